Source: an optimization exercise on an open RTL-to-GDS flow (aim: small area and a short achievable clock period). Production flows keep margins and buffers that such runs may drop.
RTL that was checked went through simulation tests only; none was proved equivalent to the original.
Runs are listed by start time; runs that overlapped did not see each other's results, and the first one shown may already differ from the original design.
Some runs may be left out. An edit can pass the tests and still lose a function that they never use.
No functional check of the RTL was part of runs 2 to 8, 10 to 13, 15, 16, 18 to 21, 23, 27, 29, 30 and 37.
No activity file was given, so power comes from the tool's default toggle rates.

File: design.v
module Registers  (
    input clk,
    input rst,
    input [31:0] in,
    output reg [31:0]  out
);
always @(posedge clk )
begin
    if(rst == 1'b1)
    begin
        out<=0;
    end
    else 
    begin
        out<=in;
    end
end
endmodule
module full_adder
(input i_bit1,input i_bit2, input i_carry,output o_sum,output o_carry);
wire g1,p1;
assign g1=i_bit1 & i_bit2;
assign p1=i_bit1 ^ i_bit2;
assign o_sum=p1 ^ i_carry;
assign o_carry = g1 | (p1&i_carry);
endmodule
module four_bit_adder(input [3:0] A,input [3:0]  B,input Cin,  output [3:0]  Sum,output   Cout);
    wire [3:0] C; 
    genvar i;
    generate
        for (i = 0; i < 4; i = i + 1) begin : loop
            full_adder FA(
                .i_bit1(A[i]),
                .i_bit2(B[i]),
                .i_carry(i == 0 ? Cin : C[i - 1]),
                .o_sum(Sum[i]),
                .o_carry(C[i])
            );
        end
    endgenerate
    assign Cout=C[3];
endmodule
module CSA  #(parameter N = 32)(input [N-1:0] A,input [N-1:0]  B,input Cin,  output [N-1:0]  Sum,output   Cout,output Overflow);
    wire [N-1:0] S0;
    wire [N-1:0] S1;
    wire [(N/4)-1:0] C0;
    wire [(N/4)-1:0] C1;
    wire [(N/4)-1:0] C;
    four_bit_adder A_inst(.A(A[3:0]),.B(B[3:0]),.Cin(Cin),.Sum(Sum[3:0]),.Cout(C[0])); 
    genvar i;
    generate
        for (i = 0; i < N/4-1; i = i + 1) begin : loop1
            four_bit_adder A0(
                .A(A[i*4+7:i*4+4]),
                .B(B[i*4+7:i*4+4]),
                .Cin(1'b0),
                .Sum(S0[i*4+7:i*4+4]),
                .Cout(C0[i+1])
            );
            four_bit_adder A1(
                .A(A[i*4+7:i*4+4]),
                .B(B[i*4+7:i*4+4]),
                .Cin(1'b1),
                .Sum(S1[i*4+7:i*4+4]),
                .Cout(C1[i+1])
            );
        end
    endgenerate
    genvar j;
    generate
    for (j = 0; j < N/4-1; j = j + 1) begin : loop2
        assign Sum[j*4+7:j*4+4] = C[j] ? S1[j*4+7:j*4+4] : S0[j*4+7:j*4+4];
        assign C[j+1] = C[j] ? C1[j+1] : C0[j+1];
    end
endgenerate
    assign Cout=C[(N/4)-1];
    assign Overflow=(A[N-1]==B[N-1]&&(A[N-1])!=Sum[N-1]);
endmodule
module normalizer
(input [23:0] A_mantissa,input [7:0] A_exponent, output  reg [22:0] O_mantissa ,output reg [7:0] O_exponent);
reg [23:0] temp_mantissa;
always @ (*)
begin 
    if(A_mantissa[23:0]==24'b000000000000000000000001)
    begin 
        temp_mantissa=A_mantissa<<23;
        O_exponent=A_exponent-23;
    end
    else if(A_mantissa[23:1]==23'b00000000000000000000001)
    begin 
        temp_mantissa=A_mantissa<<22;
        O_exponent=A_exponent-22;
    end
    else if(A_mantissa[23:2]==22'b0000000000000000000001)
    begin 
        temp_mantissa=A_mantissa<<21;
        O_exponent=A_exponent-21;
    end
    else if(A_mantissa[23:3]==21'b000000000000000000001)
    begin 
        temp_mantissa=A_mantissa<<20;
        O_exponent=A_exponent-20;
    end
    else if(A_mantissa[23:4]==20'b00000000000000000001)
    begin 
        temp_mantissa=A_mantissa<<19;
        O_exponent=A_exponent-19;
    end
    else if(A_mantissa[23:5]==19'b0000000000000000001)
    begin 
        temp_mantissa=A_mantissa<<18;
        O_exponent=A_exponent-18;
    end
    else if(A_mantissa[23:6]==18'b000000000000000001)
    begin 
        temp_mantissa=A_mantissa<<17;
        O_exponent=A_exponent-17;
    end
    else if(A_mantissa[23:7]==17'b00000000000000001)
    begin 
        temp_mantissa=A_mantissa<<16;
        O_exponent=A_exponent-16;
    end
    else if(A_mantissa[23:8]==16'b0000000000000001)
    begin 
        temp_mantissa=A_mantissa<<15;
        O_exponent=A_exponent-15;
    end
    else if(A_mantissa[23:9]==15'b000000000000001)
    begin 
        temp_mantissa=A_mantissa<<14;
        O_exponent=A_exponent-14;
    end
    else if(A_mantissa[23:10]==14'b00000000000001)
    begin 
        temp_mantissa=A_mantissa<<13;
        O_exponent=A_exponent-13;
    end
    else if(A_mantissa[23:11]==13'b0000000000001)
    begin 
        temp_mantissa=A_mantissa<<12;
        O_exponent=A_exponent-12;
    end
    else if(A_mantissa[23:12]==12'b000000000001)
    begin 
        temp_mantissa=A_mantissa<<11;
        O_exponent=A_exponent-11;
    end
    else if(A_mantissa[23:13]==11'b00000000001)
    begin 
        temp_mantissa=A_mantissa<<10;
        O_exponent=A_exponent-10;
    end
    else if(A_mantissa[23:14]==10'b0000000001)
    begin 
        temp_mantissa=A_mantissa<<9;
        O_exponent=A_exponent-9;
    end
    else if(A_mantissa[23:15]==9'b000000001)
    begin 
        temp_mantissa=A_mantissa<<8;
        O_exponent=A_exponent-8;
    end
    else if(A_mantissa[23:16]==8'b00000001)
    begin 
        temp_mantissa=A_mantissa<<7;
        O_exponent=A_exponent-7;
    end
    else if(A_mantissa[23:17]==7'b0000001)
    begin 
        temp_mantissa=A_mantissa<<6;
        O_exponent=A_exponent-6;
    end
    else if(A_mantissa[23:18]==6'b000001)
    begin 
        temp_mantissa=A_mantissa<<5;
        O_exponent=A_exponent-5;
    end
    else if(A_mantissa[23:19]==5'b00001)
    begin 
        temp_mantissa=A_mantissa<<4;
        O_exponent=A_exponent-4;
    end
    else if(A_mantissa[23:20]==4'b0001)
    begin 
        temp_mantissa=A_mantissa<<3;
        O_exponent=A_exponent-3;
    end
    else if(A_mantissa[23:21]==3'b001)
    begin 
        temp_mantissa=A_mantissa<<2;
        O_exponent=A_exponent-2;
    end
    else if(A_mantissa[23:22]==3'b01)
    begin 
        temp_mantissa=A_mantissa<<1;
        O_exponent=A_exponent-1;
    end
    else 
    begin
        temp_mantissa=A_mantissa;
        O_exponent=A_exponent;
    end 
O_mantissa=temp_mantissa[22:0];
end
endmodule
module FPA
(input [31:0] A, input [31:0] B, output [31:0] Sum,output Cout,output reg of);
reg  A_sign;
reg  B_sign;
reg  O_sign;
reg [7:0] A_exponent ;
reg [7:0] B_exponent ;
wire [7:0] O_exponent ;
reg [24:0] O_temp1_exponent ;
reg [24:0] O_temp2_exponent ;
reg [23:0] A_mantissa ;
reg [23:0] B_mantissa ;
reg [23:0] temp1_mantissa ;
reg [23:0] temp2_mantissa ;
reg [23:0] O_mantissa ;
reg [24:0] O_temp1_mantissa ;
reg [24:0] O_temp2_mantissa ;
reg [7:0] temp ;
wire [7:0] final_exponent ;
wire [22:0] final_mantissa ;
wire [7:0] pre_exponent ;
wire [22:0] pre_mantissa ;
reg [23:0] A_Adder ;
reg [23:0] B_Adder ;
wire [23:0] Sum_Adder ;
wire Cin ;
wire c ;
 CSA #(24) c1( A_Adder,B_Adder,Cin,Sum_Adder ,c ,overflow);
assign Cin=1'b0;
always @ (*)
begin
    A_sign=A[31];
    B_sign=B[31];
    A_exponent=A[30:23];
    B_exponent=B[30:23];
    A_mantissa = {1'b1,A[22:0]};
    B_mantissa ={1'b1,B[22:0]};
    if(A_exponent > B_exponent ) begin
        temp=A_exponent-B_exponent;
        O_temp1_exponent=A_exponent;
        B_mantissa=B_mantissa>>temp;
    end
    else if (A_exponent < B_exponent )begin
        temp=B_exponent-A_exponent;
        O_temp1_exponent=B_exponent;
        temp1_mantissa=A_mantissa>>temp;
        A_mantissa=temp1_mantissa;
    end
    else 
    begin
        O_temp1_exponent=A_exponent;
    end
    if(A_sign == B_sign )
    begin
        A_Adder=A_mantissa;
        B_Adder=B_mantissa;
        O_sign=A_sign;
        O_temp1_mantissa={c,Sum_Adder};
    end
     else 
    begin
        if(A_sign==1'b1)
        begin
            temp1_mantissa=~A_mantissa+1'b1;
            temp2_mantissa=B_mantissa;
            A_Adder=temp1_mantissa;
            B_Adder=temp2_mantissa;
            O_temp2_mantissa={c,Sum_Adder};
            if(A_mantissa>= B_mantissa)
            begin 
                O_temp1_mantissa=~O_temp2_mantissa+1;
                O_temp1_mantissa[24]=1'b0;
            end
            else
            begin 
                O_temp1_mantissa=O_temp2_mantissa;
                O_temp1_mantissa[24]=1'b0;
            end
        end
        else 
        begin
            temp1_mantissa=A_mantissa;
            temp2_mantissa=~B_mantissa+1'b1;
            A_Adder=temp1_mantissa;
            B_Adder=temp2_mantissa;
            O_temp2_mantissa={c,Sum_Adder};
            if(A_mantissa <= B_mantissa)
            begin 
                O_temp1_mantissa=~O_temp2_mantissa+1;
                O_temp1_mantissa[24]=1'b0;
            end
            else
            begin 
                O_temp1_mantissa=O_temp2_mantissa;
                O_temp1_mantissa[24]=1'b0;
            end
        end
        if(A_mantissa>B_mantissa)
            O_sign=A_sign;
        else if(A_mantissa<B_mantissa)
            O_sign=B_sign;
        else
        begin
            O_sign=1'b0;
        end
    end
    if(O_temp1_mantissa[24]==1'b1)
    begin
        O_temp2_exponent=O_temp1_exponent+25'd1;
        O_mantissa=O_temp1_mantissa[24:1];
        if(O_mantissa == 23'd0 &  O_temp1_exponent== A_exponent & O_temp1_exponent== B_exponent )
            begin
                O_temp1_exponent=23'd0;
            end
        else
            O_temp1_exponent=O_temp2_exponent;
    end else
    begin
        O_mantissa=O_temp1_mantissa[23:0];
        if(O_mantissa == 23'd0 &  O_temp1_exponent== A_exponent & O_temp1_exponent== B_exponent )
            begin
                O_temp1_exponent=23'd0;
            end
   end 
end
assign O_exponent=O_temp1_exponent;
normalizer N_instance( O_mantissa, O_exponent, pre_mantissa , pre_exponent);
always @ (*)
begin
    if(pre_exponent == 8'd255  || A[30:23] == 8'd255  || B[30:23] == 8'd255)
        of=1'b1;
    else
        of=1'b0;
end
assign final_exponent = of ? 8'd0 : pre_exponent;
assign final_mantissa = of ? 23'd0 : pre_mantissa;
assign Sum={O_sign & ~of,final_exponent,final_mantissa};
assign Cout=O_temp1_mantissa[24];
endmodule
module FPA_final (
input clk,
input rst,
input [31 : 0] in1,
input [31 : 0] in2,
output [31 : 0] OUT
);
wire [31 : 0]A;
wire [31 : 0]B;
wire [31 : 0]C;
Registers operand1_reg (clk,rst, in1, A);
Registers operand2_reg (clk, rst, in2, B);
FPA B1 ( .A(A), .B(B), .Sum(C), .Cout(), .of());
Registers output_reg (clk,rst, C, OUT);
endmodule
File: run.sh
#!/bin/bash
# synth_recipe.tcl (not shown) runs the flow's synth.tcl, then flattens the netlist and writes it again
# the make line also repeats each setting of config.mk as NAME=value (left out here)
make -C /OpenROAD-flow-scripts/flow DESIGN_CONFIG=/design/flow/config.mk WORK_HOME=/design/flow/orfs CLKGATE_MAP_FILE= SYNTH_SCRIPT=/design/flow/synth_recipe.tcl finish
File: config.mk
export PLATFORM = sky130hd
export DESIGN_NAME = FPA_final
export DESIGN_NICKNAME = FPA_final
export VERILOG_FILES = /design/flow/design.v
export SDC_FILE = /design/flow/constraint.sdc
export NUM_CORES = 4
export LEC_CHECK = 0
export CAP_MARGIN = 20
export CORE_MARGIN = 2
export CORE_UTILIZATION = 40
export SLEW_MARGIN = 20
File: constraint.sdc
create_clock -name core_clock -period 22.0 [get_ports {clk}]
set_input_delay 4.4000 -clock core_clock [delete_from_list [all_inputs] [get_ports {clk}]]
set_output_delay 4.4000 -clock core_clock [all_outputs]
set_load 0.01 [all_outputs]
==> run summary, run 1 <==
Synthesis
By area, the combinational part of the netlist is dominated by compound AO/OA/AOI/OAI gates. The synthesized area divided by synthesized cell count is 6.861 µm². The number of synthesized flops with an enable pin is 0. Summing the areas of all fa, ha and maj instances in the mapped netlist gives 7.817% of the synthesized area.

The number of warnings printed during yosys synthesis is 4. The post-synthesis net count is 2627. The synthesized netlist devotes 34.60% of its cell area to compound gates.

The cell area after synthesis is 16930 µm². The simple logic cell fraction of the synthesized area is 27.97%. The number of synthesized register bits is 96. Summing the areas of all xor and xnor instances in the mapped netlist gives 5.874% of the synthesized area. The cell count after synthesis came out at 2468.

The most used flip-flop cell after synthesis is sky130_fd_sc_hd__dfxtp_1. The sequential area share after synthesis is 11.35%. The count of unique library cells instantiated by Yosys is 110. The post-synthesis async set-or-reset flop share is 0%. After synthesis, the share of cell area in mux cells is 6.000%.

Finish
The finished cells cover 18660 µm². The synthesis-to-finish area growth is 10.17%. For this run, the number of standard cells in the final layout without fillers is 3004.

The net count of the finished layout is 2617. The ratio of cells with drive above 1 in the final layout is 7.836%.

Floorplanning
The x dimension of the die is 209.8 µm. During I/O placement, the number of pins put on the boundary was 98. The die covers 44000 µm². Once the floorplan was initialized, standard cells occupied 40.46% of the core. Row generation in the floorplan step produced 75 rows. After floorplanning, the core was sized to cover 41850 µm². Measured along the y axis, the die boundary spans 209.8 µm.

Timing
After layout, the worst path uses 83.48% of the clock period. The number of setup violations in the final report is 0. Subtracting the final worst setup slack from the clock period gives 18.37 ns. For the pin with the worst max-slew slack, the measured transition is 1.170 ns. The final clock skew is 0.03158 ns. The top achievable clock speed is 54.45 MHz. The max-slew violation count came to 0. The headroom to the max-slew limit is 21.17%. Setup repair after global routing left no endpoint under its margin. The final total negative setup slack is 0 ns.

Across all hold checks on the routed design, the worst slack comes to 0.9212 ns. The number of hold violations in the final report is 0.

Global route
The initial antenna violation count is 1. For this run the aggregate overflow at the end of global routing stands at 0. The via count of the first global-routing pass came to 18.92k. Entering global routing, the biggest net connects 66 pins. The total track usage is 34.41%. The wire length of the first global-routing pass is 116.4 mm.

Power
The switching share of power is 59.65%. The total leakage power is 6.912 nW. The internal portion of the total power is 915.4 µW. The sequential group share of total power is 9.6%.

Per report_power, the combinational group accounts for 82.5% of the total. Power spread over the standard cell area amounts to 121.6 nW/µm². Summed over all nets, the switching power comes to 1.353 mW. VDD sags by at most 0.09947 mV.

The power consumption is 2.269 mW. The relative contribution of the clock network to total power is 7.8%.

Clock tree
The clock-pin transition on the worst setup and hold timing paths is 0.08 ns. The clock passes through at most 2 buffers. The total CTS buffers is 9.

The CTS tree is done. After clock tree synthesis, the setup repair step added 0 buffers. The maximum level of the CTS H-tree is 3. The sink count of the clock tree is 96.

The number of buffers inserted for hold repair after clock tree synthesis is 0. In this run, post-CTS repair resized a total of 0 instances. The CTS root buffer is sky130_fd_sc_hd__clkbuf_16. The clock latency reported for the late side of the worst-skew pair is 0.43 ns.

Routing
The detail route stage leaves a number of antenna-violating nets equal to 0. The number of vias in the routed layout is 20.84k. The number of vias per cell after detailed routing is 6.938. Wires add up to 78.02 mm.

Dividing the detail-routed wire length by the instance count gives 25.97 µm. The count of routing violations after the opening detailed-route iteration is 3008. The residual DRC count is 0. The first detailed-routing pass took 8 iterations.

Worst setup path
The slowest stage of the critical path is the sky130_fd_sc_hd__or4_1 cell. The slack of the worst reg-to-reg path is 3.63 ns. The cell occurring most often along the worst timing path is sky130_fd_sc_hd__fa_1.

Among cell families on the critical path, the largest total delay comes from adder cells. Together, buffers and inverters on the worst path number 7. The element type at the critical path end is a register. The arrival time at the worst endpoint is 18.62 ns. Along the worst path, the maximum fanout reaches 23. The data required time of the critical path is 22.25 ns. STA classifies the critical path startpoint as a register. The classification of the worst setup path is register to register.

The largest stage delay on the critical path is 0.69 ns.

Run
The max-capacitance violation count is 0.

Place
At the end of routability-driven placement, the weighted congestion stood at 1.052. In this run the tool buffered the top-level ports with 97 buffer cells. Counting tap cells, the placed design contains a total of 2985 instances. Detailed placement finished with a half-perimeter wire length of 58.78 mm.

In this run the cell area measured after placement is 18340 µm².

Worst hold path
The path class of the tightest hold or removal check is register to register.

Outcome
The run finished with no timing, DRC or antenna violations.
==> registers in the layout, summed over array words and instances (netlist names) <==
register,count
operand2_reg.out,32
operand1_reg.out,32
output_reg.out,32
==> metal layers <==
metal	global-route usage, %	part of all wire, %	up-vias
li1	-	-	9236
met3	10.76	14	239
met1	49.87	43	9832
met2	46.84	39	1530
met4	12.86	3.8	4
met5	1.224	0.11	-
==> final cells by class <==
type	count	area (µm²)
well taps	539	674.4
multi-input cells	2107	13970
diodes	2	5.005
fillers	4379	23200
clock buffers	10	229.0
inverters	77	291.5
clock inverters	6	72.57
flip-flops and latches	96	1922
repair buffers	167	1495
==> through the flow <==
step / util (%) / setup slack (ns)
after floorplan: - / 6.227
after global placement: 43.82 / 4.029
after detailed placement: 43.82 / 3.804
after CTS: 44.54 / 3.653
after global routing: 44.57 / 2.638
final: 44.58 / 3.634
==> worst register-to-register path: cells and delay by family (launching register included) <==
kind / cells / cell delay (ns)
fa+ha+maj: 18 / 7.38
simple gates: 15 / 4.58
mux: 2 / 0.28
flops: 1 / 0.40
compound gates: 18 / 4.19
buf+inv: 7 / 1.23
xor+xnor: 1 / 0.19
==> logic make-up after synthesis <==
group | count (synthesis)
simple gates | 945
compound gates | 882
buf+inv | 265
xor+xnor | 111
flops | 96
fa+ha+maj | 94
mux | 75
==> Yosys cell counts, types with 58 or more instances <==
| cell type | count | area, µm² |
|---|---|---|
| sky130_fd_sc_hd__nor3_1 | 79 | 395.4 |
| sky130_fd_sc_hd__nand3_1 | 69 | 345.3 |
| sky130_fd_sc_hd__nor2b_1 | 83 | 519.3 |
| sky130_fd_sc_hd__o21ai_0 | 187 | 935.9 |
| sky130_fd_sc_hd__xnor2_1 | 81 | 709.4 |
| sky130_fd_sc_hd__dfxtp_1 | 96 | 1922 |
| sky130_fd_sc_hd__inv_1 | 70 | 262.8 |
| sky130_fd_sc_hd__nor2_1 | 217 | 814.5 |
| sky130_fd_sc_hd__a21oi_1 | 200 | 1001 |
| sky130_fd_sc_hd__clkbuf_1 | 137 | 514.2 |
| sky130_fd_sc_hd__a211oi_1 | 58 | 435.4 |
| sky130_fd_sc_hd__ha_1 | 73 | 913.4 |
| sky130_fd_sc_hd__nand2_1 | 257 | 964.7 |
==> layout by cell type, fill, tap and decap left out, types with 70 or more instances in the layout <==
cell type / synthesis / routed
sky130_fd_sc_hd__nand2_1: 257 / 257
sky130_fd_sc_hd__nor2_1: 217 / 217
sky130_fd_sc_hd__a21oi_1: 200 / 200
sky130_fd_sc_hd__o21ai_0: 187 / 187
sky130_fd_sc_hd__clkdlybuf4s50_1: 0 / 96
sky130_fd_sc_hd__dfxtp_1: 96 / 96
sky130_fd_sc_hd__nor2b_1: 83 / 83
sky130_fd_sc_hd__xnor2_1: 81 / 80
sky130_fd_sc_hd__nor3_1: 79 / 78
sky130_fd_sc_hd__ha_1: 73 / 72
sky130_fd_sc_hd__inv_1: 70 / 70
==> power by group through the flow <==
stage                     sequential, mW  clock, mW  combinational (mW)
after floorplan                    0.228          0                1.22
after global routing               0.221      0.187                1.97
final                              0.219      0.178                1.87
after detailed placement           0.223          0                1.77
after global placement             0.223          0                1.78
after CTS                          0.219      0.182                1.78
==> worst paths after layout <==
check	start	endpoint	depth (start not counted)
max	operand1_reg.out[25]	output_reg.out[9]	61
min reg2reg	operand1_reg.out[25]	output_reg.out[27]	4
max reg2reg	operand1_reg.out[25]	output_reg.out[9]	61
min	operand1_reg.out[25]	output_reg.out[27]	4
==> run 2, diff against run 1 <==
==> design.v (replaced) <==
module FPA (input [31:0] A, input [31:0] B, output [31:0] Sum);
  wire        sa = A[31], sb = B[31];
  wire [7:0]  ea = A[30:23], eb = B[30:23];
  wire [23:0] ma = {1'b1, A[22:0]}, mb = {1'b1, B[22:0]};
  wire        agb = A[30:0] >= B[30:0];
  wire        eq  = A[30:0] == B[30:0];
  wire [7:0]  eL  = agb ? ea : eb;
  wire [7:0]  d   = (ea >= eb) ? ea - eb : eb - ea;
  wire [23:0] mL  = agb ? ma : mb;
  wire [23:0] mS  = (agb ? mb : ma) >> d;
  wire        sub = sa ^ sb;
  wire [24:0] r   = sub ? {1'b0, mL} - {1'b0, mS} : {1'b0, mL} + {1'b0, mS};
  reg  [4:0]  lz;
  integer k;
  always @* begin
    lz = 5'd0;
    for (k = 0; k < 25; k = k + 1) if (r[k]) lz = 24 - k;
  end
  wire [24:0] rs = r << lz;
  wire        z  = sub & eq;
  wire [7:0]  pe = z ? 8'd0 : eL + 8'd1 - {3'b0, lz};
  wire        of = (&pe) | (&ea) | (&eb);
  wire        sign = sub ? (~eq & (agb ? sa : sb)) : sa;
  assign Sum = of ? 32'd0 : {sign, pe, rs[23:1]};
endmodule
module FPA_final (
  input         clk,
  input         rst,
  input  [31:0] in1,
  input  [31:0] in2,
  output reg [31:0] OUT
);
  reg  [31:0] A, B;
  wire [31:0] C;
  FPA B1 (.A(A), .B(B), .Sum(C));
  always @(posedge clk) begin
    if (rst) begin
      A <= 32'd0; B <= 32'd0; OUT <= 32'd0;
    end else begin
      A <= in1; B <= in2; OUT <= C;
    end
  end
endmodule
==> run summary, run 2 <==
Timing
Setup repair after global routing missed its margin: false (unchanged). The top achievable clock speed is 75.49 MHz (was 54.45 MHz). The max-slew violation count is 0 (unchanged). The measured slew at the worst slew-check pin is 1.029 ns (was 1.170 ns). The number of hold violations in the final report is 0 (unchanged). The final clock period utilization by the worst path was 60.21% (was 83.48%). The headroom to the max-slew limit is 30.91% (was 21.17%). The final clock skew came to 0.01491 ns (was 0.03158 ns). The number of setup violations in the final report is 0 (unchanged). The final total negative setup slack was 0 ns (unchanged). The final critical path time including I/O delays and setup is 13.25 ns (was 18.37 ns).

Floorplanning
The effective utilization at floorplan is 40.49% (was 40.46%). The x dimension of the die is 163.2 µm (was 209.8 µm). The core region area was 25040 µm² (was 41850 µm²).

The number of top-level pins is 98 (unchanged). The overall die area is 26640 µm² (was 44000 µm²). The number of core rows is 58 (was 75). The die outline height is 163.2 µm (was 209.8 µm).

Worst setup path
The arrival time at the worst endpoint is 13.55 ns (was 18.62 ns). The element type at the critical path end was a register (unchanged). The slack of the worst reg-to-reg path was 8.75 ns (was 3.63 ns). The launching element type of the critical path is a register (unchanged).

The worst reg2reg path startpoint was A[23] (was operand1_reg.out[25]). The slowest cell on the critical path is sky130_fd_sc_hd__or4b_1 (was sky130_fd_sc_hd__or4_1). The critical path startpoint is A[23] (was operand1_reg.out[25]).

The classification of the worst setup path is register to register (unchanged). The reg-to-reg critical path endpoint is OUT[18] (was output_reg.out[9]). The largest stage delay on the critical path is 0.68 ns (was 0.69 ns).

The largest fanout on the critical path is 65 (was 23). The data required time of the critical path came to 22.30 ns (was 22.25 ns). The capturing instance or port of the critical path is OUT[18] (was output_reg.out[9]).

The worst reg-to-reg path cell count is 48 (was 61).

Clock tree
The number of buffers inserted to repair setup after CTS is 0 (unchanged). The CTS root buffer is sky130_fd_sc_hd__clkbuf_16 (unchanged). The clock-pin transition on the worst setup and hold timing paths came to 0.08 ns (about the same). The buffer levels on the longest clock path is 2 (unchanged). The sink count of the clock tree came to 96 (unchanged).

The number of gates resized after CTS was 0 (unchanged). The total CTS buffers was 9 (unchanged). The CTS tree is done (unchanged). The clock latency reported for the late side of the worst-skew pair is 0.37 ns (was 0.43 ns). The number of buffers inserted for hold repair after clock tree synthesis is 0 (unchanged).

The maximum level of the CTS H-tree came to 3 (unchanged).

Finish
The number of nets in the final layout was 1530 (was 2617). The area taken by flip-flops and latches came to 1922 µm² (unchanged). The count of filler cells inserted in the layout is 2556 (was 4379).

Most used cells in the layout excluding fill and tap cells: sky130_fd_sc_hd__nand2_1, sky130_fd_sc_hd__nor2_1, sky130_fd_sc_hd__dfxtp_1, sky130_fd_sc_hd__clkdlybuf4s50_1, sky130_fd_sc_hd__o21ai_0 (was sky130_fd_sc_hd__nand2_1, sky130_fd_sc_hd__nor2_1, sky130_fd_sc_hd__a21oi_1). The diode insertion count for antenna repair is 0 (was 2). The ratio of cells with drive above 1 in the final layout is 7.194% (was 7.836%). The area taken by multi-input logic gates was 7614 µm² (was 13970 µm²). The commonest non-fill, non-tap cell in the layout is sky130_fd_sc_hd__nand2_1 (unchanged). Registers with the most flip-flops: A x32, B x32, OUT x32 (was operand1_reg.out x32, operand2_reg.out x32, output_reg.out x32). The synthesis-to-finish area growth is 14.98% (was 10.17%).

Routing
The per-cell routed wire length was 18.66 µm (was 25.97 µm). The first-pass iteration count of the detailed router is 6 (was 8). The residual DRC count came to 0 (unchanged). The count of routing violations after the opening detailed-route iteration is 823 (was 3008).

The sum of routed wire length over all layers came to 32.09 mm (was 78.02 mm). The number of nets with antenna violations after detailed routing was 0 (unchanged). The number of vias in the routed layout is 10.21k (was 20.84k). The number of vias per cell after detailed routing is 5.934 (was 6.938).

Synthesis
The number of synthesized flops with an enable pin is 0 (unchanged). The count of unique library cells instantiated by Yosys is 101 (was 110). The number of synthesized register bits is 96 (unchanged). Most common library cells after synthesis: sky130_fd_sc_hd__nand2_1, sky130_fd_sc_hd__nor2_1, sky130_fd_sc_hd__dfxtp_1, sky130_fd_sc_hd__o21ai_0, sky130_fd_sc_hd__a21oi_1 (was sky130_fd_sc_hd__nand2_1, sky130_fd_sc_hd__nor2_1, sky130_fd_sc_hd__a21oi_1, sky130_fd_sc_hd__o21ai_0, sky130_fd_sc_hd__clkbuf_1). Most area-consuming cells after synthesis: sky130_fd_sc_hd__dfxtp_1, sky130_fd_sc_hd__ha_1, sky130_fd_sc_hd__mux2i_1 (was sky130_fd_sc_hd__dfxtp_1, sky130_fd_sc_hd__a21oi_1, sky130_fd_sc_hd__nand2_1). The most frequently used flop master after synthesis is sky130_fd_sc_hd__dfxtp_1 (unchanged). The synthesized area divided by synthesized cell count is 7.663 µm² (was 6.861 µm²). The cell count after synthesis is 1323 (was 2468). The share of Yosys cell area claimed by the top area cell type came to 18.96% (was 11.35%).

The post-synthesis net count is 1468 (was 2627). The cell area after synthesis came to 10140 µm² (was 16930 µm²). The library cell occupying the most area in the post-synthesis netlist is sky130_fd_sc_hd__dfxtp_1 (unchanged). The post-synthesis async set-or-reset flop share is 0% (unchanged). The sequential area share after synthesis is 18.96% (was 11.35%).

The number of warnings printed during yosys synthesis is 2 (was 4). The most instantiated library cell after synthesis was sky130_fd_sc_hd__nand2_1 (unchanged).

Place
The final weighted congestion of routability-driven global placement is 0.9866 (was 1.052). The port buffer count is 97 (unchanged). The detailed placement HPWL came to 25.71 mm (was 58.78 mm).

Worst hold path
The type of the most critical hold path is register to register (unchanged).

Run
The max-capacitance violation count was 0 (unchanged).

Global route
The total overflow reported by the global router is 0 (unchanged). The pin count of the biggest net entering global routing is 66 (unchanged). The wire length of the first global-routing pass was 51.23 mm (was 116.4 mm).

The total track usage is 24.19% (was 34.41%). The via count of the first global-routing pass is 9507 (was 18.92k). The initial antenna violation count is 1 (unchanged).

Outcome
Run status: complete, no violations (unchanged).
run 2: changes by cell type in the layout (fill, tap and decap cells not counted), sizes merged, moves of 54 or more:
cell,previous run,this run
nor2,219,106
nor3,90,35
o21ai,204,94
buf,71,17
nand2,257,117
a21oi,206,87
run 2: worst min path at each step:
stage / start / cells after the start / endpoint
after global placement: B[31] / 2 / OUT[31]
after CTS: B[31] / 2 / OUT[31]
final: B[31] / 2 / OUT[31]
after floorplan: B[31] / 2 / OUT[31]
after detailed placement: B[31] / 2 / OUT[31]
after global routing: B[31] / 2 / OUT[31]
run 2: cell families (layout without fill, tap and decap cells):
group,after synthesis,after routing,share of synthesized area [%]
flops,96,96,18.96
mux,101,101,10.53
fa+ha+maj,79,79,10.05
compound gates,396,396,27.13
buf+inv,142,209,5.973
xor+xnor,48,48,4.369
simple gates,461,461,23.00
run 2: stage by stage:
step / utilization (%) / instance area, µm² / worst slack, ns / cells / hold WS (ns)
after floorplan: - / 10140 / 11.51 / 1323 / 0.4822
after global placement: 45.27 / 11330 / 9.103 / 1704 / 0.5759
after detailed placement: 45.27 / 11330 / 9.017 / 1704 / 0.5721
after CTS: 46.56 / 11660 / 8.982 / 1720 / 0.5795
after global routing: 46.56 / 11660 / 7.827 / 1720 / 0.5774
final: 46.56 / 11660 / 8.753 / 1720 / 0.5640
run 2: area by class of cell:
class                      count  share of cell area (%)
tap                          330                   3.542
clock buffer                   9                   1.932
timing repair buffer         113                   9.316
sequential                    96                   16.49
clock inverter                 7                  0.8372
inverter                      80                   2.576
multi-input combinational   1085                   65.31
run 2: per-layer routing:
| metal | vias up | GRT usage, % | part of all wire [%] |
|---|---|---|---|
| met5 | - | 0 | 0.028 |
| met4 | 2 | 6.476 | 2.3 |
| met3 | 55 | 4.139 | 6.3 |
| met2 | 398 | 39.57 | 46 |
| met1 | 4768 | 32.82 | 46 |
| li1 | 4983 | - | - |
run 2: critical path: cells and delay by family (launching register included):
family	cells	cell delay, ns
AO/OA/AOI/OAI	20	5.34
flip-flops	1	0.40
AND/OR/NAND/NOR	10	3.04
multiplexers	2	0.60
buffers and inverters	7	1.60
XOR/XNOR	3	0.39
adder cells (fa/ha/maj)	6	1.73
Power of run 2 is not shown: the default activity estimate is doubtful for this run.
==> run 3, diff against run 2 <==
--- a/config.mk
+++ b/config.mk
@@ -6,4 +6,5 @@
 export NUM_CORES = 4
 export LEC_CHECK = 0
+export ABC_AREA = 1
 export CAP_MARGIN = 20
 export CORE_MARGIN = 2
==> run summary, run 3 <==
Timing
The number of hold violations in the final report is 0 (unchanged). The final clock period utilization by the worst path was 52.50% (was 60.21%). The number of setup violations in the final report came to 0 (unchanged). The measured slew at the worst slew-check pin is 0.8555 ns (was 1.029 ns). The max-slew violation count is 0 (unchanged).

The top achievable clock speed came to 86.57 MHz (was 75.49 MHz). The final clock skew is 0.01980 ns (was 0.01491 ns). The final total negative setup slack is 0 ns (unchanged).

The headroom to the max-slew limit is 42.78% (was 30.91%). Setup repair after global routing missed its margin: false (unchanged). The final critical path time including I/O delays and setup is 11.55 ns (was 13.25 ns).

Finish
The area taken by flip-flops and latches came to 1922 µm² (unchanged). Registers with the most flip-flops: A x32, B x32, OUT x32 (unchanged). Most used cells in the layout excluding fill and tap cells: sky130_fd_sc_hd__nand2_1, sky130_fd_sc_hd__nand3_1, sky130_fd_sc_hd__inv_1 (was sky130_fd_sc_hd__nand2_1, sky130_fd_sc_hd__nor2_1, sky130_fd_sc_hd__dfxtp_1, sky130_fd_sc_hd__clkdlybuf4s50_1, sky130_fd_sc_hd__o21ai_0). The commonest non-fill, non-tap cell in the layout was sky130_fd_sc_hd__nand2_1 (unchanged). The number of standard cells in the final layout excluding fillers was 1971 (was 1720). The area taken by multi-input logic gates is 6399 µm² (was 7614 µm²). The count of filler cells inserted in the layout is 2589 (was 2556). The ratio of cells with drive above 1 in the final layout is 5.448% (was 7.194%). The diode insertion count for antenna repair is 0 (unchanged). The synthesis-to-finish area growth is 14.66% (was 14.98%). The number of nets in the final layout is 1792 (was 1530).

Synthesis
The number of warnings printed during yosys synthesis is 2 (unchanged). The cell count after synthesis is 1587 (was 1323). The synthesized area divided by synthesized cell count is 6.002 µm² (was 7.663 µm²).

The library cell occupying the most area in the post-synthesis netlist is sky130_fd_sc_hd__dfxtp_1 (unchanged). The number of synthesized flops with an enable pin is 0 (unchanged). The most instantiated library cell after synthesis is sky130_fd_sc_hd__nand2_1 (unchanged).

The share of Yosys cell area claimed by the top area cell type is 20.18% (was 18.96%). The number of synthesized register bits is 96 (unchanged). The cell area after synthesis was 9525 µm² (was 10140 µm²). The most frequently used flop master after synthesis is sky130_fd_sc_hd__dfxtp_1 (unchanged). The sequential area share after synthesis came to 20.18% (was 18.96%). Most area-consuming cells after synthesis: sky130_fd_sc_hd__dfxtp_1, sky130_fd_sc_hd__nand2_1, sky130_fd_sc_hd__nand3_1 (was sky130_fd_sc_hd__dfxtp_1, sky130_fd_sc_hd__ha_1, sky130_fd_sc_hd__mux2i_1).

The count of unique library cells instantiated by Yosys was 53 (was 101). The post-synthesis net count was 1732 (was 1468). The post-synthesis async set-or-reset flop share is 0% (unchanged). Most common library cells after synthesis: sky130_fd_sc_hd__nand2_1, sky130_fd_sc_hd__nand3_1, sky130_fd_sc_hd__inv_1, sky130_fd_sc_hd__nor2_1, sky130_fd_sc_hd__dfxtp_1 (was sky130_fd_sc_hd__nand2_1, sky130_fd_sc_hd__nor2_1, sky130_fd_sc_hd__dfxtp_1, sky130_fd_sc_hd__o21ai_0, sky130_fd_sc_hd__a21oi_1).

Routing
The per-cell routed wire length is 14.67 µm (was 18.66 µm). The residual DRC count was 0 (unchanged). The top metal layer carrying routed signals was met4 (was met5).

The sum of routed wire length over all layers is 28.92 mm (was 32.09 mm). The count of routing violations after the opening detailed-route iteration is 904 (was 823). The number of vias per cell after detailed routing is 5.051 (was 5.934). The number of nets with antenna violations after detailed routing is 0 (unchanged). The number of vias in the routed layout is 9955 (was 10.21k). The routed length on met1 is 13.74 mm (was 14.61 mm). The first-pass iteration count of the detailed router is 8 (was 6). The routed length on met2 is 13.28 mm (was 14.71 mm). The detailed route wirelength on metal3 came to 1.444 mm (was 2.026 mm).

Floorplanning
The die outline height was 158.3 µm (was 163.2 µm). The x dimension of the die is 158.3 µm (was 163.2 µm). The number of core rows is 56 (was 58). The number of top-level pins was 98 (unchanged). The core region area came to 23400 µm² (was 25040 µm²). The effective utilization at floorplan was 40.70% (was 40.49%). The overall die area is 25060 µm² (was 26640 µm²).

Run
The max-capacitance violation count came to 0 (unchanged).

Place
The detailed placement HPWL is 23.58 mm (was 25.71 mm). The final weighted congestion of routability-driven global placement is 0.9447 (was 0.9866). The port buffer count is 97 (unchanged).

The cell count after placement was 1955 (was 1704).

Global route
The total overflow reported by the global router is 0 (unchanged). The via count of the first global-routing pass was 8883 (was 9507). The wire length of the first global-routing pass is 45.82 mm (was 51.23 mm). The pin count of the biggest net entering global routing came to 87 (was 66). The total track usage is 23.32% (was 24.19%). The initial antenna violation count is 0 (was 1).

Worst setup path
The data required time of the critical path is 22.30 ns (about the same). The element type at the critical path end is a register (unchanged). The critical path startpoint is A[28] (was A[23]). The slack of the worst reg-to-reg path came to 10.45 ns (was 8.75 ns). The reg-to-reg critical path endpoint is OUT[14] (was OUT[18]). The classification of the worst setup path is register to register (unchanged). The cell occurring most often along the worst timing path is sky130_fd_sc_hd__nand2_1. The largest fanout on the critical path is 86 (was 65).

The worst reg-to-reg path cell count came to 60 (was 48). The count of cell instances traversed by the critical path is 60 (was 48). The launching element type of the critical path is a register (unchanged). The largest stage delay on the critical path is 0.75 ns (was 0.68 ns).

The combined buffer and inverter count along the critical path came to 9 (was 7). The cell family with the largest share of critical-path delay is simple AND/OR/NAND/NOR gates (was compound AO/OA/AOI/OAI gates). The slowest cell on the critical path is sky130_fd_sc_hd__nand3_4 (was sky130_fd_sc_hd__or4b_1). The worst reg2reg path startpoint was A[28] (was A[23]).

The arrival time at the worst endpoint is 11.85 ns (was 13.55 ns).

Worst hold path
The destination of the worst hold path is OUT[31] (unchanged). The source of the worst hold timing path is A[31] (was B[31]). The number of cells on the worst hold path is 2 (unchanged). The type of the most critical hold path is register to register (unchanged).

Clock tree
The CTS root buffer is sky130_fd_sc_hd__clkbuf_16 (unchanged). The clock latency reported for the late side of the worst-skew pair came to 0.37 ns (about the same). The sink count of the clock tree was 96 (unchanged).

The buffer levels on the longest clock path was 2 (unchanged). The total CTS buffers is 9 (unchanged). The maximum level of the CTS H-tree is 3 (unchanged). The CTS tree was done (unchanged).

The number of buffers inserted for hold repair after clock tree synthesis is 0 (unchanged). The number of buffers inserted to repair setup after CTS came to 0 (unchanged). The clock-pin transition on the worst setup and hold timing paths was 0.09 ns (was 0.08 ns). The number of gates resized after CTS is 0 (unchanged).

Outcome
Run status: complete, no violations (unchanged).
-- run 3: worst max path at each step --
| stage | endpoint |
|---|---|
| 2_1_floorplan | OUT[14] |
| 3_5_place_dp | OUT[14] |
| 4_1_cts | OUT[14] |
| 6_report | OUT[14] |
| 5_1_grt | OUT[14] |
| 3_3_place_gp | OUT[14] |
-- run 3: final cells by class --
type	count	share of cell area (%)
Sequential cell	96	17.60
Tap cell	319	3.654
Multi-Input combinational cell	1201	58.59
Clock buffer	9	2.062
Inverter	237	8.168
Clock inverter	7	0.7217
Timing Repair Buffer	102	9.211
-- run 3: worst reg2reg max path: cells and delay by family (launching register included) --
kind | cells | cell delay (ns)
AOI/OAI and AO/OA | 14 | 3.32
xor gates and xnor gates | 4 | 0.82
adders and majority gates | 5 | 1.76
buffers and inverters | 9 | 1.44
DFF | 1 | 0.34
and+or+nand+nor | 28 | 3.82
-- run 3: metal layers --
metal | global-route usage [%] | vias to the layer above
li1 | - | 5182
met1 | 33.42 | 4500
met2 | 37.81 | 240
met3 | 2.531 | 33
met4 | 5.019 | 0
met5 | 0 | -
-- run 3: kinds of logic after synthesis --
logic type,count (synthesis),synth area share (%)
adder cells (fa/ha/maj),79,10.69
flip-flops,96,20.18
AO/OA/AOI/OAI,158,9.247
AND/OR/NAND/NOR,914,42.56
XOR/XNOR,50,4.676
buffers and inverters,290,12.65
-- run 3: metrics by stage --
stage / setup slack [ns] / area [µm²] / hold WS (ns) / util (%)
4_1_cts: 10.58 / 10920 / 0.5602 / 46.66
2_1_floorplan: 13.16 / 9525 / 0.4501 / -
3_3_place_gp: 10.84 / 10620 / 0.5418 / 45.36
3_5_place_dp: 10.63 / 10620 / 0.5430 / 45.36
5_1_grt: 9.125 / 10920 / 0.5774 / 46.67
6_report: 10.45 / 10920 / 0.5719 / 46.67
Power of run 3 is not shown: the default activity estimate is doubtful for this run.
==> run 4, diff against run 3 <==
==> flow/run.sh (new file) <==
#!/bin/bash
# Standard layout, with a tighter internal repair target and small port buffers.
cp standard.sh standard_sh.log
cp config.mk config_orig.log
cat >> config.mk <<'EOC'
export SETUP_SLACK_MARGIN = 13
export BUFFER_PORTS_ARGS = -buffer_cell sky130_fd_sc_hd__buf_1
EOC
bash standard.sh > standard_run.log 2>&1
==> standard.sh (new file) <==
#!/bin/bash
# synth_recipe.tcl (not shown) runs the flow's synth.tcl, then flattens the netlist and writes it again
# the make line also repeats each setting of config.mk as NAME=value (left out here)
make -C /OpenROAD-flow-scripts/flow DESIGN_CONFIG=/design/flow/config.mk WORK_HOME=/design/flow/orfs CLKGATE_MAP_FILE= SYNTH_SCRIPT=/design/flow/synth_recipe.tcl "${@:-finish}"
--- a/config.mk
+++ b/config.mk
@@ -11,2 +11,4 @@
 export CORE_UTILIZATION = 40
 export SLEW_MARGIN = 20
+export SETUP_SLACK_MARGIN = 13
+export BUFFER_PORTS_ARGS = -buffer_cell sky130_fd_sc_hd__buf_1
removed: run.sh
==> run summary, run 4 <==
Outcome
Run status: complete, no violations (unchanged).

Worst setup path
The element type at the critical path end is a register (unchanged). The classification of the worst setup path is register to register (unchanged). The cell occurring most often along the worst timing path is sky130_fd_sc_hd__nand2_2 (was sky130_fd_sc_hd__nand2_1).

The slack of the worst reg-to-reg path is 13.13 ns (was 10.45 ns). The largest fanout on the critical path was 6 (was 86). The slowest cell on the critical path was sky130_fd_sc_hd__fa_2 (was sky130_fd_sc_hd__nand3_4). The arrival time at the worst endpoint is 9.19 ns (was 11.85 ns). The worst reg-to-reg path cell count is 63 (was 60). The data required time of the critical path is 22.32 ns (was 22.30 ns). The launching element type of the critical path is a register (unchanged). The largest stage delay on the critical path is 0.41 ns (was 0.75 ns).

Synthesis
The cell area after synthesis is 9525 µm² (unchanged). Most area-consuming cells after synthesis: sky130_fd_sc_hd__dfxtp_1, sky130_fd_sc_hd__nand2_1, sky130_fd_sc_hd__nand3_1 (unchanged). The number of synthesized flops with an enable pin is 0 (unchanged). The synthesized area divided by synthesized cell count is 6.002 µm² (unchanged). The post-synthesis async set-or-reset flop share came to 0% (unchanged). The largest family of logic cells by synthesized area is simple AND/OR/NAND/NOR gates (unchanged). The post-synthesis net count was 1732 (unchanged). The sequential area share after synthesis is 20.18% (unchanged). Most common library cells after synthesis: sky130_fd_sc_hd__nand2_1, sky130_fd_sc_hd__nand3_1, sky130_fd_sc_hd__inv_1, sky130_fd_sc_hd__nor2_1, sky130_fd_sc_hd__dfxtp_1 (unchanged). The synthesized-area fraction occupied by adder cells came to 10.69% (unchanged). The post-synthesis share of cell area spent on xor and xnor gates is 4.676% (unchanged). The most instantiated library cell after synthesis is sky130_fd_sc_hd__nand2_1 (unchanged). The fraction of the mapped netlist area in compound gates is 9.247% (unchanged).

The simple logic cell fraction of the synthesized area is 42.56% (unchanged). The number of synthesized register bits came to 96 (unchanged). The number of warnings printed during yosys synthesis is 2 (unchanged). The library cell occupying the most area in the post-synthesis netlist is sky130_fd_sc_hd__dfxtp_1 (unchanged).

The cell count after synthesis is 1587 (unchanged). The most frequently used flop master after synthesis is sky130_fd_sc_hd__dfxtp_1 (unchanged). The multiplexer share of the synthesized area came to 0% (unchanged). The count of unique library cells instantiated by Yosys is 53 (unchanged). The share of Yosys cell area claimed by the top area cell type is 20.18% (unchanged).

Routing
The number of vias per cell after detailed routing was 5.292 (was 5.051). The residual DRC count is 0 (unchanged). The number of vias in the routed layout came to 10.99k (was 9955).

The count of routing violations after the opening detailed-route iteration is 1071 (was 904). The number of nets with antenna violations after detailed routing is 0 (unchanged). The per-cell routed wire length is 16.00 µm (was 14.67 µm). The first-pass iteration count of the detailed router is 6 (was 8).

The sum of routed wire length over all layers was 33.21 mm (was 28.92 mm).

Floorplanning
The number of top-level pins is 98 (unchanged). The core region area is 23400 µm² (unchanged). The effective utilization at floorplan is 40.70% (unchanged). The x dimension of the die is 158.3 µm (unchanged). The overall die area is 25060 µm² (unchanged).

The die outline height is 158.3 µm (unchanged). The number of core rows is 56 (unchanged).

Timing
Setup repair after global routing missed its margin: true (was false). The top achievable clock speed was 112.7 MHz (was 86.57 MHz). The measured slew at the worst slew-check pin is 0.9000 ns (was 0.8555 ns). The max-slew violation count is 0 (unchanged). The hold slack came to 0.5385 ns (was 0.5719 ns). The number of setup violations in the final report was 0 (unchanged). The headroom to the max-slew limit is 39.37% (was 42.78%). The number of hold violations in the final report came to 0 (unchanged). The final clock skew was 0.01646 ns (was 0.01980 ns). The final clock period utilization by the worst path is 40.32% (was 52.50%).

The final critical path time including I/O delays and setup came to 8.870 ns (was 11.55 ns). The final total negative setup slack is 0 ns (unchanged).

Worst hold path
The type of the most critical hold path is register to register (unchanged). The number of cells on the worst hold path was 2 (unchanged).

Finish
The number of nets in the final layout came to 1896 (was 1792). Most used cells in the layout excluding fill and tap cells: sky130_fd_sc_hd__nand2_1, sky130_fd_sc_hd__nand3_1, sky130_fd_sc_hd__inv_1 (unchanged). Registers with the most flip-flops: A x32, B x32, OUT x32 (unchanged). The count of filler cells inserted in the layout is 2403 (was 2589).

The area taken by flip-flops and latches is 1931 µm² (was 1922 µm²). The ratio of cells with drive above 1 in the final layout is 19.31% (was 5.448%). The utilization after layout is 52.43% (was 46.67%). The synthesis-to-finish area growth is 28.81% (was 14.66%).

The commonest non-fill, non-tap cell in the layout is sky130_fd_sc_hd__nand2_1 (unchanged). The area taken by multi-input logic gates is 7428 µm² (was 6399 µm²).

Clock tree
The number of buffers inserted for hold repair after clock tree synthesis is 0 (unchanged). The CTS root buffer was sky130_fd_sc_hd__clkbuf_16 (unchanged). The clock latency reported for the late side of the worst-skew pair is 0.37 ns (about the same).

The clock-pin transition on the worst setup and hold timing paths came to 0.09 ns (about the same). The total CTS buffers is 9 (unchanged). The buffer levels on the longest clock path is 2 (unchanged).

The sink count of the clock tree is 96 (unchanged). The CTS tree is done (unchanged). The maximum level of the CTS H-tree is 3 (unchanged).

Global route
The wire length of the first global-routing pass is 48.24 mm (was 45.82 mm). The total track usage is 24.43% (was 23.32%). The total overflow reported by the global router was 0 (unchanged). The via count of the first global-routing pass is 9566 (was 8883). The pin count of the biggest net entering global routing is 66 (was 87). The initial antenna violation count was 2 (was 0).

Place
The port buffer count came to 97 (unchanged). The final weighted congestion of routability-driven global placement is 0.9146 (was 0.9447). The detailed placement HPWL is 22.99 mm (was 23.58 mm).

Run
The max-capacitance violation count is 0 (unchanged).
run 4: layout make-up:
cell class	instances	share of cell area (%)
repair inverters	4	0.2040
clock inverters	7	0.6833
multi-input cells	1216	60.54
flip-flops and latches	96	15.74
inverters	237	7.495
clock buffers	9	1.836
repair buffers	187	10.23
diodes	1	0.02040
well taps	319	3.253
run 4: logic make-up (layout without fill, tap and decap cells):
logic type / after synthesis / in the layout
compound gates: 158 / 159
xor+xnor: 50 / 50
fa+ha+maj: 79 / 79
buf+inv: 290 / 444
flops: 96 / 96
other cells: 0 / 1
simple gates: 914 / 928
run 4: path summary, 6_finish.rpt:
| kind | startpoint | endpoint |
|---|---|---|
| hold reg to reg | A[31] | OUT[31] |
| setup reg to reg | A[23] | OUT[20] |
| setup / recovery | A[23] | OUT[20] |
| hold / removal | A[31] | OUT[31] |
run 4: repair_timing:
action	in CTS	in global routing
resized for setup	85	156
buffers inserted	27	52
endpoints found under the setup margin	32	32
pin swaps	29	81
cloned	13	11
run 4: through the flow:
step                worst slack, ns  cell area [µm²]  std cells
finish                        13.13            12270       2076
global route                  12.61            12270       2075
CTS                           13.01            11040       2012
detailed placement            10.66            10020       1956
global placement              10.87            10020       1956
floorplan                     13.16             9525       1587
run 4: critical path: cells and delay by family (launching register included):
kind / cells / cell delay, ns
XOR/XNOR: 4 / 0.74
AND/OR/NAND/NOR: 29 / 3.05
buffers and inverters: 12 / 1.19
flip-flops: 1 / 0.38
adder cells (fa/ha/maj): 6 / 1.73
AO/OA/AOI/OAI: 12 / 1.77
run 4: layer usage:
layer	share of wire, %	up-vias	global-route usage, %
met5	0.039	-	0
met4	3.1	2	8.966
met3	7.4	95	4.382
met2	46	450	38.26
met1	43	5025	33.59
li1	-	5415	-
Power of run 4 is not shown: the default activity estimate is doubtful for this run.
==> run 5, diff against run 4 <==
==> design.v (replaced) <==
module Registers (
  input  [22:0] fa,
  input  [22:0] fb,
  input         agb,
  input         gt_e,
  input  [4:0]  d,
  input         dbig,
  input  [7:0]  eL,
  input         of_in,
  input         sub,
  input         sgn,
  output [31:0] Sum
);
  wire [23:0] ma = {1'b1, fa}, mb = {1'b1, fb};
  wire [23:0] mL = agb ? ma : mb;
  wire [23:0] mP = agb ? (gt_e ? {1'b0, mb[23:1]} : mb) : ma;
  wire [23:0] mS = dbig ? 24'd0 : mP >> d;
  wire [23:0] s;
  wire        c;
  CSA #(24) add (.a(mL), .b(mS ^ {24{sub}}), .cin(sub), .s(s), .cout(c));
  wire [24:0] r = {c ^ sub, s};
  wire [4:0]  lz;
  wire [24:0] rs;
  normalizer n (.r(r), .lz(lz), .o(rs));
  wire        z  = ~|r;
  wire [7:0]  e1 = eL + 8'd1;
  wire [7:0]  pe = z ? 8'd0 : e1 - {3'd0, lz};
  wire        of = (&pe) | of_in;
  wire        sign = sgn & ~z;
  assign Sum = of ? 32'd0 : {sign, pe, rs[23:1]};
endmodule
module four_bit_adder #(parameter N = 23) (input [N-1:0] a, input [N-1:0] b, output ge);
  wire [N-1:0] s;
  CSA #(N) c (.a(a), .b(~b), .cin(1'b1), .s(s), .cout(ge));
endmodule
module CSA #(parameter N = 24) (input [N-1:0] a, input [N-1:0] b, input cin,
                                output [N-1:0] s, output cout);
  wire [N-1:0] g0 = a & b;
  wire [N-1:0] p0 = a ^ b;
  reg  [N-1:0] g, p;
  integer i, l;
  always @* begin
    g = g0;
    p = p0;
    g[0] = g0[0] | (p0[0] & cin);
    for (l = 0; (1 << l) < N; l = l + 1)
      for (i = 0; i < N; i = i + 1)
        if (i & (1 << l)) begin
          g[i] = g[i] | (p[i] & g[((i >> l) << l) - 1]);
          p[i] = p[i] & p[((i >> l) << l) - 1];
        end
  end
  assign s    = p0 ^ {g[N-2:0], cin};
  assign cout = g[N-1];
endmodule
module normalizer (input [24:0] r, output [4:0] lz, output [24:0] o);
  wire [31:0] x0 = {r, 7'd0};
  wire        z4 = ~|x0[31:16];
  wire [31:0] x1 = z4 ? {x0[15:0], 16'd0} : x0;
  wire        z3 = ~|x1[31:24];
  wire [31:0] x2 = z3 ? {x1[23:0], 8'd0} : x1;
  wire        z2 = ~|x2[31:28];
  wire [31:0] x3 = z2 ? {x2[27:0], 4'd0} : x2;
  wire        z1 = ~|x3[31:30];
  wire [31:0] x4 = z1 ? {x3[29:0], 2'd0} : x3;
  wire        z0 = ~x4[31];
  wire [31:0] x5 = z0 ? {x4[30:0], 1'd0} : x4;
  assign lz = {z4, z3, z2, z1, z0};
  assign o  = x5[31:7];
endmodule
module FPA (
  input  [31:0] A,
  input  [31:0] B,
  output        agb,      
  output        gt_e,     
  output [4:0]  d,        
  output        dbig,     
  output [7:0]  eL,       
  output        of_in,    
  output        sub,      
  output        sgn       
);
  wire [7:0] ea = A[30:23], eb = B[30:23];
  wire [7:0] s0;
  CSA #(8) c (.a(ea), .b(~eb), .cin(1'b0), .s(s0), .cout(gt_e));
  wire eq_e = ea == eb;
  wire fge;
  four_bit_adder #(23) cmp (.a(A[22:0]), .b(B[22:0]), .ge(fge));
  assign agb   = gt_e | (eq_e & fge);
  wire [7:0] dd = s0 ^ {8{~gt_e}};
  assign d     = dd[4:0];
  assign dbig  = |dd[7:5];
  assign eL    = gt_e ? ea : eb;
  assign of_in = (&ea) | (&eb);
  assign sub   = A[31] ^ B[31];
  assign sgn   = agb ? A[31] : B[31];
endmodule
module FPA_final (
  input         clk,
  input         rst,
  input  [31:0] in1,
  input  [31:0] in2,
  output reg [31:0] OUT
);
  wire       agb_n, gt_n, dbig_n, of_n, sub_n, sgn_n;
  wire [4:0] d_n;
  wire [7:0] eL_n;
  FPA B1 (.A(in1), .B(in2), .agb(agb_n), .gt_e(gt_n), .d(d_n), .dbig(dbig_n),
          .eL(eL_n), .of_in(of_n), .sub(sub_n), .sgn(sgn_n));
  reg [22:0] fa, fb;
  reg        agb, gt_e, dbig, of_in, sub, sgn, rst_d;
  reg [4:0]  d;
  reg [7:0]  eL;
  always @(posedge clk) begin
    fa    <= in1[22:0];
    fb    <= in2[22:0];
    agb   <= agb_n;
    gt_e  <= gt_n;
    d     <= d_n;
    dbig  <= dbig_n;
    eL    <= eL_n;
    of_in <= of_n;
    sub   <= sub_n;
    sgn   <= sgn_n;
    rst_d <= rst;
  end
  wire [31:0] C;
  Registers M (.fa(fa), .fb(fb), .agb(agb), .gt_e(gt_e), .d(d), .dbig(dbig),
               .eL(eL), .of_in(of_in), .sub(sub), .sgn(sgn), .Sum(C));
  always @(posedge clk) begin
    if (rst)
      OUT <= 32'd0;
    else if (rst_d)
      OUT <= 32'h00800000;
    else
      OUT <= C;
  end
endmodule
--- a/flow/run.sh
+++ b/flow/run.sh
@@ -4,5 +4,5 @@
 cp config.mk config_orig.log
 cat >> config.mk <<'EOC'
-export SETUP_SLACK_MARGIN = 13
+export SETUP_SLACK_MARGIN = 15
 export BUFFER_PORTS_ARGS = -buffer_cell sky130_fd_sc_hd__buf_1
 EOC
--- a/config.mk
+++ b/config.mk
@@ -11,4 +11,4 @@
 export CORE_UTILIZATION = 40
 export SLEW_MARGIN = 20
-export SETUP_SLACK_MARGIN = 13
+export SETUP_SLACK_MARGIN = 15
 export BUFFER_PORTS_ARGS = -buffer_cell sky130_fd_sc_hd__buf_1
==> run summary, run 5 <==
Routing
The first-pass iteration count of the detailed router is 7 (was 6). The per-cell routed wire length is 14.26 µm (was 16.00 µm). The number of nets with antenna violations after detailed routing is 0 (unchanged). The sum of routed wire length over all layers is 24.95 mm (was 33.21 mm).

The number of vias in the routed layout came to 8959 (was 10.99k). The count of routing violations after the opening detailed-route iteration is 512 (was 1071). The residual DRC count came to 0 (unchanged). The number of vias per cell after detailed routing is 5.122 (was 5.292).

Global route
The total track usage is 22.75% (was 24.43%). The met3 usage in global routing is 3.395% (was 4.382%). The routing layer with the top usage in global route is met2 (unchanged). The initial antenna violation count is 0 (was 2).

The met2 global-route usage was 40.35% (was 38.26%). The global-route track usage on met1 was 27.62% (was 33.59%). The via count of the first global-routing pass is 8508 (was 9566). The wire length of the first global-routing pass is 40.54 mm (was 48.24 mm).

The pin count of the biggest net entering global routing is 41 (was 66). The total overflow reported by the global router is 0 (unchanged).

Synthesis
The post-synthesis async set-or-reset flop share came to 0% (unchanged). The count of unique library cells instantiated by Yosys was 44 (was 53). The number of synthesized flops with an enable pin is 0 (unchanged). The synthesized area divided by synthesized cell count is 6.346 µm² (was 6.002 µm²). The cell count after synthesis is 1302 (was 1587). The share of Yosys cell area claimed by the top area cell type is 23.74% (was 20.18%). The library cell occupying the most area in the post-synthesis netlist is sky130_fd_sc_hd__dfxtp_1 (unchanged). The cell area after synthesis is 8263 µm² (was 9525 µm²).

The number of warnings printed during yosys synthesis is 4 (was 2). The sequential area share after synthesis is 23.74% (was 20.18%). The number of synthesized register bits is 98 (was 96). The post-synthesis net count is 1438 (was 1732). The most frequently used flop master after synthesis is sky130_fd_sc_hd__dfxtp_1 (unchanged). Most common library cells after synthesis: sky130_fd_sc_hd__nand2_1, sky130_fd_sc_hd__inv_1, sky130_fd_sc_hd__nor2_1, sky130_fd_sc_hd__dfxtp_1, sky130_fd_sc_hd__nand3_1 (was sky130_fd_sc_hd__nand2_1, sky130_fd_sc_hd__nand3_1, sky130_fd_sc_hd__inv_1, sky130_fd_sc_hd__nor2_1, sky130_fd_sc_hd__dfxtp_1).

Most area-consuming cells after synthesis: sky130_fd_sc_hd__dfxtp_1, sky130_fd_sc_hd__nand2_1, sky130_fd_sc_hd__ha_1 (was sky130_fd_sc_hd__dfxtp_1, sky130_fd_sc_hd__nand2_1, sky130_fd_sc_hd__nand3_1). The most instantiated library cell after synthesis is sky130_fd_sc_hd__nand2_1 (unchanged).

Finish
The most flop-heavy register is OUT. The diode insertion count for antenna repair is 0 (was 1). The ratio of cells with drive above 1 in the final layout is 20.55% (was 19.31%). Registers with the most flip-flops: OUT x32, fa x23, fb x23 (was A x32, B x32, OUT x32).

The area taken by flip-flops and latches is 1979 µm² (was 1931 µm²). The number of nets in the final layout came to 1610 (was 1896). The count of filler cells inserted in the layout came to 1987 (was 2403). The synthesis-to-finish area growth is 31.15% (was 28.81%). Most used cells in the layout excluding fill and tap cells: sky130_fd_sc_hd__nand2_1, sky130_fd_sc_hd__inv_1, sky130_fd_sc_hd__nor2_1 (was sky130_fd_sc_hd__nand2_1, sky130_fd_sc_hd__nand3_1, sky130_fd_sc_hd__inv_1). The area taken by multi-input logic gates came to 6111 µm² (was 7428 µm²). The commonest non-fill, non-tap cell in the layout is sky130_fd_sc_hd__nand2_1 (unchanged). The flip-flop count of the largest register, all copies and words added is 32.

Worst setup path
The largest fanout on the critical path is 6 (unchanged). The largest stage delay on the critical path is 0.38 ns (was 0.41 ns). The classification of the worst setup path is register to register (unchanged). The slowest cell on the critical path is sky130_fd_sc_hd__dfxtp_4 (was sky130_fd_sc_hd__fa_2).

The element type at the critical path end is a register (unchanged). The data required time of the critical path is 22.26 ns (was 22.32 ns). The arrival time at the worst endpoint is 7.80 ns (was 9.19 ns).

The launching element type of the critical path is a register (unchanged). The cell occurring most often along the worst timing path was sky130_fd_sc_hd__buf_4 (was sky130_fd_sc_hd__nand2_2).

Timing
The top achievable clock speed is 132.7 MHz (was 112.7 MHz). The headroom to the max-slew limit came to 36.40% (was 39.37%). The final total negative setup slack is 0 ns (unchanged). The max-slew violation count is 0 (unchanged). The measured slew at the worst slew-check pin is 0.9504 ns (was 0.9000 ns). The hold slack came to 0.4040 ns (was 0.5385 ns). The final critical path time including I/O delays and setup was 7.534 ns (was 8.870 ns). The final clock period utilization by the worst path is 34.25% (was 40.32%). Setup repair after global routing missed its margin: true (unchanged). The final clock skew is 0.009493 ns (was 0.01646 ns).

The number of setup violations in the final report was 0 (unchanged). The number of hold violations in the final report is 0 (unchanged).

Clock tree
The CTS tree is done (unchanged). The total CTS buffers was 9 (unchanged). The buffer levels on the longest clock path is 2 (unchanged). The clock latency reported for the late side of the worst-skew pair is 0.36 ns (was 0.37 ns).

The number of buffers inserted for hold repair after clock tree synthesis is 0 (unchanged). The clock-pin transition on the worst setup and hold timing paths is 0.08 ns (was 0.09 ns). The maximum level of the CTS H-tree is 3 (unchanged). The sink count of the clock tree is 98 (was 96). The CTS root buffer is sky130_fd_sc_hd__clkbuf_16 (unchanged).

Floorplanning
The core region area is 20230 µm² (was 23400 µm²). The x dimension of the die is 147.7 µm (was 158.3 µm). The number of top-level pins is 98 (unchanged). The number of core rows was 52 (was 56). The die outline height is 147.7 µm (was 158.3 µm). The effective utilization at floorplan is 40.84% (was 40.70%). The overall die area is 21820 µm² (was 25060 µm²).

Place
The port buffer count came to 97 (unchanged). The final weighted congestion of routability-driven global placement is 0.9497 (was 0.9146). The detailed placement HPWL is 17.41 mm (was 22.99 mm).

Power
Across the VDD grid, the largest voltage drop is 0.05097 mV. The internal power is 597.6 µW. The power density over cell area is 111.5 nW/µm². The total leakage power is 5.197 nW. The power spent charging and discharging nets is 610.4 µW. The switching share of power is 50.53%. The proportion of power drawn by combinational gates is 67.2%. The clock network is responsible for 13.2% of the overall power.

The sequential group share of total power is 19.6%.

Outcome
Run status: complete, no violations (unchanged).

Worst hold path
The type of the most critical hold path is register to register (unchanged).

Run
The max-capacitance violation count is 0 (unchanged).
## run 5: cell types whose count changed after synthesis, moves of 14 or more
cell and delta:
sky130_fd_sc_hd__nand3_1 -132, sky130_fd_sc_hd__inv_1 -84, sky130_fd_sc_hd__nand2_1 -55, sky130_fd_sc_hd__nor2_1 -24, sky130_fd_sc_hd__o21ai_0 +23, sky130_fd_sc_hd__o211ai_1 +20, sky130_fd_sc_hd__a21oi_1 -15, sky130_fd_sc_hd__ha_1 -14
## run 5: worst paths after layout
path / depth (start not counted) / slack [ns] / from / end
setup reg to reg: 61 / 14.47 / agb / OUT[21]
setup / recovery: 61 / 14.47 / agb / OUT[21]
hold reg to reg: 2 / 0.40 / sgn / OUT[31]
hold / removal: 2 / 0.40 / sgn / OUT[31]
## run 5: through the flow
stage	utilization (%)	cells	power, mW	setup WS [ns]	area [µm²]
after floorplan	-	1302	0.7237	15.00	8348
after global placement	43.37	1619	0.8527	13.28	8775
after detailed placement	43.37	1619	0.8514	13.11	8775
after CTS	52.52	1740	1.167	14.72	10630
after global routing	53.56	1749	1.306	13.95	10840
final	53.56	1749	1.208	14.47	10840
## run 5: metal layers
| layer | part of all wire (%) | vias to the layer above | wire length [µm] |
|---|---|---|---|
| li1 | - | 4557 | - |
| met1 | 43 | 4126 | 10840 |
| met2 | 50 | 216 | 12450 |
| met3 | 3.6 | 60 | 895 |
| met4 | 3.1 | 0 | 765 |
| met5 | 0 | - | 0 |
## run 5: cell type report
class | instances | area share [%]
timing repair inverter | 4 | 0.3348
clock inverter | 7 | 0.6581
multi-input combinational | 1003 | 56.39
tap | 270 | 3.117
timing repair buffer | 205 | 13.52
inverter | 153 | 5.634
clock buffer | 9 | 2.078
sequential | 98 | 18.27
## run 5: logic make-up (layout without fill, tap and decap cells)
family,after synthesis,after routing,share of synthesized area [%]
simple gates,673,676,34.54
mux,18,18,2.377
flops,98,98,23.74
compound gates,197,197,13.42
xor+xnor,42,42,4.452
fa+ha+maj,70,70,11.42
buf+inv,204,378,10.05
## run 5: critical path: cells and delay by family (launching register included)
kind            cells  cell delay, ns
compound gates      4            0.38
xor+xnor            2            0.36
fa+ha+maj           2            0.68
buf+inv            30            3.44
flops               1            0.38
simple gates       23            2.14
## run 5: power groups by stage
stage	combinational, mW	clock [mW]	sequential, mW
floorplan	0.493	0	0.230
detailed placement	0.614	0	0.237
finish	0.812	0.160	0.236
global placement	0.615	0	0.237
global route	0.896	0.170	0.240
CTS	0.768	0.163	0.236
## run 5: what timing repair did
item | in CTS | in global routing
endpoints found under the setup margin | 32 | 32
gates cloned | 15 | 0
setup buffers | 90 | 9
pin swaps | 83 | 19
resized for setup | 170 | 37
==> run 6, diff against run 5 <==
--- a/flow/run.sh
+++ b/flow/run.sh
@@ -4,5 +4,5 @@
 cp config.mk config_orig.log
 cat >> config.mk <<'EOC'
-export SETUP_SLACK_MARGIN = 15
+export SETUP_SLACK_MARGIN = 16.5
 export BUFFER_PORTS_ARGS = -buffer_cell sky130_fd_sc_hd__buf_1
 EOC
--- a/config.mk
+++ b/config.mk
@@ -11,4 +11,4 @@
 export CORE_UTILIZATION = 40
 export SLEW_MARGIN = 20
-export SETUP_SLACK_MARGIN = 15
+export SETUP_SLACK_MARGIN = 16.5
 export BUFFER_PORTS_ARGS = -buffer_cell sky130_fd_sc_hd__buf_1
==> run summary, run 6 <==
Worst hold path
The type of the most critical hold path is register to register (unchanged).

Floorplanning
The effective utilization at floorplan was 40.84% (unchanged). The core region area came to 20230 µm² (unchanged). The die outline height is 147.7 µm (unchanged). The x dimension of the die came to 147.7 µm (unchanged). The number of core rows is 52 (unchanged). The number of top-level pins is 98 (unchanged). The overall die area is 21820 µm² (unchanged).

Place
The pre-CTS setup slack came to 13.17 ns (was 13.11 ns). The cell area reported after detailed placement is 8879 µm² (was 8775 µm²). The final weighted congestion of routability-driven global placement came to 0.9220 (was 0.9497). The port buffer count is 97 (unchanged). The detailed placement HPWL was 17.50 mm (was 17.41 mm).

Finish
The final standard cell area without fillers was 11080 µm² (was 10840 µm²). The area taken by multi-input logic gates is 6411 µm² (was 6111 µm²). The flip-flop count of the largest register, all copies and words added is 32 (unchanged).

The commonest non-fill, non-tap cell in the layout is sky130_fd_sc_hd__nand2_1 (unchanged). The synthesis-to-finish area growth is 34.07% (was 31.15%). Registers with the most flip-flops: OUT x32, fa x23, fb x23 (unchanged). The diode insertion count for antenna repair is 0 (unchanged).

The area taken by flip-flops and latches is 1979 µm² (unchanged). The most flop-heavy register is OUT (unchanged). The ratio of cells with drive above 1 in the final layout is 24.63% (was 20.55%).

The count of filler cells inserted in the layout is 1978 (was 1987). The number of nets in the final layout was 1601 (was 1610). Most used cells in the layout excluding fill and tap cells: sky130_fd_sc_hd__nand2_1, sky130_fd_sc_hd__inv_1, sky130_fd_sc_hd__nor2_1 (unchanged).

Run
The max-capacitance violation count is 0 (unchanged).

Timing
The final critical path time including I/O delays and setup came to 7.639 ns (was 7.534 ns). The headroom to the max-slew limit is 47.18% (was 36.40%). The final clock period utilization by the worst path is 34.72% (was 34.25%). The number of hold violations in the final report is 0 (unchanged). The final clock skew is 0.01643 ns (was 0.009493 ns). The top achievable clock speed is 130.9 MHz (was 132.7 MHz).

The final total negative setup slack is 0 ns (unchanged). The max-slew violation count was 0 (unchanged). The measured slew at the worst slew-check pin is 0.7840 ns (was 0.9504 ns). The hold slack came to 0.4293 ns (was 0.4040 ns).

The final critical-path setup slack was 14.36 ns (was 14.47 ns). Setup repair after global routing missed its margin: true (unchanged). The number of setup violations in the final report is 0 (unchanged).

Routing
The count of routing violations after the opening detailed-route iteration is 457 (was 512). The number of nets with antenna violations after detailed routing came to 0 (unchanged). The number of vias in the routed layout is 8888 (was 8959).

The sum of routed wire length over all layers was 25.21 mm (was 24.95 mm). The per-cell routed wire length is 14.49 µm (was 14.26 µm). The residual DRC count is 0 (unchanged).

The first-pass iteration count of the detailed router came to 5 (was 7). The number of vias per cell after detailed routing is 5.108 (was 5.122).

Clock tree
The buffer levels on the longest clock path came to 2 (unchanged). The total CTS buffers is 9 (unchanged). The clock latency reported for the late side of the worst-skew pair was 0.37 ns (was 0.36 ns). The maximum level of the CTS H-tree was 3 (unchanged). The CTS tree is done (unchanged). The CTS root buffer is sky130_fd_sc_hd__clkbuf_16 (unchanged). The sink count of the clock tree was 98 (unchanged). The clock-pin transition on the worst setup and hold timing paths is 0.07 ns (was 0.08 ns).

Synthesis
The most instantiated library cell after synthesis is sky130_fd_sc_hd__nand2_1 (unchanged). The number of synthesized register bits was 98 (unchanged). The library cell occupying the most area in the post-synthesis netlist is sky130_fd_sc_hd__dfxtp_1 (unchanged). The post-synthesis async set-or-reset flop share was 0% (unchanged). The most frequently used flop master after synthesis is sky130_fd_sc_hd__dfxtp_1 (unchanged). Most common library cells after synthesis: sky130_fd_sc_hd__nand2_1, sky130_fd_sc_hd__inv_1, sky130_fd_sc_hd__nor2_1, sky130_fd_sc_hd__dfxtp_1, sky130_fd_sc_hd__nand3_1 (unchanged).

The post-synthesis net count was 1438 (unchanged). The cell area after synthesis is 8263 µm² (unchanged). The count of unique library cells instantiated by Yosys is 44 (unchanged). The synthesized area divided by synthesized cell count is 6.346 µm² (unchanged). The number of warnings printed during yosys synthesis is 4 (unchanged).

The sequential area share after synthesis is 23.74% (unchanged). The number of synthesized flops with an enable pin came to 0 (unchanged). Most area-consuming cells after synthesis: sky130_fd_sc_hd__dfxtp_1, sky130_fd_sc_hd__nand2_1, sky130_fd_sc_hd__ha_1 (unchanged).

The cell count after synthesis was 1302 (unchanged). The share of Yosys cell area claimed by the top area cell type is 23.74% (unchanged).

Power
The total leakage power is 5.242 nW (was 5.197 nW). The worst-case vdd ir drop came to 0.04774 mV (was 0.05097 mV). The power density over cell area came to 112.0 nW/µm² (was 111.5 nW/µm²).

Global route
The wire length of the first global-routing pass is 39.68 mm (was 40.54 mm). The initial antenna violation count is 0 (unchanged). The total track usage came to 22.44% (was 22.75%).

The total overflow reported by the global router is 0 (unchanged). The pin count of the biggest net entering global routing is 41 (unchanged). The via count of the first global-routing pass was 8220 (was 8508).

Worst setup path
The cell occurring most often along the worst timing path is sky130_fd_sc_hd__nand2_1 (was sky130_fd_sc_hd__buf_4). The arrival time at the worst endpoint is 7.90 ns (was 7.80 ns). The largest stage delay on the critical path is 0.56 ns (was 0.38 ns). The largest fanout on the critical path came to 8 (was 6). The element type at the critical path end is a register (unchanged). The slowest cell on the critical path is sky130_fd_sc_hd__fa_2 (was sky130_fd_sc_hd__dfxtp_4). The classification of the worst setup path is register to register (unchanged). The launching element type of the critical path is a register (unchanged).

The data required time of the critical path is 22.26 ns (about the same).

Outcome
Run status: complete, no violations (unchanged).
[run 6: cell count changes in the layout (fill, tap and decap cells not counted), moves of 6 or more]
cell / previous run / this run
sky130_fd_sc_hd__nand2_2: 25 / 38
sky130_fd_sc_hd__o21ai_0: 43 / 35
sky130_fd_sc_hd__buf_1: 97 / 91
sky130_fd_sc_hd__ha_1: 56 / 49
sky130_fd_sc_hd__inv_1: 134 / 125
sky130_fd_sc_hd__inv_2: 12 / 18
sky130_fd_sc_hd__nand2_1: 373 / 356
sky130_fd_sc_hd__buf_4: 84 / 78
sky130_fd_sc_hd__o21ai_2: 20 / 26
sky130_fd_sc_hd__a21oi_1: 35 / 29
sky130_fd_sc_hd__ha_4: 5 / 11
[run 6: path summary, 6_finish.rpt]
check                           endpoint  slack [ns]  cells past startpoint  start
worst max register to register   OUT[10]       14.36                     54   gt_e
worst min register to register   OUT[31]        0.43                      2    sgn
worst min-delay path             OUT[31]        0.43                      2    sgn
worst max-delay path             OUT[10]       14.36                     54   gt_e
[run 6: layout make-up]
type,instances,share of cell area [%]
multi-input cells,1005,57.87
flip-flops and latches,98,17.87
inverters,153,5.862
repair inverters,4,0.2598
well taps,270,3.049
clock buffers,10,2.157
clock inverters,6,0.7341
repair buffers,194,12.20
[run 6: stage by stage]
step | cells | total power, mW | util (%)
4_1_cts | 1708 | 1.160 | 51.36
6_report | 1740 | 1.241 | 54.75
3_5_place_dp | 1619 | 0.8567 | 43.88
2_1_floorplan | 1302 | 0.7287 | -
5_1_grt | 1740 | 1.343 | 54.75
3_3_place_gp | 1619 | 0.8591 | 43.88
[run 6: what timing repair did]
action | in CTS | in global routing
pin swaps | 109 | 72
gates cloned | 13 | 1
gates resized for setup | 170 | 109
buffers inserted | 60 | 31
setup endpoints to repair | 49 | 48
endpoints found under the hold margin | 0 | 0
hold buffers | 0 | 0
[run 6: worst max-delay path, delay by kind of cell (launching register included)]
family | cells | cell delay, ns
adders and majority gates | 5 | 1.63
DFF | 1 | 0.48
buffers and inverters | 6 | 0.62
xor gates and xnor gates | 2 | 0.27
and+or+nand+nor | 32 | 3.40
AOI/OAI and AO/OA | 9 | 1.10
[run 6: logic make-up (layout without fill, tap and decap cells)]
group / count (synthesis) / in the layout / synth area share (%)
compound gates: 197 / 197 / 13.42
xor+xnor: 42 / 42 / 4.452
fa+ha+maj: 70 / 70 / 11.42
buf+inv: 204 / 367 / 10.05
flops: 98 / 98 / 23.74
mux: 18 / 18 / 2.377
simple gates: 673 / 678 / 34.54
[run 6: power by group]
group | switching, mW | internal, mW | leakage, nW
clock network | 0.0774 | 0.0942 | 0.159
registers | 0.0294 | 0.207 | 0.821
logic | 0.510 | 0.323 | 4.26
[run 6: layer usage]
metal	up-vias	routed length, µm	GRT usage [%]
met3	55	1080	3.704
met2	229	12600	39.35
met1	4066	10740	27.70
met4	0	792	8.125
li1	4538	-	-
met5	-	0	0
==> run 7, diff against run 6 <==
--- a/flow/run.sh
+++ b/flow/run.sh
@@ -4,5 +4,6 @@
 cp config.mk config_orig.log
 cat >> config.mk <<'EOC'
-export SETUP_SLACK_MARGIN = 16.5
+export SETUP_SLACK_MARGIN = 15
+export SETUP_MOVE_SEQUENCE = unbuffer,sizeup,swap,clone
 export BUFFER_PORTS_ARGS = -buffer_cell sky130_fd_sc_hd__buf_1
 EOC
--- a/config.mk
+++ b/config.mk
@@ -11,4 +11,5 @@
 export CORE_UTILIZATION = 40
 export SLEW_MARGIN = 20
-export SETUP_SLACK_MARGIN = 16.5
+export SETUP_SLACK_MARGIN = 15
+export SETUP_MOVE_SEQUENCE = unbuffer,sizeup,swap,clone
 export BUFFER_PORTS_ARGS = -buffer_cell sky130_fd_sc_hd__buf_1
==> run summary, run 7 <==
Outcome
Run status: complete, no violations (unchanged).

Routing
The per-cell routed wire length is 13.68 µm (was 14.49 µm). The count of routing violations after the opening detailed-route iteration is 562 (was 457). The sum of routed wire length over all layers is 22.56 mm (was 25.21 mm). The first-pass iteration count of the detailed router is 5 (unchanged).

The residual DRC count came to 0 (unchanged). The number of vias per cell after detailed routing came to 5.058 (was 5.108). The number of vias in the routed layout is 8341 (was 8888). The number of nets with antenna violations after detailed routing is 0 (unchanged).

Synthesis
The most frequently used flop master after synthesis is sky130_fd_sc_hd__dfxtp_1 (unchanged). The number of synthesized register bits came to 98 (unchanged). The post-synthesis async set-or-reset flop share was 0% (unchanged). The count of unique library cells instantiated by Yosys is 44 (unchanged). The number of synthesized flops with an enable pin came to 0 (unchanged). The cell area after synthesis is 8263 µm² (unchanged). Most common library cells after synthesis: sky130_fd_sc_hd__nand2_1, sky130_fd_sc_hd__inv_1, sky130_fd_sc_hd__nor2_1, sky130_fd_sc_hd__dfxtp_1, sky130_fd_sc_hd__nand3_1 (unchanged).

Most area-consuming cells after synthesis: sky130_fd_sc_hd__dfxtp_1, sky130_fd_sc_hd__nand2_1, sky130_fd_sc_hd__ha_1 (unchanged). The cell count after synthesis was 1302 (unchanged). The most instantiated library cell after synthesis is sky130_fd_sc_hd__nand2_1 (unchanged). The sequential area share after synthesis is 23.74% (unchanged). The share of Yosys cell area claimed by the top area cell type is 23.74% (unchanged). The synthesized area divided by synthesized cell count was 6.346 µm² (unchanged). The library cell occupying the most area in the post-synthesis netlist is sky130_fd_sc_hd__dfxtp_1 (unchanged). The post-synthesis net count came to 1438 (unchanged). The number of warnings printed during yosys synthesis is 4 (unchanged).

Power
The proportion of power drawn by combinational gates is 64.2% (was 67.1%). The power density over cell area was 112.9 nW/µm² (was 112.0 nW/µm²). The power consumption is 1.103 mW (was 1.241 mW). The worst-case vdd ir drop is 0.04644 mV (was 0.04774 mV). The total leakage power is 4.652 nW (was 5.242 nW). The power spent charging and discharging nets came to 577.6 µW (was 616.8 µW). The relative contribution of the clock network to total power is 14.3% (was 13.8%). The switching share of power is 52.35% (was 49.70%).

The internal power came to 525.8 µW (was 624.1 µW). The sequential group share of total power is 21.5% (was 19.1%).

Clock tree
The CTS tree was done (unchanged). The sink count of the clock tree was 98 (unchanged). The total CTS buffers was 9 (unchanged).

The buffer levels on the longest clock path came to 2 (unchanged). The clock-pin transition on the worst setup and hold timing paths came to 0.08 ns (was 0.07 ns). The CTS root buffer is sky130_fd_sc_hd__clkbuf_16 (unchanged). The maximum level of the CTS H-tree is 3 (unchanged).

The clock latency reported for the late side of the worst-skew pair is 0.36 ns (was 0.37 ns). The number of buffers inserted for hold repair after clock tree synthesis is 0 (unchanged).

Place
The final weighted congestion of routability-driven global placement is 0.9497 (was 0.9220). The pre-CTS setup slack is 13.11 ns (was 13.17 ns). The detailed placement HPWL is 17.41 mm (was 17.50 mm).

The cell count after placement is 1619 (unchanged). The port buffer count was 97 (unchanged).

Finish
The ratio of cells with drive above 1 in the final layout is 14.07% (was 24.63%). The number of nets in the final layout came to 1510 (was 1601). The flip-flop count of the largest register, all copies and words added is 32 (unchanged). The number of standard cells in the final layout excluding fillers is 1649 (was 1740).

Most used cells in the layout excluding fill and tap cells: sky130_fd_sc_hd__nand2_1, sky130_fd_sc_hd__inv_1, sky130_fd_sc_hd__nor2_1 (unchanged). The most flop-heavy register is OUT (unchanged). Registers with the most flip-flops: OUT x32, fa x23, fb x23 (unchanged). The diode insertion count for antenna repair came to 0 (unchanged). The commonest non-fill, non-tap cell in the layout is sky130_fd_sc_hd__nand2_1 (unchanged). The synthesis-to-finish area growth is 18.32% (was 34.07%).

Timing
The headroom to the max-slew limit is 35.51% (was 47.18%). The final total negative setup slack is 0 ns (unchanged). The final clock period utilization by the worst path came to 36.12% (was 34.72%).

The final critical-path setup slack was 14.05 ns (was 14.36 ns). The max-slew violation count came to 0 (unchanged). Setup repair after global routing missed its margin: true (unchanged). The top achievable clock speed is 125.9 MHz (was 130.9 MHz). The final clock skew is 0.01012 ns (was 0.01643 ns). The number of hold violations in the final report is 0 (unchanged).

The final critical path time including I/O delays and setup is 7.946 ns (was 7.639 ns). The measured slew at the worst slew-check pin is 0.9638 ns (was 0.7840 ns). The number of setup violations in the final report came to 0 (unchanged).

Floorplanning
The die outline height is 147.7 µm (unchanged). The core region area is 20230 µm² (unchanged). The effective utilization at floorplan came to 40.84% (unchanged). The overall die area came to 21820 µm² (unchanged). The number of top-level pins is 98 (unchanged). The number of core rows is 52 (unchanged).

The x dimension of the die is 147.7 µm (unchanged).

Worst setup path
The slowest cell on the critical path is sky130_fd_sc_hd__dfxtp_4 (was sky130_fd_sc_hd__fa_2). The largest fanout on the critical path is 32 (was 8). The launching element type of the critical path is a register (unchanged). The classification of the worst setup path is register to register (unchanged). The arrival time at the worst endpoint was 8.21 ns (was 7.90 ns).

The element type at the critical path end is a register (unchanged). The data required time of the critical path is 22.26 ns (about the same). The largest stage delay on the critical path was 0.61 ns (was 0.56 ns).

Global route
The pin count of the biggest net entering global routing is 41 (unchanged). The wire length of the first global-routing pass is 36.89 mm (was 39.68 mm). The initial antenna violation count came to 0 (unchanged). The total overflow reported by the global router was 0 (unchanged). The total track usage came to 20.63% (was 22.44%). The via count of the first global-routing pass is 7672 (was 8220).

Worst hold path
The type of the most critical hold path is register to register (unchanged).

Run
The max-capacitance violation count is 0 (unchanged).
-- run 7: path summary, 6_finish.rpt --
check / to / slack [ns] / start / cells after the start
worst min-delay path: OUT[31] / 0.41 / sgn / 2
worst max-delay path: OUT[6] / 14.05 / gt_e / 47
worst max register to register: OUT[6] / 14.05 / gt_e / 47
worst min register to register: OUT[31] / 0.41 / sgn / 2
-- run 7: worst max-delay path, delay by kind of cell (launching register included) --
family	cells	cell delay [ns]
DFF	1	0.61
and+or+nand+nor	30	3.76
buffers and inverters	3	0.39
adders and majority gates	4	1.49
AOI/OAI and AO/OA	8	1.29
xor gates and xnor gates	2	0.29
-- run 7: repair_timing --
action,CTS,global route
setup buffers,0,0
resized for setup,70,102
cloned,10,4
endpoints found under the hold margin,0,0
endpoints found under the setup margin,32,32
pin swaps,39,21
-- run 7: cells by family (layout without fill, tap and decap cells) --
family	after synthesis	after routing	synth area share, %
AOI/OAI and AO/OA	197	197	13.42
xor gates and xnor gates	42	42	4.452
adders and majority gates	70	70	11.42
buffers and inverters	204	274	10.05
DFF	98	98	23.74
muxes	18	18	2.377
and+or+nand+nor	673	680	34.54
-- run 7: layout make-up --
cell class | instances | area, µm²
clock inverters | 7 | 71.32
well taps | 270 | 337.8
flip-flops and latches | 98 | 1977
inverters | 153 | 613.1
fillers | 2108 | 10460
repair inverters | 6 | 40.04
clock buffers | 9 | 225.2
multi-input cells | 1007 | 6096
repair buffers | 99 | 416.7
-- run 7: power groups by stage --
stage               registers, mW  clock network [mW]  logic, mW
floorplan                   0.230                   0      0.493
global placement            0.237                   0      0.615
detailed placement          0.237                   0      0.614
CTS                         0.237               0.163      0.662
global route                0.242               0.169      0.791
finish                      0.238               0.158      0.708
-- run 7: stage by stage --
step | utilization [%] | cell area [µm²] | hold WS, ns
2_1_floorplan | - | 8348 | 0.3936
6_report | 48.32 | 9777 | 0.4061
3_3_place_gp | 43.37 | 8775 | 0.4054
4_1_cts | 46.47 | 9403 | 0.4113
5_1_grt | 48.32 | 9777 | 0.4350
3_5_place_dp | 43.37 | 8775 | 0.4082
-- run 7: routing by layer --
layer	GRT usage, %	share of wire (%)	vias up	wire length (µm)
li1	-	-	4355	-
met3	3.117	3.7	41	831
met5	0	0	-	0
met2	35.49	49	184	10950
met4	6.394	2.1	0	478
met1	26.64	46	3761	10300
==> run 8, diff against run 7 <==
--- a/flow/run.sh
+++ b/flow/run.sh
@@ -4,6 +4,5 @@
 cp config.mk config_orig.log
 cat >> config.mk <<'EOC'
-export SETUP_SLACK_MARGIN = 15
-export SETUP_MOVE_SEQUENCE = unbuffer,sizeup,swap,clone
+export SETUP_SLACK_MARGIN = 0
 export BUFFER_PORTS_ARGS = -buffer_cell sky130_fd_sc_hd__buf_1
 EOC
--- a/config.mk
+++ b/config.mk
@@ -11,5 +11,4 @@
 export CORE_UTILIZATION = 40
 export SLEW_MARGIN = 20
-export SETUP_SLACK_MARGIN = 15
-export SETUP_MOVE_SEQUENCE = unbuffer,sizeup,swap,clone
+export SETUP_SLACK_MARGIN = 0
 export BUFFER_PORTS_ARGS = -buffer_cell sky130_fd_sc_hd__buf_1
==> run summary, run 8 <==
Clock tree
The total CTS buffers is 9 (unchanged). The number of gates resized after CTS is 0 (was 70). The CTS root buffer is sky130_fd_sc_hd__clkbuf_16 (unchanged). The buffer levels on the longest clock path was 2 (unchanged). The number of buffers inserted for hold repair after clock tree synthesis is 0 (unchanged). The clock-pin transition on the worst setup and hold timing paths is 0.07 ns (was 0.08 ns).

The sink count of the clock tree is 98 (unchanged). The clock latency reported for the late side of the worst-skew pair is 0.36 ns (about the same). The number of buffers inserted to repair setup after CTS was 0 (unchanged). The CTS tree is done (unchanged). The maximum level of the CTS H-tree is 3 (unchanged).

Finish
The count of filler cells inserted in the layout was 2170 (was 2108). Most used cells in the layout excluding fill and tap cells: sky130_fd_sc_hd__nand2_1, sky130_fd_sc_hd__inv_1, sky130_fd_sc_hd__nor2_1 (unchanged). The commonest non-fill, non-tap cell in the layout is sky130_fd_sc_hd__nand2_1 (unchanged). The number of nets in the final layout came to 1497 (was 1510). The synthesis-to-finish area growth came to 9.721% (was 18.32%). The area taken by flip-flops and latches was 1963 µm² (was 1977 µm²).

The final standard cell area without fillers is 9066 µm² (was 9777 µm²). The flip-flop count of the largest register, all copies and words added is 32 (unchanged). The area taken by multi-input logic gates is 5470 µm² (was 6096 µm²). Registers with the most flip-flops: OUT x32, fa x23, fb x23 (unchanged). The diode insertion count for antenna repair came to 0 (unchanged). The ratio of cells with drive above 1 in the final layout is 5.637% (was 14.07%). The most flop-heavy register is OUT (unchanged).

Worst setup path
The slowest cell on the critical path is sky130_fd_sc_hd__dfxtp_1 (was sky130_fd_sc_hd__dfxtp_4). The arrival time at the worst endpoint came to 9.73 ns (was 8.21 ns). The classification of the worst setup path is register to register (unchanged). The cell that appears most often on the critical path is sky130_fd_sc_hd__nand2_1. The launching element type of the critical path is a register (unchanged). The data required time of the critical path is 22.29 ns (was 22.26 ns). The largest stage delay on the critical path came to 0.99 ns (was 0.61 ns).

The element type at the critical path end is a register (unchanged). The largest fanout on the critical path is 44 (was 32).

Routing
The first-pass iteration count of the detailed router is 6 (was 5). The number of vias in the routed layout was 8088 (was 8341). The residual DRC count came to 0 (unchanged). The sum of routed wire length over all layers is 20.68 mm (was 22.56 mm).

The number of vias per cell after detailed routing is 4.944 (was 5.058). The per-cell routed wire length is 12.64 µm (was 13.68 µm). The number of nets with antenna violations after detailed routing is 0 (unchanged). The count of routing violations after the opening detailed-route iteration was 449 (was 562).

Timing
The max-slew violation count is 0 (unchanged). The number of setup violations in the final report is 0 (unchanged). The final clock skew is 0.007063 ns (was 0.01012 ns).

Setup repair after global routing missed its margin: false (was true). The top achievable clock speed was 105.9 MHz (was 125.9 MHz). The final critical path time including I/O delays and setup is 9.443 ns (was 7.946 ns). The measured slew at the worst slew-check pin is 1.017 ns (was 0.9638 ns).

The headroom to the max-slew limit is 32.11% (was 35.51%). The final clock period utilization by the worst path is 42.92% (was 36.12%). The final total negative setup slack came to 0 ns (unchanged). The number of hold violations in the final report came to 0 (unchanged).

Synthesis
The library cell occupying the most area in the post-synthesis netlist was sky130_fd_sc_hd__dfxtp_1 (unchanged). Most area-consuming cells after synthesis: sky130_fd_sc_hd__dfxtp_1, sky130_fd_sc_hd__nand2_1, sky130_fd_sc_hd__ha_1 (unchanged). The synthesized-area fraction occupied by adder cells is 11.42% (unchanged). The post-synthesis net count is 1438 (unchanged).

The most frequently used flop master after synthesis is sky130_fd_sc_hd__dfxtp_1 (unchanged). The largest family of logic cells by synthesized area is simple AND/OR/NAND/NOR gates (unchanged). The simple logic cell fraction of the synthesized area was 34.54% (unchanged). The number of warnings printed during yosys synthesis is 4 (unchanged).

The post-synthesis async set-or-reset flop share came to 0% (unchanged). The number of synthesized register bits is 98 (unchanged). The number of synthesized flops with an enable pin is 0 (unchanged). The cell area after synthesis came to 8263 µm² (unchanged). The fraction of the mapped netlist area in compound gates was 13.42% (unchanged). The sequential area share after synthesis is 23.74% (unchanged). The synthesized area divided by synthesized cell count is 6.346 µm² (unchanged). The count of unique library cells instantiated by Yosys came to 44 (unchanged). The cell count after synthesis is 1302 (unchanged).

The most instantiated library cell after synthesis is sky130_fd_sc_hd__nand2_1 (unchanged). The post-synthesis share of cell area spent on xor and xnor gates is 4.452% (unchanged). The multiplexer share of the synthesized area is 2.377% (unchanged). Most common library cells after synthesis: sky130_fd_sc_hd__nand2_1, sky130_fd_sc_hd__inv_1, sky130_fd_sc_hd__nor2_1, sky130_fd_sc_hd__dfxtp_1, sky130_fd_sc_hd__nand3_1 (unchanged).

The share of Yosys cell area claimed by the top area cell type was 23.74% (unchanged).

Global route
The pin count of the biggest net entering global routing is 81 (was 41). The via count of the first global-routing pass came to 7327 (was 7672). The initial antenna violation count is 0 (unchanged). The wire length of the first global-routing pass was 34.27 mm (was 36.89 mm). The total track usage is 19.21% (was 20.63%). The total overflow reported by the global router came to 0 (unchanged).

Floorplanning
The x dimension of the die came to 147.7 µm (unchanged). The core region area came to 20230 µm² (unchanged). The effective utilization at floorplan is 40.84% (unchanged).

The die outline height is 147.7 µm (unchanged). The overall die area was 21820 µm² (unchanged). The number of top-level pins is 98 (unchanged). The number of core rows was 52 (unchanged).

Place
The detailed placement HPWL is 17.08 mm (was 17.41 mm). The cell area reported after detailed placement is 8727 µm² (was 8775 µm²). The port buffer count is 97 (unchanged). The final weighted congestion of routability-driven global placement was 0.9627 (was 0.9497).

Power
The sequential group share of total power is 22.5% (was 21.5%). The relative contribution of the clock network to total power is 17.5% (was 14.3%). The power density over cell area came to 112.2 nW/µm² (was 112.9 nW/µm²). The power spent charging and discharging nets is 507.0 µW (was 577.6 µW).

The worst-case vdd ir drop is 0.04420 mV (was 0.04644 mV). The total leakage power was 4.463 nW (was 4.652 nW). The switching share of power came to 49.83% (was 52.35%). The power consumption was 1.017 mW (was 1.103 mW).

The internal power is 510.5 µW (was 525.8 µW). The proportion of power drawn by combinational gates is 60.0% (was 64.2%).

Run
The max-capacitance violation count is 0 (unchanged).

Worst hold path
The type of the most critical hold path is register to register (unchanged).

Outcome
Run status: complete, no violations (unchanged).
==> run 8: cell families after synthesis <==
| kind of cell | Yosys count |
|---|---|
| AO/OA/AOI/OAI | 197 |
| XOR/XNOR | 42 |
| adder cells (fa/ha/maj) | 70 |
| buffers and inverters | 204 |
| flip-flops | 98 |
| multiplexers | 18 |
| AND/OR/NAND/NOR | 673 |
==> run 8: through the flow <==
stage	std cells	hold slack (ns)	setup WS, ns	utilization (%)
floorplan	1302	0.3936	14.63	-
global placement	1620	0.4048	12.88	43.13
finish	1636	0.4093	12.56	44.81
global route	1636	0.4352	11.48	44.81
detailed placement	1620	0.4060	12.65	43.13
CTS	1636	0.4135	12.61	44.81
==> run 8: routing by layer <==
| metal | track usage [%] | routed length [µm] |
|---|---|---|
| met5 | 0 | 0 |
| met4 | 5.962 | 411 |
| met3 | 2.562 | 661 |
| met2 | 33.40 | 9823 |
| met1 | 24.72 | 9785 |
==> run 8: final timing paths <==
kind | from | to | slack, ns | depth (start not counted)
max | gt_e | OUT[24] | 12.56 | 52
min | sgn | OUT[31] | 0.41 | 2
max reg2reg | gt_e | OUT[24] | 12.56 | 52
min reg2reg | sgn | OUT[31] | 0.41 | 2
==> run 8: cell type report <==
class,count,share of cell area [%]
sequential,98,21.65
inverter,153,6.362
tap,270,3.726
clock inverter,7,1.256
clock buffer,9,2.484
timing repair buffer,99,4.182
multi-input combinational,1000,60.34
==> run 8: power groups by stage <==
stage	sequential [mW]	combinational, mW	clock (mW)
finish	0.229	0.610	0.178
global route	0.233	0.696	0.190
CTS	0.229	0.610	0.183
detailed placement	0.234	0.608	0
global placement	0.234	0.607	0
floorplan	0.230	0.483	0
==> run 8: worst max-delay path: cells and delay by family (launching register included) <==
family                   cells  cell delay, ns
XOR/XNOR                     2            0.32
buffers and inverters        5            0.86
flip-flops                   1            0.99
multiplexers                 1            0.24
AND/OR/NAND/NOR             30            3.47
adder cells (fa/ha/maj)      5            1.93
AO/OA/AOI/OAI                9            1.51
==> run 9, diff against run 8 <==
--- a/design.v
+++ b/design.v
@@ -2,18 +2,21 @@
   input  [22:0] fa,
   input  [22:0] fb,
-  input         agb,
+  input         sa,
+  input         sb,
+  input  [7:0]  s0,
   input         gt_e,
-  input  [4:0]  d,
-  input         dbig,
+  input         eq_e,
+  input         fge,
   input  [7:0]  eL,
   input         of_in,
-  input         sub,
-  input         sgn,
   output [31:0] Sum
 );
+  wire        agb = gt_e | (eq_e & fge);    
+  wire [7:0]  dd  = s0 ^ {8{~gt_e}};
+  wire        sub = sa ^ sb;
   wire [23:0] ma = {1'b1, fa}, mb = {1'b1, fb};
   wire [23:0] mL = agb ? ma : mb;
   wire [23:0] mP = agb ? (gt_e ? {1'b0, mb[23:1]} : mb) : ma;
-  wire [23:0] mS = dbig ? 24'd0 : mP >> d;
+  wire [23:0] mS = (|dd[7:5]) ? 24'd0 : mP >> dd[4:0];
   wire [23:0] s;
   wire        c;
@@ -25,7 +28,8 @@
   wire        z  = ~|r;
   wire [7:0]  e1 = eL + 8'd1;
+  wire [7:0]  e2 = eL + 8'd2;
   wire [7:0]  pe = z ? 8'd0 : e1 - {3'd0, lz};
-  wire        of = (&pe) | of_in;
-  wire        sign = sgn & ~z;
+  wire        of = of_in | (~z & (e2 == {3'd0, lz}));
+  wire        sign = (agb ? sa : sb) & ~z;
   assign Sum = of ? 32'd0 : {sign, pe, rs[23:1]};
 endmodule
@@ -72,27 +76,17 @@
   input  [31:0] A,
   input  [31:0] B,
-  output        agb,      
+  output [7:0]  s0,       
   output        gt_e,     
-  output [4:0]  d,        
-  output        dbig,     
+  output        eq_e,     
+  output        fge,      
   output [7:0]  eL,       
-  output        of_in,    
-  output        sub,      
-  output        sgn       
+  output        of_in     
 );
   wire [7:0] ea = A[30:23], eb = B[30:23];
-  wire [7:0] s0;
   CSA #(8) c (.a(ea), .b(~eb), .cin(1'b0), .s(s0), .cout(gt_e));
-  wire eq_e = ea == eb;
-  wire fge;
+  assign eq_e = ea == eb;
   four_bit_adder #(23) cmp (.a(A[22:0]), .b(B[22:0]), .ge(fge));
-  assign agb   = gt_e | (eq_e & fge);
-  wire [7:0] dd = s0 ^ {8{~gt_e}};
-  assign d     = dd[4:0];
-  assign dbig  = |dd[7:5];
   assign eL    = gt_e ? ea : eb;
   assign of_in = (&ea) | (&eb);
-  assign sub   = A[31] ^ B[31];
-  assign sgn   = agb ? A[31] : B[31];
 endmodule
 module FPA_final (
@@ -103,29 +97,27 @@
   output reg [31:0] OUT
 );
-  wire       agb_n, gt_n, dbig_n, of_n, sub_n, sgn_n;
-  wire [4:0] d_n;
-  wire [7:0] eL_n;
-  FPA B1 (.A(in1), .B(in2), .agb(agb_n), .gt_e(gt_n), .d(d_n), .dbig(dbig_n),
-          .eL(eL_n), .of_in(of_n), .sub(sub_n), .sgn(sgn_n));
+  wire       gt_n, eq_n, fge_n, of_n;
+  wire [7:0] s0_n, eL_n;
+  FPA B1 (.A(in1), .B(in2), .s0(s0_n), .gt_e(gt_n), .eq_e(eq_n), .fge(fge_n),
+          .eL(eL_n), .of_in(of_n));
   reg [22:0] fa, fb;
-  reg        agb, gt_e, dbig, of_in, sub, sgn, rst_d;
-  reg [4:0]  d;
-  reg [7:0]  eL;
+  reg        sa, sb, gt_e, eq_e, fge, of_in, rst_d;
+  reg [7:0]  s0, eL;
   always @(posedge clk) begin
     fa    <= in1[22:0];
     fb    <= in2[22:0];
-    agb   <= agb_n;
+    sa    <= in1[31];
+    sb    <= in2[31];
+    s0    <= s0_n;
     gt_e  <= gt_n;
-    d     <= d_n;
-    dbig  <= dbig_n;
+    eq_e  <= eq_n;
+    fge   <= fge_n;
     eL    <= eL_n;
     of_in <= of_n;
-    sub   <= sub_n;
-    sgn   <= sgn_n;
     rst_d <= rst;
   end
   wire [31:0] C;
-  Registers M (.fa(fa), .fb(fb), .agb(agb), .gt_e(gt_e), .d(d), .dbig(dbig),
-               .eL(eL), .of_in(of_in), .sub(sub), .sgn(sgn), .Sum(C));
+  Registers M (.fa(fa), .fb(fb), .sa(sa), .sb(sb), .s0(s0), .gt_e(gt_e),
+               .eq_e(eq_e), .fge(fge), .eL(eL), .of_in(of_in), .Sum(C));
   always @(posedge clk) begin
     if (rst)
==> flow/run.sh (replaced) <==
#!/bin/bash
# Standard layout with three changes: the full/half-adder extraction pass is
# skipped in synthesis (ABC maps the prefix adders directly), the ports get
# sky130 buf_1 buffers, and the repair passes aim below the design's period.
cp config.mk config_orig.log
cat >> config.mk <<'EOC'
export ADDER_MAP_FILE =
export SETUP_SLACK_MARGIN = 16
export SETUP_MOVE_SEQUENCE = unbuffer,sizeup,swap,clone
export BUFFER_PORTS_ARGS = -buffer_cell sky130_fd_sc_hd__buf_1
EOC
bash standard.sh > standard_run.log 2>&1
--- a/config.mk
+++ b/config.mk
@@ -11,4 +11,6 @@
 export CORE_UTILIZATION = 40
 export SLEW_MARGIN = 20
-export SETUP_SLACK_MARGIN = 0
+export ADDER_MAP_FILE =
+export SETUP_SLACK_MARGIN = 16
+export SETUP_MOVE_SEQUENCE = unbuffer,sizeup,swap,clone
 export BUFFER_PORTS_ARGS = -buffer_cell sky130_fd_sc_hd__buf_1
==> run summary, run 9 <==
Synthesis
The cell area after synthesis is 9026 µm² (was 8263 µm²). The post-synthesis net count is 1602 (was 1438). The count of unique library cells instantiated by Yosys is 62 (was 44). The sequential area share after synthesis is 22.40% (was 23.74%).

The share of Yosys cell area claimed by the top area cell type came to 22.40% (was 23.74%). The most instantiated library cell after synthesis is sky130_fd_sc_hd__nand2_1 (unchanged). Most common library cells after synthesis: sky130_fd_sc_hd__nand2_1, sky130_fd_sc_hd__nand3_1, sky130_fd_sc_hd__inv_1, sky130_fd_sc_hd__nor2_1, sky130_fd_sc_hd__dfxtp_1 (was sky130_fd_sc_hd__nand2_1, sky130_fd_sc_hd__inv_1, sky130_fd_sc_hd__nor2_1, sky130_fd_sc_hd__dfxtp_1, sky130_fd_sc_hd__nand3_1).

The post-synthesis async set-or-reset flop share is 0% (unchanged). The synthesized area divided by synthesized cell count is 5.876 µm² (was 6.346 µm²). The cell count after synthesis came to 1536 (was 1302). The number of synthesized register bits was 101 (was 98).

The most frequently used flop master after synthesis is sky130_fd_sc_hd__dfxtp_1 (unchanged). The library cell occupying the most area in the post-synthesis netlist was sky130_fd_sc_hd__dfxtp_1 (unchanged). The number of synthesized flops with an enable pin is 0 (unchanged). The number of warnings printed during yosys synthesis is 4 (unchanged). Most area-consuming cells after synthesis: sky130_fd_sc_hd__dfxtp_1, sky130_fd_sc_hd__nand2_1, sky130_fd_sc_hd__nand3_1 (was sky130_fd_sc_hd__dfxtp_1, sky130_fd_sc_hd__nand2_1, sky130_fd_sc_hd__ha_1).

Worst setup path
The slowest cell on the critical path is sky130_fd_sc_hd__o31ai_4 (was sky130_fd_sc_hd__dfxtp_1). The arrival time at the worst endpoint is 6.13 ns (was 9.73 ns). Traced cell by cell, the critical path runs through clkbuf_2, inv_2, nor2_4, maj3_2, a21oi_2, o21bai_2, nand2_1, nand2_2, a21oi_4, o31ai_4, nand2_1, o21ai_1.

The data required time of the critical path is 22.28 ns (was 22.29 ns). The largest stage delay on the critical path came to 0.43 ns (was 0.99 ns). The launching element type of the critical path is an input pin (was register). The cell family with the largest share of critical-path delay was compound AO/OA/AOI/OAI gates (was simple AND/OR/NAND/NOR gates). The cell occurring most often along the worst timing path is sky130_fd_sc_hd__nand2_1 (unchanged). The largest fanout on the critical path was 8 (was 44).

The combined buffer and inverter count along the critical path is 2 (was 5). The classification of the worst setup path was input pin to register (was register to register). The element type at the critical path end was a register (unchanged).

Floorplanning
The x dimension of the die is 154.2 µm (was 147.7 µm). The number of core rows is 54 (was 52). The number of top-level pins is 98 (unchanged). The core region area was 21960 µm² (was 20230 µm²). The effective utilization at floorplan is 41.11% (was 40.84%). The die outline height is 154.2 µm (was 147.7 µm). The overall die area is 23780 µm² (was 21820 µm²).

Clock tree
The clock latency reported for the late side of the worst-skew pair came to 0.36 ns (about the same). The sink count of the clock tree was 101 (was 98). The CTS root buffer is sky130_fd_sc_hd__clkbuf_16 (unchanged). The number of buffers inserted for hold repair after clock tree synthesis is 0 (unchanged). The clock-pin transition on the worst setup and hold timing paths is 0.07 ns (about the same). The total CTS buffers was 9 (unchanged).

The buffer levels on the longest clock path is 2 (unchanged). The CTS tree is done (unchanged). The maximum level of the CTS H-tree is 3 (unchanged).

Routing
The per-cell routed wire length is 15.65 µm (was 12.64 µm). The sum of routed wire length over all layers is 29.98 mm (was 20.68 mm). The first-pass iteration count of the detailed router came to 6 (unchanged). The residual DRC count is 0 (unchanged).

The number of vias per cell after detailed routing is 5.370 (was 4.944). The number of vias in the routed layout is 10.29k (was 8088). The number of nets with antenna violations after detailed routing is 0 (unchanged). The count of routing violations after the opening detailed-route iteration was 992 (was 449).

Power
The worst-case vdd ir drop is 0.04601 mV (was 0.04420 mV). The power density over cell area came to 97.20 nW/µm² (was 112.2 nW/µm²). The total leakage power is 5.376 nW (was 4.463 nW).

Global route
The wire length of the first global-routing pass is 43.44 mm (was 34.27 mm). The initial antenna violation count is 0 (unchanged). The via count of the first global-routing pass is 8880 (was 7327).

The pin count of the biggest net entering global routing came to 37 (was 81). The total track usage is 22.16% (was 19.21%). The total overflow reported by the global router is 0 (unchanged).

Worst hold path
The type of the most critical hold path is register to register (unchanged).

Finish
The number of standard cells in the final layout excluding fillers is 1916 (was 1636). The diode insertion count for antenna repair was 0 (unchanged). The synthesis-to-finish area growth is 25.03% (was 9.721%).

The number of nets in the final layout was 1697 (was 1497). The flip-flop count of the largest register, all copies and words added is 32 (unchanged). Most used cells in the layout excluding fill and tap cells: sky130_fd_sc_hd__nand2_1, sky130_fd_sc_hd__nand3_1, sky130_fd_sc_hd__inv_1 (was sky130_fd_sc_hd__nand2_1, sky130_fd_sc_hd__inv_1, sky130_fd_sc_hd__nor2_1). The most flop-heavy register is OUT (unchanged). Registers with the most flip-flops: OUT x32, fa x23, fb x23 (unchanged). The ratio of cells with drive above 1 in the final layout is 20.42% (was 5.637%). The commonest non-fill, non-tap cell in the layout was sky130_fd_sc_hd__nand2_1 (unchanged).

The final standard cell area without fillers is 11290 µm² (was 9066 µm²).

Place
The cell area reported after detailed placement is 9478 µm² (was 8727 µm²). The final weighted congestion of routability-driven global placement is 0.9327 (was 0.9627). The port buffer count is 97 (unchanged). The cell count after placement is 1861 (was 1620). The detailed placement HPWL is 20.04 mm (was 17.08 mm).

Timing
Setup repair after global routing missed its margin: true (was false). The hold slack is 0.4612 ns (was 0.4093 ns). The measured slew at the worst slew-check pin is 0.9760 ns (was 1.017 ns). The final clock period utilization by the worst path is 26.59% (was 42.92%).

The final total negative setup slack is 0 ns (unchanged). The headroom to the max-slew limit is 34.69% (was 32.11%). The number of setup violations in the final report is 0 (unchanged).

The number of hold violations in the final report is 0 (unchanged). The final clock skew came to 0.01033 ns (was 0.007063 ns). The top achievable clock speed is 171.0 MHz (was 105.9 MHz). The final critical path time including I/O delays and setup was 5.849 ns (was 9.443 ns). The max-slew violation count is 0 (unchanged).

Run
The max-capacitance violation count is 0 (unchanged).

Outcome
Run status: complete, no violations (unchanged).
-- run 9: cell types whose count changed in the layout (fill, tap and decap cells not counted), moves of 28 or more --
cell                      previous run  this run
sky130_fd_sc_hd__ha_1               61         0
sky130_fd_sc_hd__nand2_1           398       432
sky130_fd_sc_hd__nand2_2            12        77
sky130_fd_sc_hd__nand3_1            95       218
sky130_fd_sc_hd__nand3_2             0        32
sky130_fd_sc_hd__nor2_1            119        91
sky130_fd_sc_hd__o21ai_0            83        55
-- run 9: area by class of cell --
class	count	area, µm²
fillers	2239	10670
multi-input cells	1221	7166
flip-flops and latches	101	2031
inverters	186	820.8
repair buffers	103	505.5
well taps	280	350.3
clock buffers	10	229.0
repair inverters	9	106.4
clock inverters	6	77.57
-- run 9: worst paths after layout --
check,startpoint,to,slack (ns),cells after the start
max,in1[23],eL[3],16.15,12
min,rst_d,OUT[23],0.46,2
max reg2reg,gt_e,OUT[28],16.17,39
min reg2reg,rst_d,OUT[23],0.46,2
-- run 9: metal layers --
layer	global-route usage [%]	routed length, µm	up-vias
met1	30.04	12860	4564
met5	0	0	-
met4	6.765	1133	0
met3	2.718	2043	107
li1	-	-	5174
met2	36.92	13950	444
-- run 9: per-stage QoR --
step | total power, mW | setup slack, ns | utilization [%]
after detailed placement | 0.7930 | 14.88 | 43.16
final | 1.097 | 16.15 | 51.40
after floorplan | 0.6786 | 16.02 | -
after global placement | 0.7934 | 15.03 | 43.16
after CTS | 0.9811 | 16.00 | 45.55
after global routing | 1.177 | 15.75 | 51.40
-- run 9: cell families (layout without fill, tap and decap cells) --
group,Yosys count,count (layout),synth area share [%]
xor+xnor,36,42,4.436
compound gates,161,162,10.49
simple gates,981,1000,49.36
buf+inv,240,314,11.42
flops,101,101,22.40
fa+ha+maj,1,1,0.1109
mux,16,16,1.774
-- run 9: tightest hold or removal path, cell delays in order (launching register included) --
cell	delay [ns]
sky130_fd_sc_hd__dfxtp_1	0.31
sky130_fd_sc_hd__inv_1	0.05
sky130_fd_sc_hd__a21oi_1	0.06
-- run 9: where the power goes --
part	switching (mW)	internal (mW)
clock	0.0786	0.0906
sequential	0.0148	0.207
combinational	0.483	0.222
total	0.577	0.520
-- run 9: timing repair --
item / 4_1_cts / 5_1_grt
endpoints found under the setup margin: 40 / 38
buffers inserted: 0 / 0
hold endpoints to repair: 0 / 0
resized for setup: 23 / 246
pin swaps: 8 / 65
cloned: 11 / 28
==> run 10, diff against run 9 <==
--- a/design.v
+++ b/design.v
@@ -1,19 +1,21 @@
 module Registers (
-  input  [22:0] fa,
-  input  [22:0] fb,
-  input         sa,
-  input         sb,
-  input  [7:0]  s0,
+  input  [31:0] A,
+  input  [31:0] B,
   input         gt_e,
   input         eq_e,
   input         fge,
-  input  [7:0]  eL,
   input         of_in,
   output [31:0] Sum
 );
+  wire        sa = A[31], sb = B[31];
+  wire [7:0]  ea = A[30:23], eb = B[30:23];
   wire        agb = gt_e | (eq_e & fge);    
+  wire [7:0]  s0;
+  wire        unused_c;
+  CSA #(8) ediff (.a(ea), .b(~eb), .cin(1'b0), .s(s0), .cout(unused_c));
   wire [7:0]  dd  = s0 ^ {8{~gt_e}};
+  wire [7:0]  eL  = gt_e ? ea : eb;
   wire        sub = sa ^ sb;
-  wire [23:0] ma = {1'b1, fa}, mb = {1'b1, fb};
+  wire [23:0] ma = {1'b1, A[22:0]}, mb = {1'b1, B[22:0]};
   wire [23:0] mL = agb ? ma : mb;
   wire [23:0] mP = agb ? (gt_e ? {1'b0, mb[23:1]} : mb) : ma;
@@ -76,16 +78,14 @@
   input  [31:0] A,
   input  [31:0] B,
-  output [7:0]  s0,       
   output        gt_e,     
   output        eq_e,     
   output        fge,      
-  output [7:0]  eL,       
   output        of_in     
 );
   wire [7:0] ea = A[30:23], eb = B[30:23];
+  wire [7:0] s0;
   CSA #(8) c (.a(ea), .b(~eb), .cin(1'b0), .s(s0), .cout(gt_e));
-  assign eq_e = ea == eb;
+  assign eq_e  = ea == eb;
   four_bit_adder #(23) cmp (.a(A[22:0]), .b(B[22:0]), .ge(fge));
-  assign eL    = gt_e ? ea : eb;
   assign of_in = (&ea) | (&eb);
 endmodule
@@ -97,27 +97,19 @@
   output reg [31:0] OUT
 );
-  wire       gt_n, eq_n, fge_n, of_n;
-  wire [7:0] s0_n, eL_n;
-  FPA B1 (.A(in1), .B(in2), .s0(s0_n), .gt_e(gt_n), .eq_e(eq_n), .fge(fge_n),
-          .eL(eL_n), .of_in(of_n));
-  reg [22:0] fa, fb;
-  reg        sa, sb, gt_e, eq_e, fge, of_in, rst_d;
-  reg [7:0]  s0, eL;
+  wire gt_n, eq_n, fge_n, of_n;
+  FPA B1 (.A(in1), .B(in2), .gt_e(gt_n), .eq_e(eq_n), .fge(fge_n), .of_in(of_n));
+  reg [31:0] A, B;
+  reg        gt_e, eq_e, fge, of_in, rst_d;
   always @(posedge clk) begin
-    fa    <= in1[22:0];
-    fb    <= in2[22:0];
-    sa    <= in1[31];
-    sb    <= in2[31];
-    s0    <= s0_n;
+    A     <= in1;
+    B     <= in2;
     gt_e  <= gt_n;
     eq_e  <= eq_n;
     fge   <= fge_n;
-    eL    <= eL_n;
     of_in <= of_n;
     rst_d <= rst;
   end
   wire [31:0] C;
-  Registers M (.fa(fa), .fb(fb), .sa(sa), .sb(sb), .s0(s0), .gt_e(gt_e),
-               .eq_e(eq_e), .fge(fge), .eL(eL), .of_in(of_in), .Sum(C));
+  Registers M (.A(A), .B(B), .gt_e(gt_e), .eq_e(eq_e), .fge(fge), .of_in(of_in), .Sum(C));
   always @(posedge clk) begin
     if (rst)
--- a/flow/run.sh
+++ b/flow/run.sh
@@ -7,5 +7,4 @@
 export ADDER_MAP_FILE =
 export SETUP_SLACK_MARGIN = 16
-export SETUP_MOVE_SEQUENCE = unbuffer,sizeup,swap,clone
 export BUFFER_PORTS_ARGS = -buffer_cell sky130_fd_sc_hd__buf_1
 EOC
--- a/config.mk
+++ b/config.mk
@@ -13,4 +13,3 @@
 export ADDER_MAP_FILE =
 export SETUP_SLACK_MARGIN = 16
-export SETUP_MOVE_SEQUENCE = unbuffer,sizeup,swap,clone
 export BUFFER_PORTS_ARGS = -buffer_cell sky130_fd_sc_hd__buf_1
==> run summary, run 10 <==
Floorplanning
The die outline height is 154.6 µm (was 154.2 µm). The number of top-level pins is 98 (unchanged). The effective utilization at floorplan was 40.43% (was 41.11%).

The core region area is 22430 µm² (was 21960 µm²). The overall die area is 23900 µm² (was 23780 µm²). The x dimension of the die was 154.6 µm (was 154.2 µm). The number of core rows is 55 (was 54).

Place
The cell count after placement is 1972 (was 1861). The final weighted congestion of routability-driven global placement is 0.9404 (was 0.9327). The detailed placement HPWL is 20.17 mm (was 20.04 mm). The port buffer count is 97 (unchanged).

Worst setup path
The largest fanout on the critical path is 2 (was 8). The critical path startpoint is in2[1] (was in1[23]). The capturing instance or port of the critical path is fge (was eL[3]).

The worst reg2reg path startpoint is A[24] (was gt_e). The slack of the worst reg-to-reg path came to 16.22 ns (was 16.17 ns). Series of cell instances along the critical path: buf_1, inv_1, nand2_1, a31oi_1, nor2_1, a211oi_2, o21ai_1, a221oi_2, or2_4, a31oi_4, o31ai_4, nand2_1, nand3_2, o2111ai_1, nand4_1 (was clkbuf_2, inv_2, nor2_4, maj3_2, a21oi_2, o21bai_2, nand2_1, nand2_2, a21oi_4, o31ai_4, nand2_1, o21ai_1). The classification of the worst setup path is input pin to register (unchanged). The data required time of the critical path came to 22.32 ns (was 22.28 ns). The largest stage delay on the critical path came to 0.26 ns (was 0.43 ns). The count of cell instances traversed by the critical path is 15 (was 12). The arrival time at the worst endpoint is 6.16 ns (was 6.13 ns).

The combined buffer and inverter count along the critical path is 2 (unchanged). The slowest cell on the critical path was sky130_fd_sc_hd__o31ai_4 (unchanged). The reg-to-reg critical path endpoint is OUT[27] (was OUT[28]).

The element type at the critical path end is a register (unchanged). The cell family with the largest share of critical-path delay is compound AO/OA/AOI/OAI gates (unchanged). The cell occurring most often along the worst timing path is sky130_fd_sc_hd__nand2_1 (unchanged). The worst reg-to-reg path cell count came to 44 (was 39). The launching element type of the critical path is an input pin (unchanged).

Routing
The count of routing violations after the opening detailed-route iteration was 897 (was 992). The per-cell routed wire length was 14.32 µm (was 15.65 µm). The first-pass iteration count of the detailed router is 6 (unchanged).

The number of vias per cell after detailed routing is 5.279 (was 5.370). The residual DRC count was 0 (unchanged). The number of vias in the routed layout came to 10.93k (was 10.29k).

The number of nets with antenna violations after detailed routing is 0 (unchanged). The sum of routed wire length over all layers was 29.65 mm (was 29.98 mm).

Synthesis
The share of Yosys cell area claimed by the top area cell type was 27.52% (was 22.40%). The count of unique library cells instantiated by Yosys is 57 (was 62). Most common library cells after synthesis: sky130_fd_sc_hd__nand2_1, sky130_fd_sc_hd__nand3_1, sky130_fd_sc_hd__inv_1, sky130_fd_sc_hd__nor2_1, sky130_fd_sc_hd__dfxtp_1 (unchanged). The most instantiated library cell after synthesis is sky130_fd_sc_hd__nand2_1 (unchanged). The post-synthesis net count is 1710 (was 1602).

The synthesized area divided by synthesized cell count is 5.517 µm² (was 5.876 µm²). The cell count after synthesis is 1644 (was 1536). The number of synthesized flops with an enable pin is 0 (unchanged). The most frequently used flop master after synthesis is sky130_fd_sc_hd__dfxtp_1 (unchanged). The cell area after synthesis was 9070 µm² (was 9026 µm²).

The number of synthesized register bits is 101 (unchanged). The sequential area share after synthesis is 22.29% (was 22.40%). Most area-consuming cells after synthesis: sky130_fd_sc_hd__nand2_1, sky130_fd_sc_hd__dfxtp_1, sky130_fd_sc_hd__nand3_1 (was sky130_fd_sc_hd__dfxtp_1, sky130_fd_sc_hd__nand2_1, sky130_fd_sc_hd__nand3_1). The post-synthesis async set-or-reset flop share was 0% (unchanged). The library cell occupying the most area in the post-synthesis netlist was sky130_fd_sc_hd__nand2_1 (was sky130_fd_sc_hd__dfxtp_1).

The number of warnings printed during yosys synthesis is 4 (unchanged).

Power
The total leakage power is 5.828 nW (was 5.376 nW). The worst-case vdd ir drop was 0.04200 mV (was 0.04601 mV). The power density over cell area came to 92.43 nW/µm² (was 97.20 nW/µm²). The power consumption is 1.075 mW (was 1.097 mW).

Timing
Setup repair after global routing missed its margin: true (unchanged). The number of setup violations in the final report is 0 (unchanged). The measured slew at the worst slew-check pin is 0.9207 ns (was 0.9760 ns). The final clock skew came to 0.01403 ns (was 0.01033 ns). The headroom to the max-slew limit is 37.97% (was 34.69%). The final total negative setup slack was 0 ns (unchanged).

The final clock period utilization by the worst path was 26.54% (was 26.59%). The final critical path time including I/O delays and setup was 5.838 ns (was 5.849 ns). The max-slew violation count was 0 (unchanged). The top achievable clock speed is 171.3 MHz (was 171.0 MHz). The number of hold violations in the final report came to 0 (unchanged).

Clock tree
The buffer levels on the longest clock path is 2 (unchanged). The CTS root buffer is sky130_fd_sc_hd__clkbuf_16 (unchanged). The maximum level of the CTS H-tree is 3 (unchanged).

The clock-pin transition on the worst setup and hold timing paths came to 0.08 ns (was 0.07 ns). The number of buffers inserted for hold repair after clock tree synthesis is 0 (unchanged). The total CTS buffers is 9 (unchanged).

The clock latency reported for the late side of the worst-skew pair is 0.38 ns (was 0.36 ns). The CTS tree is done (unchanged). The sink count of the clock tree was 101 (unchanged).

Worst hold path
The type of the most critical hold path is register to register (unchanged).

Finish
The ratio of cells with drive above 1 in the final layout came to 19.22% (was 20.42%). The area taken by flip-flops and latches was 2029 µm² (was 2031 µm²). The diode insertion count for antenna repair was 0 (unchanged). The synthesis-to-finish area growth came to 28.27% (was 25.03%). The area taken by multi-input logic gates is 6982 µm² (was 7166 µm²).

Registers with the most flip-flops: A x32, B x32, OUT x32 (was OUT x32, fa x23, fb x23). The count of filler cells inserted in the layout is 2254 (was 2239). Most used cells in the layout excluding fill and tap cells: sky130_fd_sc_hd__nand2_1, sky130_fd_sc_hd__nand3_1, sky130_fd_sc_hd__inv_1 (unchanged). The number of nets in the final layout is 1846 (was 1697). The commonest non-fill, non-tap cell in the layout is sky130_fd_sc_hd__nand2_1 (unchanged). The utilization after layout is 51.86% (was 51.40%). The number of standard cells in the final layout excluding fillers is 2070 (was 1916).

Global route
The pin count of the biggest net entering global routing is 39 (was 37). The total track usage was 22.99% (was 22.16%). The wire length of the first global-routing pass came to 45.05 mm (was 43.44 mm). The via count of the first global-routing pass is 9504 (was 8880). The total overflow reported by the global router was 0 (unchanged). The initial antenna violation count was 1 (was 0).

Run
The max-capacitance violation count is 0 (unchanged).

Outcome
Run status: complete, no violations (unchanged).
==> run 10: cell count changes after synthesis, moves of 6 or more <==
| cell | delta |
|---|---|
| sky130_fd_sc_hd__xor2_1 | -11 |
| sky130_fd_sc_hd__inv_1 | -10 |
| sky130_fd_sc_hd__a21oi_1 | +26 |
| sky130_fd_sc_hd__nand3_1 | -37 |
| sky130_fd_sc_hd__nand2_1 | +159 |
| sky130_fd_sc_hd__o21ai_0 | +8 |
| sky130_fd_sc_hd__or2_2 | +6 |
| sky130_fd_sc_hd__mux2i_1 | -6 |
| sky130_fd_sc_hd__nor2_4 | -7 |
| sky130_fd_sc_hd__a21oi_2 | -7 |
==> run 10: metrics by stage <==
stage	area, µm²	worst slack, ns	hold slack (ns)
2_1_floorplan	9070	16.18	0.4240
3_3_place_gp	9507	14.68	0.4435
3_5_place_dp	9507	14.49	0.4421
4_1_cts	10230	16.01	0.4564
5_1_grt	11630	15.85	0.4815
6_report	11630	16.16	0.4540
==> run 10: logic make-up after synthesis <==
logic type / count (synthesis) / synth area share [%]
AOI/OAI and AO/OA: 181 / 10.97
xor gates and xnor gates: 20 / 2.428
buffers and inverters: 239 / 11.09
DFF: 101 / 22.29
muxes: 10 / 1.104
and+or+nand+nor: 1093 / 52.12
==> run 10: layout make-up <==
type	count	area share, %
inverters	181	6.754
clock buffers	9	1.936
repair buffers	169	9.959
flip-flops and latches	101	17.44
repair inverters	3	0.2366
multi-input cells	1315	60.01
clock inverters	7	0.5915
well taps	285	3.065
==> run 10: repair_timing <==
| action | 4_1_cts | 5_1_grt |
|---|---|---|
| buffers inserted | 6 | 53 |
| cloned | 8 | 14 |
| hold endpoints to repair | 0 | 0 |
| endpoints found under the setup margin | 32 | 33 |
| pin swaps | 10 | 89 |
| resized for setup | 51 | 195 |
==> run 10: report_power, final <==
part,switching [mW],internal (mW)
combinational,0.463,0.236
clock,0.0847,0.0799
sequential,0.00778,0.204
total,0.555,0.520
==> run 10: worst reg2reg max path: cells and delay by family (launching register included) <==
family	cells	cell delay, ns
AND/OR/NAND/NOR	38	4.47
buffers and inverters	4	0.48
flip-flops	1	0.39
XOR/XNOR	1	0.21
AO/OA/AOI/OAI	1	0.14
==> run 10: worst min-delay path by stage <==
stage,start,end,slack [ns],depth (start not counted)
after global placement,rst_d,OUT[23],0.44,2
after floorplan,rst_d,OUT[23],0.42,2
final,rst_d,OUT[23],0.45,2
after detailed placement,rst_d,OUT[23],0.44,2
after global routing,rst_d,OUT[23],0.48,2
after CTS,rst_d,OUT[23],0.46,2
==> run 10: routing by layer <==
metal | up-vias | GRT usage (%) | part of all wire [%]
met5 | - | 0 | 0
met4 | 0 | 8.554 | 3.4
met3 | 75 | 3.334 | 5.7
met2 | 391 | 39.35 | 48
met1 | 4927 | 29.38 | 43
li1 | 5534 | - | -
==> run 11, diff against run 10 <==
--- a/flow/run.sh
+++ b/flow/run.sh
@@ -6,5 +6,5 @@
 cat >> config.mk <<'EOC'
 export ADDER_MAP_FILE =
-export SETUP_SLACK_MARGIN = 16
+export SETUP_SLACK_MARGIN = 16.7
 export BUFFER_PORTS_ARGS = -buffer_cell sky130_fd_sc_hd__buf_1
 EOC
--- a/config.mk
+++ b/config.mk
@@ -12,4 +12,4 @@
 export SLEW_MARGIN = 20
 export ADDER_MAP_FILE =
-export SETUP_SLACK_MARGIN = 16
+export SETUP_SLACK_MARGIN = 16.7
 export BUFFER_PORTS_ARGS = -buffer_cell sky130_fd_sc_hd__buf_1
==> run summary, run 11 <==
Worst setup path
The largest fanout on the critical path is 7 (was 2). The classification of the worst setup path is register to register (was input pin to register). The cell occurring most often along the worst timing path is sky130_fd_sc_hd__nand2_2 (was sky130_fd_sc_hd__nand2_1). The element type at the critical path end was a register (unchanged).

The largest stage delay on the critical path is 0.36 ns (was 0.26 ns). The arrival time at the worst endpoint is 6.24 ns (was 6.16 ns). The data required time of the critical path is 22.31 ns (was 22.32 ns). The slowest cell on the critical path is sky130_fd_sc_hd__dfxtp_2 (was sky130_fd_sc_hd__o31ai_4). The launching element type of the critical path is a register (was input pin).

Timing
The final total negative setup slack was 0 ns (unchanged). The top achievable clock speed is 168.8 MHz (was 171.3 MHz). The number of hold violations in the final report is 0 (unchanged). The headroom to the max-slew limit is 18.80% (was 37.97%). The final clock period utilization by the worst path is 26.92% (was 26.54%). The hold slack is 0.4731 ns (was 0.4540 ns). Setup repair after global routing missed its margin: true (unchanged). The measured slew at the worst slew-check pin is 1.205 ns (was 0.9207 ns). The number of setup violations in the final report is 0 (unchanged). The max-slew violation count came to 0 (unchanged). The final critical path time including I/O delays and setup is 5.923 ns (was 5.838 ns).

The final clock skew is 0.01482 ns (was 0.01403 ns).

Place
The port buffer count came to 97 (unchanged). The final weighted congestion of routability-driven global placement is 0.9404 (unchanged). The detailed placement HPWL is 20.17 mm (unchanged).

The cell area reported after detailed placement is 9507 µm² (unchanged).

Synthesis
The number of synthesized flops with an enable pin was 0 (unchanged). The count of unique library cells instantiated by Yosys came to 57 (unchanged). The post-synthesis async set-or-reset flop share is 0% (unchanged).

Most common library cells after synthesis: sky130_fd_sc_hd__nand2_1, sky130_fd_sc_hd__nand3_1, sky130_fd_sc_hd__inv_1, sky130_fd_sc_hd__nor2_1, sky130_fd_sc_hd__dfxtp_1 (unchanged). The number of synthesized register bits was 101 (unchanged). The library cell occupying the most area in the post-synthesis netlist was sky130_fd_sc_hd__nand2_1 (unchanged). The most frequently used flop master after synthesis is sky130_fd_sc_hd__dfxtp_1 (unchanged). The number of warnings printed during yosys synthesis is 4 (unchanged).

The sequential area share after synthesis is 22.29% (unchanged). The share of Yosys cell area claimed by the top area cell type is 27.52% (unchanged). The cell area after synthesis is 9070 µm² (unchanged). The cell count after synthesis came to 1644 (unchanged). The post-synthesis net count is 1710 (unchanged). Most area-consuming cells after synthesis: sky130_fd_sc_hd__nand2_1, sky130_fd_sc_hd__dfxtp_1, sky130_fd_sc_hd__nand3_1 (unchanged). The synthesized area divided by synthesized cell count is 5.517 µm² (unchanged). The most instantiated library cell after synthesis is sky130_fd_sc_hd__nand2_1 (unchanged).

Finish
The final standard cell area without fillers is 13900 µm² (was 11630 µm²). The number of nets in the final layout is 1953 (was 1846). The commonest non-fill, non-tap cell in the layout was sky130_fd_sc_hd__nand2_1 (unchanged). The ratio of cells with drive above 1 in the final layout is 36.47% (was 19.22%).

Most used cells in the layout excluding fill and tap cells: sky130_fd_sc_hd__nand2_1, sky130_fd_sc_hd__nand2_2, sky130_fd_sc_hd__inv_1 (was sky130_fd_sc_hd__nand2_1, sky130_fd_sc_hd__nand3_1, sky130_fd_sc_hd__inv_1). The count of filler cells inserted in the layout is 1894 (was 2254). Registers with the most flip-flops: A x32, B x32, OUT x32 (unchanged).

The area taken by flip-flops and latches is 2043 µm² (was 2029 µm²). The synthesis-to-finish area growth is 53.28% (was 28.27%). The area taken by multi-input logic gates is 8204 µm² (was 6982 µm²). The utilization after layout is 61.97% (was 51.86%).

The diode insertion count for antenna repair is 0 (unchanged).

Power
The worst-case vdd ir drop is 0.05123 mV (was 0.04200 mV). The power density over cell area is 93.91 nW/µm² (was 92.43 nW/µm²). The total leakage power is 6.661 nW (was 5.828 nW).

Floorplanning
The die outline height came to 154.6 µm (unchanged). The overall die area is 23900 µm² (unchanged). The effective utilization at floorplan is 40.43% (unchanged). The x dimension of the die is 154.6 µm (unchanged). The number of core rows is 55 (unchanged).

The core region area is 22430 µm² (unchanged). The number of top-level pins is 98 (unchanged).

Routing
The residual DRC count was 0 (unchanged). The per-cell routed wire length was 16.44 µm (was 14.32 µm). The count of routing violations after the opening detailed-route iteration was 967 (was 897).

The number of vias per cell after detailed routing was 5.568 (was 5.279). The sum of routed wire length over all layers is 35.80 mm (was 29.65 mm). The first-pass iteration count of the detailed router is 6 (unchanged). The number of vias in the routed layout came to 12.12k (was 10.93k). The number of nets with antenna violations after detailed routing was 0 (unchanged).

Clock tree
The number of buffers inserted for hold repair after clock tree synthesis is 0 (unchanged). The maximum level of the CTS H-tree was 3 (unchanged). The clock-pin transition on the worst setup and hold timing paths is 0.08 ns (about the same).

The total CTS buffers came to 9 (unchanged). The buffer levels on the longest clock path is 2 (unchanged). The CTS tree is done (unchanged). The CTS root buffer is sky130_fd_sc_hd__clkbuf_16 (unchanged). The sink count of the clock tree is 101 (unchanged). The clock latency reported for the late side of the worst-skew pair was 0.38 ns (about the same).

Global route
The wire length of the first global-routing pass is 52.19 mm (was 45.05 mm). The via count of the first global-routing pass was 10.85k (was 9504). The total overflow reported by the global router came to 0 (unchanged).

The initial antenna violation count is 0 (was 1). The pin count of the biggest net entering global routing is 35 (was 39). The total track usage is 26.75% (was 22.99%).

Worst hold path
The type of the most critical hold path is register to register (unchanged).

Outcome
Run status: complete, no violations (unchanged).

Run
The max-capacitance violation count is 0 (unchanged).
[run 11: cell counts after synthesis]
Identical to the previous run, type by type.
[run 11: final timing paths]
| check | start | to | slack (ns) | depth (start not counted) |
|---|---|---|---|---|
| setup / recovery | B[23] | OUT[13] | 16.08 | 47 |
| hold / removal | rst_d | OUT[23] | 0.47 | 2 |
| setup reg to reg | B[23] | OUT[13] | 16.08 | 47 |
| hold reg to reg | rst_d | OUT[23] | 0.47 | 2 |
[run 11: worst max-delay path: cells and delay by family (launching register included)]
family | cells | cell delay, ns
DFF | 1 | 0.36
and+or+nand+nor | 38 | 4.13
AOI/OAI and AO/OA | 3 | 0.57
buffers and inverters | 6 | 0.80
[run 11: layer usage]
metal  global-route usage [%]  part of all wire [%]  wire, µm
met1                    31.44                    39     13880
met2                    47.09                    48     17260
met3                    4.427                   6.7      2391
met4                    13.36                   6.3      2268
met5                        0                     0         0
[run 11: cell families (layout without fill, tap and decap cells)]
logic type | Yosys count | after routing | share of synthesized area (%)
AO/OA/AOI/OAI | 181 | 181 | 10.97
buffers and inverters | 239 | 472 | 11.09
AND/OR/NAND/NOR | 1093 | 1107 | 52.12
flip-flops | 101 | 101 | 22.29
multiplexers | 10 | 10 | 1.104
XOR/XNOR | 20 | 21 | 2.428
[run 11: timing repair]
action                                  in CTS  in global routing
endpoints found under the setup margin      33                 35
setup buffers                              104                 52
pin swaps                                  118                137
gates cloned                                28                  5
resized for setup                          285                317
[run 11: report_power, final]
group	total [mW]	switching [mW]	leakage [nW]	internal [mW]
clock network	0.166	0.0863	0.143	0.0800
registers	0.212	0.00805	0.845	0.204
logic	0.927	0.583	5.67	0.344
[run 11: area by class of cell]
class                      instances  share of cell area, %
clock buffer                       9                  1.620
clock inverter                     7                 0.4950
inverter                         181                  5.715
multi-input combinational       1319                  59.01
sequential                       101                  14.70
tap                              285                  2.565
timing repair buffer             270                  15.50
timing repair inverter             5                 0.3960
[run 11: stage by stage]
stage	cells	power [mW]	worst slack, ns
floorplan	1644	0.6437	16.18
finish	2177	1.306	16.08
CTS	2120	1.119	16.10
global route	2177	1.384	15.81
global placement	1972	0.7502	14.68
detailed placement	1972	0.7524	14.49
==> run 12, diff against run 11 <==
==> design.v (replaced) <==
module Registers (
  input  [31:0] A,
  input  [31:0] B,
  input         gt_e,
  input         eq_e,
  input         fge,
  input         of_in,
  input         rst_d,    
  output [31:0] Out
);
  function [32:0] add;
    input [31:0] a, b;
    input cin;
    input integer n;
    reg [31:0] g, p, g0, p0;
    integer i, l, j;
    begin
      g0 = a & b;
      p0 = a ^ b;
      g = g0;
      p = p0;
      g[0] = g0[0] | (p0[0] & cin);
      for (l = 0; (1 << l) < n; l = l + 1)
        for (i = 0; i < n; i = i + 1)
          if (i & (1 << l)) begin
            j = ((i >> l) << l) - 1;
            g[i] = g[i] | (p[i] & g[j]);
            p[i] = p[i] & p[j];
          end
      add = {g[n-1], p0 ^ {g[30:0], cin}};
    end
  endfunction
  wire        sa = A[31], sb = B[31];
  wire [7:0]  ea = A[30:23], eb = B[30:23];
  wire        agb = gt_e | (eq_e & fge);    
  wire [32:0] s0w = add({24'd0, ea}, {24'd0, ~eb}, 1'b0, 8);
  wire [7:0]  s0  = s0w[7:0];
  wire [7:0]  dd  = s0 ^ {8{~gt_e}};
  wire [7:0]  eL  = gt_e ? ea : eb;
  wire        sub = sa ^ sb;
  wire [23:0] ma = {1'b1, A[22:0]}, mb = {1'b1, B[22:0]};
  wire [23:0] mL = agb ? ma : mb;
  wire [23:0] mP = agb ? (gt_e ? {1'b0, mb[23:1]} : mb) : ma;
  wire [23:0] mS = (|dd[7:5]) ? 24'd0 : mP >> dd[4:0];
  wire [32:0] sw = add({8'd0, mL}, {8'd0, mS ^ {24{sub}}}, sub, 24);
  wire [24:0] r  = {sw[32] ^ sub, sw[23:0]};
  wire [31:0] x0 = {r, 7'd0};
  wire        z4 = ~|x0[31:16];
  wire [31:0] x1 = z4 ? {x0[15:0], 16'd0} : x0;
  wire        z3 = ~|x1[31:24];
  wire [31:0] x2 = z3 ? {x1[23:0], 8'd0} : x1;
  wire        z2 = ~|x2[31:28];
  wire [31:0] x3 = z2 ? {x2[27:0], 4'd0} : x2;
  wire        z1 = ~|x3[31:30];
  wire [31:0] x4 = z1 ? {x3[29:0], 2'd0} : x3;
  wire        z0 = ~x4[31];
  wire [31:0] x5 = z0 ? {x4[30:0], 1'd0} : x4;
  wire [4:0]  lz = {z4, z3, z2, z1, z0};
  wire        z  = ~|r;
  wire [7:0]  e1 = eL + 8'd1;
  wire [7:0]  e2 = eL + 8'd2;
  wire [7:0]  pe = z ? 8'd0 : e1 - {3'd0, lz};
  wire        of = of_in | (~z & (e2 == {3'd0, lz}));
  wire        sign = (agb ? sa : sb) & ~z;
  assign Out = rst_d ? 32'h00800000 : of ? 32'd0 : {sign, pe, x5[30:8]};
endmodule
module FPA (
  input  [31:0] A,
  input  [31:0] B,
  output        gt_e,     
  output        eq_e,     
  output        fge,      
  output        of_in     
);
  function [1:0] cmp;     
    input [31:0] a, b;
    input integer n;
    reg [31:0] g, e;
    integer i, l, j;
    begin
      g = a & ~b;
      e = ~(a ^ b);
      for (l = 0; (1 << l) < n; l = l + 1)
        for (i = 0; i < n; i = i + 1)
          if (i & (1 << l)) begin
            j = ((i >> l) << l) - 1;
            g[i] = g[i] | (e[i] & g[j]);
            e[i] = e[i] & e[j];
          end
      cmp = {g[n-1], e[n-1]};
    end
  endfunction
  wire [1:0] ce = cmp({24'd0, A[30:23]}, {24'd0, B[30:23]}, 8);
  wire [1:0] cf = cmp({9'd0, A[22:0]}, {9'd0, B[22:0]}, 23);
  assign gt_e  = ce[1];
  assign eq_e  = ce[0];
  assign fge   = cf[1] | cf[0];
  assign of_in = (&A[30:23]) | (&B[30:23]);
endmodule
module FPA_final (
  input         clk,
  input         rst,
  input  [31:0] in1,
  input  [31:0] in2,
  output reg [31:0] OUT
);
  wire gt_n, eq_n, fge_n, of_n;
  FPA B1 (.A(in1), .B(in2), .gt_e(gt_n), .eq_e(eq_n), .fge(fge_n), .of_in(of_n));
  reg [31:0] A, B;
  reg        gt_e, eq_e, fge, of_in, rst_d;
  always @(posedge clk) begin
    A     <= in1;
    B     <= in2;
    gt_e  <= gt_n;
    eq_e  <= eq_n;
    fge   <= fge_n;
    of_in <= of_n;
    rst_d <= rst;
  end
  wire [31:0] C;
  Registers M (.A(A), .B(B), .gt_e(gt_e), .eq_e(eq_e), .fge(fge), .of_in(of_in),
               .rst_d(rst_d), .Out(C));
  always @(posedge clk) begin
    if (rst)
      OUT <= 32'd0;
    else
      OUT <= C;
  end
endmodule
--- a/flow/run.sh
+++ b/flow/run.sh
@@ -6,5 +6,5 @@
 cat >> config.mk <<'EOC'
 export ADDER_MAP_FILE =
-export SETUP_SLACK_MARGIN = 16.7
+export SETUP_SLACK_MARGIN = 16
 export BUFFER_PORTS_ARGS = -buffer_cell sky130_fd_sc_hd__buf_1
 EOC
--- a/config.mk
+++ b/config.mk
@@ -12,4 +12,4 @@
 export SLEW_MARGIN = 20
 export ADDER_MAP_FILE =
-export SETUP_SLACK_MARGIN = 16.7
+export SETUP_SLACK_MARGIN = 16
 export BUFFER_PORTS_ARGS = -buffer_cell sky130_fd_sc_hd__buf_1
==> run summary, run 12 <==
Outcome
Run status: complete, no violations (unchanged).

Clock tree
The buffer levels on the longest clock path is 2 (unchanged). The sink count of the clock tree is 101 (unchanged). The CTS root buffer is sky130_fd_sc_hd__clkbuf_16 (unchanged).

The clock-pin transition on the worst setup and hold timing paths is 0.08 ns (about the same). The maximum level of the CTS H-tree is 3 (unchanged). The clock latency reported for the late side of the worst-skew pair is 0.37 ns (was 0.38 ns). The total CTS buffers is 9 (unchanged).

The CTS tree is done (unchanged). The number of buffers inserted for hold repair after clock tree synthesis is 0 (unchanged).

Global route
The total overflow reported by the global router is 0 (unchanged). The total track usage is 22.47% (was 26.75%). The initial antenna violation count was 0 (unchanged).

The pin count of the biggest net entering global routing is 38 (was 35). The wire length of the first global-routing pass is 43.63 mm (was 52.19 mm). The via count of the first global-routing pass is 9080 (was 10.85k).

Timing
The final clock period utilization by the worst path was 27.72% (was 26.92%). The number of hold violations in the final report came to 0 (unchanged). The top achievable clock speed is 164.0 MHz (was 168.8 MHz). The final critical path time including I/O delays and setup was 6.099 ns (was 5.923 ns). The max-slew violation count is 0 (unchanged). The number of setup violations in the final report is 0 (unchanged). The final clock skew is 0.01156 ns (was 0.01482 ns). Setup repair after global routing missed its margin: true (unchanged). The final total negative setup slack is 0 ns (unchanged). The measured slew at the worst slew-check pin is 0.9026 ns (was 1.205 ns).

The headroom to the max-slew limit is 39.19% (was 18.80%).

Routing
The per-cell routed wire length came to 14.54 µm (was 16.44 µm). The sum of routed wire length over all layers is 28.94 mm (was 35.80 mm). The count of routing violations after the opening detailed-route iteration is 633 (was 967). The number of nets with antenna violations after detailed routing is 0 (unchanged). The residual DRC count is 0 (unchanged). The number of vias per cell after detailed routing was 5.232 (was 5.568). The number of vias in the routed layout came to 10.42k (was 12.12k). The first-pass iteration count of the detailed router is 6 (unchanged).

Place
The final weighted congestion of routability-driven global placement is 0.9286 (was 0.9404). The cell count after placement is 1909 (was 1972). The cell area reported after detailed placement was 9353 µm² (was 9507 µm²).

The detailed placement HPWL was 19.88 mm (was 20.17 mm). The port buffer count is 97 (unchanged).

Synthesis
The number of synthesized flops with an enable pin is 0 (unchanged). The count of unique library cells instantiated by Yosys was 60 (was 57). The most frequently used flop master after synthesis is sky130_fd_sc_hd__dfxtp_1 (unchanged). Most common library cells after synthesis: sky130_fd_sc_hd__nand2_1, sky130_fd_sc_hd__nand3_1, sky130_fd_sc_hd__inv_1, sky130_fd_sc_hd__nor2_1, sky130_fd_sc_hd__dfxtp_1 (unchanged). The cell count after synthesis is 1583 (was 1644). The sequential area share after synthesis is 22.72% (was 22.29%). The number of synthesized register bits is 101 (unchanged).

The post-synthesis net count is 1649 (was 1710). Most area-consuming cells after synthesis: sky130_fd_sc_hd__nand2_1, sky130_fd_sc_hd__dfxtp_1, sky130_fd_sc_hd__nand3_1 (unchanged). The share of Yosys cell area claimed by the top area cell type came to 25.65% (was 27.52%). The cell area after synthesis was 8899 µm² (was 9070 µm²).

The post-synthesis async set-or-reset flop share was 0% (unchanged). The most instantiated library cell after synthesis is sky130_fd_sc_hd__nand2_1 (unchanged). The number of warnings printed during yosys synthesis was 3 (was 4). The library cell occupying the most area in the post-synthesis netlist is sky130_fd_sc_hd__nand2_1 (unchanged).

The synthesized area divided by synthesized cell count is 5.621 µm² (was 5.517 µm²).

Worst setup path
The worst reg-to-reg path cell count was 34 (was 47). The data required time of the critical path was 22.31 ns (about the same). The launching element type of the critical path was an input pin (was register).

The element type at the critical path end is a register (unchanged). The slowest cell on the critical path is sky130_fd_sc_hd__o31a_1 (was sky130_fd_sc_hd__dfxtp_2). The largest stage delay on the critical path was 0.26 ns (was 0.36 ns).

The arrival time at the worst endpoint is 6.41 ns (was 6.24 ns). The critical path goes through buf_8, nor2_4, o221ai_2, o211ai_1, nand3_1, o21ai_2, nand2_1, a22oi_2, or2_4, a31oi_4, o311ai_2, a21oi_1, o31a_1, o41ai_2, a22o_1. The largest fanout on the critical path was 3 (was 7). The classification of the worst setup path is input pin to register (was register to register).

Finish
The number of standard cells in the final layout excluding fillers is 1991 (was 2177). The synthesis-to-finish area growth was 25.27% (was 53.28%). The ratio of cells with drive above 1 in the final layout was 17.71% (was 36.47%).

Most used cells in the layout excluding fill and tap cells: sky130_fd_sc_hd__nand2_1, sky130_fd_sc_hd__nand3_1, sky130_fd_sc_hd__inv_1 (was sky130_fd_sc_hd__nand2_1, sky130_fd_sc_hd__nand2_2, sky130_fd_sc_hd__inv_1). The final standard cell area without fillers is 11150 µm² (was 13900 µm²). Registers with the most flip-flops: A x32, B x32, OUT x32 (unchanged). The count of filler cells inserted in the layout came to 2282 (was 1894). The number of nets in the final layout is 1772 (was 1953). The commonest non-fill, non-tap cell in the layout is sky130_fd_sc_hd__nand2_1 (unchanged). The diode insertion count for antenna repair is 0 (unchanged).

Floorplanning
The number of core rows is 54 (was 55). The x dimension of the die is 153.2 µm (was 154.6 µm). The core region area came to 21820 µm² (was 22430 µm²). The number of top-level pins is 98 (unchanged). The die outline height is 153.2 µm (was 154.6 µm). The overall die area is 23450 µm² (was 23900 µm²). The effective utilization at floorplan is 40.78% (was 40.43%).

Worst hold path
The number of cells on the worst hold path came to 2 (unchanged). The type of the most critical hold path is register to register (unchanged).

Power
The proportion of power drawn by combinational gates came to 64.0% (was 71.0%). The power spent charging and discharging nets is 544.3 µW (was 676.9 µW). The relative contribution of the clock network to total power came to 16.3% (was 12.7%). The internal power is 527.5 µW (was 628.6 µW). The sequential group share of total power is 19.7% (was 16.3%).

The power density over cell area is 96.15 nW/µm² (was 93.91 nW/µm²). The switching share of power was 50.79% (was 51.85%). The total leakage power is 5.441 nW (was 6.661 nW). The worst-case vdd ir drop came to 0.04122 mV (was 0.05123 mV). The power consumption came to 1.072 mW (was 1.306 mW).

Run
The max-capacitance violation count is 0 (unchanged).
[run 12: cell count changes after synthesis, moves of 4 or more]
| cell | previous run | this run |
|---|---|---|
| sky130_fd_sc_hd__nand3_1 | 213 | 174 |
| sky130_fd_sc_hd__nor2_4 | 2 | 8 |
| sky130_fd_sc_hd__nor2_1 | 107 | 116 |
| sky130_fd_sc_hd__nor2_2 | 9 | 2 |
| sky130_fd_sc_hd__buf_4 | 8 | 4 |
| sky130_fd_sc_hd__inv_1 | 151 | 155 |
| sky130_fd_sc_hd__nor4_1 | 5 | 1 |
| sky130_fd_sc_hd__o21ai_0 | 76 | 95 |
| sky130_fd_sc_hd__nand2_1 | 665 | 608 |
| sky130_fd_sc_hd__inv_2 | 25 | 21 |
[run 12: repair_timing]
item	4_1_cts	5_1_grt
cloned	9	15
pin swaps	9	45
resized for setup	43	174
setup endpoints to repair	33	33
buffers inserted	9	33
[run 12: cell families after synthesis]
kind of cell / after synthesis / synth area share (%)
simple gates: 1009 / 49.47
flops: 101 / 22.72
buf+inv: 232 / 10.71
mux: 9 / 1.012
xor+xnor: 23 / 2.995
compound gates: 209 / 13.09
[run 12: cell type report]
class	instances	area (µm²)	area share, %
Multi-Input combinational cell	1265	6718	60.27
Sequential cell	101	2029	18.21
Timing Repair Buffer	147	948.4	8.508
Inverter	178	748.2	6.712
Tap cell	280	350.3	3.143
Clock buffer	10	239.0	2.144
Clock inverter	6	77.57	0.6959
Timing Repair inverter	4	36.28	0.3255
[run 12: power groups by stage]
stage                     logic [mW]  registers [mW]  clock network [mW]
after floorplan                0.422           0.223                   0
after global placement         0.544           0.215                   0
after detailed placement       0.545           0.216                   0
after CTS                      0.583           0.212               0.178
after global routing           0.759           0.214               0.186
final                          0.686           0.211               0.174
[run 12: worst paths after layout]
kind | start | slack, ns | endpoint
max | in2[1] | 15.90 | fge
min | rst_d | 0.46 | OUT[23]
max reg2reg | gt_e | 16.37 | OUT[8]
min reg2reg | rst_d | 0.46 | OUT[23]
[run 12: layer usage]
layer	vias to the layer above	wire [µm]	part of all wire, %	GRT usage, %
met3	62	1545	5.3	2.580
met1	4714	12950	45	30.49
li1	5330	-	-	-
met5	-	0	0	0
met4	0	900	3.1	6.702
met2	310	13550	47	37.52
[run 12: per-stage QoR]
step	utilization, %	hold slack (ns)	worst slack, ns
finish	51.08	0.4570	15.90
floorplan	-	0.4240	15.86
global route	51.08	0.4785	15.72
detailed placement	42.86	0.4389	14.34
global placement	42.86	0.4392	14.53
CTS	46.06	0.4539	15.76
[run 12: worst max-delay path: cells and delay by family]
kind                   cells  cell delay [ns]
AOI/OAI and AO/OA         10             1.48
buffers and inverters      1             0.10
and+or+nand+nor            4             0.42
==> run 13, diff against run 12 <==
--- a/flow/run.sh
+++ b/flow/run.sh
@@ -6,5 +6,5 @@
 cat >> config.mk <<'EOC'
 export ADDER_MAP_FILE =
-export SETUP_SLACK_MARGIN = 16
+export SETUP_SLACK_MARGIN = 16.7
 export BUFFER_PORTS_ARGS = -buffer_cell sky130_fd_sc_hd__buf_1
 EOC
--- a/config.mk
+++ b/config.mk
@@ -11,5 +11,6 @@
 export CORE_UTILIZATION = 40
 export SLEW_MARGIN = 20
+export SYNTH_HIERARCHICAL = 1
 export ADDER_MAP_FILE =
-export SETUP_SLACK_MARGIN = 16
+export SETUP_SLACK_MARGIN = 16.7
 export BUFFER_PORTS_ARGS = -buffer_cell sky130_fd_sc_hd__buf_1
==> run summary, run 13 <==
Finish
The ratio of cells with drive above 1 in the final layout came to 31.33% (was 17.71%). The number of standard cells in the final layout excluding fillers was 2362 (was 1991). The synthesis-to-finish area growth was 45.03% (was 25.27%). Most used cells in the layout excluding fill and tap cells: sky130_fd_sc_hd__nand2_1, sky130_fd_sc_hd__inv_1, sky130_fd_sc_hd__nand3_1 (was sky130_fd_sc_hd__nand2_1, sky130_fd_sc_hd__nand3_1, sky130_fd_sc_hd__inv_1). Registers with the most flip-flops: A x32, B x32, OUT x32 (unchanged). The number of nets in the final layout is 2104 (was 1772). The diode insertion count for antenna repair came to 0 (unchanged). The commonest non-fill, non-tap cell in the layout is sky130_fd_sc_hd__nand2_1 (unchanged).

Worst hold path
The source of the worst hold timing path was A[31] (was rst_d). The type of the most critical hold path is register to register (unchanged).

Power
The total leakage power is 6.962 nW (was 5.441 nW). The power consumption is 1.339 mW (was 1.072 mW). The worst-case vdd ir drop is 0.04410 mV (was 0.04122 mV). The power density over cell area is 95.74 nW/µm² (was 96.15 nW/µm²).

Synthesis
The sequential area share after synthesis is 20.97% (was 22.72%). The share of Yosys cell area claimed by the top area cell type came to 27.91% (was 25.65%). The post-synthesis net count is 1867 (was 1649). The post-synthesis async set-or-reset flop share is 0% (unchanged). The cell count after synthesis was 1801 (was 1583). The library cell occupying the most area in the post-synthesis netlist is sky130_fd_sc_hd__nand2_1 (unchanged). The cell area after synthesis came to 9644 µm² (was 8899 µm²).

The count of unique library cells instantiated by Yosys is 47 (was 60). Most area-consuming cells after synthesis: sky130_fd_sc_hd__nand2_1, sky130_fd_sc_hd__dfxtp_1, sky130_fd_sc_hd__nand3_1 (unchanged). The most instantiated library cell after synthesis is sky130_fd_sc_hd__nand2_1 (unchanged).

The number of synthesized flops with an enable pin is 0 (unchanged). The number of warnings printed during yosys synthesis came to 9 (was 3). The number of synthesized register bits is 101 (unchanged). The synthesized area divided by synthesized cell count was 5.355 µm² (was 5.621 µm²). Most common library cells after synthesis: sky130_fd_sc_hd__nand2_1, sky130_fd_sc_hd__nand3_1, sky130_fd_sc_hd__inv_1, sky130_fd_sc_hd__nor2_1, sky130_fd_sc_hd__dfxtp_1 (unchanged).

The most frequently used flop master after synthesis is sky130_fd_sc_hd__dfxtp_1 (unchanged).

Timing
The measured slew at the worst slew-check pin was 1.189 ns (was 0.9026 ns). Setup repair after global routing missed its margin: true (unchanged). The headroom to the max-slew limit is 19.92% (was 39.19%). The final total negative setup slack is 0 ns (unchanged). The number of hold violations in the final report is 0 (unchanged). The top achievable clock speed was 173.7 MHz (was 164.0 MHz).

The final clock skew came to 0.01057 ns (was 0.01156 ns). The final critical path time including I/O delays and setup is 5.756 ns (was 6.099 ns). The final clock period utilization by the worst path was 26.16% (was 27.72%). The final critical-path setup slack is 16.24 ns (was 15.90 ns). The number of setup violations in the final report came to 0 (unchanged). The max-slew violation count is 0 (unchanged).

Floorplanning
The die outline height was 159.3 µm (was 153.2 µm). The number of core rows came to 56 (was 54). The x dimension of the die was 159.3 µm (was 153.2 µm). The overall die area was 25370 µm² (was 23450 µm²).

The core region area came to 23540 µm² (was 21820 µm²). The effective utilization at floorplan is 40.97% (was 40.78%). The number of top-level pins is 98 (unchanged).

Global route
The total track usage is 25.70% (was 22.47%). The wire length of the first global-routing pass is 54.28 mm (was 43.63 mm). The pin count of the biggest net entering global routing is 37 (was 38).

The total overflow reported by the global router is 0 (unchanged). The via count of the first global-routing pass came to 11.54k (was 9080). The initial antenna violation count is 0 (unchanged).

Clock tree
The maximum level of the CTS H-tree was 3 (unchanged). The sink count of the clock tree came to 101 (unchanged). The CTS root buffer is sky130_fd_sc_hd__clkbuf_16 (unchanged). The clock-pin transition on the worst setup and hold timing paths came to 0.08 ns (about the same).

The buffer levels on the longest clock path is 2 (unchanged). The clock latency reported for the late side of the worst-skew pair is 0.37 ns (about the same). The total CTS buffers came to 9 (unchanged).

The CTS tree is done (unchanged).

Place
The detailed placement HPWL is 21.46 mm (was 19.88 mm). The pre-CTS setup slack was 14.28 ns (was 14.34 ns). The port buffer count is 97 (unchanged). The cell count after placement is 2164 (was 1909). The final weighted congestion of routability-driven global placement is 0.8783 (was 0.9286).

Routing
The sum of routed wire length over all layers is 35.88 mm (was 28.94 mm). The number of nets with antenna violations after detailed routing was 0 (unchanged). The per-cell routed wire length was 15.19 µm (was 14.54 µm). The number of vias in the routed layout was 12.47k (was 10.42k). The count of routing violations after the opening detailed-route iteration is 1150 (was 633). The residual DRC count is 0 (unchanged).

The number of vias per cell after detailed routing is 5.280 (was 5.232). The first-pass iteration count of the detailed router is 8 (was 6).

Worst setup path
The arrival time at the worst endpoint came to 6.01 ns (was 6.41 ns). Among the stages of the critical path, the cell type that occurs most often is sky130_fd_sc_hd__buf_4. The slowest cell on the critical path is sky130_fd_sc_hd__dfxtp_4 (was sky130_fd_sc_hd__o31a_1). The element type at the critical path end is a register (unchanged).

The classification of the worst setup path is register to register (was input pin to register). The largest fanout on the critical path is 6 (was 3). The data required time of the critical path came to 22.25 ns (was 22.31 ns). The largest stage delay on the critical path was 0.39 ns (was 0.26 ns).

The launching element type of the critical path was a register (was input pin). The worst reg2reg path startpoint is A[25] (was gt_e). The critical path startpoint is A[25] (was in2[1]).

Outcome
Run status: complete, no violations (unchanged).

Run
The max-capacitance violation count is 0 (unchanged).
## run 13: final cells by class
class / count / area, µm²
Timing Repair Buffer: 260 / 1857
Inverter: 225 / 922.1
Fill cell: 2192 / 9555
Sequential cell: 101 / 2053
Clock buffer: 9 / 225.2
Multi-Input combinational cell: 1436 / 8421
Tap cell: 319 / 399.1
Timing Repair inverter: 5 / 42.54
Clock inverter: 7 / 67.56
## run 13: report_power, final
group	switching [mW]	total, mW	internal (mW)
combinational	0.606	0.965	0.359
clock	0.0799	0.160	0.0798
sequential	0.00898	0.214	0.205
## run 13: worst max-delay path: cells and delay by family (launching register included)
family / cells / cell delay [ns]
XOR/XNOR: 1 / 0.16
AND/OR/NAND/NOR: 34 / 3.37
buffers and inverters: 15 / 1.73
flip-flops: 1 / 0.39
## run 13: worst paths after layout
path	slack, ns	end	cells after the start
setup / recovery	16.24	OUT[27]	50
hold reg to reg	0.67	OUT[31]	4
setup reg to reg	16.24	OUT[27]	50
hold / removal	0.67	OUT[31]	4
## run 13: cell families after synthesis
logic type,after synthesis,share of synthesized area [%]
simple gates,1223,54.23
buf+inv,282,12.32
compound gates,161,9.004
flops,101,20.97
xor+xnor,31,3.166
mux,3,0.3114
## run 13: stage by stage
step           util, %  hold WS (ns)  cell area [µm²]
6_report         59.41        0.6693            13990
5_1_grt          59.41        0.6853            13990
4_1_cts          53.52        0.6657            12600
3_5_place_dp     42.92        0.5908            10100
3_3_place_gp     42.92        0.5998            10100
2_1_floorplan        -        0.5175             9644
## run 13: per-module statistics from Yosys (local to each module, per instance)
module,cells,area [µm²],copies in the design
FPA_final,168,2296,1
FPA,204,898.4,1
Registers,1429,6450,1
## run 13: layer usage
metal  track usage [%]  up-vias  part of all wire [%]
li1                  -     6126                     -
met1             31.00     5618                    40
met2             44.92      584                    49
met3             3.933      144                   7.0
met4             11.94        0                   4.4
met5                 0        -                     0
## run 13: timing repair
| action | 4_1_cts | 5_1_grt |
|---|---|---|
| pin swaps | 117 | 117 |
| cloned | 22 | 6 |
| buffers inserted | 110 | 44 |
| hold buffers | 0 | 0 |
| endpoints found under the setup margin | 32 | 33 |
| hold endpoints to repair | 0 | 0 |
| gates resized for setup | 297 | 267 |
==> run 14, diff against run 13 <==
==> design.v: back to that of run 9 <==
--- a/flow/run.sh
+++ b/flow/run.sh
@@ -6,5 +6,5 @@
 cat >> config.mk <<'EOC'
 export ADDER_MAP_FILE =
-export SETUP_SLACK_MARGIN = 16.7
+export SETUP_SLACK_MARGIN = 16
 export BUFFER_PORTS_ARGS = -buffer_cell sky130_fd_sc_hd__buf_1
 EOC
--- a/config.mk
+++ b/config.mk
@@ -11,6 +11,5 @@
 export CORE_UTILIZATION = 40
 export SLEW_MARGIN = 20
-export SYNTH_HIERARCHICAL = 1
 export ADDER_MAP_FILE =
-export SETUP_SLACK_MARGIN = 16.7
+export SETUP_SLACK_MARGIN = 16
 export BUFFER_PORTS_ARGS = -buffer_cell sky130_fd_sc_hd__buf_1
==> run summary, run 14 <==
Floorplanning
The die outline height was 154.2 µm (was 159.3 µm). The effective utilization at floorplan is 41.11% (was 40.97%). The number of core rows is 54 (was 56). The number of top-level pins is 98 (unchanged).

The x dimension of the die came to 154.2 µm (was 159.3 µm). The core region area is 21960 µm² (was 23540 µm²). The overall die area was 23780 µm² (was 25370 µm²).

Finish
The commonest non-fill, non-tap cell in the layout was sky130_fd_sc_hd__nand2_1 (unchanged). The area taken by flip-flops and latches is 2028 µm² (was 2053 µm²). Most used cells in the layout excluding fill and tap cells: sky130_fd_sc_hd__nand2_1, sky130_fd_sc_hd__nand3_1, sky130_fd_sc_hd__inv_1 (was sky130_fd_sc_hd__nand2_1, sky130_fd_sc_hd__inv_1, sky130_fd_sc_hd__nand3_1). The number of nets in the final layout was 1729 (was 2104). The most flop-heavy register is OUT. The number of standard cells in the final layout excluding fillers is 1948 (was 2362).

The register with the most flip-flops in the layout has 32 of them. The count of filler cells inserted in the layout came to 2274 (was 2192). The synthesis-to-finish area growth came to 20.68% (was 45.03%). Registers with the most flip-flops: OUT x32, fa x23, fb x23 (was A x32, B x32, OUT x32). The ratio of cells with drive above 1 in the final layout came to 15.47% (was 31.33%). The area taken by multi-input logic gates was 6487 µm² (was 8421 µm²). The diode insertion count for antenna repair is 0 (unchanged).

Timing
The max-slew violation count came to 0 (unchanged). The final total negative setup slack is 0 ns (unchanged). The number of hold violations in the final report is 0 (unchanged). Setup repair after global routing missed its margin: true (unchanged). The measured slew at the worst slew-check pin is 0.8476 ns (was 1.189 ns). The number of setup violations in the final report is 0 (unchanged). The final critical path time including I/O delays and setup is 5.856 ns (was 5.756 ns). The final clock period utilization by the worst path was 26.62% (was 26.16%). The top achievable clock speed came to 170.8 MHz (was 173.7 MHz). The headroom to the max-slew limit is 43.43% (was 19.92%). The final clock skew came to 0.007516 ns (was 0.01057 ns). The hold slack was 0.4601 ns (was 0.6693 ns).

Worst setup path
The slowest cell on the critical path is sky130_fd_sc_hd__maj3_2 (was sky130_fd_sc_hd__dfxtp_4). The arrival time at the worst endpoint is 6.13 ns (was 6.01 ns). The cell occurring most often along the worst timing path is sky130_fd_sc_hd__nand2_1 (was sky130_fd_sc_hd__buf_4). The largest stage delay on the critical path is 0.24 ns (was 0.39 ns). The classification of the worst setup path is input pin to register (was register to register).

The largest fanout on the critical path is 15 (was 6). The combined buffer and inverter count along the critical path is 3 (was 15). The launching element type of the critical path is an input pin (was register). The data required time of the critical path was 22.28 ns (was 22.25 ns). The cell family with the largest share of critical-path delay is compound AO/OA/AOI/OAI gates (was simple AND/OR/NAND/NOR gates). The element type at the critical path end is a register (unchanged). The signal on the critical path passes through buf_1, inv_2, nor2_4, maj3_2, a21oi_2, o21bai_1, nand2_1, nand2_2, a21oi_4, o31ai_4, buf_12, nand2_1, o21ai_1.

Global route
The wire length of the first global-routing pass is 43.33 mm (was 54.28 mm). The total track usage was 22.05% (was 25.70%). The pin count of the biggest net entering global routing is 37 (unchanged). The total overflow reported by the global router is 0 (unchanged). The via count of the first global-routing pass is 8859 (was 11.54k).

The initial antenna violation count came to 0 (unchanged).

Clock tree
The CTS root buffer is sky130_fd_sc_hd__clkbuf_16 (unchanged). The total CTS buffers came to 9 (unchanged). The clock-pin transition on the worst setup and hold timing paths is 0.07 ns (was 0.08 ns). The sink count of the clock tree came to 101 (unchanged). The maximum level of the CTS H-tree was 3 (unchanged).

The CTS tree is done (unchanged). The buffer levels on the longest clock path is 2 (unchanged). The clock latency reported for the late side of the worst-skew pair is 0.36 ns (was 0.37 ns). The number of buffers inserted for hold repair after clock tree synthesis came to 0 (unchanged).

Run
The max-capacitance violation count was 0 (unchanged).

Synthesis
The multiplexer share of the synthesized area is 1.774% (was 0.3114%). The count of unique library cells instantiated by Yosys is 62 (was 47). The largest family of logic cells by synthesized area was simple AND/OR/NAND/NOR gates (unchanged). Most area-consuming cells after synthesis: sky130_fd_sc_hd__dfxtp_1, sky130_fd_sc_hd__nand2_1, sky130_fd_sc_hd__nand3_1 (was sky130_fd_sc_hd__nand2_1, sky130_fd_sc_hd__dfxtp_1, sky130_fd_sc_hd__nand3_1). The post-synthesis net count is 1602 (was 1867). The synthesized-area fraction occupied by adder cells came to 0.1109% (was 0%).

The most frequently used flop master after synthesis is sky130_fd_sc_hd__dfxtp_1 (unchanged). The share of Yosys cell area claimed by the top area cell type is 22.40% (was 27.91%). The synthesized area divided by synthesized cell count is 5.876 µm² (was 5.355 µm²). The post-synthesis async set-or-reset flop share came to 0% (unchanged).

The number of warnings printed during yosys synthesis is 4 (was 9). The cell area after synthesis is 9026 µm² (was 9644 µm²). The fraction of the mapped netlist area in compound gates is 10.49% (was 9.004%). The sequential area share after synthesis is 22.40% (was 20.97%). The post-synthesis share of cell area spent on xor and xnor gates is 4.436% (was 3.166%). The number of synthesized register bits is 101 (unchanged). Most common library cells after synthesis: sky130_fd_sc_hd__nand2_1, sky130_fd_sc_hd__nand3_1, sky130_fd_sc_hd__inv_1, sky130_fd_sc_hd__nor2_1, sky130_fd_sc_hd__dfxtp_1 (unchanged). The most instantiated library cell after synthesis is sky130_fd_sc_hd__nand2_1 (unchanged). The cell count after synthesis was 1536 (was 1801).

The number of synthesized flops with an enable pin is 0 (unchanged). The library cell occupying the most area in the post-synthesis netlist is sky130_fd_sc_hd__dfxtp_1 (was sky130_fd_sc_hd__nand2_1). The simple logic cell fraction of the synthesized area is 49.36% (was 54.23%).

Worst hold path
The type of the most critical hold path is register to register (unchanged).

Power
The power density over cell area was 97.21 nW/µm² (was 95.74 nW/µm²). The proportion of power drawn by combinational gates is 63.3% (was 72.1%). The worst-case vdd ir drop was 0.04493 mV (was 0.04410 mV).

The switching share of power is 50.74% (was 51.89%). The total leakage power came to 5.431 nW (was 6.962 nW). The sequential group share of total power is 20.8% (was 16.0%). The internal power is 521.7 µW (was 644.2 µW). The relative contribution of the clock network to total power is 15.9% (was 11.9%). The power spent charging and discharging nets is 537.2 µW (was 694.9 µW).

Place
The port buffer count is 97 (unchanged). The final weighted congestion of routability-driven global placement is 0.9327 (was 0.8783). The detailed placement HPWL is 20.04 mm (was 21.46 mm). The cell count after placement is 1861 (was 2164).

Outcome
Run status: complete, no violations (unchanged).

Routing
The number of vias in the routed layout is 10.21k (was 12.47k). The first-pass iteration count of the detailed router is 5 (was 8). The sum of routed wire length over all layers came to 28.56 mm (was 35.88 mm).

The residual DRC count is 0 (unchanged). The number of nets with antenna violations after detailed routing is 0 (unchanged). The number of vias per cell after detailed routing is 5.242 (was 5.280).

The count of routing violations after the opening detailed-route iteration came to 902 (was 1150). The per-cell routed wire length came to 14.66 µm (was 15.19 µm).
==> run 14: cell types whose count changed after synthesis, sizes merged, moves of 13 or more <==
cell   change
o21ai     -25
nand2    -212
inv       -34
nor2      -77
mux2i     +13
a21oi     +18
nand3     +41
==> run 14: final timing paths <==
kind | from | endpoint | slack [ns] | cells after the start
setup / recovery | in1[23] | eL[3] | 16.14 | 13
hold / removal | rst_d | OUT[23] | 0.46 | 2
setup reg to reg | gt_e | OUT[25] | 16.28 | 45
hold reg to reg | rst_d | OUT[23] | 0.46 | 2
==> run 14: worst min-delay path: stages, from the launching register on <==
cell                      delay (ns)
sky130_fd_sc_hd__dfxtp_1        0.31
sky130_fd_sc_hd__inv_1          0.05
sky130_fd_sc_hd__a21oi_1        0.06
==> run 14: final cells by class <==
type,instances,area share [%]
tap,280,3.216
timing repair inverter,4,0.3216
clock buffer,10,2.102
inverter,186,7.363
clock inverter,6,0.7122
timing repair buffer,151,8.109
multi-input combinational,1210,59.56
sequential,101,18.62
==> run 14: cells by family after synthesis <==
group	count (synthesis)
AND/OR/NAND/NOR	981
buffers and inverters	240
AO/OA/AOI/OAI	161
flip-flops	101
XOR/XNOR	36
multiplexers	16
adder cells (fa/ha/maj)	1
==> run 14: per-stage QoR <==
| step | total power [mW] | utilization [%] | instance area, µm² | setup slack [ns] |
|---|---|---|---|---|
| 6_report | 1.059 | 49.61 | 10890 | 16.14 |
| 4_1_cts | 0.9809 | 45.57 | 10010 | 16.00 |
| 2_1_floorplan | 0.6786 | - | 9076 | 16.02 |
| 3_3_place_gp | 0.7934 | 43.16 | 9478 | 15.03 |
| 5_1_grt | 1.140 | 49.61 | 10890 | 15.92 |
| 3_5_place_dp | 0.7930 | 43.16 | 9478 | 14.88 |
==> run 14: power by group through the flow <==
| stage | sequential, mW | clock [mW] | combinational (mW) |
|---|---|---|---|
| 3_5_place_dp | 0.222 | 0 | 0.571 |
| 2_1_floorplan | 0.228 | 0 | 0.450 |
| 5_1_grt | 0.223 | 0.178 | 0.739 |
| 6_report | 0.220 | 0.168 | 0.671 |
| 3_3_place_gp | 0.222 | 0 | 0.571 |
| 4_1_cts | 0.220 | 0.172 | 0.590 |
==> run 14: repair_timing <==
| item | in CTS | in global routing |
|---|---|---|
| gates resized for setup | 22 | 94 |
| cloned | 8 | 13 |
| endpoints found under the hold margin | 0 | 0 |
| pin swaps | 8 | 31 |
| setup buffers | 3 | 47 |
| endpoints found under the setup margin | 40 | 33 |
==> run 14: layer usage <==
layer	wire, µm	part of all wire [%]	vias to the layer above	track usage [%]
met2	13290	47	399	37.03
met5	0	0	-	0
met3	1687	5.9	70	2.662
li1	-	-	5216	-
met4	787	2.8	0	6.320
met1	12800	45	4527	29.84
==> run 15, diff against run 14 <==
==> design.v: back to that of run 12 <==
--- a/config.mk
+++ b/config.mk
@@ -11,4 +11,5 @@
 export CORE_UTILIZATION = 40
 export SLEW_MARGIN = 20
+export SYNTH_HIERARCHICAL = 1
 export ADDER_MAP_FILE =
 export SETUP_SLACK_MARGIN = 16
==> run summary, run 15 <==
Floorplanning
The number of top-level pins was 98 (unchanged). The overall die area came to 25370 µm² (was 23780 µm²). The number of core rows came to 56 (was 54). The core region area is 23540 µm² (was 21960 µm²). The x dimension of the die came to 159.3 µm (was 154.2 µm).

The die outline height is 159.3 µm (was 154.2 µm). The effective utilization at floorplan was 40.97% (was 41.11%).

Power
The proportion of power drawn by combinational gates is 68.9% (was 63.3%). The internal power came to 575.0 µW (was 521.7 µW). The power density over cell area is 95.06 nW/µm² (was 97.21 nW/µm²). The relative contribution of the clock network to total power is 13.3% (was 15.9%). The power consumption is 1.199 mW (was 1.059 mW). The sequential group share of total power is 17.8% (was 20.8%). The switching share of power is 52.05% (was 50.74%). The power spent charging and discharging nets is 624.1 µW (was 537.2 µW).

The worst-case vdd ir drop is 0.04287 mV (was 0.04493 mV). The total leakage power is 6.378 nW (was 5.431 nW).

Routing
The first-pass iteration count of the detailed router came to 6 (was 5). The per-cell routed wire length is 14.21 µm (was 14.66 µm). The sum of routed wire length over all layers was 32.59 mm (was 28.56 mm). The count of routing violations after the opening detailed-route iteration is 859 (was 902). The number of vias per cell after detailed routing is 5.133 (was 5.242). The number of vias in the routed layout is 11.78k (was 10.21k). The residual DRC count is 0 (unchanged).

The number of nets with antenna violations after detailed routing came to 0 (unchanged).

Outcome
Run status: complete, no violations (unchanged).

Finish
The commonest non-fill, non-tap cell in the layout is sky130_fd_sc_hd__nand2_1 (unchanged). The ratio of cells with drive above 1 in the final layout came to 22.23% (was 15.47%). The number of nets in the final layout was 2036 (was 1729).

The synthesis-to-finish area growth was 30.79% (was 20.68%). Registers with the most flip-flops: A x32, B x32, OUT x32 (was OUT x32, fa x23, fb x23). Most used cells in the layout excluding fill and tap cells: sky130_fd_sc_hd__nand2_1, sky130_fd_sc_hd__inv_1, sky130_fd_sc_hd__nand3_1 (was sky130_fd_sc_hd__nand2_1, sky130_fd_sc_hd__nand3_1, sky130_fd_sc_hd__inv_1). The utilization after layout was 53.58% (was 49.61%). The diode insertion count for antenna repair is 0 (unchanged).

Synthesis
The synthesized area divided by synthesized cell count was 5.355 µm² (was 5.876 µm²). The library cell occupying the most area in the post-synthesis netlist is sky130_fd_sc_hd__nand2_1 (was sky130_fd_sc_hd__dfxtp_1). The post-synthesis net count is 1867 (was 1602). The number of synthesized flops with an enable pin is 0 (unchanged). The sequential area share after synthesis came to 20.97% (was 22.40%). The number of warnings printed during yosys synthesis is 9 (was 4).

The number of synthesized register bits is 101 (unchanged). The share of Yosys cell area claimed by the top area cell type is 27.91% (was 22.40%). The largest family of logic cells by synthesized area is simple AND/OR/NAND/NOR gates (unchanged).

The post-synthesis async set-or-reset flop share is 0% (unchanged). The fraction of the mapped netlist area in compound gates is 9.004% (was 10.49%). The simple logic cell fraction of the synthesized area was 54.23% (was 49.36%). The cell count after synthesis is 1801 (was 1536).

The most instantiated library cell after synthesis was sky130_fd_sc_hd__nand2_1 (unchanged). The synthesized-area fraction occupied by adder cells came to 0% (was 0.1109%). The count of unique library cells instantiated by Yosys is 47 (was 62). The multiplexer share of the synthesized area came to 0.3114% (was 1.774%). Most area-consuming cells after synthesis: sky130_fd_sc_hd__nand2_1, sky130_fd_sc_hd__dfxtp_1, sky130_fd_sc_hd__nand3_1 (was sky130_fd_sc_hd__dfxtp_1, sky130_fd_sc_hd__nand2_1, sky130_fd_sc_hd__nand3_1).

The post-synthesis share of cell area spent on xor and xnor gates is 3.166% (was 4.436%). The cell area after synthesis was 9644 µm² (was 9026 µm²). The most frequently used flop master after synthesis was sky130_fd_sc_hd__dfxtp_1 (unchanged). Most common library cells after synthesis: sky130_fd_sc_hd__nand2_1, sky130_fd_sc_hd__nand3_1, sky130_fd_sc_hd__inv_1, sky130_fd_sc_hd__nor2_1, sky130_fd_sc_hd__dfxtp_1 (unchanged).

Place
The port buffer count came to 97 (unchanged). The detailed placement HPWL was 21.46 mm (was 20.04 mm). The final weighted congestion of routability-driven global placement is 0.8783 (was 0.9327).

Timing
The max-slew violation count was 0 (unchanged). The hold slack came to 0.6625 ns (was 0.4601 ns). The final total negative setup slack is 0 ns (unchanged). The measured slew at the worst slew-check pin is 1.141 ns (was 0.8476 ns). The number of hold violations in the final report came to 0 (unchanged).

The top achievable clock speed is 172.6 MHz (was 170.8 MHz). The number of setup violations in the final report is 0 (unchanged). The final clock skew came to 0.01276 ns (was 0.007516 ns).

The headroom to the max-slew limit is 23.12% (was 43.43%). The final clock period utilization by the worst path is 26.33% (was 26.62%). The final critical path time including I/O delays and setup is 5.792 ns (was 5.856 ns). Setup repair after global routing missed its margin: true (unchanged).

Global route
The met2 global-route usage came to 38.68% (was 37.03%). The global-route track usage on met1 is 29.04% (was 29.84%). The initial antenna violation count is 0 (unchanged). The pin count of the biggest net entering global routing is 37 (unchanged).

The met3 usage in global routing is 3.022% (was 2.662%). The via count of the first global-routing pass is 10.28k (was 8859). The total overflow reported by the global router is 0 (unchanged).

The total track usage is 22.68% (was 22.05%). The wire length of the first global-routing pass is 48.20 mm (was 43.33 mm). The routing layer with the top usage in global route was met2 (unchanged).

Clock tree
The sink count of the clock tree was 101 (unchanged). The clock latency reported for the late side of the worst-skew pair is 0.36 ns (about the same). The number of buffers inserted for hold repair after clock tree synthesis is 0 (unchanged). The CTS root buffer is sky130_fd_sc_hd__clkbuf_16 (unchanged). The buffer levels on the longest clock path is 2 (unchanged). The clock-pin transition on the worst setup and hold timing paths came to 0.08 ns (was 0.07 ns). The maximum level of the CTS H-tree is 3 (unchanged). The total CTS buffers is 9 (unchanged). The CTS tree is done (unchanged).

Worst setup path
The reg-to-reg critical path endpoint is OUT[21] (was OUT[25]). The slack of the worst reg-to-reg path is 16.21 ns (was 16.28 ns). The classification of the worst setup path is register to register (was input pin to register). The largest stage delay on the critical path is 0.33 ns (was 0.24 ns). The worst reg-to-reg path cell count is 49 (was 45). The data required time of the critical path was 22.25 ns (was 22.28 ns). The element type at the critical path end is a register (unchanged). The arrival time at the worst endpoint came to 6.04 ns (was 6.13 ns). The slowest cell on the critical path is sky130_fd_sc_hd__dfxtp_2 (was sky130_fd_sc_hd__maj3_2). The worst reg2reg path startpoint is B[25] (was gt_e). The critical path startpoint was B[25] (was in1[23]). The largest fanout on the critical path came to 12 (was 15). The launching element type of the critical path is a register (was input pin). The capturing instance or port of the critical path was OUT[21] (was eL[3]).

Run
The max-capacitance violation count came to 0 (unchanged).

Worst hold path
The type of the most critical hold path is register to register (unchanged).
-- run 15: logic make-up (layout without fill, tap and decap cells) --
| logic type | count (synthesis) | count (layout) |
|---|---|---|
| AOI/OAI and AO/OA | 161 | 161 |
| xor gates and xnor gates | 31 | 31 |
| buffers and inverters | 282 | 438 |
| DFF | 101 | 101 |
| muxes | 3 | 3 |
| and+or+nand+nor | 1223 | 1241 |
-- run 15: timing repair --
action	in CTS	in global routing
pin swaps	11	101
endpoints found under the setup margin	32	32
cloned	12	15
buffers inserted	16	71
resized for setup	64	276
-- run 15: power by group through the flow --
| stage | Clock, mW | Combinational [mW] | Sequential, mW |
|---|---|---|---|
| global placement | 0 | 0.602 | 0.217 |
| finish | 0.159 | 0.826 | 0.214 |
| detailed placement | 0 | 0.602 | 0.218 |
| floorplan | 0 | 0.473 | 0.224 |
| CTS | 0.163 | 0.655 | 0.214 |
| global route | 0.171 | 0.913 | 0.216 |
-- run 15: worst max-delay path: cells and delay by family, from the launching register on --
kind                   cells  cell delay [ns]
DFF                        1             0.33
AOI/OAI and AO/OA          2             0.38
buffers and inverters      4             0.40
and+or+nand+nor           43             4.57
-- run 15: area by class of cell --
| cell class | instances | area (µm²) |
|---|---|---|
| Tap cell | 319 | 399.1 |
| Timing Repair Buffer | 191 | 1254 |
| Clock inverter | 7 | 67.56 |
| Fill cell | 2433 | 10930 |
| Clock buffer | 9 | 225.2 |
| Sequential cell | 101 | 2041 |
| Timing Repair inverter | 6 | 58.81 |
| Multi-Input combinational cell | 1436 | 7669 |
| Inverter | 225 | 899.6 |
-- run 15: per-layer routing --
layer	wire, µm	vias up
met5	0	-
met4	1368	0
met3	1954	103
met2	15290	418
met1	13980	5279
li1	-	5976
-- run 15: modules after synthesis (local to each module, per instance) --
module,cells,times used,flip-flops and latches,area [µm²]
FPA,204,1,0,898.4
Registers,1429,1,0,6450
FPA_final,168,1,101,2296
-- run 15: how the worst min path moves through the flow --
stage | depth (start not counted) | from | endpoint
after floorplan | 4 | A[31] | OUT[31]
after global placement | 4 | rst_d | OUT[23]
after detailed placement | 4 | rst_d | OUT[23]
after CTS | 4 | A[31] | OUT[31]
after global routing | 4 | A[31] | OUT[31]
final | 4 | A[31] | OUT[31]
-- run 15: through the flow --
stage,cell area [µm²],setup WS [ns],instances
floorplan,9644,16.86,1801
global placement,10100,14.34,2164
detailed placement,10100,14.28,2164
CTS,10940,16.00,2208
global route,12610,15.75,2294
finish,12610,16.21,2294
==> run 16, diff against run 15 <==
==> design.v (replaced) <==
module Registers (
  input  [31:0] A,
  input  [31:0] B,
  input         gt_e,
  input         eq_e,
  input         of_in,
  input         rst_d,    
  output [31:0] Out
);
  function [32:0] add;
    input [31:0] a, b;
    input cin;
    input integer n;
    reg [31:0] g, p, g0, p0;
    integer i, l, j;
    begin
      g0 = a & b;
      p0 = a ^ b;
      g = g0;
      p = p0;
      g[0] = g0[0] | (p0[0] & cin);
      for (l = 0; (1 << l) < n; l = l + 1)
        for (i = 0; i < n; i = i + 1)
          if (i & (1 << l)) begin
            j = ((i >> l) << l) - 1;
            g[i] = g[i] | (p[i] & g[j]);
            p[i] = p[i] & p[j];
          end
      add = {g[n-1], p0 ^ {g[30:0], cin}};
    end
  endfunction
  wire        sa = A[31], sb = B[31];
  wire [7:0]  ea = A[30:23], eb = B[30:23];
  wire        sub = sa ^ sb;
  wire [23:0] ma = {1'b1, A[22:0]}, mb = {1'b1, B[22:0]};
  wire [32:0] fc  = add({9'd0, A[22:0]}, {9'd0, ~B[22:0]}, 1'b1, 23);
  wire        fge = fc[32];
  wire        agb = gt_e | (eq_e & fge);    
  wire        sw  = eq_e & fge;             
  wire [32:0] s0w = add({24'd0, ea}, {24'd0, ~eb}, 1'b0, 8);
  wire [7:0]  s0  = s0w[7:0];
  wire [7:0]  dd  = s0 ^ {8{~gt_e}};
  wire [7:0]  eL  = gt_e ? ea : eb;
  wire [23:0] xP  = (gt_e ? {1'b0, mb[23:1]} : ma) ^ {24{sub}};
  wire [55:0] xw  = {{32{sub}}, xP} >> dd[4:0];
  wire [23:0] xS  = (|dd[7:5]) ? {24{sub}} : xw[23:0];
  wire [23:0] mS  = sw ? mb ^ {24{sub}} : xS;
  wire [23:0] mL  = agb ? ma : mb;
  wire [32:0] sm  = add({8'd0, mL}, {8'd0, mS}, sub, 24);
  wire [24:0] r   = {sm[32] ^ sub, sm[23:0]};
  wire [31:0] x0 = {r, 7'd0};
  wire        z4 = ~|x0[31:16];
  wire [31:0] x1 = z4 ? {x0[15:0], 16'd0} : x0;
  wire        z3 = ~|x1[31:24];
  wire [31:0] x2 = z3 ? {x1[23:0], 8'd0} : x1;
  wire        z2 = ~|x2[31:28];
  wire [31:0] x3 = z2 ? {x2[27:0], 4'd0} : x2;
  wire        z1 = ~|x3[31:30];
  wire [31:0] x4 = z1 ? {x3[29:0], 2'd0} : x3;
  wire        z0 = ~x4[31];
  wire [31:0] x5 = z0 ? {x4[30:0], 1'd0} : x4;
  wire [4:0]  lz = {z4, z3, z2, z1, z0};
  wire        z  = ~|r;
  wire [7:0]  e1 = eL + 8'd1;
  wire [7:0]  e2 = eL + 8'd2;
  wire [7:0]  pe = z ? 8'd0 : e1 - {3'd0, lz};
  wire        of = of_in | (~z & (e2 == {3'd0, lz}));
  wire        sign = (agb ? sa : sb) & ~z;
  assign Out = rst_d ? 32'h00800000 : of ? 32'd0 : {sign, pe, x5[30:8]};
endmodule
module FPA (
  input  [31:0] A,
  input  [31:0] B,
  output        gt_e,     
  output        eq_e,     
  output        of_in     
);
  wire [7:0] ea = A[30:23], eb = B[30:23];
  assign gt_e  = ea > eb;
  assign eq_e  = ea == eb;
  assign of_in = (&ea) | (&eb);
endmodule
module FPA_final (
  input         clk,
  input         rst,
  input  [31:0] in1,
  input  [31:0] in2,
  output reg [31:0] OUT
);
  wire gt_n, eq_n, of_n;
  FPA B1 (.A(in1), .B(in2), .gt_e(gt_n), .eq_e(eq_n), .of_in(of_n));
  reg [31:0] A, B;
  reg        gt_e, eq_e, of_in, rst_d;
  always @(posedge clk) begin
    A     <= in1;
    B     <= in2;
    gt_e  <= gt_n;
    eq_e  <= eq_n;
    of_in <= of_n;
    rst_d <= rst;
  end
  wire [31:0] C;
  Registers M (.A(A), .B(B), .gt_e(gt_e), .eq_e(eq_e), .of_in(of_in),
               .rst_d(rst_d), .Out(C));
  always @(posedge clk) begin
    if (rst)
      OUT <= 32'd0;
    else
      OUT <= C;
  end
endmodule
--- a/flow/run.sh
+++ b/flow/run.sh
@@ -6,5 +6,5 @@
 cat >> config.mk <<'EOC'
 export ADDER_MAP_FILE =
-export SETUP_SLACK_MARGIN = 16
+export SETUP_SLACK_MARGIN = 16.5
 export BUFFER_PORTS_ARGS = -buffer_cell sky130_fd_sc_hd__buf_1
 EOC
--- a/config.mk
+++ b/config.mk
@@ -11,6 +11,5 @@
 export CORE_UTILIZATION = 40
 export SLEW_MARGIN = 20
-export SYNTH_HIERARCHICAL = 1
 export ADDER_MAP_FILE =
-export SETUP_SLACK_MARGIN = 16
+export SETUP_SLACK_MARGIN = 16.5
 export BUFFER_PORTS_ARGS = -buffer_cell sky130_fd_sc_hd__buf_1
==> run summary, run 16 <==
Power
The total leakage power is 6.798 nW (was 6.378 nW). The worst-case vdd ir drop was 0.04862 mV (was 0.04287 mV). The power consumption is 1.283 mW (was 1.199 mW).

The power density over cell area came to 91.34 nW/µm² (was 95.06 nW/µm²).

Clock tree
The sink count of the clock tree came to 100 (was 101). The clock latency reported for the late side of the worst-skew pair is 0.37 ns (was 0.36 ns). The CTS root buffer is sky130_fd_sc_hd__clkbuf_16 (unchanged).

The total CTS buffers is 9 (unchanged). The buffer levels on the longest clock path is 2 (unchanged). The CTS tree is done (unchanged). The maximum level of the CTS H-tree is 3 (unchanged).

The clock-pin transition on the worst setup and hold timing paths is 0.08 ns (about the same).

Synthesis
The library cell occupying the most area in the post-synthesis netlist is sky130_fd_sc_hd__nand2_1 (unchanged). The number of synthesized register bits is 100 (was 101). Most common library cells after synthesis: sky130_fd_sc_hd__nand2_1, sky130_fd_sc_hd__inv_1, sky130_fd_sc_hd__nand3_1, sky130_fd_sc_hd__nor2_1, sky130_fd_sc_hd__o21ai_0 (was sky130_fd_sc_hd__nand2_1, sky130_fd_sc_hd__nand3_1, sky130_fd_sc_hd__inv_1, sky130_fd_sc_hd__nor2_1, sky130_fd_sc_hd__dfxtp_1). The share of Yosys cell area claimed by the top area cell type is 26.74% (was 27.91%). The sequential area share after synthesis is 21.58% (was 20.97%). The most instantiated library cell after synthesis is sky130_fd_sc_hd__nand2_1 (unchanged).

The count of unique library cells instantiated by Yosys is 58 (was 47). The synthesized area divided by synthesized cell count came to 5.549 µm² (was 5.355 µm²). Most area-consuming cells after synthesis: sky130_fd_sc_hd__nand2_1, sky130_fd_sc_hd__dfxtp_1, sky130_fd_sc_hd__nand3_1 (unchanged). The cell area after synthesis is 9278 µm² (was 9644 µm²).

The most frequently used flop master after synthesis was sky130_fd_sc_hd__dfxtp_1 (unchanged). The post-synthesis net count came to 1738 (was 1867). The number of warnings printed during yosys synthesis is 2 (was 9).

The cell count after synthesis came to 1672 (was 1801). The number of synthesized flops with an enable pin is 0 (unchanged). The post-synthesis async set-or-reset flop share is 0% (unchanged).

Place
The detailed placement HPWL was 22.12 mm (was 21.46 mm). The port buffer count is 97 (unchanged). The final weighted congestion of routability-driven global placement was 0.9516 (was 0.8783).

The cell count after placement is 2005 (was 2164).

Routing
The per-cell routed wire length is 16.96 µm (was 14.21 µm). The sum of routed wire length over all layers is 37.71 mm (was 32.59 mm). The count of routing violations after the opening detailed-route iteration came to 958 (was 859).

The residual DRC count is 0 (unchanged). The first-pass iteration count of the detailed router is 8 (was 6). The number of vias per cell after detailed routing is 5.489 (was 5.133).

The number of nets with antenna violations after detailed routing is 0 (unchanged). The number of vias in the routed layout is 12.20k (was 11.78k).

Worst setup path
The classification of the worst setup path is register to register (unchanged). The element type at the critical path end is a register (unchanged). The arrival time at the worst endpoint was 6.08 ns (was 6.04 ns). The launching element type of the critical path is a register (unchanged).

The largest stage delay on the critical path came to 0.35 ns (was 0.33 ns). The data required time of the critical path is 22.26 ns (was 22.25 ns). The slowest cell on the critical path is sky130_fd_sc_hd__dfxtp_2 (unchanged). The largest fanout on the critical path is 10 (was 12).

Finish
The diode insertion count for antenna repair is 0 (unchanged). The synthesis-to-finish area growth is 51.36% (was 30.79%). The ratio of cells with drive above 1 in the final layout was 36.07% (was 22.23%).

The commonest non-fill, non-tap cell in the layout is sky130_fd_sc_hd__nand2_1 (unchanged). Registers with the most flip-flops: A x32, B x32, OUT x32 (unchanged). The number of nets in the final layout came to 2000 (was 2036).

The count of filler cells inserted in the layout is 2011 (was 2433). Most used cells in the layout excluding fill and tap cells: sky130_fd_sc_hd__nand2_1, sky130_fd_sc_hd__nand2_2, sky130_fd_sc_hd__inv_1, sky130_fd_sc_hd__buf_4, sky130_fd_sc_hd__nor2_1 (was sky130_fd_sc_hd__nand2_1, sky130_fd_sc_hd__inv_1, sky130_fd_sc_hd__nand3_1). The number of standard cells in the final layout excluding fillers is 2223 (was 2294).

Timing
The max-slew violation count was 0 (unchanged). The number of hold violations in the final report was 0 (unchanged). The hold slack is 0.4649 ns (was 0.6625 ns).

The measured slew at the worst slew-check pin is 1.199 ns (was 1.141 ns). The number of setup violations in the final report was 0 (unchanged). The final total negative setup slack is 0 ns (unchanged). The top achievable clock speed is 171.8 MHz (was 172.6 MHz). The final clock skew came to 0.01172 ns (was 0.01276 ns). Setup repair after global routing missed its margin: true (unchanged). The final clock period utilization by the worst path came to 26.46% (was 26.33%). The headroom to the max-slew limit came to 19.20% (was 23.12%). The final critical path time including I/O delays and setup is 5.821 ns (was 5.792 ns).

Floorplanning
The number of core rows is 55 (was 56). The die outline height is 156.3 µm (was 159.3 µm). The overall die area is 24430 µm² (was 25370 µm²).

The x dimension of the die was 156.3 µm (was 159.3 µm). The core region area came to 22710 µm² (was 23540 µm²). The number of top-level pins is 98 (unchanged). The effective utilization at floorplan is 40.85% (was 40.97%).

Worst hold path
The type of the most critical hold path is register to register (unchanged).

Global route
The total track usage is 28.74% (was 22.68%). The total overflow reported by the global router is 0 (unchanged). The initial antenna violation count is 0 (unchanged). The wire length of the first global-routing pass is 55.92 mm (was 48.20 mm). The via count of the first global-routing pass is 11.11k (was 10.28k). The pin count of the biggest net entering global routing was 26 (was 37).

Outcome
Run status: complete, no violations (unchanged).

Run
The max-capacitance violation count came to 0 (unchanged).
-- run 16: cell families (layout without fill, tap and decap cells) --
group	after synthesis	count (layout)	share of synthesized area (%)
simple gates	1054	1065	48.78
buf+inv	239	494	11.02
compound gates	236	236	14.32
flops	100	100	21.58
xor+xnor	37	37	3.655
mux	6	6	0.6474
-- run 16: stage by stage --
stage	setup slack [ns]	utilization (%)	cell area, µm²
after floorplan	16.59	-	9278
after global placement	14.55	42.81	9722
after detailed placement	14.43	42.81	9722
after CTS	16.50	55.92	12700
after global routing	15.86	61.83	14040
final	16.18	61.83	14040
-- run 16: worst max-delay path: cells and delay by family, from the launching register on --
| family | cells | cell delay (ns) |
|---|---|---|
| and+or+nand+nor | 37 | 4.06 |
| buffers and inverters | 9 | 1.04 |
| DFF | 1 | 0.35 |
| AOI/OAI and AO/OA | 2 | 0.26 |
-- run 16: per-layer routing --
metal | track usage [%] | vias up | share of wire (%)
met1 | 35.68 | 5615 | 40
met5 | 0 | - | 0
met2 | 49.40 | 571 | 47
met3 | 4.597 | 150 | 7.7
met4 | 11.97 | 0 | 5.5
li1 | - | 5865 | -
-- run 16: layout make-up --
cell class	instances	area [µm²]	share of cell area [%]
inverter	184	804.5	5.729
clock buffer	9	225.2	1.604
tap	285	356.6	2.539
multi-input combinational	1344	8185	58.29
clock inverter	6	83.83	0.5970
sequential	100	2067	14.72
timing repair inverter	6	51.30	0.3653
timing repair buffer	289	2268	16.15
-- run 16: worst paths after layout --
check	start	endpoint	slack, ns	cells past startpoint
hold / removal	rst_d	OUT[23]	0.46	2
hold reg to reg	rst_d	OUT[23]	0.46	2
setup reg to reg	B[23]	OUT[22]	16.18	48
setup / recovery	B[23]	OUT[22]	16.18	48
-- run 16: where the power goes --
| group | switching, mW | internal (mW) | total (mW) | leakage, nW |
|---|---|---|---|---|
| sequential | 0.0116 | 0.202 | 0.214 | 0.839 |
| clock | 0.0801 | 0.0903 | 0.170 | 0.151 |
| combinational | 0.553 | 0.345 | 0.898 | 5.81 |
| total | 0.645 | 0.638 | 1.28 | 6.80 |
-- run 16: what timing repair did --
action | in CTS | in global routing
setup endpoints to repair | 32 | 34
pin swaps | 138 | 138
setup buffers | 125 | 51
gates resized for setup | 362 | 265
hold buffers | 0 | 0
endpoints found under the hold margin | 0 | 0
cloned | 23 | 4
==> run 17, diff against run 16 <==
==> design.v: back to that of run 9 <==
--- a/flow/run.sh
+++ b/flow/run.sh
@@ -6,5 +6,5 @@
 cat >> config.mk <<'EOC'
 export ADDER_MAP_FILE =
-export SETUP_SLACK_MARGIN = 16.5
+export SETUP_SLACK_MARGIN = 16
 export BUFFER_PORTS_ARGS = -buffer_cell sky130_fd_sc_hd__buf_1
 EOC
--- a/config.mk
+++ b/config.mk
@@ -9,7 +9,7 @@
 export CAP_MARGIN = 20
 export CORE_MARGIN = 2
-export CORE_UTILIZATION = 40
+export CORE_UTILIZATION = 55
 export SLEW_MARGIN = 20
 export ADDER_MAP_FILE =
-export SETUP_SLACK_MARGIN = 16.5
+export SETUP_SLACK_MARGIN = 16
 export BUFFER_PORTS_ARGS = -buffer_cell sky130_fd_sc_hd__buf_1
==> run summary, run 17 <==
Floorplanning
The core region area is 15940 µm² (was 22710 µm²). The number of core rows is 46 (was 55). The effective utilization at floorplan is 56.62% (was 40.85%). The x dimension of the die is 132.1 µm (was 156.3 µm). The die outline height is 132.1 µm (was 156.3 µm).

The number of top-level pins is 98 (unchanged). The overall die area is 17450 µm² (was 24430 µm²).

Clock tree
The sink count of the clock tree is 101 (was 100). The clock latency reported for the late side of the worst-skew pair is 0.35 ns (was 0.37 ns). The number of buffers inserted for hold repair after clock tree synthesis was 0 (unchanged). The buffer levels on the longest clock path was 2 (unchanged). The total CTS buffers is 9 (unchanged).

The CTS root buffer is sky130_fd_sc_hd__clkbuf_16 (unchanged). The CTS tree is done (unchanged). The clock-pin transition on the worst setup and hold timing paths came to 0.07 ns (was 0.08 ns). The maximum level of the CTS H-tree came to 3 (unchanged).

Synthesis
The cell area after synthesis was 9026 µm² (was 9278 µm²). The post-synthesis net count came to 1602 (was 1738). The library cell occupying the most area in the post-synthesis netlist was sky130_fd_sc_hd__dfxtp_1 (was sky130_fd_sc_hd__nand2_1). The number of synthesized register bits is 101 (was 100). The share of Yosys cell area claimed by the top area cell type came to 22.40% (was 26.74%). The sequential area share after synthesis is 22.40% (was 21.58%). The post-synthesis async set-or-reset flop share came to 0% (unchanged).

The number of synthesized flops with an enable pin is 0 (unchanged). The synthesized area divided by synthesized cell count is 5.876 µm² (was 5.549 µm²). The most instantiated library cell after synthesis is sky130_fd_sc_hd__nand2_1 (unchanged).

Most area-consuming cells after synthesis: sky130_fd_sc_hd__dfxtp_1, sky130_fd_sc_hd__nand2_1, sky130_fd_sc_hd__nand3_1 (was sky130_fd_sc_hd__nand2_1, sky130_fd_sc_hd__dfxtp_1, sky130_fd_sc_hd__nand3_1). The number of warnings printed during yosys synthesis came to 4 (was 2). The count of unique library cells instantiated by Yosys came to 62 (was 58). Most common library cells after synthesis: sky130_fd_sc_hd__nand2_1, sky130_fd_sc_hd__nand3_1, sky130_fd_sc_hd__inv_1, sky130_fd_sc_hd__nor2_1, sky130_fd_sc_hd__dfxtp_1 (was sky130_fd_sc_hd__nand2_1, sky130_fd_sc_hd__inv_1, sky130_fd_sc_hd__nand3_1, sky130_fd_sc_hd__nor2_1, sky130_fd_sc_hd__o21ai_0). The cell count after synthesis came to 1536 (was 1672). The most frequently used flop master after synthesis is sky130_fd_sc_hd__dfxtp_1 (unchanged).

Routing
The sum of routed wire length over all layers was 29.00 mm (was 37.71 mm). The residual DRC count is 0 (unchanged). The first-pass iteration count of the detailed router is 7 (was 8). The count of routing violations after the opening detailed-route iteration is 1222 (was 958). The number of nets with antenna violations after detailed routing was 0 (unchanged).

The per-cell routed wire length is 15.25 µm (was 16.96 µm). The number of vias per cell after detailed routing came to 5.525 (was 5.489). The number of vias in the routed layout is 10.51k (was 12.20k).

Finish
The commonest non-fill, non-tap cell in the layout is sky130_fd_sc_hd__nand2_1 (unchanged). The flip-flop count of the largest register, all copies and words added is 32. Registers with the most flip-flops: OUT x32, fa x23, fb x23 (was A x32, B x32, OUT x32).

The diode insertion count for antenna repair was 0 (unchanged). Most used cells in the layout excluding fill and tap cells: sky130_fd_sc_hd__nand2_1, sky130_fd_sc_hd__nand3_1, sky130_fd_sc_hd__inv_1 (was sky130_fd_sc_hd__nand2_1, sky130_fd_sc_hd__nand2_2, sky130_fd_sc_hd__inv_1, sky130_fd_sc_hd__buf_4, sky130_fd_sc_hd__nor2_1). The synthesis-to-finish area growth was 22.75% (was 51.36%). The number of nets in the final layout is 1748 (was 2000). The most flop-heavy register is OUT. The count of filler cells inserted in the layout is 1501 (was 2011). The ratio of cells with drive above 1 in the final layout was 18.62% (was 36.07%).

Global route
The pin count of the biggest net entering global routing is 37 (was 26). The wire length of the first global-routing pass was 42.95 mm (was 55.92 mm). The total track usage is 29.83% (was 28.74%).

The total overflow reported by the global router is 0 (unchanged). The initial antenna violation count is 0 (unchanged). The via count of the first global-routing pass is 8747 (was 11.11k).

Timing
The final clock period utilization by the worst path was 26.65% (was 26.46%). The top achievable clock speed was 170.6 MHz (was 171.8 MHz). The headroom to the max-slew limit is 41.26% (was 19.20%). The measured slew at the worst slew-check pin is 0.8778 ns (was 1.199 ns). The max-slew violation count was 0 (unchanged). The number of hold violations in the final report is 0 (unchanged).

The final critical path time including I/O delays and setup is 5.863 ns (was 5.821 ns). The final clock skew is 0.009621 ns (was 0.01172 ns). The final total negative setup slack is 0 ns (unchanged). The number of setup violations in the final report is 0 (unchanged). Setup repair after global routing missed its margin: true (unchanged). The final critical-path setup slack is 16.14 ns (was 16.18 ns).

Place
The detailed placement HPWL is 19.87 mm (was 22.12 mm). The port buffer count is 97 (unchanged). The final weighted congestion of routability-driven global placement is 0.9121 (was 0.9516). The pre-CTS setup slack is 14.95 ns (was 14.43 ns).

Outcome
Run status: complete, no violations (unchanged).

Worst setup path
The classification of the worst setup path is input pin to register (was register to register). The worst reg-to-reg path cell count is 44 (was 48). The arrival time at the worst endpoint is 6.13 ns (was 6.08 ns). The largest fanout on the critical path is 15 (was 10). The element type at the critical path end is a register (unchanged). The data required time of the critical path is 22.27 ns (was 22.26 ns).

The critical path startpoint is in1[23] (was B[23]). The launching element type of the critical path is an input pin (was register). The worst reg2reg path startpoint is gt_e (was B[23]). The slack of the worst reg-to-reg path is 16.18 ns (about the same). The reg-to-reg critical path endpoint is OUT[5] (was OUT[22]).

Worst hold path
The number of cells on the worst hold path is 2 (unchanged). The destination of the worst hold path is OUT[23] (unchanged). The source of the worst hold timing path was rst_d (unchanged). The type of the most critical hold path is register to register (unchanged).

Run
The max-capacitance violation count is 0 (unchanged).

Power
The worst-case vdd ir drop is 0.06880 mV (was 0.04862 mV). The power density over cell area is 98.64 nW/µm² (was 91.34 nW/µm²). The total leakage power is 5.518 nW (was 6.798 nW).
==> run 17: changes by cell type after synthesis, moves of 8 or more <==
cell	before	now
sky130_fd_sc_hd__nand3_1	139	250
sky130_fd_sc_hd__nand2_1	661	506
sky130_fd_sc_hd__a21oi_1	57	32
sky130_fd_sc_hd__nor2_1	139	108
sky130_fd_sc_hd__mux2i_1	6	16
sky130_fd_sc_hd__xnor2_1	14	6
sky130_fd_sc_hd__o21ai_0	111	68
==> run 17: what timing repair did <==
item	4_1_cts	5_1_grt
gates cloned	6	11
endpoints found under the hold margin	0	0
setup endpoints to repair	39	33
setup buffers	6	66
pin swaps	6	49
gates resized for setup	17	141
==> run 17: cells by family after synthesis <==
| logic type | synth area share (%) |
|---|---|
| XOR/XNOR | 4.436 |
| adder cells (fa/ha/maj) | 0.1109 |
| multiplexers | 1.774 |
| AO/OA/AOI/OAI | 10.49 |
| buffers and inverters | 11.42 |
| AND/OR/NAND/NOR | 49.36 |
| flip-flops | 22.40 |
==> run 17: how the worst max path moves through the flow <==
stage                          to  slack, ns
after detailed placement   OUT[5]      14.95
after global routing      OUT[28]      15.74
after global placement    OUT[15]      15.13
after floorplan             eL[1]      16.02
final                       eL[1]      16.14
after CTS                  OUT[3]      15.98
==> run 17: critical path, stage by stage <==
cell and delay, ns:
sky130_fd_sc_hd__buf_1 0.17, sky130_fd_sc_hd__inv_2 0.06, sky130_fd_sc_hd__nor2_4 0.14, sky130_fd_sc_hd__maj3_2 0.24
sky130_fd_sc_hd__a21oi_2 0.07, sky130_fd_sc_hd__o21bai_1 0.22, sky130_fd_sc_hd__nand2_1 0.10, sky130_fd_sc_hd__nand2_2 0.11
sky130_fd_sc_hd__a21oi_4 0.08, sky130_fd_sc_hd__o31ai_4 0.21, sky130_fd_sc_hd__buf_12 0.17, sky130_fd_sc_hd__nand2_1 0.05
sky130_fd_sc_hd__o21ai_1 0.11
==> run 17: power breakdown <==
group          internal [mW]  switching [mW]  total [mW]
clock                 0.0798          0.0693       0.149
combinational          0.250           0.474       0.724
sequential             0.207          0.0125       0.220
==> run 17: area by class of cell <==
| cell class | count | area (µm²) | area share (%) |
|---|---|---|---|
| Tap cell | 216 | 270.3 | 2.439 |
| Timing Repair inverter | 3 | 30.03 | 0.2710 |
| Sequential cell | 101 | 2026 | 18.28 |
| Clock buffer | 11 | 242.7 | 2.191 |
| Clock inverter | 4 | 32.53 | 0.2936 |
| Multi-Input combinational cell | 1208 | 6631 | 59.85 |
| Inverter | 186 | 787.0 | 7.103 |
| Timing Repair Buffer | 173 | 1060 | 9.565 |
==> run 17: metrics by stage <==
stage               hold slack [ns]  power, mW  util, %  instances  cell area (µm²)
floorplan                    0.4240     0.6786        -       1536             9076
global placement             0.4435     0.7911    58.99       1798             9405
detailed placement           0.4493     0.7932    58.99       1798             9405
CTS                          0.4606     0.9659    61.98       1825             9882
global route                 0.5191      1.170    69.49       1902            11080
finish                       0.4653      1.093    69.49       1902            11080
==> run 17: metal layers <==
metal | vias to the layer above | wire length [µm] | global-route usage [%]
met1 | 4613 | 12910 | 43.23
met5 | - | 0 | 0
met4 | 0 | 732 | 8.696
met2 | 555 | 12700 | 45.17
met3 | 75 | 2661 | 5.306
li1 | 5265 | - | -
==> run 18, diff against run 17 <==
==> design.v (replaced) <==
module Registers (
  input  [22:0] fa,
  input  [22:0] fb,
  input         sa,
  input         sb,
  input         gt_e,
  input         eq_e,
  input  [4:0]  d,
  input         dbig,
  input  [7:0]  eL,
  input         of_in,
  input         rst_d,    
  output [31:0] Out
);
  function [32:0] add;
    input [31:0] a, b;
    input cin;
    input integer n;
    reg [31:0] g, p, g0, p0;
    integer i, l, j;
    begin
      g0 = a & b;
      p0 = a ^ b;
      g = g0;
      p = p0;
      g[0] = g0[0] | (p0[0] & cin);
      for (l = 0; (1 << l) < n; l = l + 1)
        for (i = 0; i < n; i = i + 1)
          if (i & (1 << l)) begin
            j = ((i >> l) << l) - 1;
            g[i] = g[i] | (p[i] & g[j]);
            p[i] = p[i] & p[j];
          end
      add = {g[n-1], p0 ^ {g[30:0], cin}};
    end
  endfunction
  wire        sub = sa ^ sb;
  wire [23:0] ma = {1'b1, fa}, mb = {1'b1, fb};
  wire [32:0] fc  = add({9'd0, fa}, {9'd0, ~fb}, 1'b1, 23);
  wire        fge = fc[32];
  wire        agb = gt_e | (eq_e & fge);    
  wire        sw  = eq_e & fge;             
  wire [23:0] xP  = (gt_e ? {1'b0, mb[23:1]} : ma) ^ {24{sub}};
  wire [55:0] xw  = {{32{sub}}, xP} >> d;
  wire [23:0] xS  = dbig ? {24{sub}} : xw[23:0];
  wire [23:0] mS  = sw ? mb ^ {24{sub}} : xS;
  wire [23:0] mL  = agb ? ma : mb;
  wire [32:0] sm  = add({8'd0, mL}, {8'd0, mS}, sub, 24);
  wire [24:0] r   = {sm[32] ^ sub, sm[23:0]};
  wire [31:0] x0 = {r, 7'd0};
  wire        z4 = ~|x0[31:16];
  wire [31:0] x1 = z4 ? {x0[15:0], 16'd0} : x0;
  wire        z3 = ~|x1[31:24];
  wire [31:0] x2 = z3 ? {x1[23:0], 8'd0} : x1;
  wire        z2 = ~|x2[31:28];
  wire [31:0] x3 = z2 ? {x2[27:0], 4'd0} : x2;
  wire        z1 = ~|x3[31:30];
  wire [31:0] x4 = z1 ? {x3[29:0], 2'd0} : x3;
  wire        z0 = ~x4[31];
  wire [31:0] x5 = z0 ? {x4[30:0], 1'd0} : x4;
  wire [4:0]  lz = {z4, z3, z2, z1, z0};
  wire        z  = ~|r;
  wire [7:0]  e1 = eL + 8'd1;
  wire [7:0]  e2 = eL + 8'd2;
  wire [7:0]  pe = z ? 8'd0 : e1 - {3'd0, lz};
  wire        of = of_in | (~z & (e2 == {3'd0, lz}));
  wire        sign = (agb ? sa : sb) & ~z;
  assign Out = rst_d ? 32'h00800000 : of ? 32'd0 : {sign, pe, x5[30:8]};
endmodule
module FPA (
  input  [31:0] A,
  input  [31:0] B,
  output        gt_e,     
  output        eq_e,     
  output [4:0]  d,        
  output        dbig,     
  output [7:0]  eL,       
  output        of_in     
);
  wire [7:0] ea = A[30:23], eb = B[30:23];
  wire [8:0] s0 = {1'b0, ea} + {1'b0, ~eb};
  assign gt_e  = s0[8];
  assign eq_e  = ea == eb;
  wire [7:0] dd = s0[7:0] ^ {8{~gt_e}};
  assign d     = dd[4:0];
  assign dbig  = |dd[7:5];
  assign eL    = gt_e ? ea : eb;
  assign of_in = (&ea) | (&eb);
endmodule
module FPA_final (
  input         clk,
  input         rst,
  input  [31:0] in1,
  input  [31:0] in2,
  output reg [31:0] OUT
);
  wire       gt_n, eq_n, dbig_n, of_n;
  wire [4:0] d_n;
  wire [7:0] eL_n;
  FPA B1 (.A(in1), .B(in2), .gt_e(gt_n), .eq_e(eq_n), .d(d_n), .dbig(dbig_n),
          .eL(eL_n), .of_in(of_n));
  reg [22:0] fa, fb;
  reg        sa, sb, gt_e, eq_e, dbig, of_in, rst_d;
  reg [4:0]  d;
  reg [7:0]  eL;
  always @(posedge clk) begin
    fa    <= in1[22:0];
    fb    <= in2[22:0];
    sa    <= in1[31];
    sb    <= in2[31];
    gt_e  <= gt_n;
    eq_e  <= eq_n;
    d     <= d_n;
    dbig  <= dbig_n;
    eL    <= eL_n;
    of_in <= of_n;
    rst_d <= rst;
  end
  wire [31:0] C;
  Registers M (.fa(fa), .fb(fb), .sa(sa), .sb(sb), .gt_e(gt_e), .eq_e(eq_e),
               .d(d), .dbig(dbig), .eL(eL), .of_in(of_in), .rst_d(rst_d), .Out(C));
  always @(posedge clk) begin
    if (rst)
      OUT <= 32'd0;
    else
      OUT <= C;
  end
endmodule
--- a/flow/run.sh
+++ b/flow/run.sh
@@ -6,5 +6,5 @@
 cat >> config.mk <<'EOC'
 export ADDER_MAP_FILE =
-export SETUP_SLACK_MARGIN = 16
+export SETUP_SLACK_MARGIN = 16.3
 export BUFFER_PORTS_ARGS = -buffer_cell sky130_fd_sc_hd__buf_1
 EOC
--- a/config.mk
+++ b/config.mk
@@ -9,7 +9,7 @@
 export CAP_MARGIN = 20
 export CORE_MARGIN = 2
-export CORE_UTILIZATION = 55
+export CORE_UTILIZATION = 40
 export SLEW_MARGIN = 20
 export ADDER_MAP_FILE =
-export SETUP_SLACK_MARGIN = 16
+export SETUP_SLACK_MARGIN = 16.3
 export BUFFER_PORTS_ARGS = -buffer_cell sky130_fd_sc_hd__buf_1
==> run summary, run 18 <==
Synthesis
The share of Yosys cell area claimed by the top area cell type is 24.80% (was 22.40%). The simple logic cell fraction of the synthesized area is 51.15% (was 49.36%). The most instantiated library cell after synthesis is sky130_fd_sc_hd__nand2_1 (unchanged).

The number of synthesized register bits is 98 (was 101). The sequential area share after synthesis is 21.22% (was 22.40%). The most frequently used flop master after synthesis is sky130_fd_sc_hd__dfxtp_1 (unchanged).

The multiplexer share of the synthesized area came to 0.8660% (was 1.774%). The post-synthesis net count was 1758 (was 1602). The count of unique library cells instantiated by Yosys is 53 (was 62). Most area-consuming cells after synthesis: sky130_fd_sc_hd__nand2_1, sky130_fd_sc_hd__dfxtp_1, sky130_fd_sc_hd__nand3_1 (was sky130_fd_sc_hd__dfxtp_1, sky130_fd_sc_hd__nand2_1, sky130_fd_sc_hd__nand3_1). Most common library cells after synthesis: sky130_fd_sc_hd__nand2_1, sky130_fd_sc_hd__nand3_1, sky130_fd_sc_hd__nor2_1, sky130_fd_sc_hd__inv_1, sky130_fd_sc_hd__dfxtp_1 (was sky130_fd_sc_hd__nand2_1, sky130_fd_sc_hd__nand3_1, sky130_fd_sc_hd__inv_1, sky130_fd_sc_hd__nor2_1, sky130_fd_sc_hd__dfxtp_1). The largest family of logic cells by synthesized area is simple AND/OR/NAND/NOR gates (unchanged). The library cell occupying the most area in the post-synthesis netlist is sky130_fd_sc_hd__nand2_1 (was sky130_fd_sc_hd__dfxtp_1). The fraction of the mapped netlist area in compound gates is 12.17% (was 10.49%). The synthesized area divided by synthesized cell count came to 5.465 µm² (was 5.876 µm²). The cell count after synthesis is 1692 (was 1536).

The post-synthesis async set-or-reset flop share is 0% (unchanged). The synthesized-area fraction occupied by adder cells is 0% (was 0.1109%). The number of warnings printed during yosys synthesis came to 2 (was 4). The cell area after synthesis is 9246 µm² (was 9026 µm²). The number of synthesized flops with an enable pin came to 0 (unchanged). The post-synthesis share of cell area spent on xor and xnor gates is 3.396% (was 4.436%).

Routing
The sum of routed wire length over all layers is 33.90 mm (was 29.00 mm). The residual DRC count is 0 (unchanged). The number of nets with antenna violations after detailed routing came to 0 (unchanged). The per-cell routed wire length is 15.91 µm (was 15.25 µm). The number of vias in the routed layout is 11.54k (was 10.51k). The number of vias per cell after detailed routing is 5.419 (was 5.525). The first-pass iteration count of the detailed router is 6 (was 7). The count of routing violations after the opening detailed-route iteration is 1214 (was 1222).

Global route
The initial antenna violation count is 0 (unchanged). The total track usage is 25.80% (was 29.83%). The total overflow reported by the global router was 0 (unchanged). The via count of the first global-routing pass was 9919 (was 8747). The wire length of the first global-routing pass is 49.85 mm (was 42.95 mm). The pin count of the biggest net entering global routing came to 37 (unchanged).

Floorplanning
The number of top-level pins is 98 (unchanged). The core region area is 22640 µm² (was 15940 µm²). The number of core rows is 55 (was 46). The effective utilization at floorplan is 40.84% (was 56.62%).

The x dimension of the die is 156.0 µm (was 132.1 µm). The die outline height is 156.0 µm (was 132.1 µm). The overall die area is 24350 µm² (was 17450 µm²).

Finish
The diode insertion count for antenna repair is 0 (unchanged). The commonest non-fill, non-tap cell in the layout is sky130_fd_sc_hd__nand2_1 (unchanged). The ratio of cells with drive above 1 in the final layout is 21.79% (was 18.62%). The flip-flop count of the largest register, all copies and words added was 32 (unchanged). Registers with the most flip-flops: OUT x32, fa x23, fb x23 (unchanged).

The number of standard cells in the final layout excluding fillers is 2130 (was 1902). The synthesis-to-finish area growth came to 30.56% (was 22.75%). Most used cells in the layout excluding fill and tap cells: sky130_fd_sc_hd__nand2_1, sky130_fd_sc_hd__nand3_1, sky130_fd_sc_hd__nor2_1 (was sky130_fd_sc_hd__nand2_1, sky130_fd_sc_hd__nand3_1, sky130_fd_sc_hd__inv_1). The number of nets in the final layout is 1906 (was 1748). The most flop-heavy register is OUT (unchanged).

Clock tree
The CTS root buffer is sky130_fd_sc_hd__clkbuf_16 (unchanged). The number of buffers inserted for hold repair after clock tree synthesis came to 0 (unchanged). The clock latency reported for the late side of the worst-skew pair came to 0.36 ns (was 0.35 ns). The clock-pin transition on the worst setup and hold timing paths was 0.07 ns (about the same).

The sink count of the clock tree is 98 (was 101). The buffer levels on the longest clock path is 2 (unchanged). The CTS tree is done (unchanged). The maximum level of the CTS H-tree is 3 (unchanged). The total CTS buffers is 9 (unchanged).

Power
The worst-case vdd ir drop was 0.04159 mV (was 0.06880 mV). The total leakage power is 5.883 nW (was 5.518 nW). The power consumption is 1.123 mW (was 1.093 mW). The power density over cell area is 93.05 nW/µm² (was 98.64 nW/µm²).

Timing
The number of setup violations in the final report came to 0 (unchanged). Setup repair after global routing missed its margin: true (unchanged). The number of hold violations in the final report came to 0 (unchanged).

The headroom to the max-slew limit came to 49.02% (was 41.26%). The max-slew violation count was 0 (unchanged). The final clock period utilization by the worst path was 26.98% (was 26.65%). The hold slack was 0.4743 ns (was 0.4653 ns). The final critical path time including I/O delays and setup is 5.936 ns (was 5.863 ns).

The top achievable clock speed came to 168.5 MHz (was 170.6 MHz). The measured slew at the worst slew-check pin was 0.7618 ns (was 0.8778 ns). The final total negative setup slack is 0 ns (unchanged). The final clock skew is 0.01392 ns (was 0.009621 ns).

Run
The max-capacitance violation count is 0 (unchanged).

Worst setup path
The largest fanout on the critical path is 3 (was 15). The element type at the critical path end is a register (unchanged). The slowest cell on the critical path is sky130_fd_sc_hd__or2_4 (was sky130_fd_sc_hd__maj3_2). Series of cell instances along the critical path: buf_12, inv_12, or2_4, nand2_4, o21ai_2, nand2_1, o21ai_2, nor2_1, nor2_2, a21oi_2, o21bai_2, a21oi_2, buf_6, inv_2, nor4_4, a31oi_1 (was buf_1, inv_2, nor2_4, maj3_2, a21oi_2, o21bai_1, nand2_1, nand2_2, a21oi_4, o31ai_4, buf_12, nand2_1, o21ai_1).

The largest stage delay on the critical path is 0.26 ns (was 0.24 ns). The launching element type of the critical path is an input pin (unchanged). The data required time of the critical path was 22.23 ns (was 22.27 ns). The combined buffer and inverter count along the critical path is 4 (was 3). The arrival time at the worst endpoint is 6.16 ns (was 6.13 ns). The cell family with the largest share of critical-path delay is simple AND/OR/NAND/NOR gates (was compound AO/OA/AOI/OAI gates). The classification of the worst setup path was input pin to register (unchanged).

Place
The port buffer count is 97 (unchanged). The detailed placement HPWL is 21.71 mm (was 19.87 mm). The cell count after placement is 2019 (was 1798). The final weighted congestion of routability-driven global placement is 0.9433 (was 0.9121).

Worst hold path
The type of the most critical hold path is register to register (unchanged).

Outcome
Run status: complete, no violations (unchanged).
[run 18: final cells by class]
cell class | count | area, µm²
Fill cell | 2273 | 10570
Inverter | 182 | 794.5
Sequential cell | 98 | 2002
Clock inverter | 5 | 62.56
Timing Repair inverter | 6 | 51.30
Tap cell | 285 | 356.6
Timing Repair Buffer | 178 | 1226
Multi-Input combinational cell | 1365 | 7346
Clock buffer | 11 | 232.7
[run 18: what timing repair did]
item	4_1_cts	5_1_grt
buffers inserted	20	47
pin swaps	33	53
resized for setup	127	197
endpoints found under the setup margin	46	45
gates cloned	18	10
[run 18: per-layer routing]
layer	global-route usage [%]	vias up	part of all wire, %
met2	41.15	552	45
met1	34.01	5173	43
li1	-	5729	-
met4	9.917	0	3.6
met3	5.694	89	9.0
met5	0	-	0
[run 18: worst paths after layout]
kind	start	end	slack (ns)	depth (start not counted)
worst max-delay path	in1[24]	dbig	16.06	16
worst min-delay path	rst_d	OUT[23]	0.47	2
worst max register to register	sb	OUT[0]	16.12	45
worst min register to register	rst_d	OUT[23]	0.47	2
[run 18: metrics by stage]
stage | instance area (µm²) | setup WS, ns | util, %
after global routing | 12070 | 15.90 | 53.32
after detailed placement | 9708 | 14.73 | 42.88
after floorplan | 9298 | 15.91 | -
final | 12070 | 16.06 | 53.32
after CTS | 10890 | 16.08 | 48.08
after global placement | 9708 | 14.94 | 42.88
[run 18: where the power goes]
group	internal [mW]	total, mW	switching, mW
registers	0.201	0.220	0.0190
clock network	0.0889	0.161	0.0720
logic	0.253	0.743	0.489
total	0.543	1.12	0.580
[run 18: cell families after synthesis]
family          after synthesis
compound gates              201
xor+xnor                     35
buf+inv                     243
flops                        98
mux                           8
simple gates               1107
[run 18: worst register-to-register path: cells and delay by family, from the launching register on]
family / cells / cell delay [ns]
DFF: 1 / 0.41
and+or+nand+nor: 36 / 4.21
buffers and inverters: 5 / 0.59
AOI/OAI and AO/OA: 4 / 0.59
==> run 19, diff against run 18 <==
--- a/config.mk
+++ b/config.mk
@@ -11,4 +11,5 @@
 export CORE_UTILIZATION = 40
 export SLEW_MARGIN = 20
+export SYNTH_HIERARCHICAL = 1
 export ADDER_MAP_FILE =
 export SETUP_SLACK_MARGIN = 16.3
==> run summary, run 19 <==
Synthesis
The fraction of the mapped netlist area in compound gates was 11.53% (was 12.17%). The most frequently used flop master after synthesis is sky130_fd_sc_hd__dfxtp_1 (unchanged). The count of unique library cells instantiated by Yosys is 50 (was 53).

The synthesized area divided by synthesized cell count came to 5.433 µm² (was 5.465 µm²). The multiplexer share of the synthesized area is 0% (was 0.8660%). The number of warnings printed during yosys synthesis is 8 (was 2). The cell count after synthesis is 1819 (was 1692).

The number of synthesized register bits came to 98 (unchanged). The synthesized-area fraction occupied by adder cells is 0% (unchanged). The post-synthesis net count is 1885 (was 1758). The most instantiated library cell after synthesis is sky130_fd_sc_hd__nand2_1 (unchanged). The post-synthesis async set-or-reset flop share is 0% (unchanged). Most common library cells after synthesis: sky130_fd_sc_hd__nand2_1, sky130_fd_sc_hd__nand3_1, sky130_fd_sc_hd__inv_1, sky130_fd_sc_hd__nor2_1, sky130_fd_sc_hd__o21ai_0 (was sky130_fd_sc_hd__nand2_1, sky130_fd_sc_hd__nand3_1, sky130_fd_sc_hd__nor2_1, sky130_fd_sc_hd__inv_1, sky130_fd_sc_hd__dfxtp_1). The largest family of logic cells by synthesized area is simple AND/OR/NAND/NOR gates (unchanged). The share of Yosys cell area claimed by the top area cell type is 25.45% (was 24.80%).

The library cell occupying the most area in the post-synthesis netlist is sky130_fd_sc_hd__nand2_1 (unchanged). The sequential area share after synthesis came to 19.85% (was 21.22%). The post-synthesis share of cell area spent on xor and xnor gates is 2.798% (was 3.396%). The simple logic cell fraction of the synthesized area is 53.11% (was 51.15%). The cell area after synthesis is 9882 µm² (was 9246 µm²). Most area-consuming cells after synthesis: sky130_fd_sc_hd__nand2_1, sky130_fd_sc_hd__dfxtp_1, sky130_fd_sc_hd__nand3_1 (unchanged). The number of synthesized flops with an enable pin is 0 (unchanged).

Place
The port buffer count was 97 (unchanged). The final weighted congestion of routability-driven global placement is 0.9565 (was 0.9433). The detailed placement HPWL is 23.04 mm (was 21.71 mm). The cell count after placement is 2178 (was 2019).

Clock tree
The sink count of the clock tree was 98 (unchanged). The clock latency reported for the late side of the worst-skew pair is 0.37 ns (was 0.36 ns). The total CTS buffers was 9 (unchanged).

The maximum level of the CTS H-tree is 3 (unchanged). The buffer levels on the longest clock path came to 2 (unchanged). The number of buffers inserted for hold repair after clock tree synthesis is 0 (unchanged). The CTS tree is done (unchanged). The clock-pin transition on the worst setup and hold timing paths came to 0.08 ns (was 0.07 ns).

The CTS root buffer is sky130_fd_sc_hd__clkbuf_16 (unchanged).

Worst setup path
The capturing instance or port of the critical path is OUT[0] (was dbig). The slack of the worst reg-to-reg path is 16.07 ns (was 16.12 ns). The largest fanout on the critical path is 6 (was 3). The slowest cell on the critical path is sky130_fd_sc_hd__dfxtp_2 (was sky130_fd_sc_hd__or2_4). The critical path startpoint is fb[10] (was in1[24]). The classification of the worst setup path was register to register (was input pin to register). The largest stage delay on the critical path is 0.39 ns (was 0.26 ns). The worst reg-to-reg path cell count came to 45 (unchanged). The element type at the critical path end is a register (unchanged). The arrival time at the worst endpoint is 6.24 ns (was 6.16 ns).

The worst reg2reg path startpoint is fb[10] (was sb). The data required time of the critical path is 22.31 ns (was 22.23 ns). The reg-to-reg critical path endpoint is OUT[0] (unchanged). The launching element type of the critical path is a register (was input pin).

In this design, the critical path's most frequently occurring cell is sky130_fd_sc_hd__buf_4.

Finish
The number of standard cells in the final layout excluding fillers came to 2319 (was 2130). The most flop-heavy register was OUT (unchanged). The flip-flop count of the largest register, all copies and words added came to 32 (unchanged). The commonest non-fill, non-tap cell in the layout is sky130_fd_sc_hd__nand2_1 (unchanged). The utilization after layout is 54.57% (was 53.32%). The area taken by multi-input logic gates was 8209 µm² (was 7346 µm²). The ratio of cells with drive above 1 in the final layout is 26.42% (was 21.79%).

The count of filler cells inserted in the layout is 2446 (was 2273). The diode insertion count for antenna repair came to 0 (unchanged). The area taken by flip-flops and latches is 2016 µm² (was 2002 µm²). The synthesis-to-finish area growth is 34.30% (was 30.56%). Most used cells in the layout excluding fill and tap cells: sky130_fd_sc_hd__nand2_1, sky130_fd_sc_hd__nand3_1, sky130_fd_sc_hd__inv_1 (was sky130_fd_sc_hd__nand2_1, sky130_fd_sc_hd__nand3_1, sky130_fd_sc_hd__nor2_1). The number of nets in the final layout is 2056 (was 1906).

Registers with the most flip-flops: OUT x32, fa x23, fb x23 (unchanged).

Timing
The number of setup violations in the final report is 0 (unchanged). The final clock skew is 0.01346 ns (was 0.01392 ns). The number of hold violations in the final report is 0 (unchanged). The final total negative setup slack is 0 ns (unchanged). The final critical path time including I/O delays and setup was 5.926 ns (was 5.936 ns). The final clock period utilization by the worst path came to 26.93% (was 26.98%). The measured slew at the worst slew-check pin is 0.9310 ns (was 0.7618 ns).

The headroom to the max-slew limit is 37.28% (was 49.02%). The max-slew violation count is 0 (unchanged). Setup repair after global routing missed its margin: true (unchanged).

The top achievable clock speed is 168.8 MHz (was 168.5 MHz).

Run
The max-capacitance violation count came to 0 (unchanged).

Floorplanning
The die outline height came to 161.2 µm (was 156.0 µm). The number of core rows came to 57 (was 55). The number of top-level pins came to 98 (unchanged). The overall die area is 25980 µm² (was 24350 µm²). The core region area is 24320 µm² (was 22640 µm²). The effective utilization at floorplan is 40.63% (was 40.84%).

The x dimension of the die came to 161.2 µm (was 156.0 µm).

Power
The total leakage power came to 6.629 nW (was 5.883 nW). The power consumption is 1.270 mW (was 1.123 mW). The power density over cell area is 95.69 nW/µm² (was 93.05 nW/µm²). The proportion of power drawn by combinational gates is 68.8% (was 66.1%). The sequential group share of total power came to 17.8% (was 19.6%). The worst-case vdd ir drop is 0.04340 mV (was 0.04159 mV).

The internal power is 605.9 µW (was 542.9 µW). The power spent charging and discharging nets is 664.1 µW (was 580.4 µW). The switching share of power is 52.29% (was 51.67%). The relative contribution of the clock network to total power came to 13.4% (was 14.3%).

Global route
The pin count of the biggest net entering global routing is 41 (was 37). The initial antenna violation count was 0 (unchanged). The wire length of the first global-routing pass was 53.68 mm (was 49.85 mm). The total track usage is 25.58% (was 25.80%). The via count of the first global-routing pass is 10.95k (was 9919). The total overflow reported by the global router is 0 (unchanged).

Outcome
Run status: complete, no violations (unchanged).

Routing
The count of routing violations after the opening detailed-route iteration came to 1161 (was 1214). The first-pass iteration count of the detailed router came to 7 (was 6). The per-cell routed wire length is 15.45 µm (was 15.91 µm). The residual DRC count was 0 (unchanged). The number of vias in the routed layout is 12.35k (was 11.54k).

The number of nets with antenna violations after detailed routing is 0 (unchanged). The sum of routed wire length over all layers was 35.82 mm (was 33.90 mm). The number of vias per cell after detailed routing came to 5.323 (was 5.419).

Worst hold path
The type of the most critical hold path is register to register (unchanged).
[run 19: modules after synthesis (local to each module, per instance)]
module | copies in the design | flops+latches | area [µm²] | cells inside
Registers | 1 | 0 | 6883 | 1500
FPA | 1 | 0 | 763.2 | 154
FPA_final | 1 | 98 | 2236 | 165
[run 19: metal layers]
layer	part of all wire, %	GRT usage, %	wire length (µm)	up-vias
met1	42	32.92	15050	5601
met4	4.9	10.96	1743	0
met5	0	0	0	-
met3	6.7	3.980	2403	134
met2	46	42.57	16630	490
li1	-	-	-	6120
[run 19: kinds of logic after synthesis]
group	after synthesis
compound gates	201
xor+xnor	29
buf+inv	287
flops	98
simple gates	1204
[run 19: worst min-delay path by stage]
| stage | start | slack, ns | depth (start not counted) | end |
|---|---|---|---|---|
| final | rst_d | 0.51 | 3 | OUT[0] |
| after global routing | rst_d | 0.56 | 3 | OUT[0] |
| after CTS | rst_d | 0.50 | 3 | OUT[0] |
| after detailed placement | rst_d | 0.48 | 3 | OUT[0] |
| after global placement | rst_d | 0.48 | 3 | OUT[0] |
| after floorplan | rst_d | 0.46 | 3 | OUT[0] |
[run 19: through the flow]
stage / setup slack (ns) / area [µm²] / hold slack [ns]
after floorplan: 16.64 / 9882 / 0.4616
after global placement: 14.38 / 10260 / 0.4825
after detailed placement: 14.30 / 10260 / 0.4807
after CTS: 16.30 / 11830 / 0.5007
after global routing: 15.80 / 13270 / 0.5573
final: 16.07 / 13270 / 0.5135
[run 19: worst max-delay path: cells and delay by family (launching register included)]
| family | cells | cell delay [ns] |
|---|---|---|
| and+or+nand+nor | 27 | 2.94 |
| AOI/OAI and AO/OA | 3 | 0.53 |
| xor gates and xnor gates | 1 | 0.20 |
| buffers and inverters | 14 | 1.80 |
| DFF | 1 | 0.39 |
[run 19: area by class of cell]
| cell class | count | area share [%] |
|---|---|---|
| flip-flops and latches | 98 | 15.19 |
| repair buffers | 206 | 10.50 |
| well taps | 324 | 3.055 |
| clock buffers | 10 | 1.801 |
| clock inverters | 6 | 0.5374 |
| inverters | 220 | 6.769 |
| multi-input cells | 1452 | 61.86 |
| repair inverters | 3 | 0.2923 |
[run 19: power groups by stage]
| stage | Clock, mW | Sequential (mW) | Combinational (mW) |
|---|---|---|---|
| 2_1_floorplan | 0 | 0.225 | 0.493 |
| 3_3_place_gp | 0 | 0.227 | 0.618 |
| 3_5_place_dp | 0 | 0.227 | 0.620 |
| 4_1_cts | 0.173 | 0.225 | 0.715 |
| 5_1_grt | 0.182 | 0.229 | 0.956 |
| 6_report | 0.170 | 0.226 | 0.873 |
[run 19: what timing repair did]
action | in CTS | in global routing
pin swaps | 41 | 114
endpoints found under the setup margin | 32 | 32
endpoints found under the hold margin | 0 | 0
buffers inserted | 53 | 47
resized for setup | 151 | 296
gates cloned | 19 | 6
==> run 20, diff against run 19 <==
--- a/flow/run.sh
+++ b/flow/run.sh
@@ -7,4 +7,5 @@
 export ADDER_MAP_FILE =
 export SETUP_SLACK_MARGIN = 16.3
+export SETUP_MOVE_SEQUENCE = unbuffer,sizeup,swap,clone,split
 export BUFFER_PORTS_ARGS = -buffer_cell sky130_fd_sc_hd__buf_1
 EOC
--- a/config.mk
+++ b/config.mk
@@ -11,6 +11,6 @@
 export CORE_UTILIZATION = 40
 export SLEW_MARGIN = 20
-export SYNTH_HIERARCHICAL = 1
 export ADDER_MAP_FILE =
 export SETUP_SLACK_MARGIN = 16.3
+export SETUP_MOVE_SEQUENCE = unbuffer,sizeup,swap,clone,split
 export BUFFER_PORTS_ARGS = -buffer_cell sky130_fd_sc_hd__buf_1
==> run summary, run 20 <==
Global route
The wire length of the first global-routing pass is 50.46 mm (was 53.68 mm). The via count of the first global-routing pass is 9989 (was 10.95k). The met2 global-route usage came to 40.79% (was 42.57%).

The met3 usage in global routing is 5.389% (was 3.980%). The total overflow reported by the global router came to 0 (unchanged). The routing layer with the top usage in global route is met2 (unchanged). The pin count of the biggest net entering global routing is 37 (was 41). The total track usage is 26.11% (was 25.58%). The initial antenna violation count came to 0 (unchanged). The global-route track usage on met1 came to 34.83% (was 32.92%).

Finish
The synthesis-to-finish area growth is 31.08% (was 34.30%). The area taken by multi-input logic gates was 7855 µm² (was 8209 µm²). Registers with the most flip-flops: OUT x32, fa x23, fb x23 (unchanged).

The ratio of cells with drive above 1 in the final layout is 24.82% (was 26.42%). The most flop-heavy register is OUT (unchanged). Most used cells in the layout excluding fill and tap cells: sky130_fd_sc_hd__nand2_1, sky130_fd_sc_hd__nand3_1, sky130_fd_sc_hd__nor2_1 (was sky130_fd_sc_hd__nand2_1, sky130_fd_sc_hd__nand3_1, sky130_fd_sc_hd__inv_1).

The flip-flop count of the largest register, all copies and words added is 32 (unchanged). The count of filler cells inserted in the layout is 2285 (was 2446). The number of nets in the final layout came to 1850 (was 2056). The diode insertion count for antenna repair was 0 (unchanged). The area taken by flip-flops and latches is 2024 µm² (was 2016 µm²).

The final standard cell area without fillers is 12120 µm² (was 13270 µm²). The commonest non-fill, non-tap cell in the layout is sky130_fd_sc_hd__nand2_1 (unchanged).

Routing
The residual DRC count was 0 (unchanged). The number of vias in the routed layout is 11.39k (was 12.35k). The number of nets with antenna violations after detailed routing is 0 (unchanged).

The per-cell routed wire length came to 16.30 µm (was 15.45 µm). The number of vias per cell after detailed routing is 5.492 (was 5.323). The sum of routed wire length over all layers was 33.81 mm (was 35.82 mm). The count of routing violations after the opening detailed-route iteration was 1142 (was 1161). The first-pass iteration count of the detailed router is 7 (unchanged).

Worst hold path
The type of the most critical hold path is register to register (unchanged).

Power
The switching share of power is 53.10% (was 52.29%). The total leakage power is 5.776 nW (was 6.629 nW). The internal power is 524.0 µW (was 605.9 µW). The proportion of power drawn by combinational gates came to 65.7% (was 68.8%). The relative contribution of the clock network to total power is 14.4% (was 13.4%).

The power consumption is 1.117 mW (was 1.270 mW). The worst-case vdd ir drop is 0.04295 mV (was 0.04340 mV). The power density over cell area is 92.17 nW/µm² (was 95.69 nW/µm²). The sequential group share of total power came to 19.8% (was 17.8%). The power spent charging and discharging nets is 593.2 µW (was 664.1 µW).

Synthesis
The cell count after synthesis is 1692 (was 1819). Most common library cells after synthesis: sky130_fd_sc_hd__nand2_1, sky130_fd_sc_hd__nand3_1, sky130_fd_sc_hd__nor2_1, sky130_fd_sc_hd__inv_1, sky130_fd_sc_hd__dfxtp_1 (was sky130_fd_sc_hd__nand2_1, sky130_fd_sc_hd__nand3_1, sky130_fd_sc_hd__inv_1, sky130_fd_sc_hd__nor2_1, sky130_fd_sc_hd__o21ai_0). The number of synthesized register bits is 98 (unchanged). Most area-consuming cells after synthesis: sky130_fd_sc_hd__nand2_1, sky130_fd_sc_hd__dfxtp_1, sky130_fd_sc_hd__nand3_1 (unchanged).

The number of warnings printed during yosys synthesis came to 2 (was 8). The most instantiated library cell after synthesis is sky130_fd_sc_hd__nand2_1 (unchanged). The post-synthesis async set-or-reset flop share is 0% (unchanged). The cell area after synthesis is 9246 µm² (was 9882 µm²).

The library cell occupying the most area in the post-synthesis netlist was sky130_fd_sc_hd__nand2_1 (unchanged). The synthesized area divided by synthesized cell count is 5.465 µm² (was 5.433 µm²). The number of synthesized flops with an enable pin is 0 (unchanged). The post-synthesis net count is 1758 (was 1885). The count of unique library cells instantiated by Yosys is 53 (was 50). The sequential area share after synthesis is 21.22% (was 19.85%). The share of Yosys cell area claimed by the top area cell type is 24.80% (was 25.45%). The most frequently used flop master after synthesis is sky130_fd_sc_hd__dfxtp_1 (unchanged).

Worst setup path
The largest fanout on the critical path is 6 (unchanged). The data required time of the critical path is 22.23 ns (was 22.31 ns). The arrival time at the worst endpoint is 6.27 ns (was 6.24 ns). The classification of the worst setup path is input pin to register (was register to register). The element type at the critical path end is a register (unchanged). The launching element type of the critical path is an input pin (was register).

Clock tree
The maximum level of the CTS H-tree is 3 (unchanged). The sink count of the clock tree is 98 (unchanged). The CTS root buffer is sky130_fd_sc_hd__clkbuf_16 (unchanged). The total CTS buffers was 9 (unchanged). The clock-pin transition on the worst setup and hold timing paths is 0.07 ns (was 0.08 ns).

The number of buffers inserted to repair setup after CTS is 0 (was 53). The clock latency reported for the late side of the worst-skew pair is 0.36 ns (was 0.37 ns). The buffer levels on the longest clock path was 2 (unchanged). The CTS tree is done (unchanged).

Timing
The final critical path time including I/O delays and setup is 6.035 ns (was 5.926 ns). The headroom to the max-slew limit is 47.62% (was 37.28%). The final total negative setup slack came to 0 ns (unchanged). The number of hold violations in the final report came to 0 (unchanged). The top achievable clock speed is 165.7 MHz (was 168.8 MHz). The final clock skew is 0.01453 ns (was 0.01346 ns). Setup repair after global routing missed its margin: true (unchanged). The measured slew at the worst slew-check pin came to 0.7846 ns (was 0.9310 ns). The final clock period utilization by the worst path is 27.43% (was 26.93%). The max-slew violation count is 0 (unchanged). The number of setup violations in the final report was 0 (unchanged).

Place
The detailed placement HPWL was 21.71 mm (was 23.04 mm). The final weighted congestion of routability-driven global placement is 0.9433 (was 0.9565). The port buffer count was 97 (unchanged).

The cell area reported after detailed placement is 9708 µm² (was 10260 µm²).

Floorplanning
The x dimension of the die is 156.0 µm (was 161.2 µm). The overall die area came to 24350 µm² (was 25980 µm²). The core region area is 22640 µm² (was 24320 µm²).

The number of top-level pins is 98 (unchanged). The effective utilization at floorplan is 40.84% (was 40.63%). The number of core rows came to 55 (was 57). The die outline height came to 156.0 µm (was 161.2 µm).

Run
The max-capacitance violation count is 0 (unchanged).

Outcome
Run status: complete, no violations (unchanged).
run 20: cell types whose count changed after synthesis, sizes merged, moves of 7 or more:
cell	previous run	this run
nand2	711	629
inv	218	179
a21oi	30	52
o21ai	134	112
nand3	255	237
mux2i	0	8
xnor2	4	12
and2	1	8
buf	47	40
run 20: metrics by stage:
step                      utilization, %  hold slack (ns)  std cells  setup slack, ns
final                              53.53           0.4684       2074            15.97
after global routing               53.53           0.4841       2074            15.72
after CTS                          48.34           0.4710       2061            16.02
after detailed placement           42.88           0.4555       2019            14.73
after global placement             42.88           0.4614       2019            14.94
after floorplan                        -           0.4240       1692            15.91
run 20: cell type report:
class	count	share of cell area, %
multi-input cells	1372	64.81
well taps	285	2.942
flip-flops and latches	98	16.70
inverters	182	6.576
clock inverters	5	0.5162
repair inverters	9	0.9188
repair buffers	112	5.616
clock buffers	11	1.920
run 20: metal layers:
layer / up-vias / share of wire (%)
li1: 5631 / -
met1: 5141 / 43
met2: 523 / 44
met3: 96 / 8.6
met4: 0 / 4.1
met5: - / 0
run 20: what timing repair did:
action | 4_1_cts | 5_1_grt
pin swaps | 38 | 84
endpoints found under the setup margin | 46 | 46
hold buffers | 0 | 0
resized for setup | 175 | 290
gates cloned | 26 | 13
run 20: cells by family after synthesis:
logic type | after synthesis | synth area share (%)
mux | 8 | 0.8661
flops | 98 | 21.22
xor+xnor | 35 | 3.396
simple gates | 1107 | 51.15
buf+inv | 243 | 11.20
compound gates | 201 | 12.17
run 20: critical path, cell delays in order:
cell and delay, ns:
sky130_fd_sc_hd__buf_8 0.10, sky130_fd_sc_hd__or2_4 0.27, sky130_fd_sc_hd__nand2_4 0.09, sky130_fd_sc_hd__o21ai_4 0.06
sky130_fd_sc_hd__nand2_1 0.07, sky130_fd_sc_hd__o21ai_2 0.07, sky130_fd_sc_hd__nor2_1 0.13, sky130_fd_sc_hd__nor2_2 0.07
sky130_fd_sc_hd__a21oi_2 0.22, sky130_fd_sc_hd__o21bai_4 0.10, sky130_fd_sc_hd__a21oi_4 0.24, sky130_fd_sc_hd__buf_8 0.19
sky130_fd_sc_hd__inv_4 0.03, sky130_fd_sc_hd__nor4_1 0.17, sky130_fd_sc_hd__a31oi_1 0.06
run 20: worst paths after layout:
path | slack (ns) | end | depth (start not counted) | start
setup / recovery | 15.97 | dbig | 15 | in2[24]
hold / removal | 0.47 | OUT[23] | 2 | rst_d
setup reg to reg | 16.05 | OUT[25] | 47 | gt_e
hold reg to reg | 0.47 | OUT[23] | 2 | rst_d
run 20: power groups by stage:
| stage | Sequential, mW | Combinational, mW | Clock [mW] |
|---|---|---|---|
| after floorplan | 0.221 | 0.438 | 0 |
| after global placement | 0.221 | 0.563 | 0 |
| after detailed placement | 0.221 | 0.563 | 0 |
| after CTS | 0.219 | 0.629 | 0.166 |
| after global routing | 0.224 | 0.799 | 0.173 |
| final | 0.222 | 0.734 | 0.161 |
==> run 21, diff against run 20 <==
--- a/config.mk
+++ b/config.mk
@@ -11,4 +11,5 @@
 export CORE_UTILIZATION = 40
 export SLEW_MARGIN = 20
+export SYNTH_HIERARCHICAL = 1
 export ADDER_MAP_FILE =
 export SETUP_SLACK_MARGIN = 16.3
==> run summary, run 21 <==
Place
The final weighted congestion of routability-driven global placement came to 0.9565 (was 0.9433). The port buffer count is 97 (unchanged). The detailed placement HPWL is 23.04 mm (was 21.71 mm).

The cell area reported after detailed placement is 10260 µm² (was 9708 µm²).

Global route
The met3 usage in global routing came to 5.110% (was 5.389%). The global-route track usage on met1 is 33.18% (was 34.83%). The wire length of the first global-routing pass is 54.40 mm (was 50.46 mm).

The initial antenna violation count is 0 (unchanged). The total track usage is 25.99% (was 26.11%). The routing layer with the top usage in global route is met2 (unchanged). The pin count of the biggest net entering global routing came to 34 (was 37). The total overflow reported by the global router is 0 (unchanged).

The via count of the first global-routing pass is 11.00k (was 9989). The met2 global-route usage was 41.88% (was 40.79%).

Synthesis
The number of synthesized register bits came to 98 (unchanged). The most frequently used flop master after synthesis is sky130_fd_sc_hd__dfxtp_1 (unchanged). The number of synthesized flops with an enable pin is 0 (unchanged). The sequential area share after synthesis came to 19.85% (was 21.22%). Most common library cells after synthesis: sky130_fd_sc_hd__nand2_1, sky130_fd_sc_hd__nand3_1, sky130_fd_sc_hd__inv_1, sky130_fd_sc_hd__nor2_1, sky130_fd_sc_hd__o21ai_0 (was sky130_fd_sc_hd__nand2_1, sky130_fd_sc_hd__nand3_1, sky130_fd_sc_hd__nor2_1, sky130_fd_sc_hd__inv_1, sky130_fd_sc_hd__dfxtp_1). The post-synthesis async set-or-reset flop share was 0% (unchanged). The library cell occupying the most area in the post-synthesis netlist was sky130_fd_sc_hd__nand2_1 (unchanged). The cell count after synthesis is 1819 (was 1692). Most area-consuming cells after synthesis: sky130_fd_sc_hd__nand2_1, sky130_fd_sc_hd__dfxtp_1, sky130_fd_sc_hd__nand3_1 (unchanged). The post-synthesis net count is 1885 (was 1758). The most instantiated library cell after synthesis is sky130_fd_sc_hd__nand2_1 (unchanged). The cell area after synthesis came to 9882 µm² (was 9246 µm²). The number of warnings printed during yosys synthesis is 8 (was 2). The synthesized area divided by synthesized cell count was 5.433 µm² (was 5.465 µm²). The share of Yosys cell area claimed by the top area cell type was 25.45% (was 24.80%). The count of unique library cells instantiated by Yosys was 50 (was 53).

Timing
The max-slew violation count is 0 (unchanged). The final clock period utilization by the worst path is 28.06% (was 27.43%). The number of setup violations in the final report is 0 (unchanged). Setup repair after global routing missed its margin: true (unchanged). The top achievable clock speed is 162.0 MHz (was 165.7 MHz). The final clock skew is 0.01146 ns (was 0.01453 ns). The headroom to the max-slew limit is 37.67% (was 47.62%). The measured slew at the worst slew-check pin was 0.9252 ns (was 0.7846 ns).

The number of hold violations in the final report is 0 (unchanged). The final total negative setup slack is 0 ns (unchanged). The final critical path time including I/O delays and setup was 6.172 ns (was 6.035 ns).

Clock tree
The maximum level of the CTS H-tree is 3 (unchanged). The CTS root buffer is sky130_fd_sc_hd__clkbuf_16 (unchanged). The clock-pin transition on the worst setup and hold timing paths was 0.08 ns (was 0.07 ns).

The total CTS buffers is 9 (unchanged). The CTS tree is done (unchanged). The clock latency reported for the late side of the worst-skew pair came to 0.36 ns (about the same). The sink count of the clock tree is 98 (unchanged). The buffer levels on the longest clock path is 2 (unchanged).

Worst setup path
The reg-to-reg critical path endpoint is OUT[7] (was OUT[25]). The largest stage delay on the critical path is 0.48 ns (was 0.27 ns). The arrival time at the worst endpoint came to 6.48 ns (was 6.27 ns).

The data required time of the critical path was 22.31 ns (was 22.23 ns). The combined buffer and inverter count along the critical path is 4 (was 3). The launching element type of the critical path is a register (was input pin). The worst reg-to-reg path cell count was 46 (was 47). The worst reg2reg path startpoint is gt_e (unchanged). The largest fanout on the critical path is 21 (was 6). The slowest cell on the critical path is sky130_fd_sc_hd__dfxtp_4 (was sky130_fd_sc_hd__or2_4). The slack of the worst reg-to-reg path came to 15.83 ns (was 16.05 ns). The cell family with the largest share of critical-path delay was simple AND/OR/NAND/NOR gates (unchanged).

The element type at the critical path end is a register (unchanged). The classification of the worst setup path is register to register (was input pin to register).

Floorplanning
The number of top-level pins is 98 (unchanged). The x dimension of the die was 161.2 µm (was 156.0 µm). The die outline height was 161.2 µm (was 156.0 µm). The number of core rows is 57 (was 55). The effective utilization at floorplan is 40.63% (was 40.84%). The core region area is 24320 µm² (was 22640 µm²).

The overall die area is 25980 µm² (was 24350 µm²).

Routing
The number of vias per cell after detailed routing is 5.351 (was 5.492). The number of nets with antenna violations after detailed routing is 0 (unchanged). The count of routing violations after the opening detailed-route iteration was 1165 (was 1142). The residual DRC count came to 0 (unchanged).

The per-cell routed wire length was 15.43 µm (was 16.30 µm). The number of vias in the routed layout is 11.94k (was 11.39k). The sum of routed wire length over all layers is 34.43 mm (was 33.81 mm). The first-pass iteration count of the detailed router came to 7 (unchanged).

Finish
Most used cells in the layout excluding fill and tap cells: sky130_fd_sc_hd__nand2_1, sky130_fd_sc_hd__nand3_1, sky130_fd_sc_hd__inv_1 (was sky130_fd_sc_hd__nand2_1, sky130_fd_sc_hd__nand3_1, sky130_fd_sc_hd__nor2_1). The count of filler cells inserted in the layout came to 2544 (was 2285). The number of nets in the final layout was 1969 (was 1850).

The diode insertion count for antenna repair was 0 (unchanged). The commonest non-fill, non-tap cell in the layout is sky130_fd_sc_hd__nand2_1 (unchanged). Registers with the most flip-flops: OUT x32, fa x23, fb x23 (unchanged). The most flop-heavy register was OUT (unchanged). The flip-flop count of the largest register, all copies and words added was 32 (unchanged). The synthesis-to-finish area growth is 26.56% (was 31.08%).

The final standard cell area without fillers was 12510 µm² (was 12120 µm²). The ratio of cells with drive above 1 in the final layout is 22.96% (was 24.82%).

Power
The power density over cell area is 95.08 nW/µm² (was 92.17 nW/µm²). The worst-case vdd ir drop is 0.04092 mV (was 0.04295 mV). The total leakage power was 6.211 nW (was 5.776 nW).

Worst hold path
The destination of the worst hold path is OUT[0] (was OUT[23]). The number of cells on the worst hold path came to 3 (was 2). The source of the worst hold timing path is rst_d (unchanged). The type of the most critical hold path was register to register (unchanged).

Outcome
Run status: complete, no violations (unchanged).

Run
The max-capacitance violation count is 0 (unchanged).
[run 21: cell types whose count changed after synthesis, moves of 19 or more]
cell,delta
sky130_fd_sc_hd__nor2_1,-22
sky130_fd_sc_hd__a21oi_1,-23
sky130_fd_sc_hd__inv_1,+57
sky130_fd_sc_hd__nand3_1,+19
sky130_fd_sc_hd__o21ai_0,+37
sky130_fd_sc_hd__nor2_2,+21
sky130_fd_sc_hd__nand2_1,+59
[run 21: cell type report]
| class | instances | area (µm²) | area share [%] |
|---|---|---|---|
| tap | 324 | 405.4 | 3.241 |
| clock buffer | 10 | 239.0 | 1.911 |
| multi-input combinational | 1462 | 8227 | 65.78 |
| clock inverter | 6 | 71.32 | 0.5702 |
| timing repair inverter | 4 | 45.04 | 0.3601 |
| sequential | 98 | 2041 | 16.32 |
| inverter | 220 | 878.3 | 7.023 |
| timing repair buffer | 108 | 600.6 | 4.802 |
[run 21: worst max path at each step]
stage	startpoint	to	cells past startpoint
after floorplan	in2[26]	d[3]	10
final	gt_e	OUT[7]	46
after CTS	fa[11]	OUT[21]	48
after global placement	d[1]	OUT[2]	45
after global routing	gt_e	OUT[7]	41
after detailed placement	d[1]	OUT[2]	45
[run 21: worst reg2reg max path, delay by kind of cell (launching register included)]
kind                   cells  cell delay [ns]
buffers and inverters      4             0.39
flip-flops                 1             0.48
AND/OR/NAND/NOR           38             4.60
AO/OA/AOI/OAI              4             0.66
[run 21: through the flow]
stage	std cells	hold WS (ns)	power [mW]	util (%)	worst slack, ns
final	2232	0.4966	1.189	51.43	15.83
after floorplan	1819	0.4616	0.7181	-	16.64
after detailed placement	2178	0.4807	0.8464	42.21	14.30
after CTS	2230	0.4912	1.109	48.41	16.16
after global routing	2232	0.5538	1.288	51.43	15.48
after global placement	2178	0.4825	0.8445	42.21	14.38
[run 21: report_power, final]
part	internal, mW	switching [mW]	leakage (nW)	total (mW)
clock network	0.0926	0.0770	0.151	0.170
logic	0.256	0.536	5.24	0.792
registers	0.203	0.0248	0.825	0.228
[run 21: what timing repair did]
action                                  4_1_cts  5_1_grt
setup buffers                                 0        0
cloned                                       36        2
pin swaps                                    44       62
resized for setup                           214      211
hold buffers                                  0        0
endpoints found under the setup margin       32       32
[run 21: modules after synthesis (local to each module, per instance)]
module     cell area [µm²]  flops+latches
Registers             6883              0
FPA_final             2236             98
FPA                  763.2              0
[run 21: per-layer routing]
layer | part of all wire, % | up-vias
li1 | - | 5950
met1 | 42 | 5372
met2 | 46 | 515
met3 | 7.6 | 107
met4 | 4.4 | 0
met5 | 0 | -
[run 21: logic make-up after synthesis]
group                  count (synthesis)  share of synthesized area, %
AO/OA/AOI/OAI                        201                         11.53
AND/OR/NAND/NOR                     1204                         53.11
buffers and inverters                287                         12.70
XOR/XNOR                              29                         2.798
flip-flops                            98                         19.85
==> run 22, diff against run 21 <==
==> design.v: back to that of run 9 <==
--- a/flow/run.sh
+++ b/flow/run.sh
@@ -6,6 +6,5 @@
 cat >> config.mk <<'EOC'
 export ADDER_MAP_FILE =
-export SETUP_SLACK_MARGIN = 16.3
-export SETUP_MOVE_SEQUENCE = unbuffer,sizeup,swap,clone,split
+export SETUP_SLACK_MARGIN = 15.3
 export BUFFER_PORTS_ARGS = -buffer_cell sky130_fd_sc_hd__buf_1
 EOC
--- a/config.mk
+++ b/config.mk
@@ -11,7 +11,5 @@
 export CORE_UTILIZATION = 40
 export SLEW_MARGIN = 20
-export SYNTH_HIERARCHICAL = 1
 export ADDER_MAP_FILE =
-export SETUP_SLACK_MARGIN = 16.3
-export SETUP_MOVE_SEQUENCE = unbuffer,sizeup,swap,clone,split
+export SETUP_SLACK_MARGIN = 15.3
 export BUFFER_PORTS_ARGS = -buffer_cell sky130_fd_sc_hd__buf_1
==> run summary, run 22 <==
Outcome
Run status: complete, no violations (unchanged).

Worst hold path
The type of the most critical hold path is register to register (unchanged). The source of the worst hold timing path is rst_d (unchanged). The destination of the worst hold path is OUT[23] (was OUT[0]). The number of cells on the worst hold path is 2 (was 3).

Finish
The flip-flop count of the largest register, all copies and words added came to 32 (unchanged). Registers with the most flip-flops: OUT x32, fa x23, fb x23 (unchanged). The number of nets in the final layout is 1670 (was 1969).

The diode insertion count for antenna repair is 0 (unchanged). The synthesis-to-finish area growth is 11.01% (was 26.56%). The area taken by flip-flops and latches is 2023 µm² (was 2041 µm²).

The utilization after layout is 45.63% (was 51.43%). Most used cells in the layout excluding fill and tap cells: sky130_fd_sc_hd__nand2_1, sky130_fd_sc_hd__nand3_1, sky130_fd_sc_hd__inv_1 (unchanged). The most flop-heavy register is OUT (unchanged). The ratio of cells with drive above 1 in the final layout was 8.950% (was 22.96%). The area taken by multi-input logic gates is 6133 µm² (was 8227 µm²). The commonest non-fill, non-tap cell in the layout is sky130_fd_sc_hd__nand2_1 (unchanged). The count of filler cells inserted in the layout is 2380 (was 2544).

Worst setup path
The worst reg-to-reg path cell count is 41 (was 46). The critical path startpoint is gt_e (unchanged). The arrival time at the worst endpoint is 6.39 ns (was 6.48 ns). The slack of the worst reg-to-reg path came to 15.91 ns (was 15.83 ns).

The data required time of the critical path came to 22.30 ns (was 22.31 ns). The worst reg2reg path startpoint is gt_e (unchanged). The slowest cell on the critical path was sky130_fd_sc_hd__nor3_1 (was sky130_fd_sc_hd__dfxtp_4).

The classification of the worst setup path is register to register (unchanged). The largest fanout on the critical path is 37 (was 21). The reg-to-reg critical path endpoint was OUT[2] (was OUT[7]). The element type at the critical path end is a register (unchanged).

The launching element type of the critical path is a register (unchanged). The cell occurring most often along the worst timing path is sky130_fd_sc_hd__nand2_1. The largest stage delay on the critical path is 0.49 ns (was 0.48 ns).

Clock tree
The clock-pin transition on the worst setup and hold timing paths is 0.08 ns (about the same). The clock latency reported for the late side of the worst-skew pair came to 0.37 ns (was 0.36 ns). The sink count of the clock tree is 101 (was 98).

The total CTS buffers is 9 (unchanged). The CTS tree is done (unchanged). The maximum level of the CTS H-tree is 3 (unchanged). The CTS root buffer is sky130_fd_sc_hd__clkbuf_16 (unchanged). The buffer levels on the longest clock path is 2 (unchanged).

Routing
The count of routing violations after the opening detailed-route iteration is 809 (was 1165). The per-cell routed wire length is 14.01 µm (was 15.43 µm). The residual DRC count is 0 (unchanged).

The number of vias in the routed layout is 9819 (was 11.94k). The number of nets with antenna violations after detailed routing is 0 (unchanged). The number of vias per cell after detailed routing was 5.198 (was 5.351). The sum of routed wire length over all layers is 26.46 mm (was 34.43 mm). The first-pass iteration count of the detailed router was 6 (was 7).

Global route
The initial antenna violation count is 0 (unchanged). The pin count of the biggest net entering global routing came to 61 (was 34). The via count of the first global-routing pass was 8700 (was 11.00k).

The total overflow reported by the global router is 0 (unchanged). The total track usage came to 21.15% (was 25.99%). The wire length of the first global-routing pass came to 41.57 mm (was 54.40 mm).

Floorplanning
The overall die area was 23780 µm² (was 25980 µm²). The core region area is 21960 µm² (was 24320 µm²). The number of top-level pins is 98 (unchanged).

The x dimension of the die is 154.2 µm (was 161.2 µm). The die outline height is 154.2 µm (was 161.2 µm). The number of core rows is 54 (was 57).

The effective utilization at floorplan came to 41.11% (was 40.63%).

Timing
The measured slew at the worst slew-check pin is 0.7986 ns (was 0.9252 ns). The final clock period utilization by the worst path came to 27.67% (was 28.06%). The final clock skew is 0.01334 ns (was 0.01146 ns). The number of setup violations in the final report is 0 (unchanged). Setup repair after global routing missed its margin: false (was true).

The headroom to the max-slew limit came to 46.70% (was 37.67%). The final critical path time including I/O delays and setup is 6.088 ns (was 6.172 ns). The top achievable clock speed is 164.3 MHz (was 162.0 MHz). The number of hold violations in the final report is 0 (unchanged). The final total negative setup slack is 0 ns (unchanged). The max-slew violation count is 0 (unchanged).

Synthesis
Most area-consuming cells after synthesis: sky130_fd_sc_hd__dfxtp_1, sky130_fd_sc_hd__nand2_1, sky130_fd_sc_hd__nand3_1 (was sky130_fd_sc_hd__nand2_1, sky130_fd_sc_hd__dfxtp_1, sky130_fd_sc_hd__nand3_1). The number of synthesized register bits is 101 (was 98). The synthesized area divided by synthesized cell count was 5.876 µm² (was 5.433 µm²). The cell count after synthesis is 1536 (was 1819).

The most instantiated library cell after synthesis is sky130_fd_sc_hd__nand2_1 (unchanged). The post-synthesis async set-or-reset flop share is 0% (unchanged). The post-synthesis net count came to 1602 (was 1885). The cell area after synthesis is 9026 µm² (was 9882 µm²). The number of synthesized flops with an enable pin was 0 (unchanged). The share of Yosys cell area claimed by the top area cell type came to 22.40% (was 25.45%). The number of warnings printed during yosys synthesis came to 4 (was 8). The library cell occupying the most area in the post-synthesis netlist is sky130_fd_sc_hd__dfxtp_1 (was sky130_fd_sc_hd__nand2_1). The sequential area share after synthesis is 22.40% (was 19.85%). The count of unique library cells instantiated by Yosys is 62 (was 50). Most common library cells after synthesis: sky130_fd_sc_hd__nand2_1, sky130_fd_sc_hd__nand3_1, sky130_fd_sc_hd__inv_1, sky130_fd_sc_hd__nor2_1, sky130_fd_sc_hd__dfxtp_1 (was sky130_fd_sc_hd__nand2_1, sky130_fd_sc_hd__nand3_1, sky130_fd_sc_hd__inv_1, sky130_fd_sc_hd__nor2_1, sky130_fd_sc_hd__o21ai_0). The most frequently used flop master after synthesis is sky130_fd_sc_hd__dfxtp_1 (unchanged).

Place
The final weighted congestion of routability-driven global placement came to 0.9244 (was 0.9565). The detailed placement HPWL was 20.10 mm (was 23.04 mm). The port buffer count is 97 (unchanged).

Power
The worst-case vdd ir drop is 0.03742 mV (was 0.04092 mV). The total leakage power is 5.073 nW (was 6.211 nW). The power density over cell area came to 99.80 nW/µm² (was 95.08 nW/µm²).

Run
The max-capacitance violation count is 0 (unchanged).
[run 22: report_power, final]
part	switching (mW)	internal [mW]	total [mW]
registers	0.0125	0.207	0.220
logic	0.410	0.187	0.597
clock network	0.0783	0.105	0.183
total	0.501	0.499	1.00
[run 22: through the flow]
| stage | setup WS [ns] | cell area (µm²) | instances | power (mW) | hold WS [ns] |
|---|---|---|---|---|---|
| after detailed placement | 14.70 | 9445 | 1862 | 0.7941 | 0.4542 |
| final | 15.91 | 10020 | 1889 | 0.9999 | 0.4655 |
| after global routing | 15.18 | 10020 | 1889 | 1.086 | 0.5036 |
| after global placement | 14.93 | 9445 | 1862 | 0.7932 | 0.4434 |
| after floorplan | 15.75 | 9026 | 1536 | 0.6766 | 0.4240 |
| after CTS | 15.35 | 9823 | 1878 | 0.9805 | 0.4667 |
[run 22: layer usage]
layer	track usage, %	part of all wire, %	vias up
met5	0	0	-
li1	-	-	5092
met4	6.008	1.6	0
met1	28.67	46	4371
met3	2.382	5.9	36
met2	35.62	46	320
[run 22: logic make-up after synthesis]
logic type / count (synthesis) / share of synthesized area, %
simple gates: 981 / 49.36
buf+inv: 240 / 11.42
compound gates: 161 / 10.49
flops: 101 / 22.40
xor+xnor: 36 / 4.436
mux: 16 / 1.774
fa+ha+maj: 1 / 0.1109
[run 22: what timing repair did]
action / 4_1_cts / 5_1_grt
hold buffers: 0 / 0
pin swaps: 0 / 7
setup endpoints to repair: 32 / 32
buffers inserted: 0 / 1
gates cloned: 0 / 10
resized for setup: 7 / 18
[run 22: worst max path at each step]
stage,endpoint
after floorplan,eL[0]
after global placement,OUT[15]
after detailed placement,OUT[15]
after CTS,OUT[0]
after global routing,OUT[21]
final,OUT[2]
[run 22: critical path, delay by kind of cell, from the launching register on]
kind / cells / cell delay, ns
AND/OR/NAND/NOR: 34 / 4.37
buffers and inverters: 5 / 0.76
AO/OA/AOI/OAI: 1 / 0.24
multiplexers: 1 / 0.18
flip-flops: 1 / 0.39
[run 22: cell type report]
type                            instances  area share, %
Sequential cell                       101          20.19
Multi-Input combinational cell       1203          61.21
Clock inverter                          6          1.024
Inverter                              186          7.330
Timing Repair inverter                  1        0.04995
Clock buffer                           10          2.385
Timing Repair Buffer                  102          4.308
Tap cell                              280          3.497
==> run 23, diff against run 22 <==
==> design.v: back to that of run 18 <==
==> run summary, run 23 <==
Synthesis
Most area-consuming cells after synthesis: sky130_fd_sc_hd__nand2_1, sky130_fd_sc_hd__dfxtp_1, sky130_fd_sc_hd__nand3_1 (was sky130_fd_sc_hd__dfxtp_1, sky130_fd_sc_hd__nand2_1, sky130_fd_sc_hd__nand3_1). The synthesized area divided by synthesized cell count is 5.465 µm² (was 5.876 µm²). The post-synthesis async set-or-reset flop share was 0% (unchanged). The library cell occupying the most area in the post-synthesis netlist is sky130_fd_sc_hd__nand2_1 (was sky130_fd_sc_hd__dfxtp_1). The cell area after synthesis is 9246 µm² (was 9026 µm²). The count of unique library cells instantiated by Yosys came to 53 (was 62).

The share of Yosys cell area claimed by the top area cell type is 24.80% (was 22.40%). The number of warnings printed during yosys synthesis is 2 (was 4). The sequential area share after synthesis is 21.22% (was 22.40%). The number of synthesized flops with an enable pin was 0 (unchanged). The most instantiated library cell after synthesis is sky130_fd_sc_hd__nand2_1 (unchanged). The most frequently used flop master after synthesis is sky130_fd_sc_hd__dfxtp_1 (unchanged). The cell count after synthesis is 1692 (was 1536). Most common library cells after synthesis: sky130_fd_sc_hd__nand2_1, sky130_fd_sc_hd__nand3_1, sky130_fd_sc_hd__nor2_1, sky130_fd_sc_hd__inv_1, sky130_fd_sc_hd__dfxtp_1 (was sky130_fd_sc_hd__nand2_1, sky130_fd_sc_hd__nand3_1, sky130_fd_sc_hd__inv_1, sky130_fd_sc_hd__nor2_1, sky130_fd_sc_hd__dfxtp_1). The post-synthesis net count is 1758 (was 1602).

The number of synthesized register bits was 98 (was 101).

Power
The worst-case vdd ir drop is 0.03672 mV (was 0.03742 mV). The total leakage power is 5.273 nW (was 5.073 nW). The power density over cell area is 96.05 nW/µm² (was 99.80 nW/µm²). The power consumption is 1.000 mW (was 999.9 µW).

Global route
The pin count of the biggest net entering global routing was 50 (was 61). The initial antenna violation count was 0 (unchanged). The via count of the first global-routing pass is 9373 (was 8700).

The wire length of the first global-routing pass came to 45.15 mm (was 41.57 mm). The met2 global-route usage is 37.08% (was 35.62%). The total overflow reported by the global router was 0 (unchanged). The global-route track usage on met1 is 31.47% (was 28.67%). The routing layer with the top usage in global route was met2 (unchanged). The met3 usage in global routing is 2.694% (was 2.382%).

The total track usage came to 22.81% (was 21.15%).

Timing
The headroom to the max-slew limit is 59.41% (was 46.70%). The final critical path time including I/O delays and setup is 6.420 ns (was 6.088 ns). The number of setup violations in the final report is 0 (unchanged).

The hold slack came to 0.4747 ns (was 0.4655 ns). The final clock period utilization by the worst path is 29.18% (was 27.67%). Setup repair after global routing missed its margin: false (unchanged). The max-slew violation count is 0 (unchanged). The top achievable clock speed was 155.8 MHz (was 164.3 MHz). The final total negative setup slack is 0 ns (unchanged).

The measured slew at the worst slew-check pin came to 0.6055 ns (was 0.7986 ns). The number of hold violations in the final report came to 0 (unchanged). The final clock skew is 0.01259 ns (was 0.01334 ns).

Worst setup path
The data required time of the critical path is 22.24 ns (was 22.30 ns). The element type at the critical path end is a register (unchanged). The worst reg2reg path startpoint is fb[3] (was gt_e).

The launching element type of the critical path is an input pin (was register). The worst reg-to-reg path cell count is 46 (was 41). The slack of the worst reg-to-reg path is 15.73 ns (was 15.91 ns). The classification of the worst setup path is input pin to register (was register to register). The largest fanout on the critical path is 21 (was 37). The reg-to-reg critical path endpoint is OUT[0] (was OUT[2]). The arrival time at the worst endpoint was 6.66 ns (was 6.39 ns).

Routing
The number of vias in the routed layout is 10.84k (was 9819). The residual DRC count is 0 (unchanged). The number of vias per cell after detailed routing was 5.274 (was 5.198).

The count of routing violations after the opening detailed-route iteration is 972 (was 809). The sum of routed wire length over all layers is 30.05 mm (was 26.46 mm). The number of nets with antenna violations after detailed routing is 0 (unchanged). The first-pass iteration count of the detailed router is 8 (was 6). The per-cell routed wire length came to 14.62 µm (was 14.01 µm).

Worst hold path
The source of the worst hold timing path is rst_d (unchanged). The destination of the worst hold path is OUT[23] (unchanged). The number of cells on the worst hold path is 2 (unchanged). The type of the most critical hold path is register to register (unchanged).

Finish
The ratio of cells with drive above 1 in the final layout is 8.752% (was 8.950%). The most flop-heavy register is OUT (unchanged). The count of filler cells inserted in the layout was 2491 (was 2380).

The commonest non-fill, non-tap cell in the layout is sky130_fd_sc_hd__nand2_1 (unchanged). Registers with the most flip-flops: OUT x32, fa x23, fb x23 (unchanged). The synthesis-to-finish area growth is 12.64% (was 11.01%). The number of nets in the final layout is 1832 (was 1670). The flip-flop count of the largest register, all copies and words added is 32 (unchanged). The diode insertion count for antenna repair came to 0 (unchanged). Most used cells in the layout excluding fill and tap cells: sky130_fd_sc_hd__nand2_1, sky130_fd_sc_hd__nand3_1, sky130_fd_sc_hd__nor2_1 (was sky130_fd_sc_hd__nand2_1, sky130_fd_sc_hd__nand3_1, sky130_fd_sc_hd__inv_1). The number of standard cells in the final layout excluding fillers is 2056 (was 1889).

Clock tree
The CTS tree is done (unchanged). The buffer levels on the longest clock path is 2 (unchanged). The maximum level of the CTS H-tree is 3 (unchanged). The CTS root buffer is sky130_fd_sc_hd__clkbuf_16 (unchanged). The clock latency reported for the late side of the worst-skew pair is 0.36 ns (was 0.37 ns). The sink count of the clock tree came to 98 (was 101). The clock-pin transition on the worst setup and hold timing paths is 0.07 ns (was 0.08 ns).

The total CTS buffers came to 9 (unchanged).

Place
The final weighted congestion of routability-driven global placement came to 0.9545 (was 0.9244). The port buffer count is 97 (unchanged). The detailed placement HPWL is 21.61 mm (was 20.10 mm). The cell count after placement is 2018 (was 1862).

Run
The max-capacitance violation count is 0 (unchanged).

Outcome
Run status: complete, no violations (unchanged).

Floorplanning
The die outline height is 156.0 µm (was 154.2 µm). The core region area was 22640 µm² (was 21960 µm²). The overall die area is 24350 µm² (was 23780 µm²).

The x dimension of the die is 156.0 µm (was 154.2 µm). The number of core rows is 55 (was 54). The number of top-level pins is 98 (unchanged). The effective utilization at floorplan is 40.84% (was 41.11%).
-- run 23: layout make-up --
class | count | area (µm²) | area share [%]
clock buffer | 11 | 242.7 | 2.331
clock inverter | 5 | 85.08 | 0.8169
inverter | 182 | 734.5 | 7.052
multi-input combinational | 1361 | 6482 | 62.24
sequential | 98 | 1966 | 18.87
tap | 285 | 356.6 | 3.424
timing repair buffer | 113 | 543.0 | 5.214
timing repair inverter | 1 | 5.005 | 0.04805
-- run 23: where the power goes --
group | switching (mW) | internal, mW
clock network | 0.0737 | 0.104
registers | 0.0215 | 0.201
logic | 0.412 | 0.190
-- run 23: logic make-up after synthesis --
family          synth area share, %
flops                         21.22
compound gates                12.17
buf+inv                       11.20
simple gates                  51.15
xor+xnor                      3.396
mux                          0.8661
-- run 23: worst max path at each step --
stage / from / endpoint / slack, ns / cells past startpoint
floorplan: in1[24] / dbig / 15.59 / 14
global placement: d[1] / OUT[30] / 14.94 / 44
detailed placement: d[1] / OUT[28] / 14.76 / 44
CTS: fb[3] / OUT[28] / 15.32 / 49
global route: fb[2] / OUT[31] / 15.26 / 46
finish: in1[24] / dbig / 15.58 / 16
-- run 23: timing repair --
item                       4_1_cts  5_1_grt
gates resized for setup          9       50
setup endpoints to repair       32       33
buffers inserted                 0       10
gates cloned                     0       12
hold buffers                     0        0
pin swaps                        0        6
-- run 23: through the flow --
stage               util [%]  cell area [µm²]  setup slack (ns)
floorplan                  -             9246             15.59
global placement       42.65             9657             14.94
detailed placement     42.65             9657             14.76
CTS                    44.22            10010             15.32
global route           46.00            10420             15.26
finish                 46.00            10420             15.58
-- run 23: worst max-delay path, cell delays in order --
cell and delay [ns]:
sky130_fd_sc_hd__buf_1 0.09, sky130_fd_sc_hd__inv_1 0.06, sky130_fd_sc_hd__or2_2 0.28, sky130_fd_sc_hd__nand2_1 0.12, sky130_fd_sc_hd__o21ai_0 0.15, sky130_fd_sc_hd__nand2_1 0.09
sky130_fd_sc_hd__o21ai_0 0.13, sky130_fd_sc_hd__nor2_1 0.12, sky130_fd_sc_hd__nor2_1 0.07, sky130_fd_sc_hd__a21oi_1 0.20, sky130_fd_sc_hd__o21bai_1 0.15, sky130_fd_sc_hd__a21oi_1 0.18
sky130_fd_sc_hd__buf_6 0.21, sky130_fd_sc_hd__inv_1 0.07, sky130_fd_sc_hd__nor4_1 0.27, sky130_fd_sc_hd__a31oi_1 0.07
-- run 23: layer usage --
metal	part of all wire (%)	routed length [µm]	up-vias
li1	-	-	5552
met1	47	14210	4842
met2	43	13010	400
met3	6.9	2085	50
met4	2.4	734	0
met5	0	0	-
==> run 24, diff against run 23 <==
==> design.v: back to that of run 9 <==
--- a/flow/run.sh
+++ b/flow/run.sh
@@ -6,5 +6,5 @@
 cat >> config.mk <<'EOC'
 export ADDER_MAP_FILE =
-export SETUP_SLACK_MARGIN = 15.3
+export SETUP_SLACK_MARGIN = 14.5
 export BUFFER_PORTS_ARGS = -buffer_cell sky130_fd_sc_hd__buf_1
 EOC
--- a/config.mk
+++ b/config.mk
@@ -12,4 +12,4 @@
 export SLEW_MARGIN = 20
 export ADDER_MAP_FILE =
-export SETUP_SLACK_MARGIN = 15.3
+export SETUP_SLACK_MARGIN = 14.5
 export BUFFER_PORTS_ARGS = -buffer_cell sky130_fd_sc_hd__buf_1
==> run summary, run 24 <==
Outcome
Run status: complete, no violations (unchanged).

Power
The total leakage power is 4.998 nW (was 5.273 nW). The power consumption came to 979.2 µW (was 1.000 mW). The worst-case vdd ir drop came to 0.03661 mV (was 0.03672 mV).

The power density over cell area is 99.71 nW/µm² (was 96.05 nW/µm²).

Timing
The final total negative setup slack is 0 ns (unchanged). Setup repair after global routing missed its margin: false (unchanged). The number of setup violations in the final report is 0 (unchanged). The final critical path time including I/O delays and setup came to 6.700 ns (was 6.420 ns).

The final critical-path setup slack is 15.30 ns (was 15.58 ns). The hold slack came to 0.4660 ns (was 0.4747 ns). The headroom to the max-slew limit is 45.96% (was 59.41%). The measured slew at the worst slew-check pin is 0.8097 ns (was 0.6055 ns). The final clock period utilization by the worst path is 30.45% (was 29.18%). The final clock skew was 0.008799 ns (was 0.01259 ns). The number of hold violations in the final report was 0 (unchanged). The max-slew violation count is 0 (unchanged). The top achievable clock speed is 149.3 MHz (was 155.8 MHz).

Finish
The number of standard cells in the final layout excluding fillers was 1878 (was 2056). The final standard cell area without fillers is 9821 µm² (was 10420 µm²). The ratio of cells with drive above 1 in the final layout was 7.947% (was 8.752%). The synthesis-to-finish area growth is 8.802% (was 12.64%).

The most flop-heavy register is OUT (unchanged). Most used cells in the layout excluding fill and tap cells: sky130_fd_sc_hd__nand2_1, sky130_fd_sc_hd__nand3_1, sky130_fd_sc_hd__inv_1 (was sky130_fd_sc_hd__nand2_1, sky130_fd_sc_hd__nand3_1, sky130_fd_sc_hd__nor2_1). The commonest non-fill, non-tap cell in the layout is sky130_fd_sc_hd__nand2_1 (unchanged). Registers with the most flip-flops: OUT x32, fa x23, fb x23 (unchanged). The diode insertion count for antenna repair was 0 (unchanged). The count of filler cells inserted in the layout was 2415 (was 2491). The number of nets in the final layout is 1659 (was 1832). The utilization after layout is 44.72% (was 46.00%).

The flip-flop count of the largest register, all copies and words added is 32 (unchanged).

Synthesis
The post-synthesis net count is 1602 (was 1758). The simple logic cell fraction of the synthesized area is 49.36% (was 51.15%). The cell area after synthesis is 9026 µm² (was 9246 µm²). The sequential area share after synthesis is 22.40% (was 21.22%). The number of synthesized flops with an enable pin was 0 (unchanged). Most area-consuming cells after synthesis: sky130_fd_sc_hd__dfxtp_1, sky130_fd_sc_hd__nand2_1, sky130_fd_sc_hd__nand3_1 (was sky130_fd_sc_hd__nand2_1, sky130_fd_sc_hd__dfxtp_1, sky130_fd_sc_hd__nand3_1). The fraction of the mapped netlist area in compound gates is 10.49% (was 12.17%). The number of synthesized register bits came to 101 (was 98). The post-synthesis async set-or-reset flop share is 0% (unchanged). The library cell occupying the most area in the post-synthesis netlist is sky130_fd_sc_hd__dfxtp_1 (was sky130_fd_sc_hd__nand2_1).

The number of warnings printed during yosys synthesis is 4 (was 2). The synthesized area divided by synthesized cell count is 5.876 µm² (was 5.465 µm²). Most common library cells after synthesis: sky130_fd_sc_hd__nand2_1, sky130_fd_sc_hd__nand3_1, sky130_fd_sc_hd__inv_1, sky130_fd_sc_hd__nor2_1, sky130_fd_sc_hd__dfxtp_1 (was sky130_fd_sc_hd__nand2_1, sky130_fd_sc_hd__nand3_1, sky130_fd_sc_hd__nor2_1, sky130_fd_sc_hd__inv_1, sky130_fd_sc_hd__dfxtp_1). The synthesized-area fraction occupied by adder cells is 0.1109% (was 0%). The multiplexer share of the synthesized area came to 1.774% (was 0.8660%). The post-synthesis share of cell area spent on xor and xnor gates came to 4.436% (was 3.396%). The most frequently used flop master after synthesis is sky130_fd_sc_hd__dfxtp_1 (unchanged). The most instantiated library cell after synthesis is sky130_fd_sc_hd__nand2_1 (unchanged). The count of unique library cells instantiated by Yosys is 62 (was 53). The cell count after synthesis is 1536 (was 1692). The largest family of logic cells by synthesized area is simple AND/OR/NAND/NOR gates (unchanged). The share of Yosys cell area claimed by the top area cell type is 22.40% (was 24.80%).

Worst setup path
The data required time of the critical path came to 22.28 ns (was 22.24 ns). The launching element type of the critical path is a register (was input pin). The worst reg-to-reg path cell count is 42 (was 46). In this design, the critical path's most frequently occurring cell is sky130_fd_sc_hd__nand2_1. The slowest cell on the critical path was sky130_fd_sc_hd__o21ai_1 (was sky130_fd_sc_hd__or2_2). The arrival time at the worst endpoint came to 6.98 ns (was 6.66 ns).

The element type at the critical path end is a register (unchanged). The largest stage delay on the critical path is 0.34 ns (was 0.28 ns). The classification of the worst setup path is register to register (was input pin to register). The largest fanout on the critical path is 60 (was 21).

Clock tree
The clock latency reported for the late side of the worst-skew pair is 0.36 ns (about the same). The clock-pin transition on the worst setup and hold timing paths is 0.08 ns (was 0.07 ns). The sink count of the clock tree is 101 (was 98).

The CTS root buffer is sky130_fd_sc_hd__clkbuf_16 (unchanged). The number of buffers inserted for hold repair after clock tree synthesis is 0 (unchanged). The total CTS buffers was 9 (unchanged). The CTS tree was done (unchanged). The maximum level of the CTS H-tree is 3 (unchanged). The buffer levels on the longest clock path is 2 (unchanged).

The number of buffers inserted to repair setup after CTS is 0 (unchanged). The number of gates resized after CTS was 0 (was 9).

Place
The cell count after placement was 1862 (was 2018). The cell area reported after detailed placement is 9445 µm² (was 9657 µm²). The final weighted congestion of routability-driven global placement came to 0.9244 (was 0.9545). The detailed placement HPWL came to 20.10 mm (was 21.61 mm). The pre-CTS setup slack was 14.70 ns (was 14.76 ns). The port buffer count is 97 (unchanged).

Run
The max-capacitance violation count came to 0 (unchanged).

Routing
The per-cell routed wire length is 13.38 µm (was 14.62 µm). The count of routing violations after the opening detailed-route iteration is 789 (was 972). The number of nets with antenna violations after detailed routing came to 0 (unchanged). The first-pass iteration count of the detailed router is 6 (was 8). The sum of routed wire length over all layers is 25.12 mm (was 30.05 mm). The residual DRC count is 0 (unchanged). The number of vias in the routed layout came to 9562 (was 10.84k). The number of vias per cell after detailed routing is 5.092 (was 5.274).

Floorplanning
The number of top-level pins is 98 (unchanged). The die outline height is 154.2 µm (was 156.0 µm). The effective utilization at floorplan is 41.11% (was 40.84%). The x dimension of the die came to 154.2 µm (was 156.0 µm).

The number of core rows is 54 (was 55). The core region area was 21960 µm² (was 22640 µm²). The overall die area came to 23780 µm² (was 24350 µm²).

Global route
The pin count of the biggest net entering global routing is 61 (was 50). The total track usage is 21.13% (was 22.81%). The total overflow reported by the global router is 0 (unchanged). The via count of the first global-routing pass was 8688 (was 9373). The wire length of the first global-routing pass is 41.54 mm (was 45.15 mm). The initial antenna violation count is 0 (unchanged).

Worst hold path
The number of cells on the worst hold path was 2 (unchanged). The type of the most critical hold path is register to register (unchanged).
run 24: cell families after synthesis:
kind of cell,count (synthesis)
AO/OA/AOI/OAI,161
adder cells (fa/ha/maj),1
XOR/XNOR,36
flip-flops,101
buffers and inverters,240
multiplexers,16
AND/OR/NAND/NOR,981
run 24: power breakdown:
| group | internal [mW] | leakage [nW] | switching (mW) |
|---|---|---|---|
| Combinational | 0.181 | 3.99 | 0.398 |
| Sequential | 0.207 | 0.845 | 0.0108 |
| Clock | 0.105 | 0.166 | 0.0772 |
| Total | 0.493 | 5.00 | 0.486 |
run 24: area by class of cell:
| type | count | area (µm²) | area share (%) |
|---|---|---|---|
| Timing Repair Buffer | 100 | 390.4 | 3.975 |
| Sequential cell | 101 | 2022 | 20.59 |
| Clock inverter | 6 | 102.6 | 1.045 |
| Multi-Input combinational cell | 1195 | 6006 | 61.15 |
| Clock buffer | 10 | 239.0 | 2.433 |
| Tap cell | 280 | 350.3 | 3.567 |
| Inverter | 186 | 710.7 | 7.237 |
run 24: metal layers:
layer / global-route usage [%] / share of wire, % / routed length, µm / up-vias
met1: 28.65 / 48 / 12050 / 4241
met3: 2.382 / 4.1 / 1033 / 32
met2: 35.58 / 46 / 11620 / 229
met4: 6.008 / 1.6 / 412 / 0
met5: 0 / 0 / 0 / -
li1: - / - / - / 5060
run 24: worst paths after layout:
kind | start | slack (ns) | end
setup / recovery | gt_e | 15.30 | OUT[0]
hold / removal | rst_d | 0.47 | OUT[23]
setup reg to reg | gt_e | 15.30 | OUT[0]
hold reg to reg | rst_d | 0.47 | OUT[23]
run 24: critical path: cells and delay by family, from the launching register on:
family                 cells  cell delay [ns]
AO/OA/AOI/OAI              2             0.57
AND/OR/NAND/NOR           35             4.73
buffers and inverters      5             0.91
flip-flops                 1             0.31
==> run 25, diff against run 24 <==
--- a/flow/run.sh
+++ b/flow/run.sh
@@ -6,5 +6,5 @@
 cat >> config.mk <<'EOC'
 export ADDER_MAP_FILE =
-export SETUP_SLACK_MARGIN = 14.5
+export SETUP_SLACK_MARGIN = 15.0
 export BUFFER_PORTS_ARGS = -buffer_cell sky130_fd_sc_hd__buf_1
 EOC
--- a/config.mk
+++ b/config.mk
@@ -12,4 +12,4 @@
 export SLEW_MARGIN = 20
 export ADDER_MAP_FILE =
-export SETUP_SLACK_MARGIN = 14.5
+export SETUP_SLACK_MARGIN = 15.0
 export BUFFER_PORTS_ARGS = -buffer_cell sky130_fd_sc_hd__buf_1
==> run summary, run 25 <==
Worst hold path
The source of the worst hold timing path is rst_d (unchanged). The destination of the worst hold path is OUT[23] (unchanged). The type of the most critical hold path was register to register (unchanged). The number of cells on the worst hold path is 2 (unchanged).

Synthesis
The library cell occupying the most area in the post-synthesis netlist is sky130_fd_sc_hd__dfxtp_1 (unchanged). The number of synthesized register bits came to 101 (unchanged). The count of unique library cells instantiated by Yosys is 62 (unchanged). The sequential area share after synthesis is 22.40% (unchanged). The cell count after synthesis is 1536 (unchanged). The synthesized area divided by synthesized cell count is 5.876 µm² (unchanged). Most common library cells after synthesis: sky130_fd_sc_hd__nand2_1, sky130_fd_sc_hd__nand3_1, sky130_fd_sc_hd__inv_1, sky130_fd_sc_hd__nor2_1, sky130_fd_sc_hd__dfxtp_1 (unchanged).

The post-synthesis net count is 1602 (unchanged). The post-synthesis async set-or-reset flop share came to 0% (unchanged). The number of warnings printed during yosys synthesis is 4 (unchanged). The most instantiated library cell after synthesis is sky130_fd_sc_hd__nand2_1 (unchanged). The number of synthesized flops with an enable pin is 0 (unchanged).

Most area-consuming cells after synthesis: sky130_fd_sc_hd__dfxtp_1, sky130_fd_sc_hd__nand2_1, sky130_fd_sc_hd__nand3_1 (unchanged). The most frequently used flop master after synthesis was sky130_fd_sc_hd__dfxtp_1 (unchanged). The share of Yosys cell area claimed by the top area cell type is 22.40% (unchanged).

The cell area after synthesis is 9026 µm² (unchanged).

Timing
The final clock period utilization by the worst path is 28.99% (was 30.45%). The top achievable clock speed is 156.8 MHz (was 149.3 MHz). The measured slew at the worst slew-check pin is 0.8160 ns (was 0.8097 ns). The final clock skew was 0.009428 ns (was 0.008799 ns). The max-slew violation count came to 0 (unchanged). The final total negative setup slack was 0 ns (unchanged). The final critical path time including I/O delays and setup is 6.379 ns (was 6.700 ns). The final critical-path setup slack is 15.62 ns (was 15.30 ns).

The number of setup violations in the final report is 0 (unchanged). Setup repair after global routing missed its margin: false (unchanged). The headroom to the max-slew limit is 45.54% (was 45.96%). The number of hold violations in the final report came to 0 (unchanged).

Routing
The first-pass iteration count of the detailed router is 5 (was 6). The number of nets with antenna violations after detailed routing came to 0 (unchanged). The sum of routed wire length over all layers is 25.96 mm (was 25.12 mm). The count of routing violations after the opening detailed-route iteration is 803 (was 789). The residual DRC count is 0 (unchanged). The number of vias per cell after detailed routing is 5.165 (was 5.092). The per-cell routed wire length came to 13.78 µm (was 13.38 µm).

The number of vias in the routed layout is 9730 (was 9562).

Place
The port buffer count is 97 (unchanged). The final weighted congestion of routability-driven global placement is 0.9244 (unchanged). The cell count after placement came to 1862 (unchanged).

The pre-CTS setup slack came to 14.70 ns (unchanged). The detailed placement HPWL was 20.10 mm (unchanged).

Worst setup path
The largest stage delay on the critical path is 0.49 ns (was 0.34 ns). The combined buffer and inverter count along the critical path is 3 (was 5). The largest fanout on the critical path was 30 (was 60).

The launching element type of the critical path was a register (unchanged). The element type at the critical path end is a register (unchanged). The arrival time at the worst endpoint is 6.67 ns (was 6.98 ns). The slack of the worst reg-to-reg path is 15.62 ns (was 15.30 ns). The worst reg2reg path startpoint is eq_e (was gt_e). The cell family with the largest share of critical-path delay is simple AND/OR/NAND/NOR gates (unchanged). The worst reg-to-reg path cell count is 39 (was 42). The cell occurring most often along the worst timing path was sky130_fd_sc_hd__nand2_1 (unchanged). The reg-to-reg critical path endpoint is OUT[2] (was OUT[0]).

The data required time of the critical path was 22.29 ns (was 22.28 ns). The classification of the worst setup path was register to register (unchanged). The slowest cell on the critical path is sky130_fd_sc_hd__nor3_1 (was sky130_fd_sc_hd__o21ai_1).

Finish
Registers with the most flip-flops: OUT x32, fa x23, fb x23 (unchanged). The synthesis-to-finish area growth is 9.953% (was 8.802%). The most flop-heavy register is OUT (unchanged).

The flip-flop count of the largest register, all copies and words added came to 32 (unchanged). The commonest non-fill, non-tap cell in the layout is sky130_fd_sc_hd__nand2_1 (unchanged). The ratio of cells with drive above 1 in the final layout is 8.479% (was 7.947%). The count of filler cells inserted in the layout is 2401 (was 2415).

The diode insertion count for antenna repair is 0 (unchanged). The number of nets in the final layout is 1665 (was 1659). The number of standard cells in the final layout excluding fillers is 1884 (was 1878). Most used cells in the layout excluding fill and tap cells: sky130_fd_sc_hd__nand2_1, sky130_fd_sc_hd__nand3_1, sky130_fd_sc_hd__inv_1 (unchanged).

Floorplanning
The core region area was 21960 µm² (unchanged). The x dimension of the die came to 154.2 µm (unchanged). The number of core rows is 54 (unchanged). The die outline height is 154.2 µm (unchanged). The overall die area is 23780 µm² (unchanged).

The number of top-level pins is 98 (unchanged). The effective utilization at floorplan came to 41.11% (unchanged).

Clock tree
The buffer levels on the longest clock path came to 2 (unchanged). The CTS root buffer is sky130_fd_sc_hd__clkbuf_16 (unchanged). The sink count of the clock tree is 101 (unchanged). The CTS tree is done (unchanged). The clock latency reported for the late side of the worst-skew pair is 0.36 ns (about the same).

The clock-pin transition on the worst setup and hold timing paths is 0.08 ns (about the same). The maximum level of the CTS H-tree is 3 (unchanged). The total CTS buffers came to 9 (unchanged).

Global route
The initial antenna violation count is 0 (unchanged). The pin count of the biggest net entering global routing is 61 (unchanged). The via count of the first global-routing pass was 8688 (unchanged). The total overflow reported by the global router is 0 (unchanged). The total track usage was 21.13% (unchanged). The wire length of the first global-routing pass is 41.54 mm (unchanged).

Power
The power density over cell area is 99.97 nW/µm² (was 99.71 nW/µm²). The worst-case vdd ir drop was 0.03609 mV (was 0.03661 mV). The total leakage power is 5.038 nW (was 4.998 nW).

Outcome
Run status: complete, no violations (unchanged).

Run
The max-capacitance violation count is 0 (unchanged).
==> run 25: cell counts after synthesis <==
No cell type changed its count.
==> run 25: area by class of cell <==
| class | count | area, µm² | share of cell area, % |
|---|---|---|---|
| Inverter | 186 | 720.7 | 7.262 |
| Sequential cell | 101 | 2022 | 20.37 |
| Tap cell | 280 | 350.3 | 3.530 |
| Clock buffer | 10 | 239.0 | 2.408 |
| Multi-Input combinational cell | 1201 | 6091 | 61.37 |
| Timing Repair Buffer | 100 | 399.1 | 4.022 |
| Clock inverter | 6 | 102.6 | 1.034 |
==> run 25: worst max-delay path by stage <==
| stage | end | cells past startpoint | startpoint | slack, ns |
|---|---|---|---|---|
| floorplan | eL[0] | 11 | in1[23] | 15.75 |
| global placement | OUT[15] | 43 | gt_e | 14.93 |
| detailed placement | OUT[15] | 42 | gt_e | 14.70 |
| CTS | OUT[0] | 38 | gt_e | 15.02 |
| global route | OUT[21] | 43 | eq_e | 14.93 |
| finish | OUT[2] | 39 | eq_e | 15.62 |
==> run 25: through the flow <==
| step | power [mW] | instance area, µm² | util, % | hold slack (ns) |
|---|---|---|---|---|
| 2_1_floorplan | 0.6766 | 9026 | - | 0.4240 |
| 3_3_place_gp | 0.7932 | 9445 | 43.01 | 0.4434 |
| 3_5_place_dp | 0.7941 | 9445 | 43.01 | 0.4542 |
| 4_1_cts | 0.9788 | 9801 | 44.63 | 0.4667 |
| 5_1_grt | 1.078 | 9925 | 45.20 | 0.5036 |
| 6_report | 0.9921 | 9925 | 45.20 | 0.4661 |
==> run 25: cells by family (layout without fill, tap and decap cells) <==
group	Yosys count	in the layout	synth area share [%]
buffers and inverters	240	302	11.42
and+or+nand+nor	981	985	49.36
adders and majority gates	1	1	0.1109
muxes	16	16	1.774
DFF	101	101	22.40
AOI/OAI and AO/OA	161	161	10.49
xor gates and xnor gates	36	38	4.436
==> run 25: where the power goes <==
group	leakage [nW]	internal, mW	switching (mW)
clock network	0.166	0.105	0.0774
registers	0.845	0.207	0.0116
logic	4.03	0.184	0.407
==> run 25: timing repair <==
| action | in CTS | in global routing |
|---|---|---|
| hold buffers | 0 | 0 |
| buffers inserted | 0 | 0 |
| endpoints found under the hold margin | 0 | 0 |
| endpoints found under the setup margin | 32 | 32 |
| pin swaps | 0 | 5 |
| cloned | 0 | 6 |
| resized for setup | 3 | 13 |
==> run 25: metal layers <==
| layer | vias to the layer above | track usage (%) | part of all wire, % |
|---|---|---|---|
| met5 | - | 0 | 0 |
| met4 | 0 | 6.008 | 1.6 |
| met3 | 29 | 2.382 | 5.0 |
| met2 | 279 | 35.58 | 46 |
| met1 | 4338 | 28.65 | 47 |
| li1 | 5084 | - | - |
==> run 25: worst min-delay path, stage by stage, from the launching register on <==
cell and delay [ns]:
sky130_fd_sc_hd__dfxtp_1 0.32, sky130_fd_sc_hd__inv_1 0.05, sky130_fd_sc_hd__a21oi_1 0.06
==> run 26, diff against run 25 <==
--- a/flow/run.sh
+++ b/flow/run.sh
@@ -6,5 +6,5 @@
 cat >> config.mk <<'EOC'
 export ADDER_MAP_FILE =
-export SETUP_SLACK_MARGIN = 15.0
+export SETUP_SLACK_MARGIN = 15.3
 export BUFFER_PORTS_ARGS = -buffer_cell sky130_fd_sc_hd__buf_1
 EOC
--- a/config.mk
+++ b/config.mk
@@ -10,6 +10,7 @@
 export CORE_MARGIN = 2
 export CORE_UTILIZATION = 40
+export CTS_BUF_LIST = sky130_fd_sc_hd__clkbuf_4 sky130_fd_sc_hd__clkbuf_8
 export SLEW_MARGIN = 20
 export ADDER_MAP_FILE =
-export SETUP_SLACK_MARGIN = 15.0
+export SETUP_SLACK_MARGIN = 15.3
 export BUFFER_PORTS_ARGS = -buffer_cell sky130_fd_sc_hd__buf_1
==> run summary, run 26 <==
Power
The worst-case vdd ir drop is 0.03913 mV (was 0.03609 mV). The power density over cell area is 96.94 nW/µm² (was 99.97 nW/µm²). The total leakage power was 5.027 nW (was 5.038 nW).

Finish
The commonest non-fill, non-tap cell in the layout is sky130_fd_sc_hd__nand2_1 (unchanged). The synthesis-to-finish area growth came to 9.884% (was 9.953%). The most flop-heavy register is OUT (unchanged). The flip-flop count of the largest register, all copies and words added is 32 (unchanged). Registers with the most flip-flops: OUT x32, fa x23, fb x23 (unchanged). The number of standard cells in the final layout excluding fillers was 1889 (was 1884). The ratio of cells with drive above 1 in the final layout came to 8.950% (was 8.479%). The diode insertion count for antenna repair is 0 (unchanged). The number of nets in the final layout is 1670 (was 1665).

The count of filler cells inserted in the layout came to 2388 (was 2401). Most used cells in the layout excluding fill and tap cells: sky130_fd_sc_hd__nand2_1, sky130_fd_sc_hd__nand3_1, sky130_fd_sc_hd__inv_1 (unchanged). The final standard cell area without fillers is 9918 µm² (was 9925 µm²).

Routing
The count of routing violations after the opening detailed-route iteration is 867 (was 803). The first-pass iteration count of the detailed router is 5 (unchanged). The number of nets with antenna violations after detailed routing is 0 (unchanged). The sum of routed wire length over all layers is 26.52 mm (was 25.96 mm). The per-cell routed wire length was 14.04 µm (was 13.78 µm).

The number of vias per cell after detailed routing was 5.219 (was 5.165). The number of vias in the routed layout is 9858 (was 9730). The residual DRC count came to 0 (unchanged).

Outcome
Run status: complete, no violations (unchanged).

Worst setup path
The launching element type of the critical path was a register (unchanged). The combined buffer and inverter count along the critical path came to 3 (unchanged). The largest fanout on the critical path is 26 (was 30). The slowest cell on the critical path is sky130_fd_sc_hd__xnor2_4 (was sky130_fd_sc_hd__nor3_1). The element type at the critical path end is a register (unchanged). The classification of the worst setup path is register to register (unchanged). The worst reg-to-reg path cell count is 42 (was 39). The largest stage delay on the critical path is 0.41 ns (was 0.49 ns). The arrival time at the worst endpoint is 6.47 ns (was 6.67 ns). The count of cell instances traversed by the critical path came to 42 (was 39).

The data required time of the critical path is 22.35 ns (was 22.29 ns). The cell occurring most often along the worst timing path was sky130_fd_sc_hd__nand2_1 (unchanged). The cell family with the largest share of critical-path delay is simple AND/OR/NAND/NOR gates (unchanged).

Synthesis
The most frequently used flop master after synthesis is sky130_fd_sc_hd__dfxtp_1 (unchanged). The cell area after synthesis came to 9026 µm² (unchanged). The synthesized area divided by synthesized cell count came to 5.876 µm² (unchanged).

The library cell occupying the most area in the post-synthesis netlist is sky130_fd_sc_hd__dfxtp_1 (unchanged). Most common library cells after synthesis: sky130_fd_sc_hd__nand2_1, sky130_fd_sc_hd__nand3_1, sky130_fd_sc_hd__inv_1, sky130_fd_sc_hd__nor2_1, sky130_fd_sc_hd__dfxtp_1 (unchanged). The sequential area share after synthesis is 22.40% (unchanged). The number of synthesized register bits was 101 (unchanged). The most instantiated library cell after synthesis was sky130_fd_sc_hd__nand2_1 (unchanged). The post-synthesis net count is 1602 (unchanged). The number of warnings printed during yosys synthesis is 4 (unchanged). The share of Yosys cell area claimed by the top area cell type is 22.40% (unchanged). The number of synthesized flops with an enable pin was 0 (unchanged). The cell count after synthesis is 1536 (unchanged). The post-synthesis async set-or-reset flop share came to 0% (unchanged).

The count of unique library cells instantiated by Yosys came to 62 (unchanged). Most area-consuming cells after synthesis: sky130_fd_sc_hd__dfxtp_1, sky130_fd_sc_hd__nand2_1, sky130_fd_sc_hd__nand3_1 (unchanged).

Place
The port buffer count is 97 (unchanged). The cell count after placement is 1862 (unchanged). The cell area reported after detailed placement is 9445 µm² (unchanged).

The detailed placement HPWL is 20.10 mm (unchanged). The final weighted congestion of routability-driven global placement was 0.9244 (unchanged).

Floorplanning
The core region area is 21960 µm² (unchanged). The die outline height is 154.2 µm (unchanged). The x dimension of the die is 154.2 µm (unchanged).

The effective utilization at floorplan was 41.11% (unchanged). The overall die area is 23780 µm² (unchanged). The number of core rows was 54 (unchanged). The number of top-level pins is 98 (unchanged).

Worst hold path
The number of cells on the worst hold path is 2 (unchanged). The type of the most critical hold path was register to register (unchanged).

Timing
The number of setup violations in the final report is 0 (unchanged). The top achievable clock speed came to 163.2 MHz (was 156.8 MHz). Setup repair after global routing missed its margin: false (unchanged). The max-slew violation count is 0 (unchanged). The measured slew at the worst slew-check pin was 0.7961 ns (was 0.8160 ns).

The final total negative setup slack came to 0 ns (unchanged). The hold slack was 0.4682 ns (was 0.4661 ns). The final clock skew came to 0.01433 ns (was 0.009428 ns).

The final clock period utilization by the worst path came to 27.85% (was 28.99%). The headroom to the max-slew limit is 46.87% (was 45.54%). The number of hold violations in the final report is 0 (unchanged). The final critical path time including I/O delays and setup is 6.126 ns (was 6.379 ns).

Global route
The total track usage is 21.23% (was 21.13%). The initial antenna violation count is 0 (unchanged). The total overflow reported by the global router is 0 (unchanged). The wire length of the first global-routing pass is 41.58 mm (was 41.54 mm).

The via count of the first global-routing pass came to 8672 (was 8688). The pin count of the biggest net entering global routing came to 61 (unchanged).

Clock tree
The buffer levels on the longest clock path came to 2 (unchanged). The maximum level of the CTS H-tree is 3 (unchanged). The total CTS buffers was 9 (unchanged). The CTS root buffer is sky130_fd_sc_hd__clkbuf_8 (was sky130_fd_sc_hd__clkbuf_16). The clock latency reported for the late side of the worst-skew pair is 0.40 ns (was 0.36 ns).

The sink count of the clock tree is 101 (unchanged). The clock-pin transition on the worst setup and hold timing paths is 0.11 ns (was 0.08 ns). The CTS tree is done (unchanged). The number of buffers inserted for hold repair after clock tree synthesis is 0 (unchanged).

Run
The max-capacitance violation count was 0 (unchanged).
[run 26: cell counts after synthesis]
No cell type changed its count.
[run 26: through the flow]
step / utilization [%] / power [mW] / worst slack, ns
3_3_place_gp: 43.01 / 0.7932 / 14.93
3_5_place_dp: 43.01 / 0.7941 / 14.70
5_1_grt: 45.17 / 1.046 / 15.22
4_1_cts: 44.27 / 0.9402 / 15.36
6_report: 45.17 / 0.9614 / 15.87
2_1_floorplan: - / 0.6766 / 15.75
[run 26: power by group]
part           internal (mW)  switching (mW)  leakage [nW]
clock                 0.0692          0.0747         0.120
combinational          0.187           0.411          4.06
sequential             0.207          0.0124         0.845
[run 26: metal layers]
layer	global-route usage [%]	up-vias	part of all wire, %
met5	0	-	0
met4	5.964	0	1.9
met3	2.802	41	5.5
met2	35.43	327	46
met1	28.80	4397	47
li1	-	5093	-
[run 26: cell type report]
cell class / count / area (µm²) / area share, %
clock buffers: 10 / 137.6 / 1.388
clock inverters: 6 / 102.6 / 1.034
inverters: 186 / 734.5 / 7.405
multi-input cells: 1203 / 6133 / 61.84
flip-flops and latches: 101 / 2023 / 20.40
well taps: 280 / 350.3 / 3.532
repair buffers: 102 / 431.7 / 4.352
repair inverters: 1 / 5.005 / 0.05046
[run 26: cells by family (layout without fill, tap and decap cells)]
kind of cell	Yosys count	count (layout)	share of synthesized area [%]
adders and majority gates	1	1	0.1109
xor gates and xnor gates	36	39	4.436
AOI/OAI and AO/OA	161	161	10.49
muxes	16	16	1.774
and+or+nand+nor	981	986	49.36
buffers and inverters	240	305	11.42
DFF	101	101	22.40
[run 26: path summary, 6_finish.rpt]
path	from	endpoint	slack (ns)
setup / recovery	gt_e	OUT[5]	15.87
hold reg to reg	rst_d	OUT[23]	0.47
hold / removal	rst_d	OUT[23]	0.47
setup reg to reg	gt_e	OUT[5]	15.87
[run 26: what timing repair did]
| action | 4_1_cts | 5_1_grt |
|---|---|---|
| cloned | 0 | 10 |
| buffers inserted | 0 | 1 |
| pin swaps | 0 | 7 |
| setup endpoints to repair | 32 | 32 |
| gates resized for setup | 7 | 18 |
[run 26: tightest hold or removal path: cells and delay by family (launching register included)]
| family | cells | cell delay, ns |
|---|---|---|
| AO/OA/AOI/OAI | 1 | 0.06 |
| flip-flops | 1 | 0.33 |
| buffers and inverters | 1 | 0.05 |
==> run 27, diff against run 26 <==
--- a/design.v
+++ b/design.v
@@ -9,5 +9,4 @@
   input         fge,
   input  [7:0]  eL,
-  input         of_in,
   output [31:0] Sum
 );
@@ -30,5 +29,5 @@
   wire [7:0]  e2 = eL + 8'd2;
   wire [7:0]  pe = z ? 8'd0 : e1 - {3'd0, lz};
-  wire        of = of_in | (~z & (e2 == {3'd0, lz}));
+  wire        of = (&eL) | (~z & (e2 == {3'd0, lz}));
   wire        sign = (agb ? sa : sb) & ~z;
   assign Sum = of ? 32'd0 : {sign, pe, rs[23:1]};
@@ -80,6 +79,5 @@
   output        eq_e,     
   output        fge,      
-  output [7:0]  eL,       
-  output        of_in     
+  output [7:0]  eL        
 );
   wire [7:0] ea = A[30:23], eb = B[30:23];
@@ -88,5 +86,4 @@
   four_bit_adder #(23) cmp (.a(A[22:0]), .b(B[22:0]), .ge(fge));
   assign eL    = gt_e ? ea : eb;
-  assign of_in = (&ea) | (&eb);
 endmodule
 module FPA_final (
@@ -97,10 +94,10 @@
   output reg [31:0] OUT
 );
-  wire       gt_n, eq_n, fge_n, of_n;
+  wire       gt_n, eq_n, fge_n;
   wire [7:0] s0_n, eL_n;
   FPA B1 (.A(in1), .B(in2), .s0(s0_n), .gt_e(gt_n), .eq_e(eq_n), .fge(fge_n),
-          .eL(eL_n), .of_in(of_n));
+          .eL(eL_n));
   reg [22:0] fa, fb;
-  reg        sa, sb, gt_e, eq_e, fge, of_in, rst_d;
+  reg        sa, sb, gt_e, eq_e, fge, rst_d;
   reg [7:0]  s0, eL;
   always @(posedge clk) begin
@@ -114,10 +111,9 @@
     fge   <= fge_n;
     eL    <= eL_n;
-    of_in <= of_n;
     rst_d <= rst;
   end
   wire [31:0] C;
   Registers M (.fa(fa), .fb(fb), .sa(sa), .sb(sb), .s0(s0), .gt_e(gt_e),
-               .eq_e(eq_e), .fge(fge), .eL(eL), .of_in(of_in), .Sum(C));
+               .eq_e(eq_e), .fge(fge), .eL(eL), .Sum(C));
   always @(posedge clk) begin
     if (rst)
--- a/config.mk
+++ b/config.mk
@@ -10,5 +10,4 @@
 export CORE_MARGIN = 2
 export CORE_UTILIZATION = 40
-export CTS_BUF_LIST = sky130_fd_sc_hd__clkbuf_4 sky130_fd_sc_hd__clkbuf_8
 export SLEW_MARGIN = 20
 export ADDER_MAP_FILE =
==> run summary, run 27 <==
Synthesis
The count of unique library cells instantiated by Yosys is 58 (was 62). The sequential area share after synthesis is 22.61% (was 22.40%). The most frequently used flop master after synthesis is sky130_fd_sc_hd__dfxtp_1 (unchanged). Most area-consuming cells after synthesis: sky130_fd_sc_hd__dfxtp_1, sky130_fd_sc_hd__nand2_1, sky130_fd_sc_hd__nand3_1 (unchanged).

The share of Yosys cell area claimed by the top area cell type is 22.61% (was 22.40%). The number of synthesized flops with an enable pin is 0 (unchanged). The post-synthesis net count is 1584 (was 1602). The most instantiated library cell after synthesis is sky130_fd_sc_hd__nand2_1 (unchanged). The number of synthesized register bits is 100 (was 101). The synthesized area divided by synthesized cell count is 5.832 µm² (was 5.876 µm²). The library cell occupying the most area in the post-synthesis netlist is sky130_fd_sc_hd__dfxtp_1 (unchanged). Most common library cells after synthesis: sky130_fd_sc_hd__nand2_1, sky130_fd_sc_hd__nand3_1, sky130_fd_sc_hd__inv_1, sky130_fd_sc_hd__nor2_1, sky130_fd_sc_hd__dfxtp_1 (unchanged). The cell count after synthesis came to 1518 (was 1536). The number of warnings printed during yosys synthesis is 4 (unchanged). The cell area after synthesis is 8853 µm² (was 9026 µm²). The post-synthesis async set-or-reset flop share is 0% (unchanged).

Finish
The number of nets in the final layout is 1655 (was 1670). Most used cells in the layout excluding fill and tap cells: sky130_fd_sc_hd__nand2_1, sky130_fd_sc_hd__nand3_1, sky130_fd_sc_hd__inv_1 (unchanged). The synthesis-to-finish area growth is 10.50% (was 9.884%).

The commonest non-fill, non-tap cell in the layout is sky130_fd_sc_hd__nand2_1 (unchanged). The most flop-heavy register is OUT (unchanged). The utilization after layout was 44.97% (was 45.17%). Registers with the most flip-flops: OUT x32, fa x23, fb x23 (unchanged). The number of standard cells in the final layout excluding fillers came to 1874 (was 1889). The diode insertion count for antenna repair came to 0 (unchanged). The count of filler cells inserted in the layout came to 2411 (was 2388).

The ratio of cells with drive above 1 in the final layout is 8.532% (was 8.950%). The flip-flop count of the largest register, all copies and words added was 32 (unchanged).

Timing
The measured slew at the worst slew-check pin came to 0.6920 ns (was 0.7961 ns). The headroom to the max-slew limit came to 53.64% (was 46.87%). The final clock skew is 0.007932 ns (was 0.01433 ns). The number of setup violations in the final report is 0 (unchanged). The number of hold violations in the final report is 0 (unchanged).

Setup repair after global routing missed its margin: false (unchanged). The final total negative setup slack is 0 ns (unchanged). The final clock period utilization by the worst path came to 29.05% (was 27.85%). The top achievable clock speed was 156.5 MHz (was 163.2 MHz). The final critical path time including I/O delays and setup was 6.391 ns (was 6.126 ns).

The max-slew violation count is 0 (unchanged).

Worst setup path
The data required time of the critical path is 22.26 ns (was 22.35 ns). The capturing instance or port of the critical path is eL[5] (was OUT[5]). The combined buffer and inverter count along the critical path is 1 (was 3).

The count of cell instances traversed by the critical path is 12 (was 42). The reg-to-reg critical path endpoint is OUT[27] (was OUT[5]). The critical path startpoint is in2[23] (was gt_e). The slowest cell on the critical path is sky130_fd_sc_hd__maj3_1 (was sky130_fd_sc_hd__xnor2_4).

Traced cell by cell, the critical path runs through buf_1, nor2_1, maj3_1, a21oi_1, o21bai_1, a21oi_1, nor2_1, nor2_1, a21oi_1, nand2_1, nand2_1, o21ai_0. The worst reg2reg path startpoint is gt_e (unchanged). The classification of the worst setup path is input pin to register (was register to register). The arrival time at the worst endpoint is 6.65 ns (was 6.47 ns). The cell family with the largest share of critical-path delay is compound AO/OA/AOI/OAI gates (was simple AND/OR/NAND/NOR gates).

The largest stage delay on the critical path is 0.37 ns (was 0.41 ns). The largest fanout on the critical path is 15 (was 26). The launching element type of the critical path is an input pin (was register). The worst reg-to-reg path cell count is 40 (was 42). The slack of the worst reg-to-reg path is 15.87 ns (about the same). The element type at the critical path end is a register (unchanged).

Routing
The first-pass iteration count of the detailed router is 6 (was 5). The number of nets with antenna violations after detailed routing is 0 (unchanged). The count of routing violations after the opening detailed-route iteration is 678 (was 867). The residual DRC count was 0 (unchanged). The sum of routed wire length over all layers is 24.59 mm (was 26.52 mm). The number of vias in the routed layout was 9531 (was 9858).

The number of vias per cell after detailed routing is 5.086 (was 5.219). The per-cell routed wire length is 13.12 µm (was 14.04 µm).

Place
The final weighted congestion of routability-driven global placement came to 0.8810 (was 0.9244). The cell count after placement is 1846 (was 1862). The detailed placement HPWL was 19.15 mm (was 20.10 mm). The port buffer count is 97 (unchanged).

Global route
The via count of the first global-routing pass is 8657 (was 8672). The wire length of the first global-routing pass is 41.03 mm (was 41.58 mm). The initial antenna violation count was 0 (unchanged).

The total track usage came to 20.96% (was 21.23%). The pin count of the biggest net entering global routing is 39 (was 61). The total overflow reported by the global router is 0 (unchanged).

Floorplanning
The effective utilization at floorplan was 40.69% (was 41.11%). The number of core rows is 54 (unchanged). The core region area is 21760 µm² (was 21960 µm²). The die outline height came to 152.8 µm (was 154.2 µm). The x dimension of the die is 152.8 µm (was 154.2 µm).

The overall die area is 23340 µm² (was 23780 µm²). The number of top-level pins is 98 (unchanged).

Clock tree
The CTS root buffer was sky130_fd_sc_hd__clkbuf_16 (was sky130_fd_sc_hd__clkbuf_8). The clock-pin transition on the worst setup and hold timing paths is 0.07 ns (was 0.11 ns). The sink count of the clock tree came to 100 (was 101). The total CTS buffers is 9 (unchanged). The clock latency reported for the late side of the worst-skew pair came to 0.37 ns (was 0.40 ns). The CTS tree is done (unchanged).

The buffer levels on the longest clock path was 2 (unchanged). The maximum level of the CTS H-tree is 3 (unchanged).

Run
The max-capacitance violation count came to 0 (unchanged).

Worst hold path
The type of the most critical hold path is register to register (unchanged).

Power
The power consumption is 959.9 µW (was 961.4 µW). The worst-case vdd ir drop is 0.03825 mV (was 0.03913 mV). The power density over cell area is 98.12 nW/µm² (was 96.94 nW/µm²). The total leakage power came to 4.969 nW (was 5.027 nW).

Outcome
Run status: complete, no violations (unchanged).
## run 27: cell types whose count changed in the layout (fill, tap and decap cells not counted), sizes merged, moves of 5 or more
cell / change
nand2: -27
nand3: +14
nor2: +13
buf: +8
inv: -8
xor2: -7
nor4: +6
or2: +6
a21oi: +5
nor3: -5
## run 27: worst min-delay path by stage
| stage | from | slack (ns) | endpoint | cells after the start |
|---|---|---|---|---|
| finish | rst_d | 0.49 | OUT[23] | 2 |
| global route | sb | 0.52 | OUT[31] | 2 |
| CTS | rst_d | 0.50 | OUT[23] | 2 |
| detailed placement | rst_d | 0.48 | OUT[23] | 2 |
| global placement | rst_d | 0.48 | OUT[23] | 2 |
| floorplan | rst_d | 0.45 | OUT[23] | 2 |
## run 27: cells by family after synthesis
group,Yosys count,share of synthesized area (%)
simple gates,990,50.11
buf+inv,225,11.32
flops,100,22.61
xor+xnor,31,3.872
mux,19,2.148
compound gates,152,9.822
fa+ha+maj,1,0.1131
## run 27: per-stage QoR
| step | instance area, µm² | hold WS, ns | setup WS, ns |
|---|---|---|---|
| global route | 9783 | 0.5168 | 15.28 |
| floorplan | 8853 | 0.4473 | 15.76 |
| CTS | 9585 | 0.4995 | 15.31 |
| global placement | 9248 | 0.4792 | 14.40 |
| detailed placement | 9248 | 0.4823 | 14.37 |
| finish | 9783 | 0.4923 | 15.61 |
## run 27: tightest hold or removal path, delay by kind of cell, from the launching register on
family                 cells  cell delay (ns)
AOI/OAI and AO/OA          1             0.07
buffers and inverters      1             0.07
DFF                        1             0.30
## run 27: metal layers
| metal | part of all wire, % | routed length [µm] | track usage [%] | vias up |
|---|---|---|---|---|
| met1 | 48 | 11870 | 29.20 | 4194 |
| li1 | - | - | - | 5047 |
| met3 | 5.6 | 1378 | 1.962 | 29 |
| met4 | 1.8 | 431 | 6.041 | 0 |
| met5 | 0 | 0 | 0 | - |
| met2 | 44 | 10920 | 34.55 | 261 |
## run 27: cell type report
cell class                      instances  area [µm²]  area share, %
Clock inverter                          6       60.06         0.6139
Timing Repair Buffer                  109       475.5          4.860
Tap cell                              280       350.3          3.581
Sequential cell                       100        2007          20.51
Inverter                              172       666.9          6.817
Multi-Input combinational cell       1197        5984          61.17
Clock buffer                           10       239.0          2.443
## run 27: repair_timing
action / 4_1_cts / 5_1_grt
hold endpoints to repair: 0 / 0
endpoints found under the setup margin: 32 / 32
gates resized for setup: 6 / 28
gates cloned: 1 / 3
hold buffers: 0 / 0
pin swaps: 1 / 3
buffers inserted: 1 / 7
## run 27: where the power goes
group / leakage [nW] / switching (mW) / internal, mW
Sequential: 0.837 / 0.0124 / 0.205
Clock: 0.150 / 0.0815 / 0.0836
Combinational: 3.98 / 0.393 / 0.184
Total: 4.97 / 0.487 / 0.473
==> run 28, diff against run 27 <==
--- a/design.v
+++ b/design.v
@@ -59,15 +59,36 @@
 module normalizer (input [24:0] r, output [4:0] lz, output [24:0] o);
   wire [31:0] x0 = {r, 7'd0};
-  wire        z4 = ~|x0[31:16];
-  wire [31:0] x1 = z4 ? {x0[15:0], 16'd0} : x0;
-  wire        z3 = ~|x1[31:24];
-  wire [31:0] x2 = z3 ? {x1[23:0], 8'd0} : x1;
-  wire        z2 = ~|x2[31:28];
-  wire [31:0] x3 = z2 ? {x2[27:0], 4'd0} : x2;
-  wire        z1 = ~|x3[31:30];
-  wire [31:0] x4 = z1 ? {x3[29:0], 2'd0} : x3;
-  wire        z0 = ~x4[31];
-  wire [31:0] x5 = z0 ? {x4[30:0], 1'd0} : x4;
-  assign lz = {z4, z3, z2, z1, z0};
+  reg  [15:0] a1, c1;    
+  reg  [7:0]  a2;
+  reg  [15:0] c2;
+  reg  [3:0]  a3;
+  reg  [11:0] c3;
+  reg  [1:0]  a4;
+  reg  [7:0]  c4;
+  integer g;
+  always @* begin
+    for (g = 0; g < 16; g = g + 1) begin
+      a1[g] = ~(x0[2*g+1] | x0[2*g]);
+      c1[g] = ~x0[2*g+1];
+    end
+    for (g = 0; g < 8; g = g + 1) begin
+      a2[g] = a1[2*g+1] & a1[2*g];
+      c2[2*g +: 2] = a1[2*g+1] ? {1'b1, c1[2*g]} : {1'b0, c1[2*g+1]};
+    end
+    for (g = 0; g < 4; g = g + 1) begin
+      a3[g] = a2[2*g+1] & a2[2*g];
+      c3[3*g +: 3] = a2[2*g+1] ? {1'b1, c2[4*g +: 2]} : {1'b0, c2[4*g+2 +: 2]};
+    end
+    for (g = 0; g < 2; g = g + 1) begin
+      a4[g] = a3[2*g+1] & a3[2*g];
+      c4[4*g +: 4] = a3[2*g+1] ? {1'b1, c3[6*g +: 3]} : {1'b0, c3[6*g+3 +: 3]};
+    end
+  end
+  assign lz = a4[1] ? {1'b1, c4[3:0]} : {1'b0, c4[7:4]};
+  wire [31:0] x1 = lz[4] ? {x0[15:0], 16'd0} : x0;
+  wire [31:0] x2 = lz[3] ? {x1[23:0], 8'd0} : x1;
+  wire [31:0] x3 = lz[2] ? {x2[27:0], 4'd0} : x2;
+  wire [31:0] x4 = lz[1] ? {x3[29:0], 2'd0} : x3;
+  wire [31:0] x5 = lz[0] ? {x4[30:0], 1'd0} : x4;
   assign o  = x5[31:7];
 endmodule
--- a/flow/run.sh
+++ b/flow/run.sh
@@ -6,5 +6,5 @@
 cat >> config.mk <<'EOC'
 export ADDER_MAP_FILE =
-export SETUP_SLACK_MARGIN = 15.3
+export SETUP_SLACK_MARGIN = 16.3
 export BUFFER_PORTS_ARGS = -buffer_cell sky130_fd_sc_hd__buf_1
 EOC
--- a/config.mk
+++ b/config.mk
@@ -12,4 +12,4 @@
 export SLEW_MARGIN = 20
 export ADDER_MAP_FILE =
-export SETUP_SLACK_MARGIN = 15.3
+export SETUP_SLACK_MARGIN = 16.3
 export BUFFER_PORTS_ARGS = -buffer_cell sky130_fd_sc_hd__buf_1
==> run summary, run 28 <==
Routing
The residual DRC count is 0 (unchanged). The number of nets with antenna violations after detailed routing is 0 (unchanged). The sum of routed wire length over all layers came to 25.16 mm (was 24.59 mm). The per-cell routed wire length is 13.28 µm (was 13.12 µm). The number of vias per cell after detailed routing is 5.091 (was 5.086). The count of routing violations after the opening detailed-route iteration came to 570 (was 678). The number of vias in the routed layout is 9643 (was 9531).

The first-pass iteration count of the detailed router is 8 (was 6).

Timing
The number of hold violations in the final report is 0 (unchanged). The top achievable clock speed is 170.7 MHz (was 156.5 MHz). Setup repair after global routing missed its margin: true (was false). The final clock skew is 0.01286 ns (was 0.007932 ns).

The number of setup violations in the final report is 0 (unchanged). The final critical-path setup slack is 16.14 ns (was 15.61 ns). The headroom to the max-slew limit is 42.20% (was 53.64%). The max-slew violation count came to 0 (unchanged). The final clock period utilization by the worst path is 26.62% (was 29.05%).

The final critical path time including I/O delays and setup is 5.857 ns (was 6.391 ns). The measured slew at the worst slew-check pin is 0.8638 ns (was 0.6920 ns). The hold slack was 0.4482 ns (was 0.4923 ns).

The final total negative setup slack is 0 ns (unchanged).

Place
The port buffer count is 97 (unchanged). The pre-CTS setup slack was 14.72 ns (was 14.37 ns). The detailed placement HPWL is 19.01 mm (was 19.15 mm). The final weighted congestion of routability-driven global placement is 0.9125 (was 0.8810).

The cell area reported after detailed placement is 9260 µm² (was 9248 µm²).

Synthesis
The count of unique library cells instantiated by Yosys was 60 (was 58). The cell area after synthesis came to 8771 µm² (was 8853 µm²). The fraction of the mapped netlist area in compound gates came to 11.68% (was 9.822%). The number of synthesized register bits was 100 (unchanged). The library cell occupying the most area in the post-synthesis netlist is sky130_fd_sc_hd__dfxtp_1 (unchanged). The number of warnings printed during yosys synthesis came to 5 (was 4).

The number of synthesized flops with an enable pin came to 0 (unchanged). The synthesized area divided by synthesized cell count is 5.789 µm² (was 5.832 µm²). The share of Yosys cell area claimed by the top area cell type was 22.82% (was 22.61%). The cell count after synthesis is 1515 (was 1518). The post-synthesis net count is 1581 (was 1584). The most instantiated library cell after synthesis was sky130_fd_sc_hd__nand2_1 (unchanged). The most frequently used flop master after synthesis is sky130_fd_sc_hd__dfxtp_1 (unchanged).

The sequential area share after synthesis is 22.82% (was 22.61%). The post-synthesis share of cell area spent on xor and xnor gates came to 3.310% (was 3.872%). The multiplexer share of the synthesized area was 0.5706% (was 2.148%). The post-synthesis async set-or-reset flop share is 0% (unchanged). The synthesized-area fraction occupied by adder cells is 0.1141% (was 0.1131%). Most area-consuming cells after synthesis: sky130_fd_sc_hd__dfxtp_1, sky130_fd_sc_hd__nand2_1, sky130_fd_sc_hd__nand3_1 (unchanged). The simple logic cell fraction of the synthesized area is 50.93% (was 50.11%).

Most common library cells after synthesis: sky130_fd_sc_hd__nand2_1, sky130_fd_sc_hd__nand3_1, sky130_fd_sc_hd__inv_1, sky130_fd_sc_hd__dfxtp_1, sky130_fd_sc_hd__nor2_1 (was sky130_fd_sc_hd__nand2_1, sky130_fd_sc_hd__nand3_1, sky130_fd_sc_hd__inv_1, sky130_fd_sc_hd__nor2_1, sky130_fd_sc_hd__dfxtp_1). The largest family of logic cells by synthesized area is simple AND/OR/NAND/NOR gates (unchanged).

Worst setup path
The launching element type of the critical path is an input pin (unchanged). The largest fanout on the critical path is 2 (was 15). The most numerous cell type found on the critical path is sky130_fd_sc_hd__a31oi_4.

The slack of the worst reg-to-reg path came to 16.78 ns (was 15.87 ns). The capturing instance or port of the critical path is fge (was eL[5]). The classification of the worst setup path is input pin to register (unchanged). The arrival time at the worst endpoint was 6.14 ns (was 6.65 ns). The reg-to-reg critical path endpoint is OUT[10] (was OUT[27]). The data required time of the critical path is 22.28 ns (was 22.26 ns). The critical path startpoint is in2[1] (was in2[23]). The element type at the critical path end is a register (unchanged). The largest stage delay on the critical path was 0.23 ns (was 0.37 ns). The worst reg2reg path startpoint was gt_e (unchanged). The worst reg-to-reg path cell count is 32 (was 40). Series of cell instances along the critical path: buf_8, inv_6, nand2_4, a31oi_4, nor2_2, a211oi_2, o21ai_2, a221oi_2, or2_4, a31oi_4, o31ai_4, a21oi_2, o2111ai_2 (was buf_1, nor2_1, maj3_1, a21oi_1, o21bai_1, a21oi_1, nor2_1, nor2_1, a21oi_1, nand2_1, nand2_1, o21ai_0).

The slowest cell on the critical path is sky130_fd_sc_hd__a211oi_2 (was sky130_fd_sc_hd__maj3_1).

Clock tree
The sink count of the clock tree came to 100 (unchanged). The buffer levels on the longest clock path is 2 (unchanged). The total CTS buffers is 9 (unchanged). The clock-pin transition on the worst setup and hold timing paths is 0.08 ns (was 0.07 ns). The maximum level of the CTS H-tree is 3 (unchanged). The CTS tree was done (unchanged). The number of buffers inserted for hold repair after clock tree synthesis is 0 (unchanged). The clock latency reported for the late side of the worst-skew pair came to 0.36 ns (was 0.37 ns). The CTS root buffer is sky130_fd_sc_hd__clkbuf_16 (unchanged).

Worst hold path
The type of the most critical hold path is register to register (unchanged).

Run
The max-capacitance violation count is 0 (unchanged).

Finish
The ratio of cells with drive above 1 in the final layout is 12.83% (was 8.532%). The count of filler cells inserted in the layout was 2289 (was 2411). The most flop-heavy register is OUT (unchanged).

Most used cells in the layout excluding fill and tap cells: sky130_fd_sc_hd__nand2_1, sky130_fd_sc_hd__nand3_1, sky130_fd_sc_hd__inv_1 (unchanged). The final standard cell area without fillers is 10310 µm² (was 9783 µm²). The flip-flop count of the largest register, all copies and words added was 32 (unchanged). The diode insertion count for antenna repair is 0 (unchanged). Registers with the most flip-flops: OUT x32, fa x23, fb x23 (unchanged). The number of nets in the final layout was 1675 (was 1655). The synthesis-to-finish area growth came to 17.59% (was 10.50%). The commonest non-fill, non-tap cell in the layout is sky130_fd_sc_hd__nand2_1 (unchanged).

Floorplanning
The x dimension of the die is 152.1 µm (was 152.8 µm). The number of top-level pins came to 98 (unchanged). The overall die area was 23130 µm² (was 23340 µm²).

The effective utilization at floorplan is 40.44% (was 40.69%). The die outline height was 152.1 µm (was 152.8 µm). The core region area is 21690 µm² (was 21760 µm²). The number of core rows was 54 (unchanged).

Outcome
Run status: complete, no violations (unchanged).

Global route
The via count of the first global-routing pass was 8525 (was 8657). The initial antenna violation count came to 0 (unchanged). The total overflow reported by the global router is 0 (unchanged). The pin count of the biggest net entering global routing came to 48 (was 39). The total track usage is 20.67% (was 20.96%). The wire length of the first global-routing pass is 40.33 mm (was 41.03 mm).

Power
The total leakage power is 5.072 nW (was 4.969 nW). The power density over cell area is 91.54 nW/µm² (was 98.12 nW/µm²). The worst-case vdd ir drop was 0.03777 mV (was 0.03825 mV).
run 28: cell count changes after synthesis, moves of 7 or more:
cell and delta:
sky130_fd_sc_hd__inv_2 +7, sky130_fd_sc_hd__o21ai_0 -7, sky130_fd_sc_hd__nor2_1 -21, sky130_fd_sc_hd__inv_1 -13
sky130_fd_sc_hd__nand4_1 -7, sky130_fd_sc_hd__nand2_1 +10, sky130_fd_sc_hd__mux2i_1 -14, sky130_fd_sc_hd__nand3_1 +19
sky130_fd_sc_hd__a21oi_2 +11
run 28: cell families (layout without fill, tap and decap cells):
| kind of cell | after synthesis | after routing |
|---|---|---|
| AO/OA/AOI/OAI | 169 | 169 |
| XOR/XNOR | 28 | 28 |
| flip-flops | 100 | 100 |
| adder cells (fa/ha/maj) | 1 | 1 |
| AND/OR/NAND/NOR | 993 | 1000 |
| buffers and inverters | 219 | 311 |
| multiplexers | 5 | 5 |
run 28: worst min-delay path by stage:
stage	from	end	cells past startpoint
final	rst_d	OUT[23]	2
after global routing	rst_d	OUT[23]	2
after CTS	rst_d	OUT[23]	2
after detailed placement	rst_d	OUT[23]	2
after global placement	rst_d	OUT[23]	2
after floorplan	rst_d	OUT[23]	2
run 28: repair_timing:
action | 4_1_cts | 5_1_grt
pin swaps | 14 | 30
cloned | 2 | 5
setup endpoints to repair | 43 | 42
setup buffers | 8 | 21
resized for setup | 43 | 62
run 28: power breakdown:
| part | switching, mW | internal [mW] |
|---|---|---|
| combinational | 0.368 | 0.176 |
| sequential | 0.00941 | 0.203 |
| clock | 0.0738 | 0.113 |
| total | 0.452 | 0.492 |
run 28: final cells by class:
| cell class | instances | area (µm²) | area share [%] |
|---|---|---|---|
| timing repair buffer | 130 | 689.4 | 6.684 |
| multi-input combinational | 1203 | 6255 | 60.65 |
| tap | 280 | 350.3 | 3.397 |
| clock buffer | 10 | 229.0 | 2.220 |
| inverter | 165 | 669.4 | 6.490 |
| sequential | 100 | 2002 | 19.41 |
| clock inverter | 6 | 118.9 | 1.152 |
run 28: critical path, delay by kind of cell:
family | cells | cell delay [ns]
AND/OR/NAND/NOR | 3 | 0.26
AO/OA/AOI/OAI | 8 | 1.32
buffers and inverters | 2 | 0.15
run 28: stage by stage:
step	power, mW	cells	utilization (%)
4_1_cts	0.9225	1868	45.38
6_report	0.9441	1894	47.55
3_3_place_gp	0.7196	1840	42.59
3_5_place_dp	0.7228	1842	42.70
5_1_grt	1.027	1894	47.55
2_1_floorplan	0.6183	1515	-
run 28: per-layer routing:
| layer | global-route usage [%] | up-vias | routed length (µm) | share of wire, % |
|---|---|---|---|---|
| met5 | 0 | - | 0 | 0 |
| met4 | 6.142 | 0 | 609 | 2.4 |
| met3 | 2.738 | 42 | 1133 | 4.5 |
| met2 | 35.09 | 245 | 11860 | 47 |
| met1 | 27.40 | 4239 | 11550 | 46 |
| li1 | - | 5117 | - | - |
==> run 29, diff against run 28 <==
==> design.v (replaced) <==
module Registers (
  input  [31:0] A,
  input  [31:0] B,
  input         gt_e,
  input         eq_e,
  input         of_in,
  input         rst_d,    
  output [31:0] Out
);
  function [32:0] add;
    input [31:0] a, b;
    input cin;
    input integer n;
    reg [31:0] g, p, g0, p0;
    integer i, l, j;
    begin
      g0 = a & b;
      p0 = a ^ b;
      g = g0;
      p = p0;
      g[0] = g0[0] | (p0[0] & cin);
      for (l = 0; (1 << l) < n; l = l + 1)
        for (i = 0; i < n; i = i + 1)
          if (i & (1 << l)) begin
            j = ((i >> l) << l) - 1;
            g[i] = g[i] | (p[i] & g[j]);
            p[i] = p[i] & p[j];
          end
      add = {g[n-1], p0 ^ {g[30:0], cin}};
    end
  endfunction
  wire        sa = A[31], sb = B[31];
  wire [7:0]  ea = A[30:23], eb = B[30:23];
  wire        sub = sa ^ sb;
  wire [23:0] ma = {1'b1, A[22:0]}, mb = {1'b1, B[22:0]};
  wire [32:0] fc  = add({9'd0, A[22:0]}, {9'd0, ~B[22:0]}, 1'b1, 23);
  wire        fge = fc[32];
  wire        agb = gt_e | (eq_e & fge);    
  wire        sw  = eq_e & fge;             
  wire [32:0] s0w = add({24'd0, ea}, {24'd0, ~eb}, 1'b0, 8);
  wire [7:0]  s0  = s0w[7:0];
  wire [7:0]  dd  = s0 ^ {8{~gt_e}};
  wire [7:0]  eL  = gt_e ? ea : eb;
  wire [23:0] xP  = (gt_e ? {1'b0, mb[23:1]} : ma) ^ {24{sub}};
  wire [55:0] xw  = {{32{sub}}, xP} >> dd[4:0];
  wire [23:0] xS  = (|dd[7:5]) ? {24{sub}} : xw[23:0];
  wire [23:0] mS  = sw ? mb ^ {24{sub}} : xS;
  wire [23:0] mL  = agb ? ma : mb;
  wire [32:0] sm  = add({8'd0, mL}, {8'd0, mS}, sub, 24);
  wire [24:0] r   = {sm[32] ^ sub, sm[23:0]};
  wire [31:0] x0 = {r, 7'd0};
  reg  [15:0] a1, c1;    
  reg  [7:0]  a2;
  reg  [15:0] c2;
  reg  [3:0]  a3;
  reg  [11:0] c3;
  reg  [1:0]  a4;
  reg  [7:0]  c4;
  integer g;
  always @* begin
    for (g = 0; g < 16; g = g + 1) begin
      a1[g] = ~(x0[2*g+1] | x0[2*g]);
      c1[g] = ~x0[2*g+1];
    end
    for (g = 0; g < 8; g = g + 1) begin
      a2[g] = a1[2*g+1] & a1[2*g];
      c2[2*g +: 2] = a1[2*g+1] ? {1'b1, c1[2*g]} : {1'b0, c1[2*g+1]};
    end
    for (g = 0; g < 4; g = g + 1) begin
      a3[g] = a2[2*g+1] & a2[2*g];
      c3[3*g +: 3] = a2[2*g+1] ? {1'b1, c2[4*g +: 2]} : {1'b0, c2[4*g+2 +: 2]};
    end
    for (g = 0; g < 2; g = g + 1) begin
      a4[g] = a3[2*g+1] & a3[2*g];
      c4[4*g +: 4] = a3[2*g+1] ? {1'b1, c3[6*g +: 3]} : {1'b0, c3[6*g+3 +: 3]};
    end
  end
  wire [4:0]  lz = a4[1] ? {1'b1, c4[3:0]} : {1'b0, c4[7:4]};
  wire [31:0] x1 = lz[4] ? {x0[15:0], 16'd0} : x0;
  wire [31:0] x2 = lz[3] ? {x1[23:0], 8'd0} : x1;
  wire [31:0] x3 = lz[2] ? {x2[27:0], 4'd0} : x2;
  wire [31:0] x4 = lz[1] ? {x3[29:0], 2'd0} : x3;
  wire [31:0] x5 = lz[0] ? {x4[30:0], 1'd0} : x4;
  wire        z  = ~|r;
  wire [7:0]  e1 = eL + 8'd1;
  wire [7:0]  e2 = eL + 8'd2;
  wire [7:0]  pe = z ? 8'd0 : e1 - {3'd0, lz};
  wire        of = of_in | (~z & (e2 == {3'd0, lz}));
  wire        sign = (agb ? sa : sb) & ~z;
  assign Out = rst_d ? 32'h00800000 : of ? 32'd0 : {sign, pe, x5[30:8]};
endmodule
module FPA (
  input  [31:0] A,
  input  [31:0] B,
  output        gt_e,     
  output        eq_e,     
  output        of_in     
);
  wire [7:0] ea = A[30:23], eb = B[30:23];
  assign gt_e  = ea > eb;
  assign eq_e  = ea == eb;
  assign of_in = (&ea) | (&eb);
endmodule
module FPA_final (
  input         clk,
  input         rst,
  input  [31:0] in1,
  input  [31:0] in2,
  output reg [31:0] OUT
);
  wire gt_n, eq_n, of_n;
  FPA B1 (.A(in1), .B(in2), .gt_e(gt_n), .eq_e(eq_n), .of_in(of_n));
  reg [31:0] A, B;
  reg        gt_e, eq_e, of_in, rst_d;
  always @(posedge clk) begin
    A     <= in1;
    B     <= in2;
    gt_e  <= gt_n;
    eq_e  <= eq_n;
    of_in <= of_n;
    rst_d <= rst;
  end
  wire [31:0] C;
  Registers M (.A(A), .B(B), .gt_e(gt_e), .eq_e(eq_e), .of_in(of_in),
               .rst_d(rst_d), .Out(C));
  always @(posedge clk) begin
    if (rst)
      OUT <= 32'd0;
    else
      OUT <= C;
  end
endmodule
==> run summary, run 29 <==
Outcome
Run status: complete, no violations (unchanged).

Power
The power consumption is 1.044 mW (was 944.1 µW). The worst-case vdd ir drop came to 0.03643 mV (was 0.03777 mV). The total leakage power was 5.687 nW (was 5.072 nW). The power density over cell area came to 93.10 nW/µm² (was 91.54 nW/µm²).

Floorplanning
The effective utilization at floorplan is 40.45% (was 40.44%). The die outline height is 160.4 µm (was 152.1 µm). The core region area is 24180 µm² (was 21690 µm²). The overall die area was 25720 µm² (was 23130 µm²). The x dimension of the die is 160.4 µm (was 152.1 µm). The number of core rows was 57 (was 54).

The number of top-level pins is 98 (unchanged).

Synthesis
The count of unique library cells instantiated by Yosys is 53 (was 60). The post-synthesis net count is 1826 (was 1581). The post-synthesis async set-or-reset flop share came to 0% (unchanged). The most frequently used flop master after synthesis is sky130_fd_sc_hd__dfxtp_1 (unchanged). The number of synthesized register bits came to 100 (unchanged).

The library cell occupying the most area in the post-synthesis netlist is sky130_fd_sc_hd__nand2_1 (was sky130_fd_sc_hd__dfxtp_1). The number of synthesized flops with an enable pin is 0 (unchanged). The synthesized area divided by synthesized cell count came to 5.557 µm² (was 5.789 µm²). The cell count after synthesis was 1760 (was 1515). The number of warnings printed during yosys synthesis is 2 (was 5).

Most common library cells after synthesis: sky130_fd_sc_hd__nand2_1, sky130_fd_sc_hd__nand3_1, sky130_fd_sc_hd__inv_1, sky130_fd_sc_hd__nor2_1, sky130_fd_sc_hd__dfxtp_1 (was sky130_fd_sc_hd__nand2_1, sky130_fd_sc_hd__nand3_1, sky130_fd_sc_hd__inv_1, sky130_fd_sc_hd__dfxtp_1, sky130_fd_sc_hd__nor2_1). The most instantiated library cell after synthesis is sky130_fd_sc_hd__nand2_1 (unchanged). The sequential area share after synthesis is 20.47% (was 22.82%). The share of Yosys cell area claimed by the top area cell type is 25.37% (was 22.82%). Most area-consuming cells after synthesis: sky130_fd_sc_hd__nand2_1, sky130_fd_sc_hd__dfxtp_1, sky130_fd_sc_hd__nand3_1 (was sky130_fd_sc_hd__dfxtp_1, sky130_fd_sc_hd__nand2_1, sky130_fd_sc_hd__nand3_1). The cell area after synthesis came to 9781 µm² (was 8771 µm²).

Clock tree
The buffer levels on the longest clock path is 2 (unchanged). The clock-pin transition on the worst setup and hold timing paths is 0.08 ns (about the same). The clock latency reported for the late side of the worst-skew pair is 0.37 ns (was 0.36 ns).

The maximum level of the CTS H-tree is 3 (unchanged). The CTS root buffer is sky130_fd_sc_hd__clkbuf_16 (unchanged). The number of buffers inserted for hold repair after clock tree synthesis is 0 (unchanged). The total CTS buffers is 9 (unchanged). The sink count of the clock tree is 100 (unchanged). The CTS tree is done (unchanged).

Global route
The pin count of the biggest net entering global routing is 54 (was 48). The initial antenna violation count was 0 (unchanged). The total track usage is 23.76% (was 20.67%). The via count of the first global-routing pass is 10.15k (was 8525). The total overflow reported by the global router is 0 (unchanged). The wire length of the first global-routing pass is 50.02 mm (was 40.33 mm).

Finish
The commonest non-fill, non-tap cell in the layout is sky130_fd_sc_hd__nand2_1 (unchanged). The ratio of cells with drive above 1 in the final layout came to 11.85% (was 12.83%). The number of nets in the final layout is 1917 (was 1675). Most used cells in the layout excluding fill and tap cells: sky130_fd_sc_hd__nand2_1, sky130_fd_sc_hd__nand3_1, sky130_fd_sc_hd__inv_1 (unchanged).

Registers with the most flip-flops: A x32, B x32, OUT x32 (was OUT x32, fa x23, fb x23). The final standard cell area without fillers is 11220 µm² (was 10310 µm²). The number of standard cells in the final layout excluding fillers is 2180 (was 1894). The diode insertion count for antenna repair was 0 (unchanged).

The synthesis-to-finish area growth is 14.67% (was 17.59%).

Routing
The per-cell routed wire length came to 14.64 µm (was 13.28 µm). The residual DRC count is 0 (unchanged). The first-pass iteration count of the detailed router came to 5 (was 8). The number of vias per cell after detailed routing is 5.192 (was 5.091).

The number of vias in the routed layout is 11.32k (was 9643). The sum of routed wire length over all layers is 31.92 mm (was 25.16 mm). The count of routing violations after the opening detailed-route iteration came to 908 (was 570).

The number of nets with antenna violations after detailed routing is 0 (unchanged).

Worst setup path
The worst reg2reg path startpoint was gt_e (unchanged). The launching element type of the critical path is an input pin (unchanged). The element type at the critical path end is a register (unchanged).

The worst reg-to-reg path cell count came to 37 (was 32). The critical path startpoint is in2[24] (was in2[1]). The cell occurring most often along the worst timing path is sky130_fd_sc_hd__nor3_1 (was sky130_fd_sc_hd__a31oi_4).

The classification of the worst setup path is input pin to register (unchanged). The slowest cell on the critical path is sky130_fd_sc_hd__o21ai_0 (was sky130_fd_sc_hd__a211oi_2). Series of cell instances along the critical path: buf_1, inv_1, o21ai_0, a21oi_1, a211oi_1, nor3_1, nor3_1, nor3_1, nor3_1, nor3_1 (was buf_8, inv_6, nand2_4, a31oi_4, nor2_2, a211oi_2, o21ai_2, a221oi_2, or2_4, a31oi_4, o31ai_4, a21oi_2, o2111ai_2). The largest stage delay on the critical path came to 0.24 ns (was 0.23 ns). The largest fanout on the critical path came to 3 (was 2). The arrival time at the worst endpoint is 5.58 ns (was 6.14 ns). The data required time of the critical path is 22.26 ns (was 22.28 ns).

Timing
The number of setup violations in the final report was 0 (unchanged). The final clock period utilization by the worst path is 24.21% (was 26.62%). The headroom to the max-slew limit is 33.82% (was 42.20%). Setup repair after global routing missed its margin: false (was true). The final critical path time including I/O delays and setup is 5.327 ns (was 5.857 ns). The final total negative setup slack is 0 ns (unchanged). The max-slew violation count is 0 (unchanged).

The number of hold violations in the final report came to 0 (unchanged). The measured slew at the worst slew-check pin is 0.9823 ns (was 0.8638 ns). The top achievable clock speed is 187.7 MHz (was 170.7 MHz). The final clock skew is 0.009628 ns (was 0.01286 ns).

Place
The final weighted congestion of routability-driven global placement is 0.9339 (was 0.9125). The detailed placement HPWL is 23.47 mm (was 19.01 mm). The cell count after placement is 2127 (was 1842).

The port buffer count is 97 (unchanged). The cell area reported after detailed placement is 10230 µm² (was 9260 µm²).

Run
The max-capacitance violation count is 0 (unchanged).

Worst hold path
The source of the worst hold timing path is rst_d (unchanged). The type of the most critical hold path is register to register (unchanged). The number of cells on the worst hold path was 2 (unchanged).
[run 29: cell count changes after synthesis, sizes merged, moves of 13 or more]
cell and change:
nand2 +190, nand3 -55, o21ai +43, nor2 +41
inv +24, or2 -15, a21oi +13
[run 29: critical path, delay by kind of cell]
| kind | cells | cell delay [ns] |
|---|---|---|
| AND/OR/NAND/NOR | 5 | 0.46 |
| buffers and inverters | 2 | 0.20 |
| AO/OA/AOI/OAI | 3 | 0.52 |
[run 29: metrics by stage]
stage | setup WS (ns) | hold slack [ns] | utilization [%]
floorplan | 16.62 | 0.4240 | -
global placement | 15.22 | 0.4391 | 42.30
detailed placement | 15.02 | 0.4444 | 42.30
CTS | 16.32 | 0.4584 | 43.98
global route | 16.20 | 0.4907 | 46.39
finish | 16.67 | 0.4531 | 46.39
[run 29: logic make-up after synthesis]
logic type                after synthesis  share of synthesized area, %
and+or+nand+nor                      1150                         51.16
xor gates and xnor gates               28                         2.661
muxes                                   2                        0.2047
DFF                                   100                         20.47
buffers and inverters                 248                         11.01
AOI/OAI and AO/OA                     232                         14.49
[run 29: area by class of cell]
class                           count  area, µm²
Clock buffer                       10      239.0
Clock inverter                      6      80.08
Timing Repair inverter              1      5.005
Inverter                          189      740.7
Tap cell                          324      405.4
Timing Repair Buffer              130      703.2
Multi-Input combinational cell   1420       7037
Sequential cell                   100       2006
Fill cell                        2609      12960
[run 29: worst paths after layout]
path	to	slack, ns
setup / recovery	gt_e	16.67
hold / removal	OUT[23]	0.45
setup reg to reg	OUT[22]	16.70
hold reg to reg	OUT[23]	0.45
[run 29: layer usage]
layer | vias up | track usage (%) | part of all wire, %
met5 | - | 0 | 0
met4 | 0 | 5.651 | 1.7
met3 | 43 | 3.409 | 5.4
met2 | 314 | 40.22 | 46
met1 | 5136 | 31.99 | 47
li1 | 5825 | - | -
[run 29: power breakdown]
group,switching (mW),internal (mW),leakage (nW)
registers,0.0108,0.202,0.836
logic,0.451,0.207,4.70
clock network,0.0803,0.0934,0.152
total,0.542,0.503,5.69
[run 29: repair_timing]
action	in CTS	in global routing
pin swaps	1	13
gates cloned	0	10
setup buffers	0	27
gates resized for setup	26	55
endpoints found under the setup margin	32	32
==> run 30, diff against run 29 <==
--- a/flow/run.sh
+++ b/flow/run.sh
@@ -6,5 +6,5 @@
 cat >> config.mk <<'EOC'
 export ADDER_MAP_FILE =
-export SETUP_SLACK_MARGIN = 16.3
+export SETUP_SLACK_MARGIN = 16.0
 export BUFFER_PORTS_ARGS = -buffer_cell sky130_fd_sc_hd__buf_1
 EOC
--- a/config.mk
+++ b/config.mk
@@ -12,4 +12,4 @@
 export SLEW_MARGIN = 20
 export ADDER_MAP_FILE =
-export SETUP_SLACK_MARGIN = 16.3
+export SETUP_SLACK_MARGIN = 16.0
 export BUFFER_PORTS_ARGS = -buffer_cell sky130_fd_sc_hd__buf_1
==> run summary, run 30 <==
Clock tree
The maximum level of the CTS H-tree was 3 (unchanged). The CTS root buffer is sky130_fd_sc_hd__clkbuf_16 (unchanged). The sink count of the clock tree is 100 (unchanged). The clock-pin transition on the worst setup and hold timing paths is 0.08 ns (about the same). The buffer levels on the longest clock path is 2 (unchanged). The clock latency reported for the late side of the worst-skew pair is 0.37 ns (about the same). The CTS tree is done (unchanged).

The total CTS buffers was 9 (unchanged). The number of buffers inserted for hold repair after clock tree synthesis is 0 (unchanged).

Synthesis
The cell count after synthesis is 1760 (unchanged). Most area-consuming cells after synthesis: sky130_fd_sc_hd__nand2_1, sky130_fd_sc_hd__dfxtp_1, sky130_fd_sc_hd__nand3_1 (unchanged). The post-synthesis net count is 1826 (unchanged). The number of synthesized flops with an enable pin is 0 (unchanged). The cell area after synthesis is 9781 µm² (unchanged).

The number of warnings printed during yosys synthesis is 2 (unchanged). The share of Yosys cell area claimed by the top area cell type is 25.37% (unchanged). The most instantiated library cell after synthesis was sky130_fd_sc_hd__nand2_1 (unchanged). The sequential area share after synthesis is 20.47% (unchanged). The post-synthesis async set-or-reset flop share is 0% (unchanged). The most frequently used flop master after synthesis is sky130_fd_sc_hd__dfxtp_1 (unchanged). The synthesized area divided by synthesized cell count is 5.557 µm² (unchanged).

The count of unique library cells instantiated by Yosys is 53 (unchanged). The number of synthesized register bits is 100 (unchanged). The library cell occupying the most area in the post-synthesis netlist is sky130_fd_sc_hd__nand2_1 (unchanged). Most common library cells after synthesis: sky130_fd_sc_hd__nand2_1, sky130_fd_sc_hd__nand3_1, sky130_fd_sc_hd__inv_1, sky130_fd_sc_hd__nor2_1, sky130_fd_sc_hd__dfxtp_1 (unchanged).

Routing
The count of routing violations after the opening detailed-route iteration is 816 (was 908). The routed length on met1 came to 14.59 mm (was 14.87 mm). The top metal layer carrying routed signals is met4 (unchanged).

The per-cell routed wire length came to 14.33 µm (was 14.64 µm). The number of nets with antenna violations after detailed routing came to 0 (unchanged). The detailed route wirelength on metal3 is 1.599 mm (was 1.730 mm). The residual DRC count was 0 (unchanged). The first-pass iteration count of the detailed router came to 6 (was 5). The number of vias per cell after detailed routing is 5.150 (was 5.192).

The routed length on met2 came to 14.21 mm (was 14.77 mm). The number of vias in the routed layout is 11.11k (was 11.32k). The sum of routed wire length over all layers is 30.92 mm (was 31.92 mm).

Finish
The diode insertion count for antenna repair came to 0 (unchanged). The number of nets in the final layout was 1895 (was 1917). Registers with the most flip-flops: A x32, B x32, OUT x32 (unchanged). The number of standard cells in the final layout excluding fillers is 2158 (was 2180). The utilization after layout is 44.99% (was 46.39%). The ratio of cells with drive above 1 in the final layout is 9.978% (was 11.85%). The count of filler cells inserted in the layout is 2642 (was 2609). Most used cells in the layout excluding fill and tap cells: sky130_fd_sc_hd__nand2_1, sky130_fd_sc_hd__nand3_1, sky130_fd_sc_hd__inv_1 (unchanged).

The synthesis-to-finish area growth is 11.22% (was 14.67%). The commonest non-fill, non-tap cell in the layout is sky130_fd_sc_hd__nand2_1 (unchanged). The final standard cell area without fillers is 10880 µm² (was 11220 µm²).

Power
The total leakage power came to 5.556 nW (was 5.687 nW). The worst-case vdd ir drop is 0.03480 mV (was 0.03643 mV). The power density over cell area came to 93.93 nW/µm² (was 93.10 nW/µm²).

Place
The cell area reported after detailed placement is 10230 µm² (unchanged). The cell count after placement is 2127 (unchanged). The detailed placement HPWL is 23.47 mm (unchanged). The final weighted congestion of routability-driven global placement is 0.9339 (unchanged). The port buffer count is 97 (unchanged).

Timing
The final total negative setup slack is 0 ns (unchanged). Setup repair after global routing missed its margin: false (unchanged). The number of setup violations in the final report is 0 (unchanged).

The max-slew violation count is 0 (unchanged). The final critical path time including I/O delays and setup is 5.485 ns (was 5.327 ns). The final clock period utilization by the worst path came to 24.93% (was 24.21%). The top achievable clock speed is 182.3 MHz (was 187.7 MHz). The final clock skew is 0.008511 ns (was 0.009628 ns). The headroom to the max-slew limit is 36.49% (was 33.82%). The hold slack is 0.4538 ns (was 0.4531 ns). The measured slew at the worst slew-check pin was 0.9427 ns (was 0.9823 ns). The number of hold violations in the final report came to 0 (unchanged).

Worst hold path
The type of the most critical hold path is register to register (unchanged).

Floorplanning
The x dimension of the die is 160.4 µm (unchanged). The core region area was 24180 µm² (unchanged). The overall die area is 25720 µm² (unchanged).

The number of core rows is 57 (unchanged). The die outline height came to 160.4 µm (unchanged). The number of top-level pins was 98 (unchanged). The effective utilization at floorplan is 40.45% (unchanged).

Run
The max-capacitance violation count is 0 (unchanged).

Worst setup path
The classification of the worst setup path is register to register (was input pin to register). The largest fanout on the critical path is 23 (was 3). The cell family with the largest share of critical-path delay is simple AND/OR/NAND/NOR gates (was compound AO/OA/AOI/OAI gates). The slowest cell on the critical path is sky130_fd_sc_hd__dfxtp_1 (was sky130_fd_sc_hd__o21ai_0). The launching element type of the critical path is a register (was input pin). The arrival time at the worst endpoint is 5.74 ns (was 5.58 ns). The largest stage delay on the critical path is 0.39 ns (was 0.24 ns). The element type at the critical path end is a register (unchanged).

The cell occurring most often along the worst timing path is sky130_fd_sc_hd__nand2_1 (was sky130_fd_sc_hd__nor3_1). The combined buffer and inverter count along the critical path was 4 (was 2). The data required time of the critical path is 22.25 ns (was 22.26 ns).

Global route
The wire length of the first global-routing pass was 49.99 mm (was 50.02 mm). The total track usage came to 23.75% (was 23.76%). The initial antenna violation count came to 0 (unchanged). The via count of the first global-routing pass came to 10.13k (was 10.15k). The total overflow reported by the global router is 0 (unchanged). The pin count of the biggest net entering global routing is 54 (unchanged).

Outcome
Run status: complete, no violations (unchanged).
[run 30: changes by cell type in the layout (fill, tap and decap cells not counted), moves of 2 or more]
cell	change
sky130_fd_sc_hd__o21ai_1	+2
sky130_fd_sc_hd__dfxtp_1	+3
sky130_fd_sc_hd__buf_4	-16
sky130_fd_sc_hd__buf_12	-2
sky130_fd_sc_hd__o21ai_2	-2
sky130_fd_sc_hd__dfxtp_2	-3
sky130_fd_sc_hd__nand3_4	-2
sky130_fd_sc_hd__nand2_2	-4
sky130_fd_sc_hd__nand2_8	-4
sky130_fd_sc_hd__nand2_1	+5
[run 30: tightest hold or removal path: stages, from the launching register on]
cell and delay [ns]:
sky130_fd_sc_hd__dfxtp_1 0.31, sky130_fd_sc_hd__inv_1 0.04, sky130_fd_sc_hd__a21oi_1 0.05
[run 30: metal layers]
layer	vias up	track usage [%]
met3	41	3.409
met5	-	0
met4	0	5.610
li1	5779	-
met1	5016	32.01
met2	277	40.20
[run 30: cell type report]
cell class,count,area (µm²),share of cell area [%]
multi-input cells,1416,6880,63.25
repair inverters,1,5.005,0.04601
clock inverters,6,80.08,0.7361
repair buffers,112,528.0,4.854
well taps,324,405.4,3.727
clock buffers,10,239.0,2.197
inverters,189,738.2,6.786
flip-flops and latches,100,2002,18.40
[run 30: logic make-up (layout without fill, tap and decap cells)]
group                     Yosys count  after routing  synth area share (%)
muxes                               2              2                0.2047
xor gates and xnor gates           28             28                 2.661
AOI/OAI and AO/OA                 232            232                 14.49
buffers and inverters             248            318                 11.01
DFF                               100            100                 20.47
and+or+nand+nor                  1150           1154                 51.16
[run 30: power by group]
group	leakage [nW]	switching (mW)	internal [mW]	total (mW)
Clock	0.152	0.0814	0.0934	0.175
Combinational	4.57	0.438	0.196	0.634
Sequential	0.836	0.0106	0.202	0.213
[run 30: path summary, 6_finish.rpt]
| kind | from | to | cells past startpoint | slack, ns |
|---|---|---|---|---|
| max | B[3] | OUT[0] | 38 | 16.51 |
| min | rst_d | OUT[23] | 2 | 0.45 |
| max reg2reg | B[3] | OUT[0] | 38 | 16.51 |
| min reg2reg | rst_d | OUT[23] | 2 | 0.45 |
[run 30: timing repair]
item                       CTS  global route
setup endpoints to repair   32            32
buffers inserted             0            10
pin swaps                    0             6
resized for setup           17            34
cloned                       0             5
hold endpoints to repair     0             0
[run 30: per-stage QoR]
| step | setup slack [ns] | power, mW |
|---|---|---|
| floorplan | 16.62 | 0.6954 |
| global placement | 15.22 | 0.8262 |
| detailed placement | 15.02 | 0.8261 |
| CTS | 16.01 | 1.006 |
| global route | 15.96 | 1.119 |
| finish | 16.51 | 1.022 |
==> run 31, diff against run 30 <==
==> design.v: back to that of run 28 <==
--- a/flow/run.sh
+++ b/flow/run.sh
@@ -6,5 +6,5 @@
 cat >> config.mk <<'EOC'
 export ADDER_MAP_FILE =
-export SETUP_SLACK_MARGIN = 16.0
+export SETUP_SLACK_MARGIN = 15.8
 export BUFFER_PORTS_ARGS = -buffer_cell sky130_fd_sc_hd__buf_1
 EOC
--- a/config.mk
+++ b/config.mk
@@ -12,4 +12,4 @@
 export SLEW_MARGIN = 20
 export ADDER_MAP_FILE =
-export SETUP_SLACK_MARGIN = 16.0
+export SETUP_SLACK_MARGIN = 15.8
 export BUFFER_PORTS_ARGS = -buffer_cell sky130_fd_sc_hd__buf_1
==> run summary, run 31 <==
Worst setup path
The classification of the worst setup path is input pin to register (was register to register). The worst reg-to-reg path cell count is 35 (was 38). The element type at the critical path end is a register (unchanged). The data required time of the critical path is 22.23 ns (was 22.25 ns). The launching element type of the critical path is an input pin (was register). The critical path startpoint is in2[23] (was B[3]). The worst reg2reg path startpoint is gt_e (was B[3]). The reg-to-reg critical path endpoint is OUT[30] (was OUT[0]). The arrival time at the worst endpoint is 6.24 ns (was 5.74 ns). The largest fanout on the critical path came to 15 (was 23). The slack of the worst reg-to-reg path is 16.45 ns (was 16.51 ns). The capturing instance or port of the critical path is eL[3] (was OUT[0]).

Finish
The ratio of cells with drive above 1 in the final layout came to 8.660% (was 9.978%). The count of filler cells inserted in the layout was 2360 (was 2642). Registers with the most flip-flops: OUT x32, fa x23, fb x23 (was A x32, B x32, OUT x32). The synthesis-to-finish area growth is 10.10% (was 11.22%). Most used cells in the layout excluding fill and tap cells: sky130_fd_sc_hd__nand2_1, sky130_fd_sc_hd__nand3_1, sky130_fd_sc_hd__inv_1 (unchanged). The register with the most flip-flops in the layout has 32 of them. The commonest non-fill, non-tap cell in the layout was sky130_fd_sc_hd__nand2_1 (unchanged).

The number of nets in the final layout is 1643 (was 1895). The diode insertion count for antenna repair is 0 (unchanged). The final standard cell area without fillers is 9657 µm² (was 10880 µm²). The most flop-heavy register is OUT.

Synthesis
The number of synthesized flops with an enable pin is 0 (unchanged). The simple logic cell fraction of the synthesized area is 50.93% (was 51.16%). The most frequently used flop master after synthesis is sky130_fd_sc_hd__dfxtp_1 (unchanged). The post-synthesis net count is 1581 (was 1826). The most instantiated library cell after synthesis is sky130_fd_sc_hd__nand2_1 (unchanged). The fraction of the mapped netlist area in compound gates is 11.68% (was 14.49%). The library cell occupying the most area in the post-synthesis netlist is sky130_fd_sc_hd__dfxtp_1 (was sky130_fd_sc_hd__nand2_1). The post-synthesis share of cell area spent on xor and xnor gates is 3.310% (was 2.661%).

Most common library cells after synthesis: sky130_fd_sc_hd__nand2_1, sky130_fd_sc_hd__nand3_1, sky130_fd_sc_hd__inv_1, sky130_fd_sc_hd__dfxtp_1, sky130_fd_sc_hd__nor2_1 (was sky130_fd_sc_hd__nand2_1, sky130_fd_sc_hd__nand3_1, sky130_fd_sc_hd__inv_1, sky130_fd_sc_hd__nor2_1, sky130_fd_sc_hd__dfxtp_1). The count of unique library cells instantiated by Yosys is 60 (was 53). The number of synthesized register bits is 100 (unchanged). The synthesized-area fraction occupied by adder cells is 0.1141% (was 0%). The synthesized area divided by synthesized cell count is 5.789 µm² (was 5.557 µm²). The largest family of logic cells by synthesized area is simple AND/OR/NAND/NOR gates (unchanged). The cell count after synthesis is 1515 (was 1760). Most area-consuming cells after synthesis: sky130_fd_sc_hd__dfxtp_1, sky130_fd_sc_hd__nand2_1, sky130_fd_sc_hd__nand3_1 (was sky130_fd_sc_hd__nand2_1, sky130_fd_sc_hd__dfxtp_1, sky130_fd_sc_hd__nand3_1). The sequential area share after synthesis is 22.82% (was 20.47%). The multiplexer share of the synthesized area was 0.5706% (was 0.2047%). The cell area after synthesis is 8771 µm² (was 9781 µm²). The number of warnings printed during yosys synthesis was 5 (was 2). The share of Yosys cell area claimed by the top area cell type is 22.82% (was 25.37%). The post-synthesis async set-or-reset flop share is 0% (unchanged).

Floorplanning
The x dimension of the die is 152.1 µm (was 160.4 µm). The effective utilization at floorplan is 40.44% (was 40.45%). The number of top-level pins was 98 (unchanged). The overall die area was 23130 µm² (was 25720 µm²). The number of core rows was 54 (was 57). The core region area came to 21690 µm² (was 24180 µm²).

The die outline height was 152.1 µm (was 160.4 µm).

Routing
The number of nets with antenna violations after detailed routing is 0 (unchanged). The per-cell routed wire length is 12.96 µm (was 14.33 µm). The sum of routed wire length over all layers is 24.12 mm (was 30.92 mm). The count of routing violations after the opening detailed-route iteration is 625 (was 816). The residual DRC count is 0 (unchanged). The number of vias in the routed layout is 9380 (was 11.11k). The top metal layer carrying routed signals is met4 (unchanged). The detailed route wirelength on metal3 was 986 µm (was 1.599 mm).

The routed length on met2 is 11.26 mm (was 14.21 mm). The number of vias per cell after detailed routing is 5.038 (was 5.150). The first-pass iteration count of the detailed router came to 5 (was 6).

The routed length on met1 is 11.54 mm (was 14.59 mm).

Worst hold path
The number of cells on the worst hold path is 2 (unchanged). The source of the worst hold timing path is rst_d (unchanged). The type of the most critical hold path is register to register (unchanged).

Timing
The max-slew violation count came to 0 (unchanged). The number of setup violations in the final report is 0 (unchanged). The top achievable clock speed is 166.6 MHz (was 182.3 MHz).

The measured slew at the worst slew-check pin is 0.8177 ns (was 0.9427 ns). The final clock skew is 0.01086 ns (was 0.008511 ns). The headroom to the max-slew limit came to 45.15% (was 36.49%). The final clock period utilization by the worst path is 27.29% (was 24.93%).

The final total negative setup slack was 0 ns (unchanged). Setup repair after global routing missed its margin: false (unchanged). The final critical path time including I/O delays and setup came to 6.004 ns (was 5.485 ns). The number of hold violations in the final report was 0 (unchanged). The hold slack came to 0.4594 ns (was 0.4538 ns).

Power
The total leakage power is 4.795 nW (was 5.556 nW). The power consumption is 889.7 µW (was 1.022 mW). The worst-case vdd ir drop is 0.03607 mV (was 0.03480 mV). The power density over cell area came to 92.13 nW/µm² (was 93.93 nW/µm²).

Clock tree
The CTS tree is done (unchanged). The CTS root buffer is sky130_fd_sc_hd__clkbuf_16 (unchanged). The sink count of the clock tree was 100 (unchanged). The maximum level of the CTS H-tree is 3 (unchanged). The clock latency reported for the late side of the worst-skew pair is 0.36 ns (was 0.37 ns). The number of buffers inserted for hold repair after clock tree synthesis was 0 (unchanged). The total CTS buffers is 9 (unchanged). The clock-pin transition on the worst setup and hold timing paths came to 0.08 ns (about the same). The buffer levels on the longest clock path is 2 (unchanged).

Global route
The total track usage is 20.40% (was 23.75%). The pin count of the biggest net entering global routing is 48 (was 54). The wire length of the first global-routing pass is 39.85 mm (was 49.99 mm). The via count of the first global-routing pass was 8370 (was 10.13k). The total overflow reported by the global router is 0 (unchanged). The initial antenna violation count is 0 (unchanged).

Place
The cell area reported after detailed placement is 9218 µm² (was 10230 µm²). The detailed placement HPWL came to 19.07 mm (was 23.47 mm). The port buffer count is 97 (unchanged). The final weighted congestion of routability-driven global placement is 0.9058 (was 0.9339).

Outcome
Run status: complete, no violations (unchanged).

Run
The max-capacitance violation count came to 0 (unchanged).
[run 31: changes by cell type in the layout (fill, tap and decap cells not counted), moves of 7 or more]
cell / previous run / this run
sky130_fd_sc_hd__o21ai_0: 82 / 58
sky130_fd_sc_hd__o21ai_2: 9 / 2
sky130_fd_sc_hd__a21oi_1: 43 / 29
sky130_fd_sc_hd__o21ai_1: 33 / 21
sky130_fd_sc_hd__or2_2: 5 / 18
sky130_fd_sc_hd__nor2_1: 136 / 100
sky130_fd_sc_hd__nand2_1: 656 / 504
sky130_fd_sc_hd__nand3_1: 226 / 283
sky130_fd_sc_hd__nand2_2: 42 / 12
sky130_fd_sc_hd__inv_1: 164 / 142
[run 31: worst max-delay path, stage by stage]
cell,delay [ns]
sky130_fd_sc_hd__buf_1,0.15
sky130_fd_sc_hd__nor2_1,0.10
sky130_fd_sc_hd__maj3_1,0.39
sky130_fd_sc_hd__a21oi_2,0.21
sky130_fd_sc_hd__o21bai_2,0.10
sky130_fd_sc_hd__a21oi_2,0.16
sky130_fd_sc_hd__nor2_1,0.05
sky130_fd_sc_hd__nor2_1,0.15
sky130_fd_sc_hd__a21oi_1,0.12
sky130_fd_sc_hd__nand2_1,0.12
sky130_fd_sc_hd__nand2_4,0.12
sky130_fd_sc_hd__nand2_1,0.08
sky130_fd_sc_hd__o21ai_0,0.09
[run 31: repair_timing]
action / 4_1_cts / 5_1_grt
pin swaps: 0 / 3
setup buffers: 0 / 2
setup endpoints to repair: 37 / 40
gates cloned: 0 / 3
gates resized for setup: 7 / 22
[run 31: area by class of cell]
| cell class | count | area (µm²) | area share, % |
|---|---|---|---|
| Multi-Input combinational cell | 1198 | 5956 | 61.67 |
| Tap cell | 280 | 350.3 | 3.628 |
| Timing Repair inverter | 1 | 7.507 | 0.07774 |
| Timing Repair Buffer | 102 | 405.4 | 4.198 |
| Sequential cell | 100 | 2002 | 20.73 |
| Clock buffer | 9 | 225.2 | 2.332 |
| Clock inverter | 7 | 67.56 | 0.6997 |
| Inverter | 165 | 643.1 | 6.660 |
[run 31: how the worst min path moves through the flow]
stage	to
3_5_place_dp	OUT[23]
4_1_cts	OUT[23]
5_1_grt	OUT[23]
6_report	OUT[23]
3_3_place_gp	OUT[23]
2_1_floorplan	OUT[23]
[run 31: through the flow]
stage	std cells	util [%]	setup slack, ns
final	1862	44.53	16.00
after global routing	1862	44.53	15.80
after CTS	1857	43.97	15.80
after detailed placement	1841	42.50	14.72
after global placement	1841	42.50	14.89
after floorplan	1515	-	15.82
[run 31: power by group]
part / leakage [nW] / internal [mW] / switching [mW]
combinational: 3.81 / 0.162 / 0.356
sequential: 0.836 / 0.203 / 0.00944
clock: 0.145 / 0.0797 / 0.0800
[run 31: cell families (layout without fill, tap and decap cells)]
kind of cell | after synthesis | count (layout)
multiplexers | 5 | 5
XOR/XNOR | 28 | 28
flip-flops | 100 | 100
AND/OR/NAND/NOR | 993 | 995
buffers and inverters | 219 | 284
adder cells (fa/ha/maj) | 1 | 1
AO/OA/AOI/OAI | 169 | 169
[run 31: per-layer routing]
metal  vias up  GRT usage (%)
met3        23          3.451
met2       196          34.36
li1       5045              -
met1      4116          27.16
met5         -              0
met4         0          5.162
==> run 32, diff against run 31 <==
--- a/flow/run.sh
+++ b/flow/run.sh
@@ -6,5 +6,5 @@
 cat >> config.mk <<'EOC'
 export ADDER_MAP_FILE =
-export SETUP_SLACK_MARGIN = 15.8
+export SETUP_SLACK_MARGIN = 15.3
 export BUFFER_PORTS_ARGS = -buffer_cell sky130_fd_sc_hd__buf_1
 EOC
--- a/config.mk
+++ b/config.mk
@@ -12,4 +12,4 @@
 export SLEW_MARGIN = 20
 export ADDER_MAP_FILE =
-export SETUP_SLACK_MARGIN = 15.8
+export SETUP_SLACK_MARGIN = 15.3
 export BUFFER_PORTS_ARGS = -buffer_cell sky130_fd_sc_hd__buf_1
==> run summary, run 32 <==
Worst setup path
The classification of the worst setup path is input pin to register (unchanged). The worst reg-to-reg path cell count is 35 (unchanged). The element type at the critical path end is a register (unchanged). The arrival time at the worst endpoint is 6.58 ns (was 6.24 ns). The worst reg2reg path startpoint is gt_e (unchanged).

The data required time of the critical path is 22.26 ns (was 22.23 ns). The critical path startpoint is in2[23] (unchanged). The launching element type of the critical path is an input pin (unchanged). The largest fanout on the critical path came to 15 (unchanged).

Timing
The measured slew at the worst slew-check pin is 0.8235 ns (was 0.8177 ns). The number of hold violations in the final report is 0 (unchanged). The max-slew violation count came to 0 (unchanged). The number of setup violations in the final report is 0 (unchanged). The hold slack is 0.4509 ns (was 0.4594 ns). The final critical path time including I/O delays and setup is 6.323 ns (was 6.004 ns). The final total negative setup slack is 0 ns (unchanged). The top achievable clock speed is 158.2 MHz (was 166.6 MHz). Setup repair after global routing missed its margin: false (unchanged). The final clock skew was 0.009353 ns (was 0.01086 ns). The final clock period utilization by the worst path is 28.74% (was 27.29%).

The headroom to the max-slew limit is 44.76% (was 45.15%).

Finish
Registers with the most flip-flops: OUT x32, fa x23, fb x23 (unchanged). The most flop-heavy register is OUT (unchanged). The area taken by multi-input logic gates is 5881 µm² (was 5956 µm²).

The commonest non-fill, non-tap cell in the layout is sky130_fd_sc_hd__nand2_1 (unchanged). The synthesis-to-finish area growth is 8.859% (was 10.10%). The area taken by flip-flops and latches is 2002 µm² (unchanged).

The count of filler cells inserted in the layout is 2382 (was 2360). The diode insertion count for antenna repair is 0 (unchanged). Most used cells in the layout excluding fill and tap cells: sky130_fd_sc_hd__nand2_1, sky130_fd_sc_hd__nand3_1, sky130_fd_sc_hd__inv_1 (unchanged). The flip-flop count of the largest register, all copies and words added is 32 (unchanged).

The ratio of cells with drive above 1 in the final layout was 7.926% (was 8.660%). The number of nets in the final layout came to 1638 (was 1643).

Worst hold path
The source of the worst hold timing path was rst_d (unchanged). The number of cells on the worst hold path is 2 (unchanged). The type of the most critical hold path was register to register (unchanged).

Place
The final weighted congestion of routability-driven global placement is 0.9106 (was 0.9058). The port buffer count was 97 (unchanged). The detailed placement HPWL is 19.00 mm (was 19.07 mm).

Global route
The total track usage is 20.14% (was 20.40%). The via count of the first global-routing pass came to 8424 (was 8370). The initial antenna violation count is 0 (unchanged).

The pin count of the biggest net entering global routing is 48 (unchanged). The total overflow reported by the global router was 0 (unchanged). The wire length of the first global-routing pass is 39.52 mm (was 39.85 mm).

Synthesis
Most area-consuming cells after synthesis: sky130_fd_sc_hd__dfxtp_1, sky130_fd_sc_hd__nand2_1, sky130_fd_sc_hd__nand3_1 (unchanged). The cell area after synthesis was 8771 µm² (unchanged). The number of warnings printed during yosys synthesis was 5 (unchanged). Most common library cells after synthesis: sky130_fd_sc_hd__nand2_1, sky130_fd_sc_hd__nand3_1, sky130_fd_sc_hd__inv_1, sky130_fd_sc_hd__dfxtp_1, sky130_fd_sc_hd__nor2_1 (unchanged). The post-synthesis net count is 1581 (unchanged). The sequential area share after synthesis is 22.82% (unchanged). The number of synthesized register bits is 100 (unchanged). The cell count after synthesis is 1515 (unchanged). The most instantiated library cell after synthesis is sky130_fd_sc_hd__nand2_1 (unchanged). The post-synthesis async set-or-reset flop share came to 0% (unchanged).

The count of unique library cells instantiated by Yosys is 60 (unchanged). The share of Yosys cell area claimed by the top area cell type is 22.82% (unchanged). The library cell occupying the most area in the post-synthesis netlist is sky130_fd_sc_hd__dfxtp_1 (unchanged). The synthesized area divided by synthesized cell count came to 5.789 µm² (unchanged).

The most frequently used flop master after synthesis was sky130_fd_sc_hd__dfxtp_1 (unchanged). The number of synthesized flops with an enable pin came to 0 (unchanged).

Clock tree
The buffer levels on the longest clock path was 2 (unchanged). The clock-pin transition on the worst setup and hold timing paths is 0.07 ns (was 0.08 ns). The number of buffers inserted to repair setup after CTS is 0 (unchanged).

The number of buffers inserted for hold repair after clock tree synthesis is 0 (unchanged). The CTS root buffer is sky130_fd_sc_hd__clkbuf_16 (unchanged). The CTS tree is done (unchanged).

The sink count of the clock tree is 100 (unchanged). The maximum level of the CTS H-tree is 3 (unchanged). The clock latency reported for the late side of the worst-skew pair is 0.36 ns (about the same). The total CTS buffers is 9 (unchanged).

Routing
The detailed route wirelength on metal3 is 1.035 mm (was 986 µm). The sum of routed wire length over all layers is 23.32 mm (was 24.12 mm). The routed length on met2 is 10.68 mm (was 11.26 mm). The count of routing violations after the opening detailed-route iteration is 565 (was 625). The number of nets with antenna violations after detailed routing is 0 (unchanged).

The routed length on met1 is 11.21 mm (was 11.54 mm). The first-pass iteration count of the detailed router came to 5 (unchanged). The top metal layer carrying routed signals was met4 (unchanged). The per-cell routed wire length is 12.56 µm (was 12.96 µm).

The residual DRC count is 0 (unchanged). The number of vias per cell after detailed routing came to 4.997 (was 5.038). The number of vias in the routed layout is 9280 (was 9380).

Floorplanning
The number of top-level pins is 98 (unchanged). The die outline height was 152.1 µm (unchanged). The core region area is 21690 µm² (unchanged). The effective utilization at floorplan is 40.44% (unchanged). The overall die area is 23130 µm² (unchanged).

The number of core rows is 54 (unchanged). The x dimension of the die is 152.1 µm (unchanged).

Power
The total leakage power is 4.771 nW (was 4.795 nW). The worst-case vdd ir drop is 0.03518 mV (was 0.03607 mV). The power consumption is 879.9 µW (was 889.7 µW).

The power density over cell area was 92.15 nW/µm² (was 92.13 nW/µm²).

Outcome
Run status: complete, no violations (unchanged).

Run
The max-capacitance violation count is 0 (unchanged).
run 32: cell count changes in the layout (fill, tap and decap cells not counted), moves of 3 or more:
cell,delta
sky130_fd_sc_hd__o21ai_1,-3
sky130_fd_sc_hd__inv_6,-3
sky130_fd_sc_hd__nand2_4,-3
sky130_fd_sc_hd__buf_4,-3
sky130_fd_sc_hd__o21ai_0,+3
run 32: final timing paths:
path / slack (ns) / to
max: 15.68 / eL[3]
min: 0.45 / OUT[23]
max reg2reg: 16.13 / OUT[0]
min reg2reg: 0.45 / OUT[23]
run 32: worst max-delay path: stages:
cell and delay [ns]:
sky130_fd_sc_hd__buf_1 0.15, sky130_fd_sc_hd__nor2_1 0.10, sky130_fd_sc_hd__maj3_1 0.37, sky130_fd_sc_hd__a21oi_1 0.23, sky130_fd_sc_hd__o21bai_1 0.14, sky130_fd_sc_hd__a21oi_1 0.22
sky130_fd_sc_hd__nor2_1 0.06, sky130_fd_sc_hd__nor2_1 0.15, sky130_fd_sc_hd__a21oi_1 0.12, sky130_fd_sc_hd__nand2_1 0.07, sky130_fd_sc_hd__nand2_1 0.26, sky130_fd_sc_hd__o21ai_0 0.32
run 32: where the power goes:
part           switching (mW)  total [mW]  internal (mW)
logic                   0.350       0.509          0.159
registers             0.00936       0.212          0.203
clock network          0.0785       0.158         0.0798
run 32: logic make-up (layout without fill, tap and decap cells):
group,count (synthesis),after routing,synth area share (%)
buf+inv,219,281,10.57
mux,5,5,0.5706
xor+xnor,28,28,3.310
flops,100,100,22.82
compound gates,169,169,11.68
simple gates,993,993,50.93
fa+ha+maj,1,1,0.1141
run 32: final cells by class:
type | count | area share, %
timing repair buffer | 100 | 4.128
inverter | 165 | 6.565
clock inverter | 7 | 0.7207
tap | 280 | 3.669
sequential | 100 | 20.97
clock buffer | 9 | 2.359
multi-input combinational | 1196 | 61.59
run 32: routing by layer:
metal,up-vias,GRT usage (%)
li1,5027,-
met4,0,5.474
met2,172,33.63
met1,4057,27.22
met5,-,0
met3,24,2.881
run 32: stage by stage:
stage / cells / util, % / area (µm²) / setup slack [ns]
floorplan: 1515 / - / 8771 / 15.76
CTS: 1857 / 43.90 / 9520 / 15.41
global placement: 1840 / 42.43 / 9203 / 14.91
global route: 1857 / 44.02 / 9548 / 15.31
finish: 1857 / 44.02 / 9548 / 15.68
detailed placement: 1841 / 42.48 / 9214 / 14.71
run 32: timing repair:
item	CTS	global route
endpoints found under the hold margin	0	0
endpoints found under the setup margin	32	32
resized for setup	3	6
==> run 33, diff against run 32 <==
--- a/flow/run.sh
+++ b/flow/run.sh
@@ -6,5 +6,5 @@
 cat >> config.mk <<'EOC'
 export ADDER_MAP_FILE =
-export SETUP_SLACK_MARGIN = 15.3
+export SETUP_SLACK_MARGIN = 15.8
 export BUFFER_PORTS_ARGS = -buffer_cell sky130_fd_sc_hd__buf_1
 EOC
--- a/config.mk
+++ b/config.mk
@@ -10,6 +10,7 @@
 export CORE_MARGIN = 2
 export CORE_UTILIZATION = 40
+export CTS_BUF_LIST = sky130_fd_sc_hd__clkbuf_8
 export SLEW_MARGIN = 20
 export ADDER_MAP_FILE =
-export SETUP_SLACK_MARGIN = 15.3
+export SETUP_SLACK_MARGIN = 15.8
 export BUFFER_PORTS_ARGS = -buffer_cell sky130_fd_sc_hd__buf_1
==> run summary, run 33 <==
Timing
The max-slew violation count is 0 (unchanged). Setup repair after global routing missed its margin: false (unchanged). The number of hold violations in the final report is 0 (unchanged). The final critical path time including I/O delays and setup came to 5.978 ns (was 6.323 ns). The hold slack is 0.4632 ns (was 0.4509 ns). The measured slew at the worst slew-check pin is 0.8079 ns (was 0.8235 ns).

The number of setup violations in the final report came to 0 (unchanged). The final total negative setup slack was 0 ns (unchanged). The final clock skew is 0.02104 ns (was 0.009353 ns). The final clock period utilization by the worst path is 27.17% (was 28.74%).

The headroom to the max-slew limit is 45.80% (was 44.76%). The top achievable clock speed came to 167.3 MHz (was 158.2 MHz).

Synthesis
The share of Yosys cell area claimed by the top area cell type was 22.82% (unchanged). The cell area after synthesis was 8771 µm² (unchanged). The number of warnings printed during yosys synthesis is 5 (unchanged). The library cell occupying the most area in the post-synthesis netlist is sky130_fd_sc_hd__dfxtp_1 (unchanged). The number of synthesized flops with an enable pin came to 0 (unchanged). The post-synthesis net count was 1581 (unchanged). The count of unique library cells instantiated by Yosys is 60 (unchanged). The cell count after synthesis is 1515 (unchanged). The number of synthesized register bits is 100 (unchanged). Most area-consuming cells after synthesis: sky130_fd_sc_hd__dfxtp_1, sky130_fd_sc_hd__nand2_1, sky130_fd_sc_hd__nand3_1 (unchanged). The most instantiated library cell after synthesis is sky130_fd_sc_hd__nand2_1 (unchanged). The most frequently used flop master after synthesis is sky130_fd_sc_hd__dfxtp_1 (unchanged). Most common library cells after synthesis: sky130_fd_sc_hd__nand2_1, sky130_fd_sc_hd__nand3_1, sky130_fd_sc_hd__inv_1, sky130_fd_sc_hd__dfxtp_1, sky130_fd_sc_hd__nor2_1 (unchanged).

The post-synthesis async set-or-reset flop share is 0% (unchanged). The sequential area share after synthesis came to 22.82% (unchanged). The synthesized area divided by synthesized cell count is 5.789 µm² (unchanged).

Global route
The total track usage is 20.31% (was 20.14%). The total overflow reported by the global router is 0 (unchanged). The wire length of the first global-routing pass is 39.65 mm (was 39.52 mm). The pin count of the biggest net entering global routing is 48 (unchanged). The via count of the first global-routing pass is 8327 (was 8424). The initial antenna violation count came to 0 (unchanged).

Routing
The number of vias per cell after detailed routing is 5.052 (was 4.997). The sum of routed wire length over all layers is 24.22 mm (was 23.32 mm). The residual DRC count came to 0 (unchanged). The number of nets with antenna violations after detailed routing is 0 (unchanged). The count of routing violations after the opening detailed-route iteration is 583 (was 565).

The first-pass iteration count of the detailed router was 5 (unchanged). The number of vias in the routed layout is 9402 (was 9280). The per-cell routed wire length is 13.02 µm (was 12.56 µm).

Power
The power density over cell area is 89.04 nW/µm² (was 92.15 nW/µm²). The power consumption was 850.4 µW (was 879.9 µW). The worst-case vdd ir drop is 0.03158 mV (was 0.03518 mV). The total leakage power came to 4.745 nW (was 4.771 nW).

Worst setup path
The data required time of the critical path came to 22.27 ns (was 22.26 ns). The launching element type of the critical path is an input pin (unchanged). The largest fanout on the critical path came to 15 (unchanged). The slowest cell on the critical path is sky130_fd_sc_hd__maj3_1 (unchanged). The cell family with the largest share of critical-path delay is compound AO/OA/AOI/OAI gates (unchanged). The reg-to-reg critical path endpoint is OUT[30] (was OUT[0]). The classification of the worst setup path is input pin to register (unchanged).

Series of cell instances along the critical path: buf_1, nor2_1, maj3_1, a21oi_2, o21bai_2, a21oi_2, nor2_1, nor2_1, a21oi_1, nand2_1, nand2_4, nand2_1, o21ai_0 (was buf_1, nor2_1, maj3_1, a21oi_1, o21bai_1, a21oi_1, nor2_1, nor2_1, a21oi_1, nand2_1, nand2_1, o21ai_0). The arrival time at the worst endpoint is 6.25 ns (was 6.58 ns). The worst reg-to-reg path cell count is 28 (was 35).

The element type at the critical path end is a register (unchanged). The worst reg2reg path startpoint is gt_e (unchanged). The critical path startpoint is in2[23] (unchanged). The slack of the worst reg-to-reg path is 16.40 ns (was 16.13 ns). In this design, the critical path's most frequently occurring cell is sky130_fd_sc_hd__nor2_1. The largest stage delay on the critical path came to 0.39 ns (was 0.37 ns). The combined buffer and inverter count along the critical path is 1 (unchanged).

Finish
The area taken by multi-input logic gates is 5956 µm² (was 5881 µm²). The flip-flop count of the largest register, all copies and words added was 32 (unchanged). The most flop-heavy register is OUT (unchanged).

The ratio of cells with drive above 1 in the final layout is 8.602% (was 7.926%). Most used cells in the layout excluding fill and tap cells: sky130_fd_sc_hd__nand2_1, sky130_fd_sc_hd__nand3_1, sky130_fd_sc_hd__inv_1 (unchanged). Registers with the most flip-flops: OUT x32, fa x23, fb x23 (unchanged). The utilization after layout was 44.03% (was 44.02%).

The area taken by flip-flops and latches is 2002 µm² (unchanged). The count of filler cells inserted in the layout is 2377 (was 2382). The number of standard cells in the final layout excluding fillers was 1861 (was 1857). The synthesis-to-finish area growth is 8.887% (was 8.859%). The commonest non-fill, non-tap cell in the layout is sky130_fd_sc_hd__nand2_1 (unchanged).

The number of nets in the final layout is 1642 (was 1638). The diode insertion count for antenna repair is 0 (unchanged).

Clock tree
The number of buffers inserted for hold repair after clock tree synthesis is 0 (unchanged). The clock latency reported for the late side of the worst-skew pair is 0.40 ns (was 0.36 ns). The CTS root buffer is sky130_fd_sc_hd__clkbuf_8 (was sky130_fd_sc_hd__clkbuf_16). The sink count of the clock tree is 100 (unchanged). The total CTS buffers is 9 (unchanged).

The CTS tree is done (unchanged). The maximum level of the CTS H-tree came to 3 (unchanged). The clock-pin transition on the worst setup and hold timing paths is 0.11 ns (was 0.07 ns).

The buffer levels on the longest clock path was 2 (unchanged).

Floorplanning
The effective utilization at floorplan was 40.44% (unchanged). The core region area came to 21690 µm² (unchanged). The die outline height is 152.1 µm (unchanged).

The overall die area is 23130 µm² (unchanged). The number of core rows was 54 (unchanged). The number of top-level pins is 98 (unchanged). The x dimension of the die is 152.1 µm (unchanged).

Worst hold path
The destination of the worst hold path is OUT[23] (unchanged). The type of the most critical hold path was register to register (unchanged). The number of cells on the worst hold path is 2 (unchanged). The source of the worst hold timing path is rst_d (unchanged).

Place
The cell count after placement is 1841 (unchanged). The port buffer count came to 97 (unchanged). The final weighted congestion of routability-driven global placement is 0.9058 (was 0.9106). The detailed placement HPWL is 19.07 mm (was 19.00 mm).

Run
The max-capacitance violation count is 0 (unchanged).

Outcome
Run status: complete, no violations (unchanged).
run 33: changes by cell type in the layout (fill, tap and decap cells not counted), moves of 3 or more:
cell	change
sky130_fd_sc_hd__clkbuf_16	-9
sky130_fd_sc_hd__clkbuf_8	+10
sky130_fd_sc_hd__inv_6	+3
sky130_fd_sc_hd__nand2_4	+3
sky130_fd_sc_hd__o21ai_0	-3
sky130_fd_sc_hd__o21ai_1	+3
run 33: power breakdown:
group	switching, mW	total [mW]	internal (mW)
Clock	0.0757	0.120	0.0440
Combinational	0.356	0.518	0.162
Sequential	0.00939	0.212	0.203
run 33: per-stage QoR:
| stage | cell area (µm²) | worst slack, ns |
|---|---|---|
| CTS | 9437 | 15.80 |
| detailed placement | 9218 | 14.72 |
| global route | 9550 | 15.81 |
| finish | 9550 | 16.02 |
| global placement | 9218 | 14.89 |
| floorplan | 8778 | 15.82 |
run 33: cell families after synthesis:
logic type | after synthesis | synth area share, %
and+or+nand+nor | 993 | 50.93
muxes | 5 | 0.5706
adders and majority gates | 1 | 0.1141
DFF | 100 | 22.82
buffers and inverters | 219 | 10.57
xor gates and xnor gates | 28 | 3.310
AOI/OAI and AO/OA | 169 | 11.68
run 33: worst register-to-register path: cells and delay by family, from the launching register on:
kind,cells,cell delay (ns)
xor gates and xnor gates,2,0.59
buffers and inverters,2,0.58
DFF,1,0.32
and+or+nand+nor,21,3.31
AOI/OAI and AO/OA,3,0.72
run 33: per-layer routing:
| layer | vias to the layer above | GRT usage [%] | wire (µm) |
|---|---|---|---|
| li1 | 5043 | - | - |
| met1 | 4135 | 27.17 | 11680 |
| met2 | 199 | 34.04 | 11200 |
| met3 | 25 | 3.223 | 959 |
| met4 | 0 | 5.429 | 385 |
| met5 | - | 0 | 0 |
run 33: what timing repair did:
| item | in CTS | in global routing |
|---|---|---|
| setup buffers | 0 | 1 |
| gates cloned | 0 | 3 |
| pin swaps | 0 | 2 |
| setup endpoints to repair | 32 | 41 |
| resized for setup | 6 | 24 |
run 33: final cells by class:
type | count | share of cell area (%)
Timing Repair inverter | 1 | 0.07861
Multi-Input combinational cell | 1198 | 62.36
Tap cell | 280 | 3.668
Timing Repair Buffer | 101 | 4.192
Inverter | 165 | 6.734
Sequential cell | 100 | 20.96
Clock inverter | 7 | 0.7075
Clock buffer | 9 | 1.297
run 33: worst max path at each step:
stage,end,cells past startpoint
after floorplan,eL[5],14
after global placement,OUT[0],34
after detailed placement,OUT[0],34
after CTS,eL[4],12
after global routing,OUT[30],36
final,eL[3],13
==> run 34, diff against run 33 <==
--- a/flow/run.sh
+++ b/flow/run.sh
@@ -6,5 +6,5 @@
 cat >> config.mk <<'EOC'
 export ADDER_MAP_FILE =
-export SETUP_SLACK_MARGIN = 15.8
+export SETUP_SLACK_MARGIN = 16.05
 export BUFFER_PORTS_ARGS = -buffer_cell sky130_fd_sc_hd__buf_1
 EOC
--- a/config.mk
+++ b/config.mk
@@ -10,7 +10,6 @@
 export CORE_MARGIN = 2
 export CORE_UTILIZATION = 40
-export CTS_BUF_LIST = sky130_fd_sc_hd__clkbuf_8
 export SLEW_MARGIN = 20
 export ADDER_MAP_FILE =
-export SETUP_SLACK_MARGIN = 15.8
+export SETUP_SLACK_MARGIN = 16.05
 export BUFFER_PORTS_ARGS = -buffer_cell sky130_fd_sc_hd__buf_1
==> run summary, run 34 <==
Clock tree
The sink count of the clock tree was 100 (unchanged). The total CTS buffers is 9 (unchanged). The maximum level of the CTS H-tree is 3 (unchanged). The clock latency reported for the late side of the worst-skew pair is 0.36 ns (was 0.40 ns).

The CTS root buffer is sky130_fd_sc_hd__clkbuf_16 (was sky130_fd_sc_hd__clkbuf_8). The clock-pin transition on the worst setup and hold timing paths was 0.07 ns (was 0.11 ns). The buffer levels on the longest clock path is 2 (unchanged). The CTS tree is done (unchanged).

Synthesis
The number of warnings printed during yosys synthesis is 5 (unchanged). The post-synthesis async set-or-reset flop share is 0% (unchanged). The most instantiated library cell after synthesis is sky130_fd_sc_hd__nand2_1 (unchanged).

The number of synthesized register bits is 100 (unchanged). The count of unique library cells instantiated by Yosys is 60 (unchanged). The most frequently used flop master after synthesis is sky130_fd_sc_hd__dfxtp_1 (unchanged). The post-synthesis net count is 1581 (unchanged). Most area-consuming cells after synthesis: sky130_fd_sc_hd__dfxtp_1, sky130_fd_sc_hd__nand2_1, sky130_fd_sc_hd__nand3_1 (unchanged).

The cell count after synthesis came to 1515 (unchanged). The sequential area share after synthesis came to 22.82% (unchanged). The library cell occupying the most area in the post-synthesis netlist is sky130_fd_sc_hd__dfxtp_1 (unchanged). The number of synthesized flops with an enable pin is 0 (unchanged). The synthesized area divided by synthesized cell count is 5.789 µm² (unchanged).

The cell area after synthesis came to 8771 µm² (unchanged). The share of Yosys cell area claimed by the top area cell type is 22.82% (unchanged). Most common library cells after synthesis: sky130_fd_sc_hd__nand2_1, sky130_fd_sc_hd__nand3_1, sky130_fd_sc_hd__inv_1, sky130_fd_sc_hd__dfxtp_1, sky130_fd_sc_hd__nor2_1 (unchanged).

Global route
The total overflow reported by the global router is 0 (unchanged). The total track usage is 20.19% (was 20.31%). The initial antenna violation count is 0 (unchanged).

The via count of the first global-routing pass was 8248 (was 8327). The pin count of the biggest net entering global routing was 48 (unchanged). The wire length of the first global-routing pass was 39.44 mm (was 39.65 mm).

Floorplanning
The core region area is 21690 µm² (unchanged). The overall die area is 23130 µm² (unchanged). The x dimension of the die is 152.1 µm (unchanged). The number of core rows was 54 (unchanged). The number of top-level pins is 98 (unchanged). The die outline height is 152.1 µm (unchanged). The effective utilization at floorplan was 40.44% (unchanged).

Place
The detailed placement HPWL is 19.22 mm (was 19.07 mm). The final weighted congestion of routability-driven global placement came to 0.8978 (was 0.9058). The port buffer count is 97 (unchanged).

Routing
The number of vias per cell after detailed routing came to 5.106 (was 5.052). The residual DRC count is 0 (unchanged). The per-cell routed wire length came to 13.10 µm (was 13.02 µm). The first-pass iteration count of the detailed router is 6 (was 5). The sum of routed wire length over all layers is 24.52 mm (was 24.22 mm).

The count of routing violations after the opening detailed-route iteration is 613 (was 583). The number of vias in the routed layout was 9553 (was 9402). The number of nets with antenna violations after detailed routing is 0 (unchanged).

Worst setup path
The data required time of the critical path is 22.27 ns (about the same). The worst reg-to-reg path cell count is 33 (was 28). The launching element type of the critical path was an input pin (unchanged). The reg-to-reg critical path endpoint is OUT[0] (was OUT[30]). Series of cell instances along the critical path: buf_8, inv_8, nand2_4, a31oi_4, nor2_2, a211oi_2, o21ai_2, a221oi_2, or2_4, a31oi_1, o31ai_1, a21oi_1, o2111ai_1 (was buf_1, nor2_1, maj3_1, a21oi_2, o21bai_2, a21oi_2, nor2_1, nor2_1, a21oi_1, nand2_1, nand2_4, nand2_1, o21ai_0). The largest stage delay on the critical path was 0.25 ns (was 0.39 ns). The classification of the worst setup path is input pin to register (unchanged). The element type at the critical path end is a register (unchanged). The largest fanout on the critical path is 2 (was 15). The slack of the worst reg-to-reg path came to 16.56 ns (was 16.40 ns).

The slowest cell on the critical path is sky130_fd_sc_hd__o31ai_1 (was sky130_fd_sc_hd__maj3_1). The worst reg2reg path startpoint is gt_e (unchanged). The arrival time at the worst endpoint is 6.14 ns (was 6.25 ns).

Power
The worst-case vdd ir drop was 0.03789 mV (was 0.03158 mV). The power density over cell area was 91.32 nW/µm² (was 89.04 nW/µm²). The total leakage power is 4.886 nW (was 4.745 nW).

The power consumption is 905.3 µW (was 850.4 µW).

Timing
The measured slew at the worst slew-check pin was 0.8563 ns (was 0.8079 ns). The final clock period utilization by the worst path is 26.68% (was 27.17%). The max-slew violation count is 0 (unchanged). The final total negative setup slack is 0 ns (unchanged). The final clock skew is 0.01216 ns (was 0.02104 ns). The top achievable clock speed came to 170.4 MHz (was 167.3 MHz). Setup repair after global routing missed its margin: true (was false).

The headroom to the max-slew limit is 42.56% (was 45.80%). The final critical path time including I/O delays and setup is 5.870 ns (was 5.978 ns). The number of setup violations in the final report is 0 (unchanged).

The number of hold violations in the final report is 0 (unchanged).

Finish
Registers with the most flip-flops: OUT x32, fa x23, fb x23 (unchanged). The most flop-heavy register is OUT (unchanged). The utilization after layout was 45.71% (was 44.03%).

The ratio of cells with drive above 1 in the final layout was 10.56% (was 8.602%). The synthesis-to-finish area growth is 13.02% (was 8.887%). Most used cells in the layout excluding fill and tap cells: sky130_fd_sc_hd__nand2_1, sky130_fd_sc_hd__nand3_1, sky130_fd_sc_hd__inv_1 (unchanged). The commonest non-fill, non-tap cell in the layout is sky130_fd_sc_hd__nand2_1 (unchanged). The diode insertion count for antenna repair was 0 (unchanged).

The flip-flop count of the largest register, all copies and words added came to 32 (unchanged). The number of nets in the final layout is 1652 (was 1642).

Worst hold path
The type of the most critical hold path is register to register (unchanged). The source of the worst hold timing path is rst_d (unchanged). The destination of the worst hold path is OUT[23] (unchanged). The number of cells on the worst hold path is 2 (unchanged).

Outcome
Run status: complete, no violations (unchanged).

Run
The max-capacitance violation count was 0 (unchanged).
run 34: cell families (layout without fill, tap and decap cells):
group | count (synthesis) | in the layout | share of synthesized area, %
buffers and inverters | 219 | 290 | 10.57
AND/OR/NAND/NOR | 993 | 998 | 50.93
XOR/XNOR | 28 | 28 | 3.310
multiplexers | 5 | 5 | 0.5706
AO/OA/AOI/OAI | 169 | 169 | 11.68
adder cells (fa/ha/maj) | 1 | 1 | 0.1141
flip-flops | 100 | 100 | 22.82
run 34: metal layers:
layer | vias up | GRT usage [%] | wire, µm
li1 | 5067 | - | -
met1 | 4272 | 27.17 | 11560
met2 | 185 | 33.85 | 11550
met3 | 29 | 2.852 | 845
met4 | 0 | 5.563 | 565
met5 | - | 0 | 0
run 34: worst max-delay path: cells and delay by family:
kind            cells  cell delay [ns]
buf+inv             2             0.15
compound gates      8             1.33
simple gates        3             0.25
run 34: how the worst max path moves through the flow:
stage | start | end | slack, ns
floorplan | in1[23] | eL[6] | 15.90
global placement | gt_e | OUT[0] | 14.88
detailed placement | gt_e | OUT[0] | 14.72
CTS | in2[1] | fge | 16.01
global route | gt_e | OUT[30] | 15.97
finish | in2[1] | fge | 16.13
run 34: per-stage QoR:
stage / area [µm²] / std cells / setup slack (ns) / hold WS, ns
2_1_floorplan: 8816 / 1515 / 15.90 / 0.4240
3_5_place_dp: 9249 / 1841 / 14.72 / 0.4473
3_3_place_gp: 9238 / 1840 / 14.88 / 0.4440
5_1_grt: 9913 / 1871 / 15.97 / 0.5051
4_1_cts: 9603 / 1857 / 16.01 / 0.4547
6_report: 9913 / 1871 / 16.13 / 0.4570
run 34: final cells by class:
cell class | count | area, µm²
clock buffer | 11 | 252.7
multi-input combinational | 1201 | 6095
timing repair inverter | 1 | 7.507
sequential | 100 | 2002
timing repair buffer | 108 | 494.2
tap | 280 | 350.3
fill | 2341 | 11780
inverter | 165 | 663.1
clock inverter | 5 | 48.80
run 34: repair_timing:
| action | 4_1_cts | 5_1_grt |
|---|---|---|
| hold buffers | 0 | 0 |
| endpoints found under the setup margin | 41 | 40 |
| gates resized for setup | 17 | 50 |
| hold endpoints to repair | 0 | 0 |
| pin swaps | 3 | 11 |
| setup buffers | 0 | 8 |
| gates cloned | 0 | 6 |
run 34: power breakdown:
group	switching, mW	leakage [nW]	internal [mW]
Sequential	0.00940	0.836	0.203
Combinational	0.363	3.90	0.169
Clock	0.0746	0.151	0.0856
Total	0.447	4.89	0.458
==> run 35, diff against run 34 <==
--- a/flow/run.sh
+++ b/flow/run.sh
@@ -6,5 +6,5 @@
 cat >> config.mk <<'EOC'
 export ADDER_MAP_FILE =
-export SETUP_SLACK_MARGIN = 16.05
+export SETUP_SLACK_MARGIN = 15.8
 export BUFFER_PORTS_ARGS = -buffer_cell sky130_fd_sc_hd__buf_1
 EOC
--- a/config.mk
+++ b/config.mk
@@ -10,6 +10,7 @@
 export CORE_MARGIN = 2
 export CORE_UTILIZATION = 40
+export GPL_TIMING_DRIVEN = 1
 export SLEW_MARGIN = 20
 export ADDER_MAP_FILE =
-export SETUP_SLACK_MARGIN = 16.05
+export SETUP_SLACK_MARGIN = 15.8
 export BUFFER_PORTS_ARGS = -buffer_cell sky130_fd_sc_hd__buf_1
==> run summary, run 35 <==
Clock tree
The clock latency reported for the late side of the worst-skew pair is 0.36 ns (about the same). The buffer levels on the longest clock path is 2 (unchanged). The clock-pin transition on the worst setup and hold timing paths is 0.08 ns (was 0.07 ns). The maximum level of the CTS H-tree is 3 (unchanged). The number of buffers inserted for hold repair after clock tree synthesis came to 0 (unchanged).

The sink count of the clock tree is 100 (unchanged). The total CTS buffers came to 9 (unchanged). The CTS tree is done (unchanged). The CTS root buffer is sky130_fd_sc_hd__clkbuf_16 (unchanged).

Power
The relative contribution of the clock network to total power is 17.9% (was 17.7%). The internal power came to 444.7 µW (was 458.0 µW). The sequential group share of total power was 23.9% (was 23.5%). The proportion of power drawn by combinational gates is 58.2% (was 58.8%). The worst-case vdd ir drop is 0.03607 mV (was 0.03789 mV). The switching share of power is 50.02% (was 49.41%). The power spent charging and discharging nets is 445.0 µW (was 447.3 µW). The power density over cell area is 92.13 nW/µm² (was 91.32 nW/µm²). The power consumption is 889.7 µW (was 905.3 µW). The total leakage power is 4.795 nW (was 4.886 nW).

Worst setup path
The launching element type of the critical path is an input pin (unchanged). The classification of the worst setup path is input pin to register (unchanged). The arrival time at the worst endpoint is 6.24 ns (was 6.14 ns). The element type at the critical path end is a register (unchanged). The data required time of the critical path was 22.23 ns (was 22.27 ns). The largest fanout on the critical path is 15 (was 2).

Synthesis
The number of synthesized flops with an enable pin is 0 (unchanged). The count of unique library cells instantiated by Yosys is 60 (unchanged). The most frequently used flop master after synthesis is sky130_fd_sc_hd__dfxtp_1 (unchanged).

Most area-consuming cells after synthesis: sky130_fd_sc_hd__dfxtp_1, sky130_fd_sc_hd__nand2_1, sky130_fd_sc_hd__nand3_1 (unchanged). The number of warnings printed during yosys synthesis is 5 (unchanged). The post-synthesis net count is 1581 (unchanged). The post-synthesis async set-or-reset flop share is 0% (unchanged). The library cell occupying the most area in the post-synthesis netlist is sky130_fd_sc_hd__dfxtp_1 (unchanged).

The most instantiated library cell after synthesis was sky130_fd_sc_hd__nand2_1 (unchanged). The sequential area share after synthesis is 22.82% (unchanged). The share of Yosys cell area claimed by the top area cell type is 22.82% (unchanged). The cell count after synthesis came to 1515 (unchanged).

The synthesized area divided by synthesized cell count is 5.789 µm² (unchanged). The number of synthesized register bits came to 100 (unchanged). Most common library cells after synthesis: sky130_fd_sc_hd__nand2_1, sky130_fd_sc_hd__nand3_1, sky130_fd_sc_hd__inv_1, sky130_fd_sc_hd__dfxtp_1, sky130_fd_sc_hd__nor2_1 (unchanged). The cell area after synthesis is 8771 µm² (unchanged).

Place
The final weighted congestion of routability-driven global placement is 0.9058 (was 0.8978). The cell count after placement is 1841 (unchanged). The cell area reported after detailed placement is 9218 µm² (was 9249 µm²).

The detailed placement HPWL is 19.07 mm (was 19.22 mm). The port buffer count came to 97 (unchanged).

Timing
The headroom to the max-slew limit is 45.15% (was 42.56%). The max-slew violation count is 0 (unchanged). The final total negative setup slack is 0 ns (unchanged). The final clock skew is 0.01086 ns (was 0.01216 ns). The top achievable clock speed is 166.6 MHz (was 170.4 MHz).

The number of setup violations in the final report is 0 (unchanged). The final critical path time including I/O delays and setup is 6.004 ns (was 5.870 ns). Setup repair after global routing missed its margin: false (was true). The final clock period utilization by the worst path was 27.29% (was 26.68%). The measured slew at the worst slew-check pin was 0.8177 ns (was 0.8563 ns). The number of hold violations in the final report came to 0 (unchanged).

Floorplanning
The overall die area is 23130 µm² (unchanged). The die outline height is 152.1 µm (unchanged). The number of top-level pins is 98 (unchanged). The effective utilization at floorplan is 40.44% (unchanged). The core region area is 21690 µm² (unchanged). The x dimension of the die came to 152.1 µm (unchanged). The number of core rows is 54 (unchanged).

Run
The max-capacitance violation count is 0 (unchanged).

Finish
The final standard cell area without fillers came to 9657 µm² (was 9913 µm²). The flip-flop count of the largest register, all copies and words added came to 32 (unchanged). The number of standard cells in the final layout excluding fillers came to 1862 (was 1871). The number of nets in the final layout is 1643 (was 1652).

The most flop-heavy register is OUT (unchanged). The count of filler cells inserted in the layout was 2360 (was 2341). The synthesis-to-finish area growth is 10.10% (was 13.02%). The commonest non-fill, non-tap cell in the layout is sky130_fd_sc_hd__nand2_1 (unchanged).

The diode insertion count for antenna repair is 0 (unchanged). Most used cells in the layout excluding fill and tap cells: sky130_fd_sc_hd__nand2_1, sky130_fd_sc_hd__nand3_1, sky130_fd_sc_hd__inv_1 (unchanged). Registers with the most flip-flops: OUT x32, fa x23, fb x23 (unchanged).

The ratio of cells with drive above 1 in the final layout came to 8.660% (was 10.56%). The utilization after layout is 44.53% (was 45.71%).

Worst hold path
The type of the most critical hold path is register to register (unchanged).

Routing
The per-cell routed wire length was 12.96 µm (was 13.10 µm). The residual DRC count is 0 (unchanged). The number of nets with antenna violations after detailed routing is 0 (unchanged). The number of vias in the routed layout is 9380 (was 9553).

The number of vias per cell after detailed routing came to 5.038 (was 5.106). The sum of routed wire length over all layers is 24.12 mm (was 24.52 mm). The count of routing violations after the opening detailed-route iteration came to 625 (was 613). The first-pass iteration count of the detailed router is 5 (was 6).

Global route
The via count of the first global-routing pass is 8370 (was 8248). The pin count of the biggest net entering global routing came to 48 (unchanged). The wire length of the first global-routing pass is 39.85 mm (was 39.44 mm). The initial antenna violation count came to 0 (unchanged). The total overflow reported by the global router is 0 (unchanged). The total track usage came to 20.40% (was 20.19%).

Outcome
Run status: complete, no violations (unchanged).
## run 35: cell counts after synthesis
Identical to the previous run, type by type.
## run 35: cells by family after synthesis
group	after synthesis	share of synthesized area, %
simple gates	993	50.93
buf+inv	219	10.57
compound gates	169	11.68
flops	100	22.82
xor+xnor	28	3.310
mux	5	0.5706
fa+ha+maj	1	0.1141
## run 35: final cells by class
type / instances / area, µm² / share of cell area, %
multi-input cells: 1198 / 5956 / 61.67
flip-flops and latches: 100 / 2002 / 20.73
inverters: 165 / 643.1 / 6.660
repair buffers: 102 / 405.4 / 4.198
well taps: 280 / 350.3 / 3.628
clock buffers: 9 / 225.2 / 2.332
clock inverters: 7 / 67.56 / 0.6997
repair inverters: 1 / 7.507 / 0.07774
## run 35: path summary, 6_finish.rpt
kind	endpoint	depth (start not counted)	slack, ns	startpoint
worst min-delay path	OUT[23]	2	0.46	rst_d
worst max register to register	OUT[30]	35	16.45	gt_e
worst max-delay path	eL[3]	13	16.00	in2[23]
worst min register to register	OUT[23]	2	0.46	rst_d
## run 35: through the flow
step                      hold WS [ns]  worst slack (ns)
after CTS                       0.4625             15.80
after global routing            0.4740             15.80
final                           0.4594             16.00
after floorplan                 0.4240             15.82
after global placement          0.4444             14.89
after detailed placement        0.4500             14.72
## run 35: timing repair
item                                    in CTS  in global routing
gates resized for setup                      7                 22
cloned                                       0                  3
endpoints found under the setup margin      37                 40
pin swaps                                    0                  3
setup buffers                                0                  2
## run 35: per-layer routing
layer | up-vias | track usage [%] | share of wire (%)
met2 | 196 | 34.36 | 47
met4 | 0 | 5.162 | 1.4
met1 | 4116 | 27.16 | 48
met5 | - | 0 | 0
li1 | 5045 | - | -
met3 | 23 | 3.451 | 4.1
## run 35: power by group through the flow
stage	Sequential [mW]	Combinational (mW)	Clock (mW)
after global routing	0.215	0.588	0.172
after CTS	0.213	0.508	0.164
after detailed placement	0.217	0.506	0
after floorplan	0.222	0.395	0
final	0.213	0.517	0.160
after global placement	0.217	0.503	0
## run 35: critical path, cell delays in order
cell and delay, ns:
sky130_fd_sc_hd__buf_1 0.15, sky130_fd_sc_hd__nor2_1 0.10, sky130_fd_sc_hd__maj3_1 0.39, sky130_fd_sc_hd__a21oi_2 0.21, sky130_fd_sc_hd__o21bai_2 0.10, sky130_fd_sc_hd__a21oi_2 0.16
sky130_fd_sc_hd__nor2_1 0.05, sky130_fd_sc_hd__nor2_1 0.15, sky130_fd_sc_hd__a21oi_1 0.12, sky130_fd_sc_hd__nand2_1 0.12, sky130_fd_sc_hd__nand2_4 0.12, sky130_fd_sc_hd__nand2_1 0.08
sky130_fd_sc_hd__o21ai_0 0.09
==> run 36, diff against run 35 <==
--- a/config.mk
+++ b/config.mk
@@ -10,5 +10,5 @@
 export CORE_MARGIN = 2
 export CORE_UTILIZATION = 40
-export GPL_TIMING_DRIVEN = 1
+export PLACE_DENSITY = 0.7
 export SLEW_MARGIN = 20
 export ADDER_MAP_FILE =
==> run summary, run 36 <==
Outcome
Run status: complete, no violations (unchanged).

Timing
The number of setup violations in the final report is 0 (unchanged). The final total negative setup slack is 0 ns (unchanged). The headroom to the max-slew limit was 45.01% (was 45.15%). The final clock period utilization by the worst path was 27.58% (was 27.29%). The max-slew violation count is 0 (unchanged). The top achievable clock speed was 164.8 MHz (was 166.6 MHz). The measured slew at the worst slew-check pin is 0.8197 ns (was 0.8177 ns). The final critical path time including I/O delays and setup was 6.067 ns (was 6.004 ns). Setup repair after global routing missed its margin: false (unchanged). The final clock skew was 0.01224 ns (was 0.01086 ns). The number of hold violations in the final report is 0 (unchanged).

The hold slack is 0.4519 ns (was 0.4594 ns).

Clock tree
The clock-pin transition on the worst setup and hold timing paths is 0.08 ns (about the same). The clock latency reported for the late side of the worst-skew pair is 0.36 ns (about the same). The buffer levels on the longest clock path is 2 (unchanged). The number of buffers inserted to repair setup after CTS is 0 (unchanged).

The maximum level of the CTS H-tree came to 3 (unchanged). The CTS root buffer is sky130_fd_sc_hd__clkbuf_16 (unchanged). The sink count of the clock tree is 100 (unchanged). The CTS tree is done (unchanged).

The total CTS buffers came to 9 (unchanged).

Worst setup path
The critical path startpoint was in2[23] (unchanged). The arrival time at the worst endpoint is 6.31 ns (was 6.24 ns). The largest fanout on the critical path is 15 (unchanged). The worst reg2reg path startpoint was gt_e (unchanged). The worst reg-to-reg path cell count was 30 (was 35). The classification of the worst setup path is input pin to register (unchanged). The data required time of the critical path came to 22.24 ns (was 22.23 ns). The launching element type of the critical path is an input pin (unchanged). The element type at the critical path end is a register (unchanged).

Place
The final weighted congestion of routability-driven global placement is 0.9109 (was 0.9058). The detailed placement HPWL is 18.42 mm (was 19.07 mm). The port buffer count is 97 (unchanged).

Worst hold path
The number of cells on the worst hold path was 2 (unchanged). The type of the most critical hold path is register to register (unchanged). The source of the worst hold timing path is rst_d (unchanged).

Synthesis
The synthesized area divided by synthesized cell count is 5.789 µm² (unchanged). The library cell occupying the most area in the post-synthesis netlist was sky130_fd_sc_hd__dfxtp_1 (unchanged). The number of synthesized flops with an enable pin came to 0 (unchanged). The most frequently used flop master after synthesis was sky130_fd_sc_hd__dfxtp_1 (unchanged). The simple logic cell fraction of the synthesized area is 50.93% (unchanged). The post-synthesis share of cell area spent on xor and xnor gates is 3.310% (unchanged).

The post-synthesis net count is 1581 (unchanged). The most instantiated library cell after synthesis is sky130_fd_sc_hd__nand2_1 (unchanged). The largest family of logic cells by synthesized area is simple AND/OR/NAND/NOR gates (unchanged). The share of Yosys cell area claimed by the top area cell type was 22.82% (unchanged). The post-synthesis async set-or-reset flop share was 0% (unchanged). The fraction of the mapped netlist area in compound gates came to 11.68% (unchanged).

Most area-consuming cells after synthesis: sky130_fd_sc_hd__dfxtp_1, sky130_fd_sc_hd__nand2_1, sky130_fd_sc_hd__nand3_1 (unchanged). The synthesized-area fraction occupied by adder cells is 0.1141% (unchanged). The cell area after synthesis is 8771 µm² (unchanged). The cell count after synthesis came to 1515 (unchanged). The sequential area share after synthesis is 22.82% (unchanged).

The count of unique library cells instantiated by Yosys is 60 (unchanged). The multiplexer share of the synthesized area is 0.5706% (unchanged). Most common library cells after synthesis: sky130_fd_sc_hd__nand2_1, sky130_fd_sc_hd__nand3_1, sky130_fd_sc_hd__inv_1, sky130_fd_sc_hd__dfxtp_1, sky130_fd_sc_hd__nor2_1 (unchanged). The number of synthesized register bits came to 100 (unchanged). The number of warnings printed during yosys synthesis is 5 (unchanged).

Global route
The pin count of the biggest net entering global routing is 48 (unchanged). The via count of the first global-routing pass was 8274 (was 8370). The total overflow reported by the global router was 0 (unchanged). The wire length of the first global-routing pass is 38.47 mm (was 39.85 mm). The total track usage is 19.52% (was 20.40%). The initial antenna violation count is 0 (unchanged).

Routing
The sum of routed wire length over all layers is 23.26 mm (was 24.12 mm). The first-pass iteration count of the detailed router is 5 (unchanged). The count of routing violations after the opening detailed-route iteration came to 680 (was 625). The per-cell routed wire length came to 12.50 µm (was 12.96 µm). The number of nets with antenna violations after detailed routing is 0 (unchanged).

The number of vias in the routed layout was 9487 (was 9380). The residual DRC count was 0 (unchanged). The number of vias per cell after detailed routing is 5.101 (was 5.038).

Floorplanning
The overall die area is 23130 µm² (unchanged). The number of core rows came to 54 (unchanged). The core region area came to 21690 µm² (unchanged).

The number of top-level pins is 98 (unchanged). The effective utilization at floorplan is 40.44% (unchanged). The die outline height came to 152.1 µm (unchanged). The x dimension of the die is 152.1 µm (unchanged).

Finish
Most used cells in the layout excluding fill and tap cells: sky130_fd_sc_hd__nand2_1, sky130_fd_sc_hd__nand3_1, sky130_fd_sc_hd__inv_1 (unchanged). The ratio of cells with drive above 1 in the final layout was 8.544% (was 8.660%). The number of nets in the final layout was 1641 (was 1643). The most flop-heavy register is OUT (unchanged). The flip-flop count of the largest register, all copies and words added is 32 (unchanged). The commonest non-fill, non-tap cell in the layout was sky130_fd_sc_hd__nand2_1 (unchanged). The synthesis-to-finish area growth came to 9.857% (was 10.10%). Registers with the most flip-flops: OUT x32, fa x23, fb x23 (unchanged). The utilization after layout came to 44.43% (was 44.53%). The diode insertion count for antenna repair is 0 (unchanged).

Run
The max-capacitance violation count is 0 (unchanged).

Power
The power consumption is 886.5 µW (was 889.7 µW). The worst-case vdd ir drop is 0.04196 mV (was 0.03607 mV). The total leakage power is 4.780 nW (was 4.795 nW). The power density over cell area is 92.01 nW/µm² (was 92.13 nW/µm²).
[run 36: power breakdown]
group	internal (mW)	switching (mW)	total [mW]	leakage (nW)
Combinational	0.161	0.355	0.516	3.80
Clock	0.0819	0.0764	0.158	0.142
Sequential	0.203	0.00928	0.212	0.836
Total	0.446	0.440	0.887	4.78
[run 36: cell families (layout without fill, tap and decap cells)]
group / Yosys count / in the layout
xor+xnor: 28 / 28
mux: 5 / 5
buf+inv: 219 / 282
fa+ha+maj: 1 / 1
flops: 100 / 100
compound gates: 169 / 169
simple gates: 993 / 995
[run 36: worst paths after layout]
check / endpoint / slack (ns)
setup / recovery: eL[6] / 15.93
setup reg to reg: OUT[21] / 16.41
hold / removal: OUT[23] / 0.45
hold reg to reg: OUT[23] / 0.45
[run 36: worst max-delay path: stages]
cell                       delay [ns]
sky130_fd_sc_hd__buf_1           0.16
sky130_fd_sc_hd__nor2_1          0.10
sky130_fd_sc_hd__maj3_1          0.38
sky130_fd_sc_hd__a21oi_2         0.19
sky130_fd_sc_hd__o21bai_1        0.12
sky130_fd_sc_hd__a21oi_2         0.18
sky130_fd_sc_hd__nor2_1          0.05
sky130_fd_sc_hd__nor2_1          0.19
sky130_fd_sc_hd__a21oi_2         0.11
sky130_fd_sc_hd__nand2_1         0.11
sky130_fd_sc_hd__nand2_4         0.12
sky130_fd_sc_hd__nand2_1         0.09
sky130_fd_sc_hd__o21ai_0         0.09
[run 36: area by class of cell]
type | instances | area, µm²
fillers | 2302 | 12050
multi-input cells | 1198 | 5944
flip-flops and latches | 100 | 2002
inverters | 165 | 645.6
repair buffers | 100 | 390.4
well taps | 280 | 350.3
clock buffers | 10 | 239.0
clock inverters | 6 | 58.81
repair inverters | 1 | 5.005
[run 36: what timing repair did]
item                       in CTS  in global routing
setup endpoints to repair      37                 40
pin swaps                       0                  2
gates resized for setup         8                 18
hold buffers                    0                  0
cloned                          0                  3
[run 36: metrics by stage]
step | instances | cell area (µm²) | setup WS (ns)
2_1_floorplan | 1515 | 8778 | 15.82
3_3_place_gp | 1841 | 9218 | 15.01
3_5_place_dp | 1841 | 9218 | 14.79
4_1_cts | 1857 | 9545 | 15.89
5_1_grt | 1860 | 9635 | 15.80
6_report | 1860 | 9635 | 15.93
[run 36: layer usage]
| metal | routed length, µm | GRT usage [%] |
|---|---|---|
| met5 | 0 | 0 |
| met4 | 404 | 5.029 |
| met3 | 921 | 2.567 |
| met2 | 11010 | 33.25 |
| met1 | 10920 | 26.10 |
==> run 37, diff against run 36 <==
--- a/design.v
+++ b/design.v
@@ -4,12 +4,16 @@
   input         sa,
   input         sb,
-  input  [7:0]  s0,
+  input  [7:0]  ea,
+  input  [7:0]  eb,
   input         gt_e,
   input         eq_e,
   input         fge,
-  input  [7:0]  eL,
   output [31:0] Sum
 );
   wire        agb = gt_e | (eq_e & fge);    
+  wire [7:0]  s0;
+  wire        unused_c;
+  CSA #(8) ediff (.a(ea), .b(~eb), .cin(1'b0), .s(s0), .cout(unused_c));
+  wire [7:0]  eL  = gt_e ? ea : eb;         
   wire [7:0]  dd  = s0 ^ {8{~gt_e}};
   wire        sub = sa ^ sb;
@@ -96,15 +100,12 @@
   input  [31:0] A,
   input  [31:0] B,
-  output [7:0]  s0,       
   output        gt_e,     
   output        eq_e,     
-  output        fge,      
-  output [7:0]  eL        
+  output        fge       
 );
   wire [7:0] ea = A[30:23], eb = B[30:23];
-  CSA #(8) c (.a(ea), .b(~eb), .cin(1'b0), .s(s0), .cout(gt_e));
+  assign gt_e = ea > eb;
   assign eq_e = ea == eb;
   four_bit_adder #(23) cmp (.a(A[22:0]), .b(B[22:0]), .ge(fge));
-  assign eL    = gt_e ? ea : eb;
 endmodule
 module FPA_final (
@@ -116,10 +117,8 @@
 );
   wire       gt_n, eq_n, fge_n;
-  wire [7:0] s0_n, eL_n;
-  FPA B1 (.A(in1), .B(in2), .s0(s0_n), .gt_e(gt_n), .eq_e(eq_n), .fge(fge_n),
-          .eL(eL_n));
+  FPA B1 (.A(in1), .B(in2), .gt_e(gt_n), .eq_e(eq_n), .fge(fge_n));
   reg [22:0] fa, fb;
   reg        sa, sb, gt_e, eq_e, fge, rst_d;
-  reg [7:0]  s0, eL;
+  reg [7:0]  ea, eb;
   always @(posedge clk) begin
     fa    <= in1[22:0];
@@ -127,14 +126,14 @@
     sa    <= in1[31];
     sb    <= in2[31];
-    s0    <= s0_n;
+    ea    <= in1[30:23];
     gt_e  <= gt_n;
     eq_e  <= eq_n;
     fge   <= fge_n;
-    eL    <= eL_n;
+    eb    <= in2[30:23];
     rst_d <= rst;
   end
   wire [31:0] C;
-  Registers M (.fa(fa), .fb(fb), .sa(sa), .sb(sb), .s0(s0), .gt_e(gt_e),
-               .eq_e(eq_e), .fge(fge), .eL(eL), .Sum(C));
+  Registers M (.fa(fa), .fb(fb), .sa(sa), .sb(sb), .ea(ea), .eb(eb), .gt_e(gt_e),
+               .eq_e(eq_e), .fge(fge), .Sum(C));
   always @(posedge clk) begin
     if (rst)
--- a/config.mk
+++ b/config.mk
@@ -10,5 +10,4 @@
 export CORE_MARGIN = 2
 export CORE_UTILIZATION = 40
-export PLACE_DENSITY = 0.7
 export SLEW_MARGIN = 20
 export ADDER_MAP_FILE =
==> run summary, run 37 <==
Outcome
Run status: complete, no violations (unchanged).

Synthesis
The number of synthesized register bits is 100 (unchanged). The largest family of logic cells by synthesized area is simple AND/OR/NAND/NOR gates (unchanged). The share of Yosys cell area claimed by the top area cell type is 25.09% (was 22.82%). The fraction of the mapped netlist area in compound gates is 13.16% (was 11.68%).

The cell count after synthesis is 1672 (was 1515). The most instantiated library cell after synthesis is sky130_fd_sc_hd__nand2_1 (unchanged). Most common library cells after synthesis: sky130_fd_sc_hd__nand2_1, sky130_fd_sc_hd__nand3_1, sky130_fd_sc_hd__inv_1, sky130_fd_sc_hd__nor2_1, sky130_fd_sc_hd__dfxtp_1 (was sky130_fd_sc_hd__nand2_1, sky130_fd_sc_hd__nand3_1, sky130_fd_sc_hd__inv_1, sky130_fd_sc_hd__dfxtp_1, sky130_fd_sc_hd__nor2_1).

The simple logic cell fraction of the synthesized area is 52.09% (was 50.93%). The library cell occupying the most area in the post-synthesis netlist is sky130_fd_sc_hd__nand2_1 (was sky130_fd_sc_hd__dfxtp_1). The post-synthesis net count is 1738 (was 1581).

The synthesized-area fraction occupied by adder cells is 0% (was 0.1141%). The count of unique library cells instantiated by Yosys was 57 (was 60). The multiplexer share of the synthesized area is 0.2127% (was 0.5706%). Most area-consuming cells after synthesis: sky130_fd_sc_hd__nand2_1, sky130_fd_sc_hd__dfxtp_1, sky130_fd_sc_hd__nand3_1 (was sky130_fd_sc_hd__dfxtp_1, sky130_fd_sc_hd__nand2_1, sky130_fd_sc_hd__nand3_1). The most frequently used flop master after synthesis was sky130_fd_sc_hd__dfxtp_1 (unchanged). The number of synthesized flops with an enable pin is 0 (unchanged). The sequential area share after synthesis came to 21.27% (was 22.82%). The cell area after synthesis came to 9412 µm² (was 8771 µm²). The number of warnings printed during yosys synthesis is 5 (unchanged). The synthesized area divided by synthesized cell count is 5.629 µm² (was 5.789 µm²). The post-synthesis async set-or-reset flop share is 0% (unchanged). The post-synthesis share of cell area spent on xor and xnor gates was 1.954% (was 3.310%).

Finish
The diode insertion count for antenna repair is 0 (unchanged). The utilization after layout is 44.63% (was 44.43%). The ratio of cells with drive above 1 in the final layout is 10.16% (was 8.544%). The flip-flop count of the largest register, all copies and words added was 32 (unchanged).

Most used cells in the layout excluding fill and tap cells: sky130_fd_sc_hd__nand2_1, sky130_fd_sc_hd__nand3_1, sky130_fd_sc_hd__inv_1 (unchanged). The number of nets in the final layout is 1803 (was 1641). Registers with the most flip-flops: OUT x32, fa x23, fb x23 (unchanged). The synthesis-to-finish area growth was 10.32% (was 9.857%).

The commonest non-fill, non-tap cell in the layout is sky130_fd_sc_hd__nand2_1 (unchanged). The most flop-heavy register is OUT (unchanged).

Worst setup path
The largest fanout on the critical path came to 2 (was 15). The element type at the critical path end is a register (unchanged). The arrival time at the worst endpoint is 6.28 ns (was 6.31 ns). The launching element type of the critical path was an input pin (unchanged). The slack of the worst reg-to-reg path is 16.25 ns (was 16.41 ns). The classification of the worst setup path is input pin to register (unchanged).

The data required time of the critical path is 22.29 ns (was 22.24 ns).

Routing
The number of vias in the routed layout was 10.45k (was 9487). The first-pass iteration count of the detailed router was 6 (was 5). The per-cell routed wire length is 13.46 µm (was 12.50 µm). The number of vias per cell after detailed routing is 5.072 (was 5.101).

The number of nets with antenna violations after detailed routing is 0 (unchanged). The sum of routed wire length over all layers is 27.75 mm (was 23.26 mm). The residual DRC count was 0 (unchanged). The count of routing violations after the opening detailed-route iteration came to 730 (was 680).

Global route
The total overflow reported by the global router came to 0 (unchanged). The initial antenna violation count is 0 (unchanged). The via count of the first global-routing pass is 8832 (was 8274). The pin count of the biggest net entering global routing was 72 (was 48). The total track usage was 21.56% (was 19.52%). The wire length of the first global-routing pass came to 43.04 mm (was 38.47 mm).

Clock tree
The number of buffers inserted for hold repair after clock tree synthesis is 0 (unchanged). The CTS tree is done (unchanged). The total CTS buffers is 9 (unchanged). The clock-pin transition on the worst setup and hold timing paths is 0.07 ns (was 0.08 ns). The maximum level of the CTS H-tree is 3 (unchanged). The clock latency reported for the late side of the worst-skew pair is 0.37 ns (was 0.36 ns). The buffer levels on the longest clock path is 2 (unchanged). The sink count of the clock tree was 100 (unchanged). The CTS root buffer is sky130_fd_sc_hd__clkbuf_16 (unchanged).

Power
The power density over cell area came to 93.13 nW/µm² (was 92.01 nW/µm²). The worst-case vdd ir drop was 0.03887 mV (was 0.04196 mV). The total leakage power is 5.204 nW (was 4.780 nW).

Floorplanning
The overall die area came to 24770 µm² (was 23130 µm²). The die outline height is 157.4 µm (was 152.1 µm). The number of top-level pins is 98 (unchanged). The number of core rows is 56 (was 54). The core region area was 23260 µm² (was 21690 µm²). The effective utilization at floorplan is 40.46% (was 40.44%). The x dimension of the die is 157.4 µm (was 152.1 µm).

Place
The pre-CTS setup slack was 14.68 ns (was 14.79 ns). The final weighted congestion of routability-driven global placement is 0.9182 (was 0.9109). The port buffer count was 97 (unchanged). The detailed placement HPWL is 21.41 mm (was 18.42 mm).

Timing
The hold slack is 0.5644 ns (was 0.4519 ns). The final critical path time including I/O delays and setup is 5.993 ns (was 6.067 ns). The number of hold violations in the final report came to 0 (unchanged). The max-slew violation count was 0 (unchanged). The headroom to the max-slew limit was 39.13% (was 45.01%).

The number of setup violations in the final report is 0 (unchanged). The top achievable clock speed is 166.9 MHz (was 164.8 MHz). Setup repair after global routing missed its margin: true (was false). The final total negative setup slack is 0 ns (unchanged). The final clock period utilization by the worst path is 27.24% (was 27.58%). The measured slew at the worst slew-check pin is 0.9035 ns (was 0.8197 ns). The final clock skew is 0.01137 ns (was 0.01224 ns). The final critical-path setup slack came to 16.01 ns (was 15.93 ns).

Worst hold path
The type of the most critical hold path is register to register (unchanged).

Run
The max-capacitance violation count is 0 (unchanged).
run 37: routing by layer:
layer	vias up	global-route usage (%)	share of wire (%)
li1	5509	-	-
met1	4623	28.72	47
met2	269	36.08	47
met3	52	2.616	3.7
met4	0	7.143	2.8
met5	-	0	0
run 37: final cells by class:
cell class              count  area [µm²]
repair buffers            107       460.4
flip-flops and latches    100        2002
fillers                  2610       12880
clock inverters             7       55.05
clock buffers               9       225.2
multi-input cells        1333        6523
well taps                 319       399.1
repair inverters            1       7.507
inverters                 185       710.7
run 37: worst max-delay path: stages:
cell	delay [ns]
sky130_fd_sc_hd__buf_6	0.09
sky130_fd_sc_hd__inv_2	0.04
sky130_fd_sc_hd__nand2_1	0.04
sky130_fd_sc_hd__a31oi_1	0.13
sky130_fd_sc_hd__nor2_1	0.07
sky130_fd_sc_hd__a211oi_2	0.16
sky130_fd_sc_hd__o21ai_2	0.08
sky130_fd_sc_hd__a221oi_2	0.24
sky130_fd_sc_hd__or2_4	0.16
sky130_fd_sc_hd__a31oi_4	0.07
sky130_fd_sc_hd__o31ai_2	0.26
sky130_fd_sc_hd__nand2_1	0.07
sky130_fd_sc_hd__o211ai_1	0.18
sky130_fd_sc_hd__nand4_1	0.18
sky130_fd_sc_hd__o2111ai_2	0.09
run 37: repair_timing:
action                     in CTS  in global routing
setup endpoints to repair      32                 33
buffers inserted                0                  6
pin swaps                       1                  6
gates cloned                    1                  6
hold endpoints to repair        0                  0
resized for setup              10                 31
run 37: cell families (layout without fill, tap and decap cells):
group,Yosys count,count (layout)
AOI/OAI and AO/OA,203,203
xor gates and xnor gates,18,18
buffers and inverters,245,309
DFF,100,100
muxes,2,2
and+or+nand+nor,1104,1110
run 37: final timing paths:
kind,startpoint,endpoint,cells after the start
hold / removal,sb,OUT[31],2
setup reg to reg,gt_e,OUT[4],37
setup / recovery,in2[1],fge,15
hold reg to reg,sb,OUT[31],2
run 37: power by group:
part	total (mW)	leakage (nW)	internal (mW)	switching [mW]
combinational	0.599	4.23	0.183	0.416
clock	0.160	0.139	0.0786	0.0813
sequential	0.208	0.836	0.201	0.00691
total	0.967	5.20	0.463	0.504
run 37: stage by stage:
stage	instances	instance area, µm²	power (mW)
floorplan	1672	9412	0.6655
global placement	2032	9839	0.7785
detailed placement	2032	9839	0.7827
CTS	2049	10170	0.9462
global route	2061	10380	1.054
finish	2061	10380	0.9669
==> run 38, diff against run 37 <==
--- a/design.v
+++ b/design.v
@@ -4,16 +4,12 @@
   input         sa,
   input         sb,
-  input  [7:0]  ea,
-  input  [7:0]  eb,
+  input  [7:0]  s0,
   input         gt_e,
   input         eq_e,
   input         fge,
+  input  [7:0]  eL,
   output [31:0] Sum
 );
   wire        agb = gt_e | (eq_e & fge);    
-  wire [7:0]  s0;
-  wire        unused_c;
-  CSA #(8) ediff (.a(ea), .b(~eb), .cin(1'b0), .s(s0), .cout(unused_c));
-  wire [7:0]  eL  = gt_e ? ea : eb;         
   wire [7:0]  dd  = s0 ^ {8{~gt_e}};
   wire        sub = sa ^ sb;
@@ -100,12 +96,15 @@
   input  [31:0] A,
   input  [31:0] B,
+  output [7:0]  s0,       
   output        gt_e,     
   output        eq_e,     
-  output        fge       
+  output        fge,      
+  output [7:0]  eL        
 );
   wire [7:0] ea = A[30:23], eb = B[30:23];
-  assign gt_e = ea > eb;
+  CSA #(8) c (.a(ea), .b(~eb), .cin(1'b0), .s(s0), .cout(gt_e));
   assign eq_e = ea == eb;
   four_bit_adder #(23) cmp (.a(A[22:0]), .b(B[22:0]), .ge(fge));
+  assign eL    = gt_e ? ea : eb;
 endmodule
 module FPA_final (
@@ -117,8 +116,10 @@
 );
   wire       gt_n, eq_n, fge_n;
-  FPA B1 (.A(in1), .B(in2), .gt_e(gt_n), .eq_e(eq_n), .fge(fge_n));
+  wire [7:0] s0_n, eL_n;
+  FPA B1 (.A(in1), .B(in2), .s0(s0_n), .gt_e(gt_n), .eq_e(eq_n), .fge(fge_n),
+          .eL(eL_n));
   reg [22:0] fa, fb;
   reg        sa, sb, gt_e, eq_e, fge, rst_d;
-  reg [7:0]  ea, eb;
+  reg [7:0]  s0, eL;
   always @(posedge clk) begin
     fa    <= in1[22:0];
@@ -126,14 +127,14 @@
     sa    <= in1[31];
     sb    <= in2[31];
-    ea    <= in1[30:23];
+    s0    <= s0_n;
     gt_e  <= gt_n;
     eq_e  <= eq_n;
     fge   <= fge_n;
-    eb    <= in2[30:23];
+    eL    <= eL_n;
     rst_d <= rst;
   end
   wire [31:0] C;
-  Registers M (.fa(fa), .fb(fb), .sa(sa), .sb(sb), .ea(ea), .eb(eb), .gt_e(gt_e),
-               .eq_e(eq_e), .fge(fge), .Sum(C));
+  Registers M (.fa(fa), .fb(fb), .sa(sa), .sb(sb), .s0(s0), .gt_e(gt_e),
+               .eq_e(eq_e), .fge(fge), .eL(eL), .Sum(C));
   always @(posedge clk) begin
     if (rst)
--- a/flow/run.sh
+++ b/flow/run.sh
@@ -7,4 +7,5 @@
 export ADDER_MAP_FILE =
 export SETUP_SLACK_MARGIN = 15.8
+export SETUP_MOVE_SEQUENCE = unbuffer,sizeup,swap,clone,split
 export BUFFER_PORTS_ARGS = -buffer_cell sky130_fd_sc_hd__buf_1
 EOC
--- a/config.mk
+++ b/config.mk
@@ -13,3 +13,4 @@
 export ADDER_MAP_FILE =
 export SETUP_SLACK_MARGIN = 15.8
+export SETUP_MOVE_SEQUENCE = unbuffer,sizeup,swap,clone,split
 export BUFFER_PORTS_ARGS = -buffer_cell sky130_fd_sc_hd__buf_1
==> run summary, run 38 <==
Outcome
Run status: complete, no violations (unchanged).

Routing
The detailed route wirelength on metal3 is 969 µm (was 1.019 mm). The sum of routed wire length over all layers came to 24.20 mm (was 27.75 mm). The number of vias per cell after detailed routing is 5.047 (was 5.072). The residual DRC count came to 0 (unchanged). The routed length on met2 is 11.32 mm (was 13.00 mm).

The per-cell routed wire length is 13.00 µm (was 13.46 µm). The top metal layer carrying routed signals is met4 (unchanged). The first-pass iteration count of the detailed router is 5 (was 6). The number of vias in the routed layout is 9393 (was 10.45k).

The number of nets with antenna violations after detailed routing is 0 (unchanged). The count of routing violations after the opening detailed-route iteration is 633 (was 730). The routed length on met1 was 11.55 mm (was 12.95 mm).

Timing
The headroom to the max-slew limit was 44.55% (was 39.13%). The final clock skew was 0.01367 ns (was 0.01137 ns). The final clock period utilization by the worst path is 27.22% (was 27.24%). The number of setup violations in the final report is 0 (unchanged).

The top achievable clock speed is 167.0 MHz (was 166.9 MHz). The number of hold violations in the final report is 0 (unchanged). The final total negative setup slack was 0 ns (unchanged). Setup repair after global routing missed its margin: false (was true). The final critical path time including I/O delays and setup is 5.989 ns (was 5.993 ns). The max-slew violation count is 0 (unchanged). The measured slew at the worst slew-check pin was 0.8267 ns (was 0.9035 ns).

Synthesis
The number of synthesized register bits is 100 (unchanged). The most instantiated library cell after synthesis is sky130_fd_sc_hd__nand2_1 (unchanged). The share of Yosys cell area claimed by the top area cell type is 22.82% (was 25.09%).

The post-synthesis async set-or-reset flop share came to 0% (unchanged). The sequential area share after synthesis is 22.82% (was 21.27%). The cell count after synthesis is 1515 (was 1672). The most frequently used flop master after synthesis is sky130_fd_sc_hd__dfxtp_1 (unchanged). Most common library cells after synthesis: sky130_fd_sc_hd__nand2_1, sky130_fd_sc_hd__nand3_1, sky130_fd_sc_hd__inv_1, sky130_fd_sc_hd__dfxtp_1, sky130_fd_sc_hd__nor2_1 (was sky130_fd_sc_hd__nand2_1, sky130_fd_sc_hd__nand3_1, sky130_fd_sc_hd__inv_1, sky130_fd_sc_hd__nor2_1, sky130_fd_sc_hd__dfxtp_1). The cell area after synthesis was 8771 µm² (was 9412 µm²). The library cell occupying the most area in the post-synthesis netlist is sky130_fd_sc_hd__dfxtp_1 (was sky130_fd_sc_hd__nand2_1).

The number of warnings printed during yosys synthesis is 5 (unchanged). The number of synthesized flops with an enable pin was 0 (unchanged). Most area-consuming cells after synthesis: sky130_fd_sc_hd__dfxtp_1, sky130_fd_sc_hd__nand2_1, sky130_fd_sc_hd__nand3_1 (was sky130_fd_sc_hd__nand2_1, sky130_fd_sc_hd__dfxtp_1, sky130_fd_sc_hd__nand3_1). The post-synthesis net count was 1581 (was 1738). The synthesized area divided by synthesized cell count is 5.789 µm² (was 5.629 µm²). The count of unique library cells instantiated by Yosys came to 60 (was 57).

Power
The worst-case vdd ir drop is 0.03616 mV (was 0.03887 mV). The total leakage power is 4.787 nW (was 5.204 nW). The power consumption came to 890.9 µW (was 966.9 µW). The internal power was 444.4 µW (was 462.8 µW). The relative contribution of the clock network to total power is 17.9% (was 16.5%). The power density over cell area is 92.31 nW/µm² (was 93.13 nW/µm²). The power spent charging and discharging nets is 446.5 µW (was 504.1 µW). The proportion of power drawn by combinational gates is 58.2% (was 61.9%). The sequential group share of total power is 23.9% (was 21.6%). The switching share of power was 50.12% (was 52.13%).

Worst setup path
The slack of the worst reg-to-reg path is 16.39 ns (was 16.25 ns). The largest stage delay on the critical path is 0.39 ns (was 0.26 ns). The data required time of the critical path is 22.23 ns (was 22.29 ns). The worst reg2reg path startpoint is gt_e (unchanged). The reg-to-reg critical path endpoint is OUT[30] (was OUT[4]). The worst reg-to-reg path cell count came to 28 (was 37). The critical path startpoint is in2[23] (was in2[1]). The count of cell instances traversed by the critical path was 13 (was 15).

The element type at the critical path end is a register (unchanged). The cell family with the largest share of critical-path delay is compound AO/OA/AOI/OAI gates (unchanged). The launching element type of the critical path is an input pin (unchanged). The classification of the worst setup path is input pin to register (unchanged). Series of cell instances along the critical path: buf_1, nor2_1, maj3_1, a21oi_2, o21bai_2, a21oi_2, nor2_1, nor2_2, a21oi_1, nand2_1, nand2_4, nand2_1, o21ai_0 (was buf_6, inv_2, nand2_1, a31oi_1, nor2_1, a211oi_2, o21ai_2, a221oi_2, or2_4, a31oi_4, o31ai_2, nand2_1, o211ai_1, nand4_1, o2111ai_2). The arrival time at the worst endpoint is 6.22 ns (was 6.28 ns). The combined buffer and inverter count along the critical path came to 1 (was 2).

The slowest cell on the critical path is sky130_fd_sc_hd__maj3_1 (was sky130_fd_sc_hd__o31ai_2). The largest fanout on the critical path was 15 (was 2). The capturing instance or port of the critical path is eL[3] (was fge).

Finish
The commonest non-fill, non-tap cell in the layout is sky130_fd_sc_hd__nand2_1 (unchanged). The flip-flop count of the largest register, all copies and words added is 32 (unchanged). The number of nets in the final layout is 1642 (was 1803). The utilization after layout came to 44.50% (was 44.63%). The synthesis-to-finish area growth is 10.03% (was 10.32%). The ratio of cells with drive above 1 in the final layout is 8.665% (was 10.16%). The most flop-heavy register is OUT (unchanged). The number of standard cells in the final layout excluding fillers was 1861 (was 2061). The diode insertion count for antenna repair is 0 (unchanged). Registers with the most flip-flops: OUT x32, fa x23, fb x23 (unchanged). Most used cells in the layout excluding fill and tap cells: sky130_fd_sc_hd__nand2_1, sky130_fd_sc_hd__nand3_1, sky130_fd_sc_hd__inv_1 (unchanged).

Floorplanning
The x dimension of the die is 152.1 µm (was 157.4 µm). The core region area was 21690 µm² (was 23260 µm²). The number of core rows is 54 (was 56). The number of top-level pins is 98 (unchanged).

The overall die area is 23130 µm² (was 24770 µm²). The effective utilization at floorplan was 40.44% (was 40.46%). The die outline height is 152.1 µm (was 157.4 µm).

Place
The port buffer count is 97 (unchanged). The detailed placement HPWL came to 19.07 mm (was 21.41 mm). The cell count after placement is 1841 (was 2032). The final weighted congestion of routability-driven global placement is 0.9058 (was 0.9182).

Global route
The initial antenna violation count is 0 (unchanged). The via count of the first global-routing pass is 8370 (was 8832). The pin count of the biggest net entering global routing is 48 (was 72). The total overflow reported by the global router is 0 (unchanged). The total track usage is 20.40% (was 21.56%). The wire length of the first global-routing pass came to 39.85 mm (was 43.04 mm).

Clock tree
The number of buffers inserted for hold repair after clock tree synthesis came to 0 (unchanged). The buffer levels on the longest clock path is 2 (unchanged). The clock-pin transition on the worst setup and hold timing paths is 0.08 ns (was 0.07 ns). The CTS tree is done (unchanged).

The number of buffers inserted to repair setup after CTS is 0 (unchanged). The clock latency reported for the late side of the worst-skew pair is 0.36 ns (was 0.37 ns). The total CTS buffers was 9 (unchanged).

The CTS root buffer is sky130_fd_sc_hd__clkbuf_16 (unchanged). The maximum level of the CTS H-tree is 3 (unchanged). The sink count of the clock tree is 100 (unchanged).

Run
The max-capacitance violation count was 0 (unchanged).

Worst hold path
The type of the most critical hold path is register to register (unchanged).
-- run 38: changes by cell type after synthesis, sizes merged, moves of 5 or more --
cell,change
inv,-20
o21ai,-16
nand3,+34
o211ai,-6
a21oi,-5
or2,+13
xnor2,+8
buf,-5
nand2,-143
nor2,-18
-- run 38: repair_timing --
item                       4_1_cts  5_1_grt
pin swaps                        0        3
setup endpoints to repair       37       40
gates resized for setup          7       23
cloned                           0        4
-- run 38: through the flow --
step,instance area [µm²],setup slack (ns),hold WS (ns)
floorplan,8778,15.82,0.4240
global placement,9218,14.89,0.4444
detailed placement,9218,14.72,0.4500
CTS,9535,15.80,0.4625
global route,9651,15.82,0.4740
finish,9651,16.01,0.4586
-- run 38: how the worst min path moves through the flow --
stage | from | cells after the start | to
3_3_place_gp | rst_d | 2 | OUT[23]
3_5_place_dp | rst_d | 2 | OUT[23]
5_1_grt | rst_d | 2 | OUT[23]
6_report | rst_d | 2 | OUT[23]
4_1_cts | rst_d | 2 | OUT[23]
2_1_floorplan | rst_d | 2 | OUT[23]
-- run 38: worst register-to-register path, delay by kind of cell (launching register included) --
kind | cells | cell delay (ns)
flip-flops | 1 | 0.31
AND/OR/NAND/NOR | 21 | 3.31
buffers and inverters | 2 | 0.55
XOR/XNOR | 2 | 0.65
AO/OA/AOI/OAI | 3 | 0.72
-- run 38: power groups by stage --
stage | clock network [mW] | registers (mW) | logic (mW)
global route | 0.172 | 0.215 | 0.588
detailed placement | 0 | 0.217 | 0.506
floorplan | 0 | 0.222 | 0.395
finish | 0.160 | 0.213 | 0.519
CTS | 0.164 | 0.213 | 0.508
global placement | 0 | 0.217 | 0.503
-- run 38: kinds of logic after synthesis --
group | count (synthesis) | share of synthesized area (%)
and+or+nand+nor | 993 | 50.93
buffers and inverters | 219 | 10.57
AOI/OAI and AO/OA | 169 | 11.68
DFF | 100 | 22.82
xor gates and xnor gates | 28 | 3.310
muxes | 5 | 0.5706
adders and majority gates | 1 | 0.1141
-- run 38: final cells by class --
| type | count | area (µm²) |
|---|---|---|
| inverter | 165 | 643.1 |
| sequential | 100 | 2002 |
| timing repair inverter | 1 | 7.507 |
| tap | 280 | 350.3 |
| timing repair buffer | 100 | 390.4 |
| multi-input combinational | 1199 | 5964 |
| clock buffer | 9 | 225.2 |
| fill | 2357 | 12040 |
| clock inverter | 7 | 67.56 |
-- run 38: layer usage --
metal / vias to the layer above / global-route usage (%)
met5: - / 0
met4: 0 / 5.162
met3: 25 / 3.451
met2: 198 / 34.36
met1: 4126 / 27.16
li1: 5044 / -
==> run 39, diff against run 38 <==
--- a/flow/run.sh
+++ b/flow/run.sh
@@ -7,5 +7,4 @@
 export ADDER_MAP_FILE =
 export SETUP_SLACK_MARGIN = 15.8
-export SETUP_MOVE_SEQUENCE = unbuffer,sizeup,swap,clone,split
 export BUFFER_PORTS_ARGS = -buffer_cell sky130_fd_sc_hd__buf_1
 EOC
--- a/config.mk
+++ b/config.mk
@@ -10,7 +10,7 @@
 export CORE_MARGIN = 2
 export CORE_UTILIZATION = 40
+export CTS_BUF_LIST = sky130_fd_sc_hd__clkbuf_8 sky130_fd_sc_hd__clkbuf_16
 export SLEW_MARGIN = 20
 export ADDER_MAP_FILE =
 export SETUP_SLACK_MARGIN = 15.8
-export SETUP_MOVE_SEQUENCE = unbuffer,sizeup,swap,clone,split
 export BUFFER_PORTS_ARGS = -buffer_cell sky130_fd_sc_hd__buf_1
==> run summary, run 39 <==
Synthesis
The cell count after synthesis is 1515 (unchanged). The post-synthesis async set-or-reset flop share is 0% (unchanged). The cell area after synthesis is 8771 µm² (unchanged). The number of warnings printed during yosys synthesis is 5 (unchanged). The synthesized area divided by synthesized cell count is 5.789 µm² (unchanged). The sequential area share after synthesis is 22.82% (unchanged). The number of synthesized register bits is 100 (unchanged). The count of unique library cells instantiated by Yosys is 60 (unchanged). The post-synthesis net count is 1581 (unchanged). Most area-consuming cells after synthesis: sky130_fd_sc_hd__dfxtp_1, sky130_fd_sc_hd__nand2_1, sky130_fd_sc_hd__nand3_1 (unchanged). The library cell occupying the most area in the post-synthesis netlist is sky130_fd_sc_hd__dfxtp_1 (unchanged).

The most instantiated library cell after synthesis is sky130_fd_sc_hd__nand2_1 (unchanged). Most common library cells after synthesis: sky130_fd_sc_hd__nand2_1, sky130_fd_sc_hd__nand3_1, sky130_fd_sc_hd__inv_1, sky130_fd_sc_hd__dfxtp_1, sky130_fd_sc_hd__nor2_1 (unchanged). The number of synthesized flops with an enable pin is 0 (unchanged). The share of Yosys cell area claimed by the top area cell type is 22.82% (unchanged). The most frequently used flop master after synthesis is sky130_fd_sc_hd__dfxtp_1 (unchanged).

Floorplanning
The overall die area is 23130 µm² (unchanged). The number of core rows came to 54 (unchanged). The die outline height is 152.1 µm (unchanged). The x dimension of the die is 152.1 µm (unchanged). The core region area is 21690 µm² (unchanged). The number of top-level pins is 98 (unchanged). The effective utilization at floorplan is 40.44% (unchanged).

Place
The cell count after placement is 1841 (unchanged). The detailed placement HPWL is 19.07 mm (unchanged). The cell area reported after detailed placement is 9218 µm² (unchanged). The pre-CTS setup slack is 14.72 ns (unchanged). The final weighted congestion of routability-driven global placement is 0.9058 (unchanged). The port buffer count is 97 (unchanged).

Finish
The area taken by flip-flops and latches is 2002 µm² (unchanged). The diode insertion count for antenna repair is 0 (unchanged). The final standard cell area without fillers came to 9657 µm² (was 9651 µm²). The commonest non-fill, non-tap cell in the layout is sky130_fd_sc_hd__nand2_1 (unchanged). The flip-flop count of the largest register, all copies and words added is 32 (unchanged). The area taken by multi-input logic gates is 5956 µm² (was 5964 µm²).

The number of nets in the final layout is 1643 (was 1642). The count of filler cells inserted in the layout is 2360 (was 2357). The ratio of cells with drive above 1 in the final layout is 8.660% (was 8.665%).

Registers with the most flip-flops: OUT x32, fa x23, fb x23 (unchanged). The number of standard cells in the final layout excluding fillers is 1862 (was 1861). The synthesis-to-finish area growth is 10.10% (was 10.03%).

The most flop-heavy register is OUT (unchanged). Most used cells in the layout excluding fill and tap cells: sky130_fd_sc_hd__nand2_1, sky130_fd_sc_hd__nand3_1, sky130_fd_sc_hd__inv_1 (unchanged).

Timing
The final critical-path setup slack is 16.00 ns (was 16.01 ns). The final clock skew is 0.01086 ns (was 0.01367 ns). The measured slew at the worst slew-check pin was 0.8177 ns (was 0.8267 ns). The number of hold violations in the final report is 0 (unchanged). The top achievable clock speed is 166.6 MHz (was 167.0 MHz). The headroom to the max-slew limit was 45.15% (was 44.55%). The final clock period utilization by the worst path is 27.29% (was 27.22%). The final critical path time including I/O delays and setup is 6.004 ns (was 5.989 ns). The final total negative setup slack was 0 ns (unchanged). Setup repair after global routing missed its margin: false (unchanged).

The max-slew violation count is 0 (unchanged). The number of setup violations in the final report is 0 (unchanged).

Global route
The initial antenna violation count is 0 (unchanged). The wire length of the first global-routing pass was 39.85 mm (unchanged). The total track usage is 20.40% (unchanged). The via count of the first global-routing pass is 8370 (unchanged). The total overflow reported by the global router is 0 (unchanged). The pin count of the biggest net entering global routing came to 48 (unchanged).

Routing
The count of routing violations after the opening detailed-route iteration is 625 (was 633). The number of vias per cell after detailed routing is 5.038 (was 5.047). The number of nets with antenna violations after detailed routing is 0 (unchanged).

The residual DRC count came to 0 (unchanged). The per-cell routed wire length is 12.96 µm (was 13.00 µm). The sum of routed wire length over all layers came to 24.12 mm (was 24.20 mm). The first-pass iteration count of the detailed router came to 5 (unchanged). The number of vias in the routed layout is 9380 (was 9393).

Worst setup path
The largest fanout on the critical path is 15 (unchanged). The largest stage delay on the critical path is 0.39 ns (about the same). The slowest cell on the critical path is sky130_fd_sc_hd__maj3_1 (unchanged). The cell family with the largest share of critical-path delay is compound AO/OA/AOI/OAI gates (unchanged). The launching element type of the critical path is an input pin (unchanged).

The data required time of the critical path came to 22.23 ns (about the same). The element type at the critical path end is a register (unchanged). The classification of the worst setup path is input pin to register (unchanged).

The arrival time at the worst endpoint came to 6.24 ns (was 6.22 ns). The cell occurring most often along the worst timing path is sky130_fd_sc_hd__nor2_1. The combined buffer and inverter count along the critical path is 1 (unchanged). Series of cell instances along the critical path: buf_1, nor2_1, maj3_1, a21oi_2, o21bai_2, a21oi_2, nor2_1, nor2_1, a21oi_1, nand2_1, nand2_4, nand2_1, o21ai_0 (was buf_1, nor2_1, maj3_1, a21oi_2, o21bai_2, a21oi_2, nor2_1, nor2_2, a21oi_1, nand2_1, nand2_4, nand2_1, o21ai_0).

Clock tree
The total CTS buffers came to 9 (unchanged). The clock-pin transition on the worst setup and hold timing paths came to 0.08 ns (about the same). The CTS tree is done (unchanged). The maximum level of the CTS H-tree is 3 (unchanged).

The CTS root buffer was sky130_fd_sc_hd__clkbuf_16 (unchanged). The number of buffers inserted for hold repair after clock tree synthesis is 0 (unchanged). The sink count of the clock tree was 100 (unchanged).

The clock latency reported for the late side of the worst-skew pair was 0.36 ns (about the same). The buffer levels on the longest clock path is 2 (unchanged).

Outcome
Run status: complete, no violations (unchanged).

Power
The worst-case vdd ir drop is 0.03607 mV (was 0.03616 mV). The power density over cell area is 92.13 nW/µm² (was 92.31 nW/µm²). The total leakage power is 4.795 nW (was 4.787 nW).

Worst hold path
The type of the most critical hold path is register to register (unchanged).

Run
The max-capacitance violation count was 0 (unchanged).
run 39: cell counts after synthesis:
Identical to the previous run, type by type.
run 39: where the power goes:
group	switching [mW]	total (mW)	internal, mW	leakage, nW
Sequential	0.00944	0.213	0.203	0.836
Combinational	0.356	0.517	0.162	3.81
Clock	0.0800	0.160	0.0797	0.145
run 39: worst reg2reg max path, delay by kind of cell (launching register included):
family / cells / cell delay (ns)
simple gates: 28 / 3.85
compound gates: 2 / 0.49
flops: 1 / 0.33
buf+inv: 5 / 0.78
run 39: stage by stage:
stage / total power, mW / hold slack (ns) / utilization [%]
final: 0.8897 / 0.4594 / 44.53
after global routing: 0.9753 / 0.4740 / 44.53
after CTS: 0.8849 / 0.4625 / 43.97
after detailed placement: 0.7227 / 0.4500 / 42.50
after global placement: 0.7198 / 0.4444 / 42.50
after floorplan: 0.6173 / 0.4240 / -
run 39: logic make-up (layout without fill, tap and decap cells):
group | Yosys count | after routing | share of synthesized area, %
simple gates | 993 | 995 | 50.93
compound gates | 169 | 169 | 11.68
flops | 100 | 100 | 22.82
mux | 5 | 5 | 0.5706
buf+inv | 219 | 284 | 10.57
xor+xnor | 28 | 28 | 3.310
fa+ha+maj | 1 | 1 | 0.1141
run 39: final cells by class:
| type | count | share of cell area [%] |
|---|---|---|
| inverter | 165 | 6.660 |
| tap | 280 | 3.628 |
| sequential | 100 | 20.73 |
| multi-input combinational | 1198 | 61.67 |
| timing repair inverter | 1 | 0.07774 |
| timing repair buffer | 102 | 4.198 |
| clock inverter | 7 | 0.6997 |
| clock buffer | 9 | 2.332 |
run 39: layer usage:
layer | part of all wire (%) | GRT usage (%)
met2 | 47 | 34.36
met3 | 4.1 | 3.451
met5 | 0 | 0
met1 | 48 | 27.16
met4 | 1.4 | 5.162
run 39: path summary, 6_finish.rpt:
| check | end | slack [ns] | depth (start not counted) | startpoint |
|---|---|---|---|---|
| hold reg to reg | OUT[23] | 0.46 | 2 | rst_d |
| setup reg to reg | OUT[30] | 16.45 | 35 | gt_e |
| hold / removal | OUT[23] | 0.46 | 2 | rst_d |
| setup / recovery | eL[3] | 16.00 | 13 | in2[23] |
run 39: repair_timing:
action / in CTS / in global routing
endpoints found under the setup margin: 37 / 40
pin swaps: 0 / 3
endpoints found under the hold margin: 0 / 0
resized for setup: 7 / 22
setup buffers: 0 / 2
gates cloned: 0 / 3

## re-timing with driven ports
In the flow no input, the clock included, has a driving cell. The finished layouts below were timed again as built, in two steps.
Step 1 sets driving cells, clkbuf_16 on the clock port and buf_2 on the other inputs (assumed; they add their load-dependent delay and slew).
Step 2 adds t to the input delays and takes it off the output delays; t is the mean of the earliest and latest rising clock arrival at the registers after step 1. Input paths then give back, and output paths get back, about the clock's delay inside the block.
Three values: ideal ports, drivers, drivers and shift; two values: the first two.
run | t, ns | setup WS [ns] | hold WS [ns] | latest minus earliest clock arrival (ns)
run 1 | 0.467 | 3.634 / 3.634 / 3.634 | 0.921 / 0.921 / 0.921 | 0.032 / 0.032
run 2 | 0.411 | 8.753 / 8.753 / 8.753 | 0.564 / 0.564 / 0.564 | 0.015 / 0.014
run 3 | 0.404 | 10.449 / 10.449 / 10.449 | 0.572 / 0.572 / 0.572 | 0.019 / 0.020
run 4 | 0.406 | 13.130 / 13.130 / 13.130 | 0.538 / 0.538 / 0.538 | 0.016 / 0.016
run 5 | 0.406 | 14.466 / 14.466 / 14.466 | 0.404 / 0.404 / 0.404 | 0.010 / 0.010
run 6 | 0.405 | 14.361 / 14.361 / 14.361 | 0.429 / 0.429 / 0.429 | 0.016 / 0.016
run 7 | 0.403 | 14.054 / 14.054 / 14.054 | 0.406 / 0.406 / 0.406 | 0.010 / 0.011
run 8 | 0.403 | 12.557 / 12.557 / 12.557 | 0.409 / 0.409 / 0.409 | 0.007 / 0.007
run 9 | 0.402 | 16.151 / 16.170 / 15.768 | 0.461 / 0.461 / 0.461 | 0.010 / 0.010
run 10 | 0.419 | 16.162 / 16.190 / 15.771 | 0.454 / 0.454 / 0.454 | 0.014 / 0.014
run 11 | 0.415 | 16.077 / 16.077 / 15.772 | 0.473 / 0.473 / 0.473 | 0.015 / 0.015
run 12 | 0.410 | 15.901 / 15.910 / 15.500 | 0.457 / 0.457 / 0.457 | 0.012 / 0.011
run 13 | 0.405 | 16.244 / 16.244 / 16.244 | 0.669 / 0.669 / 0.669 | 0.011 / 0.011
run 14 | 0.404 | 16.144 / 16.166 / 15.761 | 0.460 / 0.460 / 0.460 | 0.010 / 0.009
run 15 | 0.402 | 16.208 / 16.208 / 16.208 | 0.663 / 0.663 / 0.663 | 0.013 / 0.012
run 16 | 0.405 | 16.179 / 16.179 / 16.179 | 0.465 / 0.465 / 0.465 | 0.012 / 0.012
run 17 | 0.389 | 16.138 / 16.156 / 15.768 | 0.465 / 0.465 / 0.465 | 0.013 / 0.013
run 18 | 0.406 | 16.064 / 16.046 / 15.640 | 0.474 / 0.474 / 0.474 | 0.014 / 0.014
run 19 | 0.408 | 16.074 / 16.074 / 16.074 | 0.514 / 0.514 / 0.514 | 0.014 / 0.014
run 20 | 0.402 | 15.965 / 15.951 / 15.549 | 0.468 / 0.468 / 0.468 | 0.014 / 0.015
run 21 | 0.407 | 15.828 / 15.828 / 15.828 | 0.497 / 0.497 / 0.497 | 0.011 / 0.012
run 22 | 0.406 | 15.912 / 15.912 / 15.534 | 0.466 / 0.466 / 0.466 | 0.013 / 0.013
run 23 | 0.404 | 15.580 / 15.602 / 15.197 | 0.475 / 0.475 / 0.475 | 0.013 / 0.013
run 24 | 0.403 | 15.300 / 15.300 / 15.300 | 0.466 / 0.466 / 0.466 | 0.011 / 0.011
run 25 | 0.404 | 15.621 / 15.621 / 15.535 | 0.466 / 0.466 / 0.466 | 0.012 / 0.012
run 26 | 0.442 | 15.874 / 15.874 / 15.541 | 0.468 / 0.468 / 0.468 | 0.018 / 0.018
run 27 | 0.409 | 15.609 / 15.623 / 15.214 | 0.492 / 0.492 / 0.492 | 0.008 / 0.008
run 28 | 0.404 | 16.143 / 16.151 / 15.746 | 0.448 / 0.448 / 0.448 | 0.013 / 0.013
run 29 | 0.412 | 16.673 / 16.696 / 16.283 | 0.453 / 0.453 / 0.453 | 0.011 / 0.011
run 30 | 0.415 | 16.514 / 16.514 / 16.278 | 0.454 / 0.454 / 0.454 | 0.011 / 0.011
run 31 | 0.403 | 15.996 / 16.022 / 15.619 | 0.459 / 0.459 / 0.459 | 0.011 / 0.011
run 32 | 0.407 | 15.677 / 15.700 / 15.293 | 0.451 / 0.451 / 0.451 | 0.010 / 0.010
run 33 | 0.431 | 16.022 / 16.042 / 15.611 | 0.463 / 0.463 / 0.463 | 0.021 / 0.021
run 34 | 0.402 | 16.130 / 16.138 / 15.736 | 0.457 / 0.457 / 0.457 | 0.013 / 0.012
run 35 | 0.403 | 15.996 / 16.022 / 15.619 | 0.459 / 0.459 / 0.459 | 0.011 / 0.011
run 36 | 0.397 | 15.933 / 15.955 / 15.559 | 0.452 / 0.452 / 0.452 | 0.012 / 0.013
run 37 | 0.410 | 16.007 / 16.025 / 15.614 | 0.564 / 0.564 / 0.564 | 0.011 / 0.011
run 38 | 0.402 | 16.011 / 16.037 / 15.635 | 0.459 / 0.459 / 0.459 | 0.014 / 0.014
run 39 | 0.403 | 15.996 / 16.022 / 15.619 | 0.459 / 0.459 / 0.459 | 0.011 / 0.011
After both steps every run listed still meets setup and hold. For run 18, which loses most, drivers alone change the setup slack by -0.018 ns; drivers and shift together by -0.424 ns.
